What follows belongs to an exercise in optimizing a design on an open flow for small area and a short achievable clock period; a production flow would make more cautious choices. At most, simulation tests tie the RTL to the original design; equivalence was not proved. Runs are listed by start time; runs that overlapped did not see each other's results, and the first one shown may already differ from the original design. The series may have gaps, and a smaller design here may also do less where the tests do not look. For runs 2 to 6, 10, 12, 13, 20 and 21, only the layout was checked, not whether the RTL still works.

File: flow/design.v
module Multiplier(input0, input1, out);
	input signed [31:0]input0, input1;
	output wire signed [31:0]out;
	wire signed [63:0]multi_res = input0 * input1; 
	assign out = multi_res[47:16];
endmodule
module Adder(input0, input1, out);
	input signed [31:0]input0, input1;
	output wire signed [31:0]out;
	assign out = input0 + input1; 
endmodule
module Delay(clk, rst, in, outMulti, outDelay);
	input clk, rst;
	input signed [31:0]in;
	output wire signed [31:0]outMulti, outDelay;
	reg signed [31:0]delay;
	assign outMulti = delay;
	assign outDelay = delay;
	always @(posedge clk or negedge rst)
	begin
		if(rst == 1'b0)
			delay <= 32'b0000000000000000_0000000000000000;
		else
			delay <= in;
	end
endmodule
module Filter(clk, rst, in, out);
	input clk, rst;
	input signed [31:0]in;
	output wire signed [31:0]out;
	wire signed [31:0]inSectionSectionInput_to_Adder0_in;
	wire signed [31:0]inSectionAdder0_out_to_Multi0_in;
	wire signed [31:0]inSectionMulti0_out_to_SectionOutput;
	wire signed [31:0]inSectionDelay0_out_to_Multi1_in;
	wire signed [31:0]inSectionMulti1_out_to_Adder0_in;
	wire signed [31:0]inSectionendDelayTermination;
	wire signed [31:0]outSectionSectionInput_to_Multi0_in;
	wire signed [31:0]outSectionMulti0_out_to_Adder0_in;
	wire signed [31:0]outSectionDelay0_out_to_Multi1_in;
	wire signed [31:0]outSectionDelay0_out_to_Delay1_in;
	wire signed [31:0]outSectionDelay1_out_to_Multi2_in;
	wire signed [31:0]outSectionMulti1_out_to_Adder1_in;
	wire signed [31:0]outSectionMulti2_out_to_Adder1_in;
	wire signed [31:0]outSectionAdder1_out_to_Adder0_in;
	wire signed [31:0]outSectionAdder0_out_to_SectionOutput;
	wire signed [31:0]outSectionendDelayTermination;
	assign inSectionSectionInput_to_Adder0_in = in;
	assign out = outSectionAdder0_out_to_SectionOutput;
	Multiplier inSectionMulti0(.input0(inSectionAdder0_out_to_Multi0_in), .input1(32'b1111111111111100_1101101111000001), .out(inSectionMulti0_out_to_SectionOutput));
	Multiplier inSectionMulti1(.input0(inSectionDelay0_out_to_Multi1_in), .input1(32'b0000000000000000_0101010101010101), .out(inSectionMulti1_out_to_Adder0_in));
	assign outSectionMulti0_out_to_Adder0_in = outSectionSectionInput_to_Multi0_in;
	Multiplier outSectionMulti1(.input0(outSectionDelay0_out_to_Multi1_in), .input1(32'b1111111111111101_0000000000000000), .out(outSectionMulti1_out_to_Adder1_in));
	Multiplier outSectionMulti2(.input0(outSectionDelay1_out_to_Multi2_in), .input1(32'b0000000000000110_1110011001100110), .out(outSectionMulti2_out_to_Adder1_in));
	Adder inSectionAdder0(.input0(inSectionSectionInput_to_Adder0_in), .input1(inSectionMulti1_out_to_Adder0_in), .out(inSectionAdder0_out_to_Multi0_in));
	Adder outSectionAdder0(.input0(outSectionMulti0_out_to_Adder0_in), .input1(outSectionAdder1_out_to_Adder0_in), .out(outSectionAdder0_out_to_SectionOutput));
	Adder outSectionAdder1(.input0(outSectionMulti1_out_to_Adder1_in), .input1(outSectionMulti2_out_to_Adder1_in), .out(outSectionAdder1_out_to_Adder0_in));
	Delay inSectionDelay0(.clk(clk), .rst(rst), .in(inSectionMulti0_out_to_SectionOutput), .outMulti(inSectionDelay0_out_to_Multi1_in), .outDelay(inSectionendDelayTermination));
	Delay outSectionDelay0(.clk(clk), .rst(rst), .in(outSectionSectionInput_to_Multi0_in), .outMulti(outSectionDelay0_out_to_Multi1_in), .outDelay(outSectionDelay0_out_to_Delay1_in));
	Delay outSectionDelay1(.clk(clk), .rst(rst), .in(outSectionDelay0_out_to_Delay1_in), .outMulti(outSectionDelay1_out_to_Multi2_in), .outDelay(outSectionendDelayTermination));
	reg signed [31:0]SectionConnection;
	assign outSectionSectionInput_to_Multi0_in = SectionConnection;
	always@(posedge clk or negedge rst)
	begin
	if(rst == 1'b0)
		SectionConnection <= 32'b0000000000000000_0000000000000000;
	else
		SectionConnection <= inSectionMulti0_out_to_SectionOutput;
	end
endmodule
File: flow/config.mk
export PLATFORM = sky130hd
export DESIGN_NAME = Filter
export DESIGN_NICKNAME = Filter
export VERILOG_FILES = /design/flow/design.v
export SDC_FILE = /design/flow/constraint.sdc
export NUM_CORES = 4
export LEC_CHECK = 0
export CAP_MARGIN = 20
export CORE_MARGIN = 2
export CORE_UTILIZATION = 40
export SLEW_MARGIN = 20
File: flow/constraint.sdc
create_clock -name core_clock -period 14.0 [get_ports {clk}]
set_input_delay 2.8000 -clock core_clock [delete_from_list [all_inputs] [get_ports {clk}]]
set_output_delay 2.8000 -clock core_clock [all_outputs]
set_load 0.01 [all_outputs]
File: flow/run.sh
#!/bin/bash
# synth_recipe.tcl (not shown) runs the flow's synth.tcl, then flattens the netlist and writes it again
# the make line also repeats each setting of config.mk as NAME=value (left out here)
make -C /OpenROAD-flow-scripts/flow DESIGN_CONFIG=/design/flow/config.mk WORK_HOME=/design/flow/orfs CLKGATE_MAP_FILE= SYNTH_SCRIPT=/design/flow/synth_recipe.tcl finish
==> impl_metrics.env, run 1 <==
export IMPL_status="no timing/DRC/antenna violations"
export IMPL_cts_tree="yes"
export IMPL_crit_path_max_incr_delay_ns=0.57
export IMPL_fmax_ghz=0.0748
export IMPL_ctsRootBufferMaster="clkbuf_16"
export IMPL_antenna_found_initial=1
export IMPL_setup_viol=0
export IMPL_antenna_left=0
export IMPL_layout_common_cells="1,134 x inv_1, 758 x fa_1, 663 x ha_1"
export IMPL_dieArea_mm2=0.0937
export IMPL_crit_fanout=8
export IMPL_grt_max_degree=71
export IMPL_finalCritPeriodShare=0.956
export IMPL_drc=0
export IMPL_start_util=0.404
export IMPL_globalRouteMet3Util=0.0165
export IMPL_wire_per_inst_um=17.6
export IMPL_grt_busiest_layer="met2"
export IMPL_end_kind="flip-flop"
export IMPL_clock_sinks=96
export IMPL_arrival_ns=13.64
export IMPL_synthMuxAreaShare=0.00264
export IMPL_syn_nets=5059
export IMPL_slew_viol_final=0
export IMPL_insertion_delay_ns=0.39
export IMPL_cts_buffers=9
export IMPL_synth_top_area_frac=0.416
export IMPL_slew_headroom=0.356
export IMPL_grt_remaining_overflow=0
export IMPL_hpwl_um=78400
export IMPL_path_clk_slew_ns=0.08
export IMPL_fillCellCount=8740
export IMPL_synth_seq_cells=96
export IMPL_grt_usage=0.197
export IMPL_crit_buf_inv=5
export IMPL_drtIter0Drc=1129
export IMPL_antennaDiodeCount=0
export IMPL_fin_crit_ns=13.38
export IMPL_multiInputGateArea_mm2=0.0300
export IMPL_drive_gt1_frac=0.0481
export IMPL_place_congestion=0.916
export IMPL_fin_worst_skew_ns=0.0114
export IMPL_cts_path_max_buffers=2
export IMPL_rsz0062_at_grt="yes"
export IMPL_synth_avg_cell_area_um2=10.1
export IMPL_fp_coreArea_mm2=0.0903
export IMPL_core_rowCount=110
export IMPL_drtPass1Iterations=5
export IMPL_grt_pass1_vias=26700
export IMPL_ios=66
export IMPL_synth_main_ff_cell="dfrtp_1"
export IMPL_synth_compound_area_frac=0.0763
export IMPL_synth_fa_ha_area_frac=0.644
export IMPL_synth_top_area_cell="fa_1"
export IMPL_yosysUniqueCellTypes=81
export IMPL_port_buffers=65
export IMPL_die_y_um=306
export IMPL_start_kind="flip-flop"
export IMPL_via_per_inst=4.85
export IMPL_synthSimpleGateAreaFrac=0.0458
export IMPL_synth_warnings=2
export IMPL_synth_top_family_by_area="adder cells"
export IMPL_place_inst=4885
export IMPL_cap_violations=0
export IMPL_final_setup_tns_ns=0
export IMPL_synth_xor_area_frac=0.0476
export IMPL_holdWs_ns=0.390
export IMPL_tightestPinTransition_ns=0.959
export IMPL_synth_edf_count=0
export IMPL_nNetsFinal=5195
export IMPL_synth_top_cells_by_area="fa_1 42%, ha_1 23%, inv_1 12%"
export IMPL_via_count=23800
export IMPL_critPathTopFamily="adder cells"
export IMPL_hold_violations=0
export IMPL_gr_usage_met1=0.279
export IMPL_netlist_area_mm2=0.0365
export IMPL_post_route_util=0.439
export IMPL_final_seq_area_mm2=0.00242
export IMPL_grt_pass1_wl_um=145000
export IMPL_htree_num_levels=3
export IMPL_slowest_stage="fa_1"
export IMPL_final_common_cell="inv_1"
export IMPL_crit_path_frequent_cell="fa_1"
export IMPL_area_delta_synth_final_pct=8.53
export IMPL_hold_path_class="reg2reg"
export IMPL_die_width_um=306
export IMPL_async_reset_ff_frac=1.00
export IMPL_crit_required_ns=14.26
export IMPL_finalWirelength_um=86600
export IMPL_yosysSeqAreaShare=0.0658
export IMPL_path_class="reg2reg"
export IMPL_stdcell_count=4918
export IMPL_syn_inst=3601
export IMPL_met2_usage=0.334
[timing repair]
item | in CTS | in global routing
resized for setup | 3 | 42
hold buffers | 0 | 0
endpoints found under the hold margin | 0 | 0
setup buffers | 0 | 17
pin swaps | 0 | 9
setup endpoints to repair | 2 | 19
[registers in the layout, indices dropped and copies added (netlist names)]
signal and cells:
inSectionDelay0.delay 32, outSectionDelay1.delay 32, outSectionDelay0.delay 32
[layout make-up]
cell class / count / area share
flip-flops and latches: 96 / 0.0610
repair buffers: 137 / 0.0300
clock inverters: 7 / 0.00186
clock buffers: 9 / 0.00568
multi-input cells: 2357 / 0.757
inverters: 1136 / 0.108
well taps: 1176 / 0.0371
[synthesized netlist by cell type, drive strengths merged, types with 12 or more instances]
master / instances
o21ai: 73
dfrtp: 96
a211oi: 20
and3: 16
ha: 666
o211ai: 12
nand3: 23
nand4: 19
xor2: 54
nor2b: 17
nand2b: 26
xnor2: 135
fa: 758
nand2: 70
nor3: 31
inv: 1136
a21o: 62
clkbuf: 12
nor2: 75
a31oi: 14
o21a: 18
o21bai: 21
a21oi: 135
[path summary, 6_finish.rpt]
| path | startpoint | end | slack, ns | cells after the start |
|---|---|---|---|---|
| max in group asynchronous | rst | inSectionDelay0.delay[16]$_DFF_PN0_ | 10.25 | 2 |
| worst max-delay path | inSectionDelay0.delay[14]$_DFF_PN0_ | inSectionDelay0.delay[31]$_DFF_PN0_ | 0.62 | 47 |
| min in group asynchronous | rst | inSectionDelay0.delay[31]$_DFF_PN0_ | 2.36 | 1 |
| worst min register to register | outSectionDelay0.delay[30]$_DFF_PN0_ | outSectionDelay1.delay[30]$_DFF_PN0_ | 0.39 | 0 |
| worst max register to register | inSectionDelay0.delay[14]$_DFF_PN0_ | inSectionDelay0.delay[31]$_DFF_PN0_ | 0.62 | 47 |
| worst min-delay path | outSectionDelay0.delay[30]$_DFF_PN0_ | outSectionDelay1.delay[30]$_DFF_PN0_ | 0.39 | 0 |
[per-layer routing]
metal	up-vias	part of all wire
met5	-	0.00015
met4	2	0.016
met3	73	0.033
met2	347	0.49
met1	12100	0.46
li1	11300	-
[logic make-up after synthesis]
family	count (synthesis)
AO/OA/AOI/OAI	408
AND/OR/NAND/NOR	325
flip-flops	96
adder cells (fa/ha/maj)	1424
multiplexers	9
XOR/XNOR	191
buffers and inverters	1148
[stage by stage]
stage               setup slack (ns)  cell area, um^2
floorplan                       1.18            36500
global placement              -0.146            39000
detailed placement            -0.156            39000
CTS                           0.0233            39300
global route                 -0.0849            39600
finish                         0.622            39600
Power of run 1 is not shown: default switching activity piles up to over one toggle a cycle in this logic, so the estimate is an artifact.
--- run 2: outline of the changes from run 1 ---
flow/design.v: 69 -> 2637 lines; modules unchanged: 0
  Filter: edited, 43 -> 2637 lines, shown in part
  removed: Multiplier, Adder, Delay
==> module Filter as of run 2, first 84 of 2637 lines <==
module Filter(clk, rst, in, out);
	input clk, rst;
	input signed [31:0] in;
	output wire signed [31:0] out;
	reg [31:0] v, w1, S;
	wire n_1;
	assign n_1 = 1'b1 ^ v[18];
	wire n_2;
	assign n_2 = 1'b1 & v[18];
	wire n_3;
	assign n_3 = v[19] ^ v[3];
	wire n_4;
	assign n_4 = v[19] & v[3];
	wire n_5;
	assign n_5 = v[20] ^ v[4];
	wire n_6;
	assign n_6 = v[20] & v[4];
	wire n_7;
	assign n_7 = v[21] ^ v[5];
	wire n_8;
	assign n_8 = v[21] & v[5];
	wire n_9;
	assign n_9 = v[22] ^ v[6];
	wire n_10;
	assign n_10 = v[22] & v[6];
	wire n_11;
	assign n_11 = v[23] ^ v[7];
	wire n_12;
	assign n_12 = v[23] & v[7];
	wire n_13;
	assign n_13 = v[24] ^ v[8];
	wire n_14;
	assign n_14 = v[24] & v[8];
	wire n_15;
	assign n_15 = v[25] ^ v[9];
	wire n_16;
	assign n_16 = v[25] & v[9];
	wire n_17;
	assign n_17 = v[26] ^ v[10];
	wire n_18;
	assign n_18 = v[26] & v[10];
	wire n_19;
	assign n_19 = v[27] ^ v[11];
	wire n_20;
	assign n_20 = v[27] & v[11];
	wire n_21;
	assign n_21 = v[28] ^ v[12];
	wire n_22;
	assign n_22 = v[28] & v[12];
	wire n_23;
	assign n_23 = v[29] ^ v[13];
	wire n_24;
	assign n_24 = v[29] & v[13];
	wire n_25;
	assign n_25 = v[30] ^ v[14];
	wire n_26;
	assign n_26 = v[30] & v[14];
	wire n_27;
	assign n_27 = 1'b1 ^ v[15] ^ ~v[31];
	wire n_28;
	assign n_28 = (1'b1 & v[15]) | (1'b1 & ~v[31]) | (v[15] & ~v[31]);
	wire n_29;
	assign n_29 = 1'b1 ^ v[16];
	wire n_30;
	assign n_30 = 1'b1 & v[16];
	wire n_31;
	assign n_31 = 1'b1 ^ v[17];
	wire n_32;
	assign n_32 = 1'b1 & v[17];
	wire n_33;
	assign n_33 = 1'b1 ^ v[18];
	wire n_34;
	assign n_34 = 1'b1 & v[18];
	wire n_35;
	assign n_35 = 1'b1 ^ v[19];
	wire n_36;
	assign n_36 = 1'b1 & v[19];
	wire n_37;
	assign n_37 = 1'b1 ^ v[20];
	wire n_38;
	assign n_38 = 1'b1 & v[20];
	wire n_39;
	assign n_39 = 1'b1 ^ v[13];
	wire n_40;
==> impl_metrics.env, run 2 <==
export IMPL_status="no timing/DRC/antenna violations"
export IMPL_cts_tree="yes"
export IMPL_start_util=0.403
export IMPL_setup_viol=0
export IMPL_place_congestion=0.933
export IMPL_async_reset_ff_frac=1.00
export IMPL_largestRegisters="S: 32 flops, v: 32 flops, w1: 32 flops"
export IMPL_grt_max_degree=59
export IMPL_netlist_area_mm2=0.0242
export IMPL_rsz0062_at_grt="no"
export IMPL_hold_path_class="reg2reg"
export IMPL_synth_avg_cell_area_um2=9.73
export IMPL_htree_num_levels=3
export IMPL_drc=0
export IMPL_grt_usage=0.218
export IMPL_ctsResizeCount=0
export IMPL_synth_warnings=1
export IMPL_ctsRootBufferMaster="clkbuf_16"
export IMPL_grt_remaining_overflow=0
export IMPL_yosysUniqueCellTypes=91
export IMPL_ios=66
export IMPL_syn_inst=2484
export IMPL_stdcell_count=3354
export IMPL_layout_setup_ws_ns=1.95
export IMPL_area_delta_synth_final_pct=8.58
export IMPL_cts_buffers=9
export IMPL_synth_seq_cells=96
export IMPL_dieArea_mm2=0.0624
export IMPL_insertion_delay_ns=0.42
export IMPL_clock_sinks=96
export IMPL_grt_pass1_wl_um=104000
export IMPL_dpl_cell_area_mm2=0.0259
export IMPL_cts_path_max_buffers=2
export IMPL_tightestPinTransition_ns=1.19
export IMPL_hpwl_um=55700
export IMPL_synth_main_ff_cell="dfrtp_1"
export IMPL_synth_top_cells_by_area="fa_1 41%, ha_1 13%, inv_1 12%"
export IMPL_path_class="reg2out"
export IMPL_final_common_cell="inv_1"
export IMPL_finalCritPeriodShare=0.860
export IMPL_postLayoutCellArea_mm2=0.0263
export IMPL_start_kind="flip-flop"
export IMPL_via_per_inst=5.10
export IMPL_drtIter0Drc=1127
export IMPL_nNetsFinal=3343
export IMPL_drive_gt1_frac=0.0354
export IMPL_hold_violations=0
export IMPL_syn_nets=3261
export IMPL_slew_headroom=0.206
export IMPL_finalWirelength_um=63900
export IMPL_drtPass1Iterations=5
export IMPL_cts_setup_buffers=0
export IMPL_synth_top_area_frac=0.415
export IMPL_via_count=17100
export IMPL_arrival_ns=9.25
export IMPL_layout_common_cells="752 x inv_1, 501 x fa_1, 242 x ha_1"
export IMPL_fp_coreArea_mm2=0.0600
export IMPL_cap_violations=0
export IMPL_synth_top_area_cell="fa_1"
export IMPL_fin_worst_skew_ns=0.0205
export IMPL_fmax_ghz=0.0830
export IMPL_antenna_found_initial=1
export IMPL_end_kind="primary output"
export IMPL_slew_viol_final=0
export IMPL_final_setup_tns_ns=0
export IMPL_place_ws_ns=2.65
export IMPL_synth_most_common_cell="inv_1"
export IMPL_yosysSeqAreaShare=0.0993
export IMPL_cts_hold_buffers_added=0
export IMPL_place_inst=3337
export IMPL_wire_per_inst_um=19.0
export IMPL_ys_top_cells_by_count="752 x inv_1, 501 x fa_1, 242 x ha_1, 122 x a21oi_1, 116 x xnor2_1"
export IMPL_grt_pass1_vias=18700
export IMPL_crit_required_ns=11.20
export IMPL_die_y_um=250
export IMPL_fin_crit_ns=12.05
export IMPL_synth_edf_count=0
export IMPL_die_width_um=250
export IMPL_port_buffers=65
export IMPL_crit_fanout=12
export IMPL_core_rowCount=90
export IMPL_antenna_left=0
export IMPL_path_clk_slew_ns=0.08
-- run 2: cell count changes after synthesis, sizes merged, moves of 9 or more --
cell / change
a21o: -12
a21oi: -9
and3: -11
fa: -257
ha: -424
inv: -382
nand2b: -14
nor2: +28
xnor2: -15
xor2: -10
-- run 2: final cells by class --
type                            count  area [um^2]
Fill cell                        5807        33800
Multi-Input combinational cell   1613        18900
Inverter                          755         2830
Sequential cell                    96         2400
Tap cell                          782          978
Timing Repair Buffer               91          843
Clock buffer                        9          225
Clock inverter                      7         83.8
Antenna cell                        1         2.50
-- run 2: logic make-up (layout without fill, tap and decap cells) --
kind of cell	count (synthesis)	in the layout	share of synthesized area
buffers and inverters	775	862	0.121
AND/OR/NAND/NOR	299	299	0.0603
XOR/XNOR	164	164	0.0636
AO/OA/AOI/OAI	403	403	0.114
adder cells (fa/ha/maj)	747	747	0.542
flip-flops	96	96	0.0993
other	0	1	0
-- run 2: worst max-delay path, cell delays in order, from the launching register on --
cell and delay [ns]:
dfrtp_1 0.42, inv_1 0.22, fa_1 0.55, inv_1 0.05
fa_1 0.53, fa_1 0.55, inv_1 0.04, ha_1 0.34
nand4_1 0.29, a2111oi_1 1.12, nor2_1 0.32, o21ai_0 0.37
xor2_2 0.16, buf_4 0.27, ha_1 0.35, a311oi_1 0.23
a21bo_2 0.25, a221oi_1 0.55, o221ai_1 0.25, nor2_1 0.18
nand2_1 0.08, o211ai_2 0.38, and4_4 0.29, nand4bb_1 0.13
a32oi_1 0.12, xnor2_1 0.20, clkdlybuf4s50_1 0.56
-- run 2: path summary, 6_finish.rpt --
check	from	to	slack, ns	cells after the start
min reg2reg	v[31]$_DFF_PN0_	w1[31]$_DFF_PN0_	1.19	3
max in group asynchronous	rst	v[8]$_DFF_PN0_	10.38	2
max	v[13]$_DFF_PN0_	out[31]	1.95	26
min in group asynchronous	rst	w1[24]$_DFF_PN0_	2.45	1
min	v[31]$_DFF_PN0_	w1[31]$_DFF_PN0_	1.19	3
max reg2reg	v[29]$_DFF_PN0_	v[24]$_DFF_PN0_	3.58	35
-- run 2: metrics by stage --
stage / hold slack (ns) / util
2_1_floorplan: 0.958 / -
3_3_place_gp: 1.22 / 0.432
3_5_place_dp: 1.21 / 0.432
4_1_cts: 1.22 / 0.437
5_1_grt: 1.26 / 0.437
6_report: 1.19 / 0.437
-- run 2: layer usage --
metal / vias up / wire [um] / track usage
met3: 60 / 3730 / 0.0330
met2: 494 / 30200 / 0.358
met1: 8773 / 28600 / 0.301
met5: - / 0 / 0
li1: 7785 / - / -
met4: 0 / 1370 / 0.0583
Power of run 2 is left out for the same reason.
## Run 3: large edit since run 2, in outline
flow/design.v: 2637 -> 2768 lines; modules unchanged: 0
  Filter: edited, 2637 -> 2768 lines, shown in part
==> module Filter, changes in run 3, first 74 of 3959 lines <==
@@ -4,389 +4,389 @@
 	output wire signed [31:0] out;
 	reg [31:0] v, w1, S;
 	wire n_1;
-	assign n_1 = 1'b1 ^ v[18];
+	assign n_1 = 1'b0 ^ v[12];
 	wire n_2;
-	assign n_2 = 1'b1 & v[18];
+	assign n_2 = 1'b0 | v[12];
 	wire n_3;
-	assign n_3 = v[19] ^ v[3];
+	assign n_3 = v[13] ^ v[9];
 	wire n_4;
-	assign n_4 = v[19] & v[3];
+	assign n_4 = v[13] | v[9];
 	wire n_5;
-	assign n_5 = v[20] ^ v[4];
+	assign n_5 = v[14] ^ v[10];
 	wire n_6;
-	assign n_6 = v[20] & v[4];
+	assign n_6 = v[14] | v[10];
 	wire n_7;
-	assign n_7 = v[21] ^ v[5];
+	assign n_7 = v[15] ^ v[11];
 	wire n_8;
-	assign n_8 = v[21] & v[5];
+	assign n_8 = v[15] | v[11];
 	wire n_9;
-	assign n_9 = v[22] ^ v[6];
+	assign n_9 = v[16] ^ v[12];
 	wire n_10;
-	assign n_10 = v[22] & v[6];
+	assign n_10 = v[16] | v[12];
 	wire n_11;
-	assign n_11 = v[23] ^ v[7];
+	assign n_11 = v[17] ^ v[13];
 	wire n_12;
-	assign n_12 = v[23] & v[7];
+	assign n_12 = v[17] | v[13];
 	wire n_13;
-	assign n_13 = v[24] ^ v[8];
+	assign n_13 = v[18] ^ v[14];
 	wire n_14;
-	assign n_14 = v[24] & v[8];
+	assign n_14 = v[18] | v[14];
 	wire n_15;
-	assign n_15 = v[25] ^ v[9];
+	assign n_15 = v[19] ^ v[15];
 	wire n_16;
-	assign n_16 = v[25] & v[9];
+	assign n_16 = v[19] | v[15];
 	wire n_17;
-	assign n_17 = v[26] ^ v[10];
+	assign n_17 = v[20] ^ v[16];
 	wire n_18;
-	assign n_18 = v[26] & v[10];
+	assign n_18 = v[20] | v[16];
 	wire n_19;
-	assign n_19 = v[27] ^ v[11];
+	assign n_19 = v[21] ^ v[17];
 	wire n_20;
-	assign n_20 = v[27] & v[11];
+	assign n_20 = v[21] | v[17];
 	wire n_21;
-	assign n_21 = v[28] ^ v[12];
+	assign n_21 = v[22] ^ v[18];
 	wire n_22;
-	assign n_22 = v[28] & v[12];
+	assign n_22 = v[22] | v[18];
 	wire n_23;
-	assign n_23 = v[29] ^ v[13];
+	assign n_23 = v[23] ^ v[19];
 	wire n_24;
-	assign n_24 = v[29] & v[13];
--- a/flow/config.mk
+++ b/flow/config.mk
@@ -8,4 +8,5 @@
 export CAP_MARGIN = 20
 export CORE_MARGIN = 2
 export CORE_UTILIZATION = 40
+export SETUP_SLACK_MARGIN = 5
 export SLEW_MARGIN = 20
==> impl_metrics.env, run 3 <==
export IMPL_fin_crit_ns=9.21
export IMPL_drc=0
export IMPL_start_kind="flip-flop"
export IMPL_setup_viol=0
export IMPL_final_setup_tns_ns=0
export IMPL_ctsRootBufferMaster="clkbuf_16"
export IMPL_netlist_area_mm2=0.0252
export IMPL_die_y_um=255
export IMPL_end_kind="flip-flop"
export IMPL_wire_per_inst_um=20.4
export IMPL_core_rowCount=91
export IMPL_synth_most_common_cell="inv_1"
export IMPL_r2r_end="v[31]$_DFF_PN0_"
export IMPL_via_per_inst=5.06
export IMPL_path_class="reg2reg"
export IMPL_synth_seq_cells=96
export IMPL_finalWirelength_um=74900
export IMPL_hold_violations=0
export IMPL_stdcell_count=3674
export IMPL_antenna_found_initial=1
export IMPL_dieArea_mm2=0.0649
export IMPL_slew_viol_final=0
export IMPL_largestRegisters="S: 32 flops, v: 32 flops, w1: 32 flops"
export IMPL_final_common_cell="inv_1"
export IMPL_grt_remaining_overflow=0
export IMPL_grt_pass1_vias=20500
export IMPL_slowest_stage="fa_1"
export IMPL_post_route_util=0.493
export IMPL_cts_buffers=9
export IMPL_crit_fanout=4
export IMPL_synth_top_cells_by_area="fa_1 42%, ha_1 13%, inv_1 12%"
export IMPL_drtIter0Drc=914
export IMPL_cts_tree="yes"
export IMPL_insertion_delay_ns=0.41
export IMPL_yosysUniqueCellTypes=85
export IMPL_antenna_left=0
export IMPL_htree_num_levels=3
export IMPL_port_buffers=65
export IMPL_cts_hold_buffers_added=0
export IMPL_start_util=0.406
export IMPL_drive_gt1_frac=0.189
export IMPL_status="no timing/DRC/antenna violations"
export IMPL_synth_main_ff_cell="dfrtp_1"
export IMPL_die_width_um=255
export IMPL_path_clk_slew_ns=0.08
export IMPL_synth_top_area_cell="fa_1"
export IMPL_clock_sinks=96
export IMPL_rrSetupSlack_ns=4.79
export IMPL_fmax_ghz=0.109
export IMPL_place_inst=3493
export IMPL_finalCritPeriodShare=0.658
export IMPL_hpwl_um=62800
export IMPL_min_path_cells=4
export IMPL_nNetsFinal=3651
export IMPL_worst_r2r_path_depth=38
export IMPL_crit_required_ns=14.33
export IMPL_area_delta_synth_final_pct=21.3
export IMPL_cts_path_max_buffers=2
export IMPL_fp_coreArea_mm2=0.0619
export IMPL_grt_pass1_wl_um=115000
export IMPL_tightestPinTransition_ns=1.02
export IMPL_syn_inst=2581
export IMPL_layout_common_cells="723 x inv_1, 495 x fa_1, 206 x ha_1"
export IMPL_fin_worst_skew_ns=0.0225
export IMPL_rsz0062_at_grt="yes"
export IMPL_reg2reg_from="v[20]$_DFF_PN0_"
export IMPL_crit_path_max_incr_delay_ns=0.57
export IMPL_synth_edf_count=0
export IMPL_via_count=18600
export IMPL_holdPathEnd="w1[2]$_DFF_PN0_"
export IMPL_async_reset_ff_frac=1.00
export IMPL_grt_max_degree=54
export IMPL_cap_violations=0
export IMPL_drtPass1Iterations=5
export IMPL_synth_top_area_frac=0.418
export IMPL_place_congestion=0.918
export IMPL_hp_start="v[1]$_DFF_PN0_"
export IMPL_yosysSeqAreaShare=0.0954
export IMPL_ios=66
export IMPL_synth_avg_cell_area_um2=9.75
export IMPL_synth_warnings=1
export IMPL_slew_headroom=0.319
export IMPL_syn_nets=3403
export IMPL_hold_path_class="reg2reg"
export IMPL_ys_top_cells_by_count="787 x inv_1, 526 x fa_1, 262 x ha_1, 121 x a21oi_1, 103 x xnor2_1"
export IMPL_grt_usage=0.239
export IMPL_arrival_ns=9.54
[run 3: changes by cell type in the layout (fill, tap and decap cells not counted), sizes merged, moves of 12 or more]
cell      before  now
xor2          44   57
clkinvlp       0   12
ha           242  262
buf           27  193
nand2         73   55
fa           501  526
a21o          50   69
inv          756  782
o21a          25   12
[run 3: worst max-delay path by stage]
stage                          from               to  slack, ns  cells after the start
floorplan           v[10]$_DFF_PN0_  v[30]$_DFF_PN0_       5.02                     36
detailed placement  v[12]$_DFF_PN0_  v[30]$_DFF_PN0_       2.72                     35
global placement    v[12]$_DFF_PN0_  v[30]$_DFF_PN0_       2.73                     35
finish              v[20]$_DFF_PN0_  v[31]$_DFF_PN0_       4.79                     38
CTS                 v[20]$_DFF_PN0_  v[30]$_DFF_PN0_       4.93                     40
global route        v[20]$_DFF_PN0_  v[31]$_DFF_PN0_       4.47                     38
[run 3: kinds of logic (layout without fill, tap and decap cells)]
group / Yosys count / after routing / share of synthesized area
multiplexers: 1 / 1 / 0.000398
AO/OA/AOI/OAI: 412 / 412 / 0.109
AND/OR/NAND/NOR: 309 / 309 / 0.0623
XOR/XNOR: 170 / 170 / 0.0634
adder cells (fa/ha/maj): 789 / 789 / 0.549
flip-flops: 96 / 96 / 0.0954
other: 0 / 3 / 0
buffers and inverters: 804 / 1057 / 0.120
[run 3: final cells by class]
class	instances	area, um^2
Antenna cell	3	7.51
Clock buffer	10	239
Clock inverter	6	48.8
Fill cell	5698	31400
Inverter	788	3020
Multi-Input combinational cell	1681	21500
Sequential cell	96	2430
Tap cell	837	1050
Timing Repair Buffer	253	2190
[run 3: critical path: cells and delay by family, from the launching register on]
kind,cells,cell delay (ns)
compound gates,15,3.54
xor+xnor,1,0.16
fa+ha+maj,9,3.49
buf+inv,11,1.28
flops,1,0.40
simple gates,2,0.22
[run 3: per-stage QoR]
stage / setup slack [ns] / cell area, um^2 / hold WS, ns
after floorplan: 5.02 / 25200 / 1.07
after global placement: 2.73 / 27000 / 1.41
after detailed placement: 2.72 / 27000 / 1.43
after CTS: 4.93 / 29300 / 1.37
after global routing: 4.47 / 30500 / 1.38
final: 4.79 / 30500 / 1.34
[run 3: per-layer routing]
metal | wire [um] | vias to the layer above | global-route usage
met5 | 0 | - | 0
met4 | 3790 | 0 | 0.114
met3 | 3240 | 140 | 0.0338
met2 | 37300 | 427 | 0.414
met1 | 30500 | 9586 | 0.294
li1 | - | 8441 | -
[run 3: timing repair]
item / in CTS / in global routing
setup buffers: 101 / 61
resized for setup: 254 / 202
endpoints found under the setup margin: 66 / 55
pin swaps: 82 / 127
Power of run 3 is left out for the same reason.
==> inputs of run 4 (changes only) <==
--- a/flow/config.mk
+++ b/flow/config.mk
@@ -8,5 +8,4 @@
 export CAP_MARGIN = 20
 export CORE_MARGIN = 2
 export CORE_UTILIZATION = 40
-export SETUP_SLACK_MARGIN = 5
 export SLEW_MARGIN = 20
==> impl_metrics.env, run 4 <==
export IMPL_synth_compound_area_frac=0.109
export IMPL_crit_fanout=10
export IMPL_yosysUniqueCellTypes=85
export IMPL_crit_path_frequent_cell="inv_1"
export IMPL_slowest_stage="dfrtp_1"
export IMPL_ios=66
export IMPL_clock_sinks=96
export IMPL_synth_warnings=1
export IMPL_grt_usage=0.229
export IMPL_netlist_area_mm2=0.0252
export IMPL_drive_gt1_frac=0.0292
export IMPL_synth_top_area_frac=0.418
export IMPL_path_clk_slew_ns=0.08
export IMPL_cts_setup_buffers=0
export IMPL_crit_path_max_incr_delay_ns=0.67
export IMPL_via_count=17700
export IMPL_status="no timing/DRC/antenna violations"
export IMPL_grt_pass1_vias=19700
export IMPL_grt_remaining_overflow=0
export IMPL_cts_path_max_buffers=2
export IMPL_postLayoutCellArea_mm2=0.0273
export IMPL_synth_avg_cell_area_um2=9.75
export IMPL_cts_hold_buffers_added=0
export IMPL_rsz0062_at_grt="no"
export IMPL_fin_worst_skew_ns=0.0225
export IMPL_crit_required_ns=14.33
export IMPL_slew_headroom=0.301
export IMPL_reg2reg_from="v[27]$_DFF_PN0_"
export IMPL_die_width_um=255
export IMPL_cts_tree="yes"
export IMPL_hpwl_um=62800
export IMPL_r2r_end="v[30]$_DFF_PN0_"
export IMPL_synth_seq_cells=96
export IMPL_synth_top_cells_by_area="fa_1 42%, ha_1 13%, inv_1 12%"
export IMPL_antenna_left=0
export IMPL_slew_viol_final=0
export IMPL_yosysSeqAreaShare=0.0954
export IMPL_start_kind="flip-flop"
export IMPL_synthSimpleGateAreaFrac=0.0623
export IMPL_place_congestion=0.918
export IMPL_worst_r2r_path_depth=34
export IMPL_finalCritPeriodShare=0.809
export IMPL_ctsResizeCount=0
export IMPL_min_path_cells=5
export IMPL_fmax_ghz=0.0883
export IMPL_ys_top_cells_by_count="787 x inv_1, 526 x fa_1, 262 x ha_1, 121 x a21oi_1, 103 x xnor2_1"
export IMPL_layout_common_cells="787 x inv_1, 526 x fa_1, 262 x ha_1"
export IMPL_synth_most_common_cell="inv_1"
export IMPL_antenna_found_initial=2
export IMPL_synth_top_family_by_area="adder cells"
export IMPL_area_delta_synth_final_pct=8.40
export IMPL_synthMuxAreaShare=0.000398
export IMPL_hold_path_class="reg2reg"
export IMPL_holdPathEnd="w1[1]$_DFF_PN0_"
export IMPL_path_class="reg2reg"
export IMPL_synth_xor_area_frac=0.0634
export IMPL_fin_crit_ns=11.33
export IMPL_end_kind="flip-flop"
export IMPL_syn_nets=3403
export IMPL_grt_max_degree=54
export IMPL_hold_violations=0
export IMPL_synth_fa_ha_area_frac=0.549
export IMPL_core_rowCount=91
export IMPL_htree_num_levels=3
export IMPL_post_route_util=0.441
export IMPL_cts_buffers=9
export IMPL_nNetsFinal=3489
export IMPL_synth_edf_count=0
export IMPL_final_common_cell="inv_1"
export IMPL_start_util=0.406
export IMPL_dieArea_mm2=0.0649
export IMPL_tightestPinTransition_ns=1.04
export IMPL_wire_per_inst_um=20.0
export IMPL_drtPass1Iterations=5
export IMPL_finalWirelength_um=70200
export IMPL_dpl_cell_area_mm2=0.0270
export IMPL_port_buffers=65
export IMPL_rrSetupSlack_ns=2.67
export IMPL_ctsRootBufferMaster="clkbuf_16"
export IMPL_fp_coreArea_mm2=0.0619
export IMPL_synth_top_area_cell="fa_1"
export IMPL_final_setup_tns_ns=0
export IMPL_via_per_inst=5.05
export IMPL_largestRegisters="S: 32 flops, v: 32 flops, w1: 32 flops"
export IMPL_grt_pass1_wl_um=111000
export IMPL_arrival_ns=11.65
export IMPL_async_reset_ff_frac=1.00
export IMPL_fillCellCount=6026
export IMPL_synth_main_ff_cell="dfrtp_1"
export IMPL_setup_viol=0
export IMPL_insertion_delay_ns=0.40
export IMPL_cap_violations=0
export IMPL_drtIter0Drc=861
export IMPL_hp_start="v[1]$_DFF_PN0_"
export IMPL_drc=0
export IMPL_die_y_um=255
export IMPL_syn_inst=2581
run 4: changes by cell type in the layout (fill, tap and decap cells not counted), moves of 31 or more:
cell,change
fa_2,-31
buf_4,-138
fa_1,+31
ha_4,-46
inv_1,+64
ha_1,+56
inv_2,-43
run 4: worst max path at each step:
stage | from | to | slack [ns]
3_3_place_gp | v[12]$_DFF_PN0_ | v[30]$_DFF_PN0_ | 2.73
4_1_cts | v[12]$_DFF_PN0_ | v[30]$_DFF_PN0_ | 2.65
6_report | v[27]$_DFF_PN0_ | v[30]$_DFF_PN0_ | 2.67
2_1_floorplan | v[10]$_DFF_PN0_ | v[30]$_DFF_PN0_ | 5.02
3_5_place_dp | v[12]$_DFF_PN0_ | v[30]$_DFF_PN0_ | 2.72
5_1_grt | v[27]$_DFF_PN0_ | v[30]$_DFF_PN0_ | 2.04
run 4: per-stage QoR:
step           std cells  hold slack, ns  setup slack (ns)
2_1_floorplan       2581            1.07              5.02
5_1_grt             3509            1.50              2.04
4_1_cts             3509            1.44              2.65
6_report            3510            1.43              2.67
3_3_place_gp        3493            1.41              2.73
3_5_place_dp        3493            1.43              2.72
run 4: area by class of cell:
class                   count  area [um^2]  share of cell area
clock inverters             6         48.8             0.00179
multi-input cells        1681        19700               0.724
repair buffers             91          843              0.0309
flip-flops and latches     96         2400              0.0880
diodes                      1         2.50           0.0000917
clock buffers              10          239             0.00876
well taps                 837         1050              0.0384
inverters                 788         2960               0.108
run 4: cell families (layout without fill, tap and decap cells):
group                      after synthesis  in the layout
muxes                                    1              1
DFF                                     96             96
and+or+nand+nor                        309            309
AOI/OAI and AO/OA                      412            412
adders and majority gates              789            789
buffers and inverters                  804            895
xor gates and xnor gates               170            170
other                                    0              1
run 4: layer usage:
layer | global-route usage | wire, um
met5 | 0 | 0
met3 | 0.0276 | 2720
met1 | 0.288 | 29600
met2 | 0.407 | 35500
met4 | 0.0792 | 2420
run 4: critical path, delay by kind of cell (launching register included):
family          cells  cell delay [ns]
simple gates        5             1.77
flops               1             0.67
fa+ha+maj           9             4.28
buf+inv             7             0.96
xor+xnor            1             0.13
compound gates     12             3.43
Power of run 4 is left out for the same reason.
==> run 5: too many edits to list; what changed since run 4 <==
flow/design.v: 2768 -> 2433 lines; modules unchanged: 0
  Filter: edited, 2768 -> 2433 lines, shown in part
==> module Filter, changes in run 5, first 38 of 1536 lines <==
@@ -1629,1135 +1629,800 @@
 	assign n_810 = {n_808, ~n_806, ~n_804, ~n_802, ~n_801, ~n_799, ~n_797, ~n_794, ~n_793, ~n_791, ~n_789, n_787, ~n_785, ~n_782, ~n_781, ~n_779, n_777, n_775, n_773, n_771, n_769, n_767, n_765, n_763, n_761, n_759, n_757, n_755, n_753, n_751, n_749, n_747, n_745, n_743, n_741, n_739, n_737, n_735, n_733, n_731, n_729, n_727, n_725, n_723, w[1], w[0], 1'b0, 1'b0};
 	wire [47:0] p1 = n_809 + n_810;
 	wire [31:0] vn = p1[47:16];
+	wire [33:0] w1x3 = {{2{w1[31]}}, w1} + {w1[31], w1, 1'b0};
 	wire n_811;
-	assign n_811 = w1[1] ^ w1[4];
+	assign n_811 = w1[1] ^ 1'b0;
 	wire n_812;
-	assign n_812 = w1[1] | w1[4];
+	assign n_812 = w1[1] & ~1'b0;
 	wire n_813;
-	assign n_813 = 1'b0 ^ w1[2] ^ w1[5];
+	assign n_813 = w1[2] ^ w1x3[16] ^ w1x3[12];
 	wire n_814;
-	assign n_814 = (1'b0 & w1[2]) | (1'b0 & w1[5]) | (w1[2] & w1[5]);
+	assign n_814 = (w1[2] & w1x3[16]) | (w1[2] & w1x3[12]) | (w1x3[16] & w1x3[12]);
 	wire n_815;
-	assign n_815 = w1[7] ^ w1[11];
+	assign n_815 = w1x3[8] ^ w1x3[4] ^ w1x3[0];
 	wire n_816;
-	assign n_816 = w1[7] & w1[11];
+	assign n_816 = (w1x3[8] & w1x3[4]) | (w1x3[8] & w1x3[0]) | (w1x3[4] & w1x3[0]);
 	wire n_817;
-	assign n_817 = w1[3] ^ w1[6] ^ w1[10];
+	assign n_817 = w1[3] ^ w1x3[17] ^ w1x3[13];
 	wire n_818;
-	assign n_818 = (w1[3] & w1[6]) | (w1[3] & w1[10]) | (w1[6] & w1[10]);
+	assign n_818 = (w1[3] & w1x3[17]) | (w1[3] & w1x3[13]) | (w1x3[17] & w1x3[13]);
 	wire n_819;
-	assign n_819 = w1[0] ^ w1[8] ^ w1[12];
+	assign n_819 = w1x3[9] ^ w1x3[5] ^ w1x3[1];
 	wire n_820;
-	assign n_820 = (w1[0] & w1[8]) | (w1[0] & w1[12]) | (w1[8] & w1[12]);
+	assign n_820 = (w1x3[9] & w1x3[5]) | (w1x3[9] & w1x3[1]) | (w1x3[5] & w1x3[1]);
 	wire n_821;
-	assign n_821 = w1[4] ^ w1[7] ^ w1[11];
+	assign n_821 = w1[4] ^ w1x3[18] ^ w1x3[14];
--- a/flow/config.mk
+++ b/flow/config.mk
@@ -5,7 +5,9 @@
 export SDC_FILE = /design/flow/constraint.sdc
 export NUM_CORES = 4
 export LEC_CHECK = 0
+export ABC_CLOCK_PERIOD_IN_PS = 7000
 export CAP_MARGIN = 20
 export CORE_MARGIN = 2
 export CORE_UTILIZATION = 40
+export SETUP_SLACK_MARGIN = 5
 export SLEW_MARGIN = 20
==> impl_metrics.env, run 5 <==
export IMPL_crit_buf_inv=9
export IMPL_largestRegisters="S: 32 flops, v: 32 flops, w1: 32 flops"
export IMPL_slew_headroom=0.433
export IMPL_htree_num_levels=3
export IMPL_grt_pass1_wl_um=106000
export IMPL_synth_warnings=1
export IMPL_async_reset_ff_frac=1.00
export IMPL_min_path_cells=2
export IMPL_path_clk_slew_ns=0.09
export IMPL_critPathTopFamily="adder cells"
export IMPL_grt_remaining_overflow=0
export IMPL_ios=66
export IMPL_start_kind="flip-flop"
export IMPL_synth_seq_cells=96
export IMPL_fin_crit_ns=9.11
export IMPL_clock_sinks=96
export IMPL_status="no timing/DRC/antenna violations"
export IMPL_worst_r2r_path_depth=40
export IMPL_grt_pass1_vias=18800
export IMPL_antennaDiodeCount=0
export IMPL_post_route_util=0.472
export IMPL_synth_main_ff_cell="dfrtp_1"
export IMPL_crit_fanout=5
export IMPL_syn_inst=2486
export IMPL_arrival_ns=9.44
export IMPL_antenna_found_initial=0
export IMPL_setup_viol=0
export IMPL_fmax_ghz=0.110
export IMPL_path_class="reg2reg"
export IMPL_drtPass1Iterations=6
export IMPL_fp_coreArea_mm2=0.0589
export IMPL_die_y_um=248
export IMPL_synth_edf_count=0
export IMPL_tightestPinTransition_ns=0.845
export IMPL_r2r_end="v[31]$_DFF_PN0_"
export IMPL_drive_gt1_frac=0.143
export IMPL_rrSetupSlack_ns=4.89
export IMPL_synth_top_cells_by_area="fa_1 37%, ha_1 15%, inv_1 11%"
export IMPL_slowest_stage="fa_2"
export IMPL_syn_nets=3244
export IMPL_insertion_delay_ns=0.41
export IMPL_synth_top_area_frac=0.373
export IMPL_nNetsFinal=3446
export IMPL_area_delta_synth_final_pct=17.1
export IMPL_hold_violations=0
export IMPL_final_common_cell="inv_1"
export IMPL_cts_hold_buffers_added=0
export IMPL_final_setup_tns_ns=0
export IMPL_rsz0062_at_grt="yes"
export IMPL_hold_path_class="reg2reg"
export IMPL_synth_top_area_cell="fa_1"
export IMPL_cts_buffers=9
export IMPL_via_count=17500
export IMPL_ys_top_cells_by_count="681 x inv_1, 443 x fa_1, 281 x ha_1, 124 x a21oi_1, 123 x xnor2_1"
export IMPL_fin_worst_skew_ns=0.0140
export IMPL_fillCellCount=5537
export IMPL_reg2reg_from="v[15]$_DFF_PN0_"
export IMPL_wire_per_inst_um=19.5
export IMPL_finalWirelength_um=67400
export IMPL_antenna_left=0
export IMPL_grt_usage=0.231
export IMPL_core_rowCount=89
export IMPL_place_inst=3330
export IMPL_cts_path_max_buffers=2
export IMPL_crit_start="v[15]$_DFF_PN0_"
export IMPL_die_width_um=248
export IMPL_crit_required_ns=14.33
export IMPL_start_util=0.403
export IMPL_synth_most_common_cell="inv_1"
export IMPL_endpoint="v[31]$_DFF_PN0_"
export IMPL_dieArea_mm2=0.0614
export IMPL_ctsRootBufferMaster="clkbuf_16"
export IMPL_place_congestion=0.938
export IMPL_finalCritPeriodShare=0.651
export IMPL_drc=0
export IMPL_netlist_area_mm2=0.0238
export IMPL_yosysUniqueCellTypes=76
export IMPL_yosysSeqAreaShare=0.101
export IMPL_layout_common_cells="643 x inv_1, 428 x fa_1, 251 x ha_1"
export IMPL_hpwl_um=57100
export IMPL_holdWs_ns=1.09
export IMPL_grt_max_degree=54
export IMPL_cap_violations=0
export IMPL_port_buffers=65
export IMPL_worst_path_stages=40
export IMPL_stdcell_count=3465
export IMPL_crit_path_max_incr_delay_ns=0.53
export IMPL_drtIter0Drc=827
export IMPL_via_per_inst=5.05
export IMPL_synth_avg_cell_area_um2=9.56
export IMPL_slew_viol_final=0
export IMPL_cts_tree="yes"
export IMPL_end_kind="flip-flop"
run 5: worst min-delay path by stage:
stage                     startpoint               to
finish              w1[31]$_DFF_PN0_  S[31]$_DFF_PN0_
global route        w1[31]$_DFF_PN0_  S[31]$_DFF_PN0_
CTS                 w1[31]$_DFF_PN0_  S[31]$_DFF_PN0_
detailed placement  w1[31]$_DFF_PN0_  S[31]$_DFF_PN0_
global placement    w1[31]$_DFF_PN0_  S[31]$_DFF_PN0_
floorplan           w1[31]$_DFF_PN0_  S[31]$_DFF_PN0_
run 5: tightest hold or removal path: stages (launching register included):
cell and delay (ns):
dfrtp_1 0.57, a21oi_1 0.31, xnor2_2 0.15
run 5: metal layers:
metal	vias up	share of wire	track usage
li1	8145	-	-
met1	8968	0.44	0.304
met2	320	0.49	0.397
met3	64	0.040	0.0308
met4	0	0.029	0.0627
met5	-	0	0
run 5: cells by family after synthesis:
group / synth area share
AO/OA/AOI/OAI: 0.119
XOR/XNOR: 0.0768
AND/OR/NAND/NOR: 0.0697
flip-flops: 0.101
adder cells (fa/ha/maj): 0.523
buffers and inverters: 0.111
run 5: stage by stage:
| step | area [um^2] | worst slack, ns |
|---|---|---|
| after floorplan | 23800 | 5.02 |
| after global placement | 25500 | 3.63 |
| after detailed placement | 25500 | 3.53 |
| after CTS | 26900 | 4.91 |
| after global routing | 27800 | 4.56 |
| final | 27800 | 4.89 |
run 5: layout make-up:
| class | instances | area (um^2) | share of cell area |
|---|---|---|---|
| flip-flops and latches | 96 | 2420 | 0.0871 |
| clock inverters | 4 | 52.6 | 0.00189 |
| well taps | 773 | 967 | 0.0348 |
| repair buffers | 206 | 1750 | 0.0630 |
| inverters | 683 | 2630 | 0.0946 |
| multi-input cells | 1692 | 19700 | 0.710 |
| clock buffers | 11 | 253 | 0.00909 |
run 5: timing repair:
item / in CTS / in global routing
setup endpoints to repair: 62 / 49
setup buffers: 72 / 48
pin swaps: 46 / 91
gates cloned: 0 / 0
resized for setup: 155 / 138
Power of run 5 is left out for the same reason.
==> inputs of run 6 (changes only) <==
--- a/flow/config.mk
+++ b/flow/config.mk
@@ -5,7 +5,6 @@
 export SDC_FILE = /design/flow/constraint.sdc
 export NUM_CORES = 4
 export LEC_CHECK = 0
-export ABC_CLOCK_PERIOD_IN_PS = 7000
 export CAP_MARGIN = 20
 export CORE_MARGIN = 2
 export CORE_UTILIZATION = 40
==> impl_metrics.env, run 6 <==
export IMPL_cts_hold_buffers_added=0
export IMPL_layout_common_cells="643 x inv_1, 428 x fa_1, 251 x ha_1"
export IMPL_netlist_area_mm2=0.0238
export IMPL_synth_most_common_cell="inv_1"
export IMPL_die_width_um=248
export IMPL_start_kind="flip-flop"
export IMPL_endpoint="v[31]$_DFF_PN0_"
export IMPL_end_kind="flip-flop"
export IMPL_reg2reg_from="v[15]$_DFF_PN0_"
export IMPL_place_congestion=0.938
export IMPL_grt_pass1_wl_um=106000
export IMPL_syn_nets=3244
export IMPL_synth_seq_cells=96
export IMPL_cts_tree="yes"
export IMPL_port_buffers=65
export IMPL_via_count=17500
export IMPL_yosysUniqueCellTypes=76
export IMPL_hpwl_um=57100
export IMPL_final_seq_area_mm2=0.00242
export IMPL_crit_fanout=5
export IMPL_grt_pass1_vias=18800
export IMPL_start_util=0.403
export IMPL_rsz0062_at_grt="yes"
export IMPL_crit_start="v[15]$_DFF_PN0_"
export IMPL_path_clk_slew_ns=0.09
export IMPL_slew_viol_final=0
export IMPL_synth_top_area_frac=0.373
export IMPL_r2r_end="v[31]$_DFF_PN0_"
export IMPL_grt_usage=0.231
export IMPL_htree_num_levels=3
export IMPL_antennaDiodeCount=0
export IMPL_via_per_inst=5.05
export IMPL_ys_top_cells_by_count="681 x inv_1, 443 x fa_1, 281 x ha_1, 124 x a21oi_1, 123 x xnor2_1"
export IMPL_crit_path_max_incr_delay_ns=0.53
export IMPL_yosysSeqAreaShare=0.101
export IMPL_async_reset_ff_frac=1.00
export IMPL_rrSetupSlack_ns=4.89
export IMPL_antenna_left=0
export IMPL_fin_worst_skew_ns=0.0140
export IMPL_nNetsFinal=3446
export IMPL_wire_per_inst_um=19.5
export IMPL_drive_gt1_frac=0.143
export IMPL_core_rowCount=89
export IMPL_crit_required_ns=14.33
export IMPL_hold_violations=0
export IMPL_worst_r2r_path_depth=40
export IMPL_setup_viol=0
export IMPL_arrival_ns=9.44
export IMPL_final_setup_tns_ns=0
export IMPL_cap_violations=0
export IMPL_antenna_found_initial=0
export IMPL_drc=0
export IMPL_insertion_delay_ns=0.41
export IMPL_grt_remaining_overflow=0
export IMPL_synth_edf_count=0
export IMPL_final_common_cell="inv_1"
export IMPL_slew_headroom=0.433
export IMPL_dpl_cell_area_mm2=0.0255
export IMPL_ios=66
export IMPL_fillCellCount=5537
export IMPL_cts_buffers=9
export IMPL_synth_main_ff_cell="dfrtp_1"
export IMPL_synth_avg_cell_area_um2=9.56
export IMPL_multiInputGateArea_mm2=0.0197
export IMPL_dieArea_mm2=0.0614
export IMPL_path_class="reg2reg"
export IMPL_finalWirelength_um=67400
export IMPL_drtIter0Drc=827
export IMPL_die_y_um=248
export IMPL_fp_coreArea_mm2=0.0589
export IMPL_clock_sinks=96
export IMPL_synth_warnings=1
export IMPL_tightestPinTransition_ns=0.845
export IMPL_slowest_stage="fa_2"
export IMPL_drtPass1Iterations=6
export IMPL_cts_path_max_buffers=2
export IMPL_hold_path_class="reg2reg"
export IMPL_postLayoutCellArea_mm2=0.0278
export IMPL_largestRegisters="S: 32 flops, v: 32 flops, w1: 32 flops"
export IMPL_finalCritPeriodShare=0.651
export IMPL_synth_top_area_cell="fa_1"
export IMPL_status="no timing/DRC/antenna violations"
export IMPL_fmax_ghz=0.110
export IMPL_syn_inst=2486
export IMPL_grt_max_degree=54
export IMPL_synth_top_cells_by_area="fa_1 37%, ha_1 15%, inv_1 11%"
export IMPL_area_delta_synth_final_pct=17.1
export IMPL_ctsRootBufferMaster="clkbuf_16"
export IMPL_fin_crit_ns=9.11
==> run 6: metrics by stage <==
| step | utilization | hold slack, ns | worst slack (ns) | instances |
|---|---|---|---|---|
| finish | 0.472 | 1.09 | 4.89 | 3465 |
| global route | 0.472 | 1.10 | 4.56 | 3465 |
| CTS | 0.457 | 1.05 | 4.91 | 3417 |
| detailed placement | 0.432 | 1.01 | 3.53 | 3330 |
| global placement | 0.432 | 1.02 | 3.63 | 3330 |
| floorplan | - | 0.732 | 5.02 | 2486 |
==> run 6: area by class of cell <==
cell class | count | share of cell area
Inverter | 683 | 0.0946
Clock inverter | 4 | 0.00189
Multi-Input combinational cell | 1692 | 0.710
Timing Repair Buffer | 206 | 0.0630
Clock buffer | 11 | 0.00909
Sequential cell | 96 | 0.0871
Tap cell | 773 | 0.0348
==> run 6: cell families (layout without fill, tap and decap cells) <==
kind of cell               after synthesis  after routing  synth area share
DFF                                     96             96             0.101
buffers and inverters                  698            904             0.111
AOI/OAI and AO/OA                      422            422             0.119
adders and majority gates              727            727             0.523
xor gates and xnor gates               200            200            0.0768
and+or+nand+nor                        343            343            0.0697
==> run 6: worst max-delay path, delay by kind of cell, from the launching register on <==
| family | cells | cell delay (ns) |
|---|---|---|
| fa+ha+maj | 10 | 3.89 |
| compound gates | 16 | 3.07 |
| buf+inv | 9 | 0.69 |
| flops | 1 | 0.46 |
| simple gates | 3 | 0.43 |
| xor+xnor | 2 | 0.43 |
==> run 6: worst min-delay path by stage <==
stage / cells after the start / endpoint / slack (ns) / from
floorplan: 2 / S[31]$_DFF_PN0_ / 0.73 / w1[31]$_DFF_PN0_
global placement: 2 / S[31]$_DFF_PN0_ / 1.02 / w1[31]$_DFF_PN0_
detailed placement: 2 / S[31]$_DFF_PN0_ / 1.01 / w1[31]$_DFF_PN0_
CTS: 2 / S[31]$_DFF_PN0_ / 1.05 / w1[31]$_DFF_PN0_
global route: 2 / S[31]$_DFF_PN0_ / 1.10 / w1[31]$_DFF_PN0_
finish: 2 / S[31]$_DFF_PN0_ / 1.09 / w1[31]$_DFF_PN0_
==> run 6: routing by layer <==
| layer | track usage | vias to the layer above | share of wire |
|---|---|---|---|
| met5 | 0 | - | 0 |
| met4 | 0.0627 | 0 | 0.029 |
| met3 | 0.0308 | 64 | 0.040 |
| met2 | 0.397 | 320 | 0.49 |
| met1 | 0.304 | 8968 | 0.44 |
| li1 | - | 8145 | - |
==> run 6: timing repair <==
action                                  4_1_cts  5_1_grt
endpoints found under the setup margin       62       49
hold endpoints to repair                      0        0
buffers inserted                             72       48
pin swaps                                    46       91
gates resized for setup                     155      138
Power of run 6 is left out for the same reason.
--- run 7: outline of the changes from run 6 ---
flow/design.v: 2433 -> 1926 lines; modules unchanged: 0
  FA: new, 6 lines
  Filter: edited, 2433 -> 1920 lines, shown in part
==> module FA as of run 7 <==
module FA(a, b, c, s, co);
	input a, b, c;
	output s, co;
	assign s = a ^ b ^ c;
	assign co = (a & b) | (a & c) | (b & c);
endmodule
==> module Filter, changes in run 7, first 51 of 2917 lines <==
@@ -92,173 +92,132 @@
 	wire n_44;
 	assign n_44 = v[9] | v[5];
 	wire n_45;
-	assign n_45 = v[10] ^ v[6] ^ v[3];
 	wire n_46;
-	assign n_46 = (v[10] & v[6]) | (v[10] & v[3]) | (v[6] & v[3]);
+	FA un_45 (.a(v[10]), .b(v[6]), .c(v[3]), .s(n_45), .co(n_46));
 	wire n_47;
-	assign n_47 = v[11] ^ v[7] ^ v[4];
 	wire n_48;
-	assign n_48 = (v[11] & v[7]) | (v[11] & v[4]) | (v[7] & v[4]);
+	FA un_47 (.a(v[11]), .b(v[7]), .c(v[4]), .s(n_47), .co(n_48));
 	wire n_49;
-	assign n_49 = v[8] ^ v[5] ^ v[0];
 	wire n_50;
-	assign n_50 = (v[8] & v[5]) | (v[8] & v[0]) | (v[5] & v[0]);
+	FA un_49 (.a(v[8]), .b(v[5]), .c(v[0]), .s(n_49), .co(n_50));
 	wire n_51;
 	assign n_51 = v[18] ^ v[2];
 	wire n_52;
 	assign n_52 = v[18] & v[2];
 	wire n_53;
-	assign n_53 = v[6] ^ v[1] ^ n_2;
 	wire n_54;
-	assign n_54 = (v[6] & v[1]) | (v[6] & n_2) | (v[1] & n_2);
+	FA un_53 (.a(v[6]), .b(v[1]), .c(n_2), .s(n_53), .co(n_54));
 	wire n_55;
-	assign n_55 = v[19] ^ v[3] ^ n_3;
 	wire n_56;
-	assign n_56 = (v[19] & v[3]) | (v[19] & n_3) | (v[3] & n_3);
+	FA un_55 (.a(v[19]), .b(v[3]), .c(n_3), .s(n_55), .co(n_56));
 	wire n_57;
-	assign n_57 = v[7] ^ v[2] ^ n_4;
 	wire n_58;
-	assign n_58 = (v[7] & v[2]) | (v[7] & n_4) | (v[2] & n_4);
+	FA un_57 (.a(v[7]), .b(v[2]), .c(n_4), .s(n_57), .co(n_58));
 	wire n_59;
-	assign n_59 = v[20] ^ v[4] ^ n_5;
 	wire n_60;
-	assign n_60 = (v[20] & v[4]) | (v[20] & n_5) | (v[4] & n_5);
+	FA un_59 (.a(v[20]), .b(v[4]), .c(n_5), .s(n_59), .co(n_60));
 	wire n_61;
-	assign n_61 = v[8] ^ v[3] ^ n_6;
 	wire n_62;
-	assign n_62 = (v[8] & v[3]) | (v[8] & n_6) | (v[3] & n_6);
+	FA un_61 (.a(v[8]), .b(v[3]), .c(n_6), .s(n_61), .co(n_62));
 	wire n_63;
-	assign n_63 = v[21] ^ v[5] ^ n_7;
 	wire n_64;
-	assign n_64 = (v[21] & v[5]) | (v[21] & n_7) | (v[5] & n_7);
--- a/flow/config.mk
+++ b/flow/config.mk
@@ -8,5 +8,6 @@
 export CAP_MARGIN = 20
 export CORE_MARGIN = 2
 export CORE_UTILIZATION = 40
-export SETUP_SLACK_MARGIN = 5
+export SETUP_SLACK_MARGIN = 3
 export SLEW_MARGIN = 20
+export SYNTH_HIERARCHICAL = 1
==> impl_metrics.env, run 7 <==
export IMPL_critPathTopFamily="adder cells"
export IMPL_dieArea_mm2=0.0583
export IMPL_syn_inst=2044
export IMPL_fillCellCount=5325
export IMPL_ys_top_cells_by_count="522 x fa_1, 356 x inv_1, 233 x ha_1, 103 x a21oi_1, 98 x xnor2_1"
export IMPL_crit_required_ns=14.27
export IMPL_setup_viol=0
export IMPL_grt_remaining_overflow=0
export IMPL_clock_sinks=96
export IMPL_end_kind="flip-flop"
export IMPL_finalCritPeriodShare=0.739
export IMPL_path_class="reg2reg"
export IMPL_yosysSeqAreaShare=0.106
export IMPL_slew_viol_final=0
export IMPL_hpwl_um=50400
export IMPL_status="no timing/DRC/antenna violations"
export IMPL_crit_buf_inv=2
export IMPL_final_common_cell="fa_1"
export IMPL_antennaDiodeCount=0
export IMPL_fin_crit_ns=10.34
export IMPL_drtPass1Iterations=5
export IMPL_die_width_um=241
export IMPL_layout_common_cells="522 x fa_1, 356 x inv_1, 233 x ha_1"
export IMPL_synth_warnings=7
export IMPL_cts_path_max_buffers=2
export IMPL_insertion_delay_ns=0.38
export IMPL_place_congestion=0.896
export IMPL_synth_top_area_cell="fa_1"
export IMPL_synth_top_cells_by_area="fa_1 46%, ha_1 13%, dfrtp_1 11%"
export IMPL_arrival_ns=10.61
export IMPL_antenna_left=0
export IMPL_crit_fanout=11
export IMPL_largestRegisters="S: 32 flops, v: 32 flops, w1: 32 flops"
export IMPL_hold_violations=0
export IMPL_syn_nets=2833
export IMPL_fin_worst_skew_ns=0.0200
export IMPL_drtIter0Drc=759
export IMPL_crit_path_max_incr_delay_ns=0.67
export IMPL_final_seq_area_mm2=0.00240
export IMPL_slowest_stage="dfrtp_1"
export IMPL_slew_headroom=0.318
export IMPL_ios=66
export IMPL_start_kind="flip-flop"
export IMPL_cts_buffers=9
export IMPL_fp_coreArea_mm2=0.0561
export IMPL_synth_edf_count=0
export IMPL_grt_usage=0.211
export IMPL_grt_pass1_vias=16800
export IMPL_rrSetupSlack_ns=3.66
export IMPL_path_clk_slew_ns=0.08
export IMPL_netlist_area_mm2=0.0226
export IMPL_die_y_um=241
export IMPL_port_buffers=65
export IMPL_hold_path_class="reg2reg"
export IMPL_htree_num_levels=3
export IMPL_core_rowCount=87
export IMPL_yosysUniqueCellTypes=72
export IMPL_synth_most_common_cell="fa_1"
export IMPL_drc=0
export IMPL_area_delta_synth_final_pct=10.4
export IMPL_nNetsFinal=2945
export IMPL_holdWs_ns=1.29
export IMPL_wire_per_inst_um=19.5
export IMPL_cts_tree="yes"
export IMPL_final_setup_tns_ns=0
export IMPL_synth_seq_cells=96
export IMPL_synth_main_ff_cell="dfrtp_1"
export IMPL_fmax_ghz=0.0967
export IMPL_antenna_found_initial=0
export IMPL_tightestPinTransition_ns=1.02
export IMPL_grt_pass1_wl_um=91900
export IMPL_drive_gt1_frac=0.0518
export IMPL_cap_violations=0
export IMPL_multiInputGateArea_mm2=0.0190
export IMPL_ctsRootBufferMaster="clkbuf_16"
export IMPL_crit_path_frequent_cell="fa_1"
export IMPL_synth_avg_cell_area_um2=11.0
export IMPL_via_count=15200
export IMPL_async_reset_ff_frac=1.00
export IMPL_grt_max_degree=56
export IMPL_rsz0062_at_grt="no"
export IMPL_start_util=0.402
export IMPL_finalWirelength_um=57000
export IMPL_synth_top_area_frac=0.463
export IMPL_via_per_inst=5.21
## run 7: cell count changes after synthesis, moves of 14 or more
| cell | delta |
|---|---|
| nand2b_1 | -14 |
| a21oi_1 | -21 |
| nor2_1 | -34 |
| ha_1 | -48 |
| inv_1 | -325 |
| fa_1 | +79 |
| xnor2_1 | -25 |
| xor2_1 | -21 |
## run 7: routing by layer
layer / routed length (um) / share of wire / global-route usage / vias up
met2: 29200 / 0.51 / 0.370 / 247
met5: 0 / 0 / 0 / -
met4: 1330 / 0.023 / 0.0518 / 0
met1: 24400 / 0.43 / 0.277 / 7974
met3: 2120 / 0.037 / 0.0292 / 53
li1: - / - / - / 6922
## run 7: what timing repair did
item | CTS | global route
gates resized for setup | 0 | 2
hold buffers | 0 | 0
endpoints found under the setup margin | 0 | 10
setup buffers | 0 | 2
## run 7: cell families (layout without fill, tap and decap cells)
family                     Yosys count  in the layout  share of synthesized area
DFF                                 96             96                      0.106
xor gates and xnor gates           149            149                     0.0585
adders and majority gates          755            755                      0.592
buffers and inverters              363            480                     0.0604
muxes                                1              1                   0.000444
AOI/OAI and AO/OA                  386            386                      0.117
and+or+nand+nor                    294            294                     0.0648
## run 7: stage by stage
step,setup slack (ns),cells,utilization,instance area [um^2]
after floorplan,4.09,2044,-,22600
after global placement,3.41,2899,0.438,24600
after detailed placement,3.33,2899,0.438,24600
after CTS,3.28,2915,0.443,24900
after global routing,3.18,2917,0.444,24900
final,3.66,2917,0.444,24900
## run 7: final timing paths
check,start,to,cells after the start
setup / recovery,v[25]$_DFF_PN0_,v[30]$_DFF_PN0_,33
hold / removal,w1[30]$_DFF_PN0_,S[31]$_DFF_PN0_,4
setup reg to reg,v[25]$_DFF_PN0_,v[30]$_DFF_PN0_,33
hold reg to reg,w1[30]$_DFF_PN0_,S[31]$_DFF_PN0_,4
max in group asynchronous,rst,w1[6]$_DFF_PN0_,2
min in group asynchronous,rst,v[28]$_DFF_PN0_,1
## run 7: area by class of cell
type / count / area share
clock inverters: 7 / 0.00221
clock buffers: 9 / 0.00904
inverters: 356 / 0.0536
multi-input cells: 1585 / 0.762
repair buffers: 108 / 0.0390
flip-flops and latches: 96 / 0.0964
well taps: 756 / 0.0380
## run 7: per-module statistics from Yosys (local to each module, per instance)
module / area [um^2] / flip-flops and latches / cells inside
Filter: 12100 / 96 / 1523
FA: 20.0 / 0 / 1
## run 7: tightest hold or removal path: cells and delay by family (launching register included)
| family | cells | cell delay, ns |
|---|---|---|
| flops | 1 | 0.47 |
| fa+ha+maj | 2 | 0.43 |
| xor+xnor | 2 | 0.31 |
Power of run 7 is left out for the same reason.
==> inputs of run 8 (changes only) <==
--- a/flow/config.mk
+++ b/flow/config.mk
@@ -8,6 +8,6 @@
 export CAP_MARGIN = 20
 export CORE_MARGIN = 2
 export CORE_UTILIZATION = 40
-export SETUP_SLACK_MARGIN = 3
+export SETUP_SLACK_MARGIN = 5
 export SLEW_MARGIN = 20
 export SYNTH_HIERARCHICAL = 1
==> impl_metrics.env, run 8 <==
export IMPL_status="no timing/DRC/antenna violations"
export IMPL_ctsRootBufferMaster="clkbuf_16"
export IMPL_yosysUniqueCellTypes=72
export IMPL_worst_path_stages=33
export IMPL_die_width_um=241
export IMPL_grt_remaining_overflow=0
export IMPL_async_reset_ff_frac=1.00
export IMPL_wire_per_inst_um=19.6
export IMPL_finalCritPeriodShare=0.646
export IMPL_grt_usage=0.213
export IMPL_ios=66
export IMPL_syn_nets=2833
export IMPL_grt_pass1_vias=17100
export IMPL_synth_top_area_cell="fa_1"
export IMPL_die_y_um=241
export IMPL_via_per_inst=5.21
export IMPL_hold_violations=0
export IMPL_drive_gt1_frac=0.143
export IMPL_syn_inst=2044
export IMPL_crit_start="v[18]$_DFF_PN0_"
export IMPL_core_rowCount=87
export IMPL_area_delta_synth_final_pct=16.5
export IMPL_crit_path_max_incr_delay_ns=0.54
export IMPL_setup_viol=0
export IMPL_synth_top_area_frac=0.463
export IMPL_start_kind="flip-flop"
export IMPL_synth_seq_cells=96
export IMPL_synth_most_common_cell="fa_1"
export IMPL_place_congestion=0.921
export IMPL_crit_fanout=6
export IMPL_slew_headroom=0.287
export IMPL_yosysSeqAreaShare=0.106
export IMPL_cts_buffers=9
export IMPL_via_count=15600
export IMPL_slew_viol_final=0
export IMPL_postLayoutCellArea_mm2=0.0263
export IMPL_holdWs_ns=1.25
export IMPL_cts_tree="yes"
export IMPL_synth_warnings=7
export IMPL_final_common_cell="fa_1"
export IMPL_start_util=0.402
export IMPL_path_class="reg2reg"
export IMPL_grt_pass1_wl_um=92200
export IMPL_end_kind="flip-flop"
export IMPL_finalWirelength_um=58500
export IMPL_drtIter0Drc=886
export IMPL_fin_worst_skew_ns=0.0179
export IMPL_grt_max_degree=60
export IMPL_netlist_area_mm2=0.0226
export IMPL_synth_edf_count=0
export IMPL_dieArea_mm2=0.0583
export IMPL_cts_path_max_buffers=2
export IMPL_r2r_end="v[30]$_DFF_PN0_"
export IMPL_drc=0
export IMPL_largestRegisters="S: 32 flops, v: 32 flops, w1: 32 flops"
export IMPL_final_setup_tns_ns=0
export IMPL_place_inst=2899
export IMPL_stdcell_count=2990
export IMPL_synth_main_ff_cell="dfrtp_1"
export IMPL_reg2reg_from="v[18]$_DFF_PN0_"
export IMPL_arrival_ns=9.33
export IMPL_fp_coreArea_mm2=0.0561
export IMPL_slowest_stage="fa_1"
export IMPL_antenna_found_initial=0
export IMPL_crit_buf_inv=3
export IMPL_fin_crit_ns=9.04
export IMPL_insertion_delay_ns=0.40
export IMPL_crit_required_ns=14.28
export IMPL_cts_hold_buffers_added=0
export IMPL_antennaDiodeCount=0
export IMPL_fillCellCount=5202
export IMPL_tightestPinTransition_ns=1.06
export IMPL_rrSetupSlack_ns=4.96
export IMPL_path_clk_slew_ns=0.08
export IMPL_clock_sinks=96
export IMPL_cap_violations=0
export IMPL_synth_avg_cell_area_um2=11.0
export IMPL_nNetsFinal=3018
export IMPL_port_buffers=65
export IMPL_synth_top_cells_by_area="fa_1 46%, ha_1 13%, dfrtp_1 11%"
export IMPL_layout_common_cells="508 x fa_1, 345 x inv_1, 205 x ha_1"
export IMPL_htree_num_levels=3
export IMPL_rsz0062_at_grt="yes"
export IMPL_ys_top_cells_by_count="522 x fa_1, 356 x inv_1, 233 x ha_1, 103 x a21oi_1, 98 x xnor2_1"
export IMPL_drtPass1Iterations=7
export IMPL_critPathTopFamily="adder cells"
export IMPL_crit_path_frequent_cell="fa_1"
export IMPL_antenna_left=0
export IMPL_hold_path_class="reg2reg"
export IMPL_hpwl_um=49900
export IMPL_endpoint="v[30]$_DFF_PN0_"
export IMPL_worst_r2r_path_depth=33
export IMPL_fmax_ghz=0.111
export IMPL_dpl_cell_area_mm2=0.0247
[run 8: cells by family after synthesis]
| logic type | Yosys count | share of synthesized area |
|---|---|---|
| adder cells (fa/ha/maj) | 755 | 0.592 |
| multiplexers | 1 | 0.000444 |
| AO/OA/AOI/OAI | 386 | 0.117 |
| buffers and inverters | 363 | 0.0604 |
| AND/OR/NAND/NOR | 294 | 0.0648 |
| flip-flops | 96 | 0.106 |
| XOR/XNOR | 149 | 0.0585 |
[run 8: Yosys stat by module (local to each module, per instance)]
module  cell area, um^2  copies in the design  flip-flops and latches  cells
Filter            12100                     1                      96   1523
FA                 20.0                   521                       0      1
[run 8: routing by layer]
metal / vias up / wire (um) / GRT usage / share of wire
li1: 7066 / - / - / -
met1: 8145 / 24600 / 0.273 / 0.42
met2: 312 / 29800 / 0.372 / 0.51
met3: 58 / 2750 / 0.0403 / 0.047
met4: 0 / 1390 / 0.0513 / 0.024
met5: - / 0 / 0 / 0
[run 8: metrics by stage]
step,setup WS [ns],util
3_3_place_gp,4.06,0.441
4_1_cts,4.88,0.460
5_1_grt,4.60,0.469
2_1_floorplan,4.95,-
3_5_place_dp,3.97,0.441
6_report,4.96,0.469
[run 8: final cells by class]
cell class | count | area (um^2) | area share
Multi-Input combinational cell | 1585 | 19600 | 0.747
Timing Repair Buffer | 181 | 1630 | 0.0619
Tap cell | 756 | 946 | 0.0360
Inverter | 356 | 1350 | 0.0512
Clock buffer | 9 | 225 | 0.00857
Sequential cell | 96 | 2430 | 0.0926
Clock inverter | 7 | 83.8 | 0.00319
[run 8: how the worst min path moves through the flow]
stage	start	end	slack (ns)	cells after the start
after floorplan	w1[30]$_DFF_PN0_	S[31]$_DFF_PN0_	1.05	4
after global placement	w1[30]$_DFF_PN0_	S[31]$_DFF_PN0_	1.26	4
after detailed placement	w1[30]$_DFF_PN0_	S[31]$_DFF_PN0_	1.28	4
after CTS	w1[30]$_DFF_PN0_	S[31]$_DFF_PN0_	1.30	4
after global routing	w1[30]$_DFF_PN0_	S[31]$_DFF_PN0_	1.33	4
final	w1[30]$_DFF_PN0_	S[31]$_DFF_PN0_	1.25	4
[run 8: what timing repair did]
| action | CTS | global route |
|---|---|---|
| buffers inserted | 55 | 20 |
| resized for setup | 90 | 76 |
| gates cloned | 0 | 0 |
| pin swaps | 46 | 39 |
| endpoints found under the setup margin | 41 | 38 |
[run 8: tightest hold or removal path, delay by kind of cell (launching register included)]
family	cells	cell delay [ns]
DFF	1	0.46
adders and majority gates	2	0.43
xor gates and xnor gates	2	0.29
Power of run 8 is left out for the same reason.
==> inputs of run 9 (changes only) <==
--- a/flow/config.mk
+++ b/flow/config.mk
@@ -7,7 +7,7 @@
 export LEC_CHECK = 0
 export CAP_MARGIN = 20
 export CORE_MARGIN = 2
-export CORE_UTILIZATION = 40
+export CORE_UTILIZATION = 60
 export SETUP_SLACK_MARGIN = 5
 export SLEW_MARGIN = 20
 export SYNTH_HIERARCHICAL = 1
==> impl_metrics.env, run 9 <==
export IMPL_hold_path_class="reg2reg"
export IMPL_place_congestion=0.913
export IMPL_crit_path_max_incr_delay_ns=0.58
export IMPL_async_reset_ff_frac=1.00
export IMPL_yosysSeqAreaShare=0.106
export IMPL_slew_viol_final=0
export IMPL_synth_top_area_cell="fa_1"
export IMPL_grt_remaining_overflow=0
export IMPL_final_setup_tns_ns=0
export IMPL_synth_top_area_frac=0.463
export IMPL_port_buffers=65
export IMPL_antenna_found_initial=0
export IMPL_slowest_stage="fa_2"
export IMPL_start_util=0.605
export IMPL_antennaDiodeCount=0
export IMPL_fp_coreArea_mm2=0.0373
export IMPL_wire_per_inst_um=21.1
export IMPL_via_count=15800
export IMPL_die_y_um=198
export IMPL_grt_usage=0.315
export IMPL_drc=0
export IMPL_min_path_cells=4
export IMPL_crit_required_ns=14.28
export IMPL_setup_viol=0
export IMPL_holdPathEnd="S[31]$_DFF_PN0_"
export IMPL_synth_edf_count=0
export IMPL_cts_path_max_buffers=2
export IMPL_htree_num_levels=3
export IMPL_slew_headroom=0.350
export IMPL_nNetsFinal=3026
export IMPL_dieArea_mm2=0.0392
export IMPL_synth_seq_cells=96
export IMPL_arrival_ns=9.53
export IMPL_synth_warnings=7
export IMPL_drtIter0Drc=786
export IMPL_r2r_end="v[26]$_DFF_PN0_"
export IMPL_final_common_cell="fa_1"
export IMPL_fin_worst_skew_ns=0.0171
export IMPL_insertion_delay_ns=0.39
export IMPL_netlist_area_mm2=0.0226
export IMPL_status="no timing/DRC/antenna violations"
export IMPL_hpwl_um=47800
export IMPL_cts_tree="yes"
export IMPL_path_class="reg2reg"
export IMPL_syn_inst=2044
export IMPL_synth_avg_cell_area_um2=11.0
export IMPL_rsz0062_at_grt="yes"
export IMPL_hold_violations=0
export IMPL_holdWs_ns=1.29
export IMPL_core_rowCount=71
export IMPL_largestRegisters="S: 32 flops, v: 32 flops, w1: 32 flops"
export IMPL_finalWirelength_um=57300
export IMPL_syn_nets=2833
export IMPL_reg2reg_from="v[31]$_DFF_PN0_"
export IMPL_end_kind="flip-flop"
export IMPL_ys_top_cells_by_count="522 x fa_1, 356 x inv_1, 233 x ha_1, 103 x a21oi_1, 98 x xnor2_1"
export IMPL_cap_violations=0
export IMPL_synth_top_cells_by_area="fa_1 46%, ha_1 13%, dfrtp_1 11%"
export IMPL_area_delta_synth_final_pct=14.8
export IMPL_drive_gt1_frac=0.141
export IMPL_grt_max_degree=53
export IMPL_via_per_inst=5.81
export IMPL_grt_pass1_vias=17200
export IMPL_tightestPinTransition_ns=0.968
export IMPL_grt_pass1_wl_um=91200
export IMPL_fmax_ghz=0.108
export IMPL_drtPass1Iterations=5
export IMPL_clock_sinks=96
export IMPL_worst_r2r_path_depth=31
export IMPL_fin_crit_ns=9.26
export IMPL_hp_start="w1[30]$_DFF_PN0_"
export IMPL_synth_main_ff_cell="dfrtp_1"
export IMPL_finalCritPeriodShare=0.661
export IMPL_yosysUniqueCellTypes=72
export IMPL_cts_buffers=9
export IMPL_crit_path_frequent_cell="fa_1"
export IMPL_ctsRootBufferMaster="clkbuf_16"
export IMPL_cts_hold_buffers_added=0
export IMPL_rrSetupSlack_ns=4.74
export IMPL_die_width_um=198
export IMPL_antenna_left=0
export IMPL_synth_most_common_cell="fa_1"
export IMPL_ios=66
export IMPL_crit_fanout=6
export IMPL_layout_common_cells="507 x fa_1, 342 x inv_1, 211 x ha_1"
export IMPL_path_clk_slew_ns=0.09
export IMPL_start_kind="flip-flop"
==> run 9: cell counts after synthesis <==
No cell type changed its count.
==> run 9: how the worst max path moves through the flow <==
stage | start | to | slack (ns)
2_1_floorplan | v[31]$_DFF_PN0_ | v[30]$_DFF_PN0_ | 4.95
3_3_place_gp | v[22]$_DFF_PN0_ | v[30]$_DFF_PN0_ | 4.08
3_5_place_dp | v[12]$_DFF_PN0_ | v[30]$_DFF_PN0_ | 3.94
4_1_cts | v[18]$_DFF_PN0_ | v[30]$_DFF_PN0_ | 4.81
5_1_grt | v[18]$_DFF_PN0_ | v[26]$_DFF_PN0_ | 4.49
6_report | v[31]$_DFF_PN0_ | v[26]$_DFF_PN0_ | 4.74
==> run 9: layout make-up <==
type / count / area, um^2
sequential: 96 / 2430
fill: 2845 / 11400
inverter: 356 / 1340
tap: 474 / 593
clock buffer: 9 / 225
multi-input combinational: 1585 / 19600
clock inverter: 7 / 55.1
timing repair buffer: 189 / 1690
==> run 9: metal layers <==
metal  vias up  wire, um  share of wire  track usage
met1      8176     22900           0.40        0.401
met5         -         0              0            0
met2       403     29500           0.52        0.554
met3       111      2660          0.046       0.0474
met4         0      2160          0.038        0.106
li1       7087         -              -            -
==> run 9: per-stage QoR <==
step | worst slack [ns] | cells | util | instance area [um^2]
3_5_place_dp | 3.94 | 2612 | 0.652 | 24300
4_1_cts | 4.81 | 2687 | 0.680 | 25400
5_1_grt | 4.49 | 2716 | 0.694 | 25900
2_1_floorplan | 4.95 | 2044 | - | 22800
6_report | 4.74 | 2716 | 0.694 | 25900
3_3_place_gp | 4.08 | 2612 | 0.652 | 24300
==> run 9: cell families after synthesis <==
family | count (synthesis) | synth area share
multiplexers | 1 | 0.000444
XOR/XNOR | 149 | 0.0585
adder cells (fa/ha/maj) | 755 | 0.592
flip-flops | 96 | 0.106
AO/OA/AOI/OAI | 386 | 0.117
AND/OR/NAND/NOR | 294 | 0.0648
buffers and inverters | 363 | 0.0604
==> run 9: timing repair <==
item                                    CTS  global route
pin swaps                                48            33
gates resized for setup                  78            78
endpoints found under the hold margin     0             0
buffers inserted                         59            29
endpoints found under the setup margin   45            40
==> run 9: modules after synthesis, one instance, submodules excluded <==
module	area [um^2]	copies in the design
FA	20.0	521
Filter	12100	1
==> run 9: worst max-delay path: cells and delay by family, from the launching register on <==
family | cells | cell delay [ns]
xor gates and xnor gates | 2 | 0.44
AOI/OAI and AO/OA | 13 | 3.03
adders and majority gates | 10 | 4.18
DFF | 1 | 0.46
buffers and inverters | 2 | 0.19
and+or+nand+nor | 4 | 0.82
Power of run 9 is left out for the same reason.
## Run 10: large edit since run 9, in outline
flow/design.v: 1926 -> 1932 lines; modules unchanged: 1
  Filter: edited, 1920 -> 1926 lines, shown in part
==> module Filter as of run 10, first 141 of 1926 lines <==
module Filter(clk, rst, in, out);
	input clk, rst;
	input signed [31:0] in;
	output wire signed [31:0] out;
	reg [31:0] v, w1, S;
	wire n_1;
	wire n_2;
	wire n_3;
	wire n_4;
	wire n_5;
	wire n_6;
	wire n_7;
	wire n_8;
	wire n_9;
	wire n_10;
	wire n_11;
	wire n_12;
	wire n_13;
	wire n_14;
	wire n_15;
	wire n_16;
	wire n_17;
	wire n_18;
	wire n_19;
	wire n_20;
	wire n_21;
	wire n_22;
	wire n_23;
	wire n_24;
	wire n_25;
	wire n_26;
	wire n_27;
	wire n_28;
	wire n_29;
	wire n_30;
	wire n_31;
	wire n_32;
	wire n_33;
	wire n_34;
	wire n_35;
	wire n_36;
	wire n_37;
	wire n_38;
	wire n_39;
	wire n_40;
	wire n_41;
	wire n_42;
	wire n_43;
	wire n_44;
	wire n_45;
	wire n_46;
	wire n_47;
	wire n_48;
	wire n_49;
	wire n_50;
	wire n_51;
	wire n_52;
	wire n_53;
	wire n_54;
	wire n_55;
	wire n_56;
	wire n_57;
	wire n_58;
	wire n_59;
	wire n_60;
	wire n_61;
	wire n_62;
	wire n_63;
	wire n_64;
	wire n_65;
	wire n_66;
	wire n_67;
	wire n_68;
	wire n_69;
	wire n_70;
	wire n_71;
	wire n_72;
	wire n_73;
	wire n_74;
	wire n_75;
	wire n_76;
	wire n_77;
	wire n_78;
	wire n_79;
	wire n_80;
	wire n_81;
	wire n_82;
	wire n_83;
	wire n_84;
	wire n_85;
	wire n_86;
	wire n_87;
	wire n_88;
	wire n_89;
	wire n_90;
	wire n_91;
	wire n_92;
	wire n_93;
	wire n_94;
	wire n_95;
	wire n_96;
	wire n_97;
	wire n_98;
	wire n_99;
	wire n_100;
	wire n_101;
	wire n_102;
	wire n_103;
	wire n_104;
	wire n_105;
	wire n_106;
	wire n_107;
	wire n_108;
	wire n_109;
	wire n_110;
	wire n_111;
	wire n_112;
	wire n_113;
	wire n_114;
	wire n_115;
	wire n_116;
	wire n_117;
	wire n_118;
	wire n_119;
	wire n_120;
	wire n_121;
	wire n_122;
	wire n_123;
	wire n_124;
	wire n_125;
	wire n_126;
	wire n_127;
	wire n_128;
	wire n_129;
	wire n_130;
	wire n_131;
	wire n_132;
	wire n_133;
	wire n_134;
	wire n_135;
	wire n_136;
--- a/flow/config.mk
+++ b/flow/config.mk
@@ -7,7 +7,7 @@
 export LEC_CHECK = 0
 export CAP_MARGIN = 20
 export CORE_MARGIN = 2
-export CORE_UTILIZATION = 60
+export CORE_UTILIZATION = 40
 export SETUP_SLACK_MARGIN = 5
 export SLEW_MARGIN = 20
 export SYNTH_HIERARCHICAL = 1
==> impl_metrics.env, run 10 <==
export IMPL_final_setup_tns_ns=0
export IMPL_via_per_inst=5.54
export IMPL_cts_buffers=9
export IMPL_ys_top_cells_by_count="517 x fa_1, 240 x ha_1, 144 x inv_1, 119 x a21oi_1, 97 x xnor2_1"
export IMPL_drtPass1Iterations=5
export IMPL_end_kind="primary output"
export IMPL_synth_most_common_cell="fa_1"
export IMPL_grt_max_degree=51
export IMPL_status="no timing/DRC/antenna violations"
export IMPL_tightestPinTransition_ns=1.10
export IMPL_crit_path_frequent_cell="fa_1"
export IMPL_synth_top_area_frac=0.473
export IMPL_netlist_area_mm2=0.0219
export IMPL_synth_avg_cell_area_um2=11.8
export IMPL_slowest_stage="clkdlybuf4s50_1"
export IMPL_die_y_um=238
export IMPL_crit_fanout=5
export IMPL_final_seq_area_mm2=0.00242
export IMPL_synth_main_ff_cell="dfrtp_1"
export IMPL_critical_path_cell_chain="buf_12, ha_1, fa_1, fa_1, fa_1, fa_1, ha_2, a211oi_2, a21oi_2, or4_4, and4_4, a311oi_4, o31ai_4, a21oi_2, o21bai_2, xor2_1, clkdlybuf4s50_1"
export IMPL_fin_worst_skew_ns=0.0134
export IMPL_fmax_ghz=0.113
export IMPL_place_inst=2656
export IMPL_critPathTopFamily="adder cells"
export IMPL_nNetsFinal=2859
export IMPL_hpwl_um=51400
export IMPL_setup_viol=0
export IMPL_port_buffers=65
export IMPL_multiInputGateArea_mm2=0.0199
export IMPL_grt_usage=0.226
export IMPL_yosysUniqueCellTypes=72
export IMPL_reg2reg_from="v[6]$_DFF_PN0_"
export IMPL_finalWirelength_um=60900
export IMPL_arrival_ns=6.08
export IMPL_grt_pass1_vias=17100
export IMPL_cts_path_max_buffers=2
export IMPL_path_class="reg2out"
export IMPL_crit_start="v[19]$_DFF_PN0_"
export IMPL_slew_headroom=0.262
export IMPL_antenna_found_initial=0
export IMPL_dieArea_mm2=0.0566
export IMPL_synth_edf_count=0
export IMPL_hp_start="v[31]$_DFF_PN0_"
export IMPL_drive_gt1_frac=0.167
export IMPL_grt_pass1_wl_um=95900
export IMPL_clock_sinks=96
export IMPL_antenna_left=0
export IMPL_fin_crit_ns=8.88
export IMPL_synth_seq_cells=96
export IMPL_fp_coreArea_mm2=0.0540
export IMPL_synth_top_area_cell="fa_1"
export IMPL_path_clk_slew_ns=0.09
export IMPL_insertion_delay_ns=0.39
export IMPL_hold_path_class="reg2reg"
export IMPL_finalCritPeriodShare=0.634
export IMPL_async_reset_ff_frac=1.00
export IMPL_slew_viol_final=0
export IMPL_syn_inst=1863
export IMPL_cap_violations=0
export IMPL_start_util=0.405
export IMPL_start_kind="flip-flop"
export IMPL_ctsRootBufferMaster="clkbuf_16"
export IMPL_drtIter0Drc=821
export IMPL_syn_nets=2654
export IMPL_core_rowCount=85
export IMPL_largestRegisters="S: 32 flops, v: 32 flops, w1: 32 flops"
export IMPL_post_route_util=0.479
export IMPL_via_count=15300
export IMPL_ios=66
export IMPL_yosysSeqAreaShare=0.110
export IMPL_hold_violations=0
export IMPL_rsz0062_at_grt="yes"
export IMPL_die_width_um=238
export IMPL_crit_path_max_incr_delay_ns=0.55
export IMPL_cts_tree="yes"
export IMPL_place_congestion=0.912
export IMPL_crit_buf_inv=2
export IMPL_synth_top_cells_by_area="fa_1 47%, ha_1 14%, dfrtp_1 11%"
export IMPL_layout_common_cells="490 x fa_1, 217 x ha_1, 122 x inv_1"
export IMPL_fillCellCount=4946
export IMPL_synth_warnings=7
export IMPL_final_common_cell="fa_1"
export IMPL_htree_num_levels=3
export IMPL_drc=0
export IMPL_grt_remaining_overflow=0
export IMPL_stdcell_count=2770
export IMPL_area_delta_synth_final_pct=18.2
export IMPL_crit_required_ns=11.20
export IMPL_wire_per_inst_um=22.0
## run 10: cell types whose count changed in the layout (fill, tap and decap cells not counted), moves of 12 or more
cell and delta:
inv_1 -220, a21o_1 -20, fa_1 -17, nand3_1 +15, o21a_1 -15, a21oi_1 +13
nand2_1 -13, fa_2 +12
## run 10: layout make-up
cell class | instances | area share
multi-input combinational | 1619 | 0.769
sequential | 96 | 0.0937
timing repair buffer | 198 | 0.0697
tap | 696 | 0.0337
inverter | 144 | 0.0227
clock buffer | 9 | 0.00870
clock inverter | 7 | 0.00266
antenna | 1 | 0.0000967
## run 10: per-module statistics from Yosys, one instance, submodules excluded
module  flip-flops and latches  cells inside  cell area (um^2)  copies in the design
FA                           0             1              20.0                   516
Filter                      96          1347             11600                     1
## run 10: repair_timing
item / CTS / global route
gates cloned: 0 / 0
hold buffers: 0 / 0
pin swaps: 26 / 64
setup endpoints to repair: 52 / 42
resized for setup: 113 / 124
setup buffers: 58 / 39
## run 10: path summary, 6_finish.rpt
| kind | end | slack (ns) | depth (start not counted) |
|---|---|---|---|
| worst max register to register | v[29]$_DFF_PN0_ | 5.17 | 33 |
| worst min-delay path | w1[31]$_DFF_PN0_ | 1.24 | 4 |
| min in group asynchronous | S[30]$_DFF_PN0_ | 2.43 | 1 |
| max in group asynchronous | v[16]$_DFF_PN0_ | 10.33 | 2 |
| worst min register to register | w1[31]$_DFF_PN0_ | 1.24 | 4 |
| worst max-delay path | out[19] | 5.12 | 17 |
## run 10: cells by family after synthesis
family                     count (synthesis)  synth area share
muxes                                      1          0.000457
xor gates and xnor gates                 153            0.0615
DFF                                       96             0.110
and+or+nand+nor                          320            0.0737
buffers and inverters                    148            0.0254
AOI/OAI and AO/OA                        388             0.120
adders and majority gates                757             0.610
## run 10: metal layers
metal  track usage  vias up  routed length (um)
li1              -     6828                   -
met1         0.294     8020               25500
met2         0.385      398               30100
met3        0.0404       86                3140
met4        0.0657        0                2070
met5             0        -                   0
## run 10: worst min-delay path: cells and delay by family, from the launching register on
kind | cells | cell delay, ns
flops | 1 | 0.49
fa+ha+maj | 1 | 0.24
xor+xnor | 2 | 0.33
buf+inv | 1 | 0.11
## run 10: through the flow
| step | setup slack (ns) | instance area [um^2] | hold WS, ns |
|---|---|---|---|
| floorplan | 4.98 | 22000 | 0.976 |
| global placement | 3.98 | 23800 | 1.25 |
| detailed placement | 3.76 | 23800 | 1.26 |
| CTS | 5.00 | 25000 | 1.27 |
| global route | 4.83 | 25900 | 1.32 |
| finish | 5.12 | 25900 | 1.24 |
Power of run 10 is left out for the same reason.
==> inputs of run 11 (changes only) <==
==> flow/design.v: back to that of run 7 <==
--- a/flow/config.mk
+++ b/flow/config.mk
@@ -5,6 +5,7 @@
 export SDC_FILE = /design/flow/constraint.sdc
 export NUM_CORES = 4
 export LEC_CHECK = 0
+export ABC_AREA = 1
 export CAP_MARGIN = 20
 export CORE_MARGIN = 2
 export CORE_UTILIZATION = 40
==> impl_metrics.env, run 11 <==
export IMPL_critical_path_cell_chain="clkinvlp_4, ha_1, fa_1, inv_1, fa_1, fa_1, fa_1, inv_1, ha_1, a21oi_1, inv_1, a21oi_1, o21a_1, nand2_1, a21oi_1, inv_1, a21oi_2, nor2_1, nor2_1, xnor2_1, clkdlybuf4s50_1"
export IMPL_die_width_um=260
export IMPL_layout_common_cells="656 x inv_1, 522 x fa_1, 402 x nand2_1"
export IMPL_path_clk_slew_ns=0.08
export IMPL_crit_buf_inv=6
export IMPL_fp_coreArea_mm2=0.0647
export IMPL_hp_start="w1[0]$_DFF_PN0_"
export IMPL_grt_max_degree=73
export IMPL_synth_top_area_cell="fa_1"
export IMPL_drc=0
export IMPL_synth_seq_cells=96
export IMPL_grt_remaining_overflow=0
export IMPL_path_class="reg2out"
export IMPL_fin_worst_skew_ns=0.00886
export IMPL_cap_violations=0
export IMPL_postLayoutCellArea_mm2=0.0290
export IMPL_ctsRootBufferMaster="clkbuf_16"
export IMPL_drtIter0Drc=1739
export IMPL_crit_required_ns=11.20
export IMPL_place_ws_ns=4.30
export IMPL_crit_path_max_incr_delay_ns=0.58
export IMPL_synth_avg_cell_area_um2=8.58
export IMPL_place_congestion=0.979
export IMPL_fillCellCount=6571
export IMPL_area_delta_synth_final_pct=10.4
export IMPL_synth_edf_count=0
export IMPL_insertion_delay_ns=0.38
export IMPL_hpwl_um=74100
export IMPL_synth_main_ff_cell="dfrtp_1"
export IMPL_grt_pass1_vias=22700
export IMPL_yosysUniqueCellTypes=50
export IMPL_antenna_found_initial=1
export IMPL_via_per_inst=5.30
export IMPL_tightestPinTransition_ns=1.09
export IMPL_syn_inst=3060
export IMPL_cts_path_max_buffers=2
export IMPL_netlist_area_mm2=0.0262
export IMPL_hold_violations=0
export IMPL_cts_tree="yes"
export IMPL_synth_most_common_cell="inv_1"
export IMPL_finalWirelength_um=84800
export IMPL_hold_path_class="reg2reg"
export IMPL_drive_gt1_frac=0.0565
export IMPL_cts_hold_buffers_added=0
export IMPL_largestRegisters="S: 32 flops, v: 32 flops, w1: 32 flops"
export IMPL_start_util=0.406
export IMPL_rsz0062_at_grt="yes"
export IMPL_final_setup_tns_ns=0
export IMPL_antenna_left=0
export IMPL_finalCritPeriodShare=0.626
export IMPL_worst_r2r_path_depth=34
export IMPL_dieArea_mm2=0.0677
export IMPL_syn_nets=3849
export IMPL_port_buffers=65
export IMPL_clock_sinks=96
export IMPL_core_rowCount=93
export IMPL_via_count=21400
export IMPL_arrival_ns=5.96
export IMPL_synth_top_cells_by_area="fa_1 40%, ha_1 11%, inv_1 9.4%"
export IMPL_nNetsFinal=3972
export IMPL_antennaDiodeCount=0
export IMPL_grt_usage=0.261
export IMPL_slew_viol_final=0
export IMPL_grt_pass1_wl_um=132000
export IMPL_critPathTopFamily="adder cells"
export IMPL_r2r_end="v[24]$_DFF_PN0_"
export IMPL_synth_warnings=7
export IMPL_layout_setup_ws_ns=5.24
export IMPL_post_route_util=0.448
export IMPL_synth_top_area_frac=0.398
export IMPL_drtPass1Iterations=7
export IMPL_ios=66
export IMPL_worst_path_stages=21
export IMPL_slew_headroom=0.274
export IMPL_status="no timing/DRC/antenna violations"
export IMPL_rrSetupSlack_ns=5.31
export IMPL_fmax_ghz=0.114
export IMPL_dpl_cell_area_mm2=0.0284
export IMPL_holdPathEnd="S[3]$_DFF_PN0_"
export IMPL_start_kind="flip-flop"
export IMPL_end_kind="primary output"
export IMPL_reg2reg_from="v[14]$_DFF_PN0_"
export IMPL_crit_fanout=6
export IMPL_fin_crit_ns=8.76
export IMPL_slowest_stage="fa_1"
export IMPL_ys_top_cells_by_count="658 x inv_1, 522 x fa_1, 402 x nand2_1, 269 x nor2_1, 267 x a21oi_1"
export IMPL_min_path_cells=6
export IMPL_setup_viol=0
export IMPL_die_y_um=260
export IMPL_final_common_cell="inv_1"
export IMPL_yosysSeqAreaShare=0.0915
export IMPL_async_reset_ff_frac=1.00
export IMPL_htree_num_levels=3
export IMPL_wire_per_inst_um=21.0
export IMPL_cts_buffers=9
==> run 11: Yosys stat by module (local to each module, per instance) <==
module | flip-flops and latches | cell area, um^2 | cells | copies in the design
FA | 0 | 20.0 | 1 | 521
Filter | 96 | 15800 | 2539 | 1
==> run 11: final cells by class <==
cell class,instances,area (um^2),share of cell area
multi-input cells,2302,21700,0.748
inverters,661,2490,0.0859
flip-flops and latches,96,2430,0.0838
well taps,855,1070,0.0369
repair buffers,113,1020,0.0353
clock buffers,9,225,0.00777
clock inverters,7,72.6,0.00251
==> run 11: layer usage <==
metal	part of all wire	GRT usage	vias to the layer above
met3	0.056	0.0351	126
met4	0.032	0.0776	0
met5	0	0	-
met1	0.44	0.351	10700
met2	0.47	0.437	641
li1	-	-	9946
==> run 11: kinds of logic (layout without fill, tap and decap cells) <==
family	count (synthesis)	in the layout	synth area share
compound gates	586	586	0.129
xor+xnor	141	141	0.0476
fa+ha+maj	755	755	0.509
buf+inv	662	790	0.0947
flops	96	96	0.0915
simple gates	820	820	0.128
==> run 11: timing repair <==
action                     CTS  global route
resized for setup           10            48
pin swaps                    1             2
setup endpoints to repair   29            37
setup buffers                4             5
==> run 11: through the flow <==
| step | cells | hold WS, ns |
|---|---|---|
| 4_1_cts | 4038 | 1.18 |
| 5_1_grt | 4043 | 1.23 |
| 2_1_floorplan | 3060 | 0.922 |
| 3_5_place_dp | 4018 | 1.17 |
| 3_3_place_gp | 4018 | 1.17 |
| 6_report | 4043 | 1.17 |
==> run 11: how the worst max path moves through the flow <==
stage | startpoint | to | slack (ns)
6_report | v[15]$_DFF_PN0_ | out[25] | 5.24
5_1_grt | v[16]$_DFF_PN0_ | v[31]$_DFF_PN0_ | 4.92
4_1_cts | v[14]$_DFF_PN0_ | v[25]$_DFF_PN0_ | 5.00
3_5_place_dp | v[22]$_DFF_PN0_ | v[27]$_DFF_PN0_ | 4.30
3_3_place_gp | v[22]$_DFF_PN0_ | v[27]$_DFF_PN0_ | 4.21
2_1_floorplan | v[11]$_DFF_PN0_ | v[31]$_DFF_PN0_ | 5.98
==> run 11: tightest hold or removal path: stages, from the launching register on <==
cell      delay, ns
dfrtp_1        0.51
nand2_2        0.16
o21ai_4        0.07
inv_2          0.06
o21bai_4       0.06
a31oi_1        0.16
xnor2_1        0.09
Power of run 11 is left out for the same reason.
--- run 12: outline of the changes from run 11 ---
flow/design.v: 1926 -> 1902 lines; modules unchanged: 1
  Filter: edited, 1920 -> 1896 lines, shown in part
==> module Filter as of run 12, first 141 of 1896 lines <==
module Filter(clk, rst, in, out);
	input clk, rst;
	input signed [31:0] in;
	output wire signed [31:0] out;
	reg [31:0] v, w1, S;
	wire n_1;
	wire n_2;
	wire n_3;
	wire n_4;
	wire n_5;
	wire n_6;
	wire n_7;
	wire n_8;
	wire n_9;
	wire n_10;
	wire n_11;
	wire n_12;
	wire n_13;
	wire n_14;
	wire n_15;
	wire n_16;
	wire n_17;
	wire n_18;
	wire n_19;
	wire n_20;
	wire n_21;
	wire n_22;
	wire n_23;
	wire n_24;
	wire n_25;
	wire n_26;
	wire n_27;
	wire n_28;
	wire n_29;
	wire n_30;
	wire n_31;
	wire n_32;
	wire n_33;
	wire n_34;
	wire n_35;
	wire n_36;
	wire n_37;
	wire n_38;
	wire n_39;
	wire n_40;
	wire n_41;
	wire n_42;
	wire n_43;
	wire n_44;
	wire n_45;
	wire n_46;
	wire n_47;
	wire n_48;
	wire n_49;
	wire n_50;
	wire n_51;
	wire n_52;
	wire n_53;
	wire n_54;
	wire n_55;
	wire n_56;
	wire n_57;
	wire n_58;
	wire n_59;
	wire n_60;
	wire n_61;
	wire n_62;
	wire n_63;
	wire n_64;
	wire n_65;
	wire n_66;
	wire n_67;
	wire n_68;
	wire n_69;
	wire n_70;
	wire n_71;
	wire n_72;
	wire n_73;
	wire n_74;
	wire n_75;
	wire n_76;
	wire n_77;
	wire n_78;
	wire n_79;
	wire n_80;
	wire n_81;
	wire n_82;
	wire n_83;
	wire n_84;
	wire n_85;
	wire n_86;
	wire n_87;
	wire n_88;
	wire n_89;
	wire n_90;
	wire n_91;
	wire n_92;
	wire n_93;
	wire n_94;
	wire n_95;
	wire n_96;
	wire n_97;
	wire n_98;
	wire n_99;
	wire n_100;
	wire n_101;
	wire n_102;
	wire n_103;
	wire n_104;
	wire n_105;
	wire n_106;
	wire n_107;
	wire n_108;
	wire n_109;
	wire n_110;
	wire n_111;
	wire n_112;
	wire n_113;
	wire n_114;
	wire n_115;
	wire n_116;
	wire n_117;
	wire n_118;
	wire n_119;
	wire n_120;
	wire n_121;
	wire n_122;
	wire n_123;
	wire n_124;
	wire n_125;
	wire n_126;
	wire n_127;
	wire n_128;
	wire n_129;
	wire n_130;
	wire n_131;
	wire n_132;
	wire n_133;
	wire n_134;
	wire n_135;
	wire n_136;
--- a/flow/config.mk
+++ b/flow/config.mk
@@ -5,7 +5,6 @@
 export SDC_FILE = /design/flow/constraint.sdc
 export NUM_CORES = 4
 export LEC_CHECK = 0
-export ABC_AREA = 1
 export CAP_MARGIN = 20
 export CORE_MARGIN = 2
 export CORE_UTILIZATION = 40
==> impl_metrics.env, run 12 <==
export IMPL_crit_buf_inv=2
export IMPL_clock_sinks=96
export IMPL_nNetsFinal=2880
export IMPL_yosysSeqAreaShare=0.109
export IMPL_synth_edf_count=0
export IMPL_htree_num_levels=3
export IMPL_fin_crit_ns=8.94
export IMPL_area_delta_synth_final_pct=17.5
export IMPL_crit_required_ns=11.20
export IMPL_setup_viol=0
export IMPL_ctsRootBufferMaster="clkbuf_16"
export IMPL_syn_inst=1873
export IMPL_hpwl_um=50500
export IMPL_place_congestion=0.910
export IMPL_drive_gt1_frac=0.163
export IMPL_fmax_ghz=0.112
export IMPL_drtIter0Drc=867
export IMPL_arrival_ns=6.14
export IMPL_crit_fanout=5
export IMPL_stdcell_count=2792
export IMPL_synth_top_area_cell="fa_1"
export IMPL_status="no timing/DRC/antenna violations"
export IMPL_cts_tree="yes"
export IMPL_netlist_area_mm2=0.0220
export IMPL_path_class="reg2out"
export IMPL_slew_headroom=0.269
export IMPL_cts_path_max_buffers=2
export IMPL_tightestPinTransition_ns=1.09
export IMPL_fillCellCount=4912
export IMPL_multiInputGateArea_mm2=0.0199
export IMPL_synth_avg_cell_area_um2=11.7
export IMPL_ios=66
export IMPL_antennaDiodeCount=0
export IMPL_layout_common_cells="488 x fa_1, 216 x ha_1, 127 x buf_4"
export IMPL_critPathTopFamily="adder cells"
export IMPL_fin_worst_skew_ns=0.0223
export IMPL_dieArea_mm2=0.0569
export IMPL_start_util=0.406
export IMPL_wire_per_inst_um=20.7
export IMPL_port_buffers=65
export IMPL_grt_pass1_wl_um=91800
export IMPL_fp_coreArea_mm2=0.0541
export IMPL_drtPass1Iterations=5
export IMPL_via_per_inst=5.36
export IMPL_grt_remaining_overflow=0
export IMPL_yosysUniqueCellTypes=70
export IMPL_die_width_um=238
export IMPL_final_setup_tns_ns=0
export IMPL_drc=0
export IMPL_critical_path_cell_chain="clkinvlp_4, ha_1, fa_1, fa_1, fa_1, fa_2, ha_4, a21o_1, a21o_1, a21o_1, a21oi_1, nor2b_1, o21a_1, o31ai_4, a21oi_1, or2_4, a221o_1, xor2_1, clkdlybuf4s50_1"
export IMPL_via_count=15000
export IMPL_synth_most_common_cell="fa_1"
export IMPL_synth_top_cells_by_area="fa_1 47%, ha_1 14%, dfrtp_1 11%"
export IMPL_post_route_util=0.478
export IMPL_async_reset_ff_frac=1.00
export IMPL_synth_seq_cells=96
export IMPL_synth_warnings=7
export IMPL_final_common_cell="fa_1"
export IMPL_place_inst=2672
export IMPL_synth_main_ff_cell="dfrtp_1"
export IMPL_crit_path_max_incr_delay_ns=0.60
export IMPL_antenna_left=0
export IMPL_grt_pass1_vias=16600
export IMPL_syn_nets=2662
export IMPL_end_kind="primary output"
export IMPL_largestRegisters="S: 32 flops, v: 32 flops, w1: 32 flops"
export IMPL_core_rowCount=85
export IMPL_die_y_um=238
export IMPL_cap_violations=0
export IMPL_ys_top_cells_by_count="512 x fa_1, 243 x ha_1, 136 x inv_1, 126 x a21oi_1, 103 x xnor2_1"
export IMPL_antenna_found_initial=0
export IMPL_slew_viol_final=0
export IMPL_start_kind="flip-flop"
export IMPL_synth_top_area_frac=0.466
export IMPL_slowest_stage="fa_2"
export IMPL_path_clk_slew_ns=0.08
export IMPL_finalCritPeriodShare=0.638
export IMPL_hold_violations=0
export IMPL_cts_buffers=9
export IMPL_grt_usage=0.215
export IMPL_finalWirelength_um=57900
export IMPL_rsz0062_at_grt="yes"
export IMPL_hold_path_class="reg2reg"
export IMPL_grt_max_degree=51
export IMPL_final_seq_area_mm2=0.00242
export IMPL_insertion_delay_ns=0.39
run 12: cells by family (layout without fill, tap and decap cells):
kind of cell,count (synthesis),in the layout,synth area share
AND/OR/NAND/NOR,318,318,0.0715
adder cells (fa/ha/maj),755,755,0.604
buffers and inverters,138,361,0.0236
AO/OA/AOI/OAI,407,407,0.128
flip-flops,96,96,0.109
XOR/XNOR,157,157,0.0625
multiplexers,2,2,0.000910
run 12: worst paths after layout:
kind	from	to	slack (ns)	depth (start not counted)
worst max-delay path	v[17]$_DFF_PN0_	out[27]	5.06	19
worst min-delay path	w1[0]$_DFF_PN0_	S[1]$_DFF_PN0_	1.25	4
worst max register to register	v[16]$_DFF_PN0_	v[27]$_DFF_PN0_	5.18	32
worst min register to register	w1[0]$_DFF_PN0_	S[1]$_DFF_PN0_	1.25	4
max in group asynchronous	rst	w1[5]$_DFF_PN0_	10.36	2
min in group asynchronous	rst	S[30]$_DFF_PN0_	2.43	1
run 12: worst reg2reg max path: cells and delay by family, from the launching register on:
family                   cells  cell delay [ns]
flip-flops                   1             0.46
AO/OA/AOI/OAI               15             3.15
AND/OR/NAND/NOR              2             0.25
XOR/XNOR                     2             0.32
adder cells (fa/ha/maj)      9             3.92
buffers and inverters        4             0.61
run 12: area by class of cell:
class / count / area share
Multi-Input combinational cell: 1639 / 0.769
Sequential cell: 96 / 0.0937
Timing Repair Buffer: 209 / 0.0703
Tap cell: 696 / 0.0337
Inverter: 136 / 0.0217
Clock buffer: 9 / 0.00871
Clock inverter: 7 / 0.00329
run 12: stage by stage:
step / setup slack [ns] / area (um^2) / hold WS, ns
2_1_floorplan: 5.02 / 22000 / 0.925
3_3_place_gp: 4.07 / 23900 / 1.22
3_5_place_dp: 3.97 / 23900 / 1.25
4_1_cts: 5.01 / 24600 / 1.26
5_1_grt: 4.86 / 25800 / 1.33
6_report: 5.06 / 25800 / 1.25
run 12: layer usage:
layer  wire length (um)  global-route usage
met1              24600               0.277
met2              28700               0.365
met3               2610              0.0404
met4               2020              0.0710
met5                  0                   0
run 12: what timing repair did:
| item | 4_1_cts | 5_1_grt |
|---|---|---|
| cloned | 0 | 0 |
| resized for setup | 69 | 134 |
| endpoints found under the setup margin | 44 | 32 |
| pin swaps | 13 | 52 |
| hold buffers | 0 | 0 |
| buffers inserted | 26 | 78 |
run 12: Yosys stat by module (local to each module, per instance):
module	area [um^2]	flops+latches	cells inside
FA	20.0	0	1
Filter	11800	96	1362
Power of run 12 is left out for the same reason.
==> inputs of run 13 (changes only) <==
==> flow/design.v: back to that of run 10 <==
==> flow/flow/run.sh (new file) <==
#!/bin/bash
set -euo pipefail
bash standard.sh SETUP_SLACK_MARGIN=7 finish > standard_flow.log 2>&1
==> flow/standard.sh (new file) <==
#!/bin/bash
# synth_recipe.tcl (not shown) runs the flow's synth.tcl, then flattens the netlist and writes it again
# the make line also repeats each setting of config.mk as NAME=value (left out here)
make -C /OpenROAD-flow-scripts/flow DESIGN_CONFIG=/design/flow/config.mk WORK_HOME=/design/flow/orfs CLKGATE_MAP_FILE= SYNTH_SCRIPT=/design/flow/synth_recipe.tcl "${@:-finish}"
--- a/flow/config.mk
+++ b/flow/config.mk
@@ -8,6 +8,5 @@
 export CAP_MARGIN = 20
 export CORE_MARGIN = 2
 export CORE_UTILIZATION = 40
-export SETUP_SLACK_MARGIN = 5
 export SLEW_MARGIN = 20
 export SYNTH_HIERARCHICAL = 1
removed: flow/run.sh
==> impl_metrics.env, run 13 <==
export IMPL_status="no timing/DRC/antenna violations"
export IMPL_gr_usage_met1=0.312
export IMPL_drtPass1Iterations=6
export IMPL_synth_top_area_frac=0.473
export IMPL_finalCritPeriodShare=0.643
export IMPL_wire_per_inst_um=22.4
export IMPL_antenna_left=0
export IMPL_hp_start="v[30]$_DFF_PN0_"
export IMPL_synth_warnings=7
export IMPL_area_delta_synth_final_pct=30.5
export IMPL_stdcell_count=2906
export IMPL_clock_sinks=96
export IMPL_start_util=0.405
export IMPL_async_reset_ff_frac=1.00
export IMPL_htree_num_levels=3
export IMPL_rsz0062_at_grt="yes"
export IMPL_place_congestion=0.926
export IMPL_synth_top_area_cell="fa_1"
export IMPL_path_clk_slew_ns=0.09
export IMPL_synth_top_cells_by_area="fa_1 47%, ha_1 14%, dfrtp_1 11%"
export IMPL_arrival_ns=9.28
export IMPL_fillCellCount=4578
export IMPL_crit_start="v[10]$_DFF_PN0_"
export IMPL_grt_usage=0.242
export IMPL_largestRegisters="S: 32 flops, v: 32 flops, w1: 32 flops"
export IMPL_syn_inst=1863
export IMPL_antenna_found_initial=0
export IMPL_fp_coreArea_mm2=0.0540
export IMPL_dpl_cell_area_mm2=0.0244
export IMPL_synth_most_common_cell="fa_1"
export IMPL_netlist_area_mm2=0.0219
export IMPL_drive_gt1_frac=0.319
export IMPL_holdPathEnd="w1[31]$_DFF_PN0_"
export IMPL_fmax_ghz=0.111
export IMPL_hpwl_um=52600
export IMPL_insertion_delay_ns=0.41
export IMPL_start_kind="flip-flop"
export IMPL_slew_headroom=0.307
export IMPL_place_inst=2653
export IMPL_min_path_cells=3
export IMPL_synth_avg_cell_area_um2=11.8
export IMPL_fin_worst_skew_ns=0.0174
export IMPL_final_setup_tns_ns=0
export IMPL_globalRouteMet3Util=0.0355
export IMPL_final_seq_area_mm2=0.00243
export IMPL_crit_path_max_incr_delay_ns=0.58
export IMPL_layout_common_cells="478 x fa_1, 207 x buf_4, 194 x ha_1"
export IMPL_cts_path_max_buffers=2
export IMPL_core_rowCount=85
export IMPL_rrSetupSlack_ns=5.00
export IMPL_synth_edf_count=0
export IMPL_port_buffers=65
export IMPL_synth_seq_cells=96
export IMPL_die_width_um=238
export IMPL_via_count=16100
export IMPL_dieArea_mm2=0.0566
export IMPL_multiInputGateArea_mm2=0.0215
export IMPL_cts_tree="yes"
export IMPL_grt_remaining_overflow=0
export IMPL_postLayoutCellArea_mm2=0.0286
export IMPL_drtIter0Drc=899
export IMPL_grt_max_degree=51
export IMPL_grt_busiest_layer="met2"
export IMPL_hold_violations=0
export IMPL_finalWirelength_um=65100
export IMPL_antennaDiodeCount=0
export IMPL_grt_pass1_wl_um=103000
export IMPL_slew_viol_final=0
export IMPL_crit_required_ns=14.28
export IMPL_cap_violations=0
export IMPL_reg2reg_from="v[10]$_DFF_PN0_"
export IMPL_end_kind="flip-flop"
export IMPL_hold_path_class="reg2reg"
export IMPL_cts_buffers=9
export IMPL_via_per_inst=5.53
export IMPL_nNetsFinal=2996
export IMPL_final_common_cell="fa_1"
export IMPL_syn_nets=2654
export IMPL_grt_pass1_vias=18200
export IMPL_r2r_end="v[29]$_DFF_PN0_"
export IMPL_path_class="reg2reg"
export IMPL_worst_r2r_path_depth=34
export IMPL_crit_fanout=8
export IMPL_tightestPinTransition_ns=1.03
export IMPL_drc=0
export IMPL_yosysUniqueCellTypes=72
export IMPL_die_y_um=238
export IMPL_ctsRootBufferMaster="clkbuf_16"
export IMPL_crit_path_frequent_cell="fa_1"
export IMPL_fin_crit_ns=9.00
export IMPL_slowest_stage="fa_2"
export IMPL_synth_main_ff_cell="dfrtp_1"
export IMPL_ys_top_cells_by_count="517 x fa_1, 240 x ha_1, 144 x inv_1, 119 x a21oi_1, 97 x xnor2_1"
export IMPL_met2_usage=0.428
export IMPL_yosysSeqAreaShare=0.110
export IMPL_setup_viol=0
export IMPL_ios=66
==> run 13: cell count changes in the layout (fill, tap and decap cells not counted), moves of 26 or more <==
cell,change
buf_6,+37
buf_2,+26
buf_4,+80
a21oi_1,-36
nor2_1,-37
xnor2_1,-36
==> run 13: per-stage QoR <==
| stage | worst slack [ns] | utilization | hold WS (ns) |
|---|---|---|---|
| 4_1_cts | 5.11 | 0.515 | 1.20 |
| 2_1_floorplan | 5.68 | - | 0.976 |
| 3_5_place_dp | 4.25 | 0.452 | 1.24 |
| 5_1_grt | 4.72 | 0.529 | 1.23 |
| 6_report | 5.00 | 0.529 | 1.18 |
| 3_3_place_gp | 4.25 | 0.452 | 1.23 |
==> run 13: what timing repair did <==
action                     CTS  global route
setup buffers              186            51
hold buffers                 0             0
setup endpoints to repair   88            87
pin swaps                  126            76
gates resized for setup    447            86
==> run 13: cells by family after synthesis <==
| family | after synthesis | share of synthesized area |
|---|---|---|
| simple gates | 320 | 0.0737 |
| fa+ha+maj | 757 | 0.610 |
| flops | 96 | 0.110 |
| compound gates | 388 | 0.120 |
| buf+inv | 148 | 0.0254 |
| mux | 1 | 0.000457 |
| xor+xnor | 153 | 0.0615 |
==> run 13: layout make-up <==
cell class,instances,area share
multi-input cells,1619,0.752
repair buffers,335,0.101
flip-flops and latches,96,0.0849
well taps,696,0.0305
inverters,144,0.0205
clock buffers,10,0.00836
clock inverters,6,0.00219
==> run 13: worst max-delay path by stage <==
stage          slack (ns)         endpoint  cells past startpoint
2_1_floorplan        5.68  v[18]$_DFF_PN0_                     34
3_3_place_gp         4.25  v[28]$_DFF_PN0_                     28
3_5_place_dp         4.25  v[28]$_DFF_PN0_                     29
4_1_cts              5.11  v[29]$_DFF_PN0_                     35
5_1_grt              4.72  v[29]$_DFF_PN0_                     35
6_report             5.00  v[29]$_DFF_PN0_                     34
==> run 13: metal layers <==
metal	wire length [um]	up-vias
met2	33400	356
met1	27100	8534
met3	2680	89
met4	1940	0
met5	0	-
li1	-	7091
==> run 13: per-module statistics from Yosys, one instance, submodules excluded <==
module / flops+latches / cell area [um^2] / cells inside
Filter: 96 / 11600 / 1347
FA: 0 / 20.0 / 1
==> run 13: worst max-delay path: cells and delay by family (launching register included) <==
kind            cells  cell delay, ns
flops               1            0.41
fa+ha+maj           9            4.01
compound gates     11            2.16
buf+inv             5            0.71
simple gates        7            1.25
xor+xnor            2            0.31
Power of run 13 is left out for the same reason.
==> inputs of run 14 (changes only) <==
==> flow/design.v (replaced) <==
module FA(a, b, c, s, co);
	input a, b, c;
	output s, co;
	assign s = a ^ b ^ c;
	assign co = (a & b) | (a & c) | (b & c);
endmodule
module Filter(clk, rst, in, out);
	input clk, rst;
	input signed [31:0] in;
	output wire signed [31:0] out;
	reg [31:0] v, w1, S;
	wire n_1;
	wire n_2;
	wire n_3;
	wire n_4;
	wire n_5;
	wire n_6;
	wire n_7;
	wire n_8;
	wire n_9;
	wire n_10;
	wire n_11;
	wire n_12;
	wire n_13;
	wire n_14;
	wire n_15;
	wire n_16;
	wire n_17;
	wire n_18;
	wire n_19;
	wire n_20;
	wire n_21;
	wire n_22;
	wire n_23;
	wire n_24;
	wire n_25;
	wire n_26;
	wire n_27;
	wire n_28;
	wire n_29;
	wire n_30;
	wire n_31;
	wire n_32;
	wire n_33;
	wire n_34;
	wire n_35;
	wire n_36;
	wire n_37;
	wire n_38;
	wire n_39;
	wire n_40;
	wire n_41;
	wire n_42;
	wire n_43;
	wire n_44;
	wire n_45;
	wire n_46;
	wire n_47;
	wire n_48;
	wire n_49;
	wire n_50;
	wire n_51;
	wire n_52;
	wire n_53;
	wire n_54;
	wire n_55;
	wire n_56;
	wire n_57;
	wire n_58;
	wire n_59;
	wire n_60;
	wire n_61;
	wire n_62;
	wire n_63;
	wire n_64;
	wire n_65;
	wire n_66;
	wire n_67;
	wire n_68;
	wire n_69;
	wire n_70;
	wire n_71;
	wire n_72;
	wire n_73;
	wire n_74;
	wire n_75;
	wire n_76;
	wire n_77;
	wire n_78;
	wire n_79;
	wire n_80;
	wire n_81;
	wire n_82;
	wire n_83;
	wire n_84;
	wire n_85;
	wire n_86;
	wire n_87;
	wire n_88;
	wire n_89;
	wire n_90;
	wire n_91;
	wire n_92;
	wire n_93;
	wire n_94;
	wire n_95;
	wire n_96;
	wire n_97;
	wire n_98;
	wire n_99;
	wire n_100;
	wire n_101;
	wire n_102;
	wire n_103;
	wire n_104;
	wire n_105;
	wire n_106;
	wire n_107;
	wire n_108;
	wire n_109;
	wire n_110;
	wire n_111;
	wire n_112;
	wire n_113;
	wire n_114;
	wire n_115;
	wire n_116;
	wire n_117;
	wire n_118;
	wire n_119;
	wire n_120;
	wire n_121;
	wire n_122;
	wire n_123;
	wire n_124;
	wire n_125;
	wire n_126;
	wire n_127;
	wire n_128;
	wire n_129;
	wire n_130;
	wire n_131;
	wire n_132;
	wire n_133;
	wire n_134;
	wire n_135;
	wire n_136;
	wire n_137;
	wire n_138;
	wire n_139;
	wire n_140;
	wire n_141;
	wire n_142;
	wire n_143;
	wire n_144;
	wire n_145;
	wire n_146;
	wire n_147;
	wire n_148;
	wire n_149;
	wire n_150;
	wire n_151;
	wire n_152;
	wire n_153;
	wire n_154;
	wire n_155;
	wire n_156;
	wire n_157;
	wire n_158;
	wire n_159;
	wire n_160;
	wire n_161;
	wire n_162;
	wire n_163;
	wire n_164;
	wire n_165;
	wire n_166;
	wire n_167;
	wire n_168;
	wire n_169;
	wire n_170;
	wire n_171;
	wire n_172;
	wire n_173;
	wire n_174;
	wire n_175;
	wire n_176;
	wire n_177;
	wire n_178;
	wire n_179;
	wire n_180;
	wire n_181;
	wire n_182;
	wire n_183;
	wire n_184;
	wire n_185;
	wire n_186;
	wire n_187;
	wire n_188;
	wire n_189;
	wire n_190;
	wire n_191;
	wire n_192;
	wire n_193;
	wire n_194;
	wire n_195;
	wire n_196;
	wire n_197;
	wire n_198;
	wire n_199;
	wire n_200;
	wire n_201;
	wire n_202;
	wire n_203;
	wire n_204;
	wire n_205;
	wire n_206;
	wire n_207;
	wire n_208;
	wire n_209;
	wire n_210;
	wire n_211;
	wire n_212;
	wire n_213;
	wire n_214;
	wire n_215;
	wire n_216;
	wire n_217;
	wire n_218;
	wire n_219;
	wire n_220;
	wire n_221;
	wire n_222;
	wire n_223;
	wire n_224;
	wire n_225;
	wire n_226;
	wire n_227;
	wire n_228;
	wire n_229;
	wire n_230;
	wire n_231;
	wire n_232;
	wire n_233;
	wire n_234;
	wire n_235;
	wire n_236;
	wire n_237;
	wire n_238;
	wire n_239;
	wire n_240;
	wire n_241;
	wire n_242;
	wire n_243;
	wire n_244;
	wire n_245;
	wire [47:0] n_246;
	wire [47:0] n_247;
	wire n_248;
	wire n_249;
	wire n_250;
	wire n_251;
	wire n_252;
	wire n_253;
	wire n_254;
	wire n_255;
	wire n_256;
	wire n_257;
	wire n_258;
	wire n_259;
	wire n_260;
	wire n_261;
	wire n_262;
	wire n_263;
	wire n_264;
	wire n_265;
	wire n_266;
	wire n_267;
	wire n_268;
	wire n_269;
	wire n_270;
	wire n_271;
	wire n_272;
	wire n_273;
	wire n_274;
	wire n_275;
	wire n_276;
	wire n_277;
	wire n_278;
	wire n_279;
	wire n_280;
	wire n_281;
	wire n_282;
	wire n_283;
	wire n_284;
	wire n_285;
	wire n_286;
	wire n_287;
	wire n_288;
	wire n_289;
	wire n_290;
	wire n_291;
	wire n_292;
	wire n_293;
	wire n_294;
	wire n_295;
	wire n_296;
	wire n_297;
	wire n_298;
	wire n_299;
	wire n_300;
	wire n_301;
	wire n_302;
	wire n_303;
	wire n_304;
	wire n_305;
	wire n_306;
	wire n_307;
	wire n_308;
	wire n_309;
	wire n_310;
	wire [47:0] n_311;
	wire [47:0] n_312;
	wire n_313;
	wire n_314;
	wire n_315;
	wire n_316;
	wire n_317;
	wire n_318;
	wire n_319;
	wire n_320;
	wire n_321;
	wire n_322;
	wire n_323;
	wire n_324;
	wire n_325;
	wire n_326;
	wire n_327;
	wire n_328;
	wire n_329;
	wire n_330;
	wire n_331;
	wire n_332;
	wire n_333;
	wire n_334;
	wire n_335;
	wire n_336;
	wire n_337;
	wire n_338;
	wire n_339;
	wire n_340;
	wire n_341;
	wire n_342;
	wire n_343;
	wire n_344;
	wire n_345;
	wire n_346;
	wire n_347;
	wire n_348;
	wire n_349;
	wire n_350;
	wire n_351;
	wire n_352;
	wire n_353;
	wire n_354;
	wire n_355;
	wire n_356;
	wire n_357;
	wire n_358;
	wire n_359;
	wire n_360;
	wire n_361;
	wire n_362;
	wire n_363;
	wire n_364;
	wire n_365;
	wire n_366;
	wire n_367;
	wire n_368;
	wire n_369;
	wire n_370;
	wire n_371;
	wire n_372;
	wire n_373;
	wire n_374;
	wire n_375;
	wire n_376;
	wire n_377;
	wire n_378;
	wire n_379;
	wire n_380;
	wire n_381;
	wire n_382;
	wire n_383;
	wire n_384;
	wire n_385;
	wire n_386;
	wire n_387;
	wire n_388;
	wire n_389;
	wire n_390;
	wire n_391;
	wire n_392;
	wire n_393;
	wire n_394;
	wire n_395;
	wire n_396;
	wire n_397;
	wire n_398;
	wire n_399;
	wire n_400;
	wire n_401;
	wire n_402;
	wire n_403;
	wire n_404;
	wire n_405;
	wire n_406;
	wire n_407;
	wire n_408;
	wire n_409;
	wire n_410;
	wire n_411;
	wire n_412;
	wire n_413;
	wire n_414;
	wire n_415;
	wire n_416;
	wire n_417;
	wire n_418;
	wire n_419;
	wire n_420;
	wire n_421;
	wire n_422;
	wire n_423;
	wire n_424;
	wire n_425;
	wire n_426;
	wire n_427;
	wire n_428;
	wire n_429;
	wire n_430;
	wire n_431;
	wire n_432;
	wire n_433;
	wire n_434;
	wire n_435;
	wire n_436;
	wire n_437;
	wire n_438;
	wire n_439;
	wire n_440;
	wire n_441;
	wire n_442;
	wire n_443;
	wire n_444;
	wire n_445;
	wire n_446;
	wire n_447;
	wire n_448;
	wire n_449;
	wire n_450;
	wire n_451;
	wire n_452;
	wire n_453;
	wire n_454;
	wire n_455;
	wire n_456;
	wire n_457;
	wire n_458;
	wire n_459;
	wire n_460;
	wire n_461;
	wire n_462;
	wire n_463;
	wire n_464;
	wire n_465;
	wire n_466;
	wire n_467;
	wire n_468;
	wire n_469;
	wire n_470;
	wire n_471;
	wire n_472;
	wire n_473;
	wire n_474;
	wire n_475;
	wire n_476;
	wire n_477;
	wire n_478;
	wire n_479;
	wire n_480;
	wire n_481;
	wire n_482;
	wire n_483;
	wire n_484;
	wire n_485;
	wire n_486;
	wire n_487;
	wire n_488;
	wire n_489;
	wire n_490;
	wire n_491;
	wire n_492;
	wire n_493;
	wire n_494;
	wire n_495;
	wire n_496;
	wire n_497;
	wire n_498;
	wire n_499;
	wire n_500;
	wire n_501;
	wire n_502;
	wire n_503;
	wire n_504;
	wire n_505;
	wire n_506;
	wire n_507;
	wire n_508;
	wire n_509;
	wire n_510;
	wire n_511;
	wire n_512;
	wire n_513;
	wire n_514;
	wire n_515;
	wire n_516;
	wire n_517;
	wire n_518;
	wire n_519;
	wire n_520;
	wire n_521;
	wire n_522;
	wire n_523;
	wire n_524;
	wire n_525;
	wire n_526;
	wire n_527;
	wire n_528;
	wire n_529;
	wire n_530;
	wire n_531;
	wire n_532;
	wire n_533;
	wire n_534;
	wire n_535;
	wire n_536;
	wire n_537;
	wire n_538;
	wire n_539;
	wire n_540;
	wire n_541;
	wire n_542;
	wire n_543;
	wire n_544;
	wire n_545;
	wire n_546;
	wire n_547;
	wire n_548;
	wire n_549;
	wire n_550;
	wire n_551;
	wire n_552;
	wire n_553;
	wire n_554;
	wire n_555;
	wire n_556;
	wire n_557;
	wire n_558;
	wire n_559;
	wire n_560;
	wire n_561;
	wire n_562;
	wire n_563;
	wire n_564;
	wire n_565;
	wire n_566;
	wire n_567;
	wire n_568;
	wire n_569;
	wire n_570;
	wire n_571;
	wire n_572;
	wire n_573;
	wire n_574;
	wire n_575;
	wire n_576;
	wire n_577;
	wire n_578;
	wire n_579;
	wire n_580;
	wire n_581;
	wire n_582;
	wire n_583;
	wire n_584;
	wire n_585;
	wire n_586;
	wire n_587;
	wire n_588;
	wire n_589;
	wire n_590;
	wire n_591;
	wire n_592;
	wire n_593;
	wire n_594;
	wire n_595;
	wire n_596;
	wire n_597;
	wire n_598;
	wire n_599;
	wire n_600;
	wire n_601;
	wire n_602;
	wire n_603;
	wire n_604;
	wire n_605;
	wire n_606;
	wire n_607;
	wire n_608;
	wire n_609;
	wire n_610;
	wire n_611;
	wire n_612;
	wire n_613;
	wire n_614;
	wire n_615;
	wire n_616;
	wire n_617;
	wire n_618;
	wire n_619;
	wire n_620;
	wire n_621;
	wire n_622;
	wire n_623;
	wire n_624;
	wire n_625;
	wire n_626;
	wire n_627;
	wire n_628;
	wire n_629;
	wire n_630;
	wire n_631;
	wire n_632;
	wire n_633;
	wire n_634;
	wire n_635;
	wire n_636;
	wire n_637;
	wire n_638;
	wire n_639;
	wire n_640;
	wire n_641;
	wire n_642;
	wire n_643;
	wire n_644;
	wire n_645;
	wire n_646;
	wire n_647;
	wire n_648;
	wire n_649;
	wire n_650;
	wire n_651;
	wire n_652;
	wire n_653;
	wire n_654;
	wire n_655;
	wire n_656;
	wire n_657;
	wire n_658;
	wire n_659;
	wire n_660;
	wire n_661;
	wire n_662;
	wire n_663;
	wire n_664;
	wire n_665;
	wire n_666;
	wire n_667;
	wire n_668;
	wire n_669;
	wire n_670;
	wire n_671;
	wire n_672;
	wire n_673;
	wire n_674;
	wire n_675;
	wire n_676;
	wire n_677;
	wire n_678;
	wire n_679;
	wire n_680;
	wire n_681;
	wire n_682;
	wire n_683;
	wire n_684;
	wire n_685;
	wire n_686;
	wire n_687;
	wire n_688;
	wire n_689;
	wire n_690;
	wire n_691;
	wire n_692;
	wire n_693;
	wire n_694;
	wire n_695;
	wire n_696;
	wire n_697;
	wire n_698;
	wire n_699;
	wire n_700;
	wire n_701;
	wire n_702;
	wire n_703;
	wire n_704;
	wire n_705;
	wire n_706;
	wire n_707;
	wire n_708;
	wire n_709;
	wire n_710;
	wire n_711;
	wire n_712;
	wire n_713;
	wire n_714;
	wire n_715;
	wire n_716;
	wire n_717;
	wire n_718;
	wire n_719;
	wire n_720;
	wire n_721;
	wire n_722;
	wire n_723;
	wire n_724;
	wire n_725;
	wire n_726;
	wire n_727;
	wire n_728;
	wire n_729;
	wire n_730;
	wire n_731;
	wire n_732;
	wire [47:0] n_733;
	wire [47:0] n_734;
	wire n_735;
	wire n_736;
	wire n_737;
	wire n_738;
	wire n_739;
	wire n_740;
	wire n_741;
	wire n_742;
	wire n_743;
	wire n_744;
	wire n_745;
	wire n_746;
	wire n_747;
	wire n_748;
	wire n_749;
	wire n_750;
	wire n_751;
	wire n_752;
	wire n_753;
	wire n_754;
	wire n_755;
	wire n_756;
	wire n_757;
	wire n_758;
	wire n_759;
	wire n_760;
	wire n_761;
	wire n_762;
	wire n_763;
	wire n_764;
	wire n_765;
	wire n_766;
	wire n_767;
	wire n_768;
	wire n_769;
	wire n_770;
	wire n_771;
	wire n_772;
	wire n_773;
	wire n_774;
	wire n_775;
	wire n_776;
	wire n_777;
	wire n_778;
	wire n_779;
	wire n_780;
	wire n_781;
	wire n_782;
	wire n_783;
	wire n_784;
	wire n_785;
	wire n_786;
	wire n_787;
	wire n_788;
	wire n_789;
	wire n_790;
	wire n_791;
	wire n_792;
	wire n_793;
	wire n_794;
	wire n_795;
	wire n_796;
	wire n_797;
	wire n_798;
	wire n_799;
	wire n_800;
	wire n_801;
	wire n_802;
	wire n_803;
	wire n_804;
	wire n_805;
	wire n_806;
	wire n_807;
	wire n_808;
	wire n_809;
	wire n_810;
	wire n_811;
	wire n_812;
	wire n_813;
	wire n_814;
	wire n_815;
	wire n_816;
	wire n_817;
	wire n_818;
	wire n_819;
	wire n_820;
	wire n_821;
	wire n_822;
	wire n_823;
	wire n_824;
	wire n_825;
	wire n_826;
	wire n_827;
	wire n_828;
	wire n_829;
	wire n_830;
	wire n_831;
	wire n_832;
	wire n_833;
	wire n_834;
	wire n_835;
	wire n_836;
	wire n_837;
	wire n_838;
	wire n_839;
	wire n_840;
	wire n_841;
	wire n_842;
	wire n_843;
	wire n_844;
	wire n_845;
	wire n_846;
	wire n_847;
	wire n_848;
	wire n_849;
	wire n_850;
	wire n_851;
	wire n_852;
	wire n_853;
	wire n_854;
	wire n_855;
	wire n_856;
	wire n_857;
	wire n_858;
	wire n_859;
	wire n_860;
	wire n_861;
	wire n_862;
	wire n_863;
	wire n_864;
	wire n_865;
	wire n_866;
	wire n_867;
	wire n_868;
	wire n_869;
	wire n_870;
	wire n_871;
	wire n_872;
	wire n_873;
	wire n_874;
	wire n_875;
	wire n_876;
	wire n_877;
	wire n_878;
	wire n_879;
	wire n_880;
	wire n_881;
	wire n_882;
	wire n_883;
	wire n_884;
	wire n_885;
	wire n_886;
	wire n_887;
	wire n_888;
	wire n_889;
	wire n_890;
	wire n_891;
	wire n_892;
	wire n_893;
	wire n_894;
	wire n_895;
	wire n_896;
	wire n_897;
	wire n_898;
	wire n_899;
	wire n_900;
	wire n_901;
	wire n_902;
	wire n_903;
	wire n_904;
	wire n_905;
	wire n_906;
	wire n_907;
	wire n_908;
	wire n_909;
	wire n_910;
	wire n_911;
	wire n_912;
	wire n_913;
	wire n_914;
	wire n_915;
	wire n_916;
	wire n_917;
	wire n_918;
	wire n_919;
	wire n_920;
	wire n_921;
	wire n_922;
	wire n_923;
	wire n_924;
	wire n_925;
	wire n_926;
	wire n_927;
	wire n_928;
	wire n_929;
	wire n_930;
	wire n_931;
	wire n_932;
	wire n_933;
	wire n_934;
	wire n_935;
	wire n_936;
	wire n_937;
	wire n_938;
	wire n_939;
	wire n_940;
	wire n_941;
	wire n_942;
	wire n_943;
	wire n_944;
	wire n_945;
	wire n_946;
	wire n_947;
	wire n_948;
	wire n_949;
	wire n_950;
	wire n_951;
	wire n_952;
	wire n_953;
	wire n_954;
	wire n_955;
	wire n_956;
	wire n_957;
	wire n_958;
	wire n_959;
	wire n_960;
	wire n_961;
	wire n_962;
	wire n_963;
	wire n_964;
	wire n_965;
	wire n_966;
	wire n_967;
	wire n_968;
	wire n_969;
	wire n_970;
	wire n_971;
	wire n_972;
	wire n_973;
	wire n_974;
	wire n_975;
	wire n_976;
	wire n_977;
	wire n_978;
	wire n_979;
	wire n_980;
	wire n_981;
	wire n_982;
	wire n_983;
	wire n_984;
	wire n_985;
	wire n_986;
	wire n_987;
	wire n_988;
	wire n_989;
	wire n_990;
	wire n_991;
	wire n_992;
	wire n_993;
	wire n_994;
	wire n_995;
	wire n_996;
	wire n_997;
	wire n_998;
	wire n_999;
	wire n_1000;
	wire n_1001;
	wire n_1002;
	wire n_1003;
	wire n_1004;
	wire n_1005;
	wire n_1006;
	wire n_1007;
	wire n_1008;
	wire n_1009;
	wire n_1010;
	wire n_1011;
	wire n_1012;
	wire n_1013;
	wire n_1014;
	wire n_1015;
	wire n_1016;
	wire n_1017;
	wire n_1018;
	wire n_1019;
	wire n_1020;
	wire n_1021;
	wire n_1022;
	wire n_1023;
	wire n_1024;
	wire n_1025;
	wire n_1026;
	wire n_1027;
	wire n_1028;
	wire n_1029;
	wire n_1030;
	wire n_1031;
	wire n_1032;
	wire n_1033;
	wire n_1034;
	wire n_1035;
	wire n_1036;
	wire n_1037;
	wire n_1038;
	wire n_1039;
	wire n_1040;
	wire n_1041;
	wire n_1042;
	wire n_1043;
	wire n_1044;
	wire n_1045;
	wire n_1046;
	wire n_1047;
	wire n_1048;
	wire n_1049;
	wire n_1050;
	wire n_1051;
	wire n_1052;
	wire n_1053;
	wire n_1054;
	wire n_1055;
	wire n_1056;
	wire n_1057;
	wire n_1058;
	wire n_1059;
	wire n_1060;
	wire n_1061;
	wire n_1062;
	wire n_1063;
	wire n_1064;
	wire n_1065;
	wire n_1066;
	wire n_1067;
	wire n_1068;
	wire n_1069;
	wire n_1070;
	wire n_1071;
	wire n_1072;
	wire n_1073;
	wire n_1074;
	wire n_1075;
	wire n_1076;
	wire n_1077;
	wire n_1078;
	wire n_1079;
	wire n_1080;
	wire n_1081;
	wire n_1082;
	wire n_1083;
	wire n_1084;
	wire n_1085;
	wire n_1086;
	wire n_1087;
	wire n_1088;
	wire n_1089;
	wire n_1090;
	wire n_1091;
	wire n_1092;
	wire n_1093;
	wire n_1094;
	wire n_1095;
	wire n_1096;
	wire n_1097;
	wire n_1098;
	wire n_1099;
	wire n_1100;
	wire n_1101;
	wire n_1102;
	wire n_1103;
	wire n_1104;
	wire n_1105;
	wire n_1106;
	wire n_1107;
	wire n_1108;
	wire n_1109;
	wire n_1110;
	wire n_1111;
	wire n_1112;
	wire n_1113;
	wire n_1114;
	wire n_1115;
	wire n_1116;
	wire n_1117;
	wire n_1118;
	wire n_1119;
	wire n_1120;
	wire n_1121;
	wire n_1122;
	wire n_1123;
	wire n_1124;
	wire n_1125;
	wire n_1126;
	wire n_1127;
	wire n_1128;
	wire [47:0] n_1129;
	wire [47:0] n_1130;
	wire n_1131;
	wire n_1132;
	wire n_1133;
	wire n_1134;
	wire [47:0] y = n_246 + n_247 + 1'b1;
	wire [31:0] w = y[47:16];
	wire [47:0] po = n_311 + n_312 + 1'b1;
	assign out = po[47:16];
	wire [31:0] xk = in + 32'hd5558000;    
	wire [47:0] p1 = n_733 + n_734;
	wire [31:0] vn = p1[47:16];
	wire [33:0] w1x3 = {{2{w1[31]}}, w1} + {w1[31], w1, 1'b0};
	wire [47:0] p3 = n_1129 + n_1130;
	wire [31:0] Sn = p3[47:16];
	assign n_1 = 1'b0 ^ v[16] ^ ~v[10];
	assign n_2 = (1'b0 & v[16]) | (1'b0 & ~v[10]) | (v[16] & ~v[10]);
	FA u_n_3 (.a(v[17]), .b(~v[11]), .c(~v[7]), .s(n_3), .co(n_4));
	FA u_n_5 (.a(v[18]), .b(~v[12]), .c(~v[8]), .s(n_5), .co(n_6));
	FA u_n_9 (.a(v[19]), .b(~v[13]), .c(~v[9]), .s(n_9), .co(n_10));
	FA u_n_11 (.a(~v[6]), .b(v[3]), .c(~v[1]), .s(n_11), .co(n_12));
	FA u_n_13 (.a(v[20]), .b(~v[14]), .c(~v[10]), .s(n_13), .co(n_14));
	FA u_n_15 (.a(~v[7]), .b(v[4]), .c(~v[2]), .s(n_15), .co(n_16));
	FA u_n_17 (.a(v[21]), .b(~v[15]), .c(~v[11]), .s(n_17), .co(n_18));
	FA u_n_19 (.a(~v[8]), .b(v[5]), .c(~v[3]), .s(n_19), .co(n_20));
	FA u_n_21 (.a(v[22]), .b(~v[16]), .c(~v[12]), .s(n_21), .co(n_22));
	FA u_n_23 (.a(~v[9]), .b(v[6]), .c(~v[4]), .s(n_23), .co(n_24));
	FA u_n_25 (.a(v[23]), .b(~v[17]), .c(~v[13]), .s(n_25), .co(n_26));
	FA u_n_27 (.a(~v[10]), .b(v[7]), .c(~v[5]), .s(n_27), .co(n_28));
	FA u_n_29 (.a(v[24]), .b(~v[18]), .c(~v[14]), .s(n_29), .co(n_30));
	FA u_n_31 (.a(~v[11]), .b(v[8]), .c(~v[6]), .s(n_31), .co(n_32));
	FA u_n_33 (.a(v[25]), .b(~v[19]), .c(~v[15]), .s(n_33), .co(n_34));
	FA u_n_35 (.a(~v[12]), .b(v[9]), .c(~v[7]), .s(n_35), .co(n_36));
	FA u_n_37 (.a(v[26]), .b(~v[20]), .c(~v[16]), .s(n_37), .co(n_38));
	FA u_n_39 (.a(~v[13]), .b(v[10]), .c(~v[8]), .s(n_39), .co(n_40));
	FA u_n_41 (.a(v[27]), .b(~v[21]), .c(~v[17]), .s(n_41), .co(n_42));
	FA u_n_43 (.a(~v[14]), .b(v[11]), .c(~v[9]), .s(n_43), .co(n_44));
	FA u_n_45 (.a(v[28]), .b(~v[22]), .c(~v[18]), .s(n_45), .co(n_46));
	FA u_n_47 (.a(~v[15]), .b(v[12]), .c(~v[10]), .s(n_47), .co(n_48));
	FA u_n_49 (.a(v[29]), .b(~v[23]), .c(~v[19]), .s(n_49), .co(n_50));
	FA u_n_51 (.a(~v[16]), .b(v[13]), .c(~v[11]), .s(n_51), .co(n_52));
	FA u_n_53 (.a(v[30]), .b(~v[24]), .c(~v[20]), .s(n_53), .co(n_54));
	FA u_n_55 (.a(~v[17]), .b(v[14]), .c(~v[12]), .s(n_55), .co(n_56));
	FA u_n_57 (.a(v[31]), .b(~v[25]), .c(~v[21]), .s(n_57), .co(n_58));
	FA u_n_59 (.a(~v[18]), .b(v[15]), .c(~v[13]), .s(n_59), .co(n_60));
	FA u_n_61 (.a(v[31]), .b(~v[26]), .c(~v[22]), .s(n_61), .co(n_62));
	FA u_n_63 (.a(~v[19]), .b(v[16]), .c(~v[14]), .s(n_63), .co(n_64));
	FA u_n_65 (.a(v[31]), .b(~v[27]), .c(~v[23]), .s(n_65), .co(n_66));
	FA u_n_67 (.a(~v[20]), .b(v[17]), .c(~v[15]), .s(n_67), .co(n_68));
	FA u_n_69 (.a(v[31]), .b(~v[28]), .c(~v[24]), .s(n_69), .co(n_70));
	FA u_n_71 (.a(~v[21]), .b(v[18]), .c(~v[16]), .s(n_71), .co(n_72));
	FA u_n_73 (.a(v[31]), .b(~v[29]), .c(~v[25]), .s(n_73), .co(n_74));
	FA u_n_75 (.a(~v[22]), .b(v[19]), .c(~v[17]), .s(n_75), .co(n_76));
	FA u_n_77 (.a(v[31]), .b(~v[30]), .c(~v[26]), .s(n_77), .co(n_78));
	FA u_n_79 (.a(~v[23]), .b(v[20]), .c(~v[18]), .s(n_79), .co(n_80));
	FA u_n_81 (.a(~v[31]), .b(v[31]), .c(~v[27]), .s(n_81), .co(n_82));
	FA u_n_83 (.a(~v[24]), .b(v[21]), .c(~v[19]), .s(n_83), .co(n_84));
	assign n_85 = 1'b0 ^ ~v[28] ^ ~v[25];
	assign n_86 = (1'b0 & ~v[28]) | (1'b0 & ~v[25]) | (~v[28] & ~v[25]);
	assign n_89 = 1'b0 ^ ~v[29] ^ ~v[26];
	assign n_90 = (1'b0 & ~v[29]) | (1'b0 & ~v[26]) | (~v[29] & ~v[26]);
	assign n_93 = 1'b0 ^ ~v[30] ^ ~v[27];
	assign n_94 = (1'b0 & ~v[30]) | (1'b0 & ~v[27]) | (~v[30] & ~v[27]);
	FA u_n_97 (.a(v[31]), .b(~v[28]), .c(v[25]), .s(n_97), .co(n_98));
	FA u_n_105 (.a(v[14]), .b(~v[8]), .c(~v[4]), .s(n_105), .co(n_106));
	FA u_n_107 (.a(v[15]), .b(~v[9]), .c(~v[5]), .s(n_107), .co(n_108));
	FA u_n_109 (.a(~v[6]), .b(~v[3]), .c(v[0]), .s(n_109), .co(n_110));
	FA u_n_111 (.a(~v[4]), .b(v[1]), .c(n_2), .s(n_111), .co(n_112));
	FA u_n_113 (.a(~v[0]), .b(n_7), .c(n_4), .s(n_113), .co(n_114));
	FA u_n_115 (.a(~n_8), .b(n_6), .c(n_9), .s(n_115), .co(n_116));
	FA u_n_117 (.a(n_10), .b(n_12), .c(n_13), .s(n_117), .co(n_118));
	FA u_n_119 (.a(n_14), .b(n_16), .c(n_17), .s(n_119), .co(n_120));
	FA u_n_121 (.a(n_18), .b(n_20), .c(n_21), .s(n_121), .co(n_122));
	FA u_n_123 (.a(n_22), .b(n_24), .c(n_25), .s(n_123), .co(n_124));
	FA u_n_125 (.a(n_26), .b(n_28), .c(n_29), .s(n_125), .co(n_126));
	FA u_n_127 (.a(n_30), .b(n_32), .c(n_33), .s(n_127), .co(n_128));
	FA u_n_129 (.a(n_34), .b(n_36), .c(n_37), .s(n_129), .co(n_130));
	FA u_n_131 (.a(n_38), .b(n_40), .c(n_41), .s(n_131), .co(n_132));
	FA u_n_133 (.a(n_42), .b(n_44), .c(n_45), .s(n_133), .co(n_134));
	FA u_n_135 (.a(n_46), .b(n_48), .c(n_49), .s(n_135), .co(n_136));
	FA u_n_137 (.a(n_50), .b(n_52), .c(n_53), .s(n_137), .co(n_138));
	FA u_n_139 (.a(n_54), .b(n_56), .c(n_57), .s(n_139), .co(n_140));
	FA u_n_141 (.a(n_58), .b(n_60), .c(n_61), .s(n_141), .co(n_142));
	FA u_n_143 (.a(n_62), .b(n_64), .c(n_65), .s(n_143), .co(n_144));
	FA u_n_145 (.a(n_66), .b(n_68), .c(n_69), .s(n_145), .co(n_146));
	FA u_n_147 (.a(n_70), .b(n_72), .c(n_73), .s(n_147), .co(n_148));
	FA u_n_149 (.a(n_74), .b(n_76), .c(n_77), .s(n_149), .co(n_150));
	FA u_n_151 (.a(n_78), .b(n_80), .c(n_81), .s(n_151), .co(n_152));
	FA u_n_153 (.a(n_87), .b(n_82), .c(n_84), .s(n_153), .co(n_154));
	FA u_n_155 (.a(~n_88), .b(n_91), .c(n_86), .s(n_155), .co(n_156));
	FA u_n_157 (.a(~n_92), .b(n_95), .c(n_90), .s(n_157), .co(n_158));
	FA u_n_159 (.a(~v[23]), .b(~n_96), .c(n_94), .s(n_159), .co(n_160));
	FA u_n_161 (.a(v[26]), .b(~v[24]), .c(n_99), .s(n_161), .co(n_162));
	FA u_n_163 (.a(v[27]), .b(~v[25]), .c(~n_100), .s(n_163), .co(n_164));
	FA u_n_165 (.a(v[31]), .b(v[28]), .c(~v[26]), .s(n_165), .co(n_166));
	FA u_n_173 (.a(v[11]), .b(~v[5]), .c(~v[1]), .s(n_173), .co(n_174));
	FA u_n_175 (.a(v[12]), .b(~v[6]), .c(~v[2]), .s(n_175), .co(n_176));
	FA u_n_177 (.a(~v[3]), .b(~v[0]), .c(n_103), .s(n_177), .co(n_178));
	FA u_n_179 (.a(~v[1]), .b(~n_104), .c(n_105), .s(n_179), .co(n_180));
	FA u_n_181 (.a(~v[2]), .b(n_106), .c(n_107), .s(n_181), .co(n_182));
	FA u_n_183 (.a(n_108), .b(n_109), .c(n_1), .s(n_183), .co(n_184));
	FA u_n_185 (.a(n_110), .b(n_3), .c(n_111), .s(n_185), .co(n_186));
	FA u_n_187 (.a(n_5), .b(n_112), .c(n_113), .s(n_187), .co(n_188));
	FA u_n_189 (.a(n_11), .b(n_114), .c(n_115), .s(n_189), .co(n_190));
	FA u_n_191 (.a(n_15), .b(n_116), .c(n_117), .s(n_191), .co(n_192));
	FA u_n_193 (.a(n_19), .b(n_118), .c(n_119), .s(n_193), .co(n_194));
	FA u_n_195 (.a(n_23), .b(n_120), .c(n_121), .s(n_195), .co(n_196));
	FA u_n_197 (.a(n_27), .b(n_122), .c(n_123), .s(n_197), .co(n_198));
	FA u_n_199 (.a(n_31), .b(n_124), .c(n_125), .s(n_199), .co(n_200));
	FA u_n_201 (.a(n_35), .b(n_126), .c(n_127), .s(n_201), .co(n_202));
	FA u_n_203 (.a(n_39), .b(n_128), .c(n_129), .s(n_203), .co(n_204));
	FA u_n_205 (.a(n_43), .b(n_130), .c(n_131), .s(n_205), .co(n_206));
	FA u_n_207 (.a(n_47), .b(n_132), .c(n_133), .s(n_207), .co(n_208));
	FA u_n_209 (.a(n_51), .b(n_134), .c(n_135), .s(n_209), .co(n_210));
	FA u_n_211 (.a(n_55), .b(n_136), .c(n_137), .s(n_211), .co(n_212));
	FA u_n_213 (.a(n_59), .b(n_138), .c(n_139), .s(n_213), .co(n_214));
	FA u_n_215 (.a(n_63), .b(n_140), .c(n_141), .s(n_215), .co(n_216));
	FA u_n_217 (.a(n_67), .b(n_142), .c(n_143), .s(n_217), .co(n_218));
	FA u_n_219 (.a(n_71), .b(n_144), .c(n_145), .s(n_219), .co(n_220));
	FA u_n_221 (.a(n_75), .b(n_146), .c(n_147), .s(n_221), .co(n_222));
	FA u_n_223 (.a(n_79), .b(n_148), .c(n_149), .s(n_223), .co(n_224));
	FA u_n_225 (.a(n_83), .b(n_150), .c(n_151), .s(n_225), .co(n_226));
	FA u_n_227 (.a(n_85), .b(n_152), .c(n_153), .s(n_227), .co(n_228));
	FA u_n_229 (.a(n_89), .b(n_154), .c(n_155), .s(n_229), .co(n_230));
	FA u_n_231 (.a(n_93), .b(n_156), .c(n_157), .s(n_231), .co(n_232));
	FA u_n_233 (.a(n_97), .b(n_158), .c(n_159), .s(n_233), .co(n_234));
	FA u_n_235 (.a(n_98), .b(n_161), .c(n_160), .s(n_235), .co(n_236));
	FA u_n_237 (.a(n_101), .b(n_163), .c(n_162), .s(n_237), .co(n_238));
	FA u_n_239 (.a(~n_102), .b(n_165), .c(n_164), .s(n_239), .co(n_240));
	FA u_n_241 (.a(~v[27]), .b(~n_167), .c(n_166), .s(n_241), .co(n_242));
	FA u_n_243 (.a(~v[28]), .b(n_168), .c(~n_169), .s(n_243), .co(n_244));
	FA u_n_245 (.a(~v[31]), .b(~v[29]), .c(n_170), .s(n_245), .co(n_1131));
	FA u_n_250 (.a(S[1]), .b(n_184), .c(n_185), .s(n_250), .co(n_251));
	FA u_n_252 (.a(S[2]), .b(n_186), .c(n_187), .s(n_252), .co(n_253));
	FA u_n_254 (.a(S[3]), .b(n_188), .c(n_189), .s(n_254), .co(n_255));
	FA u_n_256 (.a(S[4]), .b(n_190), .c(n_191), .s(n_256), .co(n_257));
	FA u_n_258 (.a(S[5]), .b(n_192), .c(n_193), .s(n_258), .co(n_259));
	FA u_n_260 (.a(S[6]), .b(n_194), .c(n_195), .s(n_260), .co(n_261));
	FA u_n_262 (.a(S[7]), .b(n_196), .c(n_197), .s(n_262), .co(n_263));
	FA u_n_264 (.a(S[8]), .b(n_198), .c(n_199), .s(n_264), .co(n_265));
	FA u_n_266 (.a(S[9]), .b(n_200), .c(n_201), .s(n_266), .co(n_267));
	FA u_n_268 (.a(S[10]), .b(n_202), .c(n_203), .s(n_268), .co(n_269));
	FA u_n_270 (.a(S[11]), .b(n_204), .c(n_205), .s(n_270), .co(n_271));
	FA u_n_272 (.a(S[12]), .b(n_206), .c(n_207), .s(n_272), .co(n_273));
	FA u_n_274 (.a(S[13]), .b(n_208), .c(n_209), .s(n_274), .co(n_275));
	FA u_n_276 (.a(S[14]), .b(n_210), .c(n_211), .s(n_276), .co(n_277));
	FA u_n_278 (.a(S[15]), .b(n_212), .c(n_213), .s(n_278), .co(n_279));
	FA u_n_280 (.a(S[16]), .b(n_214), .c(n_215), .s(n_280), .co(n_281));
	FA u_n_282 (.a(S[17]), .b(n_216), .c(n_217), .s(n_282), .co(n_283));
	FA u_n_284 (.a(S[18]), .b(n_218), .c(n_219), .s(n_284), .co(n_285));
	FA u_n_286 (.a(S[19]), .b(n_220), .c(n_221), .s(n_286), .co(n_287));
	FA u_n_288 (.a(S[20]), .b(n_222), .c(n_223), .s(n_288), .co(n_289));
	FA u_n_290 (.a(S[21]), .b(n_224), .c(n_225), .s(n_290), .co(n_291));
	FA u_n_292 (.a(S[22]), .b(n_226), .c(n_227), .s(n_292), .co(n_293));
	FA u_n_294 (.a(S[23]), .b(n_228), .c(n_229), .s(n_294), .co(n_295));
	FA u_n_296 (.a(S[24]), .b(n_230), .c(n_231), .s(n_296), .co(n_297));
	FA u_n_298 (.a(S[25]), .b(n_232), .c(n_233), .s(n_298), .co(n_299));
	FA u_n_300 (.a(S[26]), .b(n_234), .c(n_235), .s(n_300), .co(n_301));
	FA u_n_302 (.a(S[27]), .b(n_237), .c(n_236), .s(n_302), .co(n_303));
	FA u_n_304 (.a(S[28]), .b(n_239), .c(n_238), .s(n_304), .co(n_305));
	FA u_n_306 (.a(S[29]), .b(n_241), .c(n_240), .s(n_306), .co(n_307));
	FA u_n_308 (.a(S[30]), .b(n_243), .c(n_242), .s(n_308), .co(n_309));
	FA u_n_310 (.a(S[31]), .b(n_245), .c(n_244), .s(n_310), .co(n_1132));
	FA u_n_315 (.a(w[13]), .b(w[11]), .c(w[9]), .s(n_315), .co(n_316));
	FA u_n_317 (.a(w[14]), .b(w[12]), .c(w[10]), .s(n_317), .co(n_318));
	FA u_n_321 (.a(w[15]), .b(w[13]), .c(w[11]), .s(n_321), .co(n_322));
	FA u_n_323 (.a(w[9]), .b(w[7]), .c(w[5]), .s(n_323), .co(n_324));
	FA u_n_325 (.a(xk[0]), .b(w[16]), .c(w[14]), .s(n_325), .co(n_326));
	FA u_n_327 (.a(w[12]), .b(w[10]), .c(w[8]), .s(n_327), .co(n_328));
	FA u_n_331 (.a(xk[1]), .b(w[17]), .c(w[15]), .s(n_331), .co(n_332));
	FA u_n_333 (.a(w[13]), .b(w[11]), .c(w[9]), .s(n_333), .co(n_334));
	FA u_n_335 (.a(w[7]), .b(w[5]), .c(w[3]), .s(n_335), .co(n_336));
	FA u_n_337 (.a(xk[2]), .b(w[18]), .c(w[16]), .s(n_337), .co(n_338));
	FA u_n_339 (.a(w[14]), .b(w[12]), .c(w[10]), .s(n_339), .co(n_340));
	FA u_n_341 (.a(w[8]), .b(w[6]), .c(w[4]), .s(n_341), .co(n_342));
	FA u_n_343 (.a(xk[3]), .b(w[19]), .c(w[17]), .s(n_343), .co(n_344));
	FA u_n_345 (.a(w[15]), .b(w[13]), .c(w[11]), .s(n_345), .co(n_346));
	FA u_n_347 (.a(w[9]), .b(w[7]), .c(w[5]), .s(n_347), .co(n_348));
	FA u_n_349 (.a(xk[4]), .b(w[20]), .c(w[18]), .s(n_349), .co(n_350));
	FA u_n_351 (.a(w[16]), .b(w[14]), .c(w[12]), .s(n_351), .co(n_352));
	FA u_n_353 (.a(w[10]), .b(w[8]), .c(w[6]), .s(n_353), .co(n_354));
	FA u_n_355 (.a(xk[5]), .b(w[21]), .c(w[19]), .s(n_355), .co(n_356));
	FA u_n_357 (.a(w[17]), .b(w[15]), .c(w[13]), .s(n_357), .co(n_358));
	FA u_n_359 (.a(w[11]), .b(w[9]), .c(w[7]), .s(n_359), .co(n_360));
	FA u_n_361 (.a(xk[6]), .b(w[22]), .c(w[20]), .s(n_361), .co(n_362));
	FA u_n_363 (.a(w[18]), .b(w[16]), .c(w[14]), .s(n_363), .co(n_364));
	FA u_n_365 (.a(w[12]), .b(w[10]), .c(w[8]), .s(n_365), .co(n_366));
	FA u_n_367 (.a(xk[7]), .b(w[23]), .c(w[21]), .s(n_367), .co(n_368));
	FA u_n_369 (.a(w[19]), .b(w[17]), .c(w[15]), .s(n_369), .co(n_370));
	FA u_n_371 (.a(w[13]), .b(w[11]), .c(w[9]), .s(n_371), .co(n_372));
	FA u_n_373 (.a(xk[8]), .b(w[24]), .c(w[22]), .s(n_373), .co(n_374));
	FA u_n_375 (.a(w[20]), .b(w[18]), .c(w[16]), .s(n_375), .co(n_376));
	FA u_n_377 (.a(w[14]), .b(w[12]), .c(w[10]), .s(n_377), .co(n_378));
	FA u_n_379 (.a(xk[9]), .b(w[25]), .c(w[23]), .s(n_379), .co(n_380));
	FA u_n_381 (.a(w[21]), .b(w[19]), .c(w[17]), .s(n_381), .co(n_382));
	FA u_n_383 (.a(w[15]), .b(w[13]), .c(w[11]), .s(n_383), .co(n_384));
	FA u_n_385 (.a(xk[10]), .b(w[26]), .c(w[24]), .s(n_385), .co(n_386));
	FA u_n_387 (.a(w[22]), .b(w[20]), .c(w[18]), .s(n_387), .co(n_388));
	FA u_n_389 (.a(w[16]), .b(w[14]), .c(w[12]), .s(n_389), .co(n_390));
	FA u_n_391 (.a(xk[11]), .b(w[27]), .c(w[25]), .s(n_391), .co(n_392));
	FA u_n_393 (.a(w[23]), .b(w[21]), .c(w[19]), .s(n_393), .co(n_394));
	FA u_n_395 (.a(w[17]), .b(w[15]), .c(w[13]), .s(n_395), .co(n_396));
	FA u_n_397 (.a(xk[12]), .b(w[28]), .c(w[26]), .s(n_397), .co(n_398));
	FA u_n_399 (.a(w[24]), .b(w[22]), .c(w[20]), .s(n_399), .co(n_400));
	FA u_n_401 (.a(w[18]), .b(w[16]), .c(w[14]), .s(n_401), .co(n_402));
	FA u_n_403 (.a(xk[13]), .b(w[29]), .c(w[27]), .s(n_403), .co(n_404));
	FA u_n_405 (.a(w[25]), .b(w[23]), .c(w[21]), .s(n_405), .co(n_406));
	FA u_n_407 (.a(w[19]), .b(w[17]), .c(w[15]), .s(n_407), .co(n_408));
	FA u_n_409 (.a(xk[14]), .b(w[30]), .c(w[28]), .s(n_409), .co(n_410));
	FA u_n_411 (.a(w[26]), .b(w[24]), .c(w[22]), .s(n_411), .co(n_412));
	FA u_n_413 (.a(w[20]), .b(w[18]), .c(w[16]), .s(n_413), .co(n_414));
	FA u_n_415 (.a(xk[15]), .b(~w[31]), .c(w[29]), .s(n_415), .co(n_416));
	FA u_n_417 (.a(w[27]), .b(w[25]), .c(w[23]), .s(n_417), .co(n_418));
	FA u_n_419 (.a(w[21]), .b(w[19]), .c(w[17]), .s(n_419), .co(n_420));
	FA u_n_421 (.a(xk[16]), .b(w[30]), .c(w[28]), .s(n_421), .co(n_422));
	FA u_n_423 (.a(w[26]), .b(w[24]), .c(w[22]), .s(n_423), .co(n_424));
	FA u_n_427 (.a(xk[17]), .b(~w[31]), .c(w[29]), .s(n_427), .co(n_428));
	FA u_n_429 (.a(w[27]), .b(w[25]), .c(w[23]), .s(n_429), .co(n_430));
	FA u_n_433 (.a(xk[18]), .b(w[30]), .c(w[28]), .s(n_433), .co(n_434));
	FA u_n_435 (.a(w[26]), .b(w[24]), .c(w[22]), .s(n_435), .co(n_436));
	FA u_n_437 (.a(xk[19]), .b(~w[31]), .c(w[29]), .s(n_437), .co(n_438));
	FA u_n_441 (.a(xk[20]), .b(w[30]), .c(w[28]), .s(n_441), .co(n_442));
	FA u_n_447 (.a(w[9]), .b(w[7]), .c(w[5]), .s(n_447), .co(n_448));
	FA u_n_449 (.a(w[10]), .b(w[8]), .c(w[6]), .s(n_449), .co(n_450));
	FA u_n_453 (.a(w[11]), .b(w[9]), .c(w[7]), .s(n_453), .co(n_454));
	FA u_n_455 (.a(w[5]), .b(w[3]), .c(w[1]), .s(n_455), .co(n_456));
	FA u_n_457 (.a(w[8]), .b(w[6]), .c(w[4]), .s(n_457), .co(n_458));
	FA u_n_459 (.a(w[2]), .b(w[0]), .c(n_313), .s(n_459), .co(n_460));
	FA u_n_461 (.a(w[7]), .b(w[5]), .c(w[3]), .s(n_461), .co(n_462));
	FA u_n_463 (.a(w[1]), .b(n_314), .c(n_315), .s(n_463), .co(n_464));
	FA u_n_465 (.a(w[4]), .b(w[2]), .c(w[0]), .s(n_465), .co(n_466));
	FA u_n_467 (.a(n_319), .b(n_316), .c(n_317), .s(n_467), .co(n_468));
	FA u_n_469 (.a(w[3]), .b(w[1]), .c(n_320), .s(n_469), .co(n_470));
	FA u_n_471 (.a(n_318), .b(n_321), .c(n_323), .s(n_471), .co(n_472));
	FA u_n_473 (.a(w[2]), .b(n_329), .c(n_322), .s(n_473), .co(n_474));
	FA u_n_475 (.a(n_324), .b(n_325), .c(n_327), .s(n_475), .co(n_476));
	FA u_n_477 (.a(n_330), .b(n_326), .c(n_328), .s(n_477), .co(n_478));
	FA u_n_479 (.a(n_331), .b(n_333), .c(n_335), .s(n_479), .co(n_480));
	FA u_n_481 (.a(n_332), .b(n_334), .c(n_336), .s(n_481), .co(n_482));
	FA u_n_483 (.a(n_337), .b(n_339), .c(n_341), .s(n_483), .co(n_484));
	FA u_n_485 (.a(n_338), .b(n_340), .c(n_342), .s(n_485), .co(n_486));
	FA u_n_487 (.a(n_343), .b(n_345), .c(n_347), .s(n_487), .co(n_488));
	FA u_n_489 (.a(n_344), .b(n_346), .c(n_348), .s(n_489), .co(n_490));
	FA u_n_491 (.a(n_349), .b(n_351), .c(n_353), .s(n_491), .co(n_492));
	FA u_n_493 (.a(n_350), .b(n_352), .c(n_354), .s(n_493), .co(n_494));
	FA u_n_495 (.a(n_355), .b(n_357), .c(n_359), .s(n_495), .co(n_496));
	FA u_n_497 (.a(n_356), .b(n_358), .c(n_360), .s(n_497), .co(n_498));
	FA u_n_499 (.a(n_361), .b(n_363), .c(n_365), .s(n_499), .co(n_500));
	FA u_n_501 (.a(n_362), .b(n_364), .c(n_366), .s(n_501), .co(n_502));
	FA u_n_503 (.a(n_367), .b(n_369), .c(n_371), .s(n_503), .co(n_504));
	FA u_n_505 (.a(n_368), .b(n_370), .c(n_372), .s(n_505), .co(n_506));
	FA u_n_507 (.a(n_373), .b(n_375), .c(n_377), .s(n_507), .co(n_508));
	FA u_n_509 (.a(n_374), .b(n_376), .c(n_378), .s(n_509), .co(n_510));
	FA u_n_511 (.a(n_379), .b(n_381), .c(n_383), .s(n_511), .co(n_512));
	FA u_n_513 (.a(n_380), .b(n_382), .c(n_384), .s(n_513), .co(n_514));
	FA u_n_515 (.a(n_385), .b(n_387), .c(n_389), .s(n_515), .co(n_516));
	FA u_n_517 (.a(n_386), .b(n_388), .c(n_390), .s(n_517), .co(n_518));
	FA u_n_519 (.a(n_391), .b(n_393), .c(n_395), .s(n_519), .co(n_520));
	FA u_n_521 (.a(n_392), .b(n_394), .c(n_396), .s(n_521), .co(n_522));
	FA u_n_523 (.a(n_397), .b(n_399), .c(n_401), .s(n_523), .co(n_524));
	FA u_n_525 (.a(n_398), .b(n_400), .c(n_402), .s(n_525), .co(n_526));
	FA u_n_527 (.a(n_403), .b(n_405), .c(n_407), .s(n_527), .co(n_528));
	FA u_n_529 (.a(n_404), .b(n_406), .c(n_408), .s(n_529), .co(n_530));
	FA u_n_531 (.a(n_409), .b(n_411), .c(n_413), .s(n_531), .co(n_532));
	FA u_n_533 (.a(n_410), .b(n_412), .c(n_414), .s(n_533), .co(n_534));
	FA u_n_535 (.a(n_415), .b(n_417), .c(n_419), .s(n_535), .co(n_536));
	FA u_n_537 (.a(n_425), .b(n_416), .c(n_418), .s(n_537), .co(n_538));
	FA u_n_539 (.a(n_420), .b(n_421), .c(n_423), .s(n_539), .co(n_540));
	FA u_n_541 (.a(n_426), .b(n_431), .c(n_422), .s(n_541), .co(n_542));
	FA u_n_543 (.a(n_424), .b(n_427), .c(n_429), .s(n_543), .co(n_544));
	FA u_n_545 (.a(w[20]), .b(n_432), .c(n_428), .s(n_545), .co(n_546));
	FA u_n_547 (.a(n_430), .b(n_433), .c(n_435), .s(n_547), .co(n_548));
	FA u_n_549 (.a(w[23]), .b(w[21]), .c(n_439), .s(n_549), .co(n_550));
	FA u_n_551 (.a(n_434), .b(n_436), .c(n_437), .s(n_551), .co(n_552));
	FA u_n_553 (.a(w[26]), .b(w[24]), .c(w[22]), .s(n_553), .co(n_554));
	FA u_n_555 (.a(n_440), .b(n_438), .c(n_441), .s(n_555), .co(n_556));
	FA u_n_557 (.a(w[29]), .b(w[27]), .c(w[25]), .s(n_557), .co(n_558));
	FA u_n_559 (.a(w[23]), .b(~n_443), .c(n_442), .s(n_559), .co(n_560));
	FA u_n_561 (.a(xk[22]), .b(w[30]), .c(w[28]), .s(n_561), .co(n_562));
	FA u_n_563 (.a(w[26]), .b(w[24]), .c(n_444), .s(n_563), .co(n_564));
	FA u_n_565 (.a(xk[23]), .b(~w[31]), .c(w[29]), .s(n_565), .co(n_566));
	FA u_n_569 (.a(xk[24]), .b(w[30]), .c(w[28]), .s(n_569), .co(n_570));
	FA u_n_575 (.a(w[7]), .b(w[5]), .c(w[3]), .s(n_575), .co(n_576));
	FA u_n_577 (.a(w[4]), .b(w[2]), .c(w[0]), .s(n_577), .co(n_578));
	FA u_n_579 (.a(w[3]), .b(w[1]), .c(n_446), .s(n_579), .co(n_580));
	FA u_n_581 (.a(w[0]), .b(n_451), .c(n_448), .s(n_581), .co(n_582));
	FA u_n_583 (.a(n_452), .b(n_450), .c(n_453), .s(n_583), .co(n_584));
	FA u_n_585 (.a(n_454), .b(n_456), .c(n_457), .s(n_585), .co(n_586));
	FA u_n_587 (.a(n_458), .b(n_461), .c(n_460), .s(n_587), .co(n_588));
	FA u_n_589 (.a(n_462), .b(n_465), .c(n_464), .s(n_589), .co(n_590));
	FA u_n_591 (.a(n_466), .b(n_469), .c(n_468), .s(n_591), .co(n_592));
	FA u_n_593 (.a(n_470), .b(n_473), .c(n_472), .s(n_593), .co(n_594));
	FA u_n_595 (.a(n_474), .b(n_477), .c(n_476), .s(n_595), .co(n_596));
	FA u_n_597 (.a(n_478), .b(n_481), .c(n_480), .s(n_597), .co(n_598));
	FA u_n_599 (.a(n_482), .b(n_485), .c(n_484), .s(n_599), .co(n_600));
	FA u_n_601 (.a(n_486), .b(n_489), .c(n_488), .s(n_601), .co(n_602));
	FA u_n_603 (.a(n_490), .b(n_493), .c(n_492), .s(n_603), .co(n_604));
	FA u_n_605 (.a(n_494), .b(n_497), .c(n_496), .s(n_605), .co(n_606));
	FA u_n_607 (.a(n_498), .b(n_501), .c(n_500), .s(n_607), .co(n_608));
	FA u_n_609 (.a(n_502), .b(n_505), .c(n_504), .s(n_609), .co(n_610));
	FA u_n_611 (.a(n_506), .b(n_509), .c(n_508), .s(n_611), .co(n_612));
	FA u_n_613 (.a(n_510), .b(n_513), .c(n_512), .s(n_613), .co(n_614));
	FA u_n_615 (.a(n_514), .b(n_517), .c(n_516), .s(n_615), .co(n_616));
	FA u_n_617 (.a(n_518), .b(n_521), .c(n_520), .s(n_617), .co(n_618));
	FA u_n_619 (.a(n_522), .b(n_525), .c(n_524), .s(n_619), .co(n_620));
	FA u_n_621 (.a(n_526), .b(n_529), .c(n_528), .s(n_621), .co(n_622));
	FA u_n_623 (.a(n_530), .b(n_533), .c(n_532), .s(n_623), .co(n_624));
	FA u_n_625 (.a(n_534), .b(n_537), .c(n_536), .s(n_625), .co(n_626));
	FA u_n_627 (.a(n_538), .b(n_541), .c(n_540), .s(n_627), .co(n_628));
	FA u_n_629 (.a(n_542), .b(n_545), .c(n_544), .s(n_629), .co(n_630));
	FA u_n_631 (.a(n_549), .b(n_546), .c(n_548), .s(n_631), .co(n_632));
	FA u_n_633 (.a(n_553), .b(n_550), .c(n_552), .s(n_633), .co(n_634));
	FA u_n_635 (.a(n_554), .b(n_557), .c(n_559), .s(n_635), .co(n_636));
	FA u_n_637 (.a(n_558), .b(n_561), .c(n_563), .s(n_637), .co(n_638));
	FA u_n_639 (.a(n_567), .b(n_562), .c(n_565), .s(n_639), .co(n_640));
	FA u_n_641 (.a(w[26]), .b(n_568), .c(n_566), .s(n_641), .co(n_642));
	FA u_n_643 (.a(w[29]), .b(w[27]), .c(~n_571), .s(n_643), .co(n_644));
	FA u_n_645 (.a(xk[26]), .b(w[30]), .c(w[28]), .s(n_645), .co(n_646));
	FA u_n_651 (.a(w[5]), .b(w[3]), .c(w[1]), .s(n_651), .co(n_652));
	FA u_n_653 (.a(w[2]), .b(w[0]), .c(n_573), .s(n_653), .co(n_654));
	FA u_n_655 (.a(w[1]), .b(n_574), .c(n_575), .s(n_655), .co(n_656));
	FA u_n_657 (.a(n_445), .b(n_576), .c(n_577), .s(n_657), .co(n_658));
	FA u_n_659 (.a(n_578), .b(n_447), .c(n_579), .s(n_659), .co(n_660));
	FA u_n_661 (.a(n_449), .b(n_580), .c(n_581), .s(n_661), .co(n_662));
	FA u_n_663 (.a(n_455), .b(n_582), .c(n_583), .s(n_663), .co(n_664));
	FA u_n_665 (.a(n_459), .b(n_584), .c(n_585), .s(n_665), .co(n_666));
	FA u_n_667 (.a(n_586), .b(n_463), .c(n_587), .s(n_667), .co(n_668));
	FA u_n_669 (.a(n_467), .b(n_588), .c(n_589), .s(n_669), .co(n_670));
	FA u_n_671 (.a(n_471), .b(n_590), .c(n_591), .s(n_671), .co(n_672));
	FA u_n_673 (.a(n_475), .b(n_592), .c(n_593), .s(n_673), .co(n_674));
	FA u_n_675 (.a(n_479), .b(n_594), .c(n_595), .s(n_675), .co(n_676));
	FA u_n_677 (.a(n_483), .b(n_596), .c(n_597), .s(n_677), .co(n_678));
	FA u_n_679 (.a(n_487), .b(n_598), .c(n_599), .s(n_679), .co(n_680));
	FA u_n_681 (.a(n_491), .b(n_600), .c(n_601), .s(n_681), .co(n_682));
	FA u_n_683 (.a(n_495), .b(n_602), .c(n_603), .s(n_683), .co(n_684));
	FA u_n_685 (.a(n_499), .b(n_604), .c(n_605), .s(n_685), .co(n_686));
	FA u_n_687 (.a(n_503), .b(n_606), .c(n_607), .s(n_687), .co(n_688));
	FA u_n_689 (.a(n_507), .b(n_608), .c(n_609), .s(n_689), .co(n_690));
	FA u_n_691 (.a(n_511), .b(n_610), .c(n_611), .s(n_691), .co(n_692));
	FA u_n_693 (.a(n_515), .b(n_612), .c(n_613), .s(n_693), .co(n_694));
	FA u_n_695 (.a(n_519), .b(n_614), .c(n_615), .s(n_695), .co(n_696));
	FA u_n_697 (.a(n_523), .b(n_616), .c(n_617), .s(n_697), .co(n_698));
	FA u_n_699 (.a(n_527), .b(n_618), .c(n_619), .s(n_699), .co(n_700));
	FA u_n_701 (.a(n_531), .b(n_620), .c(n_621), .s(n_701), .co(n_702));
	FA u_n_703 (.a(n_535), .b(n_622), .c(n_623), .s(n_703), .co(n_704));
	FA u_n_705 (.a(n_539), .b(n_624), .c(n_625), .s(n_705), .co(n_706));
	FA u_n_707 (.a(n_543), .b(n_626), .c(n_627), .s(n_707), .co(n_708));
	FA u_n_709 (.a(n_547), .b(n_628), .c(n_629), .s(n_709), .co(n_710));
	FA u_n_711 (.a(n_551), .b(n_630), .c(n_631), .s(n_711), .co(n_712));
	FA u_n_713 (.a(n_555), .b(n_632), .c(n_633), .s(n_713), .co(n_714));
	FA u_n_715 (.a(n_556), .b(n_634), .c(n_635), .s(n_715), .co(n_716));
	FA u_n_717 (.a(n_560), .b(n_637), .c(n_636), .s(n_717), .co(n_718));
	FA u_n_719 (.a(n_564), .b(n_639), .c(n_638), .s(n_719), .co(n_720));
	FA u_n_721 (.a(n_569), .b(n_641), .c(n_640), .s(n_721), .co(n_722));
	FA u_n_723 (.a(n_570), .b(n_643), .c(n_642), .s(n_723), .co(n_724));
	FA u_n_725 (.a(n_572), .b(n_645), .c(n_644), .s(n_725), .co(n_726));
	FA u_n_727 (.a(w[29]), .b(~n_647), .c(n_646), .s(n_727), .co(n_728));
	FA u_n_729 (.a(xk[28]), .b(w[30]), .c(n_648), .s(n_729), .co(n_730));
	assign n_737 = 1'b1 ^ w1[2] ^ w1x3[16];
	assign n_738 = (1'b1 & w1[2]) | (1'b1 & w1x3[16]) | (w1[2] & w1x3[16]);
	FA u_n_739 (.a(w1x3[12]), .b(w1x3[8]), .c(w1x3[4]), .s(n_739), .co(n_740));
	FA u_n_741 (.a(w1[3]), .b(w1x3[17]), .c(w1x3[13]), .s(n_741), .co(n_742));
	FA u_n_743 (.a(w1x3[9]), .b(w1x3[5]), .c(w1x3[1]), .s(n_743), .co(n_744));
	FA u_n_745 (.a(w1[4]), .b(w1x3[18]), .c(w1x3[14]), .s(n_745), .co(n_746));
	FA u_n_747 (.a(w1x3[10]), .b(w1x3[6]), .c(w1x3[2]), .s(n_747), .co(n_748));
	FA u_n_749 (.a(w1[5]), .b(w1x3[19]), .c(w1x3[15]), .s(n_749), .co(n_750));
	FA u_n_751 (.a(w1x3[11]), .b(w1x3[7]), .c(w1x3[3]), .s(n_751), .co(n_752));
	FA u_n_753 (.a(w1[6]), .b(w1x3[20]), .c(w1x3[16]), .s(n_753), .co(n_754));
	FA u_n_755 (.a(w1x3[12]), .b(w1x3[8]), .c(w1x3[4]), .s(n_755), .co(n_756));
	FA u_n_757 (.a(w1[7]), .b(w1x3[21]), .c(w1x3[17]), .s(n_757), .co(n_758));
	FA u_n_759 (.a(w1x3[13]), .b(w1x3[9]), .c(w1x3[5]), .s(n_759), .co(n_760));
	FA u_n_761 (.a(w1[8]), .b(w1x3[22]), .c(w1x3[18]), .s(n_761), .co(n_762));
	FA u_n_763 (.a(w1x3[14]), .b(w1x3[10]), .c(w1x3[6]), .s(n_763), .co(n_764));
	FA u_n_765 (.a(w1[9]), .b(w1x3[23]), .c(w1x3[19]), .s(n_765), .co(n_766));
	FA u_n_767 (.a(w1x3[15]), .b(w1x3[11]), .c(w1x3[7]), .s(n_767), .co(n_768));
	FA u_n_769 (.a(w1[10]), .b(w1x3[24]), .c(w1x3[20]), .s(n_769), .co(n_770));
	FA u_n_771 (.a(w1x3[16]), .b(w1x3[12]), .c(w1x3[8]), .s(n_771), .co(n_772));
	FA u_n_773 (.a(w1[11]), .b(w1x3[25]), .c(w1x3[21]), .s(n_773), .co(n_774));
	FA u_n_775 (.a(w1x3[17]), .b(w1x3[13]), .c(w1x3[9]), .s(n_775), .co(n_776));
	FA u_n_777 (.a(w1[12]), .b(w1x3[26]), .c(w1x3[22]), .s(n_777), .co(n_778));
	FA u_n_779 (.a(w1x3[18]), .b(w1x3[14]), .c(w1x3[10]), .s(n_779), .co(n_780));
	FA u_n_781 (.a(w1[13]), .b(w1x3[27]), .c(w1x3[23]), .s(n_781), .co(n_782));
	FA u_n_783 (.a(w1x3[19]), .b(w1x3[15]), .c(w1x3[11]), .s(n_783), .co(n_784));
	FA u_n_785 (.a(w1[14]), .b(w1x3[28]), .c(w1x3[24]), .s(n_785), .co(n_786));
	FA u_n_787 (.a(w1x3[20]), .b(w1x3[16]), .c(w1x3[12]), .s(n_787), .co(n_788));
	FA u_n_789 (.a(w1[15]), .b(w1x3[29]), .c(w1x3[25]), .s(n_789), .co(n_790));
	FA u_n_791 (.a(w1x3[21]), .b(w1x3[17]), .c(w1x3[13]), .s(n_791), .co(n_792));
	FA u_n_793 (.a(w1[16]), .b(w1x3[30]), .c(w1x3[26]), .s(n_793), .co(n_794));
	FA u_n_795 (.a(w1x3[22]), .b(w1x3[18]), .c(w1x3[14]), .s(n_795), .co(n_796));
	FA u_n_797 (.a(w1[17]), .b(w1x3[31]), .c(w1x3[27]), .s(n_797), .co(n_798));
	FA u_n_799 (.a(w1x3[23]), .b(w1x3[19]), .c(w1x3[15]), .s(n_799), .co(n_800));
	FA u_n_801 (.a(w1[18]), .b(w1x3[32]), .c(w1x3[28]), .s(n_801), .co(n_802));
	FA u_n_803 (.a(w1x3[24]), .b(w1x3[20]), .c(w1x3[16]), .s(n_803), .co(n_804));
	assign n_805 = 1'b1 ^ w1[19] ^ ~w1x3[33];
	assign n_806 = (1'b1 & w1[19]) | (1'b1 & ~w1x3[33]) | (w1[19] & ~w1x3[33]);
	FA u_n_807 (.a(w1x3[29]), .b(w1x3[25]), .c(w1x3[21]), .s(n_807), .co(n_808));
	assign n_811 = 1'b1 ^ w1[20] ^ w1x3[30];
	assign n_812 = (1'b1 & w1[20]) | (1'b1 & w1x3[30]) | (w1[20] & w1x3[30]);
	FA u_n_813 (.a(w1x3[26]), .b(w1x3[22]), .c(w1x3[18]), .s(n_813), .co(n_814));
	assign n_817 = 1'b1 ^ w1[21] ^ w1x3[31];
	assign n_818 = (1'b1 & w1[21]) | (1'b1 & w1x3[31]) | (w1[21] & w1x3[31]);
	FA u_n_819 (.a(w1x3[27]), .b(w1x3[23]), .c(w1x3[19]), .s(n_819), .co(n_820));
	assign n_823 = 1'b1 ^ w1[22] ^ w1x3[32];
	assign n_824 = (1'b1 & w1[22]) | (1'b1 & w1x3[32]) | (w1[22] & w1x3[32]);
	FA u_n_825 (.a(w1x3[28]), .b(w1x3[24]), .c(w1x3[20]), .s(n_825), .co(n_826));
	FA u_n_829 (.a(w1[23]), .b(~w1x3[33]), .c(w1x3[29]), .s(n_829), .co(n_830));
	FA u_n_831 (.a(w1x3[25]), .b(w1x3[21]), .c(~w[22]), .s(n_831), .co(n_832));
	assign n_833 = 1'b1 ^ w1[24] ^ w1x3[30];
	assign n_834 = (1'b1 & w1[24]) | (1'b1 & w1x3[30]) | (w1[24] & w1x3[30]);
	assign n_837 = 1'b1 ^ w1[25] ^ w1x3[31];
	assign n_838 = (1'b1 & w1[25]) | (1'b1 & w1x3[31]) | (w1[25] & w1x3[31]);
	assign n_841 = 1'b1 ^ w1[26] ^ w1x3[32];
	assign n_842 = (1'b1 & w1[26]) | (1'b1 & w1x3[32]) | (w1[26] & w1x3[32]);
	FA u_n_845 (.a(w1[27]), .b(~w1x3[33]), .c(w1x3[29]), .s(n_845), .co(n_846));
	FA u_n_857 (.a(~n_735), .b(w1x3[15]), .c(w1x3[11]), .s(n_857), .co(n_858));
	FA u_n_861 (.a(n_736), .b(w1x3[0]), .c(n_737), .s(n_861), .co(n_862));
	FA u_n_863 (.a(n_739), .b(~w[1]), .c(~w[0]), .s(n_863), .co(n_864));
	FA u_n_865 (.a(n_738), .b(n_740), .c(n_741), .s(n_865), .co(n_866));
	FA u_n_867 (.a(n_743), .b(~w[2]), .c(~w[1]), .s(n_867), .co(n_868));
	FA u_n_869 (.a(n_742), .b(n_744), .c(n_745), .s(n_869), .co(n_870));
	FA u_n_871 (.a(n_747), .b(~w[3]), .c(~w[2]), .s(n_871), .co(n_872));
	FA u_n_873 (.a(n_746), .b(n_748), .c(n_749), .s(n_873), .co(n_874));
	FA u_n_875 (.a(n_751), .b(~w[4]), .c(~w[3]), .s(n_875), .co(n_876));
	FA u_n_877 (.a(n_750), .b(n_752), .c(n_753), .s(n_877), .co(n_878));
	FA u_n_879 (.a(n_755), .b(~w[5]), .c(~w[4]), .s(n_879), .co(n_880));
	FA u_n_881 (.a(n_754), .b(n_756), .c(n_757), .s(n_881), .co(n_882));
	FA u_n_883 (.a(n_759), .b(~w[6]), .c(~w[5]), .s(n_883), .co(n_884));
	FA u_n_885 (.a(n_758), .b(n_760), .c(n_761), .s(n_885), .co(n_886));
	FA u_n_887 (.a(n_763), .b(~w[7]), .c(~w[6]), .s(n_887), .co(n_888));
	FA u_n_889 (.a(n_762), .b(n_764), .c(n_765), .s(n_889), .co(n_890));
	FA u_n_891 (.a(n_767), .b(~w[8]), .c(~w[7]), .s(n_891), .co(n_892));
	FA u_n_893 (.a(n_766), .b(n_768), .c(n_769), .s(n_893), .co(n_894));
	FA u_n_895 (.a(n_771), .b(~w[9]), .c(~w[8]), .s(n_895), .co(n_896));
	FA u_n_897 (.a(n_770), .b(n_772), .c(n_773), .s(n_897), .co(n_898));
	FA u_n_899 (.a(n_775), .b(~w[10]), .c(~w[9]), .s(n_899), .co(n_900));
	FA u_n_901 (.a(n_774), .b(n_776), .c(n_777), .s(n_901), .co(n_902));
	FA u_n_903 (.a(n_779), .b(~w[11]), .c(~w[10]), .s(n_903), .co(n_904));
	FA u_n_905 (.a(n_778), .b(n_780), .c(n_781), .s(n_905), .co(n_906));
	FA u_n_907 (.a(n_783), .b(~w[12]), .c(~w[11]), .s(n_907), .co(n_908));
	FA u_n_909 (.a(n_782), .b(n_784), .c(n_785), .s(n_909), .co(n_910));
	FA u_n_911 (.a(n_787), .b(~w[13]), .c(~w[12]), .s(n_911), .co(n_912));
	FA u_n_913 (.a(n_786), .b(n_788), .c(n_789), .s(n_913), .co(n_914));
	FA u_n_915 (.a(n_791), .b(~w[14]), .c(~w[13]), .s(n_915), .co(n_916));
	FA u_n_917 (.a(n_790), .b(n_792), .c(n_793), .s(n_917), .co(n_918));
	FA u_n_919 (.a(n_795), .b(~w[15]), .c(~w[14]), .s(n_919), .co(n_920));
	FA u_n_921 (.a(n_794), .b(n_796), .c(n_797), .s(n_921), .co(n_922));
	FA u_n_923 (.a(n_799), .b(~w[16]), .c(~w[15]), .s(n_923), .co(n_924));
	FA u_n_925 (.a(n_798), .b(n_800), .c(n_801), .s(n_925), .co(n_926));
	FA u_n_927 (.a(n_803), .b(~w[17]), .c(~w[16]), .s(n_927), .co(n_928));
	FA u_n_929 (.a(n_802), .b(n_804), .c(n_805), .s(n_929), .co(n_930));
	FA u_n_931 (.a(n_807), .b(~w[17]), .c(~n_809), .s(n_931), .co(n_932));
	FA u_n_933 (.a(n_806), .b(n_808), .c(n_811), .s(n_933), .co(n_934));
	FA u_n_935 (.a(n_813), .b(n_810), .c(n_815), .s(n_935), .co(n_936));
	FA u_n_937 (.a(n_812), .b(n_814), .c(n_817), .s(n_937), .co(n_938));
	FA u_n_939 (.a(n_819), .b(~n_816), .c(n_821), .s(n_939), .co(n_940));
	FA u_n_941 (.a(n_818), .b(n_820), .c(n_823), .s(n_941), .co(n_942));
	FA u_n_943 (.a(n_825), .b(~n_822), .c(n_827), .s(n_943), .co(n_944));
	FA u_n_945 (.a(n_824), .b(n_826), .c(n_829), .s(n_945), .co(n_946));
	FA u_n_947 (.a(~w[21]), .b(~n_828), .c(n_831), .s(n_947), .co(n_948));
	FA u_n_949 (.a(n_835), .b(n_830), .c(n_833), .s(n_949), .co(n_950));
	FA u_n_951 (.a(~w[23]), .b(~w[22]), .c(n_832), .s(n_951), .co(n_952));
	FA u_n_953 (.a(n_836), .b(n_839), .c(n_834), .s(n_953), .co(n_954));
	FA u_n_955 (.a(n_837), .b(~w[24]), .c(~w[23]), .s(n_955), .co(n_956));
	FA u_n_957 (.a(n_840), .b(n_843), .c(n_838), .s(n_957), .co(n_958));
	FA u_n_959 (.a(n_841), .b(~w[25]), .c(~w[24]), .s(n_959), .co(n_960));
	FA u_n_961 (.a(w1x3[25]), .b(n_844), .c(n_842), .s(n_961), .co(n_962));
	FA u_n_963 (.a(n_845), .b(~w[26]), .c(~w[25]), .s(n_963), .co(n_964));
	FA u_n_965 (.a(~n_847), .b(w1x3[30]), .c(w1x3[26]), .s(n_965), .co(n_966));
	FA u_n_967 (.a(n_846), .b(~w[27]), .c(~w[26]), .s(n_967), .co(n_968));
	FA u_n_969 (.a(n_848), .b(~n_849), .c(w1x3[31]), .s(n_969), .co(n_970));
	FA u_n_971 (.a(w1x3[27]), .b(~w[28]), .c(~w[27]), .s(n_971), .co(n_972));
	FA u_n_973 (.a(n_850), .b(~n_851), .c(w1x3[32]), .s(n_973), .co(n_974));
	FA u_n_975 (.a(w1x3[28]), .b(~w[29]), .c(~w[28]), .s(n_975), .co(n_976));
	FA u_n_977 (.a(n_852), .b(n_853), .c(~w1x3[33]), .s(n_977), .co(n_978));
	FA u_n_979 (.a(w1x3[29]), .b(~w[30]), .c(~w[29]), .s(n_979), .co(n_980));
	assign n_981 = 1'b1 ^ ~n_854 ^ w1x3[30];
	FA u_n_985 (.a(w1x3[13]), .b(w1x3[9]), .c(w1x3[5]), .s(n_985), .co(n_986));
	FA u_n_987 (.a(w1x3[10]), .b(w1x3[6]), .c(w1x3[2]), .s(n_987), .co(n_988));
	FA u_n_989 (.a(n_856), .b(n_859), .c(n_857), .s(n_989), .co(n_990));
	FA u_n_991 (.a(n_860), .b(n_858), .c(n_861), .s(n_991), .co(n_992));
	FA u_n_993 (.a(n_862), .b(n_865), .c(n_864), .s(n_993), .co(n_994));
	FA u_n_995 (.a(n_866), .b(n_869), .c(n_868), .s(n_995), .co(n_996));
	FA u_n_997 (.a(n_870), .b(n_873), .c(n_872), .s(n_997), .co(n_998));
	FA u_n_999 (.a(n_874), .b(n_877), .c(n_876), .s(n_999), .co(n_1000));
	FA u_n_1001 (.a(n_878), .b(n_881), .c(n_880), .s(n_1001), .co(n_1002));
	FA u_n_1003 (.a(n_882), .b(n_885), .c(n_884), .s(n_1003), .co(n_1004));
	FA u_n_1005 (.a(n_886), .b(n_889), .c(n_888), .s(n_1005), .co(n_1006));
	FA u_n_1007 (.a(n_890), .b(n_893), .c(n_892), .s(n_1007), .co(n_1008));
	FA u_n_1009 (.a(n_894), .b(n_897), .c(n_896), .s(n_1009), .co(n_1010));
	FA u_n_1011 (.a(n_898), .b(n_901), .c(n_900), .s(n_1011), .co(n_1012));
	FA u_n_1013 (.a(n_902), .b(n_905), .c(n_904), .s(n_1013), .co(n_1014));
	FA u_n_1015 (.a(n_906), .b(n_909), .c(n_908), .s(n_1015), .co(n_1016));
	FA u_n_1017 (.a(n_910), .b(n_913), .c(n_912), .s(n_1017), .co(n_1018));
	FA u_n_1019 (.a(n_914), .b(n_917), .c(n_916), .s(n_1019), .co(n_1020));
	FA u_n_1021 (.a(n_918), .b(n_921), .c(n_920), .s(n_1021), .co(n_1022));
	FA u_n_1023 (.a(n_922), .b(n_925), .c(n_924), .s(n_1023), .co(n_1024));
	FA u_n_1025 (.a(n_926), .b(n_929), .c(n_928), .s(n_1025), .co(n_1026));
	FA u_n_1027 (.a(n_930), .b(n_933), .c(n_932), .s(n_1027), .co(n_1028));
	FA u_n_1029 (.a(n_934), .b(n_937), .c(n_936), .s(n_1029), .co(n_1030));
	FA u_n_1031 (.a(n_938), .b(n_941), .c(n_940), .s(n_1031), .co(n_1032));
	FA u_n_1033 (.a(n_942), .b(n_945), .c(n_944), .s(n_1033), .co(n_1034));
	FA u_n_1035 (.a(n_946), .b(n_949), .c(n_951), .s(n_1035), .co(n_1036));
	FA u_n_1037 (.a(n_950), .b(n_953), .c(n_955), .s(n_1037), .co(n_1038));
	FA u_n_1039 (.a(n_954), .b(n_957), .c(n_956), .s(n_1039), .co(n_1040));
	FA u_n_1041 (.a(n_958), .b(n_961), .c(n_960), .s(n_1041), .co(n_1042));
	FA u_n_1043 (.a(n_965), .b(n_962), .c(n_964), .s(n_1043), .co(n_1044));
	FA u_n_1045 (.a(n_966), .b(n_969), .c(n_968), .s(n_1045), .co(n_1046));
	FA u_n_1047 (.a(n_970), .b(n_973), .c(n_972), .s(n_1047), .co(n_1048));
	FA u_n_1049 (.a(n_974), .b(n_977), .c(n_976), .s(n_1049), .co(n_1050));
	FA u_n_1051 (.a(n_978), .b(n_981), .c(~n_982), .s(n_1051), .co(n_1133));
	FA u_n_1054 (.a(w1x3[9]), .b(w1x3[5]), .c(w1x3[1]), .s(n_1054), .co(n_1055));
	FA u_n_1056 (.a(w1x3[10]), .b(w1x3[6]), .c(w1x3[2]), .s(n_1056), .co(n_1057));
	FA u_n_1058 (.a(w1x3[11]), .b(w1x3[7]), .c(w1x3[3]), .s(n_1058), .co(n_1059));
	FA u_n_1060 (.a(w1x3[4]), .b(w1x3[0]), .c(n_983), .s(n_1060), .co(n_1061));
	FA u_n_1062 (.a(w1x3[1]), .b(n_984), .c(n_985), .s(n_1062), .co(n_1063));
	FA u_n_1064 (.a(n_855), .b(n_986), .c(n_987), .s(n_1064), .co(n_1065));
	FA u_n_1066 (.a(n_988), .b(n_989), .c(~w[0]), .s(n_1066), .co(n_1067));
	FA u_n_1068 (.a(n_990), .b(n_991), .c(n_863), .s(n_1068), .co(n_1069));
	FA u_n_1070 (.a(n_992), .b(n_867), .c(n_993), .s(n_1070), .co(n_1071));
	FA u_n_1072 (.a(n_871), .b(n_994), .c(n_995), .s(n_1072), .co(n_1073));
	FA u_n_1074 (.a(n_875), .b(n_996), .c(n_997), .s(n_1074), .co(n_1075));
	FA u_n_1076 (.a(n_879), .b(n_998), .c(n_999), .s(n_1076), .co(n_1077));
	FA u_n_1078 (.a(n_883), .b(n_1000), .c(n_1001), .s(n_1078), .co(n_1079));
	FA u_n_1080 (.a(n_887), .b(n_1002), .c(n_1003), .s(n_1080), .co(n_1081));
	FA u_n_1082 (.a(n_891), .b(n_1004), .c(n_1005), .s(n_1082), .co(n_1083));
	FA u_n_1084 (.a(n_895), .b(n_1006), .c(n_1007), .s(n_1084), .co(n_1085));
	FA u_n_1086 (.a(n_899), .b(n_1008), .c(n_1009), .s(n_1086), .co(n_1087));
	FA u_n_1088 (.a(n_903), .b(n_1010), .c(n_1011), .s(n_1088), .co(n_1089));
	FA u_n_1090 (.a(n_907), .b(n_1012), .c(n_1013), .s(n_1090), .co(n_1091));
	FA u_n_1092 (.a(n_911), .b(n_1014), .c(n_1015), .s(n_1092), .co(n_1093));
	FA u_n_1094 (.a(n_915), .b(n_1016), .c(n_1017), .s(n_1094), .co(n_1095));
	FA u_n_1096 (.a(n_919), .b(n_1018), .c(n_1019), .s(n_1096), .co(n_1097));
	FA u_n_1098 (.a(n_923), .b(n_1020), .c(n_1021), .s(n_1098), .co(n_1099));
	FA u_n_1100 (.a(n_927), .b(n_1022), .c(n_1023), .s(n_1100), .co(n_1101));
	FA u_n_1102 (.a(n_931), .b(n_1024), .c(n_1025), .s(n_1102), .co(n_1103));
	FA u_n_1104 (.a(n_935), .b(n_1026), .c(n_1027), .s(n_1104), .co(n_1105));
	FA u_n_1106 (.a(n_939), .b(n_1028), .c(n_1029), .s(n_1106), .co(n_1107));
	FA u_n_1108 (.a(n_943), .b(n_1030), .c(n_1031), .s(n_1108), .co(n_1109));
	FA u_n_1110 (.a(n_947), .b(n_1032), .c(n_1033), .s(n_1110), .co(n_1111));
	FA u_n_1112 (.a(n_948), .b(n_1034), .c(n_1035), .s(n_1112), .co(n_1113));
	FA u_n_1114 (.a(n_952), .b(n_1037), .c(n_1036), .s(n_1114), .co(n_1115));
	FA u_n_1116 (.a(n_959), .b(n_1039), .c(n_1038), .s(n_1116), .co(n_1117));
	FA u_n_1118 (.a(n_963), .b(n_1040), .c(n_1041), .s(n_1118), .co(n_1119));
	FA u_n_1120 (.a(n_967), .b(n_1042), .c(n_1043), .s(n_1120), .co(n_1121));
	FA u_n_1122 (.a(n_971), .b(n_1044), .c(n_1045), .s(n_1122), .co(n_1123));
	FA u_n_1124 (.a(n_975), .b(n_1046), .c(n_1047), .s(n_1124), .co(n_1125));
	FA u_n_1126 (.a(n_979), .b(n_1048), .c(n_1049), .s(n_1126), .co(n_1127));
	FA u_n_1128 (.a(n_980), .b(n_1051), .c(n_1050), .s(n_1128), .co(n_1134));
	assign n_7 = v[5] ^ v[2];
	assign n_8 = v[5] & ~v[2];
	assign n_87 = v[22] ^ v[20];
	assign n_88 = ~v[22] & v[20];
	assign n_91 = v[23] ^ v[21];
	assign n_92 = ~v[23] & v[21];
	assign n_95 = v[24] ^ v[22];
	assign n_96 = ~v[24] & v[22];
	assign n_99 = 1'b0 ^ v[29];
	assign n_100 = ~1'b0 & v[29];
	assign n_101 = 1'b0 ^ v[30];
	assign n_102 = ~1'b0 & v[30];
	assign n_103 = v[13] ^ v[7];
	assign n_104 = ~v[13] & v[7];
	assign n_167 = 1'b0 ^ v[29];
	assign n_168 = 1'b0 | v[29];
	assign n_169 = 1'b0 ^ v[30];
	assign n_170 = 1'b0 | v[30];
	assign n_171 = v[10] ^ v[4];
	assign n_172 = ~v[10] & v[4];
	assign n_248 = S[0] ^ n_182;
	assign n_249 = S[0] & n_182;
	assign n_313 = w[12] ^ w[10];
	assign n_314 = w[12] & w[10];
	assign n_319 = w[8] ^ w[6];
	assign n_320 = w[8] & w[6];
	assign n_329 = w[6] ^ w[4];
	assign n_330 = w[6] & w[4];
	assign n_425 = w[20] ^ w[18];
	assign n_426 = w[20] & w[18];
	assign n_431 = w[21] ^ w[19];
	assign n_432 = w[21] & w[19];
	assign n_439 = w[27] ^ w[25];
	assign n_440 = w[27] & w[25];
	assign n_443 = xk[21] ^ w[31];
	assign n_444 = xk[21] & ~w[31];
	assign n_445 = w[8] ^ w[6];
	assign n_446 = w[8] & w[6];
	assign n_451 = w[4] ^ w[2];
	assign n_452 = w[4] & w[2];
	assign n_567 = w[27] ^ w[25];
	assign n_568 = w[27] & w[25];
	assign n_571 = xk[25] ^ w[31];
	assign n_572 = xk[25] & ~w[31];
	assign n_573 = w[6] ^ w[4];
	assign n_574 = w[6] & w[4];
	assign n_647 = xk[27] ^ w[31];
	assign n_648 = xk[27] & ~w[31];
	assign n_649 = w[4] ^ w[2];
	assign n_650 = w[4] & w[2];
	assign n_731 = xk[29] ^ w[31];
	assign n_732 = xk[29] & ~w[31];
	assign n_735 = 1'b0 ^ w1[1];
	assign n_736 = ~1'b0 & w1[1];
	assign n_809 = w1x3[17] ^ w[18];
	assign n_810 = w1x3[17] & ~w[18];
	assign n_815 = w[19] ^ w[18];
	assign n_816 = w[19] | w[18];
	assign n_821 = w[20] ^ w[19];
	assign n_822 = w[20] | w[19];
	assign n_827 = w[21] ^ w[20];
	assign n_828 = w[21] | w[20];
	assign n_835 = w1x3[26] ^ w1x3[22];
	assign n_836 = w1x3[26] & w1x3[22];
	assign n_839 = w1x3[27] ^ w1x3[23];
	assign n_840 = w1x3[27] & w1x3[23];
	assign n_843 = w1x3[28] ^ w1x3[24];
	assign n_844 = w1x3[28] & w1x3[24];
	assign n_847 = 1'b0 ^ w1[28];
	assign n_848 = ~1'b0 & w1[28];
	assign n_849 = 1'b0 ^ w1[29];
	assign n_850 = ~1'b0 & w1[29];
	assign n_851 = 1'b0 ^ w1[30];
	assign n_852 = ~1'b0 & w1[30];
	assign n_853 = 1'b0 ^ w1[31];
	assign n_854 = 1'b0 | w1[31];
	assign n_855 = w1[0] ^ w1x3[14];
	assign n_856 = w1[0] & w1x3[14];
	assign n_859 = w1x3[7] ^ w1x3[3];
	assign n_860 = w1x3[7] & w1x3[3];
	assign n_982 = w[31] ^ w[30];
	assign n_983 = w1x3[12] ^ w1x3[8];
	assign n_984 = w1x3[12] & w1x3[8];
	assign n_1052 = w1x3[8] ^ w1x3[4];
	assign n_1053 = w1x3[8] & w1x3[4];
	assign n_246 = {n_245, n_243, n_241, n_239, n_237, n_234, n_232, n_230, n_228, n_226, n_224, n_222, n_220, n_218, n_216, n_214, n_212, n_210, n_208, n_206, n_204, n_202, n_200, n_198, n_196, n_194, n_192, n_190, n_188, n_186, n_184, n_182, n_180, n_178, n_176, n_174, ~n_172, ~v[0], v[9], v[8], v[7], v[6], v[5], v[4], v[3], v[2], v[1], v[0]};
	assign n_247 = {n_244, n_242, n_240, n_238, n_236, n_235, n_233, n_231, n_229, n_227, n_225, n_223, n_221, n_219, n_217, n_215, n_213, n_211, n_209, n_207, n_205, n_203, n_201, n_199, n_197, n_195, n_193, n_191, n_189, n_187, n_185, n_183, n_181, n_179, n_177, n_175, n_173, n_171, ~v[3], ~v[2], ~v[1], ~v[0], 1'b1, 1'b1, 1'b1, 1'b1, 1'b1, 1'b1};
	assign n_311 = {n_309, n_307, n_305, n_303, n_301, n_299, n_297, n_295, n_293, n_291, n_289, n_287, n_285, n_283, n_281, n_279, n_277, n_275, n_273, n_271, n_269, n_267, n_265, n_263, n_261, n_259, n_257, n_255, n_253, n_251, n_249, n_183, n_180, n_178, n_176, n_174, ~n_172, ~v[0], v[9], v[8], v[7], v[6], v[5], v[4], v[3], v[2], v[1], v[0]};
	assign n_312 = {n_310, n_308, n_306, n_304, n_302, n_300, n_298, n_296, n_294, n_292, n_290, n_288, n_286, n_284, n_282, n_280, n_278, n_276, n_274, n_272, n_270, n_268, n_266, n_264, n_262, n_260, n_258, n_256, n_254, n_252, n_250, n_248, n_181, n_179, n_177, n_175, n_173, n_171, ~v[3], ~v[2], ~v[1], ~v[0], 1'b1, 1'b1, 1'b1, 1'b1, 1'b1, 1'b1};
	assign n_733 = {xk[31], xk[30], ~n_731, n_729, n_727, n_725, n_723, n_721, n_719, n_716, n_714, n_712, n_710, n_708, n_706, n_704, n_702, n_700, n_698, n_696, n_694, n_692, n_690, n_688, n_686, n_684, n_682, n_680, n_678, n_676, n_674, n_672, n_670, n_668, n_666, n_664, n_662, n_660, n_658, n_656, n_654, n_652, n_650, w[0], w[3], w[2], w[1], w[0]};
	assign n_734 = {1'b0, n_732, n_730, n_728, n_726, n_724, n_722, n_720, n_718, n_717, n_715, n_713, n_711, n_709, n_707, n_705, n_703, n_701, n_699, n_697, n_695, n_693, n_691, n_689, n_687, n_685, n_683, n_681, n_679, n_677, n_675, n_673, n_671, n_669, n_667, n_665, n_663, n_661, n_659, n_657, n_655, n_653, n_651, n_649, w[1], w[0], 1'b0, 1'b0};
	assign n_1129 = {n_1127, n_1125, n_1123, n_1121, n_1119, n_1117, n_1116, n_1113, n_1111, n_1109, n_1107, n_1105, n_1103, n_1101, n_1099, n_1097, n_1095, n_1093, n_1091, n_1089, n_1087, n_1085, n_1083, n_1081, n_1079, n_1077, n_1075, n_1073, n_1071, n_1069, n_1067, n_1065, n_1063, n_1061, n_1059, n_1057, n_1055, n_1053, w1x3[0], w1x3[7], w1x3[6], w1x3[5], w1x3[4], w1x3[3], w1x3[2], w1x3[1], w1x3[0], 1'b0};
	assign n_1130 = {n_1128, n_1126, n_1124, n_1122, n_1120, n_1118, n_1115, n_1114, n_1112, n_1110, n_1108, n_1106, n_1104, n_1102, n_1100, n_1098, n_1096, n_1094, n_1092, n_1090, n_1088, n_1086, n_1084, n_1082, n_1080, n_1078, n_1076, n_1074, n_1072, n_1070, n_1068, n_1066, n_1064, n_1062, n_1060, n_1058, n_1056, n_1054, n_1052, w1x3[3], w1x3[2], w1x3[1], w1x3[0], 1'b0, 1'b0, 1'b0, 1'b0, 1'b0};
	always @(posedge clk or negedge rst)
		if (!rst) begin
			v <= 32'd0; w1 <= 32'd0; S <= 32'd0;
		end else begin
			v <= vn; w1 <= w; S <= Sn;
		end
endmodule
==> flow/run.sh (new file) <==
#!/bin/bash
# synth_recipe.tcl (not shown) runs the flow's synth.tcl, then flattens the netlist and writes it again
# the make line also repeats each setting of config.mk as NAME=value (left out here)
make -C /OpenROAD-flow-scripts/flow DESIGN_CONFIG=/design/flow/config.mk WORK_HOME=/design/flow/orfs CLKGATE_MAP_FILE= SYNTH_SCRIPT=/design/flow/synth_recipe.tcl finish
--- a/flow/config.mk
+++ b/flow/config.mk
@@ -8,5 +8,7 @@
 export CAP_MARGIN = 20
 export CORE_MARGIN = 2
 export CORE_UTILIZATION = 40
+export PLACE_DENSITY = 0.8
+export SETUP_SLACK_MARGIN = 5
 export SLEW_MARGIN = 20
 export SYNTH_HIERARCHICAL = 1
removed: flow/flow/run.sh
removed: flow/standard.sh
==> impl_metrics.env, run 14 <==
export IMPL_status="no timing/DRC/antenna violations"
export IMPL_synth_main_ff_cell="dfrtp_1"
export IMPL_grt_max_degree=55
export IMPL_final_seq_area_mm2=0.00242
export IMPL_slew_viol_final=0
export IMPL_yosysSeqAreaShare=0.109
export IMPL_via_count=16000
export IMPL_drtIter0Drc=1189
export IMPL_setup_viol=0
export IMPL_end_kind="primary output"
export IMPL_grt_remaining_overflow=0
export IMPL_path_class="reg2out"
export IMPL_clock_sinks=96
export IMPL_ctsRootBufferMaster="clkbuf_16"
export IMPL_die_y_um=239
export IMPL_cts_path_max_buffers=2
export IMPL_globalRouteMet3Util=0.0430
export IMPL_antenna_found_initial=0
export IMPL_synth_top_cells_by_area="fa_1 46%, ha_1 13%, dfrtp_1 11%"
export IMPL_synth_warnings=7
export IMPL_tightestPinTransition_ns=1.08
export IMPL_synth_top_area_cell="fa_1"
export IMPL_core_rowCount=86
export IMPL_synth_edf_count=0
export IMPL_ios=66
export IMPL_crit_buf_inv=2
export IMPL_finalWirelength_um=63100
export IMPL_crit_fanout=9
export IMPL_met2_usage=0.381
export IMPL_slowest_stage="fa_1"
export IMPL_finalCritPeriodShare=0.631
export IMPL_rsz0062_at_grt="yes"
export IMPL_critical_path_cell_chain="fa_1, fa_1, fa_1, fa_1, ha_1, a21o_1, a21o_1, a21oi_2, o21ai_0, a221o_1, a21oi_2, o21ai_1, o41ai_4, buf_4, xnor2_1, clkdlybuf4s50_1"
export IMPL_synth_most_common_cell="fa_1"
export IMPL_grt_busiest_layer="met2"
export IMPL_arrival_ns=6.03
export IMPL_cts_buffers=9
export IMPL_dieArea_mm2=0.0571
export IMPL_fin_worst_skew_ns=0.0122
export IMPL_critPathTopFamily="adder cells"
export IMPL_crit_path_max_incr_delay_ns=0.57
export IMPL_largestRegisters="S: 32 flops, v: 32 flops, w1: 32 flops"
export IMPL_grt_pass1_vias=17500
export IMPL_hpwl_um=54300
export IMPL_port_buffers=65
export IMPL_crit_path_frequent_cell="fa_1"
export IMPL_fin_crit_ns=8.83
export IMPL_wire_per_inst_um=22.9
export IMPL_fillCellCount=4911
export IMPL_drc=0
export IMPL_synth_avg_cell_area_um2=11.7
export IMPL_final_setup_tns_ns=0
export IMPL_drtPass1Iterations=8
export IMPL_path_clk_slew_ns=0.07
export IMPL_die_width_um=239
export IMPL_cts_hold_buffers_added=0
export IMPL_synth_top_area_frac=0.462
export IMPL_async_reset_ff_frac=1.00
export IMPL_nNetsFinal=2821
export IMPL_antenna_left=0
export IMPL_crit_required_ns=11.20
export IMPL_slew_headroom=0.274
export IMPL_start_util=0.402
export IMPL_place_congestion=0.990
export IMPL_grt_pass1_wl_um=99400
export IMPL_via_per_inst=5.79
export IMPL_final_common_cell="fa_1"
export IMPL_htree_num_levels=3
export IMPL_cap_violations=0
export IMPL_grt_usage=0.230
export IMPL_layout_common_cells="505 x fa_1, 209 x ha_1, 114 x a21o_1"
export IMPL_netlist_area_mm2=0.0221
export IMPL_ys_top_cells_by_count="509 x fa_1, 226 x ha_1, 128 x inv_1, 116 x a21oi_1, 115 x a21o_1"
export IMPL_fp_coreArea_mm2=0.0549
export IMPL_cts_tree="yes"
export IMPL_yosysUniqueCellTypes=81
export IMPL_hold_violations=0
export IMPL_synth_seq_cells=96
export IMPL_multiInputGateArea_mm2=0.0197
export IMPL_drive_gt1_frac=0.124
export IMPL_syn_nets=2662
export IMPL_start_kind="flip-flop"
export IMPL_syn_inst=1893
export IMPL_insertion_delay_ns=0.39
export IMPL_gr_usage_met1=0.304
export IMPL_fmax_ghz=0.113
export IMPL_hold_path_class="reg2reg"
export IMPL_area_delta_synth_final_pct=14.4
export IMPL_antennaDiodeCount=0
run 14: cell count changes in the layout (fill, tap and decap cells not counted), moves of 26 or more:
cell | before | now
xnor2_1 | 57 | 93
buf_2 | 26 | 0
fa_1 | 478 | 505
ha_4 | 39 | 9
a21o_1 | 63 | 114
buf_4 | 207 | 86
a21oi_1 | 76 | 105
fa_2 | 39 | 4
buf_6 | 51 | 9
clkdlybuf4s50_1 | 34 | 63
run 14: path summary, 6_finish.rpt:
| path | start | endpoint | slack [ns] | cells after the start |
|---|---|---|---|---|
| max | v[31]$_DFF_PN0_ | out[29] | 5.17 | 16 |
| min | w1[28]$_DFF_PN0_ | S[31]$_DFF_PN0_ | 1.32 | 5 |
| max reg2reg | v[19]$_DFF_PN0_ | v[30]$_DFF_PN0_ | 5.19 | 31 |
| min reg2reg | w1[28]$_DFF_PN0_ | S[31]$_DFF_PN0_ | 1.32 | 5 |
| max in group asynchronous | rst | w1[7]$_DFF_PN0_ | 10.38 | 2 |
| min in group asynchronous | rst | w1[0]$_DFF_PN0_ | 2.41 | 1 |
run 14: timing repair:
action | CTS | global route
setup buffers | 17 | 44
gates resized for setup | 78 | 67
pin swaps | 9 | 16
setup endpoints to repair | 32 | 23
run 14: cell families after synthesis:
group | Yosys count | share of synthesized area
AO/OA/AOI/OAI | 435 | 0.136
XOR/XNOR | 163 | 0.0653
adder cells (fa/ha/maj) | 735 | 0.590
buffers and inverters | 141 | 0.0243
flip-flops | 96 | 0.109
multiplexers | 3 | 0.00142
AND/OR/NAND/NOR | 320 | 0.0747
run 14: cell type report:
cell class / count / share of cell area
clock buffer: 11 / 0.0100
inverter: 128 / 0.0194
tap: 704 / 0.0349
multi-input combinational: 1656 / 0.781
timing repair buffer: 161 / 0.0566
sequential: 96 / 0.0960
clock inverter: 4 / 0.00213
run 14: per-module statistics from Yosys (local to each module, per instance):
module,area (um^2),copies in the design,cells,flip-flops and latches
FA,20.0,508,1,0
Filter,11900,1,1385,96
run 14: per-layer routing:
metal	routed length (um)	part of all wire
met4	2410	0.038
met1	26200	0.41
met2	30400	0.48
met3	4080	0.065
met5	0	0
run 14: metrics by stage:
step	std cells	utilization	setup slack, ns	cell area, um^2	hold slack (ns)
detailed placement	2684	0.435	4.12	23900	1.27
finish	2760	0.460	5.17	25300	1.32
global placement	2684	0.435	4.32	23900	1.26
global route	2760	0.460	4.87	25300	1.38
floorplan	1893	-	5.11	22100	0.955
CTS	2716	0.449	4.99	24600	1.34
run 14: worst reg2reg max path, delay by kind of cell (launching register included):
| kind | cells | cell delay, ns |
|---|---|---|
| AND/OR/NAND/NOR | 2 | 0.76 |
| adder cells (fa/ha/maj) | 9 | 4.06 |
| XOR/XNOR | 2 | 0.21 |
| buffers and inverters | 5 | 0.82 |
| AO/OA/AOI/OAI | 13 | 2.43 |
| flip-flops | 1 | 0.44 |
Power of run 14 is left out for the same reason.
==> inputs of run 15 (changes only) <==
==> flow/flow/run.sh (new file) <==
#!/bin/bash
set -euo pipefail
bash standard.sh SETUP_SLACK_MARGIN=6 finish > standard_flow.log 2>&1
==> flow/standard.sh (new file) <==
#!/bin/bash
# synth_recipe.tcl (not shown) runs the flow's synth.tcl, then flattens the netlist and writes it again
# the make line also repeats each setting of config.mk as NAME=value (left out here)
make -C /OpenROAD-flow-scripts/flow DESIGN_CONFIG=/design/flow/config.mk WORK_HOME=/design/flow/orfs CLKGATE_MAP_FILE= SYNTH_SCRIPT=/design/flow/synth_recipe.tcl "${@:-finish}"
--- a/flow/config.mk
+++ b/flow/config.mk
@@ -8,7 +8,5 @@
 export CAP_MARGIN = 20
 export CORE_MARGIN = 2
 export CORE_UTILIZATION = 40
-export PLACE_DENSITY = 0.8
-export SETUP_SLACK_MARGIN = 5
 export SLEW_MARGIN = 20
 export SYNTH_HIERARCHICAL = 1
removed: flow/run.sh
==> impl_metrics.env, run 15 <==
export IMPL_finalCritPeriodShare=0.618
export IMPL_async_reset_ff_frac=1.00
export IMPL_hold_path_class="reg2reg"
export IMPL_final_seq_area_mm2=0.00243
export IMPL_largestRegisters="S: 32 flops, v: 32 flops, w1: 32 flops"
export IMPL_drtPass1Iterations=5
export IMPL_fin_crit_ns=8.65
export IMPL_synth_most_common_cell="fa_1"
export IMPL_drtIter0Drc=1092
export IMPL_synth_top_area_frac=0.462
export IMPL_core_rowCount=86
export IMPL_dieArea_mm2=0.0571
export IMPL_crit_required_ns=14.32
export IMPL_cts_path_max_buffers=2
export IMPL_die_y_um=239
export IMPL_multiInputGateArea_mm2=0.0214
export IMPL_synth_edf_count=0
export IMPL_fin_worst_skew_ns=0.0121
export IMPL_syn_inst=1893
export IMPL_fmax_ghz=0.116
export IMPL_start_util=0.402
export IMPL_grt_pass1_wl_um=104000
export IMPL_netlist_area_mm2=0.0221
export IMPL_slew_viol_final=0
export IMPL_grt_pass1_vias=17700
export IMPL_die_width_um=239
export IMPL_final_common_cell="fa_1"
export IMPL_place_inst=2676
export IMPL_crit_path_max_incr_delay_ns=0.58
export IMPL_place_congestion=0.974
export IMPL_crit_path_frequent_cell="fa_2"
export IMPL_yosysUniqueCellTypes=81
export IMPL_via_count=16000
export IMPL_arrival_ns=8.96
export IMPL_finalWirelength_um=66200
export IMPL_stdcell_count=2871
export IMPL_setup_viol=0
export IMPL_port_buffers=65
export IMPL_ios=66
export IMPL_yosysSeqAreaShare=0.109
export IMPL_path_clk_slew_ns=0.07
export IMPL_insertion_delay_ns=0.39
export IMPL_synth_main_ff_cell="dfrtp_1"
export IMPL_clock_sinks=96
export IMPL_hpwl_um=54500
export IMPL_grt_max_degree=59
export IMPL_wire_per_inst_um=23.1
export IMPL_synth_seq_cells=96
export IMPL_antenna_found_initial=0
export IMPL_ys_top_cells_by_count="509 x fa_1, 226 x ha_1, 128 x inv_1, 116 x a21oi_1, 115 x a21o_1"
export IMPL_cts_buffers=9
export IMPL_start_kind="flip-flop"
export IMPL_crit_fanout=4
export IMPL_syn_nets=2662
export IMPL_layout_common_cells="449 x fa_1, 170 x ha_1, 166 x buf_4"
export IMPL_final_setup_tns_ns=0
export IMPL_synth_avg_cell_area_um2=11.7
export IMPL_ctsRootBufferMaster="clkbuf_16"
export IMPL_area_delta_synth_final_pct=26.3
export IMPL_via_per_inst=5.58
export IMPL_crit_buf_inv=2
export IMPL_nNetsFinal=2931
export IMPL_rsz0062_at_grt="yes"
export IMPL_antenna_left=0
export IMPL_path_class="reg2reg"
export IMPL_critPathTopFamily="adder cells"
export IMPL_end_kind="flip-flop"
export IMPL_grt_usage=0.244
export IMPL_cap_violations=0
export IMPL_htree_num_levels=3
export IMPL_status="no timing/DRC/antenna violations"
export IMPL_antennaDiodeCount=0
export IMPL_synth_top_cells_by_area="fa_1 46%, ha_1 13%, dfrtp_1 11%"
export IMPL_cts_tree="yes"
export IMPL_grt_remaining_overflow=0
export IMPL_hold_violations=0
export IMPL_slew_headroom=0.299
export IMPL_drc=0
export IMPL_drive_gt1_frac=0.279
export IMPL_fp_coreArea_mm2=0.0549
export IMPL_fillCellCount=4745
export IMPL_synth_top_area_cell="fa_1"
export IMPL_slowest_stage="fa_2"
export IMPL_synth_warnings=7
export IMPL_tightestPinTransition_ns=1.04
## run 15: cell families (layout without fill, tap and decap cells)
logic type,after synthesis,in the layout,synth area share
AO/OA/AOI/OAI,435,435,0.136
XOR/XNOR,163,163,0.0653
adder cells (fa/ha/maj),735,735,0.590
buffers and inverters,141,415,0.0243
flip-flops,96,96,0.109
multiplexers,3,3,0.00142
AND/OR/NAND/NOR,320,320,0.0747
## run 15: worst register-to-register path: cells and delay by family (launching register included)
family | cells | cell delay (ns)
flops | 1 | 0.37
fa+ha+maj | 9 | 3.89
buf+inv | 2 | 0.22
compound gates | 14 | 2.63
xor+xnor | 2 | 0.33
simple gates | 4 | 1.14
## run 15: routing by layer
layer	GRT usage	part of all wire
met1	0.326	0.42
met2	0.411	0.50
met5	0	0
met4	0.0629	0.028
met3	0.0453	0.059
## run 15: path summary, 6_finish.rpt
check,startpoint,to,slack (ns),depth (start not counted)
setup / recovery,v[9]$_DFF_PN0_,v[30]$_DFF_PN0_,5.35,31
hold / removal,w1[30]$_DFF_PN0_,S[31]$_DFF_PN0_,1.28,5
setup reg to reg,v[9]$_DFF_PN0_,v[30]$_DFF_PN0_,5.35,31
hold reg to reg,w1[30]$_DFF_PN0_,S[31]$_DFF_PN0_,1.28,5
max in group asynchronous,rst,w1[1]$_DFF_PN0_,10.26,2
min in group asynchronous,rst,v[30]$_DFF_PN0_,2.41,1
## run 15: through the flow
stage          hold slack (ns)  utilization  setup slack [ns]  instance area, um^2
2_1_floorplan             1.00            -              5.71                22600
3_3_place_gp              1.31        0.443              4.48                24300
3_5_place_dp              1.31        0.443              4.44                24300
4_1_cts                   1.33        0.490              5.40                26900
5_1_grt                   1.39        0.508              5.07                27900
6_report                  1.28        0.508              5.35                27900
## run 15: layout make-up
class | instances | area share
clock buffers | 12 | 0.00920
multi-input cells | 1656 | 0.767
inverters | 128 | 0.0184
clock inverters | 4 | 0.00103
flip-flops and latches | 96 | 0.0871
well taps | 704 | 0.0316
repair buffers | 271 | 0.0861
## run 15: Yosys stat by module, one instance, submodules excluded
module	cell area [um^2]	times used	flip-flops and latches
Filter	11900	1	96
FA	20.0	508	0
## run 15: what timing repair did
item	CTS	global route
pin swaps	144	91
hold buffers	0	0
resized for setup	341	145
buffers inserted	137	42
setup endpoints to repair	67	69
Power of run 15 is left out for the same reason.
==> inputs of run 16 (changes only) <==
==> flow/run.sh (new file) <==
#!/bin/bash
# synth_recipe.tcl (not shown) runs the flow's synth.tcl, then flattens the netlist and writes it again
# the make line also repeats each setting of config.mk as NAME=value (left out here)
make -C /OpenROAD-flow-scripts/flow DESIGN_CONFIG=/design/flow/config.mk WORK_HOME=/design/flow/orfs CLKGATE_MAP_FILE= SYNTH_SCRIPT=/design/flow/synth_recipe.tcl finish
--- a/flow/config.mk
+++ b/flow/config.mk
@@ -8,5 +8,6 @@
 export CAP_MARGIN = 20
 export CORE_MARGIN = 2
 export CORE_UTILIZATION = 40
+export SETUP_SLACK_MARGIN = 5
 export SLEW_MARGIN = 20
 export SYNTH_HIERARCHICAL = 1
removed: flow/flow/run.sh
removed: flow/standard.sh
==> impl_metrics.env, run 16 <==
export IMPL_status="no timing/DRC/antenna violations"
export IMPL_drtIter0Drc=978
export IMPL_tightestPinTransition_ns=1.03
export IMPL_postLayoutCellArea_mm2=0.0252
export IMPL_ys_top_cells_by_count="509 x fa_1, 226 x ha_1, 128 x inv_1, 116 x a21oi_1, 115 x a21o_1"
export IMPL_die_y_um=239
export IMPL_grt_usage=0.229
export IMPL_die_width_um=239
export IMPL_insertion_delay_ns=0.40
export IMPL_finalCritPeriodShare=0.632
export IMPL_crit_required_ns=14.31
export IMPL_synth_main_ff_cell="dfrtp_1"
export IMPL_place_congestion=0.969
export IMPL_hpwl_um=53900
export IMPL_drive_gt1_frac=0.124
export IMPL_synth_seq_cells=96
export IMPL_fp_coreArea_mm2=0.0549
export IMPL_synth_edf_count=0
export IMPL_dieArea_mm2=0.0571
export IMPL_setup_viol=0
export IMPL_fin_worst_skew_ns=0.0130
export IMPL_crit_path_max_incr_delay_ns=0.56
export IMPL_yosysUniqueCellTypes=81
export IMPL_grt_pass1_wl_um=97400
export IMPL_grt_remaining_overflow=0
export IMPL_start_util=0.402
export IMPL_hold_violations=0
export IMPL_slew_headroom=0.306
export IMPL_via_count=15300
export IMPL_cts_buffers=9
export IMPL_crit_path_frequent_cell="fa_1"
export IMPL_slew_viol_final=0
export IMPL_final_setup_tns_ns=0
export IMPL_synth_top_cells_by_area="fa_1 46%, ha_1 13%, dfrtp_1 11%"
export IMPL_end_kind="flip-flop"
export IMPL_synth_warnings=7
export IMPL_netlist_area_mm2=0.0221
export IMPL_grt_max_degree=61
export IMPL_antenna_found_initial=1
export IMPL_arrival_ns=9.16
export IMPL_antennaDiodeCount=0
export IMPL_cap_violations=0
export IMPL_htree_num_levels=3
export IMPL_syn_inst=1893
export IMPL_post_route_util=0.460
export IMPL_area_delta_synth_final_pct=14.3
export IMPL_wire_per_inst_um=22.3
export IMPL_core_rowCount=86
export IMPL_drtPass1Iterations=5
export IMPL_ctsRootBufferMaster="clkbuf_16"
export IMPL_path_clk_slew_ns=0.08
export IMPL_via_per_inst=5.53
export IMPL_crit_fanout=8
export IMPL_layout_common_cells="505 x fa_1, 215 x ha_1, 114 x a21o_1"
export IMPL_syn_nets=2662
export IMPL_final_common_cell="fa_1"
export IMPL_path_class="reg2reg"
export IMPL_rsz0062_at_grt="yes"
export IMPL_dpl_cell_area_mm2=0.0239
export IMPL_hold_path_class="reg2reg"
export IMPL_synth_avg_cell_area_um2=11.7
export IMPL_rrSetupSlack_ns=5.16
export IMPL_antenna_left=0
export IMPL_finalWirelength_um=61800
export IMPL_async_reset_ff_frac=1.00
export IMPL_fmax_ghz=0.113
export IMPL_grt_pass1_vias=17000
export IMPL_cts_hold_buffers_added=0
export IMPL_synth_top_area_cell="fa_1"
export IMPL_port_buffers=65
export IMPL_clock_sinks=96
export IMPL_ios=66
export IMPL_start_kind="flip-flop"
export IMPL_nNetsFinal=2829
export IMPL_slowest_stage="fa_1"
export IMPL_cts_path_max_buffers=2
export IMPL_synth_top_area_frac=0.462
export IMPL_cts_tree="yes"
export IMPL_yosysSeqAreaShare=0.109
export IMPL_fin_crit_ns=8.84
export IMPL_drc=0
export IMPL_synth_most_common_cell="fa_1"
export IMPL_largestRegisters="S: 32 flops, v: 32 flops, w1: 32 flops"
==> run 16: cells by family after synthesis <==
family,after synthesis,share of synthesized area
mux,3,0.00142
compound gates,435,0.136
xor+xnor,163,0.0653
fa+ha+maj,735,0.590
simple gates,320,0.0747
flops,96,0.109
buf+inv,141,0.0243
==> run 16: layout make-up <==
type                            count  area (um^2)
Multi-Input combinational cell   1656        19600
Clock inverter                      6         77.6
Timing Repair Buffer              169         1490
Clock buffer                       10          229
Tap cell                          704          881
Inverter                          128          510
Sequential cell                    96         2430
Fill cell                        5064        29600
==> run 16: per-stage QoR <==
step           setup WS (ns)  hold slack (ns)  instances
6_report                5.16             1.17       2769
5_1_grt                 4.88             1.24       2769
4_1_cts                 5.00             1.28       2727
3_5_place_dp            4.50             1.26       2691
3_3_place_gp            4.63             1.29       2691
2_1_floorplan           5.11            0.955       1893
==> run 16: routing by layer <==
metal  share of wire  track usage  routed length [um]  vias to the layer above
li1                -            -                   -                     6876
met1            0.43        0.301               26300                     7985
met2            0.48        0.376               29700                      362
met3           0.057       0.0476                3540                       99
met4           0.036       0.0795                2240                        2
met5         0.00021            0                  13                        -
==> run 16: modules after synthesis, one instance, submodules excluded <==
module | cell area (um^2) | flops+latches | copies in the design | cells
Filter | 11900 | 96 | 1 | 1385
FA | 20.0 | 0 | 508 | 1
==> run 16: worst paths after layout <==
kind	from	endpoint	depth (start not counted)
max	v[25]$_DFF_PN0_	v[30]$_DFF_PN0_	30
min	v[30]$_DFF_PN0_	w1[31]$_DFF_PN0_	3
max reg2reg	v[25]$_DFF_PN0_	v[30]$_DFF_PN0_	30
min reg2reg	v[30]$_DFF_PN0_	w1[31]$_DFF_PN0_	3
max in group asynchronous	rst	S[29]$_DFF_PN0_	2
min in group asynchronous	rst	v[8]$_DFF_PN0_	1
==> run 16: timing repair <==
item	4_1_cts	5_1_grt
gates resized for setup	84	58
pin swaps	6	13
endpoints found under the setup margin	30	20
buffers inserted	20	42
==> run 16: critical path, delay by kind of cell (launching register included) <==
family | cells | cell delay, ns
fa+ha+maj | 9 | 4.02
compound gates | 11 | 2.11
simple gates | 4 | 1.12
buf+inv | 4 | 0.70
flops | 1 | 0.44
xor+xnor | 2 | 0.35
Power of run 16 is left out for the same reason.
==> inputs of run 17 (changes only) <==
--- a/flow/config.mk
+++ b/flow/config.mk
@@ -8,6 +8,6 @@
 export CAP_MARGIN = 20
 export CORE_MARGIN = 2
 export CORE_UTILIZATION = 40
-export SETUP_SLACK_MARGIN = 5
+export SETUP_SLACK_MARGIN = 4.5
 export SLEW_MARGIN = 20
 export SYNTH_HIERARCHICAL = 1
==> impl_metrics.env, run 17 <==
export IMPL_status="no timing/DRC/antenna violations"
export IMPL_drtPass1Iterations=5
export IMPL_grt_pass1_vias=16800
export IMPL_drive_gt1_frac=0.0776
export IMPL_via_count=15100
export IMPL_layout_common_cells="509 x fa_1, 224 x ha_1, 122 x inv_1"
export IMPL_synth_main_ff_cell="dfrtp_1"
export IMPL_ios=66
export IMPL_place_congestion=0.969
export IMPL_grt_usage=0.226
export IMPL_hpwl_um=53900
export IMPL_slew_viol_final=0
export IMPL_fin_worst_skew_ns=0.0182
export IMPL_met2_usage=0.382
export IMPL_insertion_delay_ns=0.40
export IMPL_synth_seq_cells=96
export IMPL_synth_most_common_cell="fa_1"
export IMPL_core_rowCount=86
export IMPL_start_kind="flip-flop"
export IMPL_die_width_um=239
export IMPL_slew_headroom=0.303
export IMPL_crit_required_ns=11.20
export IMPL_largestRegisters="S: 32 flops, v: 32 flops, w1: 32 flops"
export IMPL_fp_coreArea_mm2=0.0549
export IMPL_cts_path_max_buffers=2
export IMPL_crit_fanout=5
export IMPL_port_buffers=65
export IMPL_grt_busiest_layer="met2"
export IMPL_cap_violations=0
export IMPL_tightestPinTransition_ns=1.04
export IMPL_yosysSeqAreaShare=0.109
export IMPL_fillCellCount=5102
export IMPL_setup_viol=0
export IMPL_final_seq_area_mm2=0.00241
export IMPL_grt_max_degree=61
export IMPL_grt_pass1_wl_um=96500
export IMPL_fin_crit_ns=9.21
export IMPL_yosysUniqueCellTypes=81
export IMPL_final_common_cell="fa_1"
export IMPL_antenna_left=0
export IMPL_synth_edf_count=0
export IMPL_multiInputGateArea_mm2=0.0194
export IMPL_holdWs_ns=1.27
export IMPL_htree_num_levels=3
export IMPL_antenna_found_initial=1
export IMPL_finalWirelength_um=60800
export IMPL_globalRouteMet3Util=0.0343
export IMPL_synth_top_area_frac=0.462
export IMPL_rsz0062_at_grt="no"
export IMPL_arrival_ns=6.41
export IMPL_die_y_um=239
export IMPL_hold_path_class="reg2reg"
export IMPL_area_delta_synth_final_pct=11.5
export IMPL_hold_violations=0
export IMPL_ys_top_cells_by_count="509 x fa_1, 226 x ha_1, 128 x inv_1, 116 x a21oi_1, 115 x a21o_1"
export IMPL_clock_sinks=96
export IMPL_syn_inst=1893
export IMPL_end_kind="primary output"
export IMPL_start_util=0.402
export IMPL_fmax_ghz=0.109
export IMPL_wire_per_inst_um=22.3
export IMPL_drtIter0Drc=841
export IMPL_dieArea_mm2=0.0571
export IMPL_syn_nets=2662
export IMPL_nNetsFinal=2787
export IMPL_cts_tree="yes"
export IMPL_drc=0
export IMPL_netlist_area_mm2=0.0221
export IMPL_gr_usage_met1=0.305
export IMPL_async_reset_ff_frac=1.00
export IMPL_synth_warnings=7
export IMPL_final_setup_tns_ns=0
export IMPL_synth_top_cells_by_area="fa_1 46%, ha_1 13%, dfrtp_1 11%"
export IMPL_path_class="reg2out"
export IMPL_synth_top_area_cell="fa_1"
export IMPL_path_clk_slew_ns=0.08
export IMPL_cts_buffers=9
export IMPL_finalCritPeriodShare=0.658
export IMPL_rrSetupSlack_ns=4.81
export IMPL_ctsRootBufferMaster="clkbuf_16"
export IMPL_via_per_inst=5.54
export IMPL_grt_remaining_overflow=0
export IMPL_synth_avg_cell_area_um2=11.7
export IMPL_antennaDiodeCount=0
[run 17: per-layer routing]
metal / routed length (um) / share of wire / up-vias
li1: - / - / 6793
met1: 26500 / 0.44 / 7929
met2: 29900 / 0.49 / 320
met3: 2950 / 0.049 / 66
met4: 1420 / 0.023 / 2
met5: 13 / 0.00021 / -
[run 17: cells by family after synthesis]
group | share of synthesized area
buf+inv | 0.0243
simple gates | 0.0747
xor+xnor | 0.0653
fa+ha+maj | 0.590
flops | 0.109
mux | 0.00142
compound gates | 0.136
[run 17: path summary, 6_finish.rpt]
check | from | end | depth (start not counted)
worst max-delay path | v[14]$_DFF_PN0_ | out[31] | 18
worst min-delay path | v[29]$_DFF_PN0_ | w1[31]$_DFF_PN0_ | 3
worst max register to register | v[18]$_DFF_PN0_ | v[30]$_DFF_PN0_ | 30
worst min register to register | v[29]$_DFF_PN0_ | w1[31]$_DFF_PN0_ | 3
max in group asynchronous | rst | S[23]$_DFF_PN0_ | 2
min in group asynchronous | rst | v[8]$_DFF_PN0_ | 1
[run 17: cell type report]
type                       count  share of cell area
sequential                    96              0.0980
clock inverter                 6             0.00315
clock buffer                  10             0.00931
inverter                     128              0.0200
timing repair buffer         127              0.0457
multi-input combinational   1656               0.788
tap                          704              0.0358
[run 17: per-stage QoR]
stage	cells	instance area [um^2]	setup WS, ns	utilization
2_1_floorplan	1893	22100	5.11	-
3_3_place_gp	2691	23900	4.63	0.436
3_5_place_dp	2691	23900	4.50	0.436
4_1_cts	2708	24200	4.50	0.442
5_1_grt	2727	24600	4.48	0.448
6_report	2727	24600	4.79	0.448
[run 17: Yosys stat by module, one instance, submodules excluded]
module  cells  flip-flops and latches
Filter   1385                      96
FA          1                       0
[run 17: critical path, stage by stage (launching register included)]
cell	delay [ns]
dfrtp_2	0.43
clkinvlp_4	0.16
fa_1	0.60
fa_1	0.46
fa_1	0.55
fa_1	0.44
ha_1	0.36
a21oi_1	0.22
o21ai_1	0.15
a2111oi_0	0.38
o21ai_1	0.11
buf_4	0.17
a21o_2	0.29
a21oi_2	0.19
o21ai_1	0.18
o41ai_4	0.42
nor2_1	0.10
a211oi_1	0.20
clkdlybuf4s50_1	0.59
[run 17: what timing repair did]
action,CTS,global route
pin swaps,1,6
resized for setup,3,52
endpoints found under the setup margin,7,25
buffers inserted,1,19
hold buffers,0,0
Power of run 17 is left out for the same reason.
==> inputs of run 18 (changes only) <==
--- a/flow/design.v
+++ b/flow/design.v
@@ -931,6 +931,7 @@
 	wire n_920;
 	wire n_921;
 	wire n_922;
+	wire [33:0] w1x3;
 	wire n_923;
 	wire n_924;
 	wire n_925;
@@ -1137,12 +1138,200 @@
 	wire n_1126;
 	wire n_1127;
 	wire n_1128;
-	wire [47:0] n_1129;
-	wire [47:0] n_1130;
+	wire n_1129;
+	wire n_1130;
 	wire n_1131;
 	wire n_1132;
 	wire n_1133;
 	wire n_1134;
+	wire n_1135;
+	wire n_1136;
+	wire n_1137;
+	wire n_1138;
+	wire n_1139;
+	wire n_1140;
+	wire n_1141;
+	wire n_1142;
+	wire n_1143;
+	wire n_1144;
+	wire n_1145;
+	wire n_1146;
+	wire n_1147;
+	wire n_1148;
+	wire n_1149;
+	wire n_1150;
+	wire n_1151;
+	wire n_1152;
+	wire n_1153;
+	wire n_1154;
+	wire n_1155;
+	wire n_1156;
+	wire n_1157;
+	wire n_1158;
+	wire n_1159;
+	wire n_1160;
+	wire n_1161;
+	wire n_1162;
+	wire n_1163;
+	wire n_1164;
+	wire n_1165;
+	wire n_1166;
+	wire n_1167;
+	wire n_1168;
+	wire n_1169;
+	wire n_1170;
+	wire n_1171;
+	wire n_1172;
+	wire n_1173;
+	wire n_1174;
+	wire n_1175;
+	wire n_1176;
+	wire n_1177;
+	wire n_1178;
+	wire n_1179;
+	wire n_1180;
+	wire n_1181;
+	wire n_1182;
+	wire n_1183;
+	wire n_1184;
+	wire n_1185;
+	wire n_1186;
+	wire n_1187;
+	wire n_1188;
+	wire n_1189;
+	wire n_1190;
+	wire n_1191;
+	wire n_1192;
+	wire n_1193;
+	wire n_1194;
+	wire n_1195;
+	wire n_1196;
+	wire n_1197;
+	wire n_1198;
+	wire n_1199;
+	wire n_1200;
+	wire n_1201;
+	wire n_1202;
+	wire n_1203;
+	wire n_1204;
+	wire n_1205;
+	wire n_1206;
+	wire n_1207;
+	wire n_1208;
+	wire n_1209;
+	wire n_1210;
+	wire n_1211;
+	wire n_1212;
+	wire n_1213;
+	wire n_1214;
+	wire n_1215;
+	wire n_1216;
+	wire n_1217;
+	wire n_1218;
+	wire n_1219;
+	wire n_1220;
+	wire n_1221;
+	wire n_1222;
+	wire n_1223;
+	wire n_1224;
+	wire n_1225;
+	wire n_1226;
+	wire n_1227;
+	wire n_1228;
+	wire n_1229;
+	wire n_1230;
+	wire n_1231;
+	wire n_1232;
+	wire n_1233;
+	wire n_1234;
+	wire n_1235;
+	wire n_1236;
+	wire n_1237;
+	wire n_1238;
+	wire n_1239;
+	wire n_1240;
+	wire n_1241;
+	wire n_1242;
+	wire n_1243;
+	wire n_1244;
+	wire n_1245;
+	wire n_1246;
+	wire n_1247;
+	wire n_1248;
+	wire n_1249;
+	wire n_1250;
+	wire n_1251;
+	wire n_1252;
+	wire n_1253;
+	wire n_1254;
+	wire n_1255;
+	wire n_1256;
+	wire n_1257;
+	wire n_1258;
+	wire n_1259;
+	wire n_1260;
+	wire n_1261;
+	wire n_1262;
+	wire n_1263;
+	wire n_1264;
+	wire n_1265;
+	wire n_1266;
+	wire n_1267;
+	wire n_1268;
+	wire n_1269;
+	wire n_1270;
+	wire n_1271;
+	wire n_1272;
+	wire n_1273;
+	wire n_1274;
+	wire n_1275;
+	wire n_1276;
+	wire n_1277;
+	wire n_1278;
+	wire n_1279;
+	wire n_1280;
+	wire n_1281;
+	wire n_1282;
+	wire n_1283;
+	wire n_1284;
+	wire n_1285;
+	wire n_1286;
+	wire n_1287;
+	wire n_1288;
+	wire n_1289;
+	wire n_1290;
+	wire n_1291;
+	wire n_1292;
+	wire n_1293;
+	wire n_1294;
+	wire n_1295;
+	wire n_1296;
+	wire n_1297;
+	wire n_1298;
+	wire n_1299;
+	wire n_1300;
+	wire n_1301;
+	wire n_1302;
+	wire n_1303;
+	wire n_1304;
+	wire n_1305;
+	wire n_1306;
+	wire n_1307;
+	wire n_1308;
+	wire n_1309;
+	wire n_1310;
+	wire n_1311;
+	wire n_1312;
+	wire n_1313;
+	wire n_1314;
+	wire n_1315;
+	wire n_1316;
+	wire [47:0] n_1317;
+	wire [47:0] n_1318;
+	wire n_1319;
+	wire n_1320;
+	wire n_1321;
+	wire n_1322;
 	wire [47:0] y = n_246 + n_247 + 1'b1;
 	wire [31:0] w = y[47:16];
 	wire [47:0] po = n_311 + n_312 + 1'b1;
@@ -1150,8 +1339,229 @@
 	wire [31:0] xk = in + 32'hd5558000;    
 	wire [47:0] p1 = n_733 + n_734;
 	wire [31:0] vn = p1[47:16];
-	wire [33:0] w1x3 = {{2{w1[31]}}, w1} + {w1[31], w1, 1'b0};
-	wire [47:0] p3 = n_1129 + n_1130;
+	assign n_735 = w1[0] ^ 1'b0;
+	assign n_736 = w1[0] & 1'b0;
+	assign n_737 = w1[1] ^ w1[0];
+	assign n_738 = w1[1] & w1[0];
+	assign n_739 = w1[2] ^ w1[1];
+	assign n_740 = w1[2] & w1[1];
+	assign n_741 = w1[3] ^ w1[2];
+	assign n_742 = w1[3] & w1[2];
+	assign n_743 = w1[4] ^ w1[3];
+	assign n_744 = w1[4] & w1[3];
+	assign n_745 = w1[5] ^ w1[4];
+	assign n_746 = w1[5] & w1[4];
+	assign n_747 = w1[6] ^ w1[5];
+	assign n_748 = w1[6] & w1[5];
+	assign n_749 = w1[7] ^ w1[6];
+	assign n_750 = w1[7] & w1[6];
+	assign n_751 = w1[8] ^ w1[7];
+	assign n_752 = w1[8] & w1[7];
+	assign n_753 = w1[9] ^ w1[8];
+	assign n_754 = w1[9] & w1[8];
+	assign n_755 = w1[10] ^ w1[9];
+	assign n_756 = w1[10] & w1[9];
+	assign n_757 = w1[11] ^ w1[10];
+	assign n_758 = w1[11] & w1[10];
+	assign n_759 = w1[12] ^ w1[11];
+	assign n_760 = w1[12] & w1[11];
+	assign n_761 = w1[13] ^ w1[12];
+	assign n_762 = w1[13] & w1[12];
+	assign n_763 = w1[14] ^ w1[13];
+	assign n_764 = w1[14] & w1[13];
+	assign n_765 = w1[15] ^ w1[14];
+	assign n_766 = w1[15] & w1[14];
+	assign n_767 = w1[16] ^ w1[15];
+	assign n_768 = w1[16] & w1[15];
+	assign n_769 = w1[17] ^ w1[16];
+	assign n_770 = w1[17] & w1[16];
+	assign n_771 = w1[18] ^ w1[17];
+	assign n_772 = w1[18] & w1[17];
+	assign n_773 = w1[19] ^ w1[18];
+	assign n_774 = w1[19] & w1[18];
+	assign n_775 = w1[20] ^ w1[19];
+	assign n_776 = w1[20] & w1[19];
+	assign n_777 = w1[21] ^ w1[20];
+	assign n_778 = w1[21] & w1[20];
+	assign n_779 = w1[22] ^ w1[21];
+	assign n_780 = w1[22] & w1[21];
+	assign n_781 = w1[23] ^ w1[22];
+	assign n_782 = w1[23] & w1[22];
+	assign n_783 = w1[24] ^ w1[23];
+	assign n_784 = w1[24] & w1[23];
+	assign n_785 = w1[25] ^ w1[24];
+	assign n_786 = w1[25] & w1[24];
+	assign n_787 = w1[26] ^ w1[25];
+	assign n_788 = w1[26] & w1[25];
+	assign n_789 = w1[27] ^ w1[26];
+	assign n_790 = w1[27] & w1[26];
+	assign n_791 = w1[28] ^ w1[27];
+	assign n_792 = w1[28] & w1[27];
+	assign n_793 = w1[29] ^ w1[28];
+	assign n_794 = w1[29] & w1[28];
+	assign n_795 = w1[30] ^ w1[29];
+	assign n_796 = w1[30] & w1[29];
+	assign n_797 = w1[31] ^ w1[30];
+	assign n_798 = w1[31] & w1[30];
+	assign n_799 = w1[31] ^ w1[31];
+	assign n_800 = w1[31] & w1[31];
+	assign n_801 = w1[31] ^ w1[31];
+	assign n_802 = w1[31] & w1[31];
+	assign n_803 = n_738 | (n_737 & n_736);
+	assign n_804 = n_737 & n_735;
+	assign n_805 = n_742 | (n_741 & n_740);
+	assign n_806 = n_741 & n_739;
+	assign n_807 = n_746 | (n_745 & n_744);
+	assign n_808 = n_745 & n_743;
+	assign n_809 = n_750 | (n_749 & n_748);
+	assign n_810 = n_749 & n_747;
+	assign n_811 = n_754 | (n_753 & n_752);
+	assign n_812 = n_753 & n_751;
+	assign n_813 = n_758 | (n_757 & n_756);
+	assign n_814 = n_757 & n_755;
+	assign n_815 = n_762 | (n_761 & n_760);
+	assign n_816 = n_761 & n_759;
+	assign n_817 = n_766 | (n_765 & n_764);
+	assign n_818 = n_765 & n_763;
+	assign n_819 = n_770 | (n_769 & n_768);
+	assign n_820 = n_769 & n_767;
+	assign n_821 = n_774 | (n_773 & n_772);
+	assign n_822 = n_773 & n_771;
+	assign n_823 = n_778 | (n_777 & n_776);
+	assign n_824 = n_777 & n_775;
+	assign n_825 = n_782 | (n_781 & n_780);
+	assign n_826 = n_781 & n_779;
+	assign n_827 = n_786 | (n_785 & n_784);
+	assign n_828 = n_785 & n_783;
+	assign n_829 = n_790 | (n_789 & n_788);
+	assign n_830 = n_789 & n_787;
+	assign n_831 = n_794 | (n_793 & n_792);
+	assign n_832 = n_793 & n_791;
+	assign n_833 = n_798 | (n_797 & n_796);
+	assign n_834 = n_797 & n_795;
+	assign n_835 = n_802 | (n_801 & n_800);
+	assign n_836 = n_801 & n_799;
+	assign n_837 = n_805 | (n_806 & n_803);
+	assign n_838 = n_806 & n_804;
+	assign n_839 = n_809 | (n_810 & n_807);
+	assign n_840 = n_810 & n_808;
+	assign n_841 = n_813 | (n_814 & n_811);
+	assign n_842 = n_814 & n_812;
+	assign n_843 = n_817 | (n_818 & n_815);
+	assign n_844 = n_818 & n_816;
+	assign n_845 = n_821 | (n_822 & n_819);
+	assign n_846 = n_822 & n_820;
+	assign n_847 = n_825 | (n_826 & n_823);
+	assign n_848 = n_826 & n_824;
+	assign n_849 = n_829 | (n_830 & n_827);
+	assign n_850 = n_830 & n_828;
+	assign n_851 = n_833 | (n_834 & n_831);
+	assign n_852 = n_834 & n_832;
+	assign n_853 = n_839 | (n_840 & n_837);
+	assign n_854 = n_840 & n_838;
+	assign n_855 = n_843 | (n_844 & n_841);
+	assign n_856 = n_844 & n_842;
+	assign n_857 = n_847 | (n_848 & n_845);
+	assign n_858 = n_848 & n_846;
+	assign n_859 = n_851 | (n_852 & n_849);
+	assign n_860 = n_852 & n_850;
+	assign n_861 = n_855 | (n_856 & n_853);
+	assign n_862 = n_856 & n_854;
+	assign n_863 = n_859 | (n_860 & n_857);
+	assign n_864 = n_860 & n_858;
+	assign n_865 = n_863 | (n_864 & n_861);
+	assign n_866 = n_864 & n_862;
+	assign n_867 = n_857 | (n_858 & n_861);
+	assign n_868 = n_858 & n_862;
+	assign n_869 = n_841 | (n_842 & n_853);
+	assign n_870 = n_842 & n_854;
+	assign n_871 = n_845 | (n_846 & n_861);
+	assign n_872 = n_846 & n_862;
+	assign n_873 = n_849 | (n_850 & n_867);
+	assign n_874 = n_850 & n_868;
+	assign n_875 = n_807 | (n_808 & n_837);
+	assign n_876 = n_808 & n_838;
+	assign n_877 = n_811 | (n_812 & n_853);
+	assign n_878 = n_812 & n_854;
+	assign n_879 = n_815 | (n_816 & n_869);
+	assign n_880 = n_816 & n_870;
+	assign n_881 = n_819 | (n_820 & n_861);
+	assign n_882 = n_820 & n_862;
+	assign n_883 = n_823 | (n_824 & n_871);
+	assign n_884 = n_824 & n_872;
+	assign n_885 = n_827 | (n_828 & n_867);
+	assign n_886 = n_828 & n_868;
+	assign n_887 = n_831 | (n_832 & n_873);
+	assign n_888 = n_832 & n_874;
+	assign n_889 = n_835 | (n_836 & n_865);
+	assign n_890 = n_836 & n_866;
+	assign n_891 = n_740 | (n_739 & n_803);
+	assign n_892 = n_739 & n_804;
+	assign n_893 = n_744 | (n_743 & n_837);
+	assign n_894 = n_743 & n_838;
+	assign n_895 = n_748 | (n_747 & n_875);
+	assign n_896 = n_747 & n_876;
+	assign n_897 = n_752 | (n_751 & n_853);
+	assign n_898 = n_751 & n_854;
+	assign n_899 = n_756 | (n_755 & n_877);
+	assign n_900 = n_755 & n_878;
+	assign n_901 = n_760 | (n_759 & n_869);
+	assign n_902 = n_759 & n_870;
+	assign n_903 = n_764 | (n_763 & n_879);
+	assign n_904 = n_763 & n_880;
+	assign n_905 = n_768 | (n_767 & n_861);
+	assign n_906 = n_767 & n_862;
+	assign n_907 = n_772 | (n_771 & n_881);
+	assign n_908 = n_771 & n_882;
+	assign n_909 = n_776 | (n_775 & n_871);
+	assign n_910 = n_775 & n_872;
+	assign n_911 = n_780 | (n_779 & n_883);
+	assign n_912 = n_779 & n_884;
+	assign n_913 = n_784 | (n_783 & n_867);
+	assign n_914 = n_783 & n_868;
+	assign n_915 = n_788 | (n_787 & n_885);
+	assign n_916 = n_787 & n_886;
+	assign n_917 = n_792 | (n_791 & n_873);
+	assign n_918 = n_791 & n_874;
+	assign n_919 = n_796 | (n_795 & n_887);
+	assign n_920 = n_795 & n_888;
+	assign n_921 = n_800 | (n_799 & n_865);
+	assign n_922 = n_799 & n_866;
+	assign w1x3[0] = n_735;
+	assign w1x3[1] = n_737 ^ n_736;
+	assign w1x3[2] = n_739 ^ n_803;
+	assign w1x3[3] = n_741 ^ n_891;
+	assign w1x3[4] = n_743 ^ n_837;
+	assign w1x3[5] = n_745 ^ n_893;
+	assign w1x3[6] = n_747 ^ n_875;
+	assign w1x3[7] = n_749 ^ n_895;
+	assign w1x3[8] = n_751 ^ n_853;
+	assign w1x3[9] = n_753 ^ n_897;
+	assign w1x3[10] = n_755 ^ n_877;
+	assign w1x3[11] = n_757 ^ n_899;
+	assign w1x3[12] = n_759 ^ n_869;
+	assign w1x3[13] = n_761 ^ n_901;
+	assign w1x3[14] = n_763 ^ n_879;
+	assign w1x3[15] = n_765 ^ n_903;
+	assign w1x3[16] = n_767 ^ n_861;
+	assign w1x3[17] = n_769 ^ n_905;
+	assign w1x3[18] = n_771 ^ n_881;
+	assign w1x3[19] = n_773 ^ n_907;
+	assign w1x3[20] = n_775 ^ n_871;
+	assign w1x3[21] = n_777 ^ n_909;
+	assign w1x3[22] = n_779 ^ n_883;
+	assign w1x3[23] = n_781 ^ n_911;
+	assign w1x3[24] = n_783 ^ n_867;
+	assign w1x3[25] = n_785 ^ n_913;
+	assign w1x3[26] = n_787 ^ n_885;
+	assign w1x3[27] = n_789 ^ n_915;
+	assign w1x3[28] = n_791 ^ n_873;
+	assign w1x3[29] = n_793 ^ n_917;
+	assign w1x3[30] = n_795 ^ n_887;
+	assign w1x3[31] = n_797 ^ n_919;
+	assign w1x3[32] = n_799 ^ n_865;
+	assign w1x3[33] = n_801 ^ n_921;
+	wire [47:0] p3 = n_1317 + n_1318;
 	wire [31:0] Sn = p3[47:16];
 	assign n_1 = 1'b0 ^ v[16] ^ ~v[10];
 	assign n_2 = (1'b0 & v[16]) | (1'b0 & ~v[10]) | (v[16] & ~v[10]);
@@ -1269,7 +1679,7 @@
 	FA u_n_239 (.a(~n_102), .b(n_165), .c(n_164), .s(n_239), .co(n_240));
 	FA u_n_241 (.a(~v[27]), .b(~n_167), .c(n_166), .s(n_241), .co(n_242));
 	FA u_n_243 (.a(~v[28]), .b(n_168), .c(~n_169), .s(n_243), .co(n_244));
-	FA u_n_245 (.a(~v[31]), .b(~v[29]), .c(n_170), .s(n_245), .co(n_1131));
+	FA u_n_245 (.a(~v[31]), .b(~v[29]), .c(n_170), .s(n_245), .co(n_1319));
 	FA u_n_250 (.a(S[1]), .b(n_184), .c(n_185), .s(n_250), .co(n_251));
 	FA u_n_252 (.a(S[2]), .b(n_186), .c(n_187), .s(n_252), .co(n_253));
 	FA u_n_254 (.a(S[3]), .b(n_188), .c(n_189), .s(n_254), .co(n_255));
@@ -1300,7 +1710,7 @@
 	FA u_n_304 (.a(S[28]), .b(n_239), .c(n_238), .s(n_304), .co(n_305));
 	FA u_n_306 (.a(S[29]), .b(n_241), .c(n_240), .s(n_306), .co(n_307));
 	FA u_n_308 (.a(S[30]), .b(n_243), .c(n_242), .s(n_308), .co(n_309));
-	FA u_n_310 (.a(S[31]), .b(n_245), .c(n_244), .s(n_310), .co(n_1132));
+	FA u_n_310 (.a(S[31]), .b(n_245), .c(n_244), .s(n_310), .co(n_1320));
 	FA u_n_315 (.a(w[13]), .b(w[11]), .c(w[9]), .s(n_315), .co(n_316));
 	FA u_n_317 (.a(w[14]), .b(w[12]), .c(w[10]), .s(n_317), .co(n_318));
 	FA u_n_321 (.a(w[15]), .b(w[13]), .c(w[11]), .s(n_321), .co(n_322));
@@ -1496,196 +1906,196 @@
 	FA u_n_725 (.a(n_572), .b(n_645), .c(n_644), .s(n_725), .co(n_726));
 	FA u_n_727 (.a(w[29]), .b(~n_647), .c(n_646), .s(n_727), .co(n_728));
 	FA u_n_729 (.a(xk[28]), .b(w[30]), .c(n_648), .s(n_729), .co(n_730));
-	assign n_737 = 1'b1 ^ w1[2] ^ w1x3[16];
-	assign n_738 = (1'b1 & w1[2]) | (1'b1 & w1x3[16]) | (w1[2] & w1x3[16]);
-	FA u_n_739 (.a(w1x3[12]), .b(w1x3[8]), .c(w1x3[4]), .s(n_739), .co(n_740));
-	FA u_n_741 (.a(w1[3]), .b(w1x3[17]), .c(w1x3[13]), .s(n_741), .co(n_742));
-	FA u_n_743 (.a(w1x3[9]), .b(w1x3[5]), .c(w1x3[1]), .s(n_743), .co(n_744));
-	FA u_n_745 (.a(w1[4]), .b(w1x3[18]), .c(w1x3[14]), .s(n_745), .co(n_746));
-	FA u_n_747 (.a(w1x3[10]), .b(w1x3[6]), .c(w1x3[2]), .s(n_747), .co(n_748));
-	FA u_n_749 (.a(w1[5]), .b(w1x3[19]), .c(w1x3[15]), .s(n_749), .co(n_750));
-	FA u_n_751 (.a(w1x3[11]), .b(w1x3[7]), .c(w1x3[3]), .s(n_751), .co(n_752));
-	FA u_n_753 (.a(w1[6]), .b(w1x3[20]), .c(w1x3[16]), .s(n_753), .co(n_754));
-	FA u_n_755 (.a(w1x3[12]), .b(w1x3[8]), .c(w1x3[4]), .s(n_755), .co(n_756));
-	FA u_n_757 (.a(w1[7]), .b(w1x3[21]), .c(w1x3[17]), .s(n_757), .co(n_758));
-	FA u_n_759 (.a(w1x3[13]), .b(w1x3[9]), .c(w1x3[5]), .s(n_759), .co(n_760));
-	FA u_n_761 (.a(w1[8]), .b(w1x3[22]), .c(w1x3[18]), .s(n_761), .co(n_762));
-	FA u_n_763 (.a(w1x3[14]), .b(w1x3[10]), .c(w1x3[6]), .s(n_763), .co(n_764));
-	FA u_n_765 (.a(w1[9]), .b(w1x3[23]), .c(w1x3[19]), .s(n_765), .co(n_766));
-	FA u_n_767 (.a(w1x3[15]), .b(w1x3[11]), .c(w1x3[7]), .s(n_767), .co(n_768));
-	FA u_n_769 (.a(w1[10]), .b(w1x3[24]), .c(w1x3[20]), .s(n_769), .co(n_770));
-	FA u_n_771 (.a(w1x3[16]), .b(w1x3[12]), .c(w1x3[8]), .s(n_771), .co(n_772));
-	FA u_n_773 (.a(w1[11]), .b(w1x3[25]), .c(w1x3[21]), .s(n_773), .co(n_774));
-	FA u_n_775 (.a(w1x3[17]), .b(w1x3[13]), .c(w1x3[9]), .s(n_775), .co(n_776));
-	FA u_n_777 (.a(w1[12]), .b(w1x3[26]), .c(w1x3[22]), .s(n_777), .co(n_778));
-	FA u_n_779 (.a(w1x3[18]), .b(w1x3[14]), .c(w1x3[10]), .s(n_779), .co(n_780));
-	FA u_n_781 (.a(w1[13]), .b(w1x3[27]), .c(w1x3[23]), .s(n_781), .co(n_782));
-	FA u_n_783 (.a(w1x3[19]), .b(w1x3[15]), .c(w1x3[11]), .s(n_783), .co(n_784));
-	FA u_n_785 (.a(w1[14]), .b(w1x3[28]), .c(w1x3[24]), .s(n_785), .co(n_786));
-	FA u_n_787 (.a(w1x3[20]), .b(w1x3[16]), .c(w1x3[12]), .s(n_787), .co(n_788));
-	FA u_n_789 (.a(w1[15]), .b(w1x3[29]), .c(w1x3[25]), .s(n_789), .co(n_790));
-	FA u_n_791 (.a(w1x3[21]), .b(w1x3[17]), .c(w1x3[13]), .s(n_791), .co(n_792));
-	FA u_n_793 (.a(w1[16]), .b(w1x3[30]), .c(w1x3[26]), .s(n_793), .co(n_794));
-	FA u_n_795 (.a(w1x3[22]), .b(w1x3[18]), .c(w1x3[14]), .s(n_795), .co(n_796));
-	FA u_n_797 (.a(w1[17]), .b(w1x3[31]), .c(w1x3[27]), .s(n_797), .co(n_798));
-	FA u_n_799 (.a(w1x3[23]), .b(w1x3[19]), .c(w1x3[15]), .s(n_799), .co(n_800));
-	FA u_n_801 (.a(w1[18]), .b(w1x3[32]), .c(w1x3[28]), .s(n_801), .co(n_802));
-	FA u_n_803 (.a(w1x3[24]), .b(w1x3[20]), .c(w1x3[16]), .s(n_803), .co(n_804));
-	assign n_805 = 1'b1 ^ w1[19] ^ ~w1x3[33];
-	assign n_806 = (1'b1 & w1[19]) | (1'b1 & ~w1x3[33]) | (w1[19] & ~w1x3[33]);
-	FA u_n_807 (.a(w1x3[29]), .b(w1x3[25]), .c(w1x3[21]), .s(n_807), .co(n_808));
-	assign n_811 = 1'b1 ^ w1[20] ^ w1x3[30];
-	assign n_812 = (1'b1 & w1[20]) | (1'b1 & w1x3[30]) | (w1[20] & w1x3[30]);
-	FA u_n_813 (.a(w1x3[26]), .b(w1x3[22]), .c(w1x3[18]), .s(n_813), .co(n_814));
-	assign n_817 = 1'b1 ^ w1[21] ^ w1x3[31];
-	assign n_818 = (1'b1 & w1[21]) | (1'b1 & w1x3[31]) | (w1[21] & w1x3[31]);
-	FA u_n_819 (.a(w1x3[27]), .b(w1x3[23]), .c(w1x3[19]), .s(n_819), .co(n_820));
-	assign n_823 = 1'b1 ^ w1[22] ^ w1x3[32];
-	assign n_824 = (1'b1 & w1[22]) | (1'b1 & w1x3[32]) | (w1[22] & w1x3[32]);
-	FA u_n_825 (.a(w1x3[28]), .b(w1x3[24]), .c(w1x3[20]), .s(n_825), .co(n_826));
-	FA u_n_829 (.a(w1[23]), .b(~w1x3[33]), .c(w1x3[29]), .s(n_829), .co(n_830));
-	FA u_n_831 (.a(w1x3[25]), .b(w1x3[21]), .c(~w[22]), .s(n_831), .co(n_832));
-	assign n_833 = 1'b1 ^ w1[24] ^ w1x3[30];
-	assign n_834 = (1'b1 & w1[24]) | (1'b1 & w1x3[30]) | (w1[24] & w1x3[30]);
-	assign n_837 = 1'b1 ^ w1[25] ^ w1x3[31];
-	assign n_838 = (1'b1 & w1[25]) | (1'b1 & w1x3[31]) | (w1[25] & w1x3[31]);
-	assign n_841 = 1'b1 ^ w1[26] ^ w1x3[32];
-	assign n_842 = (1'b1 & w1[26]) | (1'b1 & w1x3[32]) | (w1[26] & w1x3[32]);
-	FA u_n_845 (.a(w1[27]), .b(~w1x3[33]), .c(w1x3[29]), .s(n_845), .co(n_846));
-	FA u_n_857 (.a(~n_735), .b(w1x3[15]), .c(w1x3[11]), .s(n_857), .co(n_858));
-	FA u_n_861 (.a(n_736), .b(w1x3[0]), .c(n_737), .s(n_861), .co(n_862));
-	FA u_n_863 (.a(n_739), .b(~w[1]), .c(~w[0]), .s(n_863), .co(n_864));
-	FA u_n_865 (.a(n_738), .b(n_740), .c(n_741), .s(n_865), .co(n_866));
-	FA u_n_867 (.a(n_743), .b(~w[2]), .c(~w[1]), .s(n_867), .co(n_868));
-	FA u_n_869 (.a(n_742), .b(n_744), .c(n_745), .s(n_869), .co(n_870));
-	FA u_n_871 (.a(n_747), .b(~w[3]), .c(~w[2]), .s(n_871), .co(n_872));
-	FA u_n_873 (.a(n_746), .b(n_748), .c(n_749), .s(n_873), .co(n_874));
-	FA u_n_875 (.a(n_751), .b(~w[4]), .c(~w[3]), .s(n_875), .co(n_876));
-	FA u_n_877 (.a(n_750), .b(n_752), .c(n_753), .s(n_877), .co(n_878));
-	FA u_n_879 (.a(n_755), .b(~w[5]), .c(~w[4]), .s(n_879), .co(n_880));
-	FA u_n_881 (.a(n_754), .b(n_756), .c(n_757), .s(n_881), .co(n_882));
-	FA u_n_883 (.a(n_759), .b(~w[6]), .c(~w[5]), .s(n_883), .co(n_884));
-	FA u_n_885 (.a(n_758), .b(n_760), .c(n_761), .s(n_885), .co(n_886));
-	FA u_n_887 (.a(n_763), .b(~w[7]), .c(~w[6]), .s(n_887), .co(n_888));
-	FA u_n_889 (.a(n_762), .b(n_764), .c(n_765), .s(n_889), .co(n_890));
-	FA u_n_891 (.a(n_767), .b(~w[8]), .c(~w[7]), .s(n_891), .co(n_892));
-	FA u_n_893 (.a(n_766), .b(n_768), .c(n_769), .s(n_893), .co(n_894));
-	FA u_n_895 (.a(n_771), .b(~w[9]), .c(~w[8]), .s(n_895), .co(n_896));
-	FA u_n_897 (.a(n_770), .b(n_772), .c(n_773), .s(n_897), .co(n_898));
-	FA u_n_899 (.a(n_775), .b(~w[10]), .c(~w[9]), .s(n_899), .co(n_900));
-	FA u_n_901 (.a(n_774), .b(n_776), .c(n_777), .s(n_901), .co(n_902));
-	FA u_n_903 (.a(n_779), .b(~w[11]), .c(~w[10]), .s(n_903), .co(n_904));
-	FA u_n_905 (.a(n_778), .b(n_780), .c(n_781), .s(n_905), .co(n_906));
-	FA u_n_907 (.a(n_783), .b(~w[12]), .c(~w[11]), .s(n_907), .co(n_908));
-	FA u_n_909 (.a(n_782), .b(n_784), .c(n_785), .s(n_909), .co(n_910));
-	FA u_n_911 (.a(n_787), .b(~w[13]), .c(~w[12]), .s(n_911), .co(n_912));
-	FA u_n_913 (.a(n_786), .b(n_788), .c(n_789), .s(n_913), .co(n_914));
-	FA u_n_915 (.a(n_791), .b(~w[14]), .c(~w[13]), .s(n_915), .co(n_916));
-	FA u_n_917 (.a(n_790), .b(n_792), .c(n_793), .s(n_917), .co(n_918));
-	FA u_n_919 (.a(n_795), .b(~w[15]), .c(~w[14]), .s(n_919), .co(n_920));
-	FA u_n_921 (.a(n_794), .b(n_796), .c(n_797), .s(n_921), .co(n_922));
-	FA u_n_923 (.a(n_799), .b(~w[16]), .c(~w[15]), .s(n_923), .co(n_924));
-	FA u_n_925 (.a(n_798), .b(n_800), .c(n_801), .s(n_925), .co(n_926));
-	FA u_n_927 (.a(n_803), .b(~w[17]), .c(~w[16]), .s(n_927), .co(n_928));
-	FA u_n_929 (.a(n_802), .b(n_804), .c(n_805), .s(n_929), .co(n_930));
-	FA u_n_931 (.a(n_807), .b(~w[17]), .c(~n_809), .s(n_931), .co(n_932));
-	FA u_n_933 (.a(n_806), .b(n_808), .c(n_811), .s(n_933), .co(n_934));
-	FA u_n_935 (.a(n_813), .b(n_810), .c(n_815), .s(n_935), .co(n_936));
-	FA u_n_937 (.a(n_812), .b(n_814), .c(n_817), .s(n_937), .co(n_938));
-	FA u_n_939 (.a(n_819), .b(~n_816), .c(n_821), .s(n_939), .co(n_940));
-	FA u_n_941 (.a(n_818), .b(n_820), .c(n_823), .s(n_941), .co(n_942));
-	FA u_n_943 (.a(n_825), .b(~n_822), .c(n_827), .s(n_943), .co(n_944));
-	FA u_n_945 (.a(n_824), .b(n_826), .c(n_829), .s(n_945), .co(n_946));
-	FA u_n_947 (.a(~w[21]), .b(~n_828), .c(n_831), .s(n_947), .co(n_948));
-	FA u_n_949 (.a(n_835), .b(n_830), .c(n_833), .s(n_949), .co(n_950));
-	FA u_n_951 (.a(~w[23]), .b(~w[22]), .c(n_832), .s(n_951), .co(n_952));
-	FA u_n_953 (.a(n_836), .b(n_839), .c(n_834), .s(n_953), .co(n_954));
-	FA u_n_955 (.a(n_837), .b(~w[24]), .c(~w[23]), .s(n_955), .co(n_956));
-	FA u_n_957 (.a(n_840), .b(n_843), .c(n_838), .s(n_957), .co(n_958));
-	FA u_n_959 (.a(n_841), .b(~w[25]), .c(~w[24]), .s(n_959), .co(n_960));
-	FA u_n_961 (.a(w1x3[25]), .b(n_844), .c(n_842), .s(n_961), .co(n_962));
-	FA u_n_963 (.a(n_845), .b(~w[26]), .c(~w[25]), .s(n_963), .co(n_964));
-	FA u_n_965 (.a(~n_847), .b(w1x3[30]), .c(w1x3[26]), .s(n_965), .co(n_966));
-	FA u_n_967 (.a(n_846), .b(~w[27]), .c(~w[26]), .s(n_967), .co(n_968));
-	FA u_n_969 (.a(n_848), .b(~n_849), .c(w1x3[31]), .s(n_969), .co(n_970));
-	FA u_n_971 (.a(w1x3[27]), .b(~w[28]), .c(~w[27]), .s(n_971), .co(n_972));
-	FA u_n_973 (.a(n_850), .b(~n_851), .c(w1x3[32]), .s(n_973), .co(n_974));
-	FA u_n_975 (.a(w1x3[28]), .b(~w[29]), .c(~w[28]), .s(n_975), .co(n_976));
-	FA u_n_977 (.a(n_852), .b(n_853), .c(~w1x3[33]), .s(n_977), .co(n_978));
-	FA u_n_979 (.a(w1x3[29]), .b(~w[30]), .c(~w[29]), .s(n_979), .co(n_980));
-	assign n_981 = 1'b1 ^ ~n_854 ^ w1x3[30];
-	FA u_n_985 (.a(w1x3[13]), .b(w1x3[9]), .c(w1x3[5]), .s(n_985), .co(n_986));
-	FA u_n_987 (.a(w1x3[10]), .b(w1x3[6]), .c(w1x3[2]), .s(n_987), .co(n_988));
-	FA u_n_989 (.a(n_856), .b(n_859), .c(n_857), .s(n_989), .co(n_990));
-	FA u_n_991 (.a(n_860), .b(n_858), .c(n_861), .s(n_991), .co(n_992));
-	FA u_n_993 (.a(n_862), .b(n_865), .c(n_864), .s(n_993), .co(n_994));
-	FA u_n_995 (.a(n_866), .b(n_869), .c(n_868), .s(n_995), .co(n_996));
-	FA u_n_997 (.a(n_870), .b(n_873), .c(n_872), .s(n_997), .co(n_998));
-	FA u_n_999 (.a(n_874), .b(n_877), .c(n_876), .s(n_999), .co(n_1000));
-	FA u_n_1001 (.a(n_878), .b(n_881), .c(n_880), .s(n_1001), .co(n_1002));
-	FA u_n_1003 (.a(n_882), .b(n_885), .c(n_884), .s(n_1003), .co(n_1004));
-	FA u_n_1005 (.a(n_886), .b(n_889), .c(n_888), .s(n_1005), .co(n_1006));
-	FA u_n_1007 (.a(n_890), .b(n_893), .c(n_892), .s(n_1007), .co(n_1008));
-	FA u_n_1009 (.a(n_894), .b(n_897), .c(n_896), .s(n_1009), .co(n_1010));
-	FA u_n_1011 (.a(n_898), .b(n_901), .c(n_900), .s(n_1011), .co(n_1012));
-	FA u_n_1013 (.a(n_902), .b(n_905), .c(n_904), .s(n_1013), .co(n_1014));
-	FA u_n_1015 (.a(n_906), .b(n_909), .c(n_908), .s(n_1015), .co(n_1016));
-	FA u_n_1017 (.a(n_910), .b(n_913), .c(n_912), .s(n_1017), .co(n_1018));
-	FA u_n_1019 (.a(n_914), .b(n_917), .c(n_916), .s(n_1019), .co(n_1020));
-	FA u_n_1021 (.a(n_918), .b(n_921), .c(n_920), .s(n_1021), .co(n_1022));
-	FA u_n_1023 (.a(n_922), .b(n_925), .c(n_924), .s(n_1023), .co(n_1024));
-	FA u_n_1025 (.a(n_926), .b(n_929), .c(n_928), .s(n_1025), .co(n_1026));
-	FA u_n_1027 (.a(n_930), .b(n_933), .c(n_932), .s(n_1027), .co(n_1028));
-	FA u_n_1029 (.a(n_934), .b(n_937), .c(n_936), .s(n_1029), .co(n_1030));
-	FA u_n_1031 (.a(n_938), .b(n_941), .c(n_940), .s(n_1031), .co(n_1032));
-	FA u_n_1033 (.a(n_942), .b(n_945), .c(n_944), .s(n_1033), .co(n_1034));
-	FA u_n_1035 (.a(n_946), .b(n_949), .c(n_951), .s(n_1035), .co(n_1036));
-	FA u_n_1037 (.a(n_950), .b(n_953), .c(n_955), .s(n_1037), .co(n_1038));
-	FA u_n_1039 (.a(n_954), .b(n_957), .c(n_956), .s(n_1039), .co(n_1040));
-	FA u_n_1041 (.a(n_958), .b(n_961), .c(n_960), .s(n_1041), .co(n_1042));
-	FA u_n_1043 (.a(n_965), .b(n_962), .c(n_964), .s(n_1043), .co(n_1044));
-	FA u_n_1045 (.a(n_966), .b(n_969), .c(n_968), .s(n_1045), .co(n_1046));
-	FA u_n_1047 (.a(n_970), .b(n_973), .c(n_972), .s(n_1047), .co(n_1048));
-	FA u_n_1049 (.a(n_974), .b(n_977), .c(n_976), .s(n_1049), .co(n_1050));
-	FA u_n_1051 (.a(n_978), .b(n_981), .c(~n_982), .s(n_1051), .co(n_1133));
-	FA u_n_1054 (.a(w1x3[9]), .b(w1x3[5]), .c(w1x3[1]), .s(n_1054), .co(n_1055));
-	FA u_n_1056 (.a(w1x3[10]), .b(w1x3[6]), .c(w1x3[2]), .s(n_1056), .co(n_1057));
-	FA u_n_1058 (.a(w1x3[11]), .b(w1x3[7]), .c(w1x3[3]), .s(n_1058), .co(n_1059));
-	FA u_n_1060 (.a(w1x3[4]), .b(w1x3[0]), .c(n_983), .s(n_1060), .co(n_1061));
-	FA u_n_1062 (.a(w1x3[1]), .b(n_984), .c(n_985), .s(n_1062), .co(n_1063));
-	FA u_n_1064 (.a(n_855), .b(n_986), .c(n_987), .s(n_1064), .co(n_1065));
-	FA u_n_1066 (.a(n_988), .b(n_989), .c(~w[0]), .s(n_1066), .co(n_1067));
-	FA u_n_1068 (.a(n_990), .b(n_991), .c(n_863), .s(n_1068), .co(n_1069));
-	FA u_n_1070 (.a(n_992), .b(n_867), .c(n_993), .s(n_1070), .co(n_1071));
-	FA u_n_1072 (.a(n_871), .b(n_994), .c(n_995), .s(n_1072), .co(n_1073));
-	FA u_n_1074 (.a(n_875), .b(n_996), .c(n_997), .s(n_1074), .co(n_1075));
-	FA u_n_1076 (.a(n_879), .b(n_998), .c(n_999), .s(n_1076), .co(n_1077));
-	FA u_n_1078 (.a(n_883), .b(n_1000), .c(n_1001), .s(n_1078), .co(n_1079));
-	FA u_n_1080 (.a(n_887), .b(n_1002), .c(n_1003), .s(n_1080), .co(n_1081));
-	FA u_n_1082 (.a(n_891), .b(n_1004), .c(n_1005), .s(n_1082), .co(n_1083));
-	FA u_n_1084 (.a(n_895), .b(n_1006), .c(n_1007), .s(n_1084), .co(n_1085));
-	FA u_n_1086 (.a(n_899), .b(n_1008), .c(n_1009), .s(n_1086), .co(n_1087));
-	FA u_n_1088 (.a(n_903), .b(n_1010), .c(n_1011), .s(n_1088), .co(n_1089));
-	FA u_n_1090 (.a(n_907), .b(n_1012), .c(n_1013), .s(n_1090), .co(n_1091));
-	FA u_n_1092 (.a(n_911), .b(n_1014), .c(n_1015), .s(n_1092), .co(n_1093));
-	FA u_n_1094 (.a(n_915), .b(n_1016), .c(n_1017), .s(n_1094), .co(n_1095));
-	FA u_n_1096 (.a(n_919), .b(n_1018), .c(n_1019), .s(n_1096), .co(n_1097));
-	FA u_n_1098 (.a(n_923), .b(n_1020), .c(n_1021), .s(n_1098), .co(n_1099));
-	FA u_n_1100 (.a(n_927), .b(n_1022), .c(n_1023), .s(n_1100), .co(n_1101));
-	FA u_n_1102 (.a(n_931), .b(n_1024), .c(n_1025), .s(n_1102), .co(n_1103));
-	FA u_n_1104 (.a(n_935), .b(n_1026), .c(n_1027), .s(n_1104), .co(n_1105));
-	FA u_n_1106 (.a(n_939), .b(n_1028), .c(n_1029), .s(n_1106), .co(n_1107));
-	FA u_n_1108 (.a(n_943), .b(n_1030), .c(n_1031), .s(n_1108), .co(n_1109));
-	FA u_n_1110 (.a(n_947), .b(n_1032), .c(n_1033), .s(n_1110), .co(n_1111));
-	FA u_n_1112 (.a(n_948), .b(n_1034), .c(n_1035), .s(n_1112), .co(n_1113));
-	FA u_n_1114 (.a(n_952), .b(n_1037), .c(n_1036), .s(n_1114), .co(n_1115));
-	FA u_n_1116 (.a(n_959), .b(n_1039), .c(n_1038), .s(n_1116), .co(n_1117));
-	FA u_n_1118 (.a(n_963), .b(n_1040), .c(n_1041), .s(n_1118), .co(n_1119));
-	FA u_n_1120 (.a(n_967), .b(n_1042), .c(n_1043), .s(n_1120), .co(n_1121));
-	FA u_n_1122 (.a(n_971), .b(n_1044), .c(n_1045), .s(n_1122), .co(n_1123));
-	FA u_n_1124 (.a(n_975), .b(n_1046), .c(n_1047), .s(n_1124), .co(n_1125));
-	FA u_n_1126 (.a(n_979), .b(n_1048), .c(n_1049), .s(n_1126), .co(n_1127));
-	FA u_n_1128 (.a(n_980), .b(n_1051), .c(n_1050), .s(n_1128), .co(n_1134));
+	assign n_925 = 1'b1 ^ w1[2] ^ w1x3[16];
+	assign n_926 = (1'b1 & w1[2]) | (1'b1 & w1x3[16]) | (w1[2] & w1x3[16]);
+	FA u_n_927 (.a(w1x3[12]), .b(w1x3[8]), .c(w1x3[4]), .s(n_927), .co(n_928));
+	FA u_n_929 (.a(w1[3]), .b(w1x3[17]), .c(w1x3[13]), .s(n_929), .co(n_930));
+	FA u_n_931 (.a(w1x3[9]), .b(w1x3[5]), .c(w1x3[1]), .s(n_931), .co(n_932));
+	FA u_n_933 (.a(w1[4]), .b(w1x3[18]), .c(w1x3[14]), .s(n_933), .co(n_934));
+	FA u_n_935 (.a(w1x3[10]), .b(w1x3[6]), .c(w1x3[2]), .s(n_935), .co(n_936));
+	FA u_n_937 (.a(w1[5]), .b(w1x3[19]), .c(w1x3[15]), .s(n_937), .co(n_938));
+	FA u_n_939 (.a(w1x3[11]), .b(w1x3[7]), .c(w1x3[3]), .s(n_939), .co(n_940));
+	FA u_n_941 (.a(w1[6]), .b(w1x3[20]), .c(w1x3[16]), .s(n_941), .co(n_942));
+	FA u_n_943 (.a(w1x3[12]), .b(w1x3[8]), .c(w1x3[4]), .s(n_943), .co(n_944));
+	FA u_n_945 (.a(w1[7]), .b(w1x3[21]), .c(w1x3[17]), .s(n_945), .co(n_946));
+	FA u_n_947 (.a(w1x3[13]), .b(w1x3[9]), .c(w1x3[5]), .s(n_947), .co(n_948));
+	FA u_n_949 (.a(w1[8]), .b(w1x3[22]), .c(w1x3[18]), .s(n_949), .co(n_950));
+	FA u_n_951 (.a(w1x3[14]), .b(w1x3[10]), .c(w1x3[6]), .s(n_951), .co(n_952));
+	FA u_n_953 (.a(w1[9]), .b(w1x3[23]), .c(w1x3[19]), .s(n_953), .co(n_954));
+	FA u_n_955 (.a(w1x3[15]), .b(w1x3[11]), .c(w1x3[7]), .s(n_955), .co(n_956));
+	FA u_n_957 (.a(w1[10]), .b(w1x3[24]), .c(w1x3[20]), .s(n_957), .co(n_958));
+	FA u_n_959 (.a(w1x3[16]), .b(w1x3[12]), .c(w1x3[8]), .s(n_959), .co(n_960));
+	FA u_n_961 (.a(w1[11]), .b(w1x3[25]), .c(w1x3[21]), .s(n_961), .co(n_962));
+	FA u_n_963 (.a(w1x3[17]), .b(w1x3[13]), .c(w1x3[9]), .s(n_963), .co(n_964));
+	FA u_n_965 (.a(w1[12]), .b(w1x3[26]), .c(w1x3[22]), .s(n_965), .co(n_966));
+	FA u_n_967 (.a(w1x3[18]), .b(w1x3[14]), .c(w1x3[10]), .s(n_967), .co(n_968));
+	FA u_n_969 (.a(w1[13]), .b(w1x3[27]), .c(w1x3[23]), .s(n_969), .co(n_970));
+	FA u_n_971 (.a(w1x3[19]), .b(w1x3[15]), .c(w1x3[11]), .s(n_971), .co(n_972));
+	FA u_n_973 (.a(w1[14]), .b(w1x3[28]), .c(w1x3[24]), .s(n_973), .co(n_974));
+	FA u_n_975 (.a(w1x3[20]), .b(w1x3[16]), .c(w1x3[12]), .s(n_975), .co(n_976));
+	FA u_n_977 (.a(w1[15]), .b(w1x3[29]), .c(w1x3[25]), .s(n_977), .co(n_978));
+	FA u_n_979 (.a(w1x3[21]), .b(w1x3[17]), .c(w1x3[13]), .s(n_979), .co(n_980));
+	FA u_n_981 (.a(w1[16]), .b(w1x3[30]), .c(w1x3[26]), .s(n_981), .co(n_982));
+	FA u_n_983 (.a(w1x3[22]), .b(w1x3[18]), .c(w1x3[14]), .s(n_983), .co(n_984));
+	FA u_n_985 (.a(w1[17]), .b(w1x3[31]), .c(w1x3[27]), .s(n_985), .co(n_986));
+	FA u_n_987 (.a(w1x3[23]), .b(w1x3[19]), .c(w1x3[15]), .s(n_987), .co(n_988));
+	FA u_n_989 (.a(w1[18]), .b(w1x3[32]), .c(w1x3[28]), .s(n_989), .co(n_990));
+	FA u_n_991 (.a(w1x3[24]), .b(w1x3[20]), .c(w1x3[16]), .s(n_991), .co(n_992));
+	assign n_993 = 1'b1 ^ w1[19] ^ ~w1x3[33];
+	assign n_994 = (1'b1 & w1[19]) | (1'b1 & ~w1x3[33]) | (w1[19] & ~w1x3[33]);
+	FA u_n_995 (.a(w1x3[29]), .b(w1x3[25]), .c(w1x3[21]), .s(n_995), .co(n_996));
+	assign n_999 = 1'b1 ^ w1[20] ^ w1x3[30];
+	assign n_1000 = (1'b1 & w1[20]) | (1'b1 & w1x3[30]) | (w1[20] & w1x3[30]);
+	FA u_n_1001 (.a(w1x3[26]), .b(w1x3[22]), .c(w1x3[18]), .s(n_1001), .co(n_1002));
+	assign n_1005 = 1'b1 ^ w1[21] ^ w1x3[31];
+	assign n_1006 = (1'b1 & w1[21]) | (1'b1 & w1x3[31]) | (w1[21] & w1x3[31]);
+	FA u_n_1007 (.a(w1x3[27]), .b(w1x3[23]), .c(w1x3[19]), .s(n_1007), .co(n_1008));
+	assign n_1011 = 1'b1 ^ w1[22] ^ w1x3[32];
+	assign n_1012 = (1'b1 & w1[22]) | (1'b1 & w1x3[32]) | (w1[22] & w1x3[32]);
+	FA u_n_1013 (.a(w1x3[28]), .b(w1x3[24]), .c(w1x3[20]), .s(n_1013), .co(n_1014));
+	FA u_n_1017 (.a(w1[23]), .b(~w1x3[33]), .c(w1x3[29]), .s(n_1017), .co(n_1018));
+	FA u_n_1019 (.a(w1x3[25]), .b(w1x3[21]), .c(~w[22]), .s(n_1019), .co(n_1020));
+	assign n_1021 = 1'b1 ^ w1[24] ^ w1x3[30];
+	assign n_1022 = (1'b1 & w1[24]) | (1'b1 & w1x3[30]) | (w1[24] & w1x3[30]);
+	assign n_1025 = 1'b1 ^ w1[25] ^ w1x3[31];
+	assign n_1026 = (1'b1 & w1[25]) | (1'b1 & w1x3[31]) | (w1[25] & w1x3[31]);
+	assign n_1029 = 1'b1 ^ w1[26] ^ w1x3[32];
+	assign n_1030 = (1'b1 & w1[26]) | (1'b1 & w1x3[32]) | (w1[26] & w1x3[32]);
+	FA u_n_1033 (.a(w1[27]), .b(~w1x3[33]), .c(w1x3[29]), .s(n_1033), .co(n_1034));
+	FA u_n_1045 (.a(~n_923), .b(w1x3[15]), .c(w1x3[11]), .s(n_1045), .co(n_1046));
+	FA u_n_1049 (.a(n_924), .b(w1x3[0]), .c(n_925), .s(n_1049), .co(n_1050));
+	FA u_n_1051 (.a(n_927), .b(~w[1]), .c(~w[0]), .s(n_1051), .co(n_1052));
+	FA u_n_1053 (.a(n_926), .b(n_928), .c(n_929), .s(n_1053), .co(n_1054));
+	FA u_n_1055 (.a(n_931), .b(~w[2]), .c(~w[1]), .s(n_1055), .co(n_1056));
+	FA u_n_1057 (.a(n_930), .b(n_932), .c(n_933), .s(n_1057), .co(n_1058));
+	FA u_n_1059 (.a(n_935), .b(~w[3]), .c(~w[2]), .s(n_1059), .co(n_1060));
+	FA u_n_1061 (.a(n_934), .b(n_936), .c(n_937), .s(n_1061), .co(n_1062));
+	FA u_n_1063 (.a(n_939), .b(~w[4]), .c(~w[3]), .s(n_1063), .co(n_1064));
+	FA u_n_1065 (.a(n_938), .b(n_940), .c(n_941), .s(n_1065), .co(n_1066));
+	FA u_n_1067 (.a(n_943), .b(~w[5]), .c(~w[4]), .s(n_1067), .co(n_1068));
+	FA u_n_1069 (.a(n_942), .b(n_944), .c(n_945), .s(n_1069), .co(n_1070));
+	FA u_n_1071 (.a(n_947), .b(~w[6]), .c(~w[5]), .s(n_1071), .co(n_1072));
+	FA u_n_1073 (.a(n_946), .b(n_948), .c(n_949), .s(n_1073), .co(n_1074));
+	FA u_n_1075 (.a(n_951), .b(~w[7]), .c(~w[6]), .s(n_1075), .co(n_1076));
+	FA u_n_1077 (.a(n_950), .b(n_952), .c(n_953), .s(n_1077), .co(n_1078));
+	FA u_n_1079 (.a(n_955), .b(~w[8]), .c(~w[7]), .s(n_1079), .co(n_1080));
+	FA u_n_1081 (.a(n_954), .b(n_956), .c(n_957), .s(n_1081), .co(n_1082));
+	FA u_n_1083 (.a(n_959), .b(~w[9]), .c(~w[8]), .s(n_1083), .co(n_1084));
+	FA u_n_1085 (.a(n_958), .b(n_960), .c(n_961), .s(n_1085), .co(n_1086));
+	FA u_n_1087 (.a(n_963), .b(~w[10]), .c(~w[9]), .s(n_1087), .co(n_1088));
+	FA u_n_1089 (.a(n_962), .b(n_964), .c(n_965), .s(n_1089), .co(n_1090));
+	FA u_n_1091 (.a(n_967), .b(~w[11]), .c(~w[10]), .s(n_1091), .co(n_1092));
+	FA u_n_1093 (.a(n_966), .b(n_968), .c(n_969), .s(n_1093), .co(n_1094));
+	FA u_n_1095 (.a(n_971), .b(~w[12]), .c(~w[11]), .s(n_1095), .co(n_1096));
+	FA u_n_1097 (.a(n_970), .b(n_972), .c(n_973), .s(n_1097), .co(n_1098));
+	FA u_n_1099 (.a(n_975), .b(~w[13]), .c(~w[12]), .s(n_1099), .co(n_1100));
+	FA u_n_1101 (.a(n_974), .b(n_976), .c(n_977), .s(n_1101), .co(n_1102));
+	FA u_n_1103 (.a(n_979), .b(~w[14]), .c(~w[13]), .s(n_1103), .co(n_1104));
+	FA u_n_1105 (.a(n_978), .b(n_980), .c(n_981), .s(n_1105), .co(n_1106));
+	FA u_n_1107 (.a(n_983), .b(~w[15]), .c(~w[14]), .s(n_1107), .co(n_1108));
+	FA u_n_1109 (.a(n_982), .b(n_984), .c(n_985), .s(n_1109), .co(n_1110));
+	FA u_n_1111 (.a(n_987), .b(~w[16]), .c(~w[15]), .s(n_1111), .co(n_1112));
+	FA u_n_1113 (.a(n_986), .b(n_988), .c(n_989), .s(n_1113), .co(n_1114));
+	FA u_n_1115 (.a(n_991), .b(~w[17]), .c(~w[16]), .s(n_1115), .co(n_1116));
+	FA u_n_1117 (.a(n_990), .b(n_992), .c(n_993), .s(n_1117), .co(n_1118));
+	FA u_n_1119 (.a(n_995), .b(~w[17]), .c(~n_997), .s(n_1119), .co(n_1120));
+	FA u_n_1121 (.a(n_994), .b(n_996), .c(n_999), .s(n_1121), .co(n_1122));
+	FA u_n_1123 (.a(n_1001), .b(n_998), .c(n_1003), .s(n_1123), .co(n_1124));
+	FA u_n_1125 (.a(n_1000), .b(n_1002), .c(n_1005), .s(n_1125), .co(n_1126));
+	FA u_n_1127 (.a(n_1007), .b(~n_1004), .c(n_1009), .s(n_1127), .co(n_1128));
+	FA u_n_1129 (.a(n_1006), .b(n_1008), .c(n_1011), .s(n_1129), .co(n_1130));
+	FA u_n_1131 (.a(n_1013), .b(~n_1010), .c(n_1015), .s(n_1131), .co(n_1132));
+	FA u_n_1133 (.a(n_1012), .b(n_1014), .c(n_1017), .s(n_1133), .co(n_1134));
+	FA u_n_1135 (.a(~w[21]), .b(~n_1016), .c(n_1019), .s(n_1135), .co(n_1136));
+	FA u_n_1137 (.a(n_1023), .b(n_1018), .c(n_1021), .s(n_1137), .co(n_1138));
+	FA u_n_1139 (.a(~w[23]), .b(~w[22]), .c(n_1020), .s(n_1139), .co(n_1140));
+	FA u_n_1141 (.a(n_1024), .b(n_1027), .c(n_1022), .s(n_1141), .co(n_1142));
+	FA u_n_1143 (.a(n_1025), .b(~w[24]), .c(~w[23]), .s(n_1143), .co(n_1144));
+	FA u_n_1145 (.a(n_1028), .b(n_1031), .c(n_1026), .s(n_1145), .co(n_1146));
+	FA u_n_1147 (.a(n_1029), .b(~w[25]), .c(~w[24]), .s(n_1147), .co(n_1148));
+	FA u_n_1149 (.a(w1x3[25]), .b(n_1032), .c(n_1030), .s(n_1149), .co(n_1150));
+	FA u_n_1151 (.a(n_1033), .b(~w[26]), .c(~w[25]), .s(n_1151), .co(n_1152));
+	FA u_n_1153 (.a(~n_1035), .b(w1x3[30]), .c(w1x3[26]), .s(n_1153), .co(n_1154));
+	FA u_n_1155 (.a(n_1034), .b(~w[27]), .c(~w[26]), .s(n_1155), .co(n_1156));
+	FA u_n_1157 (.a(n_1036), .b(~n_1037), .c(w1x3[31]), .s(n_1157), .co(n_1158));
+	FA u_n_1159 (.a(w1x3[27]), .b(~w[28]), .c(~w[27]), .s(n_1159), .co(n_1160));
+	FA u_n_1161 (.a(n_1038), .b(~n_1039), .c(w1x3[32]), .s(n_1161), .co(n_1162));
+	FA u_n_1163 (.a(w1x3[28]), .b(~w[29]), .c(~w[28]), .s(n_1163), .co(n_1164));
+	FA u_n_1165 (.a(n_1040), .b(n_1041), .c(~w1x3[33]), .s(n_1165), .co(n_1166));
+	FA u_n_1167 (.a(w1x3[29]), .b(~w[30]), .c(~w[29]), .s(n_1167), .co(n_1168));
+	assign n_1169 = 1'b1 ^ ~n_1042 ^ w1x3[30];
+	FA u_n_1173 (.a(w1x3[13]), .b(w1x3[9]), .c(w1x3[5]), .s(n_1173), .co(n_1174));
+	FA u_n_1175 (.a(w1x3[10]), .b(w1x3[6]), .c(w1x3[2]), .s(n_1175), .co(n_1176));
+	FA u_n_1177 (.a(n_1044), .b(n_1047), .c(n_1045), .s(n_1177), .co(n_1178));
+	FA u_n_1179 (.a(n_1048), .b(n_1046), .c(n_1049), .s(n_1179), .co(n_1180));
+	FA u_n_1181 (.a(n_1050), .b(n_1053), .c(n_1052), .s(n_1181), .co(n_1182));
+	FA u_n_1183 (.a(n_1054), .b(n_1057), .c(n_1056), .s(n_1183), .co(n_1184));
+	FA u_n_1185 (.a(n_1058), .b(n_1061), .c(n_1060), .s(n_1185), .co(n_1186));
+	FA u_n_1187 (.a(n_1062), .b(n_1065), .c(n_1064), .s(n_1187), .co(n_1188));
+	FA u_n_1189 (.a(n_1066), .b(n_1069), .c(n_1068), .s(n_1189), .co(n_1190));
+	FA u_n_1191 (.a(n_1070), .b(n_1073), .c(n_1072), .s(n_1191), .co(n_1192));
+	FA u_n_1193 (.a(n_1074), .b(n_1077), .c(n_1076), .s(n_1193), .co(n_1194));
+	FA u_n_1195 (.a(n_1078), .b(n_1081), .c(n_1080), .s(n_1195), .co(n_1196));
+	FA u_n_1197 (.a(n_1082), .b(n_1085), .c(n_1084), .s(n_1197), .co(n_1198));
+	FA u_n_1199 (.a(n_1086), .b(n_1089), .c(n_1088), .s(n_1199), .co(n_1200));
+	FA u_n_1201 (.a(n_1090), .b(n_1093), .c(n_1092), .s(n_1201), .co(n_1202));
+	FA u_n_1203 (.a(n_1094), .b(n_1097), .c(n_1096), .s(n_1203), .co(n_1204));
+	FA u_n_1205 (.a(n_1098), .b(n_1101), .c(n_1100), .s(n_1205), .co(n_1206));
+	FA u_n_1207 (.a(n_1102), .b(n_1105), .c(n_1104), .s(n_1207), .co(n_1208));
+	FA u_n_1209 (.a(n_1106), .b(n_1109), .c(n_1108), .s(n_1209), .co(n_1210));
+	FA u_n_1211 (.a(n_1110), .b(n_1113), .c(n_1112), .s(n_1211), .co(n_1212));
+	FA u_n_1213 (.a(n_1114), .b(n_1117), .c(n_1116), .s(n_1213), .co(n_1214));
+	FA u_n_1215 (.a(n_1118), .b(n_1121), .c(n_1120), .s(n_1215), .co(n_1216));
+	FA u_n_1217 (.a(n_1122), .b(n_1125), .c(n_1124), .s(n_1217), .co(n_1218));
+	FA u_n_1219 (.a(n_1126), .b(n_1129), .c(n_1128), .s(n_1219), .co(n_1220));
+	FA u_n_1221 (.a(n_1130), .b(n_1133), .c(n_1132), .s(n_1221), .co(n_1222));
+	FA u_n_1223 (.a(n_1134), .b(n_1137), .c(n_1139), .s(n_1223), .co(n_1224));
+	FA u_n_1225 (.a(n_1138), .b(n_1141), .c(n_1143), .s(n_1225), .co(n_1226));
+	FA u_n_1227 (.a(n_1142), .b(n_1145), .c(n_1144), .s(n_1227), .co(n_1228));
+	FA u_n_1229 (.a(n_1146), .b(n_1149), .c(n_1148), .s(n_1229), .co(n_1230));
+	FA u_n_1231 (.a(n_1153), .b(n_1150), .c(n_1152), .s(n_1231), .co(n_1232));
+	FA u_n_1233 (.a(n_1154), .b(n_1157), .c(n_1156), .s(n_1233), .co(n_1234));
+	FA u_n_1235 (.a(n_1158), .b(n_1161), .c(n_1160), .s(n_1235), .co(n_1236));
+	FA u_n_1237 (.a(n_1162), .b(n_1165), .c(n_1164), .s(n_1237), .co(n_1238));
+	FA u_n_1239 (.a(n_1166), .b(n_1169), .c(~n_1170), .s(n_1239), .co(n_1321));
+	FA u_n_1242 (.a(w1x3[9]), .b(w1x3[5]), .c(w1x3[1]), .s(n_1242), .co(n_1243));
+	FA u_n_1244 (.a(w1x3[10]), .b(w1x3[6]), .c(w1x3[2]), .s(n_1244), .co(n_1245));
+	FA u_n_1246 (.a(w1x3[11]), .b(w1x3[7]), .c(w1x3[3]), .s(n_1246), .co(n_1247));
+	FA u_n_1248 (.a(w1x3[4]), .b(w1x3[0]), .c(n_1171), .s(n_1248), .co(n_1249));
+	FA u_n_1250 (.a(w1x3[1]), .b(n_1172), .c(n_1173), .s(n_1250), .co(n_1251));
+	FA u_n_1252 (.a(n_1043), .b(n_1174), .c(n_1175), .s(n_1252), .co(n_1253));
+	FA u_n_1254 (.a(n_1176), .b(n_1177), .c(~w[0]), .s(n_1254), .co(n_1255));
+	FA u_n_1256 (.a(n_1178), .b(n_1179), .c(n_1051), .s(n_1256), .co(n_1257));
+	FA u_n_1258 (.a(n_1180), .b(n_1055), .c(n_1181), .s(n_1258), .co(n_1259));
+	FA u_n_1260 (.a(n_1059), .b(n_1182), .c(n_1183), .s(n_1260), .co(n_1261));
+	FA u_n_1262 (.a(n_1063), .b(n_1184), .c(n_1185), .s(n_1262), .co(n_1263));
+	FA u_n_1264 (.a(n_1067), .b(n_1186), .c(n_1187), .s(n_1264), .co(n_1265));
+	FA u_n_1266 (.a(n_1071), .b(n_1188), .c(n_1189), .s(n_1266), .co(n_1267));
+	FA u_n_1268 (.a(n_1075), .b(n_1190), .c(n_1191), .s(n_1268), .co(n_1269));
+	FA u_n_1270 (.a(n_1079), .b(n_1192), .c(n_1193), .s(n_1270), .co(n_1271));
+	FA u_n_1272 (.a(n_1083), .b(n_1194), .c(n_1195), .s(n_1272), .co(n_1273));
+	FA u_n_1274 (.a(n_1087), .b(n_1196), .c(n_1197), .s(n_1274), .co(n_1275));
+	FA u_n_1276 (.a(n_1091), .b(n_1198), .c(n_1199), .s(n_1276), .co(n_1277));
+	FA u_n_1278 (.a(n_1095), .b(n_1200), .c(n_1201), .s(n_1278), .co(n_1279));
+	FA u_n_1280 (.a(n_1099), .b(n_1202), .c(n_1203), .s(n_1280), .co(n_1281));
+	FA u_n_1282 (.a(n_1103), .b(n_1204), .c(n_1205), .s(n_1282), .co(n_1283));
+	FA u_n_1284 (.a(n_1107), .b(n_1206), .c(n_1207), .s(n_1284), .co(n_1285));
+	FA u_n_1286 (.a(n_1111), .b(n_1208), .c(n_1209), .s(n_1286), .co(n_1287));
+	FA u_n_1288 (.a(n_1115), .b(n_1210), .c(n_1211), .s(n_1288), .co(n_1289));
+	FA u_n_1290 (.a(n_1119), .b(n_1212), .c(n_1213), .s(n_1290), .co(n_1291));
+	FA u_n_1292 (.a(n_1123), .b(n_1214), .c(n_1215), .s(n_1292), .co(n_1293));
+	FA u_n_1294 (.a(n_1127), .b(n_1216), .c(n_1217), .s(n_1294), .co(n_1295));
+	FA u_n_1296 (.a(n_1131), .b(n_1218), .c(n_1219), .s(n_1296), .co(n_1297));
+	FA u_n_1298 (.a(n_1135), .b(n_1220), .c(n_1221), .s(n_1298), .co(n_1299));
+	FA u_n_1300 (.a(n_1136), .b(n_1222), .c(n_1223), .s(n_1300), .co(n_1301));
+	FA u_n_1302 (.a(n_1140), .b(n_1225), .c(n_1224), .s(n_1302), .co(n_1303));
+	FA u_n_1304 (.a(n_1147), .b(n_1227), .c(n_1226), .s(n_1304), .co(n_1305));
+	FA u_n_1306 (.a(n_1151), .b(n_1228), .c(n_1229), .s(n_1306), .co(n_1307));
+	FA u_n_1308 (.a(n_1155), .b(n_1230), .c(n_1231), .s(n_1308), .co(n_1309));
+	FA u_n_1310 (.a(n_1159), .b(n_1232), .c(n_1233), .s(n_1310), .co(n_1311));
+	FA u_n_1312 (.a(n_1163), .b(n_1234), .c(n_1235), .s(n_1312), .co(n_1313));
+	FA u_n_1314 (.a(n_1167), .b(n_1236), .c(n_1237), .s(n_1314), .co(n_1315));
+	FA u_n_1316 (.a(n_1168), .b(n_1239), .c(n_1238), .s(n_1316), .co(n_1322));
 	assign n_7 = v[5] ^ v[2];
 	assign n_8 = v[5] & ~v[2];
 	assign n_87 = v[22] ^ v[20];
@@ -1738,47 +2148,47 @@
 	assign n_650 = w[4] & w[2];
 	assign n_731 = xk[29] ^ w[31];
 	assign n_732 = xk[29] & ~w[31];
-	assign n_735 = 1'b0 ^ w1[1];
-	assign n_736 = ~1'b0 & w1[1];
-	assign n_809 = w1x3[17] ^ w[18];
-	assign n_810 = w1x3[17] & ~w[18];
-	assign n_815 = w[19] ^ w[18];
-	assign n_816 = w[19] | w[18];
-	assign n_821 = w[20] ^ w[19];
-	assign n_822 = w[20] | w[19];
-	assign n_827 = w[21] ^ w[20];
-	assign n_828 = w[21] | w[20];
-	assign n_835 = w1x3[26] ^ w1x3[22];
-	assign n_836 = w1x3[26] & w1x3[22];
-	assign n_839 = w1x3[27] ^ w1x3[23];
-	assign n_840 = w1x3[27] & w1x3[23];
-	assign n_843 = w1x3[28] ^ w1x3[24];
-	assign n_844 = w1x3[28] & w1x3[24];
-	assign n_847 = 1'b0 ^ w1[28];
-	assign n_848 = ~1'b0 & w1[28];
-	assign n_849 = 1'b0 ^ w1[29];
-	assign n_850 = ~1'b0 & w1[29];
-	assign n_851 = 1'b0 ^ w1[30];
-	assign n_852 = ~1'b0 & w1[30];
-	assign n_853 = 1'b0 ^ w1[31];
-	assign n_854 = 1'b0 | w1[31];
-	assign n_855 = w1[0] ^ w1x3[14];
-	assign n_856 = w1[0] & w1x3[14];
-	assign n_859 = w1x3[7] ^ w1x3[3];
-	assign n_860 = w1x3[7] & w1x3[3];
-	assign n_982 = w[31] ^ w[30];
-	assign n_983 = w1x3[12] ^ w1x3[8];
-	assign n_984 = w1x3[12] & w1x3[8];
-	assign n_1052 = w1x3[8] ^ w1x3[4];
-	assign n_1053 = w1x3[8] & w1x3[4];
+	assign n_923 = 1'b0 ^ w1[1];
+	assign n_924 = ~1'b0 & w1[1];
+	assign n_997 = w1x3[17] ^ w[18];
+	assign n_998 = w1x3[17] & ~w[18];
+	assign n_1003 = w[19] ^ w[18];
+	assign n_1004 = w[19] | w[18];
+	assign n_1009 = w[20] ^ w[19];
+	assign n_1010 = w[20] | w[19];
+	assign n_1015 = w[21] ^ w[20];
+	assign n_1016 = w[21] | w[20];
+	assign n_1023 = w1x3[26] ^ w1x3[22];
+	assign n_1024 = w1x3[26] & w1x3[22];
+	assign n_1027 = w1x3[27] ^ w1x3[23];
+	assign n_1028 = w1x3[27] & w1x3[23];
+	assign n_1031 = w1x3[28] ^ w1x3[24];
+	assign n_1032 = w1x3[28] & w1x3[24];
+	assign n_1035 = 1'b0 ^ w1[28];
+	assign n_1036 = ~1'b0 & w1[28];
+	assign n_1037 = 1'b0 ^ w1[29];
+	assign n_1038 = ~1'b0 & w1[29];
+	assign n_1039 = 1'b0 ^ w1[30];
+	assign n_1040 = ~1'b0 & w1[30];
+	assign n_1041 = 1'b0 ^ w1[31];
+	assign n_1042 = 1'b0 | w1[31];
+	assign n_1043 = w1[0] ^ w1x3[14];
+	assign n_1044 = w1[0] & w1x3[14];
+	assign n_1047 = w1x3[7] ^ w1x3[3];
+	assign n_1048 = w1x3[7] & w1x3[3];
+	assign n_1170 = w[31] ^ w[30];
+	assign n_1171 = w1x3[12] ^ w1x3[8];
+	assign n_1172 = w1x3[12] & w1x3[8];
+	assign n_1240 = w1x3[8] ^ w1x3[4];
+	assign n_1241 = w1x3[8] & w1x3[4];
 	assign n_246 = {n_245, n_243, n_241, n_239, n_237, n_234, n_232, n_230, n_228, n_226, n_224, n_222, n_220, n_218, n_216, n_214, n_212, n_210, n_208, n_206, n_204, n_202, n_200, n_198, n_196, n_194, n_192, n_190, n_188, n_186, n_184, n_182, n_180, n_178, n_176, n_174, ~n_172, ~v[0], v[9], v[8], v[7], v[6], v[5], v[4], v[3], v[2], v[1], v[0]};
 	assign n_247 = {n_244, n_242, n_240, n_238, n_236, n_235, n_233, n_231, n_229, n_227, n_225, n_223, n_221, n_219, n_217, n_215, n_213, n_211, n_209, n_207, n_205, n_203, n_201, n_199, n_197, n_195, n_193, n_191, n_189, n_187, n_185, n_183, n_181, n_179, n_177, n_175, n_173, n_171, ~v[3], ~v[2], ~v[1], ~v[0], 1'b1, 1'b1, 1'b1, 1'b1, 1'b1, 1'b1};
 	assign n_311 = {n_309, n_307, n_305, n_303, n_301, n_299, n_297, n_295, n_293, n_291, n_289, n_287, n_285, n_283, n_281, n_279, n_277, n_275, n_273, n_271, n_269, n_267, n_265, n_263, n_261, n_259, n_257, n_255, n_253, n_251, n_249, n_183, n_180, n_178, n_176, n_174, ~n_172, ~v[0], v[9], v[8], v[7], v[6], v[5], v[4], v[3], v[2], v[1], v[0]};
 	assign n_312 = {n_310, n_308, n_306, n_304, n_302, n_300, n_298, n_296, n_294, n_292, n_290, n_288, n_286, n_284, n_282, n_280, n_278, n_276, n_274, n_272, n_270, n_268, n_266, n_264, n_262, n_260, n_258, n_256, n_254, n_252, n_250, n_248, n_181, n_179, n_177, n_175, n_173, n_171, ~v[3], ~v[2], ~v[1], ~v[0], 1'b1, 1'b1, 1'b1, 1'b1, 1'b1, 1'b1};
 	assign n_733 = {xk[31], xk[30], ~n_731, n_729, n_727, n_725, n_723, n_721, n_719, n_716, n_714, n_712, n_710, n_708, n_706, n_704, n_702, n_700, n_698, n_696, n_694, n_692, n_690, n_688, n_686, n_684, n_682, n_680, n_678, n_676, n_674, n_672, n_670, n_668, n_666, n_664, n_662, n_660, n_658, n_656, n_654, n_652, n_650, w[0], w[3], w[2], w[1], w[0]};
 	assign n_734 = {1'b0, n_732, n_730, n_728, n_726, n_724, n_722, n_720, n_718, n_717, n_715, n_713, n_711, n_709, n_707, n_705, n_703, n_701, n_699, n_697, n_695, n_693, n_691, n_689, n_687, n_685, n_683, n_681, n_679, n_677, n_675, n_673, n_671, n_669, n_667, n_665, n_663, n_661, n_659, n_657, n_655, n_653, n_651, n_649, w[1], w[0], 1'b0, 1'b0};
-	assign n_1129 = {n_1127, n_1125, n_1123, n_1121, n_1119, n_1117, n_1116, n_1113, n_1111, n_1109, n_1107, n_1105, n_1103, n_1101, n_1099, n_1097, n_1095, n_1093, n_1091, n_1089, n_1087, n_1085, n_1083, n_1081, n_1079, n_1077, n_1075, n_1073, n_1071, n_1069, n_1067, n_1065, n_1063, n_1061, n_1059, n_1057, n_1055, n_1053, w1x3[0], w1x3[7], w1x3[6], w1x3[5], w1x3[4], w1x3[3], w1x3[2], w1x3[1], w1x3[0], 1'b0};
-	assign n_1130 = {n_1128, n_1126, n_1124, n_1122, n_1120, n_1118, n_1115, n_1114, n_1112, n_1110, n_1108, n_1106, n_1104, n_1102, n_1100, n_1098, n_1096, n_1094, n_1092, n_1090, n_1088, n_1086, n_1084, n_1082, n_1080, n_1078, n_1076, n_1074, n_1072, n_1070, n_1068, n_1066, n_1064, n_1062, n_1060, n_1058, n_1056, n_1054, n_1052, w1x3[3], w1x3[2], w1x3[1], w1x3[0], 1'b0, 1'b0, 1'b0, 1'b0, 1'b0};
+	assign n_1317 = {n_1315, n_1313, n_1311, n_1309, n_1307, n_1305, n_1304, n_1301, n_1299, n_1297, n_1295, n_1293, n_1291, n_1289, n_1287, n_1285, n_1283, n_1281, n_1279, n_1277, n_1275, n_1273, n_1271, n_1269, n_1267, n_1265, n_1263, n_1261, n_1259, n_1257, n_1255, n_1253, n_1251, n_1249, n_1247, n_1245, n_1243, n_1241, w1x3[0], w1x3[7], w1x3[6], w1x3[5], w1x3[4], w1x3[3], w1x3[2], w1x3[1], w1x3[0], 1'b0};
+	assign n_1318 = {n_1316, n_1314, n_1312, n_1310, n_1308, n_1306, n_1303, n_1302, n_1300, n_1298, n_1296, n_1294, n_1292, n_1290, n_1288, n_1286, n_1284, n_1282, n_1280, n_1278, n_1276, n_1274, n_1272, n_1270, n_1268, n_1266, n_1264, n_1262, n_1260, n_1258, n_1256, n_1254, n_1252, n_1250, n_1248, n_1246, n_1244, n_1242, n_1240, w1x3[3], w1x3[2], w1x3[1], w1x3[0], 1'b0, 1'b0, 1'b0, 1'b0, 1'b0};
 	always @(posedge clk or negedge rst)
 		if (!rst) begin
 			v <= 32'd0; w1 <= 32'd0; S <= 32'd0;
--- a/flow/config.mk
+++ b/flow/config.mk
@@ -8,6 +8,6 @@
 export CAP_MARGIN = 20
 export CORE_MARGIN = 2
 export CORE_UTILIZATION = 40
-export SETUP_SLACK_MARGIN = 4.5
+export SETUP_SLACK_MARGIN = 5
 export SLEW_MARGIN = 20
 export SYNTH_HIERARCHICAL = 1
==> impl_metrics.env, run 18 <==
export IMPL_status="no timing/DRC/antenna violations"
export IMPL_drtPass1Iterations=5
export IMPL_synth_main_ff_cell="dfrtp_1"
export IMPL_syn_nets=2565
export IMPL_start_util=0.406
export IMPL_die_y_um=235
export IMPL_dieArea_mm2=0.0554
export IMPL_layout_setup_ws_ns=5.11
export IMPL_holdPathEnd="w1[31]$_DFF_PN0_"
export IMPL_cts_buffers=9
export IMPL_setup_viol=0
export IMPL_min_path_cells=3
export IMPL_drive_gt1_frac=0.136
export IMPL_path_class="reg2reg"
export IMPL_synth_top_area_frac=0.489
export IMPL_htree_num_levels=3
export IMPL_final_common_cell="fa_1"
export IMPL_tightestPinTransition_ns=1.05
export IMPL_nNetsFinal=2741
export IMPL_r2r_end="v[24]$_DFF_PN0_"
export IMPL_cts_tree="yes"
export IMPL_antenna_found_initial=0
export IMPL_postLayoutCellArea_mm2=0.0248
export IMPL_grt_remaining_overflow=0
export IMPL_worst_r2r_path_depth=33
export IMPL_fp_coreArea_mm2=0.0528
export IMPL_wire_per_inst_um=21.1
export IMPL_clock_sinks=96
export IMPL_fillCellCount=4787
export IMPL_ys_top_cells_by_count="523 x fa_1, 228 x ha_1, 154 x inv_1, 96 x dfrtp_1, 94 x a21oi_1"
export IMPL_stdcell_count=2649
export IMPL_core_rowCount=84
export IMPL_final_setup_tns_ns=0
export IMPL_cts_path_max_buffers=2
export IMPL_ctsRootBufferMaster="clkbuf_16"
export IMPL_port_buffers=65
export IMPL_syn_inst=1780
export IMPL_antennaDiodeCount=0
export IMPL_grt_max_degree=58
export IMPL_area_delta_synth_final_pct=15.9
export IMPL_final_seq_area_mm2=0.00242
export IMPL_crit_path_frequent_cell="fa_1"
export IMPL_synth_most_common_cell="fa_1"
export IMPL_ios=66
export IMPL_insertion_delay_ns=0.39
export IMPL_via_per_inst=5.42
export IMPL_start_kind="flip-flop"
export IMPL_grt_usage=0.212
export IMPL_reg2reg_from="v[19]$_DFF_PN0_"
export IMPL_hold_violations=0
export IMPL_grt_pass1_vias=16100
export IMPL_drtIter0Drc=786
export IMPL_synth_top_area_cell="fa_1"
export IMPL_path_clk_slew_ns=0.08
export IMPL_rsz0062_at_grt="yes"
export IMPL_crit_path_max_incr_delay_ns=0.59
export IMPL_hold_path_class="reg2reg"
export IMPL_synth_warnings=7
export IMPL_multiInputGateArea_mm2=0.0191
export IMPL_cap_violations=0
export IMPL_fmax_ghz=0.112
export IMPL_place_ws_ns=3.92
export IMPL_place_inst=2566
export IMPL_yosysSeqAreaShare=0.112
export IMPL_rrSetupSlack_ns=5.11
export IMPL_dpl_cell_area_mm2=0.0233
export IMPL_largestRegisters="S: 32 flops, v: 32 flops, w1: 32 flops"
export IMPL_synth_edf_count=0
export IMPL_end_kind="flip-flop"
export IMPL_via_count=14400
export IMPL_place_congestion=1.00
export IMPL_async_reset_ff_frac=1.00
export IMPL_antenna_left=0
export IMPL_cts_hold_buffers_added=0
export IMPL_slew_headroom=0.296
export IMPL_drc=0
export IMPL_finalWirelength_um=56000
export IMPL_slowest_stage="fa_2"
export IMPL_synth_seq_cells=96
export IMPL_crit_required_ns=14.31
export IMPL_fin_crit_ns=8.89
export IMPL_finalCritPeriodShare=0.635
export IMPL_grt_pass1_wl_um=89900
export IMPL_netlist_area_mm2=0.0214
export IMPL_synth_avg_cell_area_um2=12.0
export IMPL_layout_common_cells="513 x fa_1, 212 x ha_1, 133 x inv_1"
export IMPL_fin_worst_skew_ns=0.0124
export IMPL_crit_fanout=4
export IMPL_hp_start="v[30]$_DFF_PN0_"
export IMPL_hpwl_um=48900
export IMPL_yosysUniqueCellTypes=74
export IMPL_die_width_um=235
export IMPL_slew_viol_final=0
export IMPL_arrival_ns=9.20
export IMPL_synth_top_cells_by_area="fa_1 49%, ha_1 13%, dfrtp_1 11%"
## run 18: how the worst max path moves through the flow
stage,start,to,slack [ns],cells past startpoint
floorplan,v[15]$_DFF_PN0_,v[31]$_DFF_PN0_,5.00,31
global placement,v[15]$_DFF_PN0_,v[31]$_DFF_PN0_,4.10,31
detailed placement,v[11]$_DFF_PN0_,v[31]$_DFF_PN0_,3.92,31
CTS,v[7]$_DFF_PN0_,v[31]$_DFF_PN0_,4.99,31
global route,v[19]$_DFF_PN0_,v[31]$_DFF_PN0_,4.80,29
finish,v[19]$_DFF_PN0_,v[24]$_DFF_PN0_,5.11,33
## run 18: per-module statistics from Yosys (local to each module, per instance)
module | cells inside | copies in the design | cell area, um^2
Filter | 1272 | 1 | 11200
FA | 1 | 508 | 20.0
## run 18: critical path: cells and delay by family (launching register included)
family	cells	cell delay (ns)
adders and majority gates	9	3.97
AOI/OAI and AO/OA	11	2.29
and+or+nand+nor	8	1.36
buffers and inverters	3	0.45
DFF	1	0.44
xor gates and xnor gates	2	0.30
## run 18: cell type report
cell class	instances	area share
clock inverters	7	0.00403
inverters	154	0.0247
clock buffers	9	0.00908
flip-flops and latches	96	0.0977
repair buffers	170	0.0604
well taps	688	0.0347
multi-input cells	1525	0.769
## run 18: logic make-up (layout without fill, tap and decap cells)
group,Yosys count,after routing,synth area share
adders and majority gates,751,751,0.622
AOI/OAI and AO/OA,347,347,0.113
buffers and inverters,159,340,0.0279
DFF,96,96,0.112
muxes,1,1,0.000468
xor gates and xnor gates,144,144,0.0589
and+or+nand+nor,282,282,0.0656
## run 18: timing repair
| action | 4_1_cts | 5_1_grt |
|---|---|---|
| setup buffers | 14 | 53 |
| setup endpoints to repair | 42 | 31 |
| pin swaps | 14 | 53 |
| resized for setup | 59 | 101 |
## run 18: per-stage QoR
step | hold slack (ns) | utilization
floorplan | 0.956 | -
global placement | 1.19 | 0.441
detailed placement | 1.23 | 0.441
CTS | 1.24 | 0.454
global route | 1.19 | 0.470
finish | 1.14 | 0.470
## run 18: layer usage
metal / vias to the layer above / GRT usage / routed length, um
li1: 6414 / - / -
met1: 7587 / 0.283 / 23900
met2: 303 / 0.362 / 28200
met3: 54 / 0.0358 / 2540
met4: 0 / 0.0521 / 1330
met5: - / 0 / 0
Power of run 18 is left out for the same reason.
==> inputs of run 19 (changes only) <==
--- a/flow/config.mk
+++ b/flow/config.mk
@@ -5,9 +5,9 @@
 export SDC_FILE = /design/flow/constraint.sdc
 export NUM_CORES = 4
 export LEC_CHECK = 0
-export CAP_MARGIN = 20
+export CAP_MARGIN = 0
 export CORE_MARGIN = 2
 export CORE_UTILIZATION = 40
 export SETUP_SLACK_MARGIN = 5
-export SLEW_MARGIN = 20
+export SLEW_MARGIN = 0
 export SYNTH_HIERARCHICAL = 1
==> impl_metrics.env, run 19 <==
export IMPL_cts_tree="yes"
export IMPL_fp_coreArea_mm2=0.0528
export IMPL_crit_fanout=5
export IMPL_syn_inst=1780
export IMPL_synth_avg_cell_area_um2=12.0
export IMPL_hold_violations=0
export IMPL_synth_compound_area_frac=0.113
export IMPL_die_width_um=235
export IMPL_drtPass1Iterations=5
export IMPL_fin_worst_skew_ns=0.0124
export IMPL_grt_remaining_overflow=0
export IMPL_grt_pass1_vias=16100
export IMPL_synth_fa_ha_area_frac=0.622
export IMPL_dieArea_mm2=0.0554
export IMPL_core_rowCount=84
export IMPL_synthMuxAreaShare=0.000468
export IMPL_place_congestion=1.00
export IMPL_yosysUniqueCellTypes=74
export IMPL_slew_viol_final=0
export IMPL_synth_top_cells_by_area="fa_1 49%, ha_1 13%, dfrtp_1 11%"
export IMPL_min_path_cells=3
export IMPL_path_clk_slew_ns=0.08
export IMPL_hold_path_class="reg2reg"
export IMPL_cts_hold_buffers_added=0
export IMPL_hp_start="v[30]$_DFF_PN0_"
export IMPL_rrSetupSlack_ns=5.12
export IMPL_finalCritPeriodShare=0.635
export IMPL_fmax_ghz=0.113
export IMPL_synth_top_family_by_area="adder cells"
export IMPL_fillCellCount=4787
export IMPL_via_count=14400
export IMPL_fin_crit_ns=8.89
export IMPL_tightestPinTransition_ns=1.06
export IMPL_finalWirelength_um=56000
export IMPL_synthSimpleGateAreaFrac=0.0656
export IMPL_synth_top_area_cell="fa_1"
export IMPL_syn_nets=2565
export IMPL_start_util=0.406
export IMPL_final_setup_tns_ns=0
export IMPL_cap_violations=0
export IMPL_clock_sinks=96
export IMPL_r2r_end="v[24]$_DFF_PN0_"
export IMPL_synth_xor_area_frac=0.0589
export IMPL_grt_pass1_wl_um=89900
export IMPL_wire_per_inst_um=21.1
export IMPL_layout_common_cells="513 x fa_1, 212 x ha_1, 133 x inv_1"
export IMPL_reg2reg_from="v[19]$_DFF_PN0_"
export IMPL_grt_usage=0.212
export IMPL_arrival_ns=6.09
export IMPL_slew_headroom=0.291
export IMPL_port_buffers=65
export IMPL_antenna_left=0
export IMPL_yosysSeqAreaShare=0.112
export IMPL_grt_max_degree=58
export IMPL_synth_warnings=7
export IMPL_via_per_inst=5.42
export IMPL_ios=66
export IMPL_status="no timing/DRC/antenna violations"
export IMPL_path_class="reg2out"
export IMPL_area_delta_synth_final_pct=15.9
export IMPL_holdPathEnd="w1[31]$_DFF_PN0_"
export IMPL_die_y_um=235
export IMPL_final_common_cell="fa_1"
export IMPL_antenna_found_initial=0
export IMPL_synth_main_ff_cell="dfrtp_1"
export IMPL_antennaDiodeCount=0
export IMPL_crit_required_ns=11.20
export IMPL_ys_top_cells_by_count="523 x fa_1, 228 x ha_1, 154 x inv_1, 96 x dfrtp_1, 94 x a21oi_1"
export IMPL_setup_viol=0
export IMPL_largestRegisters="S: 32 flops, v: 32 flops, w1: 32 flops"
export IMPL_synth_most_common_cell="fa_1"
export IMPL_end_kind="primary output"
export IMPL_nNetsFinal=2741
export IMPL_worst_r2r_path_depth=33
export IMPL_netlist_area_mm2=0.0214
export IMPL_drtIter0Drc=788
export IMPL_ctsRootBufferMaster="clkbuf_16"
export IMPL_start_kind="flip-flop"
export IMPL_synth_edf_count=0
export IMPL_cts_path_max_buffers=2
export IMPL_async_reset_ff_frac=1.00
export IMPL_rsz0062_at_grt="yes"
export IMPL_drc=0
export IMPL_htree_num_levels=3
export IMPL_drive_gt1_frac=0.135
export IMPL_synth_seq_cells=96
export IMPL_synth_top_area_frac=0.489
export IMPL_cts_buffers=9
export IMPL_hpwl_um=48900
export IMPL_insertion_delay_ns=0.39
## run 19: cell families (layout without fill, tap and decap cells)
logic type | count (synthesis) | count (layout)
buffers and inverters | 159 | 340
xor gates and xnor gates | 144 | 144
muxes | 1 | 1
DFF | 96 | 96
adders and majority gates | 751 | 751
AOI/OAI and AO/OA | 347 | 347
and+or+nand+nor | 282 | 282
## run 19: timing repair
action | 4_1_cts | 5_1_grt
setup endpoints to repair | 42 | 31
cloned | 0 | 0
setup buffers | 14 | 53
pin swaps | 14 | 53
resized for setup | 59 | 101
## run 19: layout make-up
| type | instances | area (um^2) | area share |
|---|---|---|---|
| clock buffer | 9 | 225 | 0.00908 |
| clock inverter | 7 | 100 | 0.00403 |
| inverter | 154 | 613 | 0.0247 |
| multi-input combinational | 1525 | 19100 | 0.769 |
| sequential | 96 | 2420 | 0.0977 |
| tap | 688 | 861 | 0.0347 |
| timing repair buffer | 170 | 1500 | 0.0604 |
## run 19: worst max path at each step
stage	startpoint	to	slack, ns	cells after the start
finish	v[20]$_DFF_PN0_	out[21]	5.11	17
global route	v[19]$_DFF_PN0_	v[31]$_DFF_PN0_	4.80	29
CTS	v[7]$_DFF_PN0_	v[31]$_DFF_PN0_	4.99	31
detailed placement	v[11]$_DFF_PN0_	v[31]$_DFF_PN0_	3.92	31
global placement	v[15]$_DFF_PN0_	v[31]$_DFF_PN0_	4.10	31
floorplan	v[15]$_DFF_PN0_	v[31]$_DFF_PN0_	5.00	31
## run 19: modules after synthesis (local to each module, per instance)
module / area, um^2 / flip-flops and latches / cells inside
Filter: 11200 / 96 / 1272
FA: 20.0 / 0 / 1
## run 19: metal layers
metal / wire (um) / track usage / vias to the layer above / share of wire
li1: - / - / 6412 / -
met2: 28200 / 0.362 / 296 / 0.50
met5: 0 / 0 / - / 0
met1: 23900 / 0.283 / 7594 / 0.43
met4: 1350 / 0.0521 / 0 / 0.024
met3: 2560 / 0.0358 / 56 / 0.046
## run 19: through the flow
step | setup slack, ns | hold slack, ns | instances | cell area [um^2] | util
2_1_floorplan | 5.00 | 0.956 | 1780 | 21400 | -
3_3_place_gp | 4.10 | 1.19 | 2566 | 23300 | 0.441
3_5_place_dp | 3.92 | 1.23 | 2566 | 23300 | 0.441
4_1_cts | 4.99 | 1.24 | 2596 | 24000 | 0.454
5_1_grt | 4.80 | 1.19 | 2649 | 24800 | 0.470
6_report | 5.11 | 1.14 | 2649 | 24800 | 0.470
## run 19: worst max-delay path, stage by stage, from the launching register on
cell,delay [ns]
dfrtp_2,0.48
inv_2,0.14
fa_1,0.44
fa_1,0.46
fa_2,0.59
fa_1,0.42
ha_1,0.37
a21o_1,0.21
o21bai_1,0.15
a21boi_1,0.15
o21ai_1,0.11
nor3_2,0.36
a211oi_2,0.17
o311ai_2,0.40
buf_4,0.20
nand2b_1,0.10
xor2_1,0.34
clkdlybuf4s50_1,0.62
Power of run 19 is left out for the same reason.
## Run 20: large edit since run 19, in outline
flow/design.v: 2198 -> 3321 lines; modules unchanged: 1
  Filter: edited, 2192 -> 3315 lines, shown in part
==> module Filter, changes in run 20, first 117 of 2097 lines <==
@@ -925,7 +925,6 @@
 	wire n_920;
 	wire n_921;
 	wire n_922;
-	wire [33:0] w1x3;
 	wire n_923;
 	wire n_924;
 	wire n_925;
@@ -1284,6 +1283,7 @@
 	wire n_1278;
 	wire n_1279;
 	wire n_1280;
+	wire [31:0] vn;
 	wire n_1281;
 	wire n_1282;
 	wire n_1283;
@@ -1320,242 +1320,1365 @@
 	wire n_1314;
 	wire n_1315;
 	wire n_1316;
-	wire [47:0] n_1317;
-	wire [47:0] n_1318;
+	wire n_1317;
+	wire n_1318;
 	wire n_1319;
 	wire n_1320;
 	wire n_1321;
 	wire n_1322;
+	wire n_1323;
+	wire n_1324;
+	wire n_1325;
+	wire n_1326;
+	wire n_1327;
+	wire n_1328;
+	wire n_1329;
+	wire n_1330;
+	wire n_1331;
+	wire n_1332;
+	wire n_1333;
+	wire n_1334;
+	wire n_1335;
+	wire n_1336;
+	wire n_1337;
+	wire n_1338;
+	wire n_1339;
+	wire n_1340;
+	wire n_1341;
+	wire n_1342;
+	wire n_1343;
+	wire n_1344;
+	wire n_1345;
+	wire n_1346;
+	wire n_1347;
+	wire n_1348;
+	wire n_1349;
+	wire n_1350;
+	wire n_1351;
+	wire n_1352;
+	wire n_1353;
+	wire n_1354;
+	wire n_1355;
+	wire n_1356;
+	wire n_1357;
+	wire n_1358;
+	wire n_1359;
+	wire n_1360;
+	wire n_1361;
+	wire n_1362;
+	wire n_1363;
+	wire n_1364;
+	wire n_1365;
+	wire n_1366;
+	wire n_1367;
+	wire n_1368;
+	wire n_1369;
+	wire n_1370;
+	wire n_1371;
+	wire n_1372;
+	wire n_1373;
+	wire n_1374;
+	wire n_1375;
+	wire n_1376;
+	wire n_1377;
+	wire n_1378;
+	wire n_1379;
+	wire n_1380;
+	wire n_1381;
+	wire n_1382;
+	wire n_1383;
+	wire n_1384;
+	wire n_1385;
+	wire n_1386;
+	wire n_1387;
+	wire n_1388;
+	wire n_1389;
+	wire n_1390;
+	wire n_1391;
+	wire n_1392;
+	wire n_1393;
+	wire n_1394;
+	wire n_1395;
+	wire n_1396;
+	wire n_1397;
+	wire n_1398;
+	wire n_1399;
+	wire n_1400;
+	wire n_1401;
+	wire n_1402;
+	wire n_1403;
+	wire n_1404;
+	wire n_1405;
+	wire n_1406;
+	wire n_1407;
+	wire n_1408;
+	wire n_1409;
+	wire n_1410;
+	wire n_1411;
--- a/flow/config.mk
+++ b/flow/config.mk
@@ -5,9 +5,9 @@
 export SDC_FILE = /design/flow/constraint.sdc
 export NUM_CORES = 4
 export LEC_CHECK = 0
-export CAP_MARGIN = 0
+export CAP_MARGIN = 20
 export CORE_MARGIN = 2
 export CORE_UTILIZATION = 40
 export SETUP_SLACK_MARGIN = 5
-export SLEW_MARGIN = 0
+export SLEW_MARGIN = 20
 export SYNTH_HIERARCHICAL = 1
==> impl_metrics.env, run 20 <==
export IMPL_grt_max_degree=66
export IMPL_dieArea_mm2=0.0554
export IMPL_finalWirelength_um=56000
export IMPL_start_util=0.406
export IMPL_min_path_cells=3
export IMPL_die_y_um=235
export IMPL_hp_start="v[29]$_DFF_PN0_"
export IMPL_hpwl_um=49100
export IMPL_grt_remaining_overflow=0
export IMPL_drc=0
export IMPL_yosysUniqueCellTypes=66
export IMPL_via_per_inst=5.35
export IMPL_r2r_end="v[31]$_DFF_PN0_"
export IMPL_layout_common_cells="515 x fa_1, 216 x ha_1, 137 x inv_1"
export IMPL_nNetsFinal=2748
export IMPL_ios=66
export IMPL_port_buffers=65
export IMPL_async_reset_ff_frac=1.00
export IMPL_drive_gt1_frac=0.122
export IMPL_syn_inst=1788
export IMPL_die_width_um=235
export IMPL_arrival_ns=6.02
export IMPL_layout_setup_ws_ns=5.18
export IMPL_cts_buffers=9
export IMPL_yosysSeqAreaShare=0.112
export IMPL_cts_path_max_buffers=2
export IMPL_fin_crit_ns=8.82
export IMPL_synth_edf_count=0
export IMPL_path_clk_slew_ns=0.08
export IMPL_rrSetupSlack_ns=5.18
export IMPL_via_count=14200
export IMPL_netlist_area_mm2=0.0214
export IMPL_dpl_cell_area_mm2=0.0233
export IMPL_clock_sinks=96
export IMPL_place_ws_ns=4.17
export IMPL_fp_coreArea_mm2=0.0528
export IMPL_fillCellCount=4844
export IMPL_crit_buf_inv=3
export IMPL_slowest_stage="clkdlybuf4s50_1"
export IMPL_final_setup_tns_ns=0
export IMPL_antennaDiodeCount=0
export IMPL_postLayoutCellArea_mm2=0.0246
export IMPL_setup_viol=0
export IMPL_finalCritPeriodShare=0.630
export IMPL_synth_top_cells_by_area="fa_1 49%, ha_1 13%, dfrtp_1 11%"
export IMPL_fmax_ghz=0.113
export IMPL_cts_hold_buffers_added=0
export IMPL_synth_seq_cells=96
export IMPL_syn_nets=2573
export IMPL_end_kind="primary output"
export IMPL_grt_pass1_wl_um=89400
export IMPL_slew_headroom=0.307
export IMPL_status="no timing/DRC/antenna violations"
export IMPL_ctsRootBufferMaster="clkbuf_16"
export IMPL_wire_per_inst_um=21.1
export IMPL_holdPathEnd="w1[31]$_DFF_PN0_"
export IMPL_path_class="reg2out"
export IMPL_cts_tree="yes"
export IMPL_grt_usage=0.213
export IMPL_tightestPinTransition_ns=1.04
export IMPL_synth_main_ff_cell="dfrtp_1"
export IMPL_crit_path_frequent_cell="fa_1"
export IMPL_htree_num_levels=3
export IMPL_slew_viol_final=0
export IMPL_rsz0062_at_grt="yes"
export IMPL_synth_top_area_cell="fa_1"
export IMPL_start_kind="flip-flop"
export IMPL_core_rowCount=84
export IMPL_drtIter0Drc=832
export IMPL_hold_path_class="reg2reg"
export IMPL_cap_violations=0
export IMPL_area_delta_synth_final_pct=14.6
export IMPL_antenna_left=0
export IMPL_synth_most_common_cell="fa_1"
export IMPL_place_congestion=0.911
export IMPL_grt_pass1_vias=15900
export IMPL_critical_path_cell_chain="clkinvlp_4, buf_4, fa_1, fa_1, fa_1, fa_1, ha_1, and3_1, nand2_1, or4_1, o21ai_1, a21oi_2, o21ai_1, o41ai_2, o21bai_1, xnor2_1, clkdlybuf4s50_1"
export IMPL_critPathTopFamily="adder cells"
export IMPL_crit_required_ns=11.20
export IMPL_insertion_delay_ns=0.38
export IMPL_ys_top_cells_by_count="523 x fa_1, 228 x ha_1, 160 x inv_1, 109 x a21oi_1, 99 x xnor2_1"
export IMPL_synth_top_area_frac=0.489
export IMPL_antenna_found_initial=1
export IMPL_reg2reg_from="v[16]$_DFF_PN0_"
export IMPL_largestRegisters="S: 32 flops, v: 32 flops, w1: 32 flops"
export IMPL_worst_r2r_path_depth=34
export IMPL_synth_avg_cell_area_um2=12.0
export IMPL_final_common_cell="fa_1"
export IMPL_hold_violations=0
export IMPL_fin_worst_skew_ns=0.00983
export IMPL_drtPass1Iterations=7
export IMPL_crit_fanout=4
export IMPL_crit_path_max_incr_delay_ns=0.56
export IMPL_synth_warnings=7
run 20: metrics by stage:
stage | instances | util | hold slack (ns)
5_1_grt | 2656 | 0.465 | 1.31
3_5_place_dp | 2579 | 0.441 | 1.29
4_1_cts | 2617 | 0.454 | 1.24
2_1_floorplan | 1788 | - | 0.954
3_3_place_gp | 2579 | 0.441 | 1.23
6_report | 2656 | 0.465 | 1.24
run 20: worst reg2reg max path, delay by kind of cell, from the launching register on:
kind | cells | cell delay, ns
AOI/OAI and AO/OA | 10 | 1.94
xor gates and xnor gates | 2 | 0.27
adders and majority gates | 9 | 3.99
buffers and inverters | 5 | 0.74
DFF | 1 | 0.40
and+or+nand+nor | 8 | 1.40
run 20: cells by family (layout without fill, tap and decap cells):
kind of cell    Yosys count  after routing  synth area share
fa+ha+maj               751            751             0.622
compound gates          343            343             0.109
simple gates            288            288            0.0680
buf+inv                 160            340            0.0280
xor+xnor                149            149            0.0609
flops                    96             96             0.112
mux                       1              1          0.000467
run 20: worst max path at each step:
stage,from,end,slack [ns],cells past startpoint
6_report,v[15]$_DFF_PN0_,out[20],5.18,17
5_1_grt,v[17]$_DFF_PN0_,v[26]$_DFF_PN0_,4.88,35
4_1_cts,v[13]$_DFF_PN0_,v[29]$_DFF_PN0_,5.02,33
3_5_place_dp,v[11]$_DFF_PN0_,v[29]$_DFF_PN0_,4.17,31
3_3_place_gp,v[11]$_DFF_PN0_,v[29]$_DFF_PN0_,4.37,35
2_1_floorplan,v[12]$_DFF_PN0_,v[25]$_DFF_PN0_,5.19,31
run 20: area by class of cell:
type | count | area, um^2 | area share
multi-input combinational | 1532 | 18900 | 0.769
inverter | 160 | 643 | 0.0262
clock inverter | 7 | 86.3 | 0.00352
tap | 688 | 861 | 0.0351
sequential | 96 | 2430 | 0.0989
timing repair buffer | 164 | 1430 | 0.0582
clock buffer | 9 | 225 | 0.00917
run 20: what timing repair did:
item,CTS,global route
gates resized for setup,60,62
setup endpoints to repair,29,31
setup buffers,22,39
pin swaps,5,22
run 20: per-module statistics from Yosys (local to each module, per instance):
| module | copies in the design | flip-flops and latches | cells inside | cell area, um^2 |
|---|---|---|---|---|
| FA | 508 | 0 | 1 | 20.0 |
| Filter | 1 | 96 | 1280 | 11300 |
run 20: routing by layer:
metal  share of wire  global-route usage  up-vias
li1                -                   -     6394
met1            0.43               0.283     7465
met2            0.50               0.364      290
met3           0.039              0.0279       65
met4           0.032              0.0654        0
met5               0                   0        -
Power of run 20 is left out for the same reason.
==> run 21: too many edits to list; what changed since run 20 <==
flow/design.v: 3321 -> 6695 lines; modules unchanged: 1
  Filter: edited, 3315 -> 6689 lines, shown in part
==> module Filter, changes in run 21, first 107 of 6070 lines <==
@@ -313,8 +313,8 @@
 	wire n_308;
 	wire n_309;
 	wire n_310;
-	wire [47:0] n_311;
-	wire [47:0] n_312;
+	wire n_311;
+	wire n_312;
 	wire n_313;
 	wire n_314;
 	wire n_315;
@@ -735,8 +735,8 @@
 	wire n_730;
 	wire n_731;
 	wire n_732;
-	wire [47:0] n_733;
-	wire [47:0] n_734;
+	wire n_733;
+	wire n_734;
 	wire n_735;
 	wire n_736;
 	wire n_737;
@@ -797,6 +797,7 @@
 	wire n_792;
 	wire n_793;
 	wire n_794;
+	wire [31:0] w;
 	wire n_795;
 	wire n_796;
 	wire n_797;
@@ -860,8 +861,8 @@
 	wire n_855;
 	wire n_856;
 	wire n_857;
-	wire n_858;
-	wire n_859;
+	wire [47:0] n_858;
+	wire [47:0] n_859;
 	wire n_860;
 	wire n_861;
 	wire n_862;
@@ -1283,7 +1284,6 @@
 	wire n_1278;
 	wire n_1279;
 	wire n_1280;
-	wire [31:0] vn;
 	wire n_1281;
 	wire n_1282;
 	wire n_1283;
@@ -1410,6 +1410,7 @@
 	wire n_1404;
 	wire n_1405;
 	wire n_1406;
+	wire [31:0] po;
 	wire n_1407;
 	wire n_1408;
 	wire n_1409;
@@ -1472,7 +1473,6 @@
 	wire n_1466;
 	wire n_1467;
 	wire n_1468;
-	wire [33:0] w1x3;
 	wire n_1469;
 	wire n_1470;
 	wire n_1471;
@@ -1831,8 +1831,8 @@
 	wire n_1824;
 	wire n_1825;
 	wire n_1826;
-	wire n_1827;
-	wire n_1828;
+	wire [47:0] n_1827;
+	wire [47:0] n_1828;
 	wire n_1829;
 	wire n_1830;
 	wire n_1831;
@@ -1867,819 +1867,4193 @@
 	wire n_1860;
 	wire n_1861;
 	wire n_1862;
-	wire [47:0] n_1863;
-	wire [47:0] n_1864;
+	wire n_1863;
+	wire n_1864;
 	wire n_1865;
 	wire n_1866;
 	wire n_1867;
 	wire n_1868;
-	wire [47:0] y = n_246 + n_247 + 1'b1;
-	wire [31:0] w = y[47:16];
-	wire [47:0] po = n_311 + n_312 + 1'b1;
-	assign out = po[47:16];
+	wire n_1869;
+	wire n_1870;
+	wire n_1871;
+	wire n_1872;
+	wire n_1873;
+	wire n_1874;
+	wire n_1875;
+	wire n_1876;
+	wire n_1877;
+	wire n_1878;
+	wire n_1879;
+	wire n_1880;
+	wire n_1881;
+	wire n_1882;
+	wire n_1883;
==> impl_metrics.env, run 21 <==
export IMPL_fmax_ghz=0.114
export IMPL_antenna_left=0
export IMPL_port_buffers=65
export IMPL_fin_crit_ns=8.79
export IMPL_synth_warnings=7
export IMPL_grt_usage=0.199
export IMPL_netlist_area_mm2=0.0214
export IMPL_rsz0062_at_grt="yes"
export IMPL_wire_per_inst_um=20.1
export IMPL_holdWs_ns=1.17
export IMPL_final_common_cell="fa_1"
export IMPL_synth_top_cells_by_area="fa_1 49%, ha_1 13%, dfrtp_1 11%"
export IMPL_via_count=14000
export IMPL_cap_violations=0
export IMPL_synth_fa_ha_area_frac=0.625
export IMPL_synth_xor_area_frac=0.0591
export IMPL_antennaDiodeCount=0
export IMPL_end_kind="primary output"
export IMPL_ys_top_cells_by_count="523 x fa_1, 229 x ha_1, 157 x inv_1, 97 x a21oi_1, 97 x xnor2_1"
export IMPL_place_congestion=0.904
export IMPL_synth_avg_cell_area_um2=12.1
export IMPL_synth_top_area_cell="fa_1"
export IMPL_drtPass1Iterations=5
export IMPL_slew_headroom=0.306
export IMPL_synthSimpleGateAreaFrac=0.0602
export IMPL_critical_path_cell_chain="buf_12, fa_2, fa_1, fa_2, fa_1, ha_1, a21oi_1, o21ai_0, a221oi_2, o21ai_2, o2111ai_2, a21oi_2, o21ai_2, nand2b_4, a21oi_2, o21bai_1, xor2_1, clkdlybuf4s50_1"
export IMPL_nNetsFinal=2711
export IMPL_core_rowCount=84
export IMPL_place_ws_ns=4.50
export IMPL_worst_r2r_path_depth=32
export IMPL_cts_tree="yes"
export IMPL_setup_viol=0
export IMPL_layout_common_cells="507 x fa_1, 206 x ha_1, 135 x inv_1"
export IMPL_grt_remaining_overflow=0
export IMPL_async_reset_ff_frac=1.00
export IMPL_status="no timing/DRC/antenna violations"
export IMPL_synth_main_ff_cell="dfrtp_1"
export IMPL_crit_path_max_incr_delay_ns=0.63
export IMPL_synth_top_area_frac=0.490
export IMPL_hpwl_um=46400
export IMPL_grt_pass1_vias=15400
export IMPL_slowest_stage="fa_2"
export IMPL_drtIter0Drc=740
export IMPL_area_delta_synth_final_pct=14.9
export IMPL_ios=66
export IMPL_synthMuxAreaShare=0.000469
export IMPL_slew_viol_final=0
export IMPL_via_per_inst=5.36
export IMPL_ctsRootBufferMaster="clkbuf_16"
export IMPL_synth_compound_area_frac=0.115
export IMPL_finalWirelength_um=52700
export IMPL_min_path_cells=3
export IMPL_syn_nets=2554
export IMPL_final_seq_area_mm2=0.00243
export IMPL_cts_path_max_buffers=2
export IMPL_start_util=0.406
export IMPL_path_class="reg2out"
export IMPL_die_width_um=235
export IMPL_grt_max_degree=65
export IMPL_arrival_ns=5.99
export IMPL_synth_most_common_cell="fa_1"
export IMPL_post_route_util=0.466
export IMPL_finalCritPeriodShare=0.628
export IMPL_yosysSeqAreaShare=0.113
export IMPL_synth_top_family_by_area="adder cells"
export IMPL_multiInputGateArea_mm2=0.0189
export IMPL_die_y_um=235
export IMPL_hold_path_class="reg2reg"
export IMPL_crit_fanout=5
export IMPL_crit_required_ns=11.20
export IMPL_synth_seq_cells=96
export IMPL_tightestPinTransition_ns=1.03
export IMPL_fin_worst_skew_ns=0.0103
export IMPL_start_kind="flip-flop"
export IMPL_largestRegisters="S: 32 flops, v: 32 flops, w1: 32 flops"
export IMPL_drc=0
export IMPL_synth_edf_count=0
export IMPL_hold_violations=0
export IMPL_syn_inst=1768
export IMPL_fillCellCount=4818
export IMPL_dieArea_mm2=0.0552
export IMPL_drive_gt1_frac=0.135
export IMPL_antenna_found_initial=0
export IMPL_cts_buffers=9
export IMPL_grt_pass1_wl_um=85000
export IMPL_htree_num_levels=3
export IMPL_yosysUniqueCellTypes=68
export IMPL_final_setup_tns_ns=0
export IMPL_path_clk_slew_ns=0.07
export IMPL_clock_sinks=96
export IMPL_insertion_delay_ns=0.37
export IMPL_fp_coreArea_mm2=0.0527
export IMPL_layout_setup_ws_ns=5.21
## run 21: Yosys stat by module, one instance, submodules excluded
module  area (um^2)  flops+latches  cells
FA             20.0              0      1
Filter        11200             96   1260
## run 21: timing repair
item	CTS	global route
gates resized for setup	65	106
endpoints found under the setup margin	31	27
hold buffers	0	0
buffers inserted	14	33
pin swaps	6	35
## run 21: kinds of logic after synthesis
family / count (synthesis)
adder cells (fa/ha/maj): 752
AO/OA/AOI/OAI: 348
flip-flops: 96
AND/OR/NAND/NOR: 265
buffers and inverters: 162
multiplexers: 1
XOR/XNOR: 144
## run 21: critical path, delay by kind of cell, from the launching register on
family	cells	cell delay, ns
flip-flops	1	0.44
AND/OR/NAND/NOR	1	0.11
AO/OA/AOI/OAI	9	1.79
buffers and inverters	2	0.74
XOR/XNOR	1	0.22
adder cells (fa/ha/maj)	5	2.32
## run 21: worst paths after layout
path	to	start	slack, ns
worst max-delay path	out[23]	v[17]$_DFF_PN0_	5.21
worst min-delay path	w1[31]$_DFF_PN0_	v[29]$_DFF_PN0_	1.17
worst max register to register	v[27]$_DFF_PN0_	v[26]$_DFF_PN0_	5.28
worst min register to register	w1[31]$_DFF_PN0_	v[29]$_DFF_PN0_	1.17
max in group asynchronous	w1[1]$_DFF_PN0_	rst	10.37
min in group asynchronous	v[31]$_DFF_PN0_	rst	2.38
## run 21: routing by layer
metal  track usage  vias up  wire, um
li1              -     6305         -
met1         0.276     7397     23300
met2         0.337      289     26700
met3        0.0304       29      2150
met4        0.0293        0       618
met5             0        -         0
## run 21: cell type report
class,instances,area share
Inverter,157,0.0260
Timing Repair Buffer,151,0.0554
Clock buffer,11,0.00949
Multi-Input combinational cell,1510,0.772
Clock inverter,5,0.00235
Sequential cell,96,0.0992
Tap cell,688,0.0351
## run 21: stage by stage
step	cell area, um^2	cells
final	24500	2618
after detailed placement	23100	2555
after CTS	23800	2585
after global routing	24500	2618
after global placement	23100	2555
after floorplan	21400	1768
Power of run 21 is left out for the same reason.
==> inputs of run 22 (changes only) <==
--- a/flow/design.v
+++ b/flow/design.v
@@ -2975,553 +2975,6 @@
 	wire n_2960;
 	wire n_2961;
 	wire n_2962;
-	wire n_2963;
-	wire n_2964;
-	wire n_2965;
-	wire n_2966;
-	wire n_2967;
-	wire n_2968;
-	wire n_2969;
-	wire n_2970;
-	wire n_2971;
-	wire n_2972;
-	wire n_2973;
-	wire n_2974;
-	wire n_2975;
-	wire n_2976;
-	wire n_2977;
-	wire n_2978;
-	wire n_2979;
-	wire n_2980;
-	wire n_2981;
-	wire n_2982;
-	wire n_2983;
-	wire n_2984;
-	wire n_2985;
-	wire n_2986;
-	wire n_2987;
-	wire n_2988;
-	wire n_2989;
-	wire n_2990;
-	wire n_2991;
-	wire n_2992;
-	wire n_2993;
-	wire n_2994;
-	wire n_2995;
-	wire n_2996;
-	wire n_2997;
-	wire n_2998;
-	wire n_2999;
-	wire n_3000;
-	wire n_3001;
-	wire n_3002;
-	wire n_3003;
-	wire n_3004;
-	wire n_3005;
-	wire n_3006;
-	wire n_3007;
-	wire n_3008;
-	wire n_3009;
-	wire n_3010;
-	wire n_3011;
-	wire n_3012;
-	wire n_3013;
-	wire n_3014;
-	wire n_3015;
-	wire n_3016;
-	wire n_3017;
-	wire n_3018;
-	wire n_3019;
-	wire n_3020;
-	wire n_3021;
-	wire n_3022;
-	wire n_3023;
-	wire n_3024;
-	wire n_3025;
-	wire n_3026;
-	wire n_3027;
-	wire n_3028;
-	wire n_3029;
-	wire n_3030;
-	wire n_3031;
-	wire n_3032;
-	wire n_3033;
-	wire n_3034;
-	wire n_3035;
-	wire n_3036;
-	wire n_3037;
-	wire n_3038;
-	wire n_3039;
-	wire n_3040;
-	wire n_3041;
-	wire n_3042;
-	wire n_3043;
-	wire n_3044;
-	wire n_3045;
-	wire n_3046;
-	wire n_3047;
-	wire n_3048;
-	wire n_3049;
-	wire n_3050;
-	wire n_3051;
-	wire n_3052;
-	wire n_3053;
-	wire n_3054;
-	wire n_3055;
-	wire n_3056;
-	wire n_3057;
-	wire n_3058;
-	wire n_3059;
-	wire n_3060;
-	wire n_3061;
-	wire n_3062;
-	wire n_3063;
-	wire n_3064;
-	wire n_3065;
-	wire n_3066;
-	wire n_3067;
-	wire n_3068;
-	wire n_3069;
-	wire n_3070;
-	wire n_3071;
-	wire n_3072;
-	wire n_3073;
-	wire n_3074;
-	wire n_3075;
-	wire n_3076;
-	wire n_3077;
-	wire n_3078;
-	wire n_3079;
-	wire n_3080;
-	wire n_3081;
-	wire n_3082;
-	wire n_3083;
-	wire n_3084;
-	wire n_3085;
-	wire n_3086;
-	wire n_3087;
-	wire n_3088;
-	wire n_3089;
-	wire n_3090;
-	wire n_3091;
-	wire n_3092;
-	wire n_3093;
-	wire n_3094;
-	wire n_3095;
-	wire n_3096;
-	wire n_3097;
-	wire n_3098;
-	wire n_3099;
-	wire n_3100;
-	wire n_3101;
-	wire n_3102;
-	wire n_3103;
-	wire n_3104;
-	wire n_3105;
-	wire n_3106;
-	wire n_3107;
-	wire n_3108;
-	wire n_3109;
-	wire n_3110;
-	wire n_3111;
-	wire n_3112;
-	wire n_3113;
-	wire n_3114;
-	wire n_3115;
-	wire n_3116;
-	wire n_3117;
-	wire n_3118;
-	wire n_3119;
-	wire n_3120;
-	wire n_3121;
-	wire n_3122;
-	wire n_3123;
-	wire n_3124;
-	wire n_3125;
-	wire n_3126;
-	wire n_3127;
-	wire n_3128;
-	wire n_3129;
-	wire n_3130;
-	wire n_3131;
-	wire n_3132;
-	wire n_3133;
-	wire n_3134;
-	wire n_3135;
-	wire n_3136;
-	wire n_3137;
-	wire n_3138;
-	wire n_3139;
-	wire n_3140;
-	wire n_3141;
-	wire n_3142;
-	wire n_3143;
-	wire n_3144;
-	wire n_3145;
-	wire n_3146;
-	wire n_3147;
-	wire n_3148;
-	wire n_3149;
-	wire n_3150;
-	wire n_3151;
-	wire n_3152;
-	wire n_3153;
-	wire n_3154;
-	wire n_3155;
-	wire n_3156;
-	wire n_3157;
-	wire n_3158;
-	wire n_3159;
-	wire n_3160;
-	wire n_3161;
-	wire n_3162;
-	wire n_3163;
-	wire n_3164;
-	wire n_3165;
-	wire n_3166;
-	wire n_3167;
-	wire n_3168;
-	wire n_3169;
-	wire n_3170;
-	wire n_3171;
-	wire n_3172;
-	wire n_3173;
-	wire n_3174;
-	wire n_3175;
-	wire n_3176;
-	wire n_3177;
-	wire n_3178;
-	wire n_3179;
-	wire n_3180;
-	wire n_3181;
-	wire n_3182;
-	wire n_3183;
-	wire n_3184;
-	wire n_3185;
-	wire n_3186;
-	wire n_3187;
-	wire n_3188;
-	wire n_3189;
-	wire n_3190;
-	wire n_3191;
-	wire n_3192;
-	wire n_3193;
-	wire n_3194;
-	wire n_3195;
-	wire n_3196;
-	wire n_3197;
-	wire n_3198;
-	wire n_3199;
-	wire n_3200;
-	wire n_3201;
-	wire n_3202;
-	wire n_3203;
-	wire n_3204;
-	wire n_3205;
-	wire n_3206;
-	wire n_3207;
-	wire n_3208;
-	wire n_3209;
-	wire n_3210;
-	wire n_3211;
-	wire n_3212;
-	wire n_3213;
-	wire n_3214;
-	wire n_3215;
-	wire n_3216;
-	wire n_3217;
-	wire n_3218;
-	wire n_3219;
-	wire n_3220;
-	wire n_3221;
-	wire n_3222;
-	wire n_3223;
-	wire n_3224;
-	wire n_3225;
-	wire n_3226;
-	wire n_3227;
-	wire n_3228;
-	wire n_3229;
-	wire n_3230;
-	wire n_3231;
-	wire n_3232;
-	wire n_3233;
-	wire n_3234;
-	wire n_3235;
-	wire n_3236;
-	wire n_3237;
-	wire n_3238;
-	wire n_3239;
-	wire n_3240;
-	wire n_3241;
-	wire n_3242;
-	wire n_3243;
-	wire n_3244;
-	wire n_3245;
-	wire n_3246;
-	wire n_3247;
-	wire n_3248;
-	wire n_3249;
-	wire n_3250;
-	wire n_3251;
-	wire n_3252;
-	wire n_3253;
-	wire n_3254;
-	wire n_3255;
-	wire n_3256;
-	wire n_3257;
-	wire n_3258;
-	wire n_3259;
-	wire n_3260;
-	wire n_3261;
-	wire n_3262;
-	wire n_3263;
-	wire n_3264;
-	wire n_3265;
-	wire n_3266;
-	wire n_3267;
-	wire n_3268;
-	wire n_3269;
-	wire n_3270;
-	wire n_3271;
-	wire n_3272;
-	wire n_3273;
-	wire n_3274;
-	wire n_3275;
-	wire n_3276;
-	wire n_3277;
-	wire n_3278;
-	wire n_3279;
-	wire n_3280;
-	wire n_3281;
-	wire n_3282;
-	wire n_3283;
-	wire n_3284;
-	wire n_3285;
-	wire n_3286;
-	wire n_3287;
-	wire n_3288;
-	wire n_3289;
-	wire n_3290;
-	wire n_3291;
-	wire n_3292;
-	wire n_3293;
-	wire n_3294;
-	wire n_3295;
-	wire n_3296;
-	wire n_3297;
-	wire n_3298;
-	wire n_3299;
-	wire n_3300;
-	wire n_3301;
-	wire n_3302;
-	wire n_3303;
-	wire n_3304;
-	wire n_3305;
-	wire n_3306;
-	wire n_3307;
-	wire n_3308;
-	wire n_3309;
-	wire n_3310;
-	wire n_3311;
-	wire n_3312;
-	wire n_3313;
-	wire n_3314;
-	wire n_3315;
-	wire n_3316;
-	wire n_3317;
-	wire n_3318;
-	wire n_3319;
-	wire n_3320;
-	wire n_3321;
-	wire n_3322;
-	wire n_3323;
-	wire n_3324;
-	wire n_3325;
-	wire n_3326;
-	wire n_3327;
-	wire n_3328;
-	wire n_3329;
-	wire n_3330;
-	wire n_3331;
-	wire n_3332;
-	wire n_3333;
-	wire n_3334;
-	wire n_3335;
-	wire n_3336;
-	wire n_3337;
-	wire n_3338;
-	wire n_3339;
-	wire n_3340;
-	wire n_3341;
-	wire n_3342;
-	wire n_3343;
-	wire n_3344;
-	wire n_3345;
-	wire n_3346;
-	wire n_3347;
-	wire n_3348;
-	wire n_3349;
-	wire n_3350;
-	wire n_3351;
-	wire n_3352;
-	wire n_3353;
-	wire n_3354;
-	wire n_3355;
-	wire n_3356;
-	wire n_3357;
-	wire n_3358;
-	wire n_3359;
-	wire n_3360;
-	wire n_3361;
-	wire n_3362;
-	wire n_3363;
-	wire n_3364;
-	wire n_3365;
-	wire n_3366;
-	wire n_3367;
-	wire n_3368;
-	wire n_3369;
-	wire n_3370;
-	wire n_3371;
-	wire n_3372;
-	wire n_3373;
-	wire n_3374;
-	wire n_3375;
-	wire n_3376;
-	wire n_3377;
-	wire n_3378;
-	wire n_3379;
-	wire n_3380;
-	wire n_3381;
-	wire n_3382;
-	wire n_3383;
-	wire n_3384;
-	wire n_3385;
-	wire n_3386;
-	wire n_3387;
-	wire n_3388;
-	wire n_3389;
-	wire n_3390;
-	wire n_3391;
-	wire n_3392;
-	wire n_3393;
-	wire n_3394;
-	wire n_3395;
-	wire n_3396;
-	wire n_3397;
-	wire n_3398;
-	wire n_3399;
-	wire n_3400;
-	wire n_3401;
-	wire n_3402;
-	wire n_3403;
-	wire n_3404;
-	wire n_3405;
-	wire n_3406;
-	wire n_3407;
-	wire n_3408;
-	wire n_3409;
-	wire n_3410;
-	wire n_3411;
-	wire n_3412;
-	wire n_3413;
-	wire n_3414;
-	wire n_3415;
-	wire n_3416;
-	wire n_3417;
-	wire n_3418;
-	wire n_3419;
-	wire n_3420;
-	wire n_3421;
-	wire n_3422;
-	wire n_3423;
-	wire n_3424;
-	wire n_3425;
-	wire n_3426;
-	wire n_3427;
-	wire n_3428;
-	wire n_3429;
-	wire n_3430;
-	wire n_3431;
-	wire n_3432;
-	wire n_3433;
-	wire n_3434;
-	wire n_3435;
-	wire n_3436;
-	wire n_3437;
-	wire n_3438;
-	wire n_3439;
-	wire n_3440;
-	wire n_3441;
-	wire n_3442;
-	wire n_3443;
-	wire n_3444;
-	wire n_3445;
-	wire n_3446;
-	wire n_3447;
-	wire n_3448;
-	wire n_3449;
-	wire n_3450;
-	wire n_3451;
-	wire n_3452;
-	wire n_3453;
-	wire n_3454;
-	wire n_3455;
-	wire n_3456;
-	wire n_3457;
-	wire n_3458;
-	wire n_3459;
-	wire n_3460;
-	wire n_3461;
-	wire n_3462;
-	wire n_3463;
-	wire n_3464;
-	wire n_3465;
-	wire n_3466;
-	wire n_3467;
-	wire n_3468;
-	wire n_3469;
-	wire n_3470;
-	wire n_3471;
-	wire n_3472;
-	wire n_3473;
-	wire n_3474;
-	wire n_3475;
-	wire n_3476;
-	wire n_3477;
-	wire n_3478;
-	wire n_3479;
-	wire n_3480;
-	wire n_3481;
-	wire n_3482;
-	wire n_3483;
-	wire n_3484;
-	wire n_3485;
-	wire n_3486;
-	wire n_3487;
-	wire n_3488;
-	wire n_3489;
-	wire n_3490;
-	wire n_3491;
-	wire n_3492;
-	wire n_3493;
-	wire n_3494;
-	wire n_3495;
-	wire n_3496;
-	wire n_3497;
-	wire n_3498;
-	wire n_3499;
-	wire n_3500;
-	wire n_3501;
-	wire n_3502;
-	wire n_3503;
-	wire n_3504;
-	wire [31:0] Sn;
-	wire n_3505;
-	wire n_3506;
-	wire n_3507;
-	wire n_3508;
 	assign n_248 = n_246[0] ^ n_247[0];
 	assign n_249 = n_246[0] & n_247[0];
 	assign n_250 = n_246[1] ^ n_247[1];
@@ -5482,584 +4935,8 @@
 	assign w1x3[31] = n_2437 ^ n_2559;
 	assign w1x3[32] = n_2439 ^ n_2505;
 	assign w1x3[33] = n_2441 ^ n_2561;
-	assign n_2959 = n_2957[0] ^ n_2958[0];
-	assign n_2960 = n_2957[0] & n_2958[0];
-	assign n_2961 = n_2957[1] ^ n_2958[1];
-	assign n_2962 = n_2957[1] & n_2958[1];
-	assign n_2963 = n_2957[2] ^ n_2958[2];
-	assign n_2964 = n_2957[2] & n_2958[2];
-	assign n_2965 = n_2957[3] ^ n_2958[3];
-	assign n_2966 = n_2957[3] & n_2958[3];
-	assign n_2967 = n_2957[4] ^ n_2958[4];
-	assign n_2968 = n_2957[4] & n_2958[4];
-	assign n_2969 = n_2957[5] ^ n_2958[5];
-	assign n_2970 = n_2957[5] & n_2958[5];
-	assign n_2971 = n_2957[6] ^ n_2958[6];
-	assign n_2972 = n_2957[6] & n_2958[6];
-	assign n_2973 = n_2957[7] ^ n_2958[7];
-	assign n_2974 = n_2957[7] & n_2958[7];
-	assign n_2975 = n_2957[8] ^ n_2958[8];
-	assign n_2976 = n_2957[8] & n_2958[8];
-	assign n_2977 = n_2957[9] ^ n_2958[9];
-	assign n_2978 = n_2957[9] & n_2958[9];
-	assign n_2979 = n_2957[10] ^ n_2958[10];
-	assign n_2980 = n_2957[10] & n_2958[10];
-	assign n_2981 = n_2957[11] ^ n_2958[11];
-	assign n_2982 = n_2957[11] & n_2958[11];
-	assign n_2983 = n_2957[12] ^ n_2958[12];
-	assign n_2984 = n_2957[12] & n_2958[12];
-	assign n_2985 = n_2957[13] ^ n_2958[13];
-	assign n_2986 = n_2957[13] & n_2958[13];
-	assign n_2987 = n_2957[14] ^ n_2958[14];
-	assign n_2988 = n_2957[14] & n_2958[14];
-	assign n_2989 = n_2957[15] ^ n_2958[15];
-	assign n_2990 = n_2957[15] & n_2958[15];
-	assign n_2991 = n_2957[16] ^ n_2958[16];
-	assign n_2992 = n_2957[16] & n_2958[16];
-	assign n_2993 = n_2957[17] ^ n_2958[17];
-	assign n_2994 = n_2957[17] & n_2958[17];
-	assign n_2995 = n_2957[18] ^ n_2958[18];
-	assign n_2996 = n_2957[18] & n_2958[18];
-	assign n_2997 = n_2957[19] ^ n_2958[19];
-	assign n_2998 = n_2957[19] & n_2958[19];
-	assign n_2999 = n_2957[20] ^ n_2958[20];
-	assign n_3000 = n_2957[20] & n_2958[20];
-	assign n_3001 = n_2957[21] ^ n_2958[21];
-	assign n_3002 = n_2957[21] & n_2958[21];
-	assign n_3003 = n_2957[22] ^ n_2958[22];
-	assign n_3004 = n_2957[22] & n_2958[22];
-	assign n_3005 = n_2957[23] ^ n_2958[23];
-	assign n_3006 = n_2957[23] & n_2958[23];
-	assign n_3007 = n_2957[24] ^ n_2958[24];
-	assign n_3008 = n_2957[24] & n_2958[24];
-	assign n_3009 = n_2957[25] ^ n_2958[25];
-	assign n_3010 = n_2957[25] & n_2958[25];
-	assign n_3011 = n_2957[26] ^ n_2958[26];
-	assign n_3012 = n_2957[26] & n_2958[26];
-	assign n_3013 = n_2957[27] ^ n_2958[27];
-	assign n_3014 = n_2957[27] & n_2958[27];
-	assign n_3015 = n_2957[28] ^ n_2958[28];
-	assign n_3016 = n_2957[28] & n_2958[28];
-	assign n_3017 = n_2957[29] ^ n_2958[29];
-	assign n_3018 = n_2957[29] & n_2958[29];
-	assign n_3019 = n_2957[30] ^ n_2958[30];
-	assign n_3020 = n_2957[30] & n_2958[30];
-	assign n_3021 = n_2957[31] ^ n_2958[31];
-	assign n_3022 = n_2957[31] & n_2958[31];
-	assign n_3023 = n_2957[32] ^ n_2958[32];
-	assign n_3024 = n_2957[32] & n_2958[32];
-	assign n_3025 = n_2957[33] ^ n_2958[33];
-	assign n_3026 = n_2957[33] & n_2958[33];
-	assign n_3027 = n_2957[34] ^ n_2958[34];
-	assign n_3028 = n_2957[34] & n_2958[34];
-	assign n_3029 = n_2957[35] ^ n_2958[35];
-	assign n_3030 = n_2957[35] & n_2958[35];
-	assign n_3031 = n_2957[36] ^ n_2958[36];
-	assign n_3032 = n_2957[36] & n_2958[36];
-	assign n_3033 = n_2957[37] ^ n_2958[37];
-	assign n_3034 = n_2957[37] & n_2958[37];
-	assign n_3035 = n_2957[38] ^ n_2958[38];
-	assign n_3036 = n_2957[38] & n_2958[38];
-	assign n_3037 = n_2957[39] ^ n_2958[39];
-	assign n_3038 = n_2957[39] & n_2958[39];
-	assign n_3039 = n_2957[40] ^ n_2958[40];
-	assign n_3040 = n_2957[40] & n_2958[40];
-	assign n_3041 = n_2957[41] ^ n_2958[41];
-	assign n_3042 = n_2957[41] & n_2958[41];
-	assign n_3043 = n_2957[42] ^ n_2958[42];
-	assign n_3044 = n_2957[42] & n_2958[42];
-	assign n_3045 = n_2957[43] ^ n_2958[43];
-	assign n_3046 = n_2957[43] & n_2958[43];
-	assign n_3047 = n_2957[44] ^ n_2958[44];
-	assign n_3048 = n_2957[44] & n_2958[44];
-	assign n_3049 = n_2957[45] ^ n_2958[45];
-	assign n_3050 = n_2957[45] & n_2958[45];
-	assign n_3051 = n_2957[46] ^ n_2958[46];
-	assign n_3052 = n_2957[46] & n_2958[46];
-	assign n_3053 = n_2957[47] ^ n_2958[47];
-	assign n_3054 = n_2957[47] & n_2958[47];
-	assign n_3055 = n_2962 | (n_2961 & n_2960);
-	assign n_3056 = n_2961 & n_2959;
-	assign n_3057 = n_2964 | (n_2963 & n_2962);
-	assign n_3058 = n_2963 & n_2961;
-	assign n_3059 = n_2966 | (n_2965 & n_2964);
-	assign n_3060 = n_2965 & n_2963;
-	assign n_3061 = n_2968 | (n_2967 & n_2966);
-	assign n_3062 = n_2967 & n_2965;
-	assign n_3063 = n_2970 | (n_2969 & n_2968);
-	assign n_3064 = n_2969 & n_2967;
-	assign n_3065 = n_2972 | (n_2971 & n_2970);
-	assign n_3066 = n_2971 & n_2969;
-	assign n_3067 = n_2974 | (n_2973 & n_2972);
-	assign n_3068 = n_2973 & n_2971;
-	assign n_3069 = n_2976 | (n_2975 & n_2974);
-	assign n_3070 = n_2975 & n_2973;
-	assign n_3071 = n_2978 | (n_2977 & n_2976);
-	assign n_3072 = n_2977 & n_2975;
-	assign n_3073 = n_2980 | (n_2979 & n_2978);
-	assign n_3074 = n_2979 & n_2977;
-	assign n_3075 = n_2982 | (n_2981 & n_2980);
-	assign n_3076 = n_2981 & n_2979;
-	assign n_3077 = n_2984 | (n_2983 & n_2982);
-	assign n_3078 = n_2983 & n_2981;
-	assign n_3079 = n_2986 | (n_2985 & n_2984);
-	assign n_3080 = n_2985 & n_2983;
-	assign n_3081 = n_2988 | (n_2987 & n_2986);
-	assign n_3082 = n_2987 & n_2985;
-	assign n_3083 = n_2990 | (n_2989 & n_2988);
-	assign n_3084 = n_2989 & n_2987;
-	assign n_3085 = n_2992 | (n_2991 & n_2990);
-	assign n_3086 = n_2991 & n_2989;
-	assign n_3087 = n_2994 | (n_2993 & n_2992);
-	assign n_3088 = n_2993 & n_2991;
-	assign n_3089 = n_2996 | (n_2995 & n_2994);
-	assign n_3090 = n_2995 & n_2993;
-	assign n_3091 = n_2998 | (n_2997 & n_2996);
-	assign n_3092 = n_2997 & n_2995;
-	assign n_3093 = n_3000 | (n_2999 & n_2998);
-	assign n_3094 = n_2999 & n_2997;
-	assign n_3095 = n_3002 | (n_3001 & n_3000);
-	assign n_3096 = n_3001 & n_2999;
-	assign n_3097 = n_3004 | (n_3003 & n_3002);
-	assign n_3098 = n_3003 & n_3001;
-	assign n_3099 = n_3006 | (n_3005 & n_3004);
-	assign n_3100 = n_3005 & n_3003;
-	assign n_3101 = n_3008 | (n_3007 & n_3006);
-	assign n_3102 = n_3007 & n_3005;
-	assign n_3103 = n_3010 | (n_3009 & n_3008);
-	assign n_3104 = n_3009 & n_3007;
-	assign n_3105 = n_3012 | (n_3011 & n_3010);
-	assign n_3106 = n_3011 & n_3009;
-	assign n_3107 = n_3014 | (n_3013 & n_3012);
-	assign n_3108 = n_3013 & n_3011;
-	assign n_3109 = n_3016 | (n_3015 & n_3014);
-	assign n_3110 = n_3015 & n_3013;
-	assign n_3111 = n_3018 | (n_3017 & n_3016);
-	assign n_3112 = n_3017 & n_3015;
-	assign n_3113 = n_3020 | (n_3019 & n_3018);
-	assign n_3114 = n_3019 & n_3017;
-	assign n_3115 = n_3022 | (n_3021 & n_3020);
-	assign n_3116 = n_3021 & n_3019;
-	assign n_3117 = n_3024 | (n_3023 & n_3022);
-	assign n_3118 = n_3023 & n_3021;
-	assign n_3119 = n_3026 | (n_3025 & n_3024);
-	assign n_3120 = n_3025 & n_3023;
-	assign n_3121 = n_3028 | (n_3027 & n_3026);
-	assign n_3122 = n_3027 & n_3025;
-	assign n_3123 = n_3030 | (n_3029 & n_3028);
-	assign n_3124 = n_3029 & n_3027;
-	assign n_3125 = n_3032 | (n_3031 & n_3030);
-	assign n_3126 = n_3031 & n_3029;
-	assign n_3127 = n_3034 | (n_3033 & n_3032);
-	assign n_3128 = n_3033 & n_3031;
-	assign n_3129 = n_3036 | (n_3035 & n_3034);
-	assign n_3130 = n_3035 & n_3033;
-	assign n_3131 = n_3038 | (n_3037 & n_3036);
-	assign n_3132 = n_3037 & n_3035;
-	assign n_3133 = n_3040 | (n_3039 & n_3038);
-	assign n_3134 = n_3039 & n_3037;
-	assign n_3135 = n_3042 | (n_3041 & n_3040);
-	assign n_3136 = n_3041 & n_3039;
-	assign n_3137 = n_3044 | (n_3043 & n_3042);
-	assign n_3138 = n_3043 & n_3041;
-	assign n_3139 = n_3046 | (n_3045 & n_3044);
-	assign n_3140 = n_3045 & n_3043;
-	assign n_3141 = n_3048 | (n_3047 & n_3046);
-	assign n_3142 = n_3047 & n_3045;
-	assign n_3143 = n_3050 | (n_3049 & n_3048);
-	assign n_3144 = n_3049 & n_3047;
-	assign n_3145 = n_3052 | (n_3051 & n_3050);
-	assign n_3146 = n_3051 & n_3049;
-	assign n_3147 = n_3054 | (n_3053 & n_3052);
-	assign n_3148 = n_3053 & n_3051;
-	assign n_3149 = n_3057 | (n_3058 & n_2960);
-	assign n_3150 = n_3058 & n_2959;
-	assign n_3151 = n_3059 | (n_3060 & n_3055);
-	assign n_3152 = n_3060 & n_3056;
-	assign n_3153 = n_3061 | (n_3062 & n_3057);
-	assign n_3154 = n_3062 & n_3058;
-	assign n_3155 = n_3063 | (n_3064 & n_3059);
-	assign n_3156 = n_3064 & n_3060;
-	assign n_3157 = n_3065 | (n_3066 & n_3061);
-	assign n_3158 = n_3066 & n_3062;
-	assign n_3159 = n_3067 | (n_3068 & n_3063);
-	assign n_3160 = n_3068 & n_3064;
-	assign n_3161 = n_3069 | (n_3070 & n_3065);
-	assign n_3162 = n_3070 & n_3066;
-	assign n_3163 = n_3071 | (n_3072 & n_3067);
-	assign n_3164 = n_3072 & n_3068;
-	assign n_3165 = n_3073 | (n_3074 & n_3069);
-	assign n_3166 = n_3074 & n_3070;
-	assign n_3167 = n_3075 | (n_3076 & n_3071);
-	assign n_3168 = n_3076 & n_3072;
-	assign n_3169 = n_3077 | (n_3078 & n_3073);
-	assign n_3170 = n_3078 & n_3074;
-	assign n_3171 = n_3079 | (n_3080 & n_3075);
-	assign n_3172 = n_3080 & n_3076;
-	assign n_3173 = n_3081 | (n_3082 & n_3077);
-	assign n_3174 = n_3082 & n_3078;
-	assign n_3175 = n_3083 | (n_3084 & n_3079);
-	assign n_3176 = n_3084 & n_3080;
-	assign n_3177 = n_3085 | (n_3086 & n_3081);
-	assign n_3178 = n_3086 & n_3082;
-	assign n_3179 = n_3087 | (n_3088 & n_3083);
-	assign n_3180 = n_3088 & n_3084;
-	assign n_3181 = n_3089 | (n_3090 & n_3085);
-	assign n_3182 = n_3090 & n_3086;
-	assign n_3183 = n_3091 | (n_3092 & n_3087);
-	assign n_3184 = n_3092 & n_3088;
-	assign n_3185 = n_3093 | (n_3094 & n_3089);
-	assign n_3186 = n_3094 & n_3090;
-	assign n_3187 = n_3095 | (n_3096 & n_3091);
-	assign n_3188 = n_3096 & n_3092;
-	assign n_3189 = n_3097 | (n_3098 & n_3093);
-	assign n_3190 = n_3098 & n_3094;
-	assign n_3191 = n_3099 | (n_3100 & n_3095);
-	assign n_3192 = n_3100 & n_3096;
-	assign n_3193 = n_3101 | (n_3102 & n_3097);
-	assign n_3194 = n_3102 & n_3098;
-	assign n_3195 = n_3103 | (n_3104 & n_3099);
-	assign n_3196 = n_3104 & n_3100;
-	assign n_3197 = n_3105 | (n_3106 & n_3101);
-	assign n_3198 = n_3106 & n_3102;
-	assign n_3199 = n_3107 | (n_3108 & n_3103);
-	assign n_3200 = n_3108 & n_3104;
-	assign n_3201 = n_3109 | (n_3110 & n_3105);
-	assign n_3202 = n_3110 & n_3106;
-	assign n_3203 = n_3111 | (n_3112 & n_3107);
-	assign n_3204 = n_3112 & n_3108;
-	assign n_3205 = n_3113 | (n_3114 & n_3109);
-	assign n_3206 = n_3114 & n_3110;
-	assign n_3207 = n_3115 | (n_3116 & n_3111);
-	assign n_3208 = n_3116 & n_3112;
-	assign n_3209 = n_3117 | (n_3118 & n_3113);
-	assign n_3210 = n_3118 & n_3114;
-	assign n_3211 = n_3119 | (n_3120 & n_3115);
-	assign n_3212 = n_3120 & n_3116;
-	assign n_3213 = n_3121 | (n_3122 & n_3117);
-	assign n_3214 = n_3122 & n_3118;
-	assign n_3215 = n_3123 | (n_3124 & n_3119);
-	assign n_3216 = n_3124 & n_3120;
-	assign n_3217 = n_3125 | (n_3126 & n_3121);
-	assign n_3218 = n_3126 & n_3122;
-	assign n_3219 = n_3127 | (n_3128 & n_3123);
-	assign n_3220 = n_3128 & n_3124;
-	assign n_3221 = n_3129 | (n_3130 & n_3125);
-	assign n_3222 = n_3130 & n_3126;
-	assign n_3223 = n_3131 | (n_3132 & n_3127);
-	assign n_3224 = n_3132 & n_3128;
-	assign n_3225 = n_3133 | (n_3134 & n_3129);
-	assign n_3226 = n_3134 & n_3130;
-	assign n_3227 = n_3135 | (n_3136 & n_3131);
-	assign n_3228 = n_3136 & n_3132;
-	assign n_3229 = n_3137 | (n_3138 & n_3133);
-	assign n_3230 = n_3138 & n_3134;
-	assign n_3231 = n_3139 | (n_3140 & n_3135);
-	assign n_3232 = n_3140 & n_3136;
-	assign n_3233 = n_3141 | (n_3142 & n_3137);
-	assign n_3234 = n_3142 & n_3138;
-	assign n_3235 = n_3143 | (n_3144 & n_3139);
-	assign n_3236 = n_3144 & n_3140;
-	assign n_3237 = n_3145 | (n_3146 & n_3141);
-	assign n_3238 = n_3146 & n_3142;
-	assign n_3239 = n_3147 | (n_3148 & n_3143);
-	assign n_3240 = n_3148 & n_3144;
-	assign n_3241 = n_3153 | (n_3154 & n_2960);
-	assign n_3242 = n_3154 & n_2959;
-	assign n_3243 = n_3155 | (n_3156 & n_3055);
-	assign n_3244 = n_3156 & n_3056;
-	assign n_3245 = n_3157 | (n_3158 & n_3149);
-	assign n_3246 = n_3158 & n_3150;
-	assign n_3247 = n_3159 | (n_3160 & n_3151);
-	assign n_3248 = n_3160 & n_3152;
-	assign n_3249 = n_3161 | (n_3162 & n_3153);
-	assign n_3250 = n_3162 & n_3154;
-	assign n_3251 = n_3163 | (n_3164 & n_3155);
-	assign n_3252 = n_3164 & n_3156;
-	assign n_3253 = n_3165 | (n_3166 & n_3157);
-	assign n_3254 = n_3166 & n_3158;
-	assign n_3255 = n_3167 | (n_3168 & n_3159);
-	assign n_3256 = n_3168 & n_3160;
-	assign n_3257 = n_3169 | (n_3170 & n_3161);
-	assign n_3258 = n_3170 & n_3162;
-	assign n_3259 = n_3171 | (n_3172 & n_3163);
-	assign n_3260 = n_3172 & n_3164;
-	assign n_3261 = n_3173 | (n_3174 & n_3165);
-	assign n_3262 = n_3174 & n_3166;
-	assign n_3263 = n_3175 | (n_3176 & n_3167);
-	assign n_3264 = n_3176 & n_3168;
-	assign n_3265 = n_3177 | (n_3178 & n_3169);
-	assign n_3266 = n_3178 & n_3170;
-	assign n_3267 = n_3179 | (n_3180 & n_3171);
-	assign n_3268 = n_3180 & n_3172;
-	assign n_3269 = n_3181 | (n_3182 & n_3173);
-	assign n_3270 = n_3182 & n_3174;
-	assign n_3271 = n_3183 | (n_3184 & n_3175);
-	assign n_3272 = n_3184 & n_3176;
-	assign n_3273 = n_3185 | (n_3186 & n_3177);
-	assign n_3274 = n_3186 & n_3178;
-	assign n_3275 = n_3187 | (n_3188 & n_3179);
-	assign n_3276 = n_3188 & n_3180;
-	assign n_3277 = n_3189 | (n_3190 & n_3181);
-	assign n_3278 = n_3190 & n_3182;
-	assign n_3279 = n_3191 | (n_3192 & n_3183);
-	assign n_3280 = n_3192 & n_3184;
-	assign n_3281 = n_3193 | (n_3194 & n_3185);
-	assign n_3282 = n_3194 & n_3186;
-	assign n_3283 = n_3195 | (n_3196 & n_3187);
-	assign n_3284 = n_3196 & n_3188;
-	assign n_3285 = n_3197 | (n_3198 & n_3189);
-	assign n_3286 = n_3198 & n_3190;
-	assign n_3287 = n_3199 | (n_3200 & n_3191);
-	assign n_3288 = n_3200 & n_3192;
-	assign n_3289 = n_3201 | (n_3202 & n_3193);
-	assign n_3290 = n_3202 & n_3194;
-	assign n_3291 = n_3203 | (n_3204 & n_3195);
-	assign n_3292 = n_3204 & n_3196;
-	assign n_3293 = n_3205 | (n_3206 & n_3197);
-	assign n_3294 = n_3206 & n_3198;
-	assign n_3295 = n_3207 | (n_3208 & n_3199);
-	assign n_3296 = n_3208 & n_3200;
-	assign n_3297 = n_3209 | (n_3210 & n_3201);
-	assign n_3298 = n_3210 & n_3202;
-	assign n_3299 = n_3211 | (n_3212 & n_3203);
-	assign n_3300 = n_3212 & n_3204;
-	assign n_3301 = n_3213 | (n_3214 & n_3205);
-	assign n_3302 = n_3214 & n_3206;
-	assign n_3303 = n_3215 | (n_3216 & n_3207);
-	assign n_3304 = n_3216 & n_3208;
-	assign n_3305 = n_3217 | (n_3218 & n_3209);
-	assign n_3306 = n_3218 & n_3210;
-	assign n_3307 = n_3219 | (n_3220 & n_3211);
-	assign n_3308 = n_3220 & n_3212;
-	assign n_3309 = n_3221 | (n_3222 & n_3213);
-	assign n_3310 = n_3222 & n_3214;
-	assign n_3311 = n_3223 | (n_3224 & n_3215);
-	assign n_3312 = n_3224 & n_3216;
-	assign n_3313 = n_3225 | (n_3226 & n_3217);
-	assign n_3314 = n_3226 & n_3218;
-	assign n_3315 = n_3227 | (n_3228 & n_3219);
-	assign n_3316 = n_3228 & n_3220;
-	assign n_3317 = n_3229 | (n_3230 & n_3221);
-	assign n_3318 = n_3230 & n_3222;
-	assign n_3319 = n_3231 | (n_3232 & n_3223);
-	assign n_3320 = n_3232 & n_3224;
-	assign n_3321 = n_3233 | (n_3234 & n_3225);
-	assign n_3322 = n_3234 & n_3226;
-	assign n_3323 = n_3235 | (n_3236 & n_3227);
-	assign n_3324 = n_3236 & n_3228;
-	assign n_3325 = n_3237 | (n_3238 & n_3229);
-	assign n_3326 = n_3238 & n_3230;
-	assign n_3327 = n_3239 | (n_3240 & n_3231);
-	assign n_3328 = n_3240 & n_3232;
-	assign n_3329 = n_3249 | (n_3250 & n_2960);
-	assign n_3330 = n_3250 & n_2959;
-	assign n_3331 = n_3251 | (n_3252 & n_3055);
-	assign n_3332 = n_3252 & n_3056;
-	assign n_3333 = n_3253 | (n_3254 & n_3149);
-	assign n_3334 = n_3254 & n_3150;
-	assign n_3335 = n_3255 | (n_3256 & n_3151);
-	assign n_3336 = n_3256 & n_3152;
-	assign n_3337 = n_3257 | (n_3258 & n_3241);
-	assign n_3338 = n_3258 & n_3242;
-	assign n_3339 = n_3259 | (n_3260 & n_3243);
-	assign n_3340 = n_3260 & n_3244;
-	assign n_3341 = n_3261 | (n_3262 & n_3245);
-	assign n_3342 = n_3262 & n_3246;
-	assign n_3343 = n_3263 | (n_3264 & n_3247);
-	assign n_3344 = n_3264 & n_3248;
-	assign n_3345 = n_3265 | (n_3266 & n_3249);
-	assign n_3346 = n_3266 & n_3250;
-	assign n_3347 = n_3267 | (n_3268 & n_3251);
-	assign n_3348 = n_3268 & n_3252;
-	assign n_3349 = n_3269 | (n_3270 & n_3253);
-	assign n_3350 = n_3270 & n_3254;
-	assign n_3351 = n_3271 | (n_3272 & n_3255);
-	assign n_3352 = n_3272 & n_3256;
-	assign n_3353 = n_3273 | (n_3274 & n_3257);
-	assign n_3354 = n_3274 & n_3258;
-	assign n_3355 = n_3275 | (n_3276 & n_3259);
-	assign n_3356 = n_3276 & n_3260;
-	assign n_3357 = n_3277 | (n_3278 & n_3261);
-	assign n_3358 = n_3278 & n_3262;
-	assign n_3359 = n_3279 | (n_3280 & n_3263);
-	assign n_3360 = n_3280 & n_3264;
-	assign n_3361 = n_3281 | (n_3282 & n_3265);
-	assign n_3362 = n_3282 & n_3266;
-	assign n_3363 = n_3283 | (n_3284 & n_3267);
-	assign n_3364 = n_3284 & n_3268;
-	assign n_3365 = n_3285 | (n_3286 & n_3269);
-	assign n_3366 = n_3286 & n_3270;
-	assign n_3367 = n_3287 | (n_3288 & n_3271);
-	assign n_3368 = n_3288 & n_3272;
-	assign n_3369 = n_3289 | (n_3290 & n_3273);
-	assign n_3370 = n_3290 & n_3274;
-	assign n_3371 = n_3291 | (n_3292 & n_3275);
-	assign n_3372 = n_3292 & n_3276;
-	assign n_3373 = n_3293 | (n_3294 & n_3277);
-	assign n_3374 = n_3294 & n_3278;
-	assign n_3375 = n_3295 | (n_3296 & n_3279);
-	assign n_3376 = n_3296 & n_3280;
-	assign n_3377 = n_3297 | (n_3298 & n_3281);
-	assign n_3378 = n_3298 & n_3282;
-	assign n_3379 = n_3299 | (n_3300 & n_3283);
-	assign n_3380 = n_3300 & n_3284;
-	assign n_3381 = n_3301 | (n_3302 & n_3285);
-	assign n_3382 = n_3302 & n_3286;
-	assign n_3383 = n_3303 | (n_3304 & n_3287);
-	assign n_3384 = n_3304 & n_3288;
-	assign n_3385 = n_3305 | (n_3306 & n_3289);
-	assign n_3386 = n_3306 & n_3290;
-	assign n_3387 = n_3307 | (n_3308 & n_3291);
-	assign n_3388 = n_3308 & n_3292;
-	assign n_3389 = n_3309 | (n_3310 & n_3293);
-	assign n_3390 = n_3310 & n_3294;
-	assign n_3391 = n_3311 | (n_3312 & n_3295);
-	assign n_3392 = n_3312 & n_3296;
-	assign n_3393 = n_3313 | (n_3314 & n_3297);
-	assign n_3394 = n_3314 & n_3298;
-	assign n_3395 = n_3315 | (n_3316 & n_3299);
-	assign n_3396 = n_3316 & n_3300;
-	assign n_3397 = n_3317 | (n_3318 & n_3301);
-	assign n_3398 = n_3318 & n_3302;
-	assign n_3399 = n_3319 | (n_3320 & n_3303);
-	assign n_3400 = n_3320 & n_3304;
-	assign n_3401 = n_3321 | (n_3322 & n_3305);
-	assign n_3402 = n_3322 & n_3306;
-	assign n_3403 = n_3323 | (n_3324 & n_3307);
-	assign n_3404 = n_3324 & n_3308;
-	assign n_3405 = n_3325 | (n_3326 & n_3309);
-	assign n_3406 = n_3326 & n_3310;
-	assign n_3407 = n_3327 | (n_3328 & n_3311);
-	assign n_3408 = n_3328 & n_3312;
-	assign n_3409 = n_3345 | (n_3346 & n_2960);
-	assign n_3410 = n_3346 & n_2959;
-	assign n_3411 = n_3347 | (n_3348 & n_3055);
-	assign n_3412 = n_3348 & n_3056;
-	assign n_3413 = n_3349 | (n_3350 & n_3149);
-	assign n_3414 = n_3350 & n_3150;
-	assign n_3415 = n_3351 | (n_3352 & n_3151);
-	assign n_3416 = n_3352 & n_3152;
-	assign n_3417 = n_3353 | (n_3354 & n_3241);
-	assign n_3418 = n_3354 & n_3242;
-	assign n_3419 = n_3355 | (n_3356 & n_3243);
-	assign n_3420 = n_3356 & n_3244;
-	assign n_3421 = n_3357 | (n_3358 & n_3245);
-	assign n_3422 = n_3358 & n_3246;
-	assign n_3423 = n_3359 | (n_3360 & n_3247);
-	assign n_3424 = n_3360 & n_3248;
-	assign n_3425 = n_3361 | (n_3362 & n_3329);
-	assign n_3426 = n_3362 & n_3330;
-	assign n_3427 = n_3363 | (n_3364 & n_3331);
-	assign n_3428 = n_3364 & n_3332;
-	assign n_3429 = n_3365 | (n_3366 & n_3333);
-	assign n_3430 = n_3366 & n_3334;
-	assign n_3431 = n_3367 | (n_3368 & n_3335);
-	assign n_3432 = n_3368 & n_3336;
-	assign n_3433 = n_3369 | (n_3370 & n_3337);
-	assign n_3434 = n_3370 & n_3338;
-	assign n_3435 = n_3371 | (n_3372 & n_3339);
-	assign n_3436 = n_3372 & n_3340;
-	assign n_3437 = n_3373 | (n_3374 & n_3341);
-	assign n_3438 = n_3374 & n_3342;
-	assign n_3439 = n_3375 | (n_3376 & n_3343);
-	assign n_3440 = n_3376 & n_3344;
-	assign n_3441 = n_3377 | (n_3378 & n_3345);
-	assign n_3442 = n_3378 & n_3346;
-	assign n_3443 = n_3379 | (n_3380 & n_3347);
-	assign n_3444 = n_3380 & n_3348;
-	assign n_3445 = n_3381 | (n_3382 & n_3349);
-	assign n_3446 = n_3382 & n_3350;
-	assign n_3447 = n_3383 | (n_3384 & n_3351);
-	assign n_3448 = n_3384 & n_3352;
-	assign n_3449 = n_3385 | (n_3386 & n_3353);
-	assign n_3450 = n_3386 & n_3354;
-	assign n_3451 = n_3387 | (n_3388 & n_3355);
-	assign n_3452 = n_3388 & n_3356;
-	assign n_3453 = n_3389 | (n_3390 & n_3357);
-	assign n_3454 = n_3390 & n_3358;
-	assign n_3455 = n_3391 | (n_3392 & n_3359);
-	assign n_3456 = n_3392 & n_3360;
-	assign n_3457 = n_3393 | (n_3394 & n_3361);
-	assign n_3458 = n_3394 & n_3362;
-	assign n_3459 = n_3395 | (n_3396 & n_3363);
-	assign n_3460 = n_3396 & n_3364;
-	assign n_3461 = n_3397 | (n_3398 & n_3365);
-	assign n_3462 = n_3398 & n_3366;
-	assign n_3463 = n_3399 | (n_3400 & n_3367);
-	assign n_3464 = n_3400 & n_3368;
-	assign n_3465 = n_3401 | (n_3402 & n_3369);
-	assign n_3466 = n_3402 & n_3370;
-	assign n_3467 = n_3403 | (n_3404 & n_3371);
-	assign n_3468 = n_3404 & n_3372;
-	assign n_3469 = n_3405 | (n_3406 & n_3373);
-	assign n_3470 = n_3406 & n_3374;
-	assign n_3471 = n_3407 | (n_3408 & n_3375);
-	assign n_3472 = n_3408 & n_3376;
-	assign n_3473 = n_3441 | (n_3442 & n_2960);
-	assign n_3474 = n_3442 & n_2959;
-	assign n_3475 = n_3443 | (n_3444 & n_3055);
-	assign n_3476 = n_3444 & n_3056;
-	assign n_3477 = n_3445 | (n_3446 & n_3149);
-	assign n_3478 = n_3446 & n_3150;
-	assign n_3479 = n_3447 | (n_3448 & n_3151);
-	assign n_3480 = n_3448 & n_3152;
-	assign n_3481 = n_3449 | (n_3450 & n_3241);
-	assign n_3482 = n_3450 & n_3242;
-	assign n_3483 = n_3451 | (n_3452 & n_3243);
-	assign n_3484 = n_3452 & n_3244;
-	assign n_3485 = n_3453 | (n_3454 & n_3245);
-	assign n_3486 = n_3454 & n_3246;
-	assign n_3487 = n_3455 | (n_3456 & n_3247);
-	assign n_3488 = n_3456 & n_3248;
-	assign n_3489 = n_3457 | (n_3458 & n_3329);
-	assign n_3490 = n_3458 & n_3330;
-	assign n_3491 = n_3459 | (n_3460 & n_3331);
-	assign n_3492 = n_3460 & n_3332;
-	assign n_3493 = n_3461 | (n_3462 & n_3333);
-	assign n_3494 = n_3462 & n_3334;
-	assign n_3495 = n_3463 | (n_3464 & n_3335);
-	assign n_3496 = n_3464 & n_3336;
-	assign n_3497 = n_3465 | (n_3466 & n_3337);
-	assign n_3498 = n_3466 & n_3338;
-	assign n_3499 = n_3467 | (n_3468 & n_3339);
-	assign n_3500 = n_3468 & n_3340;
-	assign n_3501 = n_3469 | (n_3470 & n_3341);
-	assign n_3502 = n_3470 & n_3342;
-	assign n_3503 = n_3471 | (n_3472 & n_3343);
-	assign n_3504 = n_3472 & n_3344;
-	assign Sn[0] = n_2991 ^ n_3343;
-	assign Sn[1] = n_2993 ^ n_3409;
-	assign Sn[2] = n_2995 ^ n_3411;
-	assign Sn[3] = n_2997 ^ n_3413;
-	assign Sn[4] = n_2999 ^ n_3415;
-	assign Sn[5] = n_3001 ^ n_3417;
-	assign Sn[6] = n_3003 ^ n_3419;
-	assign Sn[7] = n_3005 ^ n_3421;
-	assign Sn[8] = n_3007 ^ n_3423;
-	assign Sn[9] = n_3009 ^ n_3425;
-	assign Sn[10] = n_3011 ^ n_3427;
-	assign Sn[11] = n_3013 ^ n_3429;
-	assign Sn[12] = n_3015 ^ n_3431;
-	assign Sn[13] = n_3017 ^ n_3433;
-	assign Sn[14] = n_3019 ^ n_3435;
-	assign Sn[15] = n_3021 ^ n_3437;
-	assign Sn[16] = n_3023 ^ n_3439;
-	assign Sn[17] = n_3025 ^ n_3473;
-	assign Sn[18] = n_3027 ^ n_3475;
-	assign Sn[19] = n_3029 ^ n_3477;
-	assign Sn[20] = n_3031 ^ n_3479;
-	assign Sn[21] = n_3033 ^ n_3481;
-	assign Sn[22] = n_3035 ^ n_3483;
-	assign Sn[23] = n_3037 ^ n_3485;
-	assign Sn[24] = n_3039 ^ n_3487;
-	assign Sn[25] = n_3041 ^ n_3489;
-	assign Sn[26] = n_3043 ^ n_3491;
-	assign Sn[27] = n_3045 ^ n_3493;
-	assign Sn[28] = n_3047 ^ n_3495;
-	assign Sn[29] = n_3049 ^ n_3497;
-	assign Sn[30] = n_3051 ^ n_3499;
-	assign Sn[31] = n_3053 ^ n_3501;
+	wire [47:0] p3 = n_2957 + n_2958;
+	wire [31:0] Sn = p3[47:16];
 	assign n_1 = 1'b0 ^ v[16] ^ ~v[10];
 	assign n_2 = (1'b0 & v[16]) | (1'b0 & ~v[10]) | (v[16] & ~v[10]);
 	FA u_n_3 (.a(v[17]), .b(~v[11]), .c(~v[7]), .s(n_3), .co(n_4));
@@ -6176,7 +5053,7 @@
 	FA u_n_239 (.a(~n_102), .b(n_165), .c(n_164), .s(n_239), .co(n_240));
 	FA u_n_241 (.a(~v[27]), .b(~n_167), .c(n_166), .s(n_241), .co(n_242));
 	FA u_n_243 (.a(~v[28]), .b(n_168), .c(~n_169), .s(n_243), .co(n_244));
-	FA u_n_245 (.a(~v[31]), .b(~v[29]), .c(n_170), .s(n_245), .co(n_3505));
+	FA u_n_245 (.a(~v[31]), .b(~v[29]), .c(n_170), .s(n_245), .co(n_2959));
 	FA u_n_797 (.a(S[1]), .b(n_184), .c(n_185), .s(n_797), .co(n_798));
 	FA u_n_799 (.a(S[2]), .b(n_186), .c(n_187), .s(n_799), .co(n_800));
 	FA u_n_801 (.a(S[3]), .b(n_188), .c(n_189), .s(n_801), .co(n_802));
@@ -6207,7 +5084,7 @@
 	FA u_n_851 (.a(S[28]), .b(n_239), .c(n_238), .s(n_851), .co(n_852));
 	FA u_n_853 (.a(S[29]), .b(n_241), .c(n_240), .s(n_853), .co(n_854));
 	FA u_n_855 (.a(S[30]), .b(n_243), .c(n_242), .s(n_855), .co(n_856));
-	FA u_n_857 (.a(S[31]), .b(n_245), .c(n_244), .s(n_857), .co(n_3506));
+	FA u_n_857 (.a(S[31]), .b(n_245), .c(n_244), .s(n_857), .co(n_2960));
 	FA u_n_1409 (.a(w[13]), .b(w[11]), .c(w[9]), .s(n_1409), .co(n_1410));
 	FA u_n_1411 (.a(w[14]), .b(w[12]), .c(w[10]), .s(n_1411), .co(n_1412));
 	FA u_n_1415 (.a(w[15]), .b(w[13]), .c(w[11]), .s(n_1415), .co(n_1416));
@@ -6554,7 +5431,7 @@
 	FA u_n_2873 (.a(n_2794), .b(n_2797), .c(n_2796), .s(n_2873), .co(n_2874));
 	FA u_n_2875 (.a(n_2798), .b(n_2801), .c(n_2800), .s(n_2875), .co(n_2876));
 	FA u_n_2877 (.a(n_2802), .b(n_2805), .c(n_2804), .s(n_2877), .co(n_2878));
-	FA u_n_2879 (.a(n_2806), .b(n_2809), .c(~n_2810), .s(n_2879), .co(n_3507));
+	FA u_n_2879 (.a(n_2806), .b(n_2809), .c(~n_2810), .s(n_2879), .co(n_2961));
 	FA u_n_2882 (.a(w1x3[9]), .b(w1x3[5]), .c(w1x3[1]), .s(n_2882), .co(n_2883));
 	FA u_n_2884 (.a(w1x3[10]), .b(w1x3[6]), .c(w1x3[2]), .s(n_2884), .co(n_2885));
 	FA u_n_2886 (.a(w1x3[11]), .b(w1x3[7]), .c(w1x3[3]), .s(n_2886), .co(n_2887));
@@ -6592,7 +5469,7 @@
 	FA u_n_2950 (.a(n_2799), .b(n_2872), .c(n_2873), .s(n_2950), .co(n_2951));
 	FA u_n_2952 (.a(n_2803), .b(n_2874), .c(n_2875), .s(n_2952), .co(n_2953));
 	FA u_n_2954 (.a(n_2807), .b(n_2876), .c(n_2877), .s(n_2954), .co(n_2955));
-	FA u_n_2956 (.a(n_2808), .b(n_2879), .c(n_2878), .s(n_2956), .co(n_3508));
+	FA u_n_2956 (.a(n_2808), .b(n_2879), .c(n_2878), .s(n_2956), .co(n_2962));
 	assign n_7 = v[5] ^ v[2];
 	assign n_8 = v[5] & ~v[2];
 	assign n_87 = v[22] ^ v[20];
==> impl_metrics.env, run 22 <==
export IMPL_netlist_area_mm2=0.0216
export IMPL_drc=0
export IMPL_grt_pass1_wl_um=93300
export IMPL_ctsRootBufferMaster="clkbuf_16"
export IMPL_ios=66
export IMPL_antenna_left=0
export IMPL_synth_top_area_cell="fa_1"
export IMPL_grt_pass1_vias=16300
export IMPL_tightestPinTransition_ns=1.09
export IMPL_start_util=0.402
export IMPL_finalCritPeriodShare=0.625
export IMPL_finalWirelength_um=58700
export IMPL_synth_most_common_cell="fa_1"
export IMPL_yosysSeqAreaShare=0.111
export IMPL_start_kind="flip-flop"
export IMPL_rrSetupSlack_ns=5.25
export IMPL_via_per_inst=5.42
export IMPL_fmax_ghz=0.114
export IMPL_largestRegisters="S: 32 flops, v: 32 flops, w1: 32 flops"
export IMPL_area_delta_synth_final_pct=13.4
export IMPL_async_reset_ff_frac=1.00
export IMPL_die_width_um=236
export IMPL_worst_r2r_path_depth=31
export IMPL_synth_main_ff_cell="dfrtp_1"
export IMPL_critPathTopFamily="adder cells"
export IMPL_antennaDiodeCount=0
export IMPL_port_buffers=65
export IMPL_yosysUniqueCellTypes=61
export IMPL_status="no timing/DRC/antenna violations"
export IMPL_end_kind="flip-flop"
export IMPL_synthMuxAreaShare=0
export IMPL_crit_path_frequent_cell="fa_1"
export IMPL_synth_xor_area_frac=0.0622
export IMPL_hpwl_um=51400
export IMPL_synth_warnings=7
export IMPL_cts_hold_buffers_added=0
export IMPL_synthSimpleGateAreaFrac=0.0627
export IMPL_slew_headroom=0.268
export IMPL_hold_violations=0
export IMPL_drtPass1Iterations=7
export IMPL_clock_sinks=96
export IMPL_synth_top_family_by_area="adder cells"
export IMPL_place_congestion=0.886
export IMPL_synth_avg_cell_area_um2=11.8
export IMPL_crit_buf_inv=3
export IMPL_synth_top_area_frac=0.486
export IMPL_final_seq_area_mm2=0.00242
export IMPL_cts_buffers=9
export IMPL_syn_nets=2609
export IMPL_layout_common_cells="522 x fa_1, 216 x ha_1, 141 x inv_1"
export IMPL_arrival_ns=9.07
export IMPL_synth_edf_count=0
export IMPL_hp_start="w1[30]$_DFF_PN0_"
export IMPL_grt_usage=0.224
export IMPL_via_count=14500
export IMPL_antenna_found_initial=0
export IMPL_hold_path_class="reg2reg"
export IMPL_path_clk_slew_ns=0.08
export IMPL_dieArea_mm2=0.0558
export IMPL_slew_viol_final=0
export IMPL_die_y_um=236
export IMPL_synth_compound_area_frac=0.116
export IMPL_multiInputGateArea_mm2=0.0190
export IMPL_wire_per_inst_um=22.0
export IMPL_cap_violations=0
export IMPL_syn_inst=1823
export IMPL_crit_required_ns=14.32
export IMPL_final_common_cell="fa_1"
export IMPL_crit_fanout=9
export IMPL_fin_crit_ns=8.75
export IMPL_r2r_end="v[27]$_DFF_PN0_"
export IMPL_synth_seq_cells=96
export IMPL_htree_num_levels=3
export IMPL_nNetsFinal=2757
export IMPL_fillCellCount=4949
export IMPL_fp_coreArea_mm2=0.0536
export IMPL_ys_top_cells_by_count="523 x fa_1, 229 x ha_1, 157 x inv_1, 118 x a21oi_1, 99 x xnor2_1"
export IMPL_synth_top_cells_by_area="fa_1 49%, ha_1 13%, dfrtp_1 11%"
export IMPL_grt_max_degree=52
export IMPL_insertion_delay_ns=0.40
export IMPL_cts_tree="yes"
export IMPL_reg2reg_from="v[13]$_DFF_PN0_"
export IMPL_slowest_stage="fa_1"
export IMPL_setup_viol=0
export IMPL_worst_path_stages=31
export IMPL_min_path_cells=5
export IMPL_cts_path_max_buffers=2
export IMPL_final_setup_tns_ns=0
export IMPL_holdPathEnd="S[31]$_DFF_PN0_"
export IMPL_grt_remaining_overflow=0
export IMPL_rsz0062_at_grt="yes"
export IMPL_drive_gt1_frac=0.104
export IMPL_path_class="reg2reg"
export IMPL_core_rowCount=85
export IMPL_crit_path_max_incr_delay_ns=0.52
export IMPL_drtIter0Drc=730
export IMPL_synth_fa_ha_area_frac=0.619
export IMPL_fin_worst_skew_ns=0.0154
==> run 22: cell types whose count changed in the layout (fill, tap and decap cells not counted), moves of 15 or more <==
cell,delta
fa_2,-15
a21oi_1,+24
fa_1,+15
o21ai_0,+27
nand2_1,+18
nor2_1,-25
==> run 22: worst max path at each step <==
stage | start | end | slack [ns]
5_1_grt | v[13]$_DFF_PN0_ | v[27]$_DFF_PN0_ | 4.88
4_1_cts | v[13]$_DFF_PN0_ | out[25] | 5.01
3_3_place_gp | v[12]$_DFF_PN0_ | v[31]$_DFF_PN0_ | 4.61
3_5_place_dp | v[12]$_DFF_PN0_ | v[27]$_DFF_PN0_ | 4.45
6_report | v[13]$_DFF_PN0_ | v[27]$_DFF_PN0_ | 5.25
2_1_floorplan | v[17]$_DFF_PN0_ | v[27]$_DFF_PN0_ | 5.28
==> run 22: worst register-to-register path: cells and delay by family, from the launching register on <==
| family | cells | cell delay [ns] |
|---|---|---|
| xor+xnor | 2 | 0.29 |
| simple gates | 2 | 0.55 |
| fa+ha+maj | 9 | 4.11 |
| buf+inv | 3 | 0.62 |
| flops | 1 | 0.40 |
| compound gates | 15 | 2.68 |
==> run 22: Yosys stat by module (local to each module, per instance) <==
module / copies in the design / flip-flops and latches / area (um^2) / cells
FA: 508 / 0 / 20.0 / 1
Filter: 1 / 96 / 11400 / 1315
==> run 22: final cells by class <==
class,count,share of cell area
well taps,696,0.0356
multi-input cells,1562,0.776
clock inverters,5,0.00159
repair buffers,145,0.0528
flip-flops and latches,96,0.0991
clock buffers,11,0.00993
inverters,157,0.0253
==> run 22: cells by family after synthesis <==
group	count (synthesis)
AO/OA/AOI/OAI	385
XOR/XNOR	153
adder cells (fa/ha/maj)	752
AND/OR/NAND/NOR	272
buffers and inverters	165
flip-flops	96
==> run 22: through the flow <==
stage	cells	instance area (um^2)	util	hold WS, ns	setup slack [ns]
detailed placement	2613	23400	0.436	1.24	4.45
CTS	2637	23900	0.446	1.25	5.01
floorplan	1823	21600	-	0.973	5.28
global route	2672	24400	0.456	1.33	4.88
global placement	2613	23400	0.436	1.23	4.61
finish	2672	24400	0.456	1.23	5.25
==> run 22: what timing repair did <==
item | in CTS | in global routing
pin swaps | 5 | 15
setup buffers | 8 | 35
setup endpoints to repair | 22 | 28
resized for setup | 51 | 62
==> run 22: metal layers <==
metal | up-vias | part of all wire | track usage
met4 | 0 | 0.028 | 0.0612
met5 | - | 0 | 0
li1 | 6496 | - | -
met2 | 338 | 0.51 | 0.391
met1 | 7573 | 0.42 | 0.282
met3 | 68 | 0.049 | 0.0449
Power of run 22 is left out for the same reason.
==> inputs of run 23 (changes only) <==
--- a/flow/config.mk
+++ b/flow/config.mk
@@ -8,6 +8,7 @@
 export CAP_MARGIN = 20
 export CORE_MARGIN = 2
 export CORE_UTILIZATION = 40
+export GPL_ROUTABILITY_DRIVEN = 0
 export SETUP_SLACK_MARGIN = 5
 export SLEW_MARGIN = 20
 export SYNTH_HIERARCHICAL = 1
==> impl_metrics.env, run 23 <==
export IMPL_rsz0062_at_grt="yes"
export IMPL_crit_path_frequent_cell="fa_1"
export IMPL_synth_top_area_frac=0.486
export IMPL_grt_remaining_overflow=0
export IMPL_fp_coreArea_mm2=0.0536
export IMPL_largestRegisters="S: 32 flops, v: 32 flops, w1: 32 flops"
export IMPL_drtPass1Iterations=5
export IMPL_grt_usage=0.219
export IMPL_start_util=0.402
export IMPL_fmax_ghz=0.114
export IMPL_cts_path_max_buffers=2
export IMPL_globalRouteMet3Util=0.0444
export IMPL_multiInputGateArea_mm2=0.0189
export IMPL_grt_pass1_vias=16500
export IMPL_end_kind="flip-flop"
export IMPL_final_common_cell="fa_1"
export IMPL_crit_start="v[24]$_DFF_PN0_"
export IMPL_finalWirelength_um=57600
export IMPL_cts_hold_buffers_added=0
export IMPL_slew_headroom=0.327
export IMPL_wire_per_inst_um=21.6
export IMPL_crit_fanout=9
export IMPL_area_delta_synth_final_pct=12.6
export IMPL_path_clk_slew_ns=0.08
export IMPL_crit_path_max_incr_delay_ns=0.56
export IMPL_htree_num_levels=3
export IMPL_yosysUniqueCellTypes=61
export IMPL_drtIter0Drc=798
export IMPL_ys_top_cells_by_count="523 x fa_1, 229 x ha_1, 157 x inv_1, 118 x a21oi_1, 99 x xnor2_1"
export IMPL_reg2reg_from="v[24]$_DFF_PN0_"
export IMPL_synth_most_common_cell="fa_1"
export IMPL_dieArea_mm2=0.0558
export IMPL_drive_gt1_frac=0.0930
export IMPL_synth_avg_cell_area_um2=11.8
export IMPL_final_setup_tns_ns=0
export IMPL_cts_tree="yes"
export IMPL_slowest_stage="fa_1"
export IMPL_hold_violations=0
export IMPL_synth_seq_cells=96
export IMPL_final_seq_area_mm2=0.00242
export IMPL_synth_top_area_cell="fa_1"
export IMPL_antenna_found_initial=0
export IMPL_insertion_delay_ns=0.39
export IMPL_antenna_left=0
export IMPL_fin_worst_skew_ns=0.0114
export IMPL_fin_crit_ns=8.75
export IMPL_async_reset_ff_frac=1.00
export IMPL_crit_required_ns=14.31
export IMPL_ctsRootBufferMaster="clkbuf_16"
export IMPL_met2_usage=0.378
export IMPL_min_path_cells=3
export IMPL_status="no timing/DRC/antenna violations"
export IMPL_drc=0
export IMPL_start_kind="flip-flop"
export IMPL_cap_violations=0
export IMPL_yosysSeqAreaShare=0.111
export IMPL_synth_edf_count=0
export IMPL_setup_viol=0
export IMPL_syn_nets=2609
export IMPL_gr_usage_met1=0.273
export IMPL_fillCellCount=5013
export IMPL_path_class="reg2reg"
export IMPL_die_y_um=236
export IMPL_port_buffers=65
export IMPL_synth_warnings=7
export IMPL_hold_path_class="reg2reg"
export IMPL_ios=66
export IMPL_via_per_inst=5.48
export IMPL_clock_sinks=96
export IMPL_hpwl_um=50300
export IMPL_arrival_ns=9.07
export IMPL_core_rowCount=85
export IMPL_grt_pass1_wl_um=91800
export IMPL_hp_start="v[29]$_DFF_PN0_"
export IMPL_layout_common_cells="523 x fa_1, 221 x ha_1, 141 x inv_1"
export IMPL_finalCritPeriodShare=0.625
export IMPL_syn_inst=1823
export IMPL_die_width_um=236
export IMPL_cts_buffers=9
export IMPL_via_count=14600
export IMPL_grt_busiest_layer="met2"
export IMPL_synth_main_ff_cell="dfrtp_1"
export IMPL_netlist_area_mm2=0.0216
export IMPL_synth_top_cells_by_area="fa_1 49%, ha_1 13%, dfrtp_1 11%"
export IMPL_slew_viol_final=0
export IMPL_antennaDiodeCount=0
export IMPL_worst_r2r_path_depth=33
export IMPL_nNetsFinal=2748
export IMPL_grt_max_degree=73
export IMPL_tightestPinTransition_ns=1.01
## run 23: cell count changes in the layout (fill, tap and decap cells not counted), sizes merged
cell | before | now
inv | 153 | 156
bufinv | 0 | 1
clkdlybuf4s50 | 60 | 61
dlymetal6s2s | 4 | 3
clkbuf | 11 | 12
buf | 81 | 72
clkinvlp | 7 | 3
clkinv | 2 | 1
## run 23: area by class of cell
| type | instances | area share |
|---|---|---|
| multi-input cells | 1562 | 0.777 |
| flip-flops and latches | 96 | 0.0997 |
| repair buffers | 136 | 0.0499 |
| well taps | 696 | 0.0359 |
| inverters | 157 | 0.0247 |
| clock buffers | 12 | 0.0106 |
| clock inverters | 4 | 0.00211 |
## run 23: logic make-up after synthesis
group                      synth area share
AOI/OAI and AO/OA                     0.116
and+or+nand+nor                      0.0627
DFF                                   0.111
buffers and inverters                0.0291
xor gates and xnor gates             0.0622
adders and majority gates             0.619
## run 23: modules after synthesis (local to each module, per instance)
module / copies in the design / cells / flops+latches
Filter: 1 / 1315 / 96
FA: 508 / 1 / 0
## run 23: per-layer routing
| layer | part of all wire | vias up | routed length, um |
|---|---|---|---|
| li1 | - | 6464 | - |
| met1 | 0.40 | 7675 | 23300 |
| met2 | 0.50 | 361 | 28800 |
| met3 | 0.056 | 100 | 3230 |
| met4 | 0.039 | 0 | 2240 |
| met5 | 0 | - | 0 |
## run 23: final timing paths
check                              endpoint  slack (ns)
max                         v[27]$_DFF_PN0_        5.25
min                        w1[31]$_DFF_PN0_        1.23
max reg2reg                 v[27]$_DFF_PN0_        5.25
min reg2reg                w1[31]$_DFF_PN0_        1.23
max in group asynchronous    v[5]$_DFF_PN0_       10.53
min in group asynchronous  w1[24]$_DFF_PN0_        2.33
## run 23: worst max-delay path: cells and delay by family (launching register included)
kind                       cells  cell delay [ns]
AOI/OAI and AO/OA             16             2.97
xor gates and xnor gates       2             0.28
adders and majority gates      9             4.09
buffers and inverters          2             0.40
DFF                            1             0.52
and+or+nand+nor                4             0.40
## run 23: timing repair
action / in CTS / in global routing
setup endpoints to repair: 18 / 38
gates resized for setup: 28 / 61
cloned: 0 / 0
pin swaps: 1 / 12
setup buffers: 3 / 30
## run 23: metrics by stage
| step | utilization | std cells | worst slack (ns) | hold slack, ns | instance area (um^2) |
|---|---|---|---|---|---|
| 4_1_cts | 0.444 | 2633 | 5.00 | 1.24 | 23800 |
| 3_3_place_gp | 0.436 | 2614 | 4.80 | 1.22 | 23400 |
| 2_1_floorplan | - | 1823 | 5.28 | 0.973 | 21600 |
| 3_5_place_dp | 0.436 | 2614 | 4.66 | 1.23 | 23400 |
| 6_report | 0.453 | 2663 | 5.25 | 1.23 | 24300 |
| 5_1_grt | 0.453 | 2663 | 4.83 | 1.28 | 24300 |
Power of run 23 is left out for the same reason.
==> inputs of run 24 (changes only) <==
--- a/flow/config.mk
+++ b/flow/config.mk
@@ -7,8 +7,7 @@
 export LEC_CHECK = 0
 export CAP_MARGIN = 20
 export CORE_MARGIN = 2
-export CORE_UTILIZATION = 40
-export GPL_ROUTABILITY_DRIVEN = 0
+export CORE_UTILIZATION = 55
 export SETUP_SLACK_MARGIN = 5
 export SLEW_MARGIN = 20
 export SYNTH_HIERARCHICAL = 1
==> impl_metrics.env, run 24 <==
export IMPL_finalWirelength_um=56000
export IMPL_tightestPinTransition_ns=1.13
export IMPL_slew_headroom=0.241
export IMPL_die_width_um=202
export IMPL_drive_gt1_frac=0.0967
export IMPL_core_rowCount=72
export IMPL_rsz0062_at_grt="yes"
export IMPL_cap_violations=0
export IMPL_largestRegisters="S: 32 flops, v: 32 flops, w1: 32 flops"
export IMPL_cts_hold_buffers_added=0
export IMPL_async_reset_ff_frac=1.00
export IMPL_synth_most_common_cell="fa_1"
export IMPL_drtPass1Iterations=5
export IMPL_fp_coreArea_mm2=0.0386
export IMPL_final_setup_tns_ns=0
export IMPL_clock_sinks=96
export IMPL_slew_viol_final=0
export IMPL_synth_warnings=7
export IMPL_grt_pass1_wl_um=90400
export IMPL_final_common_cell="fa_1"
export IMPL_ctsRootBufferMaster="clkbuf_16"
export IMPL_insertion_delay_ns=0.39
export IMPL_grt_max_degree=52
export IMPL_drc=0
export IMPL_synth_avg_cell_area_um2=11.8
export IMPL_crit_path_frequent_cell="fa_1"
export IMPL_netlist_area_mm2=0.0216
export IMPL_via_per_inst=5.80
export IMPL_path_class="reg2reg"
export IMPL_fin_crit_ns=8.78
export IMPL_syn_inst=1823
export IMPL_port_buffers=65
export IMPL_status="no timing/DRC/antenna violations"
export IMPL_path_clk_slew_ns=0.08
export IMPL_fin_worst_skew_ns=0.0138
export IMPL_ys_top_cells_by_count="523 x fa_1, 229 x ha_1, 157 x inv_1, 118 x a21oi_1, 99 x xnor2_1"
export IMPL_cts_buffers=9
export IMPL_area_delta_synth_final_pct=11.6
export IMPL_crit_fanout=6
export IMPL_synth_seq_cells=96
export IMPL_antenna_left=0
export IMPL_cts_path_max_buffers=2
export IMPL_cts_tree="yes"
export IMPL_die_y_um=202
export IMPL_layout_common_cells="522 x fa_1, 216 x ha_1, 140 x inv_1"
export IMPL_drtIter0Drc=650
export IMPL_setup_viol=0
export IMPL_fmax_ghz=0.114
export IMPL_yosysUniqueCellTypes=61
export IMPL_dieArea_mm2=0.0408
export IMPL_slowest_stage="or4_1"
export IMPL_synth_top_area_cell="fa_1"
export IMPL_htree_num_levels=3
export IMPL_wire_per_inst_um=22.5
export IMPL_grt_remaining_overflow=0
export IMPL_hold_violations=0
export IMPL_ios=66
export IMPL_hold_path_class="reg2reg"
export IMPL_synth_main_ff_cell="dfrtp_1"
export IMPL_finalCritPeriodShare=0.627
export IMPL_nNetsFinal=2745
export IMPL_yosysSeqAreaShare=0.111
export IMPL_end_kind="flip-flop"
export IMPL_start_util=0.558
export IMPL_arrival_ns=9.05
export IMPL_synth_top_cells_by_area="fa_1 49%, ha_1 13%, dfrtp_1 11%"
export IMPL_syn_nets=2609
export IMPL_crit_path_max_incr_delay_ns=0.55
export IMPL_grt_pass1_vias=16200
export IMPL_hpwl_um=49000
export IMPL_via_count=14400
export IMPL_place_congestion=0.912
export IMPL_antenna_found_initial=0
export IMPL_synth_edf_count=0
export IMPL_synth_top_area_frac=0.486
export IMPL_grt_usage=0.297
export IMPL_start_kind="flip-flop"
export IMPL_crit_required_ns=14.27
export IMPL_antennaDiodeCount=0
==> run 24: what timing repair did <==
item / 4_1_cts / 5_1_grt
gates resized for setup: 43 / 59
endpoints found under the setup margin: 18 / 34
cloned: 0 / 1
pin swaps: 3 / 11
setup buffers: 5 / 27
==> run 24: Yosys stat by module (local to each module, per instance) <==
| module | cell area, um^2 | times used | cells inside |
|---|---|---|---|
| Filter | 11400 | 1 | 1315 |
| FA | 20.0 | 508 | 1 |
==> run 24: path summary, 6_finish.rpt <==
| kind | start | end | depth (start not counted) | slack, ns |
|---|---|---|---|---|
| max in group asynchronous | rst | v[31]$_DFF_PN0_ | 2 | 10.30 |
| hold reg to reg | v[29]$_DFF_PN0_ | w1[31]$_DFF_PN0_ | 3 | 1.22 |
| hold / removal | v[29]$_DFF_PN0_ | w1[31]$_DFF_PN0_ | 3 | 1.22 |
| setup / recovery | v[17]$_DFF_PN0_ | v[29]$_DFF_PN0_ | 31 | 5.22 |
| setup reg to reg | v[17]$_DFF_PN0_ | v[29]$_DFF_PN0_ | 31 | 5.22 |
| min in group asynchronous | rst | w1[0]$_DFF_PN0_ | 1 | 2.51 |
==> run 24: kinds of logic after synthesis <==
group	share of synthesized area
and+or+nand+nor	0.0627
xor gates and xnor gates	0.0622
DFF	0.111
AOI/OAI and AO/OA	0.116
buffers and inverters	0.0291
adders and majority gates	0.619
==> run 24: worst max-delay path: cells and delay by family (launching register included) <==
kind,cells,cell delay (ns)
AOI/OAI and AO/OA,9,1.66
adders and majority gates,9,4.05
xor gates and xnor gates,2,0.31
and+or+nand+nor,8,1.74
DFF,1,0.43
buffers and inverters,3,0.45
==> run 24: final cells by class <==
cell class | count | area, um^2
Clock buffer | 10 | 239
Clock inverter | 6 | 58.8
Fill cell | 3202 | 14600
Inverter | 157 | 617
Multi-Input combinational cell | 1562 | 18900
Sequential cell | 96 | 2420
Tap cell | 518 | 648
Timing Repair Buffer | 133 | 1190
==> run 24: per-layer routing <==
| layer | vias to the layer above | wire length (um) | GRT usage |
|---|---|---|---|
| met5 | - | 0 | 0 |
| met4 | 0 | 1310 | 0.0651 |
| met3 | 61 | 1810 | 0.0326 |
| met2 | 273 | 29800 | 0.541 |
| met1 | 7593 | 23000 | 0.384 |
| li1 | 6475 | - | - |
==> run 24: through the flow <==
stage / utilization / worst slack [ns] / instances / hold WS [ns] / cell area [um^2]
final: 0.622 / 5.22 / 2482 / 1.22 / 24100
after global routing: 0.622 / 4.85 / 2482 / 1.29 / 24100
after CTS: 0.610 / 5.00 / 2454 / 1.24 / 23600
after detailed placement: 0.598 / 4.51 / 2433 / 1.25 / 23100
after global placement: 0.598 / 4.78 / 2433 / 1.24 / 23100
after floorplan: - / 5.28 / 1823 / 0.973 / 21600
Power of run 24 is left out for the same reason.
==> inputs of run 25 (changes only) <==
--- a/flow/design.v
+++ b/flow/design.v
@@ -804,6 +804,7 @@
 	wire n_793;
 	wire n_794;
 	wire [31:0] w;
+	wire [31:0] wn;
 	wire n_795;
 	wire n_796;
 	wire n_797;
@@ -3554,6 +3555,38 @@
 	assign w[29] = n_338 ^ n_787;
 	assign w[30] = n_340 ^ n_789;
 	assign w[31] = n_342 ^ n_791;
+	assign wn[0] = ~(n_280 ^ n_633);
+	assign wn[1] = ~(n_282 ^ n_699);
+	assign wn[2] = ~(n_284 ^ n_701);
+	assign wn[3] = ~(n_286 ^ n_703);
+	assign wn[4] = ~(n_288 ^ n_705);
+	assign wn[5] = ~(n_290 ^ n_707);
+	assign wn[6] = ~(n_292 ^ n_709);
+	assign wn[7] = ~(n_294 ^ n_711);
+	assign wn[8] = ~(n_296 ^ n_713);
+	assign wn[9] = ~(n_298 ^ n_715);
+	assign wn[10] = ~(n_300 ^ n_717);
+	assign wn[11] = ~(n_302 ^ n_719);
+	assign wn[12] = ~(n_304 ^ n_721);
+	assign wn[13] = ~(n_306 ^ n_723);
+	assign wn[14] = ~(n_308 ^ n_725);
+	assign wn[15] = ~(n_310 ^ n_727);
+	assign wn[16] = ~(n_312 ^ n_729);
+	assign wn[17] = ~(n_314 ^ n_763);
+	assign wn[18] = ~(n_316 ^ n_765);
+	assign wn[19] = ~(n_318 ^ n_767);
+	assign wn[20] = ~(n_320 ^ n_769);
+	assign wn[21] = ~(n_322 ^ n_771);
+	assign wn[22] = ~(n_324 ^ n_773);
+	assign wn[23] = ~(n_326 ^ n_775);
+	assign wn[24] = ~(n_328 ^ n_777);
+	assign wn[25] = ~(n_330 ^ n_779);
+	assign wn[26] = ~(n_332 ^ n_781);
+	assign wn[27] = ~(n_334 ^ n_783);
+	assign wn[28] = ~(n_336 ^ n_785);
+	assign wn[29] = ~(n_338 ^ n_787);
+	assign wn[30] = ~(n_340 ^ n_789);
+	assign wn[31] = ~(n_342 ^ n_791);
 	assign n_860 = n_858[0] ^ n_859[0];
 	assign n_861 = n_858[0] & n_859[0];
 	assign n_862 = n_858[1] ^ n_859[1];
@@ -5328,7 +5361,7 @@
 	assign n_2652 = (1'b1 & w1[22]) | (1'b1 & w1x3[32]) | (w1[22] & w1x3[32]);
 	FA u_n_2653 (.a(w1x3[28]), .b(w1x3[24]), .c(w1x3[20]), .s(n_2653), .co(n_2654));
 	FA u_n_2657 (.a(w1[23]), .b(~w1x3[33]), .c(w1x3[29]), .s(n_2657), .co(n_2658));
-	FA u_n_2659 (.a(w1x3[25]), .b(w1x3[21]), .c(~w[22]), .s(n_2659), .co(n_2660));
+	FA u_n_2659 (.a(w1x3[25]), .b(w1x3[21]), .c(wn[22]), .s(n_2659), .co(n_2660));
 	assign n_2661 = 1'b1 ^ w1[24] ^ w1x3[30];
 	assign n_2662 = (1'b1 & w1[24]) | (1'b1 & w1x3[30]) | (w1[24] & w1x3[30]);
 	assign n_2665 = 1'b1 ^ w1[25] ^ w1x3[31];
@@ -5338,65 +5371,65 @@
 	FA u_n_2673 (.a(w1[27]), .b(~w1x3[33]), .c(w1x3[29]), .s(n_2673), .co(n_2674));
 	FA u_n_2685 (.a(~n_2563), .b(w1x3[15]), .c(w1x3[11]), .s(n_2685), .co(n_2686));
 	FA u_n_2689 (.a(n_2564), .b(w1x3[0]), .c(n_2565), .s(n_2689), .co(n_2690));
-	FA u_n_2691 (.a(n_2567), .b(~w[1]), .c(~w[0]), .s(n_2691), .co(n_2692));
+	FA u_n_2691 (.a(n_2567), .b(wn[1]), .c(wn[0]), .s(n_2691), .co(n_2692));
 	FA u_n_2693 (.a(n_2566), .b(n_2568), .c(n_2569), .s(n_2693), .co(n_2694));
-	FA u_n_2695 (.a(n_2571), .b(~w[2]), .c(~w[1]), .s(n_2695), .co(n_2696));
+	FA u_n_2695 (.a(n_2571), .b(wn[2]), .c(wn[1]), .s(n_2695), .co(n_2696));
 	FA u_n_2697 (.a(n_2570), .b(n_2572), .c(n_2573), .s(n_2697), .co(n_2698));
-	FA u_n_2699 (.a(n_2575), .b(~w[3]), .c(~w[2]), .s(n_2699), .co(n_2700));
+	FA u_n_2699 (.a(n_2575), .b(wn[3]), .c(wn[2]), .s(n_2699), .co(n_2700));
 	FA u_n_2701 (.a(n_2574), .b(n_2576), .c(n_2577), .s(n_2701), .co(n_2702));
-	FA u_n_2703 (.a(n_2579), .b(~w[4]), .c(~w[3]), .s(n_2703), .co(n_2704));
+	FA u_n_2703 (.a(n_2579), .b(wn[4]), .c(wn[3]), .s(n_2703), .co(n_2704));
 	FA u_n_2705 (.a(n_2578), .b(n_2580), .c(n_2581), .s(n_2705), .co(n_2706));
-	FA u_n_2707 (.a(n_2583), .b(~w[5]), .c(~w[4]), .s(n_2707), .co(n_2708));
+	FA u_n_2707 (.a(n_2583), .b(wn[5]), .c(wn[4]), .s(n_2707), .co(n_2708));
 	FA u_n_2709 (.a(n_2582), .b(n_2584), .c(n_2585), .s(n_2709), .co(n_2710));
-	FA u_n_2711 (.a(n_2587), .b(~w[6]), .c(~w[5]), .s(n_2711), .co(n_2712));
+	FA u_n_2711 (.a(n_2587), .b(wn[6]), .c(wn[5]), .s(n_2711), .co(n_2712));
 	FA u_n_2713 (.a(n_2586), .b(n_2588), .c(n_2589), .s(n_2713), .co(n_2714));
-	FA u_n_2715 (.a(n_2591), .b(~w[7]), .c(~w[6]), .s(n_2715), .co(n_2716));
+	FA u_n_2715 (.a(n_2591), .b(wn[7]), .c(wn[6]), .s(n_2715), .co(n_2716));
 	FA u_n_2717 (.a(n_2590), .b(n_2592), .c(n_2593), .s(n_2717), .co(n_2718));
-	FA u_n_2719 (.a(n_2595), .b(~w[8]), .c(~w[7]), .s(n_2719), .co(n_2720));
+	FA u_n_2719 (.a(n_2595), .b(wn[8]), .c(wn[7]), .s(n_2719), .co(n_2720));
 	FA u_n_2721 (.a(n_2594), .b(n_2596), .c(n_2597), .s(n_2721), .co(n_2722));
-	FA u_n_2723 (.a(n_2599), .b(~w[9]), .c(~w[8]), .s(n_2723), .co(n_2724));
+	FA u_n_2723 (.a(n_2599), .b(wn[9]), .c(wn[8]), .s(n_2723), .co(n_2724));
 	FA u_n_2725 (.a(n_2598), .b(n_2600), .c(n_2601), .s(n_2725), .co(n_2726));
-	FA u_n_2727 (.a(n_2603), .b(~w[10]), .c(~w[9]), .s(n_2727), .co(n_2728));
+	FA u_n_2727 (.a(n_2603), .b(wn[10]), .c(wn[9]), .s(n_2727), .co(n_2728));
 	FA u_n_2729 (.a(n_2602), .b(n_2604), .c(n_2605), .s(n_2729), .co(n_2730));
-	FA u_n_2731 (.a(n_2607), .b(~w[11]), .c(~w[10]), .s(n_2731), .co(n_2732));
+	FA u_n_2731 (.a(n_2607), .b(wn[11]), .c(wn[10]), .s(n_2731), .co(n_2732));
 	FA u_n_2733 (.a(n_2606), .b(n_2608), .c(n_2609), .s(n_2733), .co(n_2734));
-	FA u_n_2735 (.a(n_2611), .b(~w[12]), .c(~w[11]), .s(n_2735), .co(n_2736));
+	FA u_n_2735 (.a(n_2611), .b(wn[12]), .c(wn[11]), .s(n_2735), .co(n_2736));
 	FA u_n_2737 (.a(n_2610), .b(n_2612), .c(n_2613), .s(n_2737), .co(n_2738));
-	FA u_n_2739 (.a(n_2615), .b(~w[13]), .c(~w[12]), .s(n_2739), .co(n_2740));
+	FA u_n_2739 (.a(n_2615), .b(wn[13]), .c(wn[12]), .s(n_2739), .co(n_2740));
 	FA u_n_2741 (.a(n_2614), .b(n_2616), .c(n_2617), .s(n_2741), .co(n_2742));
-	FA u_n_2743 (.a(n_2619), .b(~w[14]), .c(~w[13]), .s(n_2743), .co(n_2744));
+	FA u_n_2743 (.a(n_2619), .b(wn[14]), .c(wn[13]), .s(n_2743), .co(n_2744));
 	FA u_n_2745 (.a(n_2618), .b(n_2620), .c(n_2621), .s(n_2745), .co(n_2746));
-	FA u_n_2747 (.a(n_2623), .b(~w[15]), .c(~w[14]), .s(n_2747), .co(n_2748));
+	FA u_n_2747 (.a(n_2623), .b(wn[15]), .c(wn[14]), .s(n_2747), .co(n_2748));
 	FA u_n_2749 (.a(n_2622), .b(n_2624), .c(n_2625), .s(n_2749), .co(n_2750));
-	FA u_n_2751 (.a(n_2627), .b(~w[16]), .c(~w[15]), .s(n_2751), .co(n_2752));
+	FA u_n_2751 (.a(n_2627), .b(wn[16]), .c(wn[15]), .s(n_2751), .co(n_2752));
 	FA u_n_2753 (.a(n_2626), .b(n_2628), .c(n_2629), .s(n_2753), .co(n_2754));
-	FA u_n_2755 (.a(n_2631), .b(~w[17]), .c(~w[16]), .s(n_2755), .co(n_2756));
+	FA u_n_2755 (.a(n_2631), .b(wn[17]), .c(wn[16]), .s(n_2755), .co(n_2756));
 	FA u_n_2757 (.a(n_2630), .b(n_2632), .c(n_2633), .s(n_2757), .co(n_2758));
-	FA u_n_2759 (.a(n_2635), .b(~w[17]), .c(~n_2637), .s(n_2759), .co(n_2760));
+	FA u_n_2759 (.a(n_2635), .b(wn[17]), .c(n_2637), .s(n_2759), .co(n_2760));
 	FA u_n_2761 (.a(n_2634), .b(n_2636), .c(n_2639), .s(n_2761), .co(n_2762));
 	FA u_n_2763 (.a(n_2641), .b(n_2638), .c(n_2643), .s(n_2763), .co(n_2764));
 	FA u_n_2765 (.a(n_2640), .b(n_2642), .c(n_2645), .s(n_2765), .co(n_2766));
-	FA u_n_2767 (.a(n_2647), .b(~n_2644), .c(n_2649), .s(n_2767), .co(n_2768));
+	FA u_n_2767 (.a(n_2647), .b(n_2644), .c(n_2649), .s(n_2767), .co(n_2768));
 	FA u_n_2769 (.a(n_2646), .b(n_2648), .c(n_2651), .s(n_2769), .co(n_2770));
-	FA u_n_2771 (.a(n_2653), .b(~n_2650), .c(n_2655), .s(n_2771), .co(n_2772));
+	FA u_n_2771 (.a(n_2653), .b(n_2650), .c(n_2655), .s(n_2771), .co(n_2772));
 	FA u_n_2773 (.a(n_2652), .b(n_2654), .c(n_2657), .s(n_2773), .co(n_2774));
-	FA u_n_2775 (.a(~w[21]), .b(~n_2656), .c(n_2659), .s(n_2775), .co(n_2776));
+	FA u_n_2775 (.a(wn[21]), .b(n_2656), .c(n_2659), .s(n_2775), .co(n_2776));
 	FA u_n_2777 (.a(n_2663), .b(n_2658), .c(n_2661), .s(n_2777), .co(n_2778));
-	FA u_n_2779 (.a(~w[23]), .b(~w[22]), .c(n_2660), .s(n_2779), .co(n_2780));
+	FA u_n_2779 (.a(wn[23]), .b(wn[22]), .c(n_2660), .s(n_2779), .co(n_2780));
 	FA u_n_2781 (.a(n_2664), .b(n_2667), .c(n_2662), .s(n_2781), .co(n_2782));
-	FA u_n_2783 (.a(n_2665), .b(~w[24]), .c(~w[23]), .s(n_2783), .co(n_2784));
+	FA u_n_2783 (.a(n_2665), .b(wn[24]), .c(wn[23]), .s(n_2783), .co(n_2784));
 	FA u_n_2785 (.a(n_2668), .b(n_2671), .c(n_2666), .s(n_2785), .co(n_2786));
-	FA u_n_2787 (.a(n_2669), .b(~w[25]), .c(~w[24]), .s(n_2787), .co(n_2788));
+	FA u_n_2787 (.a(n_2669), .b(wn[25]), .c(wn[24]), .s(n_2787), .co(n_2788));
 	FA u_n_2789 (.a(w1x3[25]), .b(n_2672), .c(n_2670), .s(n_2789), .co(n_2790));
-	FA u_n_2791 (.a(n_2673), .b(~w[26]), .c(~w[25]), .s(n_2791), .co(n_2792));
+	FA u_n_2791 (.a(n_2673), .b(wn[26]), .c(wn[25]), .s(n_2791), .co(n_2792));
 	FA u_n_2793 (.a(~n_2675), .b(w1x3[30]), .c(w1x3[26]), .s(n_2793), .co(n_2794));
-	FA u_n_2795 (.a(n_2674), .b(~w[27]), .c(~w[26]), .s(n_2795), .co(n_2796));
+	FA u_n_2795 (.a(n_2674), .b(wn[27]), .c(wn[26]), .s(n_2795), .co(n_2796));
 	FA u_n_2797 (.a(n_2676), .b(~n_2677), .c(w1x3[31]), .s(n_2797), .co(n_2798));
-	FA u_n_2799 (.a(w1x3[27]), .b(~w[28]), .c(~w[27]), .s(n_2799), .co(n_2800));
+	FA u_n_2799 (.a(w1x3[27]), .b(wn[28]), .c(wn[27]), .s(n_2799), .co(n_2800));
 	FA u_n_2801 (.a(n_2678), .b(~n_2679), .c(w1x3[32]), .s(n_2801), .co(n_2802));
-	FA u_n_2803 (.a(w1x3[28]), .b(~w[29]), .c(~w[28]), .s(n_2803), .co(n_2804));
+	FA u_n_2803 (.a(w1x3[28]), .b(wn[29]), .c(wn[28]), .s(n_2803), .co(n_2804));
 	FA u_n_2805 (.a(n_2680), .b(n_2681), .c(~w1x3[33]), .s(n_2805), .co(n_2806));
-	FA u_n_2807 (.a(w1x3[29]), .b(~w[30]), .c(~w[29]), .s(n_2807), .co(n_2808));
+	FA u_n_2807 (.a(w1x3[29]), .b(wn[30]), .c(wn[29]), .s(n_2807), .co(n_2808));
 	assign n_2809 = 1'b1 ^ ~n_2682 ^ w1x3[30];
 	FA u_n_2813 (.a(w1x3[13]), .b(w1x3[9]), .c(w1x3[5]), .s(n_2813), .co(n_2814));
 	FA u_n_2815 (.a(w1x3[10]), .b(w1x3[6]), .c(w1x3[2]), .s(n_2815), .co(n_2816));
@@ -5438,7 +5471,7 @@
 	FA u_n_2888 (.a(w1x3[4]), .b(w1x3[0]), .c(n_2811), .s(n_2888), .co(n_2889));
 	FA u_n_2890 (.a(w1x3[1]), .b(n_2812), .c(n_2813), .s(n_2890), .co(n_2891));
 	FA u_n_2892 (.a(n_2683), .b(n_2814), .c(n_2815), .s(n_2892), .co(n_2893));
-	FA u_n_2894 (.a(n_2816), .b(n_2817), .c(~w[0]), .s(n_2894), .co(n_2895));
+	FA u_n_2894 (.a(n_2816), .b(n_2817), .c(wn[0]), .s(n_2894), .co(n_2895));
 	FA u_n_2896 (.a(n_2818), .b(n_2819), .c(n_2691), .s(n_2896), .co(n_2897));
 	FA u_n_2898 (.a(n_2820), .b(n_2695), .c(n_2821), .s(n_2898), .co(n_2899));
 	FA u_n_2900 (.a(n_2699), .b(n_2822), .c(n_2823), .s(n_2900), .co(n_2901));
@@ -5524,14 +5557,14 @@
 	assign n_1826 = xk[29] & ~w[31];
 	assign n_2563 = 1'b0 ^ w1[1];
 	assign n_2564 = ~1'b0 & w1[1];
-	assign n_2637 = w1x3[17] ^ w[18];
-	assign n_2638 = w1x3[17] & ~w[18];
-	assign n_2643 = w[19] ^ w[18];
-	assign n_2644 = w[19] | w[18];
-	assign n_2649 = w[20] ^ w[19];
-	assign n_2650 = w[20] | w[19];
-	assign n_2655 = w[21] ^ w[20];
-	assign n_2656 = w[21] | w[20];
+	assign n_2637 = w1x3[17] ^ wn[18];
+	assign n_2638 = w1x3[17] & wn[18];
+	assign n_2643 = wn[19] ^ wn[18];
+	assign n_2644 = wn[19] & wn[18];
+	assign n_2649 = wn[20] ^ wn[19];
+	assign n_2650 = wn[20] & wn[19];
+	assign n_2655 = wn[21] ^ wn[20];
+	assign n_2656 = wn[21] & wn[20];
 	assign n_2663 = w1x3[26] ^ w1x3[22];
 	assign n_2664 = w1x3[26] & w1x3[22];
 	assign n_2667 = w1x3[27] ^ w1x3[23];
@@ -5550,7 +5583,7 @@
 	assign n_2684 = w1[0] & w1x3[14];
 	assign n_2687 = w1x3[7] ^ w1x3[3];
 	assign n_2688 = w1x3[7] & w1x3[3];
-	assign n_2810 = w[31] ^ w[30];
+	assign n_2810 = wn[31] ^ wn[30];
 	assign n_2811 = w1x3[12] ^ w1x3[8];
 	assign n_2812 = w1x3[12] & w1x3[8];
 	assign n_2880 = w1x3[8] ^ w1x3[4];
--- a/flow/config.mk
+++ b/flow/config.mk
@@ -7,7 +7,7 @@
 export LEC_CHECK = 0
 export CAP_MARGIN = 20
 export CORE_MARGIN = 2
-export CORE_UTILIZATION = 55
+export CORE_UTILIZATION = 40
 export SETUP_SLACK_MARGIN = 5
 export SLEW_MARGIN = 20
 export SYNTH_HIERARCHICAL = 1
==> impl_metrics.env, run 25 <==
export IMPL_cts_hold_buffers_added=0
export IMPL_setup_viol=0
export IMPL_synth_edf_count=0
export IMPL_via_count=13800
export IMPL_ys_top_cells_by_count="523 x fa_1, 229 x ha_1, 162 x inv_1, 106 x a21oi_1, 97 x xnor2_1"
export IMPL_met2_usage=0.380
export IMPL_drtPass1Iterations=5
export IMPL_finalWirelength_um=54500
export IMPL_insertion_delay_ns=0.40
export IMPL_path_clk_slew_ns=0.08
export IMPL_slowest_stage="fa_2"
export IMPL_status="no timing/DRC/antenna violations"
export IMPL_start_util=0.404
export IMPL_slew_headroom=0.282
export IMPL_crit_required_ns=11.20
export IMPL_netlist_area_mm2=0.0211
export IMPL_grt_pass1_wl_um=86200
export IMPL_hp_start="v[29]$_DFF_PN0_"
export IMPL_fin_crit_ns=8.77
export IMPL_area_delta_synth_final_pct=14.1
export IMPL_synth_most_common_cell="fa_1"
export IMPL_hold_violations=0
export IMPL_via_per_inst=5.34
export IMPL_syn_nets=2521
export IMPL_synth_top_area_frac=0.496
export IMPL_largestRegisters="S: 32 flops, v: 32 flops, w1: 32 flops"
export IMPL_core_rowCount=84
export IMPL_hpwl_um=47700
export IMPL_antenna_found_initial=0
export IMPL_critical_path_cell_chain="clkinvlp_4, fa_2, fa_1, fa_2, fa_1, ha_1, nand4_1, or4_4, a21oi_4, a31o_4, a31o_2, a21oi_2, a311oi_2, a21oi_1, xnor2_1, clkdlybuf4s50_1"
export IMPL_drc=0
export IMPL_yosysSeqAreaShare=0.114
export IMPL_cts_path_max_buffers=2
export IMPL_htree_num_levels=3
export IMPL_synth_top_area_cell="fa_1"
export IMPL_fp_coreArea_mm2=0.0523
export IMPL_place_congestion=0.904
export IMPL_layout_setup_ws_ns=5.23
export IMPL_crit_path_max_incr_delay_ns=0.60
export IMPL_place_ws_ns=4.38
export IMPL_tightestPinTransition_ns=1.07
export IMPL_grt_usage=0.213
export IMPL_final_setup_tns_ns=0
export IMPL_start_kind="flip-flop"
export IMPL_min_path_cells=5
export IMPL_final_common_cell="fa_1"
export IMPL_die_width_um=234
export IMPL_antenna_left=0
export IMPL_layout_common_cells="517 x fa_1, 216 x ha_1, 145 x inv_1"
export IMPL_fillCellCount=4805
export IMPL_nNetsFinal=2682
export IMPL_yosysUniqueCellTypes=66
export IMPL_hold_path_class="reg2reg"
export IMPL_rrSetupSlack_ns=5.24
export IMPL_crit_fanout=6
export IMPL_reg2reg_from="v[13]$_DFF_PN0_"
export IMPL_syn_inst=1735
export IMPL_grt_busiest_layer="met2"
export IMPL_antennaDiodeCount=0
export IMPL_finalCritPeriodShare=0.626
export IMPL_async_reset_ff_frac=1.00
export IMPL_ios=66
export IMPL_drive_gt1_frac=0.117
export IMPL_drtIter0Drc=598
export IMPL_fmax_ghz=0.114
export IMPL_synth_top_cells_by_area="fa_1 50%, ha_1 14%, dfrtp_1 11%"
export IMPL_holdPathEnd="w1[31]$_DFF_PN0_"
export IMPL_grt_pass1_vias=15700
export IMPL_end_kind="primary output"
export IMPL_cap_violations=0
export IMPL_ctsRootBufferMaster="clkbuf_16"
export IMPL_path_class="reg2out"
export IMPL_rsz0062_at_grt="no"
export IMPL_arrival_ns=5.97
export IMPL_synth_avg_cell_area_um2=12.2
export IMPL_grt_remaining_overflow=0
export IMPL_slew_viol_final=0
export IMPL_globalRouteMet3Util=0.0303
export IMPL_die_y_um=234
export IMPL_fin_worst_skew_ns=0.0133
export IMPL_r2r_end="v[25]$_DFF_PN0_"
export IMPL_synth_main_ff_cell="dfrtp_1"
export IMPL_crit_start="v[13]$_DFF_PN0_"
export IMPL_cts_tree="yes"
export IMPL_cts_buffers=9
export IMPL_worst_r2r_path_depth=34
export IMPL_gr_usage_met1=0.268
export IMPL_synth_warnings=7
export IMPL_port_buffers=65
export IMPL_wire_per_inst_um=21.1
export IMPL_synth_seq_cells=96
export IMPL_dieArea_mm2=0.0547
export IMPL_clock_sinks=96
export IMPL_grt_max_degree=74
## run 25: cell types whose count changed after synthesis, moves of 12 or more
cell,before,now
xor2_1,54,41
o21ai_0,65,32
a21oi_1,118,106
nand2_1,63,42
## run 25: kinds of logic after synthesis
| kind of cell | synth area share |
|---|---|
| AND/OR/NAND/NOR | 0.0603 |
| AO/OA/AOI/OAI | 0.107 |
| adder cells (fa/ha/maj) | 0.631 |
| XOR/XNOR | 0.0580 |
| buffers and inverters | 0.0288 |
| multiplexers | 0.000474 |
| flip-flops | 0.114 |
## run 25: repair_timing
item	4_1_cts	5_1_grt
pin swaps	3	17
setup buffers	8	45
resized for setup	23	85
endpoints found under the setup margin	24	42
gates cloned	0	1
## run 25: critical path, delay by kind of cell, from the launching register on
kind,cells,cell delay [ns]
buffers and inverters,2,0.76
adder cells (fa/ha/maj),5,2.37
AO/OA/AOI/OAI,6,1.29
XOR/XNOR,1,0.15
AND/OR/NAND/NOR,2,0.58
flip-flops,1,0.39
## run 25: cell type report
| cell class | count | area (um^2) | area share |
|---|---|---|---|
| multi-input cells | 1477 | 18600 | 0.770 |
| clock buffers | 9 | 225 | 0.00934 |
| clock inverters | 6 | 85.1 | 0.00353 |
| repair buffers | 150 | 1310 | 0.0541 |
| inverters | 162 | 644 | 0.0267 |
| flip-flops and latches | 96 | 2420 | 0.101 |
| well taps | 688 | 861 | 0.0357 |
## run 25: layer usage
| metal | share of wire | wire length, um | vias to the layer above |
|---|---|---|---|
| met3 | 0.036 | 1940 | 62 |
| met4 | 0.032 | 1760 | 0 |
| li1 | - | - | 6169 |
| met2 | 0.51 | 27900 | 253 |
| met1 | 0.42 | 22900 | 7334 |
| met5 | 0 | 0 | - |
## run 25: how the worst max path moves through the flow
stage	endpoint	slack [ns]	cells past startpoint
after floorplan	v[25]$_DFF_PN0_	5.23	32
after global placement	v[25]$_DFF_PN0_	4.58	32
after detailed placement	v[25]$_DFF_PN0_	4.38	32
after CTS	v[25]$_DFF_PN0_	4.90	33
after global routing	v[25]$_DFF_PN0_	4.96	34
final	out[30]	5.23	16
## run 25: modules after synthesis, one instance, submodules excluded
module,cell area [um^2],times used,cells
FA,20.0,508,1
Filter,11000,1,1227
## run 25: stage by stage
step / util / cells / instance area (um^2) / hold WS, ns
after floorplan: - / 1735 / 21100 / 1.09
after global placement: 0.438 / 2519 / 22900 / 1.36
after detailed placement: 0.438 / 2519 / 22900 / 1.35
after CTS: 0.447 / 2542 / 23400 / 1.38
after global routing: 0.461 / 2588 / 24100 / 1.34
final: 0.461 / 2588 / 24100 / 1.26
Power of run 25 is left out for the same reason.
==> inputs of run 26 (changes only) <==
==> flow/flow/run.sh (new file) <==
#!/bin/bash
# The standard layout (standard.sh), with the port buffers that every
# input and output gets made from buf_2 cells instead of the flow's own pick.
set -euo pipefail
bash standard.sh "BUFFER_PORTS_ARGS=-buffer_cell sky130_fd_sc_hd__buf_2" finish > standard_flow.log 2>&1
==> flow/standard.sh (new file) <==
#!/bin/bash
# synth_recipe.tcl (not shown) runs the flow's synth.tcl, then flattens the netlist and writes it again
# the make line also repeats each setting of config.mk as NAME=value (left out here)
make -C /OpenROAD-flow-scripts/flow DESIGN_CONFIG=/design/flow/config.mk WORK_HOME=/design/flow/orfs CLKGATE_MAP_FILE= SYNTH_SCRIPT=/design/flow/synth_recipe.tcl "${@:-finish}"
removed: flow/run.sh
==> impl_metrics.env, run 26 <==
export IMPL_layout_common_cells="520 x fa_1, 221 x ha_1, 145 x inv_1"
export IMPL_start_kind="flip-flop"
export IMPL_finalWirelength_um=54200
export IMPL_synth_top_area_frac=0.496
export IMPL_syn_inst=1735
export IMPL_fmax_ghz=0.114
export IMPL_wire_per_inst_um=21.0
export IMPL_fin_worst_skew_ns=0.00995
export IMPL_via_count=13800
export IMPL_cts_hold_buffers_added=0
export IMPL_hold_violations=0
export IMPL_gr_usage_met1=0.272
export IMPL_die_y_um=234
export IMPL_finalCritPeriodShare=0.628
export IMPL_yosysSeqAreaShare=0.114
export IMPL_grt_busiest_layer="met2"
export IMPL_slowest_stage="fa_1"
export IMPL_final_setup_tns_ns=0
export IMPL_synth_warnings=7
export IMPL_drtPass1Iterations=5
export IMPL_grt_usage=0.213
export IMPL_syn_nets=2521
export IMPL_place_congestion=0.876
export IMPL_fin_crit_ns=8.79
export IMPL_hold_path_class="reg2reg"
export IMPL_antenna_left=0
export IMPL_grt_remaining_overflow=0
export IMPL_area_delta_synth_final_pct=11.9
export IMPL_crit_buf_inv=1
export IMPL_synth_most_common_cell="fa_1"
export IMPL_grt_max_degree=51
export IMPL_stdcell_count=2581
export IMPL_post_route_util=0.452
export IMPL_clock_sinks=96
export IMPL_cts_buffers=9
export IMPL_port_buffers=65
export IMPL_slew_headroom=0.252
export IMPL_path_clk_slew_ns=0.08
export IMPL_arrival_ns=9.07
export IMPL_antenna_found_initial=0
export IMPL_slew_viol_final=0
export IMPL_cap_violations=0
export IMPL_ctsRootBufferMaster="clkbuf_16"
export IMPL_setup_viol=0
export IMPL_antennaDiodeCount=0
export IMPL_place_inst=2519
export IMPL_globalRouteMet3Util=0.0344
export IMPL_status="no timing/DRC/antenna violations"
export IMPL_drive_gt1_frac=0.144
export IMPL_synth_seq_cells=96
export IMPL_cts_path_max_buffers=2
export IMPL_fp_coreArea_mm2=0.0523
export IMPL_synth_top_cells_by_area="fa_1 50%, ha_1 14%, dfrtp_1 11%"
export IMPL_ios=66
export IMPL_cts_tree="yes"
export IMPL_htree_num_levels=3
export IMPL_synth_avg_cell_area_um2=12.2
export IMPL_rsz0062_at_grt="yes"
export IMPL_yosysUniqueCellTypes=66
export IMPL_synth_main_ff_cell="dfrtp_1"
export IMPL_crit_path_frequent_cell="fa_1"
export IMPL_grt_pass1_vias=15500
export IMPL_drtIter0Drc=682
export IMPL_drc=0
export IMPL_path_class="reg2reg"
export IMPL_core_rowCount=84
export IMPL_dieArea_mm2=0.0547
export IMPL_critPathTopFamily="adder cells"
export IMPL_crit_path_max_incr_delay_ns=0.60
export IMPL_final_common_cell="fa_1"
export IMPL_synth_top_area_cell="fa_1"
export IMPL_synth_edf_count=0
export IMPL_largestRegisters="S: 32 flops, v: 32 flops, w1: 32 flops"
export IMPL_async_reset_ff_frac=1.00
export IMPL_via_per_inst=5.33
export IMPL_crit_fanout=6
export IMPL_hpwl_um=47400
export IMPL_grt_pass1_wl_um=86000
export IMPL_end_kind="flip-flop"
export IMPL_insertion_delay_ns=0.39
export IMPL_rrSetupSlack_ns=5.21
export IMPL_met2_usage=0.375
export IMPL_nNetsFinal=2674
export IMPL_tightestPinTransition_ns=1.11
export IMPL_die_width_um=234
export IMPL_crit_required_ns=14.28
export IMPL_ys_top_cells_by_count="523 x fa_1, 229 x ha_1, 162 x inv_1, 106 x a21oi_1, 97 x xnor2_1"
export IMPL_start_util=0.404
export IMPL_netlist_area_mm2=0.0211
run 26: cell counts after synthesis:
Identical to the previous run, type by type.
run 26: modules after synthesis (local to each module, per instance):
module	times used	cell area (um^2)	cells	flops+latches
Filter	1	11000	1227	96
FA	508	20.0	1	0
run 26: tightest hold or removal path, stage by stage (launching register included):
cell and delay (ns):
dfrtp_1 0.54, fa_1 0.31, xnor2_1 0.10, xnor2_1 0.14, buf_6 0.17, inv_1 0.06
run 26: area by class of cell:
type,count,area (um^2)
well taps,688,861
clock inverters,6,68.8
flip-flops and latches,96,2420
repair buffers,142,935
inverters,162,647
multi-input cells,1477,18500
clock buffers,10,239
fillers,4806,28700
run 26: through the flow:
step	worst slack [ns]	cell area (um^2)	hold WS (ns)
after CTS	4.96	23100	1.36
after global placement	4.54	22600	1.34
after detailed placement	4.49	22600	1.35
final	5.21	23600	1.34
after floorplan	5.23	21100	1.09
after global routing	4.94	23600	1.38
run 26: path summary, 6_finish.rpt:
kind	start	endpoint	cells past startpoint
max	v[20]$_DFF_PN0_	v[25]$_DFF_PN0_	32
min	v[30]$_DFF_PN0_	w1[31]$_DFF_PN0_	5
max reg2reg	v[20]$_DFF_PN0_	v[25]$_DFF_PN0_	32
min reg2reg	v[30]$_DFF_PN0_	w1[31]$_DFF_PN0_	5
max in group asynchronous	rst	v[22]$_DFF_PN0_	2
min in group asynchronous	rst	w1[1]$_DFF_PN0_	1
run 26: kinds of logic after synthesis:
logic type,Yosys count,share of synthesized area
compound gates,334,0.107
buf+inv,162,0.0288
xor+xnor,139,0.0580
flops,96,0.114
fa+ha+maj,752,0.631
simple gates,251,0.0603
mux,1,0.000474
run 26: repair_timing:
action                     4_1_cts  5_1_grt
pin swaps                        2       17
resized for setup               28       65
gates cloned                     0        1
setup endpoints to repair       17       35
setup buffers                    7       38
run 26: per-layer routing:
metal / part of all wire / up-vias
met4: 0.026 / 0
met3: 0.038 / 58
met5: 0 / -
met2: 0.51 / 240
met1: 0.42 / 7290
li1: - / 6177
Power of run 26 is left out for the same reason.
==> inputs of run 27 (changes only) <==
==> flow/flow/run.sh (replaced) <==
#!/bin/bash
set -euo pipefail
bash standard.sh "BUFFER_PORTS_ARGS=-buffer_cell sky130_fd_sc_hd__buf_2" RECOVER_POWER=60 finish > standard_flow.log 2>&1
==> impl_metrics.env, run 27 <==
export IMPL_grt_pass1_vias=15500
export IMPL_synth_main_ff_cell="dfrtp_1"
export IMPL_slowest_stage="clkbuf_1"
export IMPL_synth_top_cells_by_area="fa_1 50%, ha_1 14%, dfrtp_1 11%"
export IMPL_clock_sinks=96
export IMPL_synth_most_common_cell="fa_1"
export IMPL_fin_crit_ns=9.75
export IMPL_setup_viol=0
export IMPL_layout_common_cells="520 x fa_1, 221 x ha_1, 145 x inv_1"
export IMPL_synth_warnings=7
export IMPL_cts_tree="yes"
export IMPL_hpwl_um=47400
export IMPL_so_faults="capacitance limit, slew limit"
export IMPL_multiInputGateArea_mm2=0.0184
export IMPL_crit_required_ns=14.28
export IMPL_netlist_area_mm2=0.0211
export IMPL_htree_num_levels=3
export IMPL_die_y_um=234
export IMPL_finalCritPeriodShare=0.696
export IMPL_synth_avg_cell_area_um2=12.2
export IMPL_cap_violations=5
export IMPL_antenna_left=0
export IMPL_cts_hold_buffers_added=0
export IMPL_dieArea_mm2=0.0547
export IMPL_area_delta_synth_final_pct=11.2
export IMPL_yosysUniqueCellTypes=66
export IMPL_ctsRootBufferMaster="clkbuf_16"
export IMPL_ios=66
export IMPL_antenna_found_initial=0
export IMPL_crit_fanout=9
export IMPL_start_kind="flip-flop"
export IMPL_die_width_um=234
export IMPL_grt_pass1_wl_um=86000
export IMPL_fillCellCount=4859
export IMPL_final_common_cell="fa_1"
export IMPL_async_reset_ff_frac=1.00
export IMPL_grt_remaining_overflow=0
export IMPL_place_congestion=0.876
export IMPL_rsz0062_at_grt="yes"
export IMPL_syn_nets=2521
export IMPL_post_route_util=0.449
export IMPL_core_rowCount=84
export IMPL_insertion_delay_ns=0.39
export IMPL_cts_path_max_buffers=2
export IMPL_worst_r2r_path_depth=32
export IMPL_synth_top_area_cell="fa_1"
export IMPL_path_clk_slew_ns=0.08
export IMPL_crit_path_frequent_cell="fa_1"
export IMPL_ys_top_cells_by_count="523 x fa_1, 229 x ha_1, 162 x inv_1, 106 x a21oi_1, 97 x xnor2_1"
export IMPL_via_per_inst=5.34
export IMPL_tightestPinTransition_ns=3.22
export IMPL_crit_path_max_incr_delay_ns=0.72
export IMPL_drtIter0Drc=713
export IMPL_drc=0
export IMPL_hold_violations=0
export IMPL_min_path_cells=5
export IMPL_drtPass1Iterations=5
export IMPL_yosysSeqAreaShare=0.114
export IMPL_cts_buffers=9
export IMPL_fp_coreArea_mm2=0.0523
export IMPL_synth_edf_count=0
export IMPL_slew_headroom=-1.15
export IMPL_port_buffers=65
export IMPL_status="failed layout checks"
export IMPL_start_util=0.404
export IMPL_slew_viol_final=131
export IMPL_finalWirelength_um=54200
export IMPL_drive_gt1_frac=0.125
export IMPL_wire_per_inst_um=21.0
export IMPL_hold_path_class="reg2reg"
export IMPL_syn_inst=1735
export IMPL_fmax_ghz=0.103
export IMPL_synth_seq_cells=96
export IMPL_via_count=13800
export IMPL_path_class="reg2reg"
export IMPL_final_seq_area_mm2=0.00242
export IMPL_nNetsFinal=2674
export IMPL_end_kind="flip-flop"
export IMPL_grt_usage=0.213
export IMPL_fin_worst_skew_ns=0.0105
export IMPL_arrival_ns=10.03
export IMPL_grt_max_degree=51
export IMPL_largestRegisters="S: 32 flops, v: 32 flops, w1: 32 flops"
export IMPL_synth_top_area_frac=0.496
export IMPL_final_setup_tns_ns=0
-- run 27: cell families after synthesis --
logic type,share of synthesized area
muxes,0.000474
xor gates and xnor gates,0.0580
adders and majority gates,0.631
buffers and inverters,0.0288
AOI/OAI and AO/OA,0.107
DFF,0.114
and+or+nand+nor,0.0603
-- run 27: per-stage QoR --
stage          worst slack [ns]  std cells  cell area (um^2)  hold WS, ns
2_1_floorplan              5.23       1735             21100         1.09
6_report                   4.25       2582             23500         1.32
3_5_place_dp               4.49       2519             22600         1.35
5_1_grt                    3.78       2581             23500         1.38
3_3_place_gp               4.54       2519             22600         1.34
4_1_cts                    4.96       2542             23100         1.36
-- run 27: critical path: cells and delay by family, from the launching register on --
kind | cells | cell delay (ns)
adders and majority gates | 9 | 4.16
AOI/OAI and AO/OA | 14 | 3.12
buffers and inverters | 3 | 1.17
and+or+nand+nor | 5 | 0.70
DFF | 1 | 0.36
xor gates and xnor gates | 1 | 0.13
-- run 27: per-layer routing --
metal / track usage / wire (um)
met1: 0.272 / 22700
met2: 0.375 / 27900
met4: 0.0550 / 1400
met5: 0 / 0
met3: 0.0344 / 2150
-- run 27: area by class of cell --
class,count,share of cell area
Multi-Input combinational cell,1477,0.784
Sequential cell,96,0.103
Tap cell,688,0.0367
Timing Repair Buffer,142,0.0358
Inverter,162,0.0274
Clock buffer,10,0.0102
Clock inverter,6,0.00293
Antenna cell,1,0.000107
-- run 27: worst paths after layout --
check	from	end	slack, ns
hold reg to reg	v[29]$_DFF_PN0_	w1[31]$_DFF_PN0_	1.32
min in group asynchronous	rst	w1[1]$_DFF_PN0_	3.47
hold / removal	v[29]$_DFF_PN0_	w1[31]$_DFF_PN0_	1.32
setup reg to reg	v[13]$_DFF_PN0_	v[25]$_DFF_PN0_	4.25
max in group asynchronous	rst	v[22]$_DFF_PN0_	6.43
setup / recovery	v[13]$_DFF_PN0_	v[25]$_DFF_PN0_	4.25
-- run 27: timing repair --
action / CTS / global route
setup buffers: 7 / 38
endpoints found under the setup margin: 17 / 35
pin swaps: 2 / 17
gates resized for setup: 28 / 65
gates cloned: 0 / 1
-- run 27: modules after synthesis, one instance, submodules excluded --
module / flip-flops and latches / times used / cells inside / area, um^2
Filter: 96 / 1 / 1227 / 11000
FA: 0 / 508 / 1 / 20.0
Power of run 27 is left out for the same reason.
==> inputs of run 28 (changes only) <==
==> flow/flow/run.sh (replaced) <==
#!/bin/bash
set -euo pipefail
bash standard.sh "BUFFER_PORTS_ARGS=-buffer_cell sky130_fd_sc_hd__buf_2" RECOVER_POWER=20 finish > standard_flow.log 2>&1
==> impl_metrics.env, run 28 <==
export IMPL_synth_warnings=7
export IMPL_ctsRootBufferMaster="clkbuf_16"
export IMPL_ys_top_cells_by_count="523 x fa_1, 229 x ha_1, 162 x inv_1, 106 x a21oi_1, 97 x xnor2_1"
export IMPL_place_congestion=0.876
export IMPL_grt_pass1_wl_um=86000
export IMPL_setup_viol=0
export IMPL_drtIter0Drc=710
export IMPL_fmax_ghz=0.114
export IMPL_nNetsFinal=2674
export IMPL_tightestPinTransition_ns=3.23
export IMPL_syn_nets=2521
export IMPL_worst_path_stages=32
export IMPL_via_count=13800
export IMPL_critPathTopFamily="adder cells"
export IMPL_htree_num_levels=3
export IMPL_status="failed layout checks"
export IMPL_path_clk_slew_ns=0.08
export IMPL_drive_gt1_frac=0.144
export IMPL_worst_r2r_path_depth=32
export IMPL_globalRouteMet3Util=0.0344
export IMPL_fillCellCount=4808
export IMPL_clock_sinks=96
export IMPL_core_rowCount=84
export IMPL_slew_viol_final=48
export IMPL_yosysSeqAreaShare=0.114
export IMPL_antennaDiodeCount=0
export IMPL_synth_most_common_cell="fa_1"
export IMPL_slowest_stage="fa_1"
export IMPL_synth_top_area_frac=0.496
export IMPL_cts_buffers=9
export IMPL_final_common_cell="fa_1"
export IMPL_arrival_ns=9.07
export IMPL_start_kind="flip-flop"
export IMPL_cap_violations=1
export IMPL_crit_required_ns=14.28
export IMPL_synth_top_cells_by_area="fa_1 50%, ha_1 14%, dfrtp_1 11%"
export IMPL_hpwl_um=47400
export IMPL_drc=0
export IMPL_final_setup_tns_ns=0
export IMPL_insertion_delay_ns=0.39
export IMPL_via_per_inst=5.33
export IMPL_grt_pass1_vias=15500
export IMPL_path_class="reg2reg"
export IMPL_die_y_um=234
export IMPL_cts_hold_buffers_added=0
export IMPL_rsz0062_at_grt="yes"
export IMPL_area_delta_synth_final_pct=11.9
export IMPL_fp_coreArea_mm2=0.0523
export IMPL_so_faults="capacitance limit, slew limit"
export IMPL_crit_path_max_incr_delay_ns=0.60
export IMPL_finalCritPeriodShare=0.628
export IMPL_grt_busiest_layer="met2"
export IMPL_cts_tree="yes"
export IMPL_min_path_cells=5
export IMPL_grt_max_degree=51
export IMPL_crit_path_frequent_cell="fa_1"
export IMPL_grt_usage=0.213
export IMPL_crit_buf_inv=1
export IMPL_fin_worst_skew_ns=0.00981
export IMPL_yosysUniqueCellTypes=66
export IMPL_largestRegisters="S: 32 flops, v: 32 flops, w1: 32 flops"
export IMPL_syn_inst=1735
export IMPL_layout_common_cells="520 x fa_1, 221 x ha_1, 145 x inv_1"
export IMPL_slew_headroom=-1.15
export IMPL_port_buffers=65
export IMPL_start_util=0.404
export IMPL_synth_seq_cells=96
export IMPL_async_reset_ff_frac=1.00
export IMPL_crit_fanout=6
export IMPL_synth_top_area_cell="fa_1"
export IMPL_grt_remaining_overflow=0
export IMPL_netlist_area_mm2=0.0211
export IMPL_hold_path_class="reg2reg"
export IMPL_finalWirelength_um=54200
export IMPL_ios=66
export IMPL_end_kind="flip-flop"
export IMPL_met2_usage=0.375
export IMPL_dieArea_mm2=0.0547
export IMPL_synth_edf_count=0
export IMPL_antenna_left=0
export IMPL_hold_violations=0
export IMPL_gr_usage_met1=0.272
export IMPL_fin_crit_ns=8.79
export IMPL_die_width_um=234
export IMPL_antenna_found_initial=0
export IMPL_cts_path_max_buffers=2
export IMPL_drtPass1Iterations=5
export IMPL_synth_main_ff_cell="dfrtp_1"
export IMPL_wire_per_inst_um=21.0
export IMPL_synth_avg_cell_area_um2=12.2
-- run 28: cell counts after synthesis --
No cell type changed its count.
-- run 28: final cells by class --
class	count	area [um^2]	share of cell area
Clock buffer	10	239	0.0101
Timing Repair Buffer	142	931	0.0394
Multi-Input combinational cell	1477	18500	0.781
Sequential cell	96	2420	0.103
Inverter	162	647	0.0274
Tap cell	688	861	0.0364
Clock inverter	6	68.8	0.00291
-- run 28: cell families after synthesis --
group	after synthesis	share of synthesized area
fa+ha+maj	752	0.631
flops	96	0.114
mux	1	0.000474
simple gates	251	0.0603
compound gates	334	0.107
buf+inv	162	0.0288
xor+xnor	139	0.0580
-- run 28: worst paths after layout --
| kind | start | to | slack [ns] |
|---|---|---|---|
| worst max-delay path | v[20]$_DFF_PN0_ | v[25]$_DFF_PN0_ | 5.21 |
| worst min register to register | v[30]$_DFF_PN0_ | w1[31]$_DFF_PN0_ | 1.34 |
| max in group asynchronous | rst | v[6]$_DFF_PN0_ | 8.45 |
| min in group asynchronous | rst | w1[1]$_DFF_PN0_ | 3.47 |
| worst max register to register | v[20]$_DFF_PN0_ | v[25]$_DFF_PN0_ | 5.21 |
| worst min-delay path | v[30]$_DFF_PN0_ | w1[31]$_DFF_PN0_ | 1.34 |
-- run 28: per-module statistics from Yosys (local to each module, per instance) --
module	area, um^2	flops+latches	cells inside	times used
Filter	11000	96	1227	1
FA	20.0	0	1	508
-- run 28: repair_timing --
item                       CTS  global route
pin swaps                    2            17
gates cloned                 0             1
gates resized for setup     28            65
setup buffers                7            38
setup endpoints to repair   17            35
-- run 28: per-layer routing --
layer	part of all wire	wire length (um)
met5	0	0
met4	0.026	1420
met1	0.42	22900
met2	0.51	27900
met3	0.037	2020
-- run 28: through the flow --
stage | util | area (um^2) | setup slack (ns) | instances | hold WS (ns)
2_1_floorplan | - | 21100 | 5.23 | 1735 | 1.09
3_3_place_gp | 0.432 | 22600 | 4.54 | 2519 | 1.34
3_5_place_dp | 0.432 | 22600 | 4.49 | 2519 | 1.35
4_1_cts | 0.441 | 23100 | 4.96 | 2542 | 1.36
5_1_grt | 0.452 | 23600 | 4.94 | 2581 | 1.38
6_report | 0.452 | 23600 | 5.21 | 2581 | 1.34
-- run 28: worst reg2reg max path, delay by kind of cell, from the launching register on --
kind	cells	cell delay, ns
buffers and inverters	1	0.17
DFF	1	0.48
AOI/OAI and AO/OA	16	2.97
xor gates and xnor gates	1	0.19
adders and majority gates	9	4.17
and+or+nand+nor	5	0.72
Power of run 28 is left out for the same reason.

==> re-timing with driven ports <==
How much do the figures lean on ideal ports? The routed layouts below were timed once more, with nothing changed but the port constraints.
Step 1 assumes that a clkbuf_16 drives the clock port and a buf_2 every other input.
Step 2 adds t to the input delays and takes it off the output delays; t is the mean of the earliest and latest rising clock arrival at the registers after step 1. Input paths then give back, and output paths get back, about the clock's delay inside the block.
Slacks: ideal ports / drivers / drivers and shift; pairs: ideal ports / drivers.
run	t, ns	setup slack, ns	clock arrival spread, ns	worst register clock-pin slew, ns	worst data-port slew with drivers (ns)
run 1	0.440	0.622 / 0.622 / 0.622	0.015 / 0.015	0.09 / 0.09	0.06
run 2	0.463	1.955 / 1.901 / 2.363	0.021 / 0.021	0.09 / 0.09	0.04
run 3	0.452	4.789 / 4.789 / 4.789	0.022 / 0.022	0.09 / 0.09	0.07
run 4	0.448	2.672 / 2.672 / 2.672	0.023 / 0.022	0.09 / 0.09	0.06
run 5	0.458	4.889 / 4.889 / 4.889	0.014 / 0.014	0.09 / 0.09	0.04
run 6	0.458	4.889 / 4.889 / 4.889	0.014 / 0.014	0.09 / 0.09	0.04
run 7	0.425	3.655 / 3.655 / 3.655	0.020 / 0.021	0.08 / 0.08	0.04
run 8	0.438	4.959 / 4.959 / 4.959	0.019 / 0.019	0.08 / 0.08	0.04
run 9	0.428	4.742 / 4.742 / 4.742	0.017 / 0.017	0.09 / 0.09	0.05
run 10	0.436	5.120 / 5.067 / 5.171	0.013 / 0.014	0.09 / 0.09	0.04
run 11	0.432	5.242 / 5.189 / 5.315	0.009 / 0.009	0.08 / 0.08	0.04
run 12	0.433	5.061 / 5.009 / 5.179	0.022 / 0.022	0.09 / 0.09	0.04
run 13	0.452	4.995 / 4.995 / 4.995	0.018 / 0.018	0.09 / 0.09	0.04
run 14	0.433	5.167 / 5.115 / 5.192	0.012 / 0.012	0.08 / 0.08	0.05
run 15	0.437	5.354 / 5.354 / 5.354	0.013 / 0.012	0.08 / 0.08	0.05
run 16	0.447	5.156 / 5.156 / 5.156	0.013 / 0.013	0.09 / 0.09	0.04
run 17	0.445	4.793 / 4.739 / 4.812	0.019 / 0.019	0.09 / 0.09	0.04
run 18	0.436	5.110 / 5.061 / 5.110	0.012 / 0.012	0.09 / 0.09	0.04
run 19	0.436	5.114 / 5.061 / 5.115	0.012 / 0.012	0.09 / 0.09	0.04
run 20	0.428	5.176 / 5.122 / 5.181	0.010 / 0.010	0.08 / 0.08	0.04
run 21	0.421	5.211 / 5.160 / 5.277	0.011 / 0.010	0.08 / 0.08	0.03
run 22	0.449	5.255 / 5.248 / 5.255	0.015 / 0.015	0.08 / 0.08	0.05
run 23	0.439	5.247 / 5.221 / 5.247	0.011 / 0.011	0.08 / 0.08	0.04
run 24	0.431	5.222 / 5.222 / 5.222	0.014 / 0.014	0.08 / 0.08	0.04
run 25	0.448	5.232 / 5.177 / 5.238	0.013 / 0.013	0.08 / 0.08	0.04
run 26	0.437	5.210 / 5.210 / 5.210	0.009 / 0.010	0.08 / 0.08	0.05
run 27	0.436	4.250 / 4.250 / 4.250	0.011 / 0.011	0.08 / 0.08	0.05
run 28	0.436	5.209 / 5.209 / 5.209	0.010 / 0.009	0.08 / 0.08	0.05
